This design comes from an exercise in tuning for small area, a short achievable clock period and few clock cycles per item on the open sky130 flow, not from production work. Where RTL was checked, it was by simulation tests only, not by an equivalence proof against the original. Order is by start time. A run may have started before the one above it ended, and the first run may already hold edits. Not every run is shown, and edits may drop behaviour that the tests do not exercise. No functional check of the RTL was part of runs 5 to 12, 15 to 17, 19, 24 to 26, 28, 29, 33, 34, 38, 39, 43 and 44.

==> design.v <==
`timescale 1ns / 1ps
module verilog_multiplier(clk, rst, ready, op1, op2, res, done);
    input wire clk, rst;
    input wire ready;
    input wire[31:0] op1, op2;
    output reg[31:0] res;
    output reg done;
    parameter ST_START=0, ST_INIT=1, ST_SNAN1=2, ST_SNAN2=3, ST_QNAN=4, ST_ZERO=5, ST_INF=6, ST_ADJ3=7, ST_ADJ2=8, ST_ADJ1=9, ST_ELAB=10, ST_SHIFTR=11, ST_SHIFTL=12, ST_NORM=13, ST_CHECK=14, ST_SUBNORM=15, ST_ROUND=16, ST_WRITE=17, ST_FINISH=18;
    reg[4:0] STATE, NEXT_STATE;
    reg sign1, sign2;
    reg[7:0] exp1, exp2;
    reg[23:0] mant1, mant2;
    reg[9:0] exp_tmp;
    reg[47:0] mant_tmp;
always @(STATE, ready, exp1, mant1, exp2, mant2, exp_tmp, mant_tmp)
begin
    case (STATE)        
        ST_START: begin
            if (ready == 1'b1)
                NEXT_STATE <= ST_INIT;
            else
                NEXT_STATE <= STATE;
        end
        ST_INIT: begin        
            if (((exp1 == 8'd0 && mant1[22:0] == 23'd0) && (exp2 == 8'd255 && mant2[22:0] == 23'd0)) || 
               ((exp1 == 8'd255 && mant1[22:0] == 23'd0) && (exp2 == 8'd0 && mant2[22:0] == 23'd0)))
                NEXT_STATE <= ST_QNAN;
            else if (exp2 == 8'd255 && mant2[22:0] != 23'd0)
                NEXT_STATE <= ST_SNAN2;
            else if (exp1 == 8'd255 && mant1[22:0] != 23'd0)
                NEXT_STATE <= ST_SNAN1;
            else if ((exp1 == 8'd0 && mant1[22:0] == 23'd0) || (exp2 == 8'd0 && mant2[22:0] == 23'd0))
                NEXT_STATE <= ST_ZERO;
            else if ((exp1 == 8'd255 && mant1[22:0] == 23'd0) || (exp2 == 8'd255 && mant2[22:0] == 23'd0))
                NEXT_STATE <= ST_INF;
            else if ((exp1 == 8'd0 && mant1[22:0] != 23'd0) && (exp2 == 8'd0 && mant2[22:0] != 23'd0))
                NEXT_STATE <= ST_ADJ3;
            else if (exp2 == 8'd0 && mant2[22:0] != 23'd0)
                NEXT_STATE <= ST_ADJ2;
            else if (exp1 == 8'd0 && mant1[22:0] != 23'd0)
                NEXT_STATE <= ST_ADJ1;
            else
                NEXT_STATE <= ST_ELAB;            
        end
        ST_QNAN: begin
            NEXT_STATE <= ST_FINISH;
        end
        ST_SNAN2: begin
            NEXT_STATE <= ST_FINISH;
        end
        ST_SNAN1: begin
            NEXT_STATE <= ST_FINISH;
        end
        ST_ZERO: begin
            NEXT_STATE <= ST_FINISH;
        end
        ST_INF: begin
            NEXT_STATE <= ST_FINISH;
        end
        ST_ADJ3: begin
            NEXT_STATE <= ST_ELAB;
        end
        ST_ADJ2: begin
            NEXT_STATE <= ST_ELAB;
        end
        ST_ADJ1: begin
            NEXT_STATE <= ST_ELAB;
        end
        ST_ELAB: begin
            if (mant_tmp[47] == 1'b1)                                
                NEXT_STATE <= ST_SHIFTR;
            else if (mant_tmp[46] == 1'b1)                           
                NEXT_STATE <= ST_CHECK;
            else                                                     
                NEXT_STATE <= ST_SHIFTL;                             
        end
        ST_SHIFTR: begin
            NEXT_STATE <= ST_CHECK;
        end
        ST_SHIFTL: begin
            NEXT_STATE <= ST_NORM;
        end
        ST_NORM: begin                
            if ((exp_tmp[9] == 10'd1) || (exp_tmp == 10'd0))         
                NEXT_STATE <= ST_CHECK;                              
            else if (mant_tmp[46] == 10'd1)
                NEXT_STATE <= ST_CHECK;                              
            else
                NEXT_STATE <= ST_SHIFTL;                             
        end
        ST_CHECK: begin           
            if (exp_tmp[9:8] == 2'b01)                                               
                NEXT_STATE <= ST_INF;                                                
            else if (exp_tmp == 10'd0)                                               
                NEXT_STATE <= ST_SUBNORM;                                            
            else if ((exp_tmp[9:8] == 2'b00) && (mant_tmp[22] == 1'b0))              
                NEXT_STATE <= ST_WRITE;                                              
            else if ((exp_tmp[9:8] == 2'b00) && (mant_tmp[22] == 1'b1))              
                NEXT_STATE <= ST_ROUND;                                              
            else if (((exp_tmp + 10'd21) < 10'b1000000000))                          
                NEXT_STATE <= ST_SHIFTR;                                             
            else                                                                     
                NEXT_STATE <= ST_ZERO;                                               
        end
        ST_SUBNORM: begin
            NEXT_STATE <= ST_WRITE;
        end
        ST_ROUND: begin
            if (mant_tmp[47] == 1)
                NEXT_STATE <= ST_SHIFTR;      
            else
                NEXT_STATE <= ST_WRITE;
        end
        ST_WRITE: begin
            NEXT_STATE <= ST_FINISH;
        end
        ST_FINISH: begin
            NEXT_STATE <= ST_START;
        end
        default : begin
            NEXT_STATE <= STATE;
        end
    endcase
end
always @(posedge clk, posedge rst)
begin
    if (rst == 1'b1) begin                   
        STATE <= ST_START;
        done <= 1'b0;
        res <= 32'd0;
        exp_tmp <= 24'd0;            
        mant_tmp <= 48'd0;  
        sign1 <= 1'b0;             
        exp1 <= 10'd0;
        mant1 <= 24'd0; 
        sign2 <= 1'b0;             
        exp2 <= 10'd0;
        mant2 <= 24'd0;
end 
else begin
        STATE <= NEXT_STATE;                 
        case (NEXT_STATE)
            ST_START: begin 
                done <= 1'b0;                
                exp_tmp <= 24'd0;
                mant_tmp <= 48'd0;
                sign1 <= 1'b0;             
                exp1 <= 10'd0;
                mant1 <= 24'd0;
                sign2 <= 1'b0;             
                exp2 <= 10'd0;
                mant2 <= 24'd0;
            end       
            ST_INIT: begin
                sign1 <= op1[31];             
                exp1 <= op1[30:23];
                mant1[23] <= 1'b1;
                mant1[22:0] <= op1[22:0];
                sign2 <= op2[31];             
                exp2 <= op2[30:23];
                mant2[23] <= 1'b1;
                mant2[22:0] <= op2[22:0];
            end
            ST_QNAN: begin
                res[31] <= 1'b1;
                res[30:23] <= 8'd255;
                res[22] <= 1'b1;
                res[21:0] <= 8'd0;
            end
            ST_SNAN2: begin
                res[31] <= sign2;
                res[30:23] <= 8'd255;
                res[22] <= 1'b1;
                res[21:0] <= mant2[21:0];
            end
            ST_SNAN1: begin
                res[31] <= sign1;
                res[30:23] <= 8'd255;
                res[22] <= 1'b1;
                res[21:0] <= mant1[21:0];
            end
            ST_ZERO: begin
                res[31] = sign1 ^ sign2;
                res[30:23] = 8'd0;
                res[22:0] = 31'd0;
            end
            ST_INF: begin
                res[31] = sign1 ^ sign2;
                res[30:23] = 8'd255;
                res[22:0] = 31'd0;
            end
            ST_ADJ3: begin
                mant1[23] = 1'b0;
                exp1 = 10'd1;    
                mant2[23] = 1'b0;
                exp2 = 10'd1;    
            end
            ST_ADJ2: begin
                mant2[23] = 1'b0;
                exp2 = 10'd1;    
            end
            ST_ADJ1: begin
                mant1[23] = 1'b0;
                exp1 = 10'd1;    
            end
            ST_ELAB: begin
                exp_tmp <= exp1 + exp2 - 10'd127;
                mant_tmp <= mant1 * mant2;
            end
            ST_SHIFTR: begin
                mant_tmp <= mant_tmp >> 1'b1;
                exp_tmp <= exp_tmp + 10'd1;
            end
            ST_SHIFTL: begin
                mant_tmp <= mant_tmp << 1'b1;
                exp_tmp <= exp_tmp - 10'd1;
            end
            ST_NORM: begin
            end
            ST_CHECK: begin
            end
            ST_SUBNORM: begin
                mant_tmp <= mant_tmp >> 1'd1;  
            end
            ST_ROUND: begin
                mant_tmp[47:23] <= mant_tmp[47:23] + 24'd1;          
            end
            ST_WRITE: begin
                res[31] = sign1 ^ sign2;
                res[30:23] = exp_tmp[7:0];
                res[22:0] = mant_tmp[45:23];
            end
            ST_FINISH: begin
                done = 1'b1;
            end                
            default : begin
            end
        endcase
    end    
end
endmodule
==> run.sh <==
#!/bin/bash
# synth_recipe.tcl (not shown) runs the flow's synth.tcl, then flattens the netlist and writes it again
# the make line also repeats each setting of config.mk as NAME=value (left out here)
make -C /OpenROAD-flow-scripts/flow DESIGN_CONFIG=/design/flow/config.mk WORK_HOME=/design/flow/orfs CLKGATE_MAP_FILE= SYNTH_SCRIPT=/design/flow/synth_recipe.tcl finish
==> config.mk <==
export PLATFORM = sky130hd
export DESIGN_NAME = verilog_multiplier
export DESIGN_NICKNAME = verilog_multiplier
export VERILOG_FILES = /design/flow/design.v
export SDC_FILE = /design/flow/constraint.sdc
export NUM_CORES = 4
export LEC_CHECK = 0
export CAP_MARGIN = 20
export CORE_MARGIN = 2
export CORE_UTILIZATION = 40
export SLEW_MARGIN = 20
==> constraint.sdc <==
create_clock -name core_clock -period 8.0 [get_ports {clk}]
set_input_delay 1.6000 -clock core_clock [delete_from_list [all_inputs] [get_ports {clk}]]
set_output_delay 1.6000 -clock core_clock [all_outputs]
set_load 0.01 [all_outputs]
==> reports/results.ini, run 1 <==
[synthesis]
ys_seq_area_frac = 0.146
synth-main-ff-cell = dfrtp_1
synth_top_family_by_area = adder cells
synth_cell_types = 79
synth_xor_xnor_area_share = 0.0189
syn_inst = 3097
synthSimpleGateAreaFrac = 0.170
synth_seq_cells = 162
syn_area_um2 = 27800
ys_warn_count = 1
yosys.area_share.adder = 0.438
avgSynthCellArea_um2 = 8.98
synth-edff-count = 0
synth_compound_area_frac = 0.114
synthMuxAreaShare = 0.00144
ys_async_sr_fraction = 1.00

[clocking]
ctsHtreeMaxLevel = 4
hold_buffers = 0
cts_tree = built
clkTransAtPathRegs_ns = 0.08
cts_buffers = 17
root_buffer = clkbuf_16
clock-sinks = 162
clockBufferDepth = 2
clk_latency_ns = 0.47

[placed_design]
placed_cell_area_um2 = 30000
portBuffers = 99
place_ws_ns = 0.223
hpwl_um = 61400
gp_congestion = 0.909

[timing]
layout_setup_ws_ns = 0.318
setup_viol = 0
fmax_mhz = 130
rsz0062_at_grt = false
finalMaxSlewViolations = 0
tns_ns = 0
worst_pin_slew_ns = 1.18
relSlewSlack = 0.212
fin_skew_ns = 0.0213
finalWorstPathRequiredPeriod_ns = 7.68
hold_violations = 0
fin_crit_sh = 0.960

[worst_setup_path]
rr_startpoint = mant1[17]
startpoint = mant1[17]
r2r-end = mant_tmp[46]
worstPathArrival_ns = 8.05
reg2regPathDepth = 25
crit_end = mant_tmp[46]
rrSetupSlack_ns = 0.32
path_class = register to register
cp_max_fo = 9
cp.required_ns = 8.37
end_kind = register
cp-start-kind = register

[grt]
grt_pass1_vias = 22700
grt_pass1_wl_um = 128000
grt_max_degree = 80
overflow = 0
antenna_found_initial = 0
grtUsageTotal = 0.229

[run_status]
status = timing/DRC/antenna clean

[die]
std_cell_rows = 96
start_util = 0.405
coreArea_um2 = 68700
dieWidth_um = 268
die_h_um = 268
dieArea_um2 = 71700
num_io_pins = 100

[finish]
num-fill-cells = 6806
drive_gt1_frac = 0.0558
n_antenna_cell = 0
num-nets-final = 3857
syn_to_final_growth_pct = 9.75
final_area_um2 = 30500
post-route-util = 0.444

[routing]
drc_errors = 0
wire_per_inst_um = 19.2
drtIter0Drc = 1832
antenna_left = 0
first_pass_iters = 7
finalWirelength_um = 77900
vias_per_cell = 5.32
dr_total_vias = 21500

[flow_run]
max_cap_violations = 0

[min_path]
hp-class = register to register

## Yosys cell counts (4+ instances only)
cell      count  area, µm²
buf_2        31        155
or3_1         8       50.1
fa_1        484       9690
mux2i_1       4       40.0
o21bai_1     10       75.1
dfrtp_1     162       4050
a21oi_1      72        360
o211ai_1     12       90.1
ha_1        199       2490
nor3b_1       5       37.5
and4_1        5       43.8
clkbuf_1    170        638
or2_2         4       25.0
nand3_1      29        145
a22o_1       68        596
o22ai_1       7       43.8
xor2_1       23        201
a222oi_1     45        450
inv_1       600       2250
nor2b_1      17        106
a211oi_1      7       52.6
nor2_1       65        244
a22oi_1      16        120
nand2b_1      8       50.1
a21o_1       25        188
and3_1       12       75.1
nand4_1      13       81.3
nor3_1       19       95.1
a21boi_0      4       30.0
xnor2_1      37        324
a211o_1       4       35.0
and2_1      287       1800
a221oi_1      8       70.1
a221o_1      22        220
nand2_1     449       1690
o21a_1        4       30.0
o21ai_0      51        255
o21ai_1      14       70.1
nor4_1       22        138
o31ai_1       7       52.6
## layout by cell type (no fill, tap or decap), types with 37 or more instances in the layout
cell type / count
a222oi_1: 45
inv_1: 599
dfrtp_1: 153
fa_1: 484
buf_4: 97
a22o_1: 68
xnor2_1: 37
a21oi_1: 72
clkdlybuf4s50_1: 99
nor2_1: 65
and2_1: 287
ha_1: 199
nand2_1: 448
o21ai_0: 51
## routing by layer
layer	vias to the layer above	global-route usage	routed length (µm)
li1	9745	-	-
met1	11000	0.328	34900
met2	729	0.368	36300
met3	104	0.0282	4960
met4	0	0.0572	1720
met5	-	0	0
## through the flow
step                      instances  hold WS [ns]
after floorplan                3097         0.447
after global routing           4051         0.502
final                          4051         0.475
after detailed placement       4019         0.463
after global placement         4019         0.460
after CTS                      4051         0.482
## worst max-delay path, cell delays in order (launching register included)
cell and delay (ns):
dfrtp_1 0.71, nand2_1 0.17, fa_1 0.56, inv_1 0.05
fa_1 0.48, inv_1 0.06, fa_1 0.49, fa_1 0.51
inv_1 0.05, fa_1 0.49, fa_1 0.51, inv_1 0.05
fa_1 0.50, inv_1 0.06, ha_1 0.33, and2_1 0.23
and4_1 0.25, o211ai_1 0.15, a21oi_1 0.27, o31ai_1 0.14
a21oi_1 0.34, o221ai_2 0.21, o311ai_0 0.47, a21oi_1 0.15
xor2_1 0.17, o211ai_1 0.15
## state kept, by name (all words and copies together), names as in the netlist
name	cells
STATE	5
done	1
exp1	8
exp2	8
exp_tmp	10
mant1	24
mant2	24
mant_tmp	48
res	32
sign1	1
sign2	1
## worst min-delay path by stage
stage                     start     endpoint  slack (ns)  cells past startpoint
finish                   res[4]       res[4]        0.47                      2
global route             res[4]       res[4]        0.50                      2
CTS                      res[4]       res[4]        0.48                      2
detailed placement      res[17]      res[17]        0.46                      2
global placement         res[5]       res[5]        0.46                      2
floorplan           mant_tmp[0]  mant_tmp[0]        0.45                      2
## area by class of cell
| cell class | count | area [µm²] | share of cell area |
|---|---|---|---|
| timing repair buffer | 199 | 1780 | 0.0583 |
| sequential | 162 | 4070 | 0.133 |
| tap | 931 | 1160 | 0.0381 |
| multi-input combinational | 2124 | 20700 | 0.678 |
| clock buffer | 19 | 433 | 0.0142 |
| clock inverter | 13 | 133 | 0.00434 |
| inverter | 603 | 2270 | 0.0743 |
## cells by family after synthesis
group                    after synthesis
AND/OR/NAND/NOR                      960
buffers and inverters                811
adder cells (fa/ha/maj)              683
AO/OA/AOI/OAI                        417
flip-flops                           162
XOR/XNOR                              60
multiplexers                           4
## timing repair
action,CTS,global route
buffers inserted,0,0
resized for setup,0,11
setup endpoints to repair,0,6
Testbench counts, summed over its fixed seeds: cycles 22,733, items 3,200.
Power of run 1 is not shown: the default activity estimate is doubtful for this run.
## Run 2: large edit since run 1, in outline
design.v: 241 -> 461 lines; modules unchanged: 0
  verilog_multiplier: edited, 240 -> 460 lines, shown in part
==> module verilog_multiplier as of run 2, first 25 of 460 lines <==
module verilog_multiplier(clk, rst, ready, op1, op2, res, done);
    input wire clk, rst;
    input wire ready;
    input wire [31:0] op1, op2;
    output wire [31:0] res;
    output reg done;
    localparam IDLE = 3'd0, M1 = 3'd1, M2 = 3'd2, M3 = 3'd3,
               CHK = 3'd4, LSH = 3'd5, RSH = 3'd6;
    reg [2:0] st;
    reg [23:0] m1;       
    reg [23:0] acc;      
    reg [23:0] mq;       
    reg [9:0]  E;        
    reg        sgn;
    reg        rare;     
    reg        nornd;    
    reg        spec, fz, fnan, fs1, fs2;
    wire e1z = (op1[30:23] == 8'd0);
    wire e2z = (op2[30:23] == 8'd0);
    wire e1f = (op1[30:23] == 8'hff);
    wire e2f = (op2[30:23] == 8'hff);
    wire f1z = (op1[22:0] == 23'd0);
    wire f2z = (op2[22:0] == 23'd0);
    wire zero1 = e1z & f1z, zero2 = e2z & f2z;
    wire inf1 = e1f & f1z, inf2 = e2f & f2z;
==> reports/results.ini, run 2 <==
[run_status]
status = timing/DRC/antenna clean

[clocking]
clock-sinks = 94
hold_buffers = 0
post-cts-setup-buffer-count = 0
clk_latency_ns = 0.38
clockBufferDepth = 2
cts_buffers = 9
clkTransAtPathRegs_ns = 0.08
ctsResizeCount = 0
ctsHtreeMaxLevel = 3
cts_tree = built
root_buffer = clkbuf_16

[grt]
overflow = 0
antenna_found_initial = 3
grt_pass1_vias = 11900
grtUsageTotal = 0.246
grt_pass1_wl_um = 67800
grt_max_degree = 47

[die]
dieWidth_um = 189
start_util = 0.407
die_h_um = 189
coreArea_um2 = 33500
std_cell_rows = 67
num_io_pins = 100
dieArea_um2 = 35600

[placed_design]
hpwl_um = 33400
gp_congestion = 0.916
placed_cell_area_um2 = 15000
portBuffers = 99

[timing]
finalWorstPathRequiredPeriod_ns = 6.79
fmax_mhz = 147
worst_pin_slew_ns = 1.16
hold_violations = 0
finalMaxSlewViolations = 0
rsz0062_at_grt = false
relSlewSlack = 0.229
fin_skew_ns = 0.0160
tns_ns = 0
setup_viol = 0
fin_crit_sh = 0.849

[worst_setup_path]
cpMaxStageDelayCell = clkdlybuf4s50_1
cp-start-kind = register
crit_chain = buf_4 -> mux2i_1 -> nor2_1 -> ha_1 -> ha_1 -> nand2_1 -> a2111oi_4 -> and2_1 -> nand4b_4 -> nor3_4 -> o211a_1 -> fa_1 -> ha_1 -> nand4_1 -> a21oi_2 -> buf_4 -> nand3_1 -> nand3_1 -> clkdlybuf4s50_1
end_kind = primary output
crit_path_frequent_cell = ha_1
cp_max_fo = 31
worstPathArrival_ns = 5.19
path_class = register to primary output
cp.required_ns = 6.40
slowest_delay_ns = 0.59

[synthesis]
synth-edff-count = 90
syn_inst = 1606
yosysMostFrequentCell = inv_1
synth_seq_cells = 94
synthTopCellsByArea = fa_1 (23%), edfxtp_1 (20%), inv_1 (6.8%)
synth_cell_types = 75
yosysTopAreaCell = fa_1
syn_area_um2 = 13600
synth-main-ff-cell = edfxtp_1
ys_async_sr_fraction = 0.0426
synthTopCellsByCount = inv_1 (247), nand2_1 (188), fa_1 (156)
ys_warn_count = 1
ys_seq_area_frac = 0.205
avgSynthCellArea_um2 = 8.50
synth_top_area_frac = 0.229

[finish]
layout_common_cells = inv_1 (247), nand2_1 (188), fa_1 (156), clkdlybuf4s50_1 (99), a21oi_1 (93)
largestRegisters = acc x24, m1 x24, mq x24
n_antenna_cell = 0
final_area_um2 = 15300
drive_gt1_frac = 0.0348
syn_to_final_growth_pct = 11.8
mostFrequentLayoutCell = inv_1
num-fill-cells = 3339
num-nets-final = 1918

[min_path]
hp-class = register to register

[routing]
first_pass_iters = 7
antenna_left = 0
drc_errors = 0
dr_total_vias = 12000
drtIter0Drc = 1147
vias_per_cell = 5.73
wire_per_inst_um = 20.6
finalWirelength_um = 42900

[flow_run]
max_cap_violations = 0

## run 2: changes by cell type after synthesis, sizes merged, moves of 19 or more
| cell | previous run | this run |
|---|---|---|
| dfrtp | 162 | 4 |
| fa | 484 | 156 |
| edfxtp | 0 | 90 |
| a21oi | 73 | 95 |
| nand2 | 450 | 188 |
| ha | 199 | 61 |
| clkbuf | 170 | 80 |
| inv | 603 | 247 |
| a222oi | 45 | 4 |
| a221o | 22 | 3 |
| a22oi | 16 | 40 |
| a22o | 68 | 43 |
| and2 | 287 | 93 |
## run 2: final cells by class
class | instances | area (µm²) | share of cell area
clock buffers | 9 | 225 | 0.0148
clock inverters | 7 | 75.1 | 0.00492
inverters | 249 | 935 | 0.0613
multi-input cells | 1162 | 9530 | 0.624
flip-flops and latches | 94 | 2800 | 0.184
well taps | 448 | 561 | 0.0367
repair buffers | 118 | 1130 | 0.0743
## run 2: kinds of logic (layout without fill, tap and decap cells)
| kind of cell | count (synthesis) | in the layout | synth area share |
|---|---|---|---|
| and+or+nand+nor | 493 | 493 | 0.176 |
| buffers and inverters | 350 | 383 | 0.0984 |
| adders and majority gates | 217 | 217 | 0.285 |
| DFF | 94 | 94 | 0.205 |
| xor gates and xnor gates | 64 | 64 | 0.0411 |
| AOI/OAI and AO/OA | 373 | 373 | 0.183 |
| muxes | 15 | 15 | 0.0114 |
## run 2: through the flow
step / util / setup WS (ns) / hold slack [ns] / cells
finish: 0.455 / 1.21 / 0.639 / 2087
global route: 0.455 / 0.939 / 0.684 / 2087
CTS: 0.455 / 1.31 / 0.642 / 2087
detailed placement: 0.446 / 1.73 / 0.623 / 2071
global placement: 0.446 / 1.82 / 0.619 / 2071
floorplan: - / 1.62 / 0.565 / 1606
## run 2: final timing paths
kind | cells after the start | slack [ns] | startpoint | end
worst min register to register | 3 | 0.64 | rare | st[2]
max in group asynchronous | 2 | 6.41 | rst | st[1]
worst max-delay path | 19 | 1.21 | acc[23] | res[12]
worst min-delay path | 3 | 0.64 | rare | st[2]
worst max register to register | 16 | 2.06 | mq[0] | acc[22]
min in group asynchronous | 2 | 1.43 | rst | done
## run 2: layer usage
metal	vias up	track usage	part of all wire
met5	-	0	0
met4	0	0.0757	0.026
met3	63	0.0374	0.075
met2	480	0.395	0.46
met1	5963	0.343	0.44
li1	5461	-	-
## run 2: worst max-delay path: cells and delay by family, from the launching register on
kind | cells | cell delay [ns]
simple gates | 8 | 1.45
buf+inv | 3 | 1.20
fa+ha+maj | 4 | 0.88
compound gates | 3 | 0.74
flops | 1 | 0.39
mux | 1 | 0.14
Testbench counts for the RTL of run 2, summed over its fixed seeds: cycles 16,000, items 3,200.
Power of run 2 is not shown: default switching activity piles up to over one toggle a cycle in this logic, so the estimate is an artifact.
==> run 3: changes to the inputs <==
--- a/config.mk
+++ b/config.mk
@@ -5,7 +5,9 @@
 export SDC_FILE = /design/flow/constraint.sdc
 export NUM_CORES = 4
 export LEC_CHECK = 0
+export ABC_CLOCK_PERIOD_IN_PS = 3500
 export CAP_MARGIN = 20
 export CORE_MARGIN = 2
 export CORE_UTILIZATION = 40
+export SETUP_SLACK_MARGIN = 4.5
 export SLEW_MARGIN = 20
==> reports/results.ini, run 3 <==
[run_status]
status = timing/DRC/antenna clean

[worst_setup_path]
worstPathArrival_ns = 4.04
cpMaxStageDelayCell = edfxtp_1
cp.required_ns = 6.40
startpoint = acc[23]
crit_chain = buf_12 -> mux2i_1 -> nor2_2 -> ha_4 -> ha_4 -> nand2_4 -> a2111oi_4 -> and2_4 -> nand4b_4 -> nor3_4 -> o211a_1 -> fa_2 -> ha_4 -> nand4_1 -> a21oi_4 -> buf_12 -> buf_12 -> buf_16 -> a22o_1 -> buf_2
cp_max_fo = 7
rr_startpoint = mq[0]
reg2regPathDepth = 21
cp-start-kind = register
end_kind = primary output
slowest_delay_ns = 0.44
rrSetupSlack_ns = 3.17
path_class = register to primary output
r2r-end = acc[16]

[clocking]
clock-sinks = 94
cts_buffers = 9
clkTransAtPathRegs_ns = 0.08
ctsHtreeMaxLevel = 3
clockBufferDepth = 2
root_buffer = clkbuf_16
cts_tree = built
clk_latency_ns = 0.37
hold_buffers = 0

[finish]
ff_latch_area_um2 = 2800
num-nets-final = 2062
mostFrequentLayoutCell = inv_1
n_antenna_cell = 0
syn_to_final_growth_pct = 31.9
layout_common_cells = inv_1 (230), nand2_1 (170), fa_1 (131), buf_4 (107), edfxtp_1 (90)
multiInputGateArea_um2 = 10900
post-route-util = 0.537
largestRegisters = acc x24, m1 x24, mq x24
drive_gt1_frac = 0.252
num-fill-cells = 3099

[synthesis]
ys_warn_count = 1
synthTopCellsByArea = fa_1 (23%), edfxtp_1 (20%), inv_1 (6.8%)
synth-edff-count = 90
synth_cell_types = 75
synth-main-ff-cell = edfxtp_1
yosysTopAreaCell = fa_1
syn_inst = 1606
yosysMostFrequentCell = inv_1
synth_seq_cells = 94
syn_area_um2 = 13600
synth_top_area_frac = 0.229
avgSynthCellArea_um2 = 8.50
ys_seq_area_frac = 0.205
synthTopCellsByCount = inv_1 (247), nand2_1 (188), fa_1 (156)
ys_async_sr_fraction = 0.0426

[grt]
antenna_found_initial = 1
grtUsageTotal = 0.270
grt_pass1_vias = 12700
grtUsageMet1 = 0.358
grtUsageMet3 = 0.0466
grt_pass1_wl_um = 73200
overflow = 0
grtUsageMet2 = 0.440
grt.busiest_layer = met2
grt_max_degree = 49

[timing]
finalWorstPathRequiredPeriod_ns = 5.64
fmax_mhz = 177
finalMaxSlewViolations = 0
hold_violations = 0
relSlewSlack = 0.320
fin_crit_sh = 0.705
worst_pin_slew_ns = 1.02
fin_skew_ns = 0.0163
rsz0062_at_grt = true
tns_ns = 0
setup_viol = 0
layout_setup_ws_ns = 2.36

[routing]
dr_total_vias = 12700
vias_per_cell = 5.71
antenna_left = 0
drtIter0Drc = 1240
first_pass_iters = 6
wire_per_inst_um = 21.5
drc_errors = 0
finalWirelength_um = 47900

[min_path]
holdPathStages = 3
hp-class = register to register
worstHoldStart = rare
min_to = st[2]

[placed_design]
place_ws_ns = 1.61
gp_congestion = 0.914
portBuffers = 99
hpwl_um = 33500

[die]
die_h_um = 189
dieWidth_um = 189
start_util = 0.407
num_io_pins = 100
dieArea_um2 = 35600
coreArea_um2 = 33500
std_cell_rows = 67

[flow_run]
max_cap_violations = 0

run 3: cell counts after synthesis:
Identical to the previous run, type by type.
run 3: per-stage QoR:
stage | hold slack [ns] | cells | instance area [µm²]
global placement | 0.604 | 2070 | 15400
CTS | 0.654 | 2210 | 17600
finish | 0.646 | 2231 | 18000
floorplan | 0.565 | 1606 | 14400
detailed placement | 0.632 | 2070 | 15400
global route | 0.715 | 2231 | 18000
run 3: layer usage:
layer / up-vias / routed length [µm]
met5: - / 0
met2: 565 / 22500
met4: 0 / 1760
met1: 6338 / 20000
met3: 89 / 3590
li1: 5738 / -
run 3: worst max-delay path: cells and delay by family (launching register included):
kind                     cells  cell delay [ns]
AO/OA/AOI/OAI                4             0.82
adder cells (fa/ha/maj)      4             0.69
buffers and inverters        5             0.67
flip-flops                   1             0.44
multiplexers                 1             0.11
AND/OR/NAND/NOR              6             0.92
run 3: cells by family (layout without fill, tap and decap cells):
| group | count (synthesis) | after routing | share of synthesized area |
|---|---|---|---|
| simple gates | 493 | 493 | 0.176 |
| compound gates | 373 | 373 | 0.183 |
| buf+inv | 350 | 527 | 0.0984 |
| fa+ha+maj | 217 | 217 | 0.285 |
| flops | 94 | 94 | 0.205 |
| xor+xnor | 64 | 64 | 0.0411 |
| mux | 15 | 15 | 0.0114 |
run 3: layout make-up:
class                      instances  area share
clock buffer                       9      0.0125
clock inverter                     7     0.00445
inverter                         249      0.0519
multi-input combinational       1162       0.603
sequential                        94       0.156
tap                              448      0.0311
timing repair buffer             262       0.141
run 3: worst max path at each step:
stage | slack [ns] | endpoint
CTS | 2.35 | res[9]
finish | 2.36 | res[9]
global route | 2.17 | res[9]
global placement | 1.75 | res[12]
floorplan | 2.21 | res[14]
detailed placement | 1.61 | res[12]
run 3: what timing repair did:
item / in CTS / in global routing
gates resized for setup: 370 / 63
setup buffers: 118 / 21
cloned: 6 / 0
pin swaps: 103 / 57
hold endpoints to repair: 0 / 0
setup endpoints to repair: 68 / 104
Power of run 3 is left out for the same reason.
==> run 4: changes to the inputs <==
--- a/config.mk
+++ b/config.mk
@@ -5,9 +5,8 @@
 export SDC_FILE = /design/flow/constraint.sdc
 export NUM_CORES = 4
 export LEC_CHECK = 0
-export ABC_CLOCK_PERIOD_IN_PS = 3500
+export ABC_CLOCK_PERIOD_IN_PS = 3000
 export CAP_MARGIN = 20
 export CORE_MARGIN = 2
 export CORE_UTILIZATION = 40
-export SETUP_SLACK_MARGIN = 4.5
 export SLEW_MARGIN = 20
==> reports/results.ini, run 4 <==
[timing]
setup_viol = 0
relSlewSlack = 0.229
tns_ns = 0
fin_skew_ns = 0.0160
rsz0062_at_grt = false
finalMaxSlewViolations = 0
fin_crit_sh = 0.849
hold_violations = 0
fmax_mhz = 147
layout_setup_ws_ns = 1.21
finalWorstPathRequiredPeriod_ns = 6.79
worst_pin_slew_ns = 1.16

[run_status]
status = timing/DRC/antenna clean

[synthesis]
syn_area_um2 = 13600
synthTopCellsByArea = fa_1 (23%), edfxtp_1 (20%), inv_1 (6.8%)
synth_seq_cells = 94
ys_warn_count = 1
synth_cell_types = 75
ys_async_sr_fraction = 0.0426
avgSynthCellArea_um2 = 8.50
synth-main-ff-cell = edfxtp_1
syn_inst = 1606
synth_top_area_frac = 0.229
yosysMostFrequentCell = inv_1
ys_seq_area_frac = 0.205
synth-edff-count = 90
synthTopCellsByCount = inv_1 (247), nand2_1 (188), fa_1 (156)
yosysTopAreaCell = fa_1

[min_path]
min_to = st[2]
holdPathStages = 3
hp-class = register to register
worstHoldStart = rare

[routing]
first_pass_iters = 7
vias_per_cell = 5.73
drc_errors = 0
finalWirelength_um = 42900
antenna_left = 0
wire_per_inst_um = 20.6
drtIter0Drc = 1147
dr_total_vias = 12000

[placed_design]
gp_congestion = 0.916
hpwl_um = 33400
place_ws_ns = 1.73
placed_cell_area_um2 = 15000
portBuffers = 99

[grt]
antenna_found_initial = 3
grtUsageTotal = 0.246
grt_max_degree = 47
grt_pass1_wl_um = 67800
overflow = 0
grt_pass1_vias = 11900

[worst_setup_path]
cp_max_fo = 31
reg2regPathDepth = 16
cp.required_ns = 6.40
cp-start-kind = register
end_kind = primary output
r2r-end = acc[22]
path_class = register to primary output
rrSetupSlack_ns = 2.06
worstPathArrival_ns = 5.19
rr_startpoint = mq[0]

[clocking]
clkTransAtPathRegs_ns = 0.08
clock-sinks = 94
hold_buffers = 0
ctsHtreeMaxLevel = 3
post-cts-setup-buffer-count = 0
ctsResizeCount = 0
cts_buffers = 9
clk_latency_ns = 0.38
root_buffer = clkbuf_16
clockBufferDepth = 2
cts_tree = built

[finish]
layout_common_cells = inv_1 (247), nand2_1 (188), fa_1 (156), clkdlybuf4s50_1 (99), a21oi_1 (93)
syn_to_final_growth_pct = 11.8
largestRegisters = acc x24, m1 x24, mq x24
final_area_um2 = 15300
drive_gt1_frac = 0.0348
n_antenna_cell = 0
mostFrequentLayoutCell = inv_1
num-nets-final = 1918

[die]
dieArea_um2 = 35600
std_cell_rows = 67
die_h_um = 189
num_io_pins = 100
start_util = 0.407
dieWidth_um = 189
coreArea_um2 = 33500

[flow_run]
max_cap_violations = 0

run 4: cell counts after synthesis:
No cell type changed its count.
run 4: cell type report:
cell class                      count  area [µm²]
Clock buffer                        9         225
Clock inverter                      7        75.1
Fill cell                        3339       18300
Inverter                          249         935
Multi-Input combinational cell   1162        9530
Sequential cell                    94        2800
Tap cell                          448         561
Timing Repair Buffer              118        1130
run 4: worst max-delay path by stage:
stage	startpoint	endpoint	slack, ns
final	acc[23]	res[12]	1.21
after CTS	acc[23]	res[12]	1.31
after global routing	acc[23]	res[12]	0.94
after floorplan	acc[23]	res[14]	1.62
after detailed placement	acc[23]	res[12]	1.73
after global placement	acc[23]	res[12]	1.82
run 4: critical path, stage by stage, from the launching register on:
cell             delay [ns]
edfxtp_1               0.39
buf_4                  0.23
mux2i_1                0.14
nor2_1                 0.14
ha_1                   0.18
ha_1                   0.22
nand2_1                0.12
a2111oi_4              0.34
and2_1                 0.41
nand4b_4               0.17
nor3_4                 0.21
o211a_1                0.20
fa_1                   0.22
ha_1                   0.26
nand4_1                0.15
a21oi_2                0.20
buf_4                  0.38
nand3_1                0.14
nand3_1                0.11
clkdlybuf4s50_1        0.59
run 4: kinds of logic (layout without fill, tap and decap cells):
family	after synthesis	after routing	synth area share
buffers and inverters	350	383	0.0984
AO/OA/AOI/OAI	373	373	0.183
XOR/XNOR	64	64	0.0411
flip-flops	94	94	0.205
AND/OR/NAND/NOR	493	493	0.176
adder cells (fa/ha/maj)	217	217	0.285
multiplexers	15	15	0.0114
run 4: metal layers:
metal  vias up  global-route usage  share of wire
li1       5461                   -              -
met5         -                   0              0
met2       480               0.395           0.46
met3        63              0.0374          0.075
met1      5963               0.343           0.44
met4         0              0.0757          0.026
run 4: per-stage QoR:
| stage | util | hold WS, ns | cells |
|---|---|---|---|
| global placement | 0.446 | 0.619 | 2071 |
| finish | 0.455 | 0.639 | 2087 |
| floorplan | - | 0.565 | 1606 |
| CTS | 0.455 | 0.642 | 2087 |
| global route | 0.455 | 0.684 | 2087 |
| detailed placement | 0.446 | 0.623 | 2071 |
Power of run 4 is left out for the same reason.
--- run 5: outline of the changes from run 4 ---
design.v: 461 -> 1122 lines; modules unchanged: 0
  verilog_multiplier: edited, 460 -> 1121 lines, shown in part
==> module verilog_multiplier, changes in run 5, first 17 of 1507 lines <==
@@ -4,17 +4,11 @@
     input wire [31:0] op1, op2;
     output wire [31:0] res;
     output reg done;
-    localparam IDLE = 3'd0, M1 = 3'd1, M2 = 3'd2, M3 = 3'd3,
-               CHK = 3'd4, LSH = 3'd5, RSH = 3'd6;
-    reg [2:0] st;
-    reg [23:0] m1;       
-    reg [23:0] acc;      
-    reg [23:0] mq;       
+    localparam IDLE = 2'd0, R0 = 2'd1, LSH = 2'd2, RSH = 2'd3;
+    reg [1:0] st;
+    reg [47:0] S, C;     
     reg [9:0]  E;        
-    reg        sgn;
-    reg        rare;     
-    reg        nornd;    
--- a/config.mk
+++ b/config.mk
@@ -5,8 +5,8 @@
 export SDC_FILE = /design/flow/constraint.sdc
 export NUM_CORES = 4
 export LEC_CHECK = 0
-export ABC_CLOCK_PERIOD_IN_PS = 3000
 export CAP_MARGIN = 20
 export CORE_MARGIN = 2
 export CORE_UTILIZATION = 40
+export SETUP_SLACK_MARGIN = 3.0
 export SLEW_MARGIN = 20
==> reports/results.ini, run 5 <==
[run_status]
status = timing/DRC/antenna clean

[die]
dieWidth_um = 259
dieArea_um2 = 67300
die_h_um = 259
coreArea_um2 = 64500
start_util = 0.405
std_cell_rows = 93
num_io_pins = 100

[timing]
rsz0062_at_grt = true
holdWs_ns = 0.675
fin_crit_sh = 0.854
finalWorstPathRequiredPeriod_ns = 6.83
fmax_mhz = 146
setup_viol = 0
fin_skew_ns = 0.0167
tns_ns = 0
hold_violations = 0
relSlewSlack = 0.350
finalMaxSlewViolations = 0
worst_pin_slew_ns = 0.972

[clocking]
clock-sinks = 111
clockBufferDepth = 2
cts_tree = built
hold_buffers = 0
cts_buffers = 9
ctsHtreeMaxLevel = 3
clk_latency_ns = 0.38
root_buffer = clkbuf_16
clkTransAtPathRegs_ns = 0.08

[routing]
wire_per_inst_um = 20.6
first_pass_iters = 5
vias_per_cell = 5.34
dr_total_vias = 21700
finalWirelength_um = 83600
antenna_left = 0
drc_errors = 0
drtIter0Drc = 1660

[placed_design]
hpwl_um = 64600
portBuffers = 99
gp_congestion = 0.951

[worst_setup_path]
cp_max_fo = 8
path_class = register to primary output
r2r-end = E[6]
crit_path_frequent_cell = ha_4
crit_chain = ha_4 -> and4_4 -> a311oi_1 -> a2111o_1 -> a2111oi_4 -> buf_4 -> nor2_4 -> xor2_2 -> nor4b_2 -> nand4_2 -> nor4_4 -> xnor2_4 -> inv_2 -> ha_4 -> ha_4 -> nand3_4 -> nor2_4 -> xnor2_4 -> nand2b_4 -> buf_12 -> a311oi_1 -> buf_2
slowest_delay_ns = 0.50
rr_startpoint = C[9]
cp.required_ns = 6.40
worstPathArrival_ns = 5.23
cpMaxStageDelayCell = a2111o_1
reg2regPathDepth = 14
rrSetupSlack_ns = 3.09
cp-start-kind = register
end_kind = primary output

[finish]
n_antenna_cell = 0
drive_gt1_frac = 0.237
largest_register_ffs = 48
num-nets-final = 3847
syn_to_final_growth_pct = 18.8
largestRegisters = S x48, C x46, E x10
top_register = S
layout_common_cells = inv_1 (423), and2_1 (381), fa_1 (343), nand2_1 (336), fa_2 (142)
mostFrequentLayoutCell = inv_1

[synthesis]
synth_cell_types = 99
yosysMostFrequentCell = inv_1
synth-main-ff-cell = dfxtp_1
syn_area_um2 = 26100
syn_inst = 3104
synthTopCellsByArea = fa_1 (37%), and2_1 (9.8%), inv_1 (7.5%)
synthTopCellsByCount = inv_1 (524), fa_1 (485), and2_1 (409)
ys_seq_area_frac = 0.0915
synth_top_area_frac = 0.372
ys_warn_count = 1
ys_async_sr_fraction = 0.0270
synth_seq_cells = 111
synth-edff-count = 15
yosysTopAreaCell = fa_1
avgSynthCellArea_um2 = 8.41

[grt]
overflow = 0
grt_pass1_vias = 23000
grtUsageTotal = 0.253
grt_max_degree = 64
antenna_found_initial = 0
grt_pass1_wl_um = 132000

[flow_run]
max_cap_violations = 0

[min_path]
holdPathStages = 2
worstHoldStart = st[1]
min_to = st[1]
hp-class = register to register

-- run 5: layout make-up --
cell class              instances  area, µm²
clock buffers                  10        229
repair buffers                279       2660
inverters                     525       1970
well taps                     855       1070
flip-flops and latches        111       2390
multi-input cells            2281      22600
clock inverters                 6       60.1
fillers                      6219      33500
-- run 5: worst max-delay path by stage --
stage                     startpoint  endpoint  slack [ns]  depth (start not counted)
after floorplan                 S[1]   res[12]        1.66                         23
after global placement         C[32]    res[8]        0.57                         21
after detailed placement        C[9]   res[10]        0.54                         21
after CTS                       C[1]   res[21]        1.14                         23
after global routing            C[1]   res[21]        0.98                         23
final                           C[9]   res[21]        1.17                         22
-- run 5: metal layers --
layer	wire length [µm]	GRT usage
met1	36700	0.339
met2	40200	0.430
met3	4460	0.0298
met4	2260	0.0715
met5	0	0
-- run 5: worst max-delay path, delay by kind of cell, from the launching register on --
family | cells | cell delay [ns]
AO/OA/AOI/OAI | 4 | 1.25
XOR/XNOR | 3 | 0.55
adder cells (fa/ha/maj) | 3 | 0.65
buffers and inverters | 4 | 0.63
flip-flops | 1 | 0.34
AND/OR/NAND/NOR | 8 | 1.42
-- run 5: timing repair --
| item | 4_1_cts | 5_1_grt |
|---|---|---|
| setup buffers | 52 | 30 |
| gates resized for setup | 713 | 144 |
| endpoints found under the hold margin | 0 | 0 |
| cloned | 2 | 0 |
| pin swaps | 135 | 97 |
| setup endpoints to repair | 123 | 109 |
-- run 5: logic make-up (layout without fill, tap and decap cells) --
logic type      after synthesis  after routing  share of synthesized area
buf+inv                     712            820                      0.106
compound gates              436            436                      0.110
simple gates               1131           1131                      0.228
flops                       111            111                     0.0915
xor+xnor                    111            111                     0.0384
mux                          30             30                     0.0116
fa+ha+maj                   573            573                      0.414
-- run 5: through the flow --
step / worst slack [ns] / cells / util / instance area [µm²]
5_1_grt: 0.978 / 4067 / 0.481 / 31000
3_5_place_dp: 0.542 / 3967 / 0.447 / 28800
4_1_cts: 1.14 / 4037 / 0.471 / 30300
6_report: 1.17 / 4067 / 0.481 / 31000
3_3_place_gp: 0.570 / 3967 / 0.447 / 28800
2_1_floorplan: 1.66 / 3104 / - / 27100
Power of run 5 is not shown: the default activity estimate is doubtful for this run.
==> run 6: changes to the inputs <==
--- a/config.mk
+++ b/config.mk
@@ -8,5 +8,4 @@
 export CAP_MARGIN = 20
 export CORE_MARGIN = 2
 export CORE_UTILIZATION = 40
-export SETUP_SLACK_MARGIN = 3.0
 export SLEW_MARGIN = 20
==> reports/results.ini, run 6 <==
[run_status]
status = timing/DRC/antenna clean

[timing]
finalMaxSlewViolations = 0
fin_crit_sh = 0.957
setup_viol = 0
fmax_mhz = 131
hold_violations = 0
worst_pin_slew_ns = 1.13
holdWs_ns = 0.692
finalWorstPathRequiredPeriod_ns = 7.66
layout_setup_ws_ns = 0.343
relSlewSlack = 0.246
fin_skew_ns = 0.0188

[min_path]
worstHoldStart = st[1]
hp-class = register to register

[synthesis]
yosysMostFrequentCell = inv_1
synthTopCellsByCount = inv_1 (524), fa_1 (485), and2_1 (409)
synth-main-ff-cell = dfxtp_1
ys_async_sr_fraction = 0.0270
avgSynthCellArea_um2 = 8.41
ys_warn_count = 1
ys_seq_area_frac = 0.0915
synth_top_area_frac = 0.372
synth-edff-count = 15
synth_seq_cells = 111
synth_cell_types = 99
yosysTopAreaCell = fa_1
syn_inst = 3104
synthTopCellsByArea = fa_1 (37%), and2_1 (9.8%), inv_1 (7.5%)
syn_area_um2 = 26100

[clocking]
clockBufferDepth = 2
cts_buffers = 9
root_buffer = clkbuf_16
hold_buffers = 0
cts_tree = built
clk_latency_ns = 0.38
clkTransAtPathRegs_ns = 0.09
ctsHtreeMaxLevel = 3
clock-sinks = 111

[finish]
mostFrequentLayoutCell = inv_1
n_antenna_cell = 0
largestRegisters = S x48, C x46, E x10
drive_gt1_frac = 0.0597
top_register = S
layout_common_cells = inv_1 (524), fa_1 (485), and2_1 (409), nand2_1 (360), a21oi_1 (131)
syn_to_final_growth_pct = 9.47
final_area_um2 = 28600
largest_register_ffs = 48
num-nets-final = 3766

[grt]
antenna_found_initial = 0
grtUsageTotal = 0.248
grt_pass1_wl_um = 130000
overflow = 0
grt_max_degree = 81
grt_pass1_vias = 22400

[die]
dieWidth_um = 259
std_cell_rows = 93
coreArea_um2 = 64500
num_io_pins = 100
die_h_um = 259
dieArea_um2 = 67300
start_util = 0.405

[routing]
drtIter0Drc = 1486
antenna_left = 0
vias_per_cell = 5.34
dr_total_vias = 21300
first_pass_iters = 5
drc_errors = 0
wire_per_inst_um = 20.5
finalWirelength_um = 81800

[worst_setup_path]
rr_startpoint = S[8]
cp-start-kind = register
cp_max_fo = 23
startpoint = C[24]
rrSetupSlack_ns = 3.10
cp.required_ns = 6.40
end_kind = primary output
path_class = register to primary output
worstPathArrival_ns = 6.06

[flow_run]
max_cap_violations = 0

[placed_design]
place_ws_ns = 0.495
portBuffers = 99
hpwl_um = 64400
gp_congestion = 0.942
placed_cell_area_um2 = 28100

==> run 6: critical path, cell delays in order, from the launching register on <==
cell and delay (ns):
dfxtp_1 0.31, ha_1 0.41, a21oi_1 0.29, o21ai_0 0.15, a2111oi_0 0.66, o21bai_1 0.26
o21ba_2 0.29, or4_1 0.54, nand3b_4 0.18, nand4b_4 0.12, nor4_4 0.19, xnor2_2 0.16
inv_2 0.06, ha_1 0.20, ha_1 0.21, nand3_1 0.14, nor2_1 0.07, xnor2_1 0.13
buf_4 0.17, nand2b_1 0.07, buf_4 0.23, o31ai_1 0.26, clkdlybuf4s50_1 0.57
==> run 6: cell families after synthesis <==
group / share of synthesized area
compound gates: 0.110
xor+xnor: 0.0384
fa+ha+maj: 0.414
buf+inv: 0.106
flops: 0.0915
mux: 0.0116
simple gates: 0.228
==> run 6: what timing repair did <==
item | 4_1_cts | 5_1_grt
setup buffers | 0 | 4
gates resized for setup | 0 | 23
setup endpoints to repair | 0 | 23
==> run 6: cell type report <==
| class | instances | area [µm²] |
|---|---|---|
| clock inverters | 5 | 32.5 |
| well taps | 855 | 1070 |
| inverters | 525 | 1970 |
| flip-flops and latches | 111 | 2390 |
| fillers | 6508 | 35900 |
| repair buffers | 198 | 1730 |
| clock buffers | 11 | 233 |
| multi-input cells | 2281 | 21100 |
==> run 6: metal layers <==
layer	wire length (µm)	GRT usage	up-vias
met5	0	0	-
met4	1840	0.0608	0
met3	4380	0.0279	134
met2	39200	0.424	686
met1	36400	0.336	10700
li1	-	-	9749
==> run 6: worst paths after layout <==
check                      endpoint  depth (start not counted)
setup / recovery            res[22]                         22
hold / removal                st[1]                          2
setup reg to reg               E[6]                         15
hold reg to reg               st[1]                          2
max in group asynchronous     st[0]                          2
min in group asynchronous     st[1]                          2
==> run 6: through the flow <==
stage	TNS (ns)	utilization	cells
after CTS	0	0.440	3982
after floorplan	0	-	3104
final	0	0.443	3986
after global placement	0	0.436	3965
after global routing	-0.0283	0.443	3986
after detailed placement	0	0.436	3966
Power of run 6 is not shown: the default activity estimate is doubtful for this run.
--- run 7: outline of the changes from run 6 ---
design.v: 1122 -> 1124 lines; modules unchanged: 0
  verilog_multiplier: edited, 1121 -> 1123 lines, shown in part
==> module verilog_multiplier as of run 7, first 18 of 1123 lines <==
module verilog_multiplier(clk, rst, ready, op1, op2, res, done);
    input wire clk, rst;
    input wire ready;
    input wire [31:0] op1, op2;
    output wire [31:0] res;
    output reg done;
    localparam IDLE = 2'd0, R0 = 2'd1, LSH = 2'd2, RSH = 2'd3;
    reg [1:0] st;
    reg [47:0] S, C;     
    reg [9:0]  E;        
    reg        sgn, fnan, fz, nornd;
    wire e1z = (op1[30:23] == 8'd0);
    wire e2z = (op2[30:23] == 8'd0);
    wire e1f = (op1[30:23] == 8'hff);
    wire e2f = (op2[30:23] == 8'hff);
    wire f1z = (op1[22:0] == 23'd0);
    wire f2z = (op2[22:0] == 23'd0);
    wire zero1 = e1z & f1z, zero2 = e2z & f2z;
--- a/config.mk
+++ b/config.mk
@@ -8,4 +8,5 @@
 export CAP_MARGIN = 20
 export CORE_MARGIN = 2
 export CORE_UTILIZATION = 40
+export SETUP_SLACK_MARGIN = 3.0
 export SLEW_MARGIN = 20
==> reports/results.ini, run 7 <==
[grt]
grtUsageTotal = 0.273
overflow = 0
grt_pass1_wl_um = 141000
grt_max_degree = 67
grt_pass1_vias = 24100
antenna_found_initial = 1

[placed_design]
placed_cell_area_um2 = 28700
hpwl_um = 66900
place_ws_ns = 0.998
portBuffers = 99
gp_congestion = 0.970

[synthesis]
synthSimpleGateAreaFrac = 0.220
yosys.area_share.adder = 0.411
synth_top_area_frac = 0.371
synthMuxAreaShare = 0.0269
syn_inst = 3087
synth_xor_xnor_area_share = 0.0331
synth-edff-count = 15
yosysTopAreaCell = fa_1
ys_seq_area_frac = 0.0911
ys_async_sr_fraction = 0.0270
yosysMostFrequentCell = fa_1
synth_compound_area_frac = 0.117
synth_top_family_by_area = adder cells
synth_seq_cells = 111
avgSynthCellArea_um2 = 8.49
synthTopCellsByCount = fa_1 (485), inv_1 (477), nand2_1 (383)
syn_area_um2 = 26200
synth-main-ff-cell = dfxtp_1
synthTopCellsByArea = fa_1 (37%), and2_1 (8.8%), dfxtp_1 (7.1%)
ys_warn_count = 1
synth_cell_types = 103

[worst_setup_path]
worstPathArrival_ns = 4.65
crit_chain = ha_1 -> nand2_1 -> o21ai_0 -> a21oi_1 -> o21bai_1 -> a21oi_2 -> xnor2_1 -> nand4_1 -> buf_4 -> nor2_2 -> a31oi_4 -> o21ai_1 -> or3b_4 -> buf_16 -> a2111oi_4 -> buf_2
slowest_delay_ns = 0.51
path_class = register to primary output
cpMaxStageDelayCell = xnor2_1
cp_max_fo = 7
end_kind = primary output
cp-start-kind = register
cp.required_ns = 6.40

[finish]
drive_gt1_frac = 0.224
layout_common_cells = inv_1 (435), fa_1 (379), nand2_1 (370), and2_1 (308), buf_4 (157)
syn_to_final_growth_pct = 20.0
num-nets-final = 3852
top_register = S
largest_register_ffs = 48
mostFrequentLayoutCell = inv_1
largestRegisters = S x48, C x46, E x10
final_area_um2 = 31400

[clocking]
cts_buffers = 9
clkTransAtPathRegs_ns = 0.08
clock-sinks = 111
ctsHtreeMaxLevel = 3
clk_latency_ns = 0.38
cts_tree = built
clockBufferDepth = 2
root_buffer = clkbuf_16

[routing]
drtIter0Drc = 1996
antenna_left = 0
vias_per_cell = 5.61
finalWirelength_um = 90900
first_pass_iters = 8
drc_errors = 0
wire_per_inst_um = 22.3
dr_total_vias = 22900

[die]
dieArea_um2 = 67600
std_cell_rows = 93
dieWidth_um = 260
num_io_pins = 100
start_util = 0.406
die_h_um = 260
coreArea_um2 = 64600

[timing]
hold_violations = 0
relSlewSlack = 0.481
layout_setup_ws_ns = 1.75
fmax_mhz = 160
finalMaxSlewViolations = 0
fin_skew_ns = 0.0129
fin_crit_sh = 0.781
finalWorstPathRequiredPeriod_ns = 6.25
rsz0062_at_grt = true
worst_pin_slew_ns = 0.779
setup_viol = 0
tns_ns = 0

[min_path]
hp-class = register to register

[run_status]
status = timing/DRC/antenna clean

[flow_run]
max_cap_violations = 0

run 7: cell count changes after synthesis, moves of 10 or more:
| cell | previous run | this run |
|---|---|---|
| xnor2_1 | 73 | 60 |
| nor2_1 | 117 | 106 |
| mux2i_1 | 29 | 67 |
| a221oi_1 | 2 | 13 |
| and2_1 | 409 | 369 |
| inv_1 | 524 | 477 |
| a21oi_1 | 132 | 95 |
| o21ai_0 | 101 | 133 |
| nand2_1 | 360 | 383 |
| a22o_1 | 11 | 1 |
| clkbuf_1 | 148 | 163 |
run 7: repair_timing:
action / 4_1_cts / 5_1_grt
buffers inserted: 105 / 21
hold buffers: 0 / 0
resized for setup: 827 / 95
gates cloned: 6 / 0
setup endpoints to repair: 148 / 78
pin swaps: 141 / 72
run 7: through the flow:
step / hold WS, ns / util / std cells
6_report: 0.570 / 0.487 / 4076
5_1_grt: 0.616 / 0.487 / 4075
4_1_cts: 0.576 / 0.480 / 4054
3_5_place_dp: 0.555 / 0.444 / 3927
3_3_place_gp: 0.546 / 0.444 / 3927
2_1_floorplan: 0.506 / - / 3087
run 7: final timing paths:
kind                       start      to  slack [ns]  depth (start not counted)
max reg2reg                C[12]    E[4]        3.54                         13
max                        C[19]  res[7]        1.75                         16
max in group asynchronous    rst   st[1]        6.43                          2
min                         S[0]    S[1]        0.57                          2
min reg2reg                 S[0]    S[1]        0.57                          2
min in group asynchronous    rst   st[0]        1.42                          2
run 7: cell type report:
| type | count | area [µm²] |
|---|---|---|
| clock buffers | 11 | 253 |
| repair buffers | 323 | 3280 |
| multi-input cells | 2291 | 22600 |
| flip-flops and latches | 111 | 2390 |
| diodes | 1 | 2.50 |
| clock inverters | 5 | 31.3 |
| well taps | 855 | 1070 |
| fillers | 6104 | 33100 |
| inverters | 479 | 1800 |
run 7: cell families (layout without fill, tap and decap cells):
family                     Yosys count  in the layout
xor gates and xnor gates            95             95
adders and majority gates          570            570
buffers and inverters              685            818
AOI/OAI and AO/OA                  446            446
and+or+nand+nor                   1110           1110
other                                0              1
DFF                                111            111
muxes                               70             70
run 7: per-layer routing:
layer  vias up  track usage  part of all wire
met5         -            0                 0
met4         0       0.0782             0.032
met3       177       0.0361             0.075
met2      1009        0.457              0.47
met1     11700        0.370              0.42
li1       9990            -                 -
run 7: worst max-delay path: cells and delay by family (launching register included):
family | cells | cell delay (ns)
xor gates and xnor gates | 1 | 0.51
DFF | 1 | 0.31
and+or+nand+nor | 4 | 0.90
AOI/OAI and AO/OA | 7 | 1.57
adders and majority gates | 1 | 0.44
buffers and inverters | 3 | 0.56
Power of run 7 is not shown: the default activity estimate is doubtful for this run.
==> run 8: changes to the inputs <==
--- a/config.mk
+++ b/config.mk
@@ -8,5 +8,5 @@
 export CAP_MARGIN = 20
 export CORE_MARGIN = 2
 export CORE_UTILIZATION = 40
-export SETUP_SLACK_MARGIN = 3.0
+export SETUP_SLACK_MARGIN = 1.5
 export SLEW_MARGIN = 20
==> reports/results.ini, run 8 <==
[timing]
rsz0062_at_grt = false
fin_crit_sh = 0.789
setup_viol = 0
fmax_mhz = 158
hold_violations = 0
finalWorstPathRequiredPeriod_ns = 6.31
fin_skew_ns = 0.0150
relSlewSlack = 0.305
finalMaxSlewViolations = 0
tns_ns = 0
worst_pin_slew_ns = 1.04

[worst_setup_path]
cp-start-kind = register
path_class = register to primary output
cp.required_ns = 6.40
cp_max_fo = 11
end_kind = primary output
worstPathArrival_ns = 4.71

[synthesis]
syn_area_um2 = 26200
synth_xor_xnor_area_share = 0.0331
synthTopCellsByCount = fa_1 (485), inv_1 (477), nand2_1 (383)
synthTopCellsByArea = fa_1 (37%), and2_1 (8.8%), dfxtp_1 (7.1%)
synth_seq_cells = 111
synth_top_family_by_area = adder cells
avgSynthCellArea_um2 = 8.49
syn_inst = 3087
synthSimpleGateAreaFrac = 0.220
ys_seq_area_frac = 0.0911
synth_cell_types = 103
yosys.area_share.adder = 0.411
synth_top_area_frac = 0.371
yosysMostFrequentCell = fa_1
synth-edff-count = 15
yosysTopAreaCell = fa_1
synthMuxAreaShare = 0.0269
ys_warn_count = 1
synth_compound_area_frac = 0.117
synth-main-ff-cell = dfxtp_1
ys_async_sr_fraction = 0.0270

[placed_design]
hpwl_um = 64800
gp_congestion = 0.965
portBuffers = 99

[clocking]
ctsHtreeMaxLevel = 3
clkTransAtPathRegs_ns = 0.08
clock-sinks = 111
root_buffer = clkbuf_16
clockBufferDepth = 2
cts_tree = built
cts_buffers = 9
clk_latency_ns = 0.37

[finish]
num-nets-final = 3751
num-fill-cells = 6395
post-route-util = 0.452
largest_register_ffs = 48
largestRegisters = S x48, C x46, E x10
syn_to_final_growth_pct = 11.4
top_register = S
layout_common_cells = fa_1 (484), inv_1 (477), nand2_1 (381), and2_1 (369), o21ai_0 (129)
mostFrequentLayoutCell = fa_1
drive_gt1_frac = 0.0846

[flow_run]
max_cap_violations = 0

[routing]
drc_errors = 0
drtIter0Drc = 1800
antenna_left = 0
top_layer = met4
first_pass_iters = 6
vias_per_cell = 5.48
dr_total_vias = 21800
wire_per_inst_um = 21.2
finalWirelength_um = 84200
m1WireLength_um = 37100
dr_wl_met2_um = 38200
wl_met3_um = 6960

[grt]
antenna_found_initial = 2
overflow = 0
grt_pass1_wl_um = 132000
grt_pass1_vias = 22200
grt_max_degree = 93
grtUsageTotal = 0.254

[die]
dieArea_um2 = 67600
die_h_um = 260
dieWidth_um = 260
num_io_pins = 100
std_cell_rows = 93
coreArea_um2 = 64600
start_util = 0.406

[run_status]
status = timing/DRC/antenna clean

[min_path]
hp-class = register to register

## run 8: final cells by class
class                   count  area (µm²)  area share
repair buffers            222        2010      0.0687
well taps                 855        1070      0.0367
multi-input cells        2291       21600       0.740
diodes                      2        5.00    0.000172
clock inverters             5        78.8     0.00270
clock buffers              11         253     0.00866
flip-flops and latches    111        2390      0.0818
inverters                 479        1800      0.0616
## run 8: logic make-up after synthesis
family	count (synthesis)
muxes	70
AOI/OAI and AO/OA	446
xor gates and xnor gates	95
DFF	111
adders and majority gates	570
and+or+nand+nor	1110
buffers and inverters	685
## run 8: final timing paths
path,startpoint,end,slack [ns],cells after the start
worst max register to register,C[12],S[19],3.23,16
max in group asynchronous,rst,done,6.47,2
worst max-delay path,S[32],res[5],1.69,17
min in group asynchronous,rst,st[1],1.39,2
worst min-delay path,S[0],S[1],0.58,2
worst min register to register,S[0],S[1],0.58,2
## run 8: routing by layer
metal / vias to the layer above / global-route usage
li1: 9804 / -
met2: 901 / 0.407
met1: 11000 / 0.361
met5: - / 0
met3: 106 / 0.0388
met4: 0 / 0.0568
## run 8: worst max-delay path, stage by stage, from the launching register on
cell           delay (ns)
dfxtp_1              0.33
ha_4                 0.31
nand2_4              0.06
or4_4                0.56
or2_0                0.23
a311o_1              0.40
a211oi_2             0.38
buf_4                0.18
or4_1                0.12
nand3_2              0.10
nor3_4               0.23
a31oi_2              0.13
buf_6                0.16
o21ai_1              0.10
or3b_4               0.44
clkbuf_16            0.20
a211oi_2             0.14
dlygate4sd2_1        0.29
## run 8: what timing repair did
| action | CTS | global route |
|---|---|---|
| pin swaps | 7 | 21 |
| hold endpoints to repair | 0 | 0 |
| endpoints found under the setup margin | 33 | 47 |
| gates cloned | 0 | 1 |
| hold buffers | 0 | 0 |
| resized for setup | 42 | 91 |
| buffers inserted | 12 | 20 |
## run 8: through the flow
stage / hold slack [ns] / std cells / worst slack [ns] / cell area [µm²]
finish: 0.581 / 3976 / 1.69 / 29200
global route: 0.589 / 3974 / 1.49 / 29200
CTS: 0.577 / 3952 / 1.30 / 28600
detailed placement: 0.553 / 3924 / 1.06 / 28100
global placement: 0.563 / 3924 / 1.10 / 28100
floorplan: 0.507 / 3087 / 2.14 / 26200
Power of run 8 is not shown: the default activity estimate is doubtful for this run.
==> run 9: changes to the inputs <==
--- a/design.v
+++ b/design.v
@@ -1045,14 +1045,14 @@
 assign t_1011 = ((a[23] & b[22]) & (a[22] & b[23])) | ((a[23] & b[22]) & t_923) | ((a[22] & b[23]) & t_923);
 assign tree_s = {1'b0, t_1011, t_1009, t_1007, t_1005, t_1003, t_1001, t_999, t_997, t_995, t_993, t_991, t_989, t_987, t_985, t_983, t_981, t_979, t_977, t_975, t_973, t_971, t_969, t_967, t_965, t_963, t_961, t_959, t_957, t_955, t_953, t_951, t_949, t_947, t_945, t_943, t_941, t_939, t_937, t_935, t_933, t_931, t_929, t_927, t_925, t_924, (a[1] & b[0]), (a[0] & b[0])};
 assign tree_c = {1'b0, (a[23] & b[23]), t_1010, t_1008, t_1006, t_1004, t_1002, t_1000, t_998, t_996, t_994, t_992, t_990, t_988, t_986, t_984, t_982, t_980, t_978, t_976, t_974, t_972, t_970, t_968, t_966, t_964, t_962, t_960, t_958, t_956, t_954, t_952, t_950, t_948, t_946, t_944, t_942, t_940, t_938, t_936, t_934, t_932, t_930, t_928, t_926, (a[0] & b[2]), (a[0] & b[1]), 1'b0};
-    wire [47:0] p = S + C;
+    wire rnd = (st == IDLE) & ~nornd;
+    wire [47:0] q0 = S + C + {25'd0, rnd, 22'd0};
+    wire [47:0] q1 = S + C + {24'd0, 1'b1, 23'd0};
+    wire [47:0] p = q0;
     wire top = p[47];
     wire p46 = p[46];
-    wire [24:0] w0 = p[47:23];
-    wire [24:0] w1 = w0 + 25'd1;
-    wire r = p[22] & ~nornd;
-    wire hi = top | (r & w1[24]);
-    wire [22:0] field = top ? w1[23:1] : r ? w1[22:0] : w0[22:0];
+    wire hi = q0[47];
+    wire [22:0] field = hi ? q1[46:24] : q0[45:23];
     wire [9:0] e1 = E + 10'd1;
     wire [7:0] ex = hi ? e1[7:0] : E[7:0];
     wire ovf = hi ? e1[8] : E[8];
==> reports/results.ini, run 9 <==
[finish]
largestRegisters = S x48, C x46, E x10
top_register = S
num-fill-cells = 6441
post-route-util = 0.457
drive_gt1_frac = 0.109
layout_common_cells = inv_1 (485), fa_1 (484), nand2_1 (387), and2_1 (365), nor2_1 (134)
largest_register_ffs = 48
num-nets-final = 3794
mostFrequentLayoutCell = inv_1
syn_to_final_growth_pct = 12.8

[synthesis]
yosysTopAreaCell = fa_1
synth_cell_types = 97
ys_seq_area_frac = 0.0913
synth-main-ff-cell = dfxtp_1
syn_area_um2 = 26200
syn_inst = 3105
synthTopCellsByCount = fa_1 (485), inv_1 (485), nand2_1 (391)
synth_seq_cells = 111
synthTopCellsByArea = fa_1 (37%), and2_1 (8.8%), dfxtp_1 (7.1%)
synth_top_area_frac = 0.371
avgSynthCellArea_um2 = 8.42
ys_async_sr_fraction = 0.0270
synth-edff-count = 15
ys_warn_count = 1

[die]
dieArea_um2 = 67400
dieWidth_um = 260
std_cell_rows = 93
die_h_um = 260
coreArea_um2 = 64600
num_io_pins = 100
start_util = 0.405

[routing]
wire_per_inst_um = 21.6
dr_total_vias = 22300
finalWirelength_um = 86800
drc_errors = 0
vias_per_cell = 5.56
first_pass_iters = 6
drtIter0Drc = 1591
antenna_left = 0

[clocking]
clkTransAtPathRegs_ns = 0.07
root_buffer = clkbuf_16
cts_buffers = 9
clk_latency_ns = 0.37
cts_tree = built
ctsHtreeMaxLevel = 3
clockBufferDepth = 2
clock-sinks = 111

[placed_design]
portBuffers = 99
gp_congestion = 0.965
hpwl_um = 66700
place_ws_ns = 0.289

[timing]
hold_violations = 0
finalWorstPathRequiredPeriod_ns = 6.56
worst_pin_slew_ns = 1.01
fin_crit_sh = 0.821
tns_ns = 0
layout_setup_ws_ns = 1.44
fmax_mhz = 152
fin_skew_ns = 0.0160
relSlewSlack = 0.327
finalMaxSlewViolations = 0
setup_viol = 0
rsz0062_at_grt = true

[min_path]
hp-class = register to register

[worst_setup_path]
worstPathArrival_ns = 4.96
cp-start-kind = register
crit_buf_inv = 3
slowest_delay_ns = 0.48
cp.required_ns = 6.40
cp_max_fo = 7
path_delay_family = simple AND/OR/NAND/NOR gates
path_class = register to primary output
crit_chain = ha_2 -> fa_2 -> a211oi_4 -> buf_4 -> o211a_1 -> nor3_4 -> o21a_4 -> nor3_1 -> nand4bb_4 -> or3_4 -> or4_4 -> or4_4 -> nand2_4 -> nor3_2 -> or3_4 -> buf_6 -> a211oi_4 -> buf_2
end_kind = primary output
cpMaxStageDelayCell = or4_4

[run_status]
status = timing/DRC/antenna clean

[grt]
grt_pass1_vias = 22900
grt_max_degree = 89
grtUsageTotal = 0.257
antenna_found_initial = 2
overflow = 0
grt_pass1_wl_um = 134000

[flow_run]
max_cap_violations = 0

run 9: cell count changes after synthesis, sizes merged, moves of 11 or more:
cell,before,now
nor2,106,146
o21ai,139,75
o221ai,5,18
mux2i,67,46
o211ai,33,20
a221oi,15,4
a221o,2,22
a21oi,98,131
run 9: logic make-up after synthesis:
logic type | synth area share
and+or+nand+nor | 0.228
DFF | 0.0913
xor gates and xnor gates | 0.0321
buffers and inverters | 0.0999
adders and majority gates | 0.413
AOI/OAI and AO/OA | 0.115
muxes | 0.0202
run 9: worst paths after layout:
check	to	slack, ns	depth (start not counted)	start
setup reg to reg	S[6]	2.36	17	C[1]
min in group asynchronous	done	1.40	2	rst
hold reg to reg	S[1]	0.48	2	S[0]
max in group asynchronous	st[0]	6.47	2	rst
setup / recovery	res[19]	1.44	18	C[1]
hold / removal	S[1]	0.48	2	S[0]
run 9: routing by layer:
layer | track usage | up-vias | part of all wire
met5 | 0 | - | 0
met4 | 0.0789 | 0 | 0.033
met3 | 0.0445 | 172 | 0.077
met2 | 0.414 | 889 | 0.46
met1 | 0.354 | 11300 | 0.43
li1 | - | 9951 | -
run 9: area by class of cell:
class / count / area, µm² / share of cell area
multi-input cells: 2316 / 21900 / 0.743
flip-flops and latches: 111 / 2390 / 0.0810
repair buffers: 231 / 2020 / 0.0686
inverters: 486 / 1820 / 0.0618
well taps: 855 / 1070 / 0.0363
clock buffers: 11 / 243 / 0.00823
clock inverters: 5 / 40.0 / 0.00136
diodes: 1 / 2.50 / 0.0000848
run 9: stage by stage:
| step | std cells | hold slack (ns) | area (µm²) |
|---|---|---|---|
| floorplan | 3105 | 0.429 | 26200 |
| global placement | 3948 | 0.459 | 28100 |
| detailed placement | 3948 | 0.464 | 28100 |
| CTS | 3990 | 0.476 | 28700 |
| global route | 4016 | 0.508 | 29500 |
| finish | 4016 | 0.478 | 29500 |
run 9: worst min-delay path, stage by stage, from the launching register on:
cell      delay, ns
edfxtp_1       0.32
a32oi_1        0.05
o21ai_0        0.07
run 9: timing repair:
item,CTS,global route
endpoints found under the hold margin,0,0
hold buffers,0,0
cloned,2,3
setup buffers,24,22
pin swaps,23,32
gates resized for setup,186,125
endpoints found under the setup margin,36,41
Power of run 9 is not shown: the default activity estimate is doubtful for this run.
==> run 10: changes to the inputs <==
--- a/config.mk
+++ b/config.mk
@@ -8,5 +8,5 @@
 export CAP_MARGIN = 20
 export CORE_MARGIN = 2
 export CORE_UTILIZATION = 40
-export SETUP_SLACK_MARGIN = 1.5
+export SETUP_SLACK_MARGIN = 2.5
 export SLEW_MARGIN = 20
==> reports/results.ini, run 10 <==
[routing]
first_pass_iters = 6
wire_per_inst_um = 22.7
antenna_left = 0
drtIter0Drc = 1925
drc_errors = 0
vias_per_cell = 5.59
finalWirelength_um = 92300
dr_total_vias = 22700

[timing]
hold_violations = 0
fin_skew_ns = 0.0174
holdWs_ns = 0.506
finalMaxSlewViolations = 0
tns_ns = 0
relSlewSlack = 0.306
fin_crit_sh = 0.837
setup_viol = 0
finalWorstPathRequiredPeriod_ns = 6.69
fmax_mhz = 149
layout_setup_ws_ns = 1.31
worst_pin_slew_ns = 1.03
rsz0062_at_grt = true

[die]
start_util = 0.405
dieArea_um2 = 67400
coreArea_um2 = 64600
die_h_um = 260
num_io_pins = 100
dieWidth_um = 260
std_cell_rows = 93

[synthesis]
synth_compound_area_frac = 0.115
avgSynthCellArea_um2 = 8.42
synth-main-ff-cell = dfxtp_1
ys_warn_count = 1
synth_top_family_by_area = adder cells
synthTopCellsByArea = fa_1 (37%), and2_1 (8.8%), dfxtp_1 (7.1%)
syn_inst = 3105
ys_seq_area_frac = 0.0913
synth_seq_cells = 111
synthSimpleGateAreaFrac = 0.228
syn_area_um2 = 26200
synth-edff-count = 15
yosysTopAreaCell = fa_1
ys_async_sr_fraction = 0.0270
synthTopCellsByCount = fa_1 (485), inv_1 (485), nand2_1 (391)
synth_top_area_frac = 0.371
yosys.area_share.adder = 0.413
synth_xor_xnor_area_share = 0.0322
synth_cell_types = 97
synthMuxAreaShare = 0.0202

[clocking]
cts_tree = built
clockBufferDepth = 2
root_buffer = clkbuf_16
cts_buffers = 9
clk_latency_ns = 0.38
ctsHtreeMaxLevel = 3
clkTransAtPathRegs_ns = 0.07
clock-sinks = 111
hold_buffers = 0

[worst_setup_path]
cp-start-kind = register
worstPathArrival_ns = 5.09
crit_chain = ha_4 -> fa_2 -> a211oi_4 -> o21ai_2 -> a41oi_2 -> a21o_1 -> xnor2_2 -> ha_2 -> nand2_2 -> or3_4 -> or4_4 -> or4_4 -> nand2_8 -> nor3_2 -> or3_4 -> buf_6 -> buf_12 -> a211oi_4 -> buf_2
end_kind = primary output
slowest_delay_ns = 0.49
cp_max_fo = 5
startpoint = S[1]
path_class = register to primary output
cpMaxStageDelayCell = or4_4
rr_startpoint = C[16]
cp.required_ns = 6.40

[finish]
num-fill-cells = 6272
drive_gt1_frac = 0.157
largestRegisters = S x48, C x46, E x10
layout_common_cells = inv_1 (463), fa_1 (449), nand2_1 (378), and2_1 (347), nor2_1 (139)
multiInputGateArea_um2 = 22100
num-nets-final = 3841
mostFrequentLayoutCell = inv_1
largest_register_ffs = 48
final_area_um2 = 30700
ff_latch_area_um2 = 2390
syn_to_final_growth_pct = 17.3
top_register = S

[placed_design]
portBuffers = 99
hpwl_um = 67900
gp_congestion = 0.994
placed_cell_area_um2 = 28400
place_ws_ns = 0.336

[grt]
overflow = 0
grtUsageTotal = 0.273
grt_pass1_wl_um = 141000
grt_max_degree = 82
grt_pass1_vias = 23600
antenna_found_initial = 1

[flow_run]
max_cap_violations = 0

[min_path]
hp-class = register to register
worstHoldStart = S[0]

[run_status]
status = timing/DRC/antenna clean

==> run 10: cell count changes in the layout (fill, tap and decap cells not counted), sizes merged, moves of 3 or more <==
cell / before / now
clkdlybuf4s50: 41 / 6
clkbuf: 13 / 28
clkdlybuf4s15: 2 / 11
buf: 157 / 233
clkinv: 4 / 1
dlymetal6s2s: 19 / 0
bufbuf: 0 / 3
==> run 10: layout make-up <==
cell class / count / area share
Antenna cell: 1 / 0.0000816
Clock buffer: 13 / 0.00816
Clock inverter: 3 / 0.00143
Inverter: 486 / 0.0595
Multi-Input combinational cell: 2318 / 0.722
Sequential cell: 111 / 0.0779
Tap cell: 855 / 0.0349
Timing Repair Buffer: 276 / 0.0961
==> run 10: stage by stage <==
step,std cells,utilization
final,4063,0.475
after global routing,4062,0.475
after CTS,4018,0.460
after detailed placement,3944,0.440
after global placement,3944,0.440
after floorplan,3105,-
==> run 10: kinds of logic after synthesis <==
group	Yosys count
adders and majority gates	572
buffers and inverters	678
DFF	111
muxes	52
AOI/OAI and AO/OA	432
xor gates and xnor gates	96
and+or+nand+nor	1164
==> run 10: final timing paths <==
path,cells past startpoint,slack (ns),end
max,19,1.31,res[2]
min,2,0.51,S[1]
max reg2reg,17,2.56,S[3]
min reg2reg,2,0.51,S[1]
max in group asynchronous,2,6.49,st[0]
min in group asynchronous,2,1.38,done
==> run 10: timing repair <==
item	in CTS	in global routing
gates cloned	9	7
endpoints found under the setup margin	118	98
endpoints found under the hold margin	0	0
setup buffers	49	37
pin swaps	59	76
gates resized for setup	501	172
==> run 10: routing by layer <==
layer	global-route usage	wire (µm)
met1	0.377	39400
met2	0.442	42700
met3	0.0321	6830
met4	0.0982	3390
met5	0	0
==> run 10: worst max-delay path, delay by kind of cell (launching register included) <==
family | cells | cell delay, ns
simple gates | 7 | 1.97
compound gates | 5 | 1.07
fa+ha+maj | 3 | 0.75
buf+inv | 3 | 0.46
flops | 1 | 0.33
xor+xnor | 1 | 0.15
Power of run 10 is not shown: the default activity estimate is doubtful for this run.
## Run 11: large edit since run 10, in outline
design.v: 1124 -> 1287 lines; modules unchanged: 0
  verilog_multiplier: edited, 1123 -> 1286 lines, shown in part
==> module verilog_multiplier, changes in run 11, first 5 of 183 lines <==
@@ -29,6 +29,7 @@
     wire [23:0] a = {~e1z, op1[22:0]};
     wire [23:0] b = {~e2z, op2[22:0]};
     wire [47:0] tree_s, tree_c;
+    wire rnd;
--- a/config.mk
+++ b/config.mk
@@ -8,5 +8,5 @@
 export CAP_MARGIN = 20
 export CORE_MARGIN = 2
 export CORE_UTILIZATION = 40
-export SETUP_SLACK_MARGIN = 2.5
+export SETUP_SLACK_MARGIN = 1.5
 export SLEW_MARGIN = 20
==> reports/results.ini, run 11 <==
[grt]
grtUsageMet1 = 0.367
antenna_found_initial = 3
grtUsageMet2 = 0.419
grtUsageTotal = 0.261
overflow = 0
grt.busiest_layer = met2
grtUsageMet3 = 0.0364
grt_max_degree = 57
grt_pass1_vias = 21400
grt_pass1_wl_um = 127000

[synthesis]
syn_inst = 2848
syn_area_um2 = 24800
yosysTopAreaCell = fa_1
synth_top_area_frac = 0.395
synth-main-ff-cell = dfxtp_1
ys_warn_count = 1
ys_seq_area_frac = 0.0963
synthTopCellsByArea = fa_1 (39%), and2_1 (9.2%), dfxtp_1 (7.5%)
synth_seq_cells = 111
ys_async_sr_fraction = 0.0270
yosysMostFrequentCell = fa_1
avgSynthCellArea_um2 = 8.70
synthTopCellsByCount = fa_1 (489), inv_1 (484), and2_1 (365)
synth_cell_types = 79
synth-edff-count = 15

[worst_setup_path]
cp-start-kind = register
reg2regPathDepth = 19
cp_max_fo = 6
rr_startpoint = S[5]
rrSetupSlack_ns = 2.71
cp.required_ns = 6.40
worstPathArrival_ns = 4.88
path_class = register to primary output
r2r-end = S[44]
end_kind = primary output

[timing]
tns_ns = 0
worst_pin_slew_ns = 1.12
fin_skew_ns = 0.0120
setup_viol = 0
relSlewSlack = 0.253
rsz0062_at_grt = true
fin_crit_sh = 0.810
finalWorstPathRequiredPeriod_ns = 6.48
finalMaxSlewViolations = 0
fmax_mhz = 154
hold_violations = 0

[run_status]
status = timing/DRC/antenna clean

[finish]
n_antenna_cell = 0
top_register = S
largestRegisters = S x48, C x46, E x10
largest_register_ffs = 48
layout_common_cells = fa_1 (487), inv_1 (483), and2_1 (365), nand2_1 (321), buf_4 (100)
drive_gt1_frac = 0.0737
final_area_um2 = 27700
mostFrequentLayoutCell = fa_1
num-nets-final = 3547
syn_to_final_growth_pct = 11.7
finalNonFillerCells = 3679

[placed_design]
portBuffers = 99
gp_congestion = 0.921
hpwl_um = 63400
placedCellCount = 3641
placed_cell_area_um2 = 26700

[min_path]
hp-class = register to register
holdPathStages = 1
min_to = st[0]
worstHoldStart = st[0]

[clocking]
ctsHtreeMaxLevel = 3
root_buffer = clkbuf_16
clock-sinks = 111
clkTransAtPathRegs_ns = 0.08
clk_latency_ns = 0.37
hold_buffers = 0
cts_tree = built
cts_buffers = 9
clockBufferDepth = 2

[routing]
antenna_left = 0
wire_per_inst_um = 22.4
finalWirelength_um = 82600
drc_errors = 0
dr_total_vias = 20700
drtIter0Drc = 1591
vias_per_cell = 5.63
first_pass_iters = 5

[die]
dieWidth_um = 253
coreArea_um2 = 61500
die_h_um = 253
num_io_pins = 100
start_util = 0.403
std_cell_rows = 91
dieArea_um2 = 64000

[flow_run]
max_cap_violations = 0

run 11: cell count changes in the layout (fill, tap and decap cells not counted), sizes merged, moves of 18 or more:
| cell | delta |
|---|---|
| a221o | -18 |
| xnor2 | -21 |
| ha | +20 |
| a221oi | +21 |
| buf | -126 |
| mux2i | -35 |
| a21oi | -43 |
| o221ai | +19 |
| clkdlybuf4s50 | +54 |
| a211oi | -20 |
| nor2 | -46 |
| nand2 | -70 |
| nand4 | -20 |
run 11: per-layer routing:
layer  part of all wire  up-vias
met3              0.080      156
met2               0.46      931
li1                   -     9066
met5            0.00027        -
met1               0.43    10600
met4              0.030        4
run 11: cells by family after synthesis:
group                      after synthesis  share of synthesized area
adders and majority gates              596                      0.449
AOI/OAI and AO/OA                      399                      0.114
and+or+nand+nor                        992                      0.206
DFF                                    111                     0.0963
muxes                                   13                    0.00535
buffers and inverters                  665                      0.104
xor gates and xnor gates                72                     0.0254
run 11: stage by stage:
step | util | hold WS (ns) | worst slack [ns]
after floorplan | - | 0.535 | 1.79
after global placement | 0.434 | 0.554 | 0.638
after detailed placement | 0.434 | 0.563 | 0.548
after CTS | 0.445 | 0.581 | 1.48
after global routing | 0.450 | 0.603 | 1.35
final | 0.450 | 0.578 | 1.52
run 11: timing repair:
item	4_1_cts	5_1_grt
endpoints found under the setup margin	32	38
gates cloned	1	2
pin swaps	15	19
resized for setup	99	53
hold endpoints to repair	0	0
buffers inserted	9	10
run 11: critical path, stage by stage (launching register included):
cell and delay [ns]:
dfxtp_2 0.33, ha_4 0.23, a21o_1 0.19, a31o_4 0.23, o31ai_4 0.24, a2111oi_4 0.13
nor2_2 0.17, fa_2 0.21, inv_1 0.05, fa_2 0.41, a21oi_4 0.18, nor2_4 0.07
o311ai_4 0.28, buf_4 0.18, nand2_2 0.12, a311oi_4 0.41, o21bai_1 0.12, xor2_1 0.32
a21oi_1 0.17, o31ai_4 0.27, clkbuf_2 0.19
run 11: cell type report:
type                            count  area, µm²
Timing Repair Buffer              205       1850
Multi-Input combinational cell   2072      20300
Sequential cell                   111       2390
Clock buffer                       10        229
Fill cell                        5947      33800
Tap cell                          790        988
Clock inverter                      6       75.1
Inverter                          485       1820
run 11: worst max-delay path by stage:
stage | start | to | slack (ns) | cells after the start
4_1_cts | C[5] | res[22] | 1.48 | 19
3_5_place_dp | C[5] | res[22] | 0.55 | 19
3_3_place_gp | C[5] | res[13] | 0.64 | 18
5_1_grt | C[2] | res[3] | 1.35 | 19
2_1_floorplan | C[5] | res[13] | 1.79 | 18
6_report | S[5] | res[22] | 1.52 | 20
Power of run 11 is not shown: the default activity estimate is doubtful for this run.
==> run 12: changes to the inputs <==
==> flow/run.sh (new file) <==
#!/bin/bash
# Own flow: the standard layout, except that synthesis runs Yosys's fine
# stage without its early "abc -fast", so that extract_fa finds the design's
# full adders as written (no inverter between adders). The standard synthesis
# runs first; its register names are given to the own netlist's registers,
# and the standard netlist is used as it is if the registers do not match.
set -uo pipefail
W=$(pwd)
R=$W/orfs/results/$FLOW_PLATFORM/verilog_multiplier/base
bash standard.sh synth > log_standard_synth.txt 2>&1 || exit 1
cp "$R/1_2_yosys.v" "$W/ref_1_2_yosys.v"
sed '1s/.*/proc synth {args} { if {[lsearch -glob $args "fine:*"] >= 0} { yosys synth -nofsm -noshare -noabc {*}$args } else { yosys synth -nofsm -noshare {*}$args } }/' synth_recipe.tcl > own_synth.tcl
sed "s|SYNTH_SCRIPT=[^ ]*|SYNTH_SCRIPT=$W/own_synth.tcl|" standard.sh > own_standard.sh
if bash own_standard.sh do-yosys > log_own_synth.txt 2>&1 \
   && python3 flow/rename.py "$W/ref_1_2_yosys.v" "$R/1_2_yosys.v" "$W/own_1_2_yosys.v" > log_rename.txt 2>&1; then
  cp "$W/own_1_2_yosys.v" "$R/1_2_yosys.v"
  echo "own synthesis used" >> log_rename.txt
else
  cp "$W/ref_1_2_yosys.v" "$R/1_2_yosys.v"
  echo "standard synthesis used" >> log_rename.txt
fi
rm -f "$R/1_synth.odb" "$R/1_synth.sdc"
bash standard.sh > log_standard_finish.txt 2>&1
==> flow/rename.py (new file) <==
#!/usr/bin/env python3
# rename.py REF OWN OUT: give OWN's flip-flops the instance names that the
# standard synthesis (REF) gave the same registers. Registers are matched by
# their name without Yosys's "$_<cell>_" suffix. Exits 1 if the registers
# (count, names or cell types, drive strength aside) do not correspond.
import re, sys

pat = re.compile(r'^(\s*)(sky130_fd_sc_hd__(\w+?)_(\d+))\s+(\\\S+|\w+)\s*\(', re.M)

def flops(text):
    out = {}
    for m in pat.finditer(text):
        typ = m.group(3)
        if not (typ.startswith("df") or typ.startswith("edf") or typ.startswith("sdf") or typ.startswith("dl")):
            continue
        name = m.group(5)
        key = re.sub(r'\$_[A-Z0-9_]+_$', '', name.rstrip())
        if key in out:
            sys.exit("duplicate key %s" % key)
        out[key] = (typ, name)
    return out

ref = open(sys.argv[1]).read()
own = open(sys.argv[2]).read()
fr, fo = flops(ref), flops(own)
if set(fr) != set(fo):
    sys.exit("register sets differ: %s" % sorted(set(fr) ^ set(fo))[:10])
for k in fr:
    if fr[k][0] != fo[k][0]:
        sys.exit("cell type differs for %s: %s %s" % (k, fr[k][0], fo[k][0]))
ren = {fo[k][1]: fr[k][1] for k in fr if fo[k][1] != fr[k][1]}
def sub(m):
    name = m.group(5)
    if name in ren:
        return "%s%s %s (" % (m.group(1), m.group(2), ren[name] if ren[name].startswith("\\") is False else ren[name] + " ")
    return m.group(0)
new = pat.sub(sub, own)
# no instance name may clash after renaming
names = [m.group(5).rstrip() for m in pat.finditer(new)]
if len(names) != len(set(names)):
    sys.exit("name clash after renaming")
open(sys.argv[3], "w").write(new)
print("renamed %d of %d registers" % (len(ren), len(fr)))
==> standard.sh (new file) <==
#!/bin/bash
# synth_recipe.tcl (not shown) runs the flow's synth.tcl, then flattens the netlist and writes it again
# the make line also repeats each setting of config.mk as NAME=value (left out here)
make -C /OpenROAD-flow-scripts/flow DESIGN_CONFIG=/design/flow/config.mk WORK_HOME=/design/flow/orfs CLKGATE_MAP_FILE= SYNTH_SCRIPT=/design/flow/synth_recipe.tcl "${@:-finish}"
removed: run.sh
==> reports/results.ini, run 12 <==
[routing]
finalWirelength_um = 77100
dr_total_vias = 18400
first_pass_iters = 6
vias_per_cell = 5.74
drtIter0Drc = 1396
wire_per_inst_um = 24.1
drc_errors = 0
antenna_left = 0

[finish]
largest_register_ffs = 48
largestRegisters = S x48, C x46, E x10
mostFrequentLayoutCell = and2_1
syn_to_final_growth_pct = 11.2
final_area_um2 = 26300
drive_gt1_frac = 0.0826
top_register = S
finalNonFillerCells = 3199
num-fill-cells = 5621
num-nets-final = 3082
layout_common_cells = and2_1 (620), fa_1 (487), nand2_1 (132), nor2_1 (107), ha_1 (101)

[synthesis]
yosysTopAreaCell = fa_1
synthTopCellsByCount = and2_1 (620), fa_1 (489), clkbuf_1 (136)
synth-edff-count = 15
synth_top_area_frac = 0.414
syn_area_um2 = 23700
synth_seq_cells = 111
avgSynthCellArea_um2 = 9.92
synthTopCellsByArea = fa_1 (41%), and2_1 (16%), dfxtp_1 (7.9%)
ys_warn_count = 1
syn_inst = 2384
yosysMostFrequentCell = and2_1
synth-main-ff-cell = dfxtp_1
ys_async_sr_fraction = 0.0270
synth_cell_types = 90
ys_seq_area_frac = 0.101

[timing]
holdWs_ns = 0.585
worst_pin_slew_ns = 1.15
fin_crit_sh = 0.793
fmax_mhz = 158
hold_violations = 0
setup_viol = 0
finalMaxSlewViolations = 0
tns_ns = 0
rsz0062_at_grt = true
relSlewSlack = 0.233
fin_skew_ns = 0.0149
finalWorstPathRequiredPeriod_ns = 6.34

[clocking]
root_buffer = clkbuf_16
clkTransAtPathRegs_ns = 0.08
cts_tree = built
clk_latency_ns = 0.38
clockBufferDepth = 2
ctsHtreeMaxLevel = 3
cts_buffers = 9
clock-sinks = 111

[worst_setup_path]
cp_max_fo = 12
cp-start-kind = input pin
cp.required_ns = 8.27
worstPathArrival_ns = 6.61
path_class = input pin to register
end_kind = register

[grt]
overflow = 0
grtUsageTotal = 0.259
antenna_found_initial = 4
grt_pass1_vias = 20000
grt_pass1_wl_um = 120000
grt_max_degree = 66

[die]
std_cell_rows = 89
num_io_pins = 100
die_h_um = 247
coreArea_um2 = 58800
dieArea_um2 = 61100
dieWidth_um = 247
start_util = 0.402

[placed_design]
portBuffers = 99
placed_cell_area_um2 = 25500
placedCellCount = 3157
gp_congestion = 0.917
hpwl_um = 57800

[run_status]
status = timing/DRC/antenna clean

[min_path]
hp-class = register to register

[flow_run]
max_cap_violations = 0

[run 12: final timing paths]
path                          to  slack [ns]    from  cells past startpoint
min                        st[0]        0.58   st[0]                      1
min in group asynchronous   done        1.39     rst                      2
max in group asynchronous  st[0]        6.48     rst                      2
min reg2reg                st[0]        0.58   st[0]                      1
max                        S[32]        1.66  op2[5]                     12
max reg2reg                S[39]        2.65    S[2]                     18
[run 12: final cells by class]
cell class                 count  area, µm²  share of cell area
inverter                      23       86.3             0.00328
tap                          773        967              0.0368
timing repair buffer         190       1760              0.0668
multi-input combinational   2082      20800               0.789
clock inverter                 4       55.1             0.00209
clock buffer                  12        289              0.0110
antenna                        4       10.0            0.000380
sequential                   111       2390              0.0910
[run 12: logic make-up after synthesis]
logic type | synth area share
AND/OR/NAND/NOR | 0.237
adder cells (fa/ha/maj) | 0.471
AO/OA/AOI/OAI | 0.105
buffers and inverters | 0.0336
flip-flops | 0.101
XOR/XNOR | 0.0336
multiplexers | 0.0187
[run 12: metrics by stage]
stage,utilization,setup slack (ns)
4_1_cts,0.443,1.44
5_1_grt,0.447,1.47
3_3_place_gp,0.433,0.862
3_5_place_dp,0.433,0.819
2_1_floorplan,-,1.76
6_report,0.448,1.66
[run 12: layer usage]
metal	track usage	vias up	part of all wire
met5	0	-	0.00012
met4	0.0815	2	0.032
met3	0.0414	167	0.073
met2	0.417	752	0.46
met1	0.357	9497	0.44
li1	-	7953	-
[run 12: timing repair]
| action | 4_1_cts | 5_1_grt |
|---|---|---|
| endpoints found under the setup margin | 36 | 41 |
| buffers inserted | 12 | 6 |
| endpoints found under the hold margin | 0 | 0 |
| gates resized for setup | 77 | 66 |
| pin swaps | 11 | 19 |
| hold buffers | 0 | 0 |
| gates cloned | 2 | 2 |
[run 12: critical path: stages]
cell	delay, ns
clkdlybuf4s50_1	0.77
and2_1	0.33
fa_1	0.46
fa_1	0.49
fa_1	0.49
fa_1	0.47
fa_1	0.58
fa_1	0.43
fa_1	0.39
mux2i_1	0.14
a21oi_1	0.16
a22o_1	0.27
Power of run 12 is not shown: the default activity estimate is doubtful for this run.
==> run 13: changes to the inputs <==
--- a/design.v
+++ b/design.v
@@ -1046,8 +1046,98 @@
 assign t_1011 = ((a[23] & b[22]) & (a[22] & b[23])) | ((a[23] & b[22]) & t_923) | ((a[22] & b[23]) & t_923);
 assign tree_s = {1'b0, t_1011, t_1009, t_1007, t_1005, t_1003, t_1001, t_999, t_997, t_995, t_993, t_991, t_989, t_987, t_985, t_983, t_981, t_979, t_977, t_975, t_973, t_971, t_969, t_967, t_965, t_963, t_961, t_959, t_957, t_955, t_953, t_951, t_949, t_947, t_945, t_943, t_941, t_939, t_937, t_935, t_933, t_931, t_929, t_927, t_925, t_924, (a[1] & b[0]), (a[0] & b[0])};
 assign tree_c = {1'b0, (a[23] & b[23]), t_1010, t_1008, t_1006, t_1004, t_1002, t_1000, t_998, t_996, t_994, t_992, t_990, t_988, t_986, t_984, t_982, t_980, t_978, t_976, t_974, t_972, t_970, t_968, t_966, t_964, t_962, t_960, t_958, t_956, t_954, t_952, t_950, t_948, t_946, t_944, t_942, t_940, t_938, t_936, t_934, t_932, t_930, t_928, t_926, (a[0] & b[2]), (a[0] & b[1]), 1'b0};
-wire [22:0] lo = S[21:0] + C[21:0];
-wire c22 = lo[22];
+wire lk_g0_1 = (S[1] & C[1]) | ((S[1] ^ C[1]) & (S[0] & C[0]));
+wire lk_p0_1 = (S[1] ^ C[1]) & (S[0] ^ C[0]);
+wire lk_g0_3 = (S[3] & C[3]) | ((S[3] ^ C[3]) & (S[2] & C[2]));
+wire lk_p0_3 = (S[3] ^ C[3]) & (S[2] ^ C[2]);
+wire lk_g0_5 = (S[5] & C[5]) | ((S[5] ^ C[5]) & (S[4] & C[4]));
+wire lk_p0_5 = (S[5] ^ C[5]) & (S[4] ^ C[4]);
+wire lk_g0_7 = (S[7] & C[7]) | ((S[7] ^ C[7]) & (S[6] & C[6]));
+wire lk_p0_7 = (S[7] ^ C[7]) & (S[6] ^ C[6]);
+wire lk_g0_9 = (S[9] & C[9]) | ((S[9] ^ C[9]) & (S[8] & C[8]));
+wire lk_p0_9 = (S[9] ^ C[9]) & (S[8] ^ C[8]);
+wire lk_g0_11 = (S[11] & C[11]) | ((S[11] ^ C[11]) & (S[10] & C[10]));
+wire lk_p0_11 = (S[11] ^ C[11]) & (S[10] ^ C[10]);
+wire lk_g0_13 = (S[13] & C[13]) | ((S[13] ^ C[13]) & (S[12] & C[12]));
+wire lk_p0_13 = (S[13] ^ C[13]) & (S[12] ^ C[12]);
+wire lk_g0_15 = (S[15] & C[15]) | ((S[15] ^ C[15]) & (S[14] & C[14]));
+wire lk_p0_15 = (S[15] ^ C[15]) & (S[14] ^ C[14]);
+wire lk_g0_17 = (S[17] & C[17]) | ((S[17] ^ C[17]) & (S[16] & C[16]));
+wire lk_p0_17 = (S[17] ^ C[17]) & (S[16] ^ C[16]);
+wire lk_g0_19 = (S[19] & C[19]) | ((S[19] ^ C[19]) & (S[18] & C[18]));
+wire lk_p0_19 = (S[19] ^ C[19]) & (S[18] ^ C[18]);
+wire lk_g0_21 = (S[21] & C[21]) | ((S[21] ^ C[21]) & (S[20] & C[20]));
+wire lk_p0_21 = (S[21] ^ C[21]) & (S[20] ^ C[20]);
+wire lk_g1_2 = (S[2] & C[2]) | ((S[2] ^ C[2]) & lk_g0_1);
+wire lk_p1_2 = (S[2] ^ C[2]) & lk_p0_1;
+wire lk_g1_3 = lk_g0_3 | (lk_p0_3 & lk_g0_1);
+wire lk_p1_3 = lk_p0_3 & lk_p0_1;
+wire lk_g1_6 = (S[6] & C[6]) | ((S[6] ^ C[6]) & lk_g0_5);
+wire lk_p1_6 = (S[6] ^ C[6]) & lk_p0_5;
+wire lk_g1_7 = lk_g0_7 | (lk_p0_7 & lk_g0_5);
+wire lk_p1_7 = lk_p0_7 & lk_p0_5;
+wire lk_g1_10 = (S[10] & C[10]) | ((S[10] ^ C[10]) & lk_g0_9);
+wire lk_p1_10 = (S[10] ^ C[10]) & lk_p0_9;
+wire lk_g1_11 = lk_g0_11 | (lk_p0_11 & lk_g0_9);
+wire lk_p1_11 = lk_p0_11 & lk_p0_9;
+wire lk_g1_14 = (S[14] & C[14]) | ((S[14] ^ C[14]) & lk_g0_13);
+wire lk_p1_14 = (S[14] ^ C[14]) & lk_p0_13;
+wire lk_g1_15 = lk_g0_15 | (lk_p0_15 & lk_g0_13);
+wire lk_p1_15 = lk_p0_15 & lk_p0_13;
+wire lk_g1_18 = (S[18] & C[18]) | ((S[18] ^ C[18]) & lk_g0_17);
+wire lk_p1_18 = (S[18] ^ C[18]) & lk_p0_17;
+wire lk_g1_19 = lk_g0_19 | (lk_p0_19 & lk_g0_17);
+wire lk_p1_19 = lk_p0_19 & lk_p0_17;
+wire lk_g2_4 = (S[4] & C[4]) | ((S[4] ^ C[4]) & lk_g1_3);
+wire lk_p2_4 = (S[4] ^ C[4]) & lk_p1_3;
+wire lk_g2_5 = lk_g0_5 | (lk_p0_5 & lk_g1_3);
+wire lk_p2_5 = lk_p0_5 & lk_p1_3;
+wire lk_g2_6 = lk_g1_6 | (lk_p1_6 & lk_g1_3);
+wire lk_p2_6 = lk_p1_6 & lk_p1_3;
+wire lk_g2_7 = lk_g1_7 | (lk_p1_7 & lk_g1_3);
+wire lk_p2_7 = lk_p1_7 & lk_p1_3;
+wire lk_g2_12 = (S[12] & C[12]) | ((S[12] ^ C[12]) & lk_g1_11);
+wire lk_p2_12 = (S[12] ^ C[12]) & lk_p1_11;
+wire lk_g2_13 = lk_g0_13 | (lk_p0_13 & lk_g1_11);
+wire lk_p2_13 = lk_p0_13 & lk_p1_11;
+wire lk_g2_14 = lk_g1_14 | (lk_p1_14 & lk_g1_11);
+wire lk_p2_14 = lk_p1_14 & lk_p1_11;
+wire lk_g2_15 = lk_g1_15 | (lk_p1_15 & lk_g1_11);
+wire lk_p2_15 = lk_p1_15 & lk_p1_11;
+wire lk_g2_20 = (S[20] & C[20]) | ((S[20] ^ C[20]) & lk_g1_19);
+wire lk_p2_20 = (S[20] ^ C[20]) & lk_p1_19;
+wire lk_g2_21 = lk_g0_21 | (lk_p0_21 & lk_g1_19);
+wire lk_p2_21 = lk_p0_21 & lk_p1_19;
+wire lk_g3_8 = (S[8] & C[8]) | ((S[8] ^ C[8]) & lk_g2_7);
+wire lk_p3_8 = (S[8] ^ C[8]) & lk_p2_7;
+wire lk_g3_9 = lk_g0_9 | (lk_p0_9 & lk_g2_7);
+wire lk_p3_9 = lk_p0_9 & lk_p2_7;
+wire lk_g3_10 = lk_g1_10 | (lk_p1_10 & lk_g2_7);
+wire lk_p3_10 = lk_p1_10 & lk_p2_7;
+wire lk_g3_11 = lk_g1_11 | (lk_p1_11 & lk_g2_7);
+wire lk_p3_11 = lk_p1_11 & lk_p2_7;
+wire lk_g3_12 = lk_g2_12 | (lk_p2_12 & lk_g2_7);
+wire lk_p3_12 = lk_p2_12 & lk_p2_7;
+wire lk_g3_13 = lk_g2_13 | (lk_p2_13 & lk_g2_7);
+wire lk_p3_13 = lk_p2_13 & lk_p2_7;
+wire lk_g3_14 = lk_g2_14 | (lk_p2_14 & lk_g2_7);
+wire lk_p3_14 = lk_p2_14 & lk_p2_7;
+wire lk_g3_15 = lk_g2_15 | (lk_p2_15 & lk_g2_7);
+wire lk_p3_15 = lk_p2_15 & lk_p2_7;
+wire lk_g4_16 = (S[16] & C[16]) | ((S[16] ^ C[16]) & lk_g3_15);
+wire lk_p4_16 = (S[16] ^ C[16]) & lk_p3_15;
+wire lk_g4_17 = lk_g0_17 | (lk_p0_17 & lk_g3_15);
+wire lk_p4_17 = lk_p0_17 & lk_p3_15;
+wire lk_g4_18 = lk_g1_18 | (lk_p1_18 & lk_g3_15);
+wire lk_p4_18 = lk_p1_18 & lk_p3_15;
+wire lk_g4_19 = lk_g1_19 | (lk_p1_19 & lk_g3_15);
+wire lk_p4_19 = lk_p1_19 & lk_p3_15;
+wire lk_g4_20 = lk_g2_20 | (lk_p2_20 & lk_g3_15);
+wire lk_p4_20 = lk_p2_20 & lk_p3_15;
+wire lk_g4_21 = lk_g2_21 | (lk_p2_21 & lk_g3_15);
+wire lk_p4_21 = lk_p2_21 & lk_p3_15;
+wire c22 = lk_g4_21;
+wire [21:0] lo = {((S[21] ^ C[21]) ^ lk_g4_20), ((S[20] ^ C[20]) ^ lk_g4_19), ((S[19] ^ C[19]) ^ lk_g4_18), ((S[18] ^ C[18]) ^ lk_g4_17), ((S[17] ^ C[17]) ^ lk_g4_16), ((S[16] ^ C[16]) ^ lk_g3_15), ((S[15] ^ C[15]) ^ lk_g3_14), ((S[14] ^ C[14]) ^ lk_g3_13), ((S[13] ^ C[13]) ^ lk_g3_12), ((S[12] ^ C[12]) ^ lk_g3_11), ((S[11] ^ C[11]) ^ lk_g3_10), ((S[10] ^ C[10]) ^ lk_g3_9), ((S[9] ^ C[9]) ^ lk_g3_8), ((S[8] ^ C[8]) ^ lk_g2_7), ((S[7] ^ C[7]) ^ lk_g2_6), ((S[6] ^ C[6]) ^ lk_g2_5), ((S[5] ^ C[5]) ^ lk_g2_4), ((S[4] ^ C[4]) ^ lk_g1_3), ((S[3] ^ C[3]) ^ lk_g1_2), ((S[2] ^ C[2]) ^ lk_g0_1), ((S[1] ^ C[1]) ^ (S[0] & C[0])), (S[0] ^ C[0])};
 wire [47:22] ha = S[47:22] ^ C[47:22];
 wire [47:22] hb = S[47:22] & C[47:22];
 wire ut24 = ha[24] ^ hb[23];
@@ -1215,14 +1305,17 @@
     wire top = p[47];
     wire p46 = p[46];
     wire hi = q0[47];
-    wire [22:0] field = hi ? q1[46:24] : q0[45:23];
     wire [9:0] e1 = E + 10'd1;
-    wire [7:0] ex = hi ? e1[7:0] : E[7:0];
-    wire ovf = hi ? e1[8] : E[8];
+    wire kz1 = fz | e1[8];
+    wire kz0 = fz | E[8];
+    wire [7:0] x1 = fz ? 8'd0 : e1[8] ? 8'hff : e1[7:0];
+    wire [7:0] x0 = fz ? 8'd0 : E[8] ? 8'hff : E[7:0];
+    wire [22:0] d1 = q1[46:24] & {23{~kz1}};
+    wire [22:0] d0 = q0[45:23] & {23{~kz0}};
     assign res[31] = sgn;
-    assign res[30:23] = fz ? 8'd0 : ovf ? 8'hff : ex;
-    assign res[22] = fnan | (~fz & ~ovf & field[22]);
-    assign res[21:0] = (fz | ovf) ? 22'd0 : field[21:0];
+    assign res[30:23] = hi ? x1 : x0;
+    assign res[22] = fnan | (hi ? d1[22] : d0[22]);
+    assign res[21:0] = hi ? d1[21:0] : d0[21:0];
     wire e_pos = ~E[9] & (E != 10'd0);      
     wire e_zero = (E == 10'd0);
     wire e_under = E[9] & (E < 10'h3eb);     
--- a/flow/run.sh
+++ b/flow/run.sh
@@ -20,4 +20,4 @@
   echo "standard synthesis used" >> log_rename.txt
 fi
 rm -f "$R/1_synth.odb" "$R/1_synth.sdc"
-bash standard.sh > log_standard_finish.txt 2>&1
+bash standard.sh "BUFFER_PORTS_ARGS=-buffer_cell sky130_fd_sc_hd__buf_4" finish > log_standard_finish.txt 2>&1
--- a/config.mk
+++ b/config.mk
@@ -8,5 +8,5 @@
 export CAP_MARGIN = 20
 export CORE_MARGIN = 2
 export CORE_UTILIZATION = 40
-export SETUP_SLACK_MARGIN = 1.5
+export SETUP_SLACK_MARGIN = 2.5
 export SLEW_MARGIN = 20
==> reports/results.ini, run 13 <==
[synthesis]
synth-main-ff-cell = dfxtp_1
yosysTopAreaCell = fa_1
ys_async_sr_fraction = 0.0270
synth_cell_types = 93
synthTopCellsByArea = fa_1 (42%), and2_1 (15%), dfxtp_1 (7.9%)
ys_seq_area_frac = 0.101
yosysMostFrequentCell = and2_1
synthTopCellsByCount = and2_1 (578), fa_1 (492), clkbuf_1 (134)
avgSynthCellArea_um2 = 10.1
ys_warn_count = 1
syn_area_um2 = 23600
synth_seq_cells = 111
syn_inst = 2330
synth-edff-count = 15
synth_top_area_frac = 0.417

[clocking]
ctsHtreeMaxLevel = 3
clkTransAtPathRegs_ns = 0.08
cts_tree = built
cts_buffers = 9
hold_buffers = 0
clock-sinks = 111
clk_latency_ns = 0.38
root_buffer = clkbuf_16
clockBufferDepth = 2

[die]
dieWidth_um = 247
die_h_um = 247
dieArea_um2 = 61000
start_util = 0.402
coreArea_um2 = 58700
std_cell_rows = 89
num_io_pins = 100

[timing]
rsz0062_at_grt = true
worst_pin_slew_ns = 1.11
setup_viol = 0
fin_crit_sh = 0.766
layout_setup_ws_ns = 1.87
fmax_mhz = 163
hold_violations = 0
fin_skew_ns = 0.0138
finalWorstPathRequiredPeriod_ns = 6.13
relSlewSlack = 0.258
finalMaxSlewViolations = 0
tns_ns = 0

[routing]
wire_per_inst_um = 24.5
first_pass_iters = 6
dr_total_vias = 18300
drtIter0Drc = 1507
finalWirelength_um = 76000
antenna_left = 0
vias_per_cell = 5.87
drc_errors = 0

[grt]
antenna_found_initial = 1
grt_pass1_vias = 19900
overflow = 0
grt_pass1_wl_um = 118000
grt_max_degree = 70
grtUsageTotal = 0.254

[worst_setup_path]
r2r-end = S[0]
rrSetupSlack_ns = 2.66
startpoint = C[4]
crit_end = res[28]
cp-start-kind = register
cp_max_fo = 6
rr_startpoint = C[4]
reg2regPathDepth = 17
worstPathArrival_ns = 4.53
path_class = register to primary output
cp.required_ns = 6.40
end_kind = primary output

[placed_design]
place_ws_ns = 1.36
portBuffers = 99
hpwl_um = 53100
gp_congestion = 0.884

[finish]
top_register = S
n_antenna_cell = 0
syn_to_final_growth_pct = 10.5
mostFrequentLayoutCell = and2_1
layout_common_cells = and2_1 (570), fa_1 (442), buf_4 (113), ha_1 (106)
num-fill-cells = 5499
drive_gt1_frac = 0.143
largest_register_ffs = 48
multiInputGateArea_um2 = 20800
num-nets-final = 2999
ff_latch_area_um2 = 2390
largestRegisters = S x48, C x46, E x10

[run_status]
status = timing/DRC/antenna clean

[min_path]
hp-class = register to register
holdPathStages = 2

[flow_run]
max_cap_violations = 0

-- run 13: cell count changes after synthesis, sizes merged, moves of 13 or more --
| cell | before | now |
|---|---|---|
| and3 | 11 | 61 |
| nand2 | 133 | 89 |
| and2 | 621 | 578 |
| a21oi | 102 | 86 |
| nor3 | 17 | 33 |
| nor2 | 108 | 95 |
| o22ai | 5 | 18 |
-- run 13: layout make-up --
type                    count  area share
clock buffers               9     0.00863
well taps                 773      0.0371
clock inverters             7     0.00288
flip-flops and latches    111      0.0917
inverters                  29     0.00417
repair buffers            158      0.0575
multi-input cells        2022       0.798
-- run 13: cell families after synthesis --
logic type / synth area share
buffers and inverters: 0.0396
XOR/XNOR: 0.0300
flip-flops: 0.101
multiplexers: 0.0215
adder cells (fa/ha/maj): 0.475
AO/OA/AOI/OAI: 0.101
AND/OR/NAND/NOR: 0.232
-- run 13: worst min path at each step --
stage / start / end
after detailed placement: S[0] / S[1]
after CTS: S[0] / S[1]
after global routing: S[0] / S[1]
final: S[0] / S[1]
after global placement: S[0] / S[1]
after floorplan: S[0] / S[1]
-- run 13: worst max-delay path, cell delays in order (launching register included) --
cell and delay [ns]:
dfxtp_2 0.34, ha_4 0.23, and2_4 0.15, a221o_1 0.32, o2111a_2 0.31, o21ai_2 0.14
a21o_1 0.14, nand2_2 0.06, fa_2 0.34, fa_2 0.38, nand3_2 0.10, o211ai_4 0.10
a31oi_4 0.21, buf_6 0.14, mux2i_4 0.40, nor3_4 0.11, nand2_1 0.15, a21oi_2 0.07
a311oi_2 0.28, buf_4 0.17
-- run 13: layer usage --
metal  share of wire  vias up  track usage
met5               0        -            0
met4           0.026        0       0.0744
met3           0.070      127       0.0358
met2            0.47      766        0.417
met1            0.44     9589        0.350
li1                -     7773            -
-- run 13: stage by stage --
step	cells	instance area [µm²]	utilization	hold WS (ns)
finish	3109	26100	0.445	0.508
global route	3109	26100	0.445	0.532
CTS	3100	25700	0.438	0.503
detailed placement	3048	24800	0.423	0.479
global placement	3047	24800	0.423	0.473
floorplan	2330	23900	-	0.429
-- run 13: repair_timing --
action / 4_1_cts / 5_1_grt
setup endpoints to repair: 43 / 45
gates resized for setup: 67 / 88
pin swaps: 24 / 25
setup buffers: 35 / 7
gates cloned: 1 / 2
Testbench counts for the RTL of run 13, summed over its fixed seeds: cycles 6,400, items 3,200.
Power of run 13 is not shown: the default activity estimate is doubtful for this run.
==> run 14: changes to the inputs <==
--- a/config.mk
+++ b/config.mk
@@ -8,5 +8,5 @@
 export CAP_MARGIN = 20
 export CORE_MARGIN = 2
 export CORE_UTILIZATION = 40
-export SETUP_SLACK_MARGIN = 2.5
+export SETUP_SLACK_MARGIN = 1.5
 export SLEW_MARGIN = 20
==> reports/results.ini, run 14 <==
[placed_design]
place_ws_ns = 1.44
portBuffers = 99
placedCellCount = 3050
hpwl_um = 52300
gp_congestion = 0.885

[timing]
tns_ns = 0
hold_violations = 0
finalMaxSlewViolations = 0
layout_setup_ws_ns = 1.66
relSlewSlack = 0.405
fmax_mhz = 158
setup_viol = 0
finalWorstPathRequiredPeriod_ns = 6.34
fin_crit_sh = 0.792
fin_skew_ns = 0.0139
rsz0062_at_grt = false
worst_pin_slew_ns = 0.885

[synthesis]
synth-edff-count = 15
syn_inst = 2330
synthSimpleGateAreaFrac = 0.232
synthMuxAreaShare = 0.0215
synth_compound_area_frac = 0.101
synth-main-ff-cell = dfxtp_1
synth_cell_types = 93
synthTopCellsByCount = and2_1 (578), fa_1 (492), clkbuf_1 (134)
ys_async_sr_fraction = 0.0270
ys_seq_area_frac = 0.101
ys_warn_count = 1
synth_seq_cells = 111
synth_top_family_by_area = adder cells
syn_area_um2 = 23600
synth_top_area_frac = 0.417
yosys.area_share.adder = 0.475
synthTopCellsByArea = fa_1 (42%), and2_1 (15%), dfxtp_1 (7.9%)
yosysTopAreaCell = fa_1
yosysMostFrequentCell = and2_1
avgSynthCellArea_um2 = 10.1
synth_xor_xnor_area_share = 0.0300

[die]
coreArea_um2 = 58700
dieWidth_um = 247
start_util = 0.402
die_h_um = 247
num_io_pins = 100
std_cell_rows = 89
dieArea_um2 = 61000

[routing]
vias_per_cell = 5.86
wl_met3_um = 4920
m1WireLength_um = 33000
dr_wl_met2_um = 35300
finalWirelength_um = 74800
antenna_left = 0
drc_errors = 0
first_pass_iters = 5
dr_total_vias = 18000
wire_per_inst_um = 24.3
top_layer = met4
drtIter0Drc = 1432

[worst_setup_path]
rrSetupSlack_ns = 2.68
cp.required_ns = 6.40
reg2regPathDepth = 17
cp-start-kind = register
r2r-end = S[0]
path_class = register to primary output
cp_max_fo = 8
rr_startpoint = C[4]
worstPathArrival_ns = 4.74
end_kind = primary output

[clocking]
cts_tree = built
clk_latency_ns = 0.37
root_buffer = clkbuf_16
hold_buffers = 0
ctsHtreeMaxLevel = 3
cts_buffers = 9
clkTransAtPathRegs_ns = 0.08
clockBufferDepth = 2
clock-sinks = 111

[finish]
largestRegisters = S x48, C x46, E x10
syn_to_final_growth_pct = 6.68
num-nets-final = 2968
layout_common_cells = and2_1 (578), fa_1 (490), buf_4 (124), ha_1 (107), dfxtp_1 (92)
mostFrequentLayoutCell = and2_1
top_register = S
drive_gt1_frac = 0.0885
largest_register_ffs = 48
finalNonFillerCells = 3079

[grt]
grt_max_degree = 59
grt_pass1_vias = 19500
grt_pass1_wl_um = 118000
grtUsageTotal = 0.252
overflow = 0
antenna_found_initial = 1

[run_status]
status = timing/DRC/antenna clean

[flow_run]
max_cap_violations = 0

[min_path]
hp-class = register to register
holdPathStages = 2
min_to = S[1]
worstHoldStart = S[0]

run 14: per-layer routing:
metal | vias to the layer above | GRT usage
met1 | 9507 | 0.354
met5 | - | 0
met3 | 118 | 0.0316
li1 | 7703 | -
met2 | 701 | 0.411
met4 | 0 | 0.0666
run 14: layout make-up:
type                    count  area (µm²)
fillers                  5605       33500
repair buffers            128         985
inverters                  29         109
well taps                 773         967
clock buffers              11         253
clock inverters             5        51.3
diodes                      1        2.50
flip-flops and latches    111        2390
multi-input cells        2021       20400
run 14: kinds of logic after synthesis:
group	Yosys count
compound gates	341
xor+xnor	81
fa+ha+maj	601
buf+inv	198
flops	111
mux	50
simple gates	948
run 14: repair_timing:
item                                    in CTS  in global routing
gates cloned                                 1                  0
pin swaps                                    2                  7
resized for setup                           16                 17
setup buffers                                3                  7
endpoints found under the setup margin      31                 28
endpoints found under the hold margin        0                  0
run 14: worst max-delay path by stage:
stage	startpoint	to	slack, ns	cells after the start
floorplan	C[5]	res[8]	2.08	18
detailed placement	C[7]	res[14]	1.44	18
CTS	C[5]	res[26]	1.53	19
finish	C[4]	res[22]	1.66	19
global placement	C[7]	res[14]	1.57	18
global route	S[4]	res[27]	1.48	19
run 14: worst max-delay path: stages, from the launching register on:
cell and delay (ns):
dfxtp_2 0.34, ha_1 0.27, and2_1 0.17, a221o_1 0.33
o2111a_2 0.29, o21ai_2 0.14, a21o_1 0.13, nand2_1 0.07
fa_2 0.37, fa_2 0.41, nand3_2 0.11, o211ai_4 0.13
a31oi_4 0.26, mux2_4 0.35, a21o_4 0.25, nor2_4 0.17
buf_6 0.17, a21oi_1 0.08, o21ai_1 0.17, buf_4 0.17
run 14: through the flow:
| stage | hold slack [ns] | area [µm²] | utilization |
|---|---|---|---|
| after floorplan | 0.429 | 23600 | - |
| after global placement | 0.454 | 24600 | 0.420 |
| after detailed placement | 0.458 | 24700 | 0.420 |
| after CTS | 0.483 | 25100 | 0.427 |
| after global routing | 0.510 | 25200 | 0.429 |
| final | 0.477 | 25200 | 0.429 |
Power of run 14 is not shown: the default activity estimate is doubtful for this run.
--- run 15: outline of the changes from run 14 ---
design.v: 1380 -> 1382 lines; modules unchanged: 0
  verilog_multiplier: edited, 1379 -> 1381 lines, shown in part
==> module verilog_multiplier as of run 15, first 23 of 1381 lines <==
module verilog_multiplier(clk, rst, ready, op1, op2, res, done);
    input wire clk, rst;
    input wire ready;
    input wire [31:0] op1, op2;
    output wire [31:0] res;
    output reg done;
    localparam IDLE = 2'd0, R0 = 2'd1, LSH = 2'd2, RSH = 2'd3;
    reg [1:0] st;
    reg [47:0] S, C;     
    reg [9:0]  E;        
    reg        sgn, fnan, fz, nornd, fpay;
    reg [21:0] pay;      
    wire e1z = (op1[30:23] == 8'd0);
    wire e2z = (op2[30:23] == 8'd0);
    wire e1f = (op1[30:23] == 8'hff);
    wire e2f = (op2[30:23] == 8'hff);
    wire f1z = (op1[22:0] == 23'd0);
    wire f2z = (op2[22:0] == 23'd0);
    wire zero1 = e1z & f1z, zero2 = e2z & f2z;
    wire inf1 = e1f & f1z, inf2 = e2f & f2z;
    wire nan1 = e1f & ~f1z, nan2 = e2f & ~f2z;
    wire qnan = (zero1 & inf2) | (inf1 & zero2);
    wire nanx = ~qnan & (nan1 | nan2);           
==> reports/results.ini, run 15 <==
[routing]
antenna_left = 0
wire_per_inst_um = 26.6
first_pass_iters = 6
drc_errors = 0
dr_total_vias = 19300
drtIter0Drc = 1912
finalWirelength_um = 81400
vias_per_cell = 6.30

[die]
coreArea_um2 = 59000
dieArea_um2 = 61600
die_h_um = 248
dieWidth_um = 248
std_cell_rows = 89
start_util = 0.404
num_io_pins = 100

[worst_setup_path]
end_kind = primary output
cp-start-kind = register
cp.required_ns = 6.40
path_class = register to primary output
worstPathArrival_ns = 4.78
cp_max_fo = 20

[placed_design]
gp_congestion = 0.891
hpwl_um = 54400
portBuffers = 99

[clocking]
hold_buffers = 0
clk_latency_ns = 0.45
clockBufferDepth = 2
cts_buffers = 17
clkTransAtPathRegs_ns = 0.07
root_buffer = clkbuf_16
clock-sinks = 134
cts_tree = built
ctsHtreeMaxLevel = 4

[timing]
rsz0062_at_grt = true
fmax_mhz = 157
relSlewSlack = 0.222
worst_pin_slew_ns = 1.17
finalMaxSlewViolations = 0
hold_violations = 0
finalWorstPathRequiredPeriod_ns = 6.38
tns_ns = 0
setup_viol = 0
fin_skew_ns = 0.0135
fin_crit_sh = 0.797

[grt]
overflow = 0
grt_max_degree = 339
grtUsageTotal = 0.268
grt_pass1_wl_um = 124000
antenna_found_initial = 5
grt_pass1_vias = 20400

[synthesis]
avgSynthCellArea_um2 = 10.1
yosysMostFrequentCell = and3_1
synth-main-ff-cell = dfxtp_1
ys_async_sr_fraction = 0.0224
ys_seq_area_frac = 0.119
synth_seq_cells = 134
syn_area_um2 = 23800
ys_warn_count = 1
synthTopCellsByArea = fa_1 (41%), and3_1 (15%), dfxtp_1 (9.7%)
yosysTopAreaCell = fa_1
synth_top_area_frac = 0.412
synthTopCellsByCount = and3_1 (561), fa_1 (491), clkbuf_1 (183)
synth_cell_types = 94
synth-edff-count = 15
syn_inst = 2353

[finish]
mostFrequentLayoutCell = and3_1
layout_common_cells = and3_1 (560), fa_1 (491), dfxtp_1 (116), buf_4 (112), ha_1 (111)
largestRegisters = S x48, C x46, pay x22
n_antenna_cell = 0
drive_gt1_frac = 0.0945
num-nets-final = 2942
syn_to_final_growth_pct = 6.97
top_register = S
largest_register_ffs = 48

[min_path]
hp-class = register to register

[run_status]
status = timing/DRC/antenna clean

[flow_run]
max_cap_violations = 0

-- run 15: path summary, 6_finish.rpt --
path                            start     end  slack (ns)  cells after the start
worst min register to register   S[0]    S[1]        0.49                      2
worst max-delay path            C[33]  res[7]        1.62                     12
min in group asynchronous         rst    done        1.01                      2
worst max register to register  st[1]   S[19]        1.85                     13
max in group asynchronous         rst   st[1]        6.86                      2
worst min-delay path             S[0]    S[1]        0.49                      2
-- run 15: final cells by class --
cell class                 instances  area (µm²)
multi-input combinational       1956       20000
fill                            5652       33500
clock inverter                    10         106
inverter                          49         184
clock buffer                      22         517
tap                              773         967
timing repair buffer             114         881
sequential                       134        2850
-- run 15: logic make-up (layout without fill, tap and decap cells) --
family,Yosys count,count (layout),synth area share
simple gates,860,860,0.210
buf+inv,263,195,0.0441
mux,63,63,0.0276
fa+ha+maj,603,603,0.471
flops,134,134,0.119
compound gates,347,347,0.0979
xor+xnor,83,83,0.0305
-- run 15: critical path, cell delays in order (launching register included) --
cell and delay, ns:
dfxtp_1 0.31, ha_1 0.31, ha_1 0.55, a211oi_2 0.13
o21bai_2 0.39, o31ai_4 0.13, o221ai_2 0.41, a21oi_4 0.12
o21ai_2 0.30, nand4_2 0.24, or3_2 0.71, o21ai_0 0.48
buf_4 0.21
-- run 15: through the flow --
stage / std cells / hold slack [ns] / worst slack, ns / cell area [µm²] / utilization
final: 3058 / 0.489 / 1.62 / 25500 / 0.432
after global routing: 3058 / 0.532 / 1.47 / 25500 / 0.432
after CTS: 3056 / 0.489 / 1.51 / 25500 / 0.432
after detailed placement: 3023 / 0.474 / 1.78 / 24800 / 0.421
after global placement: 3022 / 0.464 / 1.64 / 24800 / 0.421
after floorplan: 2353 / 0.437 / 2.25 / 23800 / -
-- run 15: timing repair --
| action | 4_1_cts | 5_1_grt |
|---|---|---|
| pin swaps | 1 | 1 |
| setup buffers | 1 | 2 |
| gates resized for setup | 3 | 5 |
| gates cloned | 0 | 0 |
| setup endpoints to repair | 13 | 18 |
-- run 15: layer usage --
metal	track usage	wire [µm]
met5	0	9
met1	0.376	34800
met4	0.0814	2070
met2	0.416	36200
met3	0.0584	8290
Power of run 15 is not shown: the default activity estimate is doubtful for this run.
--- run 16: outline of the changes from run 15 ---
design.v: 1382 -> 1393 lines; modules unchanged: 0
  verilog_multiplier: edited, 1381 -> 1392 lines, shown in part
==> module verilog_multiplier, changes in run 16, first 21 of 175 lines <==
@@ -6,7 +6,9 @@
     output reg done;
     localparam IDLE = 2'd0, R0 = 2'd1, LSH = 2'd2, RSH = 2'd3;
     reg [1:0] st;
-    reg [47:0] S, C;     
+    reg [47:0] S;
+    reg [47:22] C;
+    reg        cc22;
     reg [9:0]  E;        
     reg        sgn, fnan, fz, nornd, fpay;
     reg [21:0] pay;      
@@ -30,6 +32,10 @@
     wire [23:0] a = {~e1z, op1[22:0]};
     wire [23:0] b = {~e2z, op2[22:0]};
     wire [47:0] tree_s, tree_c;
+    wire [21:0] t_lo;
+    wire t_c22;
+    wire [47:23] t_ha;
+    wire [46:23] t_hb;
     wire idle = (st == IDLE);    
     wire rnd;
==> reports/results.ini, run 16 <==
[grt]
grtUsageTotal = 0.253
grt_pass1_wl_um = 116000
overflow = 0
grt_pass1_vias = 19900
antenna_found_initial = 1
grt_max_degree = 236

[die]
start_util = 0.406
std_cell_rows = 87
num_io_pins = 100
die_h_um = 243
dieWidth_um = 243
coreArea_um2 = 56500
dieArea_um2 = 59300

[worst_setup_path]
end_kind = primary output
cpMaxStageDelayCell = ha_4
reg2regPathDepth = 16
path_class = register to primary output
cp-start-kind = register
cp.required_ns = 6.40
cp_max_fo = 33
path_delay_family = buffers and inverters
worstSetupPathDepth = 15
crit_chain = inv_1 -> ha_4 -> buf_4 -> buf_4 -> nand4b_1 -> nand3_1 -> nand2_1 -> a21boi_2 -> o21a_2 -> xor2_2 -> nor4_4 -> buf_4 -> a222oi_1 -> inv_1 -> buf_4
crit_buf_inv = 6
crit_path_frequent_cell = buf_4
worstPathArrival_ns = 4.64
slowest_delay_ns = 0.48

[timing]
relSlewSlack = 0.292
fin_crit_sh = 0.780
fmax_mhz = 160
holdWs_ns = 0.477
finalWorstPathRequiredPeriod_ns = 6.24
hold_violations = 0
finalMaxSlewViolations = 0
rsz0062_at_grt = false
setup_viol = 0
worst_pin_slew_ns = 1.06
fin_skew_ns = 0.0214
tns_ns = 0

[min_path]
hp-class = register to register
holdPathStages = 2

[synthesis]
yosysTopAreaCell = fa_1
synthTopCellsByCount = and3_1 (561), fa_1 (491), clkbuf_1 (186)
syn_inst = 2259
synthMuxAreaShare = 0.0313
syn_area_um2 = 22900
synth_top_area_frac = 0.429
avgSynthCellArea_um2 = 10.2
ys_async_sr_fraction = 0.0263
synth-edff-count = 15
yosysMostFrequentCell = and3_1
ys_seq_area_frac = 0.107
synth_cell_types = 76
synth_seq_cells = 114
synth_compound_area_frac = 0.0884
yosys.area_share.adder = 0.490
synth_xor_xnor_area_share = 0.0309
synth_top_family_by_area = adder cells
synth-main-ff-cell = dfxtp_1
ys_warn_count = 1
synthTopCellsByArea = fa_1 (43%), and3_1 (15%), dfxtp_1 (8.4%)
synthSimpleGateAreaFrac = 0.210

[routing]
drc_errors = 0
antenna_left = 0
finalWirelength_um = 74300
wire_per_inst_um = 25.1
dr_total_vias = 18500
drtIter0Drc = 1678
first_pass_iters = 7
vias_per_cell = 6.24

[clocking]
cts_buffers = 17
clkTransAtPathRegs_ns = 0.06
hold_buffers = 0
clk_latency_ns = 0.44
root_buffer = clkbuf_16
ctsHtreeMaxLevel = 4
clock-sinks = 114
clockBufferDepth = 2
cts_tree = built

[placed_design]
hpwl_um = 50100
gp_congestion = 0.855
portBuffers = 99

[finish]
layout_common_cells = and3_1 (561), fa_1 (491), buf_4 (113), ha_1 (111), dfxtp_1 (96)
mostFrequentLayoutCell = and3_1
largestRegisters = S x48, C x25, pay x22
drive_gt1_frac = 0.0926
largest_register_ffs = 48
syn_to_final_growth_pct = 7.35
top_register = S
num-nets-final = 2859

[run_status]
status = timing/DRC/antenna clean

[flow_run]
max_cap_violations = 0

[run 16: cell count changes in the layout (fill, tap and decap cells not counted), moves of 5 or more]
cell,previous run,this run
a22oi_1,21,14
a221o_1,9,18
o21ai_1,37,9
nand2_1,71,78
inv_1,49,42
a21o_1,13,18
o21a_1,10,4
o21ai_0,57,68
dfxtp_1,116,96
a221oi_1,1,6
xnor2_1,48,43
nor2_1,93,75
[run 16: kinds of logic after synthesis]
group / Yosys count
and+or+nand+nor: 834
adders and majority gates: 603
buffers and inverters: 250
muxes: 68
DFF: 114
AOI/OAI and AO/OA: 310
xor gates and xnor gates: 80
[run 16: repair_timing]
item,in CTS,in global routing
buffers inserted,1,2
endpoints found under the hold margin,0,0
endpoints found under the setup margin,1,7
pin swaps,1,1
resized for setup,0,6
[run 16: worst paths after layout]
path | slack (ns) | end | start
min in group asynchronous | 1.03 | st[1] | rst
max | 1.76 | res[6] | st[1]
max reg2reg | 1.87 | cc22 | st[1]
min reg2reg | 0.48 | S[1] | S[0]
max in group asynchronous | 6.83 | done | rst
min | 0.48 | S[1] | S[0]
[run 16: per-layer routing]
| metal | GRT usage | vias up | wire length, µm |
|---|---|---|---|
| li1 | - | 7788 | - |
| met1 | 0.344 | 9595 | 31200 |
| met2 | 0.407 | 953 | 34500 |
| met3 | 0.0525 | 133 | 6970 |
| met4 | 0.0754 | 0 | 1740 |
| met5 | 0 | - | 0 |
[run 16: metrics by stage]
step | instances | worst slack, ns | instance area [µm²] | util
floorplan | 2259 | 1.72 | 22900 | -
global placement | 2923 | 1.25 | 24000 | 0.424
detailed placement | 2923 | 1.14 | 24000 | 0.424
CTS | 2956 | 1.59 | 24600 | 0.435
global route | 2958 | 1.52 | 24600 | 0.436
finish | 2959 | 1.76 | 24600 | 0.436
[run 16: worst register-to-register path, cell delays in order, from the launching register on]
cell       delay (ns)
dfrtp_1          0.42
inv_1            0.13
ha_4             0.48
buf_4            0.72
and3_1           0.33
fa_1             0.47
fa_1             0.47
fa_1             0.55
fa_1             0.46
fa_1             0.49
ha_1             0.34
nand2_1          0.09
a2bb2oi_1        0.23
a31oi_1          0.16
o21a_1           0.23
o21a_1           0.18
or2_2            0.26
[run 16: layout make-up]
class | count | area [µm²]
fill | 5346 | 31900
timing repair buffer | 119 | 933
tap | 756 | 946
antenna | 1 | 2.50
multi-input combinational | 1895 | 19600
clock buffer | 17 | 425
sequential | 114 | 2450
inverter | 42 | 158
clock inverter | 15 | 148
Power of run 16 is not shown: default switching activity piles up to over one toggle a cycle in this logic, so the estimate is an artifact.
==> run 17: changes to the inputs <==
--- a/config.mk
+++ b/config.mk
@@ -8,5 +8,5 @@
 export CAP_MARGIN = 20
 export CORE_MARGIN = 2
 export CORE_UTILIZATION = 40
-export SETUP_SLACK_MARGIN = 1.5
+export SETUP_SLACK_MARGIN = 2.5
 export SLEW_MARGIN = 20
==> reports/results.ini, run 17 <==
[die]
die_h_um = 243
dieArea_um2 = 59300
start_util = 0.406
num_io_pins = 100
std_cell_rows = 87
coreArea_um2 = 56500
dieWidth_um = 243

[clocking]
clock-sinks = 114
clkTransAtPathRegs_ns = 0.06
root_buffer = clkbuf_16
ctsHtreeMaxLevel = 4
clockBufferDepth = 2
clk_latency_ns = 0.43
cts_buffers = 17
cts_tree = built

[grt]
grt_max_degree = 82
grt_pass1_wl_um = 118000
grtUsageTotal = 0.257
antenna_found_initial = 1
grt_pass1_vias = 20000
overflow = 0

[routing]
dr_wl_met2_um = 36300
wl_met3_um = 7240
wire_per_inst_um = 25.8
finalWirelength_um = 78400
drtIter0Drc = 1595
drc_errors = 0
m1WireLength_um = 32800
antenna_left = 0
dr_total_vias = 18800
top_layer = met4
first_pass_iters = 7
vias_per_cell = 6.19

[worst_setup_path]
cp.required_ns = 8.32
cp_max_fo = 6
path_delay_family = adder cells
crit_path_frequent_cell = fa_1
crit_buf_inv = 4
worstPathArrival_ns = 6.25
reg2regPathDepth = 20
worstSetupPathDepth = 19
path_class = input pin to register
cp-start-kind = input pin
end_kind = register
cpMaxStageDelayCell = fa_1
crit_chain = bufbuf_16 -> buf_4 -> and3_1 -> fa_1 -> fa_1 -> fa_1 -> fa_1 -> ha_4 -> a21oi_1 -> o21ai_2 -> nand2_1 -> o211ai_1 -> buf_4 -> buf_6 -> o211ai_1 -> a31oi_2 -> o21a_1 -> o21a_1 -> or2_4
slowest_delay_ns = 0.56

[synthesis]
synth_cell_types = 76
synth_compound_area_frac = 0.0884
avgSynthCellArea_um2 = 10.2
synth_seq_cells = 114
synth-edff-count = 15
synth_top_area_frac = 0.429
yosys.area_share.adder = 0.490
synthMuxAreaShare = 0.0313
synth_top_family_by_area = adder cells
ys_async_sr_fraction = 0.0263
synth_xor_xnor_area_share = 0.0309
synth-main-ff-cell = dfxtp_1
syn_inst = 2259
synthTopCellsByArea = fa_1 (43%), and3_1 (15%), dfxtp_1 (8.4%)
synthTopCellsByCount = and3_1 (561), fa_1 (491), clkbuf_1 (186)
yosysMostFrequentCell = and3_1
synthSimpleGateAreaFrac = 0.210
syn_area_um2 = 22900
ys_seq_area_frac = 0.107
ys_warn_count = 1
yosysTopAreaCell = fa_1

[placed_design]
hpwl_um = 50300
gp_congestion = 0.888
portBuffers = 99

[min_path]
hp-class = register to register
holdPathStages = 2

[finish]
num-nets-final = 2933
largestRegisters = S x48, C x25, pay x22
drive_gt1_frac = 0.192
layout_common_cells = and3_1 (527), fa_1 (400), buf_4 (106), ha_1 (98), dfxtp_1 (96)
syn_to_final_growth_pct = 17.0
largest_register_ffs = 48
top_register = S
mostFrequentLayoutCell = and3_1
n_antenna_cell = 0

[timing]
fin_crit_sh = 0.741
worst_pin_slew_ns = 0.831
relSlewSlack = 0.438
setup_viol = 0
finalWorstPathRequiredPeriod_ns = 5.93
fmax_mhz = 169
fin_skew_ns = 0.0113
tns_ns = 0
rsz0062_at_grt = true
finalMaxSlewViolations = 0
hold_violations = 0

[run_status]
status = timing/DRC/antenna clean

[flow_run]
max_cap_violations = 0

[run 17: layout make-up]
cell class                      instances  area [µm²]
Clock buffer                           18         450
Inverter                               42         158
Fill cell                            5058       29700
Sequential cell                       114        2450
Tap cell                              756         946
Clock inverter                         14         125
Timing Repair Buffer                  193        2490
Multi-Input combinational cell       1895       20200
[run 17: metrics by stage]
step,setup slack [ns],cell area [µm²],util,hold WS (ns),instances
finish,2.07,26800,0.475,0.490,3032
global route,1.91,26800,0.475,0.534,3032
CTS,2.18,25800,0.458,0.489,2996
detailed placement,1.33,24300,0.431,0.486,2927
global placement,1.42,24300,0.431,0.448,2927
floorplan,1.88,23400,-,0.433,2259
[run 17: kinds of logic (layout without fill, tap and decap cells)]
kind of cell             Yosys count  count (layout)
AND/OR/NAND/NOR                  834             834
buffers and inverters            250             267
multiplexers                      68              68
adder cells (fa/ha/maj)          603             603
XOR/XNOR                          80              80
AO/OA/AOI/OAI                    310             310
flip-flops                       114             114
[run 17: path summary, 6_finish.rpt]
kind / start / to / slack (ns)
max: op2[0] / cc22 / 2.07
min: S[0] / S[1] / 0.49
max reg2reg: st[0] / S[16] / 2.40
min reg2reg: S[0] / S[1] / 0.49
max in group asynchronous: rst / done / 6.76
min in group asynchronous: rst / st[1] / 1.06
[run 17: worst reg2reg max path, delay by kind of cell, from the launching register on]
kind	cells	cell delay, ns
adder cells (fa/ha/maj)	8	3.42
buffers and inverters	5	0.74
AO/OA/AOI/OAI	5	0.59
flip-flops	1	0.42
AND/OR/NAND/NOR	2	0.30
[run 17: per-layer routing]
layer,global-route usage,vias up
li1,-,7948
met1,0.354,9770
met2,0.412,941
met3,0.0495,119
met4,0.0769,0
met5,0,-
[run 17: repair_timing]
action	in CTS	in global routing
gates resized for setup	109	116
gates cloned	6	12
pin swaps	49	83
endpoints found under the setup margin	69	48
endpoints found under the hold margin	0	0
hold buffers	0	0
buffers inserted	31	24
Power of run 17 is left out for the same reason.
==> run 18: changes to the inputs <==
--- a/design.v
+++ b/design.v
@@ -8,10 +8,11 @@
     localparam IDLE = 2'd0, R0 = 2'd1, LSH = 2'd2, RSH = 2'd3;
     reg [1:0] st;
     reg [47:0] S;
-    reg [47:22] C;
-    reg        cc22;
+    reg [47:16] C;
+    reg        ccl;
     reg [9:0]  E;        
-    reg        sgn, fnan, fz, nornd, fpay;
+    reg        sgn, fnan, fz, fpay;
+    reg        rndr;     
     reg [21:0] pay;      
     wire e1z = (op1[30:23] == 8'd0);
     wire e2z = (op2[30:23] == 8'd0);
@@ -33,8 +34,8 @@
     wire [23:0] a = {~e1z, op1[22:0]};
     wire [23:0] b = {~e2z, op2[22:0]};
     wire [47:0] tree_s, tree_c;
-    wire [21:0] t_lo;
-    wire t_c22;
+    wire [15:0] t_lo;
+    wire t_cl;
     wire [47:23] t_ha;
     wire [46:23] t_hb;
     wire idle = (st == IDLE);    
@@ -1070,12 +1071,6 @@
 wire lk_p0_13 = (tree_s[13] ^ tree_c[13]) & (tree_s[12] ^ tree_c[12]);
 wire lk_g0_15 = (tree_s[15] & tree_c[15]) | ((tree_s[15] ^ tree_c[15]) & (tree_s[14] & tree_c[14]));
 wire lk_p0_15 = (tree_s[15] ^ tree_c[15]) & (tree_s[14] ^ tree_c[14]);
-wire lk_g0_17 = (tree_s[17] & tree_c[17]) | ((tree_s[17] ^ tree_c[17]) & (tree_s[16] & tree_c[16]));
-wire lk_p0_17 = (tree_s[17] ^ tree_c[17]) & (tree_s[16] ^ tree_c[16]);
-wire lk_g0_19 = (tree_s[19] & tree_c[19]) | ((tree_s[19] ^ tree_c[19]) & (tree_s[18] & tree_c[18]));
-wire lk_p0_19 = (tree_s[19] ^ tree_c[19]) & (tree_s[18] ^ tree_c[18]);
-wire lk_g0_21 = (tree_s[21] & tree_c[21]) | ((tree_s[21] ^ tree_c[21]) & (tree_s[20] & tree_c[20]));
-wire lk_p0_21 = (tree_s[21] ^ tree_c[21]) & (tree_s[20] ^ tree_c[20]);
 wire lk_g1_2 = (tree_s[2] & tree_c[2]) | ((tree_s[2] ^ tree_c[2]) & lk_g0_1);
 wire lk_p1_2 = (tree_s[2] ^ tree_c[2]) & lk_p0_1;
 wire lk_g1_3 = lk_g0_3 | (lk_p0_3 & lk_g0_1);
@@ -1092,10 +1087,6 @@
 wire lk_p1_14 = (tree_s[14] ^ tree_c[14]) & lk_p0_13;
 wire lk_g1_15 = lk_g0_15 | (lk_p0_15 & lk_g0_13);
 wire lk_p1_15 = lk_p0_15 & lk_p0_13;
-wire lk_g1_18 = (tree_s[18] & tree_c[18]) | ((tree_s[18] ^ tree_c[18]) & lk_g0_17);
-wire lk_p1_18 = (tree_s[18] ^ tree_c[18]) & lk_p0_17;
-wire lk_g1_19 = lk_g0_19 | (lk_p0_19 & lk_g0_17);
-wire lk_p1_19 = lk_p0_19 & lk_p0_17;
 wire lk_g2_4 = (tree_s[4] & tree_c[4]) | ((tree_s[4] ^ tree_c[4]) & lk_g1_3);
 wire lk_p2_4 = (tree_s[4] ^ tree_c[4]) & lk_p1_3;
 wire lk_g2_5 = lk_g0_5 | (lk_p0_5 & lk_g1_3);
@@ -1112,10 +1103,6 @@
 wire lk_p2_14 = lk_p1_14 & lk_p1_11;
 wire lk_g2_15 = lk_g1_15 | (lk_p1_15 & lk_g1_11);
 wire lk_p2_15 = lk_p1_15 & lk_p1_11;
-wire lk_g2_20 = (tree_s[20] & tree_c[20]) | ((tree_s[20] ^ tree_c[20]) & lk_g1_19);
-wire lk_p2_20 = (tree_s[20] ^ tree_c[20]) & lk_p1_19;
-wire lk_g2_21 = lk_g0_21 | (lk_p0_21 & lk_g1_19);
-wire lk_p2_21 = lk_p0_21 & lk_p1_19;
 wire lk_g3_8 = (tree_s[8] & tree_c[8]) | ((tree_s[8] ^ tree_c[8]) & lk_g2_7);
 wire lk_p3_8 = (tree_s[8] ^ tree_c[8]) & lk_p2_7;
 wire lk_g3_9 = lk_g0_9 | (lk_p0_9 & lk_g2_7);
@@ -1132,24 +1119,30 @@
 wire lk_p3_14 = lk_p2_14 & lk_p2_7;
 wire lk_g3_15 = lk_g2_15 | (lk_p2_15 & lk_g2_7);
 wire lk_p3_15 = lk_p2_15 & lk_p2_7;
-wire lk_g4_16 = (tree_s[16] & tree_c[16]) | ((tree_s[16] ^ tree_c[16]) & lk_g3_15);
-wire lk_p4_16 = (tree_s[16] ^ tree_c[16]) & lk_p3_15;
-wire lk_g4_17 = lk_g0_17 | (lk_p0_17 & lk_g3_15);
-wire lk_p4_17 = lk_p0_17 & lk_p3_15;
-wire lk_g4_18 = lk_g1_18 | (lk_p1_18 & lk_g3_15);
-wire lk_p4_18 = lk_p1_18 & lk_p3_15;
-wire lk_g4_19 = lk_g1_19 | (lk_p1_19 & lk_g3_15);
-wire lk_p4_19 = lk_p1_19 & lk_p3_15;
-wire lk_g4_20 = lk_g2_20 | (lk_p2_20 & lk_g3_15);
-wire lk_p4_20 = lk_p2_20 & lk_p3_15;
-wire lk_g4_21 = lk_g2_21 | (lk_p2_21 & lk_g3_15);
-wire lk_p4_21 = lk_p2_21 & lk_p3_15;
-assign t_c22 = lk_g4_21;
-assign t_lo = {((tree_s[21] ^ tree_c[21]) ^ lk_g4_20), ((tree_s[20] ^ tree_c[20]) ^ lk_g4_19), ((tree_s[19] ^ tree_c[19]) ^ lk_g4_18), ((tree_s[18] ^ tree_c[18]) ^ lk_g4_17), ((tree_s[17] ^ tree_c[17]) ^ lk_g4_16), ((tree_s[16] ^ tree_c[16]) ^ lk_g3_15), ((tree_s[15] ^ tree_c[15]) ^ lk_g3_14), ((tree_s[14] ^ tree_c[14]) ^ lk_g3_13), ((tree_s[13] ^ tree_c[13]) ^ lk_g3_12), ((tree_s[12] ^ tree_c[12]) ^ lk_g3_11), ((tree_s[11] ^ tree_c[11]) ^ lk_g3_10), ((tree_s[10] ^ tree_c[10]) ^ lk_g3_9), ((tree_s[9] ^ tree_c[9]) ^ lk_g3_8), ((tree_s[8] ^ tree_c[8]) ^ lk_g2_7), ((tree_s[7] ^ tree_c[7]) ^ lk_g2_6), ((tree_s[6] ^ tree_c[6]) ^ lk_g2_5), ((tree_s[5] ^ tree_c[5]) ^ lk_g2_4), ((tree_s[4] ^ tree_c[4]) ^ lk_g1_3), ((tree_s[3] ^ tree_c[3]) ^ lk_g1_2), ((tree_s[2] ^ tree_c[2]) ^ lk_g0_1), ((tree_s[1] ^ tree_c[1]) ^ (tree_s[0] & tree_c[0])), (tree_s[0] ^ tree_c[0])};
+assign t_cl = lk_g3_15;
+assign t_lo = {((tree_s[15] ^ tree_c[15]) ^ lk_g3_14), ((tree_s[14] ^ tree_c[14]) ^ lk_g3_13), ((tree_s[13] ^ tree_c[13]) ^ lk_g3_12), ((tree_s[12] ^ tree_c[12]) ^ lk_g3_11), ((tree_s[11] ^ tree_c[11]) ^ lk_g3_10), ((tree_s[10] ^ tree_c[10]) ^ lk_g3_9), ((tree_s[9] ^ tree_c[9]) ^ lk_g3_8), ((tree_s[8] ^ tree_c[8]) ^ lk_g2_7), ((tree_s[7] ^ tree_c[7]) ^ lk_g2_6), ((tree_s[6] ^ tree_c[6]) ^ lk_g2_5), ((tree_s[5] ^ tree_c[5]) ^ lk_g2_4), ((tree_s[4] ^ tree_c[4]) ^ lk_g1_3), ((tree_s[3] ^ tree_c[3]) ^ lk_g1_2), ((tree_s[2] ^ tree_c[2]) ^ lk_g0_1), ((tree_s[1] ^ tree_c[1]) ^ (tree_s[0] & tree_c[0])), (tree_s[0] ^ tree_c[0])};
 assign t_ha = tree_s[47:23] ^ tree_c[47:23];
 assign t_hb = tree_s[46:23] & tree_c[46:23];
-wire c22 = cc22;
-wire [21:0] lo = S[21:0];
+wire mk_g0_1 = (S[16] & C[16]) | ((S[16] ^ C[16]) & ccl);
+wire mk_p0_1 = (S[16] ^ C[16]) & 1'b0;
+wire mk_g0_3 = (S[18] & C[18]) | ((S[18] ^ C[18]) & (S[17] & C[17]));
+wire mk_p0_3 = (S[18] ^ C[18]) & (S[17] ^ C[17]);
+wire mk_g0_5 = (S[20] & C[20]) | ((S[20] ^ C[20]) & (S[19] & C[19]));
+wire mk_p0_5 = (S[20] ^ C[20]) & (S[19] ^ C[19]);
+wire mk_g1_2 = (S[17] & C[17]) | ((S[17] ^ C[17]) & mk_g0_1);
+wire mk_p1_2 = (S[17] ^ C[17]) & mk_p0_1;
+wire mk_g1_3 = mk_g0_3 | (mk_p0_3 & mk_g0_1);
+wire mk_p1_3 = mk_p0_3 & mk_p0_1;
+wire mk_g1_6 = (S[21] & C[21]) | ((S[21] ^ C[21]) & mk_g0_5);
+wire mk_p1_6 = (S[21] ^ C[21]) & mk_p0_5;
+wire mk_g2_4 = (S[19] & C[19]) | ((S[19] ^ C[19]) & mk_g1_3);
+wire mk_p2_4 = (S[19] ^ C[19]) & mk_p1_3;
+wire mk_g2_5 = mk_g0_5 | (mk_p0_5 & mk_g1_3);
+wire mk_p2_5 = mk_p0_5 & mk_p1_3;
+wire mk_g2_6 = mk_g1_6 | (mk_p1_6 & mk_g1_3);
+wire mk_p2_6 = mk_p1_6 & mk_p1_3;
+wire c22 = mk_g2_6;
+wire [21:0] lo = {((S[21] ^ C[21]) ^ mk_g2_5), ((S[20] ^ C[20]) ^ mk_g2_4), ((S[19] ^ C[19]) ^ mk_g1_3), ((S[18] ^ C[18]) ^ mk_g1_2), ((S[17] ^ C[17]) ^ mk_g0_1), ((S[16] ^ C[16]) ^ ccl), S[15:0]};
 wire [47:22] ha = {S[47:23], S[22] ^ C[22]};
 wire [46:22] hb = {C[47:24], S[22] & C[22]};
 wire ut24 = ha[24] ^ hb[23];
@@ -1312,7 +1305,7 @@
 wire k1 = ha[23] | hb[22] | (c22 & ha[22]);
 wire [47:0] q0 = {(ut47 ^ (sk_g4_22 | (sk_p4_22 & k0))), (ut46 ^ (sk_g4_21 | (sk_p4_21 & k0))), (ut45 ^ (sk_g4_20 | (sk_p4_20 & k0))), (ut44 ^ (sk_g4_19 | (sk_p4_19 & k0))), (ut43 ^ (sk_g4_18 | (sk_p4_18 & k0))), (ut42 ^ (sk_g4_17 | (sk_p4_17 & k0))), (ut41 ^ (sk_g4_16 | (sk_p4_16 & k0))), (ut40 ^ (sk_g3_15 | (sk_p3_15 & k0))), (ut39 ^ (sk_g3_14 | (sk_p3_14 & k0))), (ut38 ^ (sk_g3_13 | (sk_p3_13 & k0))), (ut37 ^ (sk_g3_12 | (sk_p3_12 & k0))), (ut36 ^ (sk_g3_11 | (sk_p3_11 & k0))), (ut35 ^ (sk_g3_10 | (sk_p3_10 & k0))), (ut34 ^ (sk_g3_9 | (sk_p3_9 & k0))), (ut33 ^ (sk_g3_8 | (sk_p3_8 & k0))), (ut32 ^ (sk_g2_7 | (sk_p2_7 & k0))), (ut31 ^ (sk_g2_6 | (sk_p2_6 & k0))), (ut30 ^ (sk_g2_5 | (sk_p2_5 & k0))), (ut29 ^ (sk_g2_4 | (sk_p2_4 & k0))), (ut28 ^ (sk_g1_3 | (sk_p1_3 & k0))), (ut27 ^ (sk_g1_2 | (sk_p1_2 & k0))), (ut26 ^ (sk_g0_1 | (sk_p0_1 & k0))), (ut25 ^ (ug24 | (ut24 & k0))), (ut24 ^ k0), q0b23, q0b22, lo[21:0]};
 wire [47:24] q1 = {(ut47 ^ (sk_g4_22 | (sk_p4_22 & k1))), (ut46 ^ (sk_g4_21 | (sk_p4_21 & k1))), (ut45 ^ (sk_g4_20 | (sk_p4_20 & k1))), (ut44 ^ (sk_g4_19 | (sk_p4_19 & k1))), (ut43 ^ (sk_g4_18 | (sk_p4_18 & k1))), (ut42 ^ (sk_g4_17 | (sk_p4_17 & k1))), (ut41 ^ (sk_g4_16 | (sk_p4_16 & k1))), (ut40 ^ (sk_g3_15 | (sk_p3_15 & k1))), (ut39 ^ (sk_g3_14 | (sk_p3_14 & k1))), (ut38 ^ (sk_g3_13 | (sk_p3_13 & k1))), (ut37 ^ (sk_g3_12 | (sk_p3_12 & k1))), (ut36 ^ (sk_g3_11 | (sk_p3_11 & k1))), (ut35 ^ (sk_g3_10 | (sk_p3_10 & k1))), (ut34 ^ (sk_g3_9 | (sk_p3_9 & k1))), (ut33 ^ (sk_g3_8 | (sk_p3_8 & k1))), (ut32 ^ (sk_g2_7 | (sk_p2_7 & k1))), (ut31 ^ (sk_g2_6 | (sk_p2_6 & k1))), (ut30 ^ (sk_g2_5 | (sk_p2_5 & k1))), (ut29 ^ (sk_g2_4 | (sk_p2_4 & k1))), (ut28 ^ (sk_g1_3 | (sk_p1_3 & k1))), (ut27 ^ (sk_g1_2 | (sk_p1_2 & k1))), (ut26 ^ (sk_g0_1 | (sk_p0_1 & k1))), (ut25 ^ (ug24 | (ut24 & k1))), (ut24 ^ k1)};
-    assign rnd = (st == IDLE) & ~nornd;
+    assign rnd = rndr;
     wire [47:0] p = q0;
     wire top = p[47];
     wire p46 = p[46];
@@ -1335,26 +1328,29 @@
         if (rst) begin
             st <= IDLE;
             done <= 1'b0;
+            rndr <= 1'b1;
         end else begin
             done <= 1'b0;
+            rndr <= 1'b0;
             case (st)
-                IDLE: if (ready) begin
-                    if (fast) done <= 1'b1;
-                    else st <= R0;
-                end
+                IDLE: if (ready & ~fast) st <= R0;
+                      else begin
+                          if (ready) done <= 1'b1;
+                          rndr <= 1'b1;
+                      end
                 R0: begin
                     if (top) begin
-                        if (~E[9]) begin done <= 1'b1; st <= IDLE; end
+                        if (~E[9]) begin done <= 1'b1; st <= IDLE; rndr <= 1'b1; end
                         else st <= RSH;
                     end else if (p46) begin
-                        if (e_pos) begin done <= 1'b1; st <= IDLE; end
+                        if (e_pos) begin done <= 1'b1; st <= IDLE; rndr <= 1'b1; end
                         else st <= RSH;
                     end else
                         st <= LSH;
                 end
                 LSH: begin
                     if (~e_pos) st <= RSH;
-                    else if (p46) begin done <= 1'b1; st <= IDLE; end
+                    else if (p46) begin done <= 1'b1; st <= IDLE; rndr <= 1'b1; end
                 end
                 RSH: begin
                     if (e_under | e_zero) begin done <= 1'b1; st <= IDLE; end
@@ -1366,9 +1362,9 @@
     wire shr = (st == R0) ? (top & E[9]) : (st == RSH) ? ~e_under : 1'b0;
     wire [47:0] p_next = shl ? {p[46:0], 1'b0} : shr ? {1'b0, p[47:1]} : p;
     always @(posedge clk) begin
-        S <= {t_ha, tree_s[22], t_lo} | (p_next & {48{~idle}});
-        C <= {t_hb, 1'b0, tree_c[22]};
-        cc22 <= t_c22;
+        S <= {t_ha, tree_s[22:16], t_lo} | (p_next & {48{~idle}});
+        C <= {t_hb, 1'b0, tree_c[22:16]};
+        ccl <= t_cl;
         pay <= nan2 ? op2[21:0] : op1[21:0];
         case (st)
             IDLE: begin
@@ -1377,7 +1373,6 @@
                 fnan <= qnan | nanx;
                 fpay <= nanx;
                 fz <= zerox;
-                nornd <= 1'b0;
             end
             R0, LSH: begin
                 if (shl) E <= E - 10'd1;
@@ -1385,8 +1380,7 @@
             end
             RSH: begin
                 if (e_under) fz <= 1'b1;
-                else if (e_zero) nornd <= 1'b1;
-                else E <= E + 10'd1;
+                else if (~e_zero) E <= E + 10'd1;
             end
         endcase
     end
--- a/config.mk
+++ b/config.mk
@@ -8,5 +8,5 @@
 export CAP_MARGIN = 20
 export CORE_MARGIN = 2
 export CORE_UTILIZATION = 40
-export SETUP_SLACK_MARGIN = 2.5
+export SETUP_SLACK_MARGIN = 1.5
 export SLEW_MARGIN = 20
==> reports/results.ini, run 18 <==
[run_status]
status = timing/DRC/antenna clean

[worst_setup_path]
slowest_delay_ns = 0.61
startpoint = st[0]
rr_startpoint = st[0]
end_kind = register
path_class = register to register
crit_chain = inv_1 -> ha_4 -> buf_4 -> and3_1 -> fa_1 -> fa_1 -> fa_1 -> fa_1 -> fa_1 -> fa_1 -> fa_1 -> ha_1 -> a221o_1
cp.required_ns = 8.31
cpMaxStageDelayCell = buf_4
crit_path_frequent_cell = fa_1
cp_max_fo = 84
worstPathArrival_ns = 6.51
cp-start-kind = register

[routing]
dr_total_vias = 18500
vias_per_cell = 6.23
drtIter0Drc = 1856
drc_errors = 0
antenna_left = 0
finalWirelength_um = 75600
wire_per_inst_um = 25.5
first_pass_iters = 6

[finish]
multiInputGateArea_um2 = 19400
num-fill-cells = 5405
syn_to_final_growth_pct = 7.09
ff_latch_area_um2 = 2560
layout_common_cells = and3_1 (560), fa_1 (493), nand2_1 (148), buf_4 (113), ha_1 (110)
top_register = S
drive_gt1_frac = 0.0879
largest_register_ffs = 48
mostFrequentLayoutCell = and3_1
largestRegisters = S x48, C x31, pay x22
num-nets-final = 2867

[synthesis]
ys_warn_count = 1
ys_seq_area_frac = 0.112
yosysTopAreaCell = fa_1
synth_top_area_frac = 0.430
synth_cell_types = 78
synth_seq_cells = 120
avgSynthCellArea_um2 = 10.1
yosysMostFrequentCell = and3_1
synth-edff-count = 14
syn_area_um2 = 23000
synthTopCellsByCount = and3_1 (560), fa_1 (493), clkbuf_1 (188)
syn_inst = 2269
synthTopCellsByArea = fa_1 (43%), and3_1 (15%), dfxtp_1 (8.9%)
ys_async_sr_fraction = 0.0333
synth-main-ff-cell = dfxtp_1

[grt]
antenna_found_initial = 1
grtUsageTotal = 0.258
grt_pass1_vias = 19800
grt_pass1_wl_um = 118000
overflow = 0
grt_max_degree = 173

[timing]
worst_pin_slew_ns = 0.856
finalMaxSlewViolations = 0
rsz0062_at_grt = false
fmax_mhz = 161
relSlewSlack = 0.429
finalWorstPathRequiredPeriod_ns = 6.20
setup_viol = 0
hold_violations = 0
fin_skew_ns = 0.0146
tns_ns = 0
fin_crit_sh = 0.775

[die]
coreArea_um2 = 56600
num_io_pins = 100
die_h_um = 244
dieWidth_um = 244
start_util = 0.406
dieArea_um2 = 59400
std_cell_rows = 87

[clocking]
cts_buffers = 17
root_buffer = clkbuf_16
clockBufferDepth = 2
cts_tree = built
clock-sinks = 120
ctsHtreeMaxLevel = 4
clk_latency_ns = 0.44
clkTransAtPathRegs_ns = 0.06
post-cts-setup-buffer-count = 0

[placed_design]
portBuffers = 99
gp_congestion = 0.936
hpwl_um = 51000

[min_path]
hp-class = register to register
worstHoldStart = S[11]

[flow_run]
max_cap_violations = 0

## run 18: repair_timing
action,CTS,global route
resized for setup,0,1
endpoints found under the setup margin,0,3
hold buffers,0,0
## run 18: cell families (layout without fill, tap and decap cells)
family	after synthesis	after routing	share of synthesized area
flip-flops	120	120	0.112
AO/OA/AOI/OAI	272	272	0.0854
other	0	1	0
XOR/XNOR	84	84	0.0320
multiplexers	30	30	0.0145
adder cells (fa/ha/maj)	605	605	0.490
AND/OR/NAND/NOR	903	903	0.222
buffers and inverters	255	194	0.0443
## run 18: cell type report
cell class,count,share of cell area
multi-input cells,1894,0.789
flip-flops and latches,120,0.104
well taps,756,0.0384
repair buffers,114,0.0353
clock buffers,21,0.0193
inverters,49,0.00748
clock inverters,10,0.00575
diodes,1,0.000102
## run 18: final timing paths
path                            cells after the start  slack [ns]    end
worst max register to register                     13        1.80  S[23]
worst min-delay path                                2        0.47  S[11]
min in group asynchronous                           2        1.07   done
max in group asynchronous                           2        6.69   rndr
worst max-delay path                               13        1.80  S[23]
worst min register to register                      2        0.47  S[11]
## run 18: metrics by stage
| step | std cells | util | cell area (µm²) | hold slack (ns) | setup WS, ns |
|---|---|---|---|---|---|
| floorplan | 2269 | - | 23000 | 0.431 | 1.79 |
| global placement | 2933 | 0.424 | 24000 | 0.451 | 1.50 |
| detailed placement | 2933 | 0.424 | 24000 | 0.457 | 1.42 |
| CTS | 2964 | 0.435 | 24600 | 0.465 | 1.64 |
| global route | 2964 | 0.435 | 24600 | 0.488 | 1.51 |
| finish | 2965 | 0.435 | 24600 | 0.469 | 1.80 |
## run 18: layer usage
layer,vias up,share of wire,global-route usage
met3,123,0.092,0.0585
li1,7778,-,-
met2,950,0.44,0.394
met5,-,0,0
met4,0,0.024,0.0775
met1,9633,0.44,0.364
## run 18: critical path: cells and delay by family (launching register included)
family | cells | cell delay [ns]
adders and majority gates | 9 | 4.34
DFF | 1 | 0.41
and+or+nand+nor | 1 | 0.27
buffers and inverters | 2 | 0.74
AOI/OAI and AO/OA | 1 | 0.25
Testbench counts for the RTL of run 18, summed over its fixed seeds: cycles 6,400, items 3,200.
Power of run 18 is not shown: the default activity estimate is doubtful for this run.
==> run 19: changes to the inputs <==
--- a/design.v
+++ b/design.v
@@ -8,7 +8,7 @@
     localparam IDLE = 2'd0, R0 = 2'd1, LSH = 2'd2, RSH = 2'd3;
     reg [1:0] st;
     reg [47:0] S;
-    reg [47:16] C;
+    reg [47:12] C;
     reg        ccl;
     reg [9:0]  E;        
     reg        sgn, fnan, fz, fpay;
@@ -34,7 +34,7 @@
     wire [23:0] a = {~e1z, op1[22:0]};
     wire [23:0] b = {~e2z, op2[22:0]};
     wire [47:0] tree_s, tree_c;
-    wire [15:0] t_lo;
+    wire [11:0] t_lo;
     wire t_cl;
     wire [47:23] t_ha;
     wire [46:23] t_hb;
@@ -1067,10 +1067,6 @@
 wire lk_p0_9 = (tree_s[9] ^ tree_c[9]) & (tree_s[8] ^ tree_c[8]);
 wire lk_g0_11 = (tree_s[11] & tree_c[11]) | ((tree_s[11] ^ tree_c[11]) & (tree_s[10] & tree_c[10]));
 wire lk_p0_11 = (tree_s[11] ^ tree_c[11]) & (tree_s[10] ^ tree_c[10]);
-wire lk_g0_13 = (tree_s[13] & tree_c[13]) | ((tree_s[13] ^ tree_c[13]) & (tree_s[12] & tree_c[12]));
-wire lk_p0_13 = (tree_s[13] ^ tree_c[13]) & (tree_s[12] ^ tree_c[12]);
-wire lk_g0_15 = (tree_s[15] & tree_c[15]) | ((tree_s[15] ^ tree_c[15]) & (tree_s[14] & tree_c[14]));
-wire lk_p0_15 = (tree_s[15] ^ tree_c[15]) & (tree_s[14] ^ tree_c[14]);
 wire lk_g1_2 = (tree_s[2] & tree_c[2]) | ((tree_s[2] ^ tree_c[2]) & lk_g0_1);
 wire lk_p1_2 = (tree_s[2] ^ tree_c[2]) & lk_p0_1;
 wire lk_g1_3 = lk_g0_3 | (lk_p0_3 & lk_g0_1);
@@ -1083,10 +1079,6 @@
 wire lk_p1_10 = (tree_s[10] ^ tree_c[10]) & lk_p0_9;
 wire lk_g1_11 = lk_g0_11 | (lk_p0_11 & lk_g0_9);
 wire lk_p1_11 = lk_p0_11 & lk_p0_9;
-wire lk_g1_14 = (tree_s[14] & tree_c[14]) | ((tree_s[14] ^ tree_c[14]) & lk_g0_13);
-wire lk_p1_14 = (tree_s[14] ^ tree_c[14]) & lk_p0_13;
-wire lk_g1_15 = lk_g0_15 | (lk_p0_15 & lk_g0_13);
-wire lk_p1_15 = lk_p0_15 & lk_p0_13;
 wire lk_g2_4 = (tree_s[4] & tree_c[4]) | ((tree_s[4] ^ tree_c[4]) & lk_g1_3);
 wire lk_p2_4 = (tree_s[4] ^ tree_c[4]) & lk_p1_3;
 wire lk_g2_5 = lk_g0_5 | (lk_p0_5 & lk_g1_3);
@@ -1095,14 +1087,6 @@
 wire lk_p2_6 = lk_p1_6 & lk_p1_3;
 wire lk_g2_7 = lk_g1_7 | (lk_p1_7 & lk_g1_3);
 wire lk_p2_7 = lk_p1_7 & lk_p1_3;
-wire lk_g2_12 = (tree_s[12] & tree_c[12]) | ((tree_s[12] ^ tree_c[12]) & lk_g1_11);
-wire lk_p2_12 = (tree_s[12] ^ tree_c[12]) & lk_p1_11;
-wire lk_g2_13 = lk_g0_13 | (lk_p0_13 & lk_g1_11);
-wire lk_p2_13 = lk_p0_13 & lk_p1_11;
-wire lk_g2_14 = lk_g1_14 | (lk_p1_14 & lk_g1_11);
-wire lk_p2_14 = lk_p1_14 & lk_p1_11;
-wire lk_g2_15 = lk_g1_15 | (lk_p1_15 & lk_g1_11);
-wire lk_p2_15 = lk_p1_15 & lk_p1_11;
 wire lk_g3_8 = (tree_s[8] & tree_c[8]) | ((tree_s[8] ^ tree_c[8]) & lk_g2_7);
 wire lk_p3_8 = (tree_s[8] ^ tree_c[8]) & lk_p2_7;
 wire lk_g3_9 = lk_g0_9 | (lk_p0_9 & lk_g2_7);
@@ -1111,38 +1095,46 @@
 wire lk_p3_10 = lk_p1_10 & lk_p2_7;
 wire lk_g3_11 = lk_g1_11 | (lk_p1_11 & lk_g2_7);
 wire lk_p3_11 = lk_p1_11 & lk_p2_7;
-wire lk_g3_12 = lk_g2_12 | (lk_p2_12 & lk_g2_7);
-wire lk_p3_12 = lk_p2_12 & lk_p2_7;
-wire lk_g3_13 = lk_g2_13 | (lk_p2_13 & lk_g2_7);
-wire lk_p3_13 = lk_p2_13 & lk_p2_7;
-wire lk_g3_14 = lk_g2_14 | (lk_p2_14 & lk_g2_7);
-wire lk_p3_14 = lk_p2_14 & lk_p2_7;
-wire lk_g3_15 = lk_g2_15 | (lk_p2_15 & lk_g2_7);
-wire lk_p3_15 = lk_p2_15 & lk_p2_7;
-assign t_cl = lk_g3_15;
-assign t_lo = {((tree_s[15] ^ tree_c[15]) ^ lk_g3_14), ((tree_s[14] ^ tree_c[14]) ^ lk_g3_13), ((tree_s[13] ^ tree_c[13]) ^ lk_g3_12), ((tree_s[12] ^ tree_c[12]) ^ lk_g3_11), ((tree_s[11] ^ tree_c[11]) ^ lk_g3_10), ((tree_s[10] ^ tree_c[10]) ^ lk_g3_9), ((tree_s[9] ^ tree_c[9]) ^ lk_g3_8), ((tree_s[8] ^ tree_c[8]) ^ lk_g2_7), ((tree_s[7] ^ tree_c[7]) ^ lk_g2_6), ((tree_s[6] ^ tree_c[6]) ^ lk_g2_5), ((tree_s[5] ^ tree_c[5]) ^ lk_g2_4), ((tree_s[4] ^ tree_c[4]) ^ lk_g1_3), ((tree_s[3] ^ tree_c[3]) ^ lk_g1_2), ((tree_s[2] ^ tree_c[2]) ^ lk_g0_1), ((tree_s[1] ^ tree_c[1]) ^ (tree_s[0] & tree_c[0])), (tree_s[0] ^ tree_c[0])};
+assign t_cl = lk_g3_11;
+assign t_lo = {((tree_s[11] ^ tree_c[11]) ^ lk_g3_10), ((tree_s[10] ^ tree_c[10]) ^ lk_g3_9), ((tree_s[9] ^ tree_c[9]) ^ lk_g3_8), ((tree_s[8] ^ tree_c[8]) ^ lk_g2_7), ((tree_s[7] ^ tree_c[7]) ^ lk_g2_6), ((tree_s[6] ^ tree_c[6]) ^ lk_g2_5), ((tree_s[5] ^ tree_c[5]) ^ lk_g2_4), ((tree_s[4] ^ tree_c[4]) ^ lk_g1_3), ((tree_s[3] ^ tree_c[3]) ^ lk_g1_2), ((tree_s[2] ^ tree_c[2]) ^ lk_g0_1), ((tree_s[1] ^ tree_c[1]) ^ (tree_s[0] & tree_c[0])), (tree_s[0] ^ tree_c[0])};
 assign t_ha = tree_s[47:23] ^ tree_c[47:23];
 assign t_hb = tree_s[46:23] & tree_c[46:23];
-wire mk_g0_1 = (S[16] & C[16]) | ((S[16] ^ C[16]) & ccl);
-wire mk_p0_1 = (S[16] ^ C[16]) & 1'b0;
-wire mk_g0_3 = (S[18] & C[18]) | ((S[18] ^ C[18]) & (S[17] & C[17]));
-wire mk_p0_3 = (S[18] ^ C[18]) & (S[17] ^ C[17]);
-wire mk_g0_5 = (S[20] & C[20]) | ((S[20] ^ C[20]) & (S[19] & C[19]));
-wire mk_p0_5 = (S[20] ^ C[20]) & (S[19] ^ C[19]);
-wire mk_g1_2 = (S[17] & C[17]) | ((S[17] ^ C[17]) & mk_g0_1);
-wire mk_p1_2 = (S[17] ^ C[17]) & mk_p0_1;
+wire mk_g0_1 = (S[12] & C[12]) | ((S[12] ^ C[12]) & ccl);
+wire mk_p0_1 = (S[12] ^ C[12]) & 1'b0;
+wire mk_g0_3 = (S[14] & C[14]) | ((S[14] ^ C[14]) & (S[13] & C[13]));
+wire mk_p0_3 = (S[14] ^ C[14]) & (S[13] ^ C[13]);
+wire mk_g0_5 = (S[16] & C[16]) | ((S[16] ^ C[16]) & (S[15] & C[15]));
+wire mk_p0_5 = (S[16] ^ C[16]) & (S[15] ^ C[15]);
+wire mk_g0_7 = (S[18] & C[18]) | ((S[18] ^ C[18]) & (S[17] & C[17]));
+wire mk_p0_7 = (S[18] ^ C[18]) & (S[17] ^ C[17]);
+wire mk_g0_9 = (S[20] & C[20]) | ((S[20] ^ C[20]) & (S[19] & C[19]));
+wire mk_p0_9 = (S[20] ^ C[20]) & (S[19] ^ C[19]);
+wire mk_g1_2 = (S[13] & C[13]) | ((S[13] ^ C[13]) & mk_g0_1);
+wire mk_p1_2 = (S[13] ^ C[13]) & mk_p0_1;
 wire mk_g1_3 = mk_g0_3 | (mk_p0_3 & mk_g0_1);
 wire mk_p1_3 = mk_p0_3 & mk_p0_1;
-wire mk_g1_6 = (S[21] & C[21]) | ((S[21] ^ C[21]) & mk_g0_5);
-wire mk_p1_6 = (S[21] ^ C[21]) & mk_p0_5;
-wire mk_g2_4 = (S[19] & C[19]) | ((S[19] ^ C[19]) & mk_g1_3);
-wire mk_p2_4 = (S[19] ^ C[19]) & mk_p1_3;
+wire mk_g1_6 = (S[17] & C[17]) | ((S[17] ^ C[17]) & mk_g0_5);
+wire mk_p1_6 = (S[17] ^ C[17]) & mk_p0_5;
+wire mk_g1_7 = mk_g0_7 | (mk_p0_7 & mk_g0_5);
+wire mk_p1_7 = mk_p0_7 & mk_p0_5;
+wire mk_g1_10 = (S[21] & C[21]) | ((S[21] ^ C[21]) & mk_g0_9);
+wire mk_p1_10 = (S[21] ^ C[21]) & mk_p0_9;
+wire mk_g2_4 = (S[15] & C[15]) | ((S[15] ^ C[15]) & mk_g1_3);
+wire mk_p2_4 = (S[15] ^ C[15]) & mk_p1_3;
 wire mk_g2_5 = mk_g0_5 | (mk_p0_5 & mk_g1_3);
 wire mk_p2_5 = mk_p0_5 & mk_p1_3;
 wire mk_g2_6 = mk_g1_6 | (mk_p1_6 & mk_g1_3);
 wire mk_p2_6 = mk_p1_6 & mk_p1_3;
-wire c22 = mk_g2_6;
-wire [21:0] lo = {((S[21] ^ C[21]) ^ mk_g2_5), ((S[20] ^ C[20]) ^ mk_g2_4), ((S[19] ^ C[19]) ^ mk_g1_3), ((S[18] ^ C[18]) ^ mk_g1_2), ((S[17] ^ C[17]) ^ mk_g0_1), ((S[16] ^ C[16]) ^ ccl), S[15:0]};
+wire mk_g2_7 = mk_g1_7 | (mk_p1_7 & mk_g1_3);
+wire mk_p2_7 = mk_p1_7 & mk_p1_3;
+wire mk_g3_8 = (S[19] & C[19]) | ((S[19] ^ C[19]) & mk_g2_7);
+wire mk_p3_8 = (S[19] ^ C[19]) & mk_p2_7;
+wire mk_g3_9 = mk_g0_9 | (mk_p0_9 & mk_g2_7);
+wire mk_p3_9 = mk_p0_9 & mk_p2_7;
+wire mk_g3_10 = mk_g1_10 | (mk_p1_10 & mk_g2_7);
+wire mk_p3_10 = mk_p1_10 & mk_p2_7;
+wire c22 = mk_g3_10;
+wire [21:0] lo = {((S[21] ^ C[21]) ^ mk_g3_9), ((S[20] ^ C[20]) ^ mk_g3_8), ((S[19] ^ C[19]) ^ mk_g2_7), ((S[18] ^ C[18]) ^ mk_g2_6), ((S[17] ^ C[17]) ^ mk_g2_5), ((S[16] ^ C[16]) ^ mk_g2_4), ((S[15] ^ C[15]) ^ mk_g1_3), ((S[14] ^ C[14]) ^ mk_g1_2), ((S[13] ^ C[13]) ^ mk_g0_1), ((S[12] ^ C[12]) ^ ccl), S[11:0]};
 wire [47:22] ha = {S[47:23], S[22] ^ C[22]};
 wire [46:22] hb = {C[47:24], S[22] & C[22]};
 wire ut24 = ha[24] ^ hb[23];
@@ -1362,8 +1354,8 @@
     wire shr = (st == R0) ? (top & E[9]) : (st == RSH) ? ~e_under : 1'b0;
     wire [47:0] p_next = shl ? {p[46:0], 1'b0} : shr ? {1'b0, p[47:1]} : p;
     always @(posedge clk) begin
-        S <= {t_ha, tree_s[22:16], t_lo} | (p_next & {48{~idle}});
-        C <= {t_hb, 1'b0, tree_c[22:16]};
+        S <= {t_ha, tree_s[22:12], t_lo} | (p_next & {48{~idle}});
+        C <= {t_hb, 1'b0, tree_c[22:12]};
         ccl <= t_cl;
         pay <= nan2 ? op2[21:0] : op1[21:0];
         case (st)
==> reports/results.ini, run 19 <==
[routing]
drtIter0Drc = 1697
drc_errors = 0
vias_per_cell = 6.24
top_layer = met4
first_pass_iters = 5
dr_total_vias = 18600
dr_wl_met2_um = 35100
finalWirelength_um = 77400
wl_met3_um = 7150
m1WireLength_um = 33000
antenna_left = 0
wire_per_inst_um = 25.9

[synthesis]
synth_seq_cells = 124
synthTopCellsByArea = fa_1 (42%), and3_1 (15%), dfxtp_1 (9.1%)
synth-edff-count = 14
synth-main-ff-cell = dfxtp_1
ys_seq_area_frac = 0.113
synthSimpleGateAreaFrac = 0.215
synth_xor_xnor_area_share = 0.0285
syn_area_um2 = 23400
ys_async_sr_fraction = 0.0323
avgSynthCellArea_um2 = 10.2
synth_cell_types = 77
yosysTopAreaCell = fa_1
synth_top_family_by_area = adder cells
syn_inst = 2285
synthMuxAreaShare = 0.0301
synth_compound_area_frac = 0.0878
yosys.area_share.adder = 0.482
ys_warn_count = 1
synth_top_area_frac = 0.423
synthTopCellsByCount = and3_1 (543), fa_1 (494), clkbuf_1 (183)
yosysMostFrequentCell = and3_1

[timing]
hold_violations = 0
finalMaxSlewViolations = 0
rsz0062_at_grt = false
relSlewSlack = 0.278
fin_crit_sh = 0.783
setup_viol = 0
fin_skew_ns = 0.0151
fmax_mhz = 160
worst_pin_slew_ns = 1.08
tns_ns = 0
finalWorstPathRequiredPeriod_ns = 6.26

[placed_design]
gp_congestion = 0.907
portBuffers = 99
hpwl_um = 52700

[worst_setup_path]
crit_chain = fa_1 -> a21o_1 -> and3_1 -> o21a_1 -> nor2_1 -> o21bai_1 -> ha_1 -> nand2b_1 -> and3_1 -> a211oi_1 -> inv_1 -> a41o_1 -> xnor2_1 -> nor2_1 -> a221o_1 -> buf_4
cpMaxStageDelayCell = a211oi_1
worstPathArrival_ns = 4.66
path_delay_family = compound AO/OA/AOI/OAI gates
slowest_delay_ns = 0.54
r2r-end = S[23]
crit_buf_inv = 2
cp.required_ns = 6.40
startpoint = C[12]
cp-start-kind = register
cp_max_fo = 5
crit_end = res[11]
rrSetupSlack_ns = 1.78
rr_startpoint = st[0]
worstSetupPathDepth = 16
end_kind = primary output
path_class = register to primary output
reg2regPathDepth = 13

[clocking]
ctsHtreeMaxLevel = 4
root_buffer = clkbuf_16
clk_latency_ns = 0.44
cts_tree = built
clkTransAtPathRegs_ns = 0.05
clock-sinks = 124
cts_buffers = 17
clockBufferDepth = 2

[run_status]
status = timing/DRC/antenna clean

[grt]
grtUsageTotal = 0.261
grt_pass1_wl_um = 120000
overflow = 0
antenna_found_initial = 0
grt_max_degree = 119
grt_pass1_vias = 20200

[die]
std_cell_rows = 88
dieArea_um2 = 60400
num_io_pins = 100
start_util = 0.405
dieWidth_um = 246
coreArea_um2 = 57800
die_h_um = 246

[finish]
num-fill-cells = 5476
top_register = S
ff_latch_area_um2 = 2640
syn_to_final_growth_pct = 7.09
multiInputGateArea_um2 = 19800
layout_common_cells = and3_1 (543), fa_1 (494), buf_4 (113), ha_1 (110), dfxtp_1 (106)
largest_register_ffs = 48
mostFrequentLayoutCell = and3_1
n_antenna_cell = 0
num-nets-final = 2879
drive_gt1_frac = 0.0977
largestRegisters = S x48, C x35, pay x22

[min_path]
hp-class = register to register

[flow_run]
max_cap_violations = 0

## run 19: cell types whose count changed after synthesis, moves of 10 or more
cell / previous run / this run
a221o_1: 4 / 45
a221oi_1: 37 / 1
and2_1: 7 / 24
and3_1: 560 / 543
inv_1: 49 / 39
mux2_2: 24 / 49
nand2_1: 148 / 89
nand2b_1: 5 / 15
nor2_1: 71 / 87
## run 19: final cells by class
type | count | area share
multi-input combinational | 1908 | 0.789
clock inverter | 11 | 0.00714
tap | 765 | 0.0382
clock buffer | 21 | 0.0188
timing repair buffer | 114 | 0.0347
inverter | 42 | 0.00629
sequential | 124 | 0.106
## run 19: cells by family after synthesis
kind of cell    after synthesis
fa+ha+maj                   605
buf+inv                     253
mux                          64
xor+xnor                     76
compound gates              283
flops                       124
simple gates                880
## run 19: stage by stage
step           hold slack (ns)  std cells  utilization  cell area [µm²]  setup WS (ns)
4_1_cts                  0.489       2985        0.433            25000           1.63
5_1_grt                  0.512       2985        0.433            25100           1.51
6_report                 0.488       2985        0.433            25100           1.74
3_3_place_gp             0.464       2953        0.422            24400           1.54
3_5_place_dp             0.476       2953        0.422            24400           1.49
2_1_floorplan            0.455       2285            -            23400           1.80
## run 19: layer usage
metal / vias up / global-route usage
li1: 7882 / -
met1: 9640 / 0.359
met2: 956 / 0.410
met3: 141 / 0.0527
met4: 0 / 0.0879
met5: - / 0
## run 19: how the worst min path moves through the flow
stage,startpoint,to,slack [ns],depth (start not counted)
floorplan,S[0],S[1],0.46,1
global placement,S[0],S[1],0.46,1
detailed placement,S[0],S[1],0.48,1
CTS,S[0],S[1],0.49,1
global route,S[0],S[1],0.51,1
finish,S[0],S[1],0.49,1
## run 19: timing repair
action | CTS | global route
hold buffers | 0 | 0
buffers inserted | 0 | 0
setup endpoints to repair | 0 | 1
resized for setup | 0 | 1
Power of run 19 is not shown: the default activity estimate is doubtful for this run.
==> run 20: changes to the inputs <==
==> design.v: back to that of run 18 <==
--- a/config.mk
+++ b/config.mk
@@ -8,5 +8,5 @@
 export CAP_MARGIN = 20
 export CORE_MARGIN = 2
 export CORE_UTILIZATION = 40
-export SETUP_SLACK_MARGIN = 1.5
+export SETUP_SLACK_MARGIN = 2.0
 export SLEW_MARGIN = 20
==> reports/results.ini, run 20 <==
[run_status]
status = timing/DRC/antenna clean

[worst_setup_path]
cp.required_ns = 8.32
cp-start-kind = input pin
rr_startpoint = st[0]
path_delay_family = adder cells
r2r-end = S[30]
rrSetupSlack_ns = 2.33
cpMaxStageDelayCell = fa_1
crit_buf_inv = 1
worstPathArrival_ns = 6.19
reg2regPathDepth = 14
path_class = input pin to register
slowest_delay_ns = 0.62
crit_path_frequent_cell = fa_1
end_kind = register
crit_chain = buf_4 -> and3_1 -> fa_1 -> fa_1 -> fa_1 -> fa_1 -> fa_1 -> fa_1 -> fa_1 -> ha_1 -> a221oi_1 -> nand2_1
cp_max_fo = 26
worstSetupPathDepth = 12

[finish]
post-route-util = 0.436
layout_common_cells = and3_1 (559), fa_1 (493), nand2_1 (147), buf_4 (111), ha_1 (110)
largestRegisters = S x48, C x31, pay x22
num-nets-final = 2875
drive_gt1_frac = 0.0939
largest_register_ffs = 48
mostFrequentLayoutCell = and3_1
n_antenna_cell = 0
top_register = S
syn_to_final_growth_pct = 7.47

[clocking]
clockBufferDepth = 2
root_buffer = clkbuf_16
cts_tree = built
cts_buffers = 17
clkTransAtPathRegs_ns = 0.06
clock-sinks = 120
hold_buffers = 0
clk_latency_ns = 0.44
ctsHtreeMaxLevel = 4

[routing]
vias_per_cell = 6.25
drc_errors = 0
drtIter0Drc = 1700
first_pass_iters = 5
antenna_left = 0
dr_total_vias = 18600
wire_per_inst_um = 25.7
finalWirelength_um = 76500

[timing]
rsz0062_at_grt = false
fin_crit_sh = 0.734
fin_skew_ns = 0.0129
setup_viol = 0
hold_violations = 0
worst_pin_slew_ns = 1.09
holdWs_ns = 0.460
finalMaxSlewViolations = 0
relSlewSlack = 0.259
finalWorstPathRequiredPeriod_ns = 5.87
tns_ns = 0
fmax_mhz = 170

[min_path]
worstHoldStart = S[11]
holdPathStages = 2
hp-class = register to register
min_to = S[11]

[synthesis]
synthTopCellsByArea = fa_1 (43%), and3_1 (15%), dfxtp_1 (8.9%)
synth-edff-count = 14
ys_async_sr_fraction = 0.0333
yosysMostFrequentCell = and3_1
synth_seq_cells = 120
synth-main-ff-cell = dfxtp_1
avgSynthCellArea_um2 = 10.1
syn_area_um2 = 23000
ys_warn_count = 1
synth_cell_types = 78
synth_top_area_frac = 0.430
syn_inst = 2269
yosysTopAreaCell = fa_1
ys_seq_area_frac = 0.112
synthTopCellsByCount = and3_1 (560), fa_1 (493), clkbuf_1 (188)

[die]
start_util = 0.406
dieArea_um2 = 59400
coreArea_um2 = 56600
dieWidth_um = 244
std_cell_rows = 87
die_h_um = 244
num_io_pins = 100

[grt]
grt_max_degree = 208
grtUsageTotal = 0.259
antenna_found_initial = 0
overflow = 0
grt_pass1_wl_um = 118000
grt_pass1_vias = 19700

[placed_design]
portBuffers = 99
hpwl_um = 51000
gp_congestion = 0.920

[flow_run]
max_cap_violations = 0

## run 20: cell types whose count changed after synthesis, moves of 9 or more
cell	delta
mux2i_1	-9
inv_1	+10
a221o_1	-41
buf_2	-9
nand2_1	+59
mux2_2	-25
nor2_1	-16
nand2b_1	-10
a221oi_1	+36
and2_1	-17
and3_1	+17
## run 20: through the flow
step,cell area (µm²),setup WS [ns],cells
floorplan,23000,2.01,2269
global placement,24000,1.49,2932
detailed placement,24000,1.51,2932
CTS,24600,2.02,2965
global route,24700,2.00,2972
finish,24700,2.13,2972
## run 20: worst max-delay path by stage
stage                       start       to  slack (ns)
after floorplan           op1[25]    S[26]        2.01
after global placement    op2[26]    S[26]        1.49
after detailed placement  op2[26]    S[24]        1.51
after CTS                   C[22]  res[12]        2.02
after global routing       op1[7]    S[15]        2.00
final                      op2[2]    S[24]        2.13
## run 20: final cells by class
| class | count | area [µm²] |
|---|---|---|
| clock buffer | 21 | 472 |
| clock inverter | 10 | 68.8 |
| fill | 5468 | 31900 |
| inverter | 49 | 184 |
| multi-input combinational | 1894 | 19400 |
| sequential | 120 | 2560 |
| tap | 756 | 946 |
| timing repair buffer | 122 | 1010 |
## run 20: worst min-delay path: stages, from the launching register on
cell	delay (ns)
dfxtp_1	0.32
nand2_1	0.06
nand2_1	0.04
## run 20: routing by layer
layer	GRT usage	wire length (µm)
met1	0.376	33000
met2	0.392	33700
met3	0.0492	7760
met4	0.0811	2090
met5	0	0
## run 20: cell families after synthesis
family,share of synthesized area
compound gates,0.0854
xor+xnor,0.0320
fa+ha+maj,0.490
buf+inv,0.0443
flops,0.112
mux,0.0145
simple gates,0.222
## run 20: what timing repair did
action | 4_1_cts | 5_1_grt
setup endpoints to repair | 16 | 24
pin swaps | 1 | 3
gates cloned | 0 | 1
buffers inserted | 2 | 6
resized for setup | 3 | 13
Testbench counts for the RTL of run 20, summed over its fixed seeds: cycles 6,400, items 3,200.
Power of run 20 is not shown: the default activity estimate is doubtful for this run.
==> run 21: changes to the inputs <==
--- a/config.mk
+++ b/config.mk
@@ -7,6 +7,6 @@
 export LEC_CHECK = 0
 export CAP_MARGIN = 20
 export CORE_MARGIN = 2
-export CORE_UTILIZATION = 40
-export SETUP_SLACK_MARGIN = 2.0
+export CORE_UTILIZATION = 60
+export SETUP_SLACK_MARGIN = 1.5
 export SLEW_MARGIN = 20
==> reports/results.ini, run 21 <==
[grt]
grt_pass1_wl_um = 115000
overflow = 0
grt_pass1_vias = 19200
antenna_found_initial = 3
grtUsageTotal = 0.393
grt_max_degree = 129

[finish]
layout_common_cells = and3_1 (560), fa_1 (493), nand2_1 (148), buf_4 (116), ha_1 (110)
largestRegisters = S x48, C x31, pay x22
drive_gt1_frac = 0.0904
top_register = S
syn_to_final_growth_pct = 5.75
largest_register_ffs = 48
finalNonFillerCells = 2726
mostFrequentLayoutCell = and3_1
num-nets-final = 2871

[synthesis]
synthTopCellsByCount = and3_1 (560), fa_1 (493), clkbuf_1 (188)
syn_area_um2 = 23000
ys_seq_area_frac = 0.112
synth_cell_types = 78
syn_inst = 2269
yosysTopAreaCell = fa_1
synth-main-ff-cell = dfxtp_1
ys_warn_count = 1
synth-edff-count = 14
yosysMostFrequentCell = and3_1
synth_top_area_frac = 0.430
synth_seq_cells = 120
ys_async_sr_fraction = 0.0333
synthTopCellsByArea = fa_1 (43%), and3_1 (15%), dfxtp_1 (8.9%)
avgSynthCellArea_um2 = 10.1

[routing]
wire_per_inst_um = 27.7
antenna_left = 0
first_pass_iters = 7
dr_total_vias = 18800
finalWirelength_um = 75500
drc_errors = 0
vias_per_cell = 6.91
drtIter0Drc = 2138

[min_path]
hp-class = register to register

[clocking]
cts_tree = built
cts_buffers = 17
clk_latency_ns = 0.44
post-cts-setup-buffer-count = 0
clkTransAtPathRegs_ns = 0.06
hold_buffers = 0
root_buffer = clkbuf_16
clock-sinks = 120
clockBufferDepth = 2
ctsHtreeMaxLevel = 4
ctsResizeCount = 0

[flow_run]
max_cap_violations = 0

[timing]
fin_crit_sh = 0.766
tns_ns = 0
relSlewSlack = 0.354
finalWorstPathRequiredPeriod_ns = 6.13
worst_pin_slew_ns = 0.965
rsz0062_at_grt = false
holdWs_ns = 0.468
fmax_mhz = 163
finalMaxSlewViolations = 0
setup_viol = 0
hold_violations = 0
fin_skew_ns = 0.00881

[worst_setup_path]
worstPathArrival_ns = 6.46
cpMaxStageDelayCell = fa_1
cp.required_ns = 8.33
path_class = register to register
slowest_delay_ns = 0.56
cp-start-kind = register
crit_buf_inv = 3
cp_max_fo = 96
crit_path_frequent_cell = fa_1
crit_chain = inv_1 -> ha_4 -> buf_16 -> buf_4 -> and3_1 -> fa_1 -> fa_1 -> fa_1 -> fa_1 -> fa_1 -> fa_1 -> fa_1 -> ha_1 -> a221oi_1 -> nand2_1
path_delay_family = adder cells
end_kind = register

[placed_design]
placedCellCount = 2691
gp_congestion = 0.926
portBuffers = 99
hpwl_um = 50100

[die]
std_cell_rows = 71
die_h_um = 200
start_util = 0.610
dieWidth_um = 200
coreArea_um2 = 37700
dieArea_um2 = 39900
num_io_pins = 100

[run_status]
status = timing/DRC/antenna clean

run 21: cell counts after synthesis:
Identical to the previous run, type by type.
run 21: cell type report:
type	instances	area, µm²
multi-input combinational	1894	19400
fill	3155	13400
sequential	120	2560
timing repair buffer	118	910
tap	511	639
clock buffer	17	425
inverter	49	184
clock inverter	15	140
antenna	2	5.00
run 21: per-stage QoR:
stage          area, µm²  utilization  worst slack, ns
2_1_floorplan      23000            -             1.79
3_3_place_gp       23700        0.629             1.49
3_5_place_dp       23700        0.629             1.40
4_1_cts            24300        0.644             1.61
5_1_grt            24300        0.645             1.59
6_report           24300        0.645             1.87
run 21: worst register-to-register path, stage by stage (launching register included):
cell	delay, ns
dfrtp_1	0.42
inv_1	0.13
ha_4	0.47
buf_16	0.36
buf_4	0.48
and3_1	0.25
fa_1	0.46
fa_1	0.51
fa_1	0.56
fa_1	0.46
fa_1	0.41
fa_1	0.53
fa_1	0.42
ha_1	0.28
a221oi_1	0.21
nand2_1	0.07
run 21: cell families after synthesis:
kind of cell | share of synthesized area
simple gates | 0.222
xor+xnor | 0.0320
fa+ha+maj | 0.490
compound gates | 0.0854
flops | 0.112
buf+inv | 0.0443
mux | 0.0145
run 21: final timing paths:
path | startpoint | to | slack [ns] | depth (start not counted)
worst max-delay path | st[0] | S[27] | 1.87 | 15
worst min-delay path | S[11] | S[11] | 0.47 | 2
worst max register to register | st[0] | S[27] | 1.87 | 15
worst min register to register | S[11] | S[11] | 0.47 | 2
max in group asynchronous | rst | rndr | 6.74 | 2
min in group asynchronous | rst | st[0] | 1.04 | 2
run 21: routing by layer:
layer,part of all wire,routed length (µm),global-route usage
met2,0.44,33100,0.586
met1,0.40,30500,0.559
met3,0.13,9730,0.111
met4,0.027,2070,0.120
met5,0.00072,54,0.0102
Power of run 21 is not shown: the default activity estimate is doubtful for this run.
==> run 22: changes to the inputs <==
--- a/config.mk
+++ b/config.mk
@@ -8,5 +8,5 @@
 export CAP_MARGIN = 20
 export CORE_MARGIN = 2
 export CORE_UTILIZATION = 60
-export SETUP_SLACK_MARGIN = 1.5
+export SETUP_SLACK_MARGIN = 2.5
 export SLEW_MARGIN = 20
==> reports/results.ini, run 22 <==
[finish]
largest_register_ffs = 48
drive_gt1_frac = 0.167
layout_common_cells = and3_1 (532), fa_1 (429), nand2_1 (147), ha_1 (102), dfxtp_1 (99)
syn_to_final_growth_pct = 13.3
top_register = S
num-nets-final = 2914
n_antenna_cell = 0
mostFrequentLayoutCell = and3_1
largestRegisters = S x48, C x31, pay x22

[timing]
setup_viol = 0
layout_setup_ws_ns = 2.48
worst_pin_slew_ns = 0.662
fin_crit_sh = 0.689
fin_skew_ns = 0.00815
fmax_mhz = 181
finalWorstPathRequiredPeriod_ns = 5.52
tns_ns = 0
finalMaxSlewViolations = 0
rsz0062_at_grt = true
relSlewSlack = 0.556
hold_violations = 0

[worst_setup_path]
worstPathArrival_ns = 5.84
end_kind = register
path_class = input pin to register
cp_max_fo = 13
cp-start-kind = input pin
cp.required_ns = 8.32

[die]
num_io_pins = 100
die_h_um = 200
dieWidth_um = 200
dieArea_um2 = 39900
std_cell_rows = 71
coreArea_um2 = 37700
start_util = 0.610

[grt]
grt_pass1_wl_um = 115000
overflow = 0
antenna_found_initial = 1
grtUsageTotal = 0.389
grt_pass1_vias = 19700
grt_max_degree = 99

[clocking]
cts_buffers = 17
clockBufferDepth = 2
root_buffer = clkbuf_16
clk_latency_ns = 0.44
clock-sinks = 120
hold_buffers = 0
cts_tree = built
ctsHtreeMaxLevel = 4
clkTransAtPathRegs_ns = 0.06

[routing]
vias_per_cell = 6.86
drtIter0Drc = 1843
wire_per_inst_um = 28.1
first_pass_iters = 6
dr_total_vias = 19000
finalWirelength_um = 77800
drc_errors = 0
antenna_left = 0

[synthesis]
syn_area_um2 = 23000
ys_warn_count = 1
yosysMostFrequentCell = and3_1
ys_async_sr_fraction = 0.0333
yosysTopAreaCell = fa_1
avgSynthCellArea_um2 = 10.1
synthTopCellsByArea = fa_1 (43%), and3_1 (15%), dfxtp_1 (8.9%)
synth_top_area_frac = 0.430
synthTopCellsByCount = and3_1 (560), fa_1 (493), clkbuf_1 (188)
synth-edff-count = 14
ys_seq_area_frac = 0.112
synth_cell_types = 78
synth-main-ff-cell = dfxtp_1
syn_inst = 2269
synth_seq_cells = 120

[placed_design]
place_ws_ns = 1.66
hpwl_um = 49500
portBuffers = 99
gp_congestion = 0.917

[run_status]
status = timing/DRC/antenna clean

[flow_run]
max_cap_violations = 0

[min_path]
hp-class = register to register

==> run 22: cell types whose count changed in the layout (fill, tap and decap cells not counted), moves of 8 or more <==
cell | before | now
and3_1 | 560 | 532
and3_4 | 1 | 29
buf_12 | 0 | 19
buf_16 | 1 | 11
buf_4 | 116 | 97
buf_6 | 1 | 13
buf_8 | 0 | 8
clkbuf_16 | 17 | 30
fa_1 | 493 | 429
fa_2 | 0 | 64
ha_1 | 110 | 102
o21ai_0 | 39 | 31
==> run 22: per-stage QoR <==
| step | util | hold slack [ns] | area [µm²] | cells |
|---|---|---|---|---|
| detailed placement | 0.634 | 0.458 | 23900 | 2686 |
| global placement | 0.634 | 0.453 | 23900 | 2686 |
| global route | 0.691 | 0.485 | 26000 | 2767 |
| finish | 0.691 | 0.467 | 26000 | 2767 |
| CTS | 0.666 | 0.467 | 25100 | 2741 |
| floorplan | - | 0.431 | 23300 | 2269 |
==> run 22: what timing repair did <==
item	in CTS	in global routing
resized for setup	89	120
buffers inserted	21	15
endpoints found under the setup margin	59	48
pin swaps	24	58
cloned	2	11
==> run 22: cell families (layout without fill, tap and decap cells) <==
kind of cell               count (synthesis)  count (layout)  share of synthesized area
adders and majority gates                605             605                      0.490
and+or+nand+nor                          903             904                      0.222
AOI/OAI and AO/OA                        272             272                     0.0854
buffers and inverters                    255             241                     0.0443
muxes                                     30              30                     0.0145
DFF                                      120             120                      0.112
xor gates and xnor gates                  84              84                     0.0320
==> run 22: routing by layer <==
layer / global-route usage / share of wire / up-vias
li1: - / - / 7891
met1: 0.546 / 0.40 / 9718
met2: 0.579 / 0.44 / 1244
met3: 0.129 / 0.13 / 139
met4: 0.114 / 0.024 / 0
met5: 0 / 0 / -
==> run 22: critical path, cell delays in order <==
cell	delay, ns
buf_16	0.13
and3_1	0.20
fa_1	0.57
fa_2	0.47
fa_2	0.56
fa_2	0.45
fa_2	0.37
fa_2	0.53
fa_1	0.41
ha_1	0.29
a221oi_2	0.17
nand2_1	0.07
==> run 22: cell type report <==
type | instances | area, µm²
Inverter | 49 | 184
Clock inverter | 11 | 109
Tap cell | 511 | 639
Clock buffer | 21 | 493
Timing Repair Buffer | 160 | 1990
Multi-Input combinational cell | 1895 | 20100
Fill cell | 2929 | 11600
Sequential cell | 120 | 2570
==> run 22: worst paths after layout <==
path,start,to,slack [ns],depth (start not counted)
max,op2[3],S[24],2.48,12
min,S[6],S[6],0.47,2
max reg2reg,st[0],S[28],2.62,15
min reg2reg,S[6],S[6],0.47,2
max in group asynchronous,rst,rndr,6.73,2
min in group asynchronous,rst,done,1.04,2
Power of run 22 is not shown: the default activity estimate is doubtful for this run.
==> run 23: changes to the inputs <==
--- a/config.mk
+++ b/config.mk
@@ -8,5 +8,5 @@
 export CAP_MARGIN = 20
 export CORE_MARGIN = 2
 export CORE_UTILIZATION = 60
-export SETUP_SLACK_MARGIN = 2.5
+export SETUP_SLACK_MARGIN = 2.0
 export SLEW_MARGIN = 20
==> reports/results.ini, run 23 <==
[timing]
fmax_mhz = 171
finalMaxSlewViolations = 0
hold_violations = 0
fin_skew_ns = 0.0162
fin_crit_sh = 0.731
tns_ns = 0
finalWorstPathRequiredPeriod_ns = 5.85
rsz0062_at_grt = false
setup_viol = 0
worst_pin_slew_ns = 0.814
relSlewSlack = 0.455

[synthesis]
syn_inst = 2269
yosysMostFrequentCell = and3_1
synth_cell_types = 78
synth-edff-count = 14
ys_warn_count = 1
yosysTopAreaCell = fa_1
synth_seq_cells = 120
synth_top_area_frac = 0.430
ys_seq_area_frac = 0.112
synthTopCellsByCount = and3_1 (560), fa_1 (493), clkbuf_1 (188)
synthTopCellsByArea = fa_1 (43%), and3_1 (15%), dfxtp_1 (8.9%)
ys_async_sr_fraction = 0.0333
avgSynthCellArea_um2 = 10.1
syn_area_um2 = 23000
synth-main-ff-cell = dfxtp_1

[grt]
grtUsageTotal = 0.391
overflow = 0
grt_max_degree = 164
grt_pass1_vias = 19700
grt_pass1_wl_um = 115000
antenna_found_initial = 1

[die]
dieWidth_um = 200
num_io_pins = 100
die_h_um = 200
coreArea_um2 = 37700
start_util = 0.610
dieArea_um2 = 39900
std_cell_rows = 71

[worst_setup_path]
cp_max_fo = 26
cp-start-kind = input pin
rr_startpoint = st[0]
worstPathArrival_ns = 6.16
r2r-end = S[23]
path_class = input pin to register
reg2regPathDepth = 13
rrSetupSlack_ns = 2.27
cp.required_ns = 8.31
end_kind = register

[clocking]
clock-sinks = 120
clk_latency_ns = 0.43
clockBufferDepth = 2
clkTransAtPathRegs_ns = 0.07
root_buffer = clkbuf_16
ctsHtreeMaxLevel = 4
cts_tree = built
cts_buffers = 17

[finish]
top_register = S
largest_register_ffs = 48
mostFrequentLayoutCell = and3_1
syn_to_final_growth_pct = 6.49
layout_common_cells = and3_1 (559), fa_1 (492), nand2_1 (147), buf_4 (111), ha_1 (110)
largestRegisters = S x48, C x31, pay x22
finalNonFillerCells = 2728
num-nets-final = 2876
drive_gt1_frac = 0.0947
n_antenna_cell = 0

[routing]
antenna_left = 0
finalWirelength_um = 75200
drtIter0Drc = 1824
dr_total_vias = 18800
wire_per_inst_um = 27.6
vias_per_cell = 6.90
first_pass_iters = 8
drc_errors = 0

[run_status]
status = timing/DRC/antenna clean

[placed_design]
hpwl_um = 49600
gp_congestion = 0.913
placedCellCount = 2686
portBuffers = 99

[min_path]
worstHoldStart = S[8]
min_to = S[7]
hp-class = register to register
holdPathStages = 2

[flow_run]
max_cap_violations = 0

## run 23: cell counts after synthesis
Identical to the previous run, type by type.
## run 23: worst max-delay path by stage
stage                 start      end  slack, ns  cells past startpoint
global placement    op1[25]    S[26]       1.65                     13
floorplan           op1[25]    S[26]       2.01                     13
finish              op1[19]    S[24]       2.15                     12
detailed placement  op1[25]    S[27]       1.54                     13
global route        op1[10]    S[15]       2.00                     15
CTS                   C[22]  res[12]       1.99                     13
## run 23: worst max-delay path, cell delays in order
cell and delay, ns:
buf_4 0.35, and3_1 0.25, fa_1 0.44, fa_1 0.43
fa_1 0.45, fa_1 0.61, fa_1 0.47, fa_1 0.54
fa_1 0.42, ha_1 0.29, a221oi_1 0.22, nand2_1 0.08
## run 23: per-stage QoR
step | cell area [µm²] | setup slack, ns | utilization | hold slack (ns)
global route | 24500 | 2.00 | 0.650 | 0.487
global placement | 23700 | 1.65 | 0.629 | 0.447
floorplan | 23000 | 2.01 | - | 0.431
CTS | 24400 | 1.99 | 0.647 | 0.462
detailed placement | 23700 | 1.54 | 0.629 | 0.456
finish | 24500 | 2.15 | 0.650 | 0.458
## run 23: cells by family (layout without fill, tap and decap cells)
| logic type | count (synthesis) | after routing | share of synthesized area |
|---|---|---|---|
| flops | 120 | 120 | 0.112 |
| simple gates | 903 | 904 | 0.222 |
| xor+xnor | 84 | 84 | 0.0320 |
| mux | 30 | 30 | 0.0145 |
| compound gates | 272 | 272 | 0.0854 |
| fa+ha+maj | 605 | 605 | 0.490 |
| buf+inv | 255 | 202 | 0.0443 |
## run 23: cell type report
type	count	area (µm²)
inverters	49	184
well taps	511	639
repair buffers	122	1010
fillers	3149	13200
clock buffers	22	507
flip-flops and latches	120	2560
clock inverters	9	86.3
multi-input cells	1895	19500
## run 23: layer usage
layer / track usage / vias to the layer above / share of wire / routed length [µm]
met4: 0.115 / 0 / 0.025 / 1900
met1: 0.553 / 9608 / 0.41 / 30600
met5: 0 / - / 0 / 0
met2: 0.590 / 1276 / 0.44 / 33000
li1: - / 7791 / - / -
met3: 0.109 / 140 / 0.13 / 9770
## run 23: repair_timing
action,4_1_cts,5_1_grt
hold buffers,0,0
buffers inserted,4,6
resized for setup,3,14
endpoints found under the setup margin,23,36
endpoints found under the hold margin,0,0
gates cloned,1,0
pin swaps,2,3
Power of run 23 is not shown: the default activity estimate is doubtful for this run.
==> run 24: changes to the inputs <==
--- a/design.v
+++ b/design.v
@@ -5,8 +5,8 @@
     input wire [31:0] op1, op2;
     output wire [31:0] res;
     output reg done;
-    localparam IDLE = 2'd0, R0 = 2'd1, LSH = 2'd2, RSH = 2'd3;
-    reg [1:0] st;
+    localparam IDLE = 3'd0, R0 = 3'd1, CHK = 3'd2, LSH = 3'd3, RSH = 3'd4;
+    reg [2:0] st;
     reg [47:0] S;
     reg [47:16] C;
     reg        ccl;
@@ -1306,9 +1306,8 @@
 wire [47:0] q0 = {(ut47 ^ (sk_g4_22 | (sk_p4_22 & k0))), (ut46 ^ (sk_g4_21 | (sk_p4_21 & k0))), (ut45 ^ (sk_g4_20 | (sk_p4_20 & k0))), (ut44 ^ (sk_g4_19 | (sk_p4_19 & k0))), (ut43 ^ (sk_g4_18 | (sk_p4_18 & k0))), (ut42 ^ (sk_g4_17 | (sk_p4_17 & k0))), (ut41 ^ (sk_g4_16 | (sk_p4_16 & k0))), (ut40 ^ (sk_g3_15 | (sk_p3_15 & k0))), (ut39 ^ (sk_g3_14 | (sk_p3_14 & k0))), (ut38 ^ (sk_g3_13 | (sk_p3_13 & k0))), (ut37 ^ (sk_g3_12 | (sk_p3_12 & k0))), (ut36 ^ (sk_g3_11 | (sk_p3_11 & k0))), (ut35 ^ (sk_g3_10 | (sk_p3_10 & k0))), (ut34 ^ (sk_g3_9 | (sk_p3_9 & k0))), (ut33 ^ (sk_g3_8 | (sk_p3_8 & k0))), (ut32 ^ (sk_g2_7 | (sk_p2_7 & k0))), (ut31 ^ (sk_g2_6 | (sk_p2_6 & k0))), (ut30 ^ (sk_g2_5 | (sk_p2_5 & k0))), (ut29 ^ (sk_g2_4 | (sk_p2_4 & k0))), (ut28 ^ (sk_g1_3 | (sk_p1_3 & k0))), (ut27 ^ (sk_g1_2 | (sk_p1_2 & k0))), (ut26 ^ (sk_g0_1 | (sk_p0_1 & k0))), (ut25 ^ (ug24 | (ut24 & k0))), (ut24 ^ k0), q0b23, q0b22, lo[21:0]};
 wire [47:24] q1 = {(ut47 ^ (sk_g4_22 | (sk_p4_22 & k1))), (ut46 ^ (sk_g4_21 | (sk_p4_21 & k1))), (ut45 ^ (sk_g4_20 | (sk_p4_20 & k1))), (ut44 ^ (sk_g4_19 | (sk_p4_19 & k1))), (ut43 ^ (sk_g4_18 | (sk_p4_18 & k1))), (ut42 ^ (sk_g4_17 | (sk_p4_17 & k1))), (ut41 ^ (sk_g4_16 | (sk_p4_16 & k1))), (ut40 ^ (sk_g3_15 | (sk_p3_15 & k1))), (ut39 ^ (sk_g3_14 | (sk_p3_14 & k1))), (ut38 ^ (sk_g3_13 | (sk_p3_13 & k1))), (ut37 ^ (sk_g3_12 | (sk_p3_12 & k1))), (ut36 ^ (sk_g3_11 | (sk_p3_11 & k1))), (ut35 ^ (sk_g3_10 | (sk_p3_10 & k1))), (ut34 ^ (sk_g3_9 | (sk_p3_9 & k1))), (ut33 ^ (sk_g3_8 | (sk_p3_8 & k1))), (ut32 ^ (sk_g2_7 | (sk_p2_7 & k1))), (ut31 ^ (sk_g2_6 | (sk_p2_6 & k1))), (ut30 ^ (sk_g2_5 | (sk_p2_5 & k1))), (ut29 ^ (sk_g2_4 | (sk_p2_4 & k1))), (ut28 ^ (sk_g1_3 | (sk_p1_3 & k1))), (ut27 ^ (sk_g1_2 | (sk_p1_2 & k1))), (ut26 ^ (sk_g0_1 | (sk_p0_1 & k1))), (ut25 ^ (ug24 | (ut24 & k1))), (ut24 ^ k1)};
     assign rnd = rndr;
-    wire [47:0] p = q0;
-    wire top = p[47];
-    wire p46 = p[46];
+    wire top = S[47];
+    wire p46 = S[46];
     wire hi = q0[47];
     wire [9:0] e1 = E + 10'd1;
     wire kz1 = fz | e1[8] | fpay;
@@ -1338,7 +1337,8 @@
                           if (ready) done <= 1'b1;
                           rndr <= 1'b1;
                       end
-                R0: begin
+                R0: st <= CHK;
+                CHK: begin
                     if (top) begin
                         if (~E[9]) begin done <= 1'b1; st <= IDLE; rndr <= 1'b1; end
                         else st <= RSH;
@@ -1358,9 +1358,9 @@
             endcase
         end
     end
-    wire shl = (st == R0) ? (~top & ~p46) : (st == LSH) ? (e_pos & ~p46) : 1'b0;
-    wire shr = (st == R0) ? (top & E[9]) : (st == RSH) ? ~e_under : 1'b0;
-    wire [47:0] p_next = shl ? {p[46:0], 1'b0} : shr ? {1'b0, p[47:1]} : p;
+    wire shl = (st == CHK) ? (~top & ~p46) : (st == LSH) ? (e_pos & ~p46) : 1'b0;
+    wire shr = (st == CHK) ? (top & E[9]) : (st == RSH) ? ~e_under : 1'b0;
+    wire [47:0] p_next = (st == R0) ? q0 : shl ? {S[46:0], 1'b0} : shr ? {1'b0, S[47:1]} : S;
     always @(posedge clk) begin
         S <= {t_ha, tree_s[22:16], t_lo} | (p_next & {48{~idle}});
         C <= {t_hb, 1'b0, tree_c[22:16]};
@@ -1374,7 +1374,7 @@
                 fpay <= nanx;
                 fz <= zerox;
             end
-            R0, LSH: begin
+            CHK, LSH: begin
                 if (shl) E <= E - 10'd1;
                 else if (shr) E <= E + 10'd1;
             end
==> reports/results.ini, run 24 <==
[min_path]
hp-class = register to register

[die]
coreArea_um2 = 40900
dieWidth_um = 208
num_io_pins = 100
start_util = 0.608
dieArea_um2 = 43100
std_cell_rows = 74
die_h_um = 208

[routing]
drc_errors = 0
antenna_left = 0
finalWirelength_um = 86100
vias_per_cell = 6.33
dr_total_vias = 21000
wire_per_inst_um = 26.0
drtIter0Drc = 2304
first_pass_iters = 6

[finish]
mostFrequentLayoutCell = inv_1
largestRegisters = S x47, C x31, pay x22
drive_gt1_frac = 0.0953
syn_to_final_growth_pct = 6.36
num-nets-final = 3434
post-route-util = 0.647
layout_common_cells = inv_1 (496), fa_1 (490), nand2_1 (336), and3_1 (302), buf_4 (116)
num-fill-cells = 3501
largest_register_ffs = 47
top_register = S

[worst_setup_path]
crit_chain = buf_6 -> and2_4 -> nand2_1 -> fa_1 -> fa_1 -> inv_1 -> fa_1 -> inv_1 -> fa_1 -> inv_1 -> fa_1 -> fa_1 -> fa_1 -> ha_1 -> a221o_1
crit_path_frequent_cell = fa_1
path_delay_family = adder cells
worstPathArrival_ns = 6.23
cpMaxStageDelayCell = fa_1
slowest_delay_ns = 0.53
cp.required_ns = 8.33
crit_buf_inv = 4
cp-start-kind = input pin
path_class = input pin to register
end_kind = register
cp_max_fo = 20

[grt]
grt_pass1_wl_um = 131000
grt_pass1_vias = 22000
antenna_found_initial = 3
grt_max_degree = 179
grtUsageTotal = 0.405
overflow = 0

[run_status]
status = timing/DRC/antenna clean

[timing]
hold_violations = 0
fin_skew_ns = 0.0126
relSlewSlack = 0.275
finalMaxSlewViolations = 0
tns_ns = 0
rsz0062_at_grt = false
fin_crit_sh = 0.738
finalWorstPathRequiredPeriod_ns = 5.90
worst_pin_slew_ns = 1.09
fmax_mhz = 169
setup_viol = 0

[synthesis]
ys_warn_count = 1
avgSynthCellArea_um2 = 8.83
syn_inst = 2816
syn_area_um2 = 24900

[clocking]
cts_tree = built
ctsHtreeMaxLevel = 4
clock-sinks = 121
cts_buffers = 17
clkTransAtPathRegs_ns = 0.06
root_buffer = clkbuf_16
clockBufferDepth = 2
clk_latency_ns = 0.44

[placed_design]
portBuffers = 99
gp_congestion = 0.936
hpwl_um = 60400

[flow_run]
max_cap_violations = 0

[run 24: routing by layer]
metal | up-vias | share of wire | global-route usage
met5 | - | 0 | 0
met4 | 0 | 0.047 | 0.171
met3 | 267 | 0.12 | 0.116
met2 | 1378 | 0.44 | 0.622
met1 | 10500 | 0.39 | 0.540
li1 | 8887 | - | -
[run 24: final timing paths]
check / start / endpoint / slack, ns / cells after the start
min in group asynchronous: rst / done / 1.06 / 2
max reg2reg: st[1] / S[27] / 2.22 / 18
min: S[8] / S[8] / 0.53 / 2
max in group asynchronous: rst / rndr / 6.69 / 2
min reg2reg: S[8] / S[8] / 0.53 / 2
max: op1[16] / S[27] / 2.10 / 15
[run 24: through the flow]
stage / setup WS (ns) / cell area [µm²] / cells / hold WS [ns]
2_1_floorplan: 1.98 / 24900 / 2816 / 0.483
3_3_place_gp: 1.25 / 25600 / 3261 / 0.511
3_5_place_dp: 1.18 / 25600 / 3261 / 0.513
4_1_cts: 2.00 / 26200 / 3295 / 0.528
5_1_grt: 2.00 / 26500 / 3315 / 0.578
6_report: 2.10 / 26500 / 3317 / 0.525
[run 24: layout make-up]
class,instances,area [µm²],area share
Sequential cell,121,2600,0.0983
Antenna cell,3,7.51,0.000284
Inverter,497,1870,0.0705
Clock inverter,10,93.8,0.00355
Clock buffer,22,474,0.0179
Tap cell,532,666,0.0252
Timing Repair Buffer,133,1110,0.0418
Multi-Input combinational cell,1999,19600,0.743
[run 24: tightest hold or removal path, delay by kind of cell, from the launching register on]
kind / cells / cell delay, ns
flops: 1 / 0.33
compound gates: 1 / 0.08
simple gates: 1 / 0.06
[run 24: timing repair]
action | in CTS | in global routing
hold buffers | 0 | 0
pin swaps | 1 | 4
endpoints found under the setup margin | 22 | 20
resized for setup | 21 | 36
cloned | 1 | 2
setup buffers | 1 | 17
Power of run 24 is not shown: the default activity estimate is doubtful for this run.
==> run 25: changes to the inputs <==
--- a/config.mk
+++ b/config.mk
@@ -8,5 +8,5 @@
 export CAP_MARGIN = 20
 export CORE_MARGIN = 2
 export CORE_UTILIZATION = 60
-export SETUP_SLACK_MARGIN = 2.0
+export SETUP_SLACK_MARGIN = 2.5
 export SLEW_MARGIN = 20
==> reports/results.ini, run 25 <==
[run_status]
status = timing/DRC/antenna clean

[placed_design]
hpwl_um = 61200
portBuffers = 99
gp_congestion = 0.989

[synthesis]
ys_warn_count = 1
syn_area_um2 = 24900
syn_inst = 2816
avgSynthCellArea_um2 = 8.83

[clocking]
cts_buffers = 17
cts_tree = built
ctsHtreeMaxLevel = 4
clockBufferDepth = 2
clkTransAtPathRegs_ns = 0.06
clk_latency_ns = 0.45
clock-sinks = 121
root_buffer = clkbuf_16

[finish]
num-nets-final = 3498
largestRegisters = S x47, C x31, pay x22
syn_to_final_growth_pct = 12.3
largest_register_ffs = 47
top_register = S
num-fill-cells = 3332
drive_gt1_frac = 0.157
layout_common_cells = inv_1 (478), fa_1 (448), nand2_1 (324), and3_1 (293), buf_4 (130)
mostFrequentLayoutCell = inv_1

[routing]
finalWirelength_um = 88500
vias_per_cell = 6.32
drtIter0Drc = 2588
wire_per_inst_um = 26.2
dr_total_vias = 21400
first_pass_iters = 7
antenna_left = 0
drc_errors = 0

[timing]
relSlewSlack = 0.287
rsz0062_at_grt = true
tns_ns = 0
fin_crit_sh = 0.714
hold_violations = 0
worst_pin_slew_ns = 1.07
fin_skew_ns = 0.0122
setup_viol = 0
finalWorstPathRequiredPeriod_ns = 5.71
finalMaxSlewViolations = 0
fmax_mhz = 175

[grt]
grt.busiest_layer = met2
grtUsageMet1 = 0.541
grtUsageTotal = 0.408
grt_pass1_wl_um = 132000
grtUsageMet2 = 0.633
grtUsageMet3 = 0.0964
overflow = 0
grt_max_degree = 102
grt_pass1_vias = 22200
antenna_found_initial = 4

[die]
num_io_pins = 100
std_cell_rows = 74
dieWidth_um = 208
dieArea_um2 = 43100
start_util = 0.608
die_h_um = 208
coreArea_um2 = 40900

[worst_setup_path]
cp.required_ns = 8.34
end_kind = register
cp_max_fo = 4
cp-start-kind = input pin
path_class = input pin to register
worstPathArrival_ns = 6.04

[min_path]
hp-class = register to register

[flow_run]
max_cap_violations = 0

## run 25: stage by stage
step / util / area (µm²) / worst slack [ns] / instances / hold slack, ns
2_1_floorplan: - / 25000 / 1.99 / 2816 / 0.483
3_3_place_gp: 0.627 / 25600 / 1.51 / 3262 / 0.507
3_5_place_dp: 0.627 / 25600 / 1.44 / 3262 / 0.520
4_1_cts: 0.659 / 27000 / 2.31 / 3324 / 0.532
5_1_grt: 0.683 / 27900 / 2.22 / 3378 / 0.563
6_report: 0.683 / 27900 / 2.29 / 3382 / 0.536
## run 25: final cells by class
cell class | instances | area (µm²) | area share
Clock buffer | 17 | 425 | 0.0152
Clock inverter | 15 | 176 | 0.00631
Antenna cell | 4 | 10.0 | 0.000358
Timing Repair Buffer | 194 | 2100 | 0.0751
Multi-Input combinational cell | 2002 | 20100 | 0.719
Sequential cell | 121 | 2610 | 0.0932
Inverter | 497 | 1870 | 0.0668
Tap cell | 532 | 666 | 0.0238
## run 25: routing by layer
metal	wire, µm	vias up
met5	0	-
met2	39600	1393
met3	10600	318
met4	4860	0
met1	33500	10600
li1	-	9035
## run 25: worst max-delay path: stages
cell	delay [ns]
buf_16	0.10
and2_4	0.17
nand2_2	0.07
fa_1	0.55
inv_1	0.06
fa_2	0.51
inv_1	0.05
fa_1	0.47
inv_1	0.05
fa_1	0.48
inv_1	0.06
fa_2	0.35
inv_2	0.06
fa_2	0.44
fa_1	0.48
ha_1	0.29
a221o_1	0.26
## run 25: repair_timing
| action | 4_1_cts | 5_1_grt |
|---|---|---|
| buffers inserted | 28 | 47 |
| cloned | 2 | 7 |
| hold buffers | 0 | 0 |
| gates resized for setup | 139 | 122 |
| pin swaps | 21 | 55 |
| endpoints found under the setup margin | 58 | 32 |
## run 25: final timing paths
check / end / cells after the start / start / slack, ns
max: S[27] / 17 / op1[21] / 2.29
min: S[5] / 2 / S[5] / 0.54
max reg2reg: S[26] / 15 / st[1] / 2.53
min reg2reg: S[5] / 2 / S[5] / 0.54
max in group asynchronous: rndr / 2 / rst / 6.72
min in group asynchronous: st[1] / 2 / rst / 1.05
Power of run 25 is not shown: the default activity estimate is doubtful for this run.
==> run 26: changes to the inputs <==
==> flow/rename.py (replaced) <==
#!/usr/bin/env python3
# rename.py REF OWN OUT: make OWN's flip-flops match those of the standard
# synthesis REF: the same instance names and cell types (drive strength may
# differ). Registers are paired by the net their Q drives. Where the two
# syntheses inferred an enable differently, the register is rebuilt in REF's
# cell type with the same function: an enable flip-flop with its enable tied
# high, or a plain flip-flop behind a 2:1 multiplexer. Exits 1 if registers
# cannot be paired.
import re, sys

inst_re = re.compile(r'^(\s*)(sky130_fd_sc_hd__(\w+?)_(\d+))\s+(\\\S+\s|\w+)\s*\((.*?)\);', re.M | re.S)
pin_re = re.compile(r'\.(\w+)\(([^()]*)\)')

def is_ff(base):
    return base.startswith(("df", "edf", "sdf", "dl"))

def flops(text):
    out = {}
    for m in inst_re.finditer(text):
        base = m.group(3)
        if not is_ff(base):
            continue
        pins = {p: n.strip() for p, n in pin_re.findall(m.group(6))}
        q = pins.get("Q") or pins.get("Q_N")
        if q is None or q in out:
            sys.exit("cannot key register %s" % m.group(5))
        out[q] = (base, m.group(5).strip(), pins, m)
    return out

ref = open(sys.argv[1]).read()
own = open(sys.argv[2]).read()
fr, fo = flops(ref), flops(own)
if set(fr) != set(fo):
    sys.exit("register sets differ: %s" % sorted(set(fr) ^ set(fo))[:10])

def esc(name):
    return name + " " if name.startswith("\\") else name

edits = {}   # start offset -> (end offset, replacement)
extra = []
decl = []
need_one = False
renamed = converted = 0
for q, (rbase, rname, rpins, _) in fr.items():
    obase, oname, opins, m = fo[q]
    ind = m.group(1)
    if rbase == obase:
        if oname != rname:
            text = m.group(0)
            new = text.replace(m.group(5), esc(rname), 1)
            edits[m.start()] = (m.end(), new)
            renamed += 1
        continue
    pins = ", ".join(".%s(%s)" % (p, n) for p, n in opins.items())
    if rbase == "edfxtp" and obase == "dfxtp":
        new = "%ssky130_fd_sc_hd__edfxtp_1 %s (.CLK(%s), .D(%s), .DE(my_one), .Q(%s));" % (
            ind, esc(rname), esc(opins["CLK"]), esc(opins["D"]), esc(opins["Q"]))
        need_one = True
    elif rbase == "dfxtp" and obase == "edfxtp":
        mo = "my_mux_%d" % converted
        decl.append("  wire %s;" % mo)
        extra.append("  sky130_fd_sc_hd__mux2_1 %s_c (.A0(%s), .A1(%s), .S(%s), .X(%s));" % (
            mo, esc(opins["Q"]), esc(opins["D"]), esc(opins["DE"]), mo))
        new = "%ssky130_fd_sc_hd__dfxtp_1 %s (.CLK(%s), .D(%s), .Q(%s));" % (
            ind, esc(rname), esc(opins["CLK"]), mo, esc(opins["Q"]))
    else:
        sys.exit("cell type differs for %s: %s %s" % (q, rbase, obase))
    edits[m.start()] = (m.end(), new)
    converted += 1

out, pos = [], 0
for start in sorted(edits):
    end, new = edits[start]
    out.append(own[pos:start]); out.append(new); pos = end
out.append(own[pos:])
text = "".join(out)
if need_one:
    decl.append("  wire my_one, my_zero;")
    extra.append("  sky130_fd_sc_hd__conb_1 my_tie (.HI(my_one), .LO(my_zero));")
if extra:
    i = text.rindex("endmodule")
    text = text[:i] + "\n".join(extra) + "\n" + text[i:]
if decl:
    i = text.index("\n  wire ")
    text = text[:i + 1] + "\n".join(decl) + "\n" + text[i + 1:]
# the result must pair with REF exactly
f2 = flops(text)
for q, (rbase, rname, _, _) in fr.items():
    if q not in f2 or f2[q][0] != rbase or f2[q][1] != rname:
        sys.exit("pairing failed for %s" % q)
names = [m.group(5).strip() for m in inst_re.finditer(text)]
if len(names) != len(set(names)):
    sys.exit("name clash after renaming")
open(sys.argv[3], "w").write(text)
print("renamed %d, rebuilt %d of %d registers" % (renamed, converted, len(fr)))
--- a/config.mk
+++ b/config.mk
@@ -8,5 +8,5 @@
 export CAP_MARGIN = 20
 export CORE_MARGIN = 2
 export CORE_UTILIZATION = 60
-export SETUP_SLACK_MARGIN = 2.5
+export SETUP_SLACK_MARGIN = 2.0
 export SLEW_MARGIN = 20
==> reports/results.ini, run 26 <==
[finish]
drive_gt1_frac = 0.0974
syn_to_final_growth_pct = 6.30
num-fill-cells = 3177
mostFrequentLayoutCell = and3_1
largest_register_ffs = 47
num-nets-final = 2933
multiInputGateArea_um2 = 19800
top_register = S
layout_common_cells = and3_1 (542), fa_1 (493), nand2_1 (166), nor2_1 (116), buf_4 (115)
largestRegisters = S x47, C x31, pay x22
ff_latch_area_um2 = 2600

[clocking]
ctsHtreeMaxLevel = 4
hold_buffers = 0
clk_latency_ns = 0.42
cts_buffers = 17
clkTransAtPathRegs_ns = 0.06
clock-sinks = 121
clockBufferDepth = 2
root_buffer = clkbuf_16
cts_tree = built

[die]
std_cell_rows = 72
die_h_um = 201
dieArea_um2 = 40300
start_util = 0.604
coreArea_um2 = 38500
num_io_pins = 100
dieWidth_um = 201

[timing]
finalWorstPathRequiredPeriod_ns = 5.92
finalMaxSlewViolations = 0
fin_crit_sh = 0.740
hold_violations = 0
holdWs_ns = 0.532
relSlewSlack = 0.322
layout_setup_ws_ns = 2.08
setup_viol = 0
worst_pin_slew_ns = 1.02
fmax_mhz = 169
tns_ns = 0
fin_skew_ns = 0.0103
rsz0062_at_grt = false

[flow_run]
max_cap_violations = 0

[min_path]
holdPathStages = 2
hp-class = register to register
min_to = S[4]
worstHoldStart = S[4]

[routing]
antenna_left = 0
dr_total_vias = 18900
vias_per_cell = 6.76
finalWirelength_um = 74400
first_pass_iters = 5
wire_per_inst_um = 26.6
drc_errors = 0
drtIter0Drc = 1970

[worst_setup_path]
crit_chain = ha_1 -> inv_1 -> ha_1 -> o21a_1 -> a31oi_2 -> a2111oi_2 -> nor3_2 -> a211oi_4 -> mux2_2 -> and2_1 -> a221o_1 -> buf_4
reg2regPathDepth = 15
r2r-end = S[25]
rr_startpoint = st[2]
path_class = register to primary output
cp.required_ns = 6.40
crit_path_frequent_cell = ha_1
cp_max_fo = 23
worstPathArrival_ns = 4.32
rrSetupSlack_ns = 2.25
slowest_delay_ns = 0.73
cpMaxStageDelayCell = a2111oi_2
end_kind = primary output
cp-start-kind = register

[run_status]
status = timing/DRC/antenna clean

[synthesis]
avgSynthCellArea_um2 = 9.91
syn_area_um2 = 23200
syn_inst = 2345
ys_warn_count = 1

[placed_design]
portBuffers = 99
place_ws_ns = 1.63
hpwl_um = 48400
gp_congestion = 0.911

[grt]
grt_pass1_wl_um = 116000
grtUsageTotal = 0.377
overflow = 0
antenna_found_initial = 1
grt_max_degree = 136
grt_pass1_vias = 19800

==> run 26: worst max-delay path: cells and delay by family, from the launching register on <==
family	cells	cell delay, ns
simple gates	2	0.37
mux	1	0.60
buf+inv	2	0.22
flops	1	0.37
compound gates	5	1.79
fa+ha+maj	2	0.53
==> run 26: per-layer routing <==
metal	GRT usage	vias up	routed length, µm
met1	0.538	9636	30700
met5	0	-	0
met2	0.582	1118	33700
met4	0.122	0	2250
li1	-	8002	-
met3	0.0776	161	7730
==> run 26: metrics by stage <==
| stage | util | std cells | cell area [µm²] |
|---|---|---|---|
| final | 0.642 | 2799 | 24700 |
| after global routing | 0.642 | 2798 | 24700 |
| after CTS | 0.640 | 2795 | 24600 |
| after detailed placement | 0.622 | 2761 | 23900 |
| after global placement | 0.622 | 2761 | 23900 |
| after floorplan | - | 2345 | 23200 |
==> run 26: area by class of cell <==
class,instances,area share
Multi-Input combinational cell,1981,0.800
Sequential cell,121,0.105
Clock buffer,23,0.0210
Timing Repair inverter,2,0.000709
Timing Repair Buffer,118,0.0367
Inverter,26,0.00502
Antenna cell,1,0.000101
Tap cell,518,0.0262
Clock inverter,9,0.00446
==> run 26: what timing repair did <==
action,4_1_cts,5_1_grt
pin swaps,0,1
gates cloned,2,0
setup buffers,0,3
gates resized for setup,5,12
endpoints found under the setup margin,23,22
==> run 26: worst max-delay path by stage <==
stage / startpoint / to / cells past startpoint
after CTS: S[16] / res[11] / 16
after detailed placement: op1[30] / S[25] / 13
final: S[22] / res[10] / 12
after floorplan: op1[30] / S[26] / 12
after global routing: S[22] / res[10] / 12
after global placement: op1[30] / S[35] / 12
Power of run 26 is not shown: the default activity estimate is doubtful for this run.
==> run 27: changes to the inputs <==
==> design.v: back to that of run 18 <==
==> reports/results.ini, run 27 <==
[synthesis]
synth_top_area_frac = 0.430
ys_async_sr_fraction = 0.0333
synth_top_family_by_area = adder cells
synth-edff-count = 14
synth_compound_area_frac = 0.0854
synth_xor_xnor_area_share = 0.0320
syn_area_um2 = 23000
yosysMostFrequentCell = and3_1
syn_inst = 2269
synthTopCellsByCount = and3_1 (560), fa_1 (493), clkbuf_1 (188)
avgSynthCellArea_um2 = 10.1
synth_seq_cells = 120
ys_seq_area_frac = 0.112
yosys.area_share.adder = 0.490
synth_cell_types = 78
synthTopCellsByArea = fa_1 (43%), and3_1 (15%), dfxtp_1 (8.9%)
synthMuxAreaShare = 0.0145
ys_warn_count = 1
synth-main-ff-cell = dfxtp_1
yosysTopAreaCell = fa_1
synthSimpleGateAreaFrac = 0.222

[finish]
drive_gt1_frac = 0.0947
syn_to_final_growth_pct = 6.49
multiInputGateArea_um2 = 19500
num-fill-cells = 3149
largestRegisters = S x48, C x31, pay x22
mostFrequentLayoutCell = and3_1
layout_common_cells = and3_1 (559), fa_1 (492), nand2_1 (147), buf_4 (111), ha_1 (110)
n_antenna_cell = 0
top_register = S
largest_register_ffs = 48
num-nets-final = 2876
finalNonFillerCells = 2728
ff_latch_area_um2 = 2560

[die]
start_util = 0.610
dieWidth_um = 200
dieArea_um2 = 39900
coreArea_um2 = 37700
die_h_um = 200
std_cell_rows = 71
num_io_pins = 100

[grt]
grt_pass1_vias = 19700
grtUsageTotal = 0.391
antenna_found_initial = 1
grt_pass1_wl_um = 115000
grt_max_degree = 164
overflow = 0

[timing]
layout_setup_ws_ns = 2.15
finalMaxSlewViolations = 0
fin_crit_sh = 0.731
worst_pin_slew_ns = 0.814
fmax_mhz = 171
hold_violations = 0
finalWorstPathRequiredPeriod_ns = 5.85
rsz0062_at_grt = false
relSlewSlack = 0.455
tns_ns = 0
setup_viol = 0
holdWs_ns = 0.458
fin_skew_ns = 0.0162

[worst_setup_path]
path_delay_family = adder cells
crit_chain = buf_4 -> and3_1 -> fa_1 -> fa_1 -> fa_1 -> fa_1 -> fa_1 -> fa_1 -> fa_1 -> ha_1 -> a221oi_1 -> nand2_1
slowest_delay_ns = 0.61
worstPathArrival_ns = 6.16
cpMaxStageDelayCell = fa_1
end_kind = register
crit_path_frequent_cell = fa_1
cp.required_ns = 8.31
cp-start-kind = input pin
path_class = input pin to register
cp_max_fo = 26
crit_buf_inv = 1

[min_path]
hp-class = register to register

[flow_run]
max_cap_violations = 0

[run_status]
status = timing/DRC/antenna clean

[clocking]
cts_buffers = 17
clock-sinks = 120
clkTransAtPathRegs_ns = 0.07
ctsHtreeMaxLevel = 4
hold_buffers = 0
cts_tree = built
root_buffer = clkbuf_16
clk_latency_ns = 0.43
clockBufferDepth = 2

[placed_design]
portBuffers = 99
place_ws_ns = 1.54
gp_congestion = 0.913
placedCellCount = 2686
hpwl_um = 49600

[routing]
finalWirelength_um = 75200
drc_errors = 0
first_pass_iters = 8
antenna_left = 0
wire_per_inst_um = 27.6
vias_per_cell = 6.90
dr_total_vias = 18800
drtIter0Drc = 1824

[run 27: kinds of logic after synthesis]
group	after synthesis
simple gates	903
fa+ha+maj	605
compound gates	272
buf+inv	255
flops	120
xor+xnor	84
mux	30
[run 27: final cells by class]
type / instances / area share
Multi-Input combinational cell: 1895 / 0.796
Clock buffer: 22 / 0.0207
Timing Repair Buffer: 122 / 0.0414
Clock inverter: 9 / 0.00353
Inverter: 49 / 0.00752
Sequential cell: 120 / 0.105
Tap cell: 511 / 0.0261
[run 27: tightest hold or removal path, stage by stage, from the launching register on]
cell and delay [ns]:
dfxtp_1 0.33, nand2_1 0.06, nand2_1 0.04
[run 27: timing repair]
item | in CTS | in global routing
setup buffers | 4 | 6
pin swaps | 2 | 3
gates resized for setup | 3 | 14
endpoints found under the setup margin | 23 | 36
gates cloned | 1 | 0
[run 27: metrics by stage]
stage	utilization	instance area [µm²]
3_5_place_dp	0.629	23700
5_1_grt	0.650	24500
4_1_cts	0.647	24400
3_3_place_gp	0.629	23700
6_report	0.650	24500
2_1_floorplan	-	23000
[run 27: path summary, 6_finish.rpt]
path | slack [ns] | start | depth (start not counted) | to
worst max-delay path | 2.15 | op1[19] | 12 | S[24]
worst min-delay path | 0.46 | S[8] | 2 | S[7]
worst max register to register | 2.27 | st[0] | 13 | S[23]
worst min register to register | 0.46 | S[8] | 2 | S[7]
max in group asynchronous | 6.72 | rst | 2 | rndr
min in group asynchronous | 1.06 | rst | 2 | st[1]
[run 27: per-layer routing]
layer | routed length, µm | global-route usage | part of all wire
met2 | 33000 | 0.590 | 0.44
met3 | 9770 | 0.109 | 0.13
met4 | 1900 | 0.115 | 0.025
met1 | 30600 | 0.553 | 0.41
met5 | 0 | 0 | 0
Testbench counts for the RTL of run 27, summed over its fixed seeds: cycles 6,400, items 3,200.
Power of run 27 is not shown: the default activity estimate is doubtful for this run.
==> run 28: too many edits to list; what changed since run 27 <==
design.v: 1387 -> 1387 lines; modules unchanged: 0
  verilog_multiplier: edited, 1386 -> 1386 lines, shown in part
==> module verilog_multiplier, changes in run 28, first 21 of 93 lines <==
@@ -4,8 +4,8 @@
     input wire [31:0] op1, op2;
     output wire [31:0] res;
     output reg done;
-    localparam IDLE = 2'd0, R0 = 2'd1, LSH = 2'd2, RSH = 2'd3;
-    reg [1:0] st;
+    localparam IDLE = 3'd0, R0 = 3'd1, CHK = 3'd2, LSH = 3'd3, RSH = 3'd4;
+    reg [2:0] st;
     reg [47:0] S;
     reg [47:16] C;
     reg        ccl;
@@ -35,8 +35,8 @@
     wire [47:0] tree_s, tree_c;
     wire [15:0] t_lo;
     wire t_cl;
-    wire [47:23] t_ha;
-    wire [46:23] t_hb;
+    wire [47:22] t_ha;
+    wire [46:22] t_hb;
     wire idle = (st == IDLE);    
     wire rnd;
==> reports/results.ini, run 28 <==
[die]
coreArea_um2 = 38600
die_h_um = 202
dieArea_um2 = 40800
std_cell_rows = 72
dieWidth_um = 202
start_util = 0.608
num_io_pins = 100

[clocking]
cts_buffers = 17
hold_buffers = 0
ctsHtreeMaxLevel = 4
clock-sinks = 121
clk_latency_ns = 0.44
clkTransAtPathRegs_ns = 0.06
clockBufferDepth = 2
cts_tree = built
root_buffer = clkbuf_16

[routing]
m1WireLength_um = 29700
drtIter0Drc = 2316
vias_per_cell = 7.01
dr_wl_met2_um = 37100
top_layer = met4
first_pass_iters = 6
wl_met3_um = 7140
dr_total_vias = 20000
finalWirelength_um = 78600
drc_errors = 0
wire_per_inst_um = 27.5
antenna_left = 0

[worst_setup_path]
cp_max_fo = 6
worstPathArrival_ns = 4.26
cp-start-kind = register
end_kind = primary output
path_class = register to primary output
cp.required_ns = 6.40

[placed_design]
placedCellCount = 2811
portBuffers = 99
placed_cell_area_um2 = 24200
hpwl_um = 50800
place_ws_ns = 1.57
gp_congestion = 0.903

[timing]
tns_ns = 0
finalWorstPathRequiredPeriod_ns = 5.86
fin_skew_ns = 0.0170
fin_crit_sh = 0.733
worst_pin_slew_ns = 1.11
finalMaxSlewViolations = 0
setup_viol = 0
relSlewSlack = 0.238
fmax_mhz = 171
hold_violations = 0
layout_setup_ws_ns = 2.14
rsz0062_at_grt = false

[finish]
num-nets-final = 2981
finalNonFillerCells = 2853
drive_gt1_frac = 0.0885
largestRegisters = S x47, C x31, pay x22
syn_to_final_growth_pct = 5.88
top_register = S
layout_common_cells = and3_1 (544), fa_1 (493), nand2_1 (155), nor2_1 (146), buf_4 (113)
largest_register_ffs = 47
mostFrequentLayoutCell = and3_1
final_area_um2 = 24900

[synthesis]
ys_warn_count = 1
avgSynthCellArea_um2 = 9.78
syn_area_um2 = 23500
syn_inst = 2404

[flow_run]
max_cap_violations = 0

[grt]
grt_max_degree = 114
overflow = 0
grt_pass1_vias = 21200
antenna_found_initial = 5
grt_pass1_wl_um = 122000
grtUsageTotal = 0.395

[run_status]
status = timing/DRC/antenna clean

[min_path]
hp-class = register to register

## run 28: cell types whose count changed in the layout (fill, tap and decap cells not counted), moves of 18 or more
cell and change:
a31oi_1 +23, o221ai_1 +18, a221oi_1 -34, nor2_1 +76
o21ai_0 +27, inv_1 -24, a221o_1 +24, xnor2_1 -18
## run 28: per-stage QoR
step                      hold slack [ns]  utilization
after global placement              0.512        0.626
after CTS                           0.534        0.642
after detailed placement            0.526        0.626
after floorplan                     0.492            -
after global routing                0.567        0.644
final                               0.528        0.644
## run 28: worst max-delay path, stage by stage, from the launching register on
cell	delay [ns]
dfxtp_1	0.35
fa_1	0.49
a211oi_2	0.24
o21ai_2	0.13
a21o_1	0.23
ha_1	0.19
nand2b_2	0.25
a2111o_1	0.45
a31oi_4	0.24
o21ai_1	0.18
a21oi_2	0.27
o21ai_0	0.13
xor2_1	0.16
a221o_1	0.36
buf_4	0.16
## run 28: path summary, 6_finish.rpt
check,slack (ns),cells after the start,to,start
setup / recovery,2.14,14,res[15],S[16]
hold / removal,0.53,2,S[1],S[1]
setup reg to reg,2.18,14,S[28],st[2]
hold reg to reg,0.53,2,S[1],S[1]
max in group asynchronous,6.64,2,rndr,rst
min in group asynchronous,1.09,2,done,rst
## run 28: cell type report
class	count	area [µm²]
clock buffers	19	464
repair inverters	2	17.5
inverters	27	128
well taps	518	648
fillers	3222	13700
repair buffers	116	890
clock inverters	13	106
flip-flops and latches	121	2600
multi-input cells	2030	20000
diodes	7	17.5
## run 28: timing repair
action | in CTS | in global routing
resized for setup | 10 | 12
setup endpoints to repair | 31 | 31
cloned | 2 | 0
pin swaps | 1 | 3
setup buffers | 0 | 1
## run 28: layer usage
metal,up-vias,global-route usage
met3,315,0.0747
met5,-,0
met1,10200,0.504
li1,8257,-
met2,1218,0.635
met4,0,0.223
Power of run 28 is left out: the tool's default activity adds up to more than one toggle a clock period on the data nets, which glitch-free logic cannot reach.
==> run 29: changes to the inputs <==
--- a/design.v
+++ b/design.v
@@ -8,7 +8,7 @@
     localparam IDLE = 3'd0, R0 = 3'd1, CHK = 3'd2, LSH = 3'd3, RSH = 3'd4;
     reg [2:0] st;
     reg [47:0] S;
-    reg [47:16] C;
+    reg [47:14] C;
     reg        ccl;
     reg [9:0]  E;        
     reg        sgn, fnan, fz, fpay;
@@ -34,7 +34,7 @@
     wire [23:0] a = {~e1z, op1[22:0]};
     wire [23:0] b = {~e2z, op2[22:0]};
     wire [47:0] tree_s, tree_c;
-    wire [15:0] t_lo;
+    wire [13:0] t_lo;
     wire t_cl;
     wire [47:22] t_ha;
     wire [46:22] t_hb;
@@ -1069,8 +1069,6 @@
 wire lk_p0_11 = (tree_s[11] ^ tree_c[11]) & (tree_s[10] ^ tree_c[10]);
 wire lk_g0_13 = (tree_s[13] & tree_c[13]) | ((tree_s[13] ^ tree_c[13]) & (tree_s[12] & tree_c[12]));
 wire lk_p0_13 = (tree_s[13] ^ tree_c[13]) & (tree_s[12] ^ tree_c[12]);
-wire lk_g0_15 = (tree_s[15] & tree_c[15]) | ((tree_s[15] ^ tree_c[15]) & (tree_s[14] & tree_c[14]));
-wire lk_p0_15 = (tree_s[15] ^ tree_c[15]) & (tree_s[14] ^ tree_c[14]);
 wire lk_g1_2 = (tree_s[2] & tree_c[2]) | ((tree_s[2] ^ tree_c[2]) & lk_g0_1);
 wire lk_p1_2 = (tree_s[2] ^ tree_c[2]) & lk_p0_1;
 wire lk_g1_3 = lk_g0_3 | (lk_p0_3 & lk_g0_1);
@@ -1083,10 +1081,6 @@
 wire lk_p1_10 = (tree_s[10] ^ tree_c[10]) & lk_p0_9;
 wire lk_g1_11 = lk_g0_11 | (lk_p0_11 & lk_g0_9);
 wire lk_p1_11 = lk_p0_11 & lk_p0_9;
-wire lk_g1_14 = (tree_s[14] & tree_c[14]) | ((tree_s[14] ^ tree_c[14]) & lk_g0_13);
-wire lk_p1_14 = (tree_s[14] ^ tree_c[14]) & lk_p0_13;
-wire lk_g1_15 = lk_g0_15 | (lk_p0_15 & lk_g0_13);
-wire lk_p1_15 = lk_p0_15 & lk_p0_13;
 wire lk_g2_4 = (tree_s[4] & tree_c[4]) | ((tree_s[4] ^ tree_c[4]) & lk_g1_3);
 wire lk_p2_4 = (tree_s[4] ^ tree_c[4]) & lk_p1_3;
 wire lk_g2_5 = lk_g0_5 | (lk_p0_5 & lk_g1_3);
@@ -1099,10 +1093,6 @@
 wire lk_p2_12 = (tree_s[12] ^ tree_c[12]) & lk_p1_11;
 wire lk_g2_13 = lk_g0_13 | (lk_p0_13 & lk_g1_11);
 wire lk_p2_13 = lk_p0_13 & lk_p1_11;
-wire lk_g2_14 = lk_g1_14 | (lk_p1_14 & lk_g1_11);
-wire lk_p2_14 = lk_p1_14 & lk_p1_11;
-wire lk_g2_15 = lk_g1_15 | (lk_p1_15 & lk_g1_11);
-wire lk_p2_15 = lk_p1_15 & lk_p1_11;
 wire lk_g3_8 = (tree_s[8] & tree_c[8]) | ((tree_s[8] ^ tree_c[8]) & lk_g2_7);
 wire lk_p3_8 = (tree_s[8] ^ tree_c[8]) & lk_p2_7;
 wire lk_g3_9 = lk_g0_9 | (lk_p0_9 & lk_g2_7);
@@ -1115,34 +1105,38 @@
 wire lk_p3_12 = lk_p2_12 & lk_p2_7;
 wire lk_g3_13 = lk_g2_13 | (lk_p2_13 & lk_g2_7);
 wire lk_p3_13 = lk_p2_13 & lk_p2_7;
-wire lk_g3_14 = lk_g2_14 | (lk_p2_14 & lk_g2_7);
-wire lk_p3_14 = lk_p2_14 & lk_p2_7;
-wire lk_g3_15 = lk_g2_15 | (lk_p2_15 & lk_g2_7);
-wire lk_p3_15 = lk_p2_15 & lk_p2_7;
-assign t_cl = lk_g3_15;
-assign t_lo = {((tree_s[15] ^ tree_c[15]) ^ lk_g3_14), ((tree_s[14] ^ tree_c[14]) ^ lk_g3_13), ((tree_s[13] ^ tree_c[13]) ^ lk_g3_12), ((tree_s[12] ^ tree_c[12]) ^ lk_g3_11), ((tree_s[11] ^ tree_c[11]) ^ lk_g3_10), ((tree_s[10] ^ tree_c[10]) ^ lk_g3_9), ((tree_s[9] ^ tree_c[9]) ^ lk_g3_8), ((tree_s[8] ^ tree_c[8]) ^ lk_g2_7), ((tree_s[7] ^ tree_c[7]) ^ lk_g2_6), ((tree_s[6] ^ tree_c[6]) ^ lk_g2_5), ((tree_s[5] ^ tree_c[5]) ^ lk_g2_4), ((tree_s[4] ^ tree_c[4]) ^ lk_g1_3), ((tree_s[3] ^ tree_c[3]) ^ lk_g1_2), ((tree_s[2] ^ tree_c[2]) ^ lk_g0_1), ((tree_s[1] ^ tree_c[1]) ^ (tree_s[0] & tree_c[0])), (tree_s[0] ^ tree_c[0])};
+assign t_cl = lk_g3_13;
+assign t_lo = {((tree_s[13] ^ tree_c[13]) ^ lk_g3_12), ((tree_s[12] ^ tree_c[12]) ^ lk_g3_11), ((tree_s[11] ^ tree_c[11]) ^ lk_g3_10), ((tree_s[10] ^ tree_c[10]) ^ lk_g3_9), ((tree_s[9] ^ tree_c[9]) ^ lk_g3_8), ((tree_s[8] ^ tree_c[8]) ^ lk_g2_7), ((tree_s[7] ^ tree_c[7]) ^ lk_g2_6), ((tree_s[6] ^ tree_c[6]) ^ lk_g2_5), ((tree_s[5] ^ tree_c[5]) ^ lk_g2_4), ((tree_s[4] ^ tree_c[4]) ^ lk_g1_3), ((tree_s[3] ^ tree_c[3]) ^ lk_g1_2), ((tree_s[2] ^ tree_c[2]) ^ lk_g0_1), ((tree_s[1] ^ tree_c[1]) ^ (tree_s[0] & tree_c[0])), (tree_s[0] ^ tree_c[0])};
 assign t_ha = tree_s[47:22] ^ tree_c[47:22];
 assign t_hb = tree_s[46:22] & tree_c[46:22];
-wire mk_g0_1 = (S[16] & C[16]) | ((S[16] ^ C[16]) & ccl);
-wire mk_p0_1 = (S[16] ^ C[16]) & 1'b0;
-wire mk_g0_3 = (S[18] & C[18]) | ((S[18] ^ C[18]) & (S[17] & C[17]));
-wire mk_p0_3 = (S[18] ^ C[18]) & (S[17] ^ C[17]);
-wire mk_g0_5 = (S[20] & C[20]) | ((S[20] ^ C[20]) & (S[19] & C[19]));
-wire mk_p0_5 = (S[20] ^ C[20]) & (S[19] ^ C[19]);
-wire mk_g1_2 = (S[17] & C[17]) | ((S[17] ^ C[17]) & mk_g0_1);
-wire mk_p1_2 = (S[17] ^ C[17]) & mk_p0_1;
+wire mk_g0_1 = (S[14] & C[14]) | ((S[14] ^ C[14]) & ccl);
+wire mk_p0_1 = (S[14] ^ C[14]) & 1'b0;
+wire mk_g0_3 = (S[16] & C[16]) | ((S[16] ^ C[16]) & (S[15] & C[15]));
+wire mk_p0_3 = (S[16] ^ C[16]) & (S[15] ^ C[15]);
+wire mk_g0_5 = (S[18] & C[18]) | ((S[18] ^ C[18]) & (S[17] & C[17]));
+wire mk_p0_5 = (S[18] ^ C[18]) & (S[17] ^ C[17]);
+wire mk_g0_7 = (S[20] & C[20]) | ((S[20] ^ C[20]) & (S[19] & C[19]));
+wire mk_p0_7 = (S[20] ^ C[20]) & (S[19] ^ C[19]);
+wire mk_g1_2 = (S[15] & C[15]) | ((S[15] ^ C[15]) & mk_g0_1);
+wire mk_p1_2 = (S[15] ^ C[15]) & mk_p0_1;
 wire mk_g1_3 = mk_g0_3 | (mk_p0_3 & mk_g0_1);
 wire mk_p1_3 = mk_p0_3 & mk_p0_1;
-wire mk_g1_6 = (S[21] & C[21]) | ((S[21] ^ C[21]) & mk_g0_5);
-wire mk_p1_6 = (S[21] ^ C[21]) & mk_p0_5;
-wire mk_g2_4 = (S[19] & C[19]) | ((S[19] ^ C[19]) & mk_g1_3);
-wire mk_p2_4 = (S[19] ^ C[19]) & mk_p1_3;
+wire mk_g1_6 = (S[19] & C[19]) | ((S[19] ^ C[19]) & mk_g0_5);
+wire mk_p1_6 = (S[19] ^ C[19]) & mk_p0_5;
+wire mk_g1_7 = mk_g0_7 | (mk_p0_7 & mk_g0_5);
+wire mk_p1_7 = mk_p0_7 & mk_p0_5;
+wire mk_g2_4 = (S[17] & C[17]) | ((S[17] ^ C[17]) & mk_g1_3);
+wire mk_p2_4 = (S[17] ^ C[17]) & mk_p1_3;
 wire mk_g2_5 = mk_g0_5 | (mk_p0_5 & mk_g1_3);
 wire mk_p2_5 = mk_p0_5 & mk_p1_3;
 wire mk_g2_6 = mk_g1_6 | (mk_p1_6 & mk_g1_3);
 wire mk_p2_6 = mk_p1_6 & mk_p1_3;
-wire c22 = mk_g2_6;
-wire [21:0] lo = {((S[21] ^ C[21]) ^ mk_g2_5), ((S[20] ^ C[20]) ^ mk_g2_4), ((S[19] ^ C[19]) ^ mk_g1_3), ((S[18] ^ C[18]) ^ mk_g1_2), ((S[17] ^ C[17]) ^ mk_g0_1), ((S[16] ^ C[16]) ^ ccl), S[15:0]};
+wire mk_g2_7 = mk_g1_7 | (mk_p1_7 & mk_g1_3);
+wire mk_p2_7 = mk_p1_7 & mk_p1_3;
+wire mk_g3_8 = (S[21] & C[21]) | ((S[21] ^ C[21]) & mk_g2_7);
+wire mk_p3_8 = (S[21] ^ C[21]) & mk_p2_7;
+wire c22 = mk_g3_8;
+wire [21:0] lo = {((S[21] ^ C[21]) ^ mk_g2_7), ((S[20] ^ C[20]) ^ mk_g2_6), ((S[19] ^ C[19]) ^ mk_g2_5), ((S[18] ^ C[18]) ^ mk_g2_4), ((S[17] ^ C[17]) ^ mk_g1_3), ((S[16] ^ C[16]) ^ mk_g1_2), ((S[15] ^ C[15]) ^ mk_g0_1), ((S[14] ^ C[14]) ^ ccl), S[13:0]};
 wire [47:22] ha = S[47:22];
 wire [46:22] hb = C[47:23];
 wire ut24 = ha[24] ^ hb[23];
@@ -1362,8 +1356,8 @@
     wire shr = (st == CHK) ? (top & E[9]) : (st == RSH) ? ~e_under : 1'b0;
     wire [47:0] p_next = (st == R0) ? q0 : shl ? {S[46:0], 1'b0} : shr ? {1'b0, S[47:1]} : S;
     always @(posedge clk) begin
-        S <= {t_ha, tree_s[21:16], t_lo} | (p_next & {48{~idle}});
-        C <= {t_hb, 1'b0, tree_c[21:16]};
+        S <= {t_ha, tree_s[21:14], t_lo} | (p_next & {48{~idle}});
+        C <= {t_hb, 1'b0, tree_c[21:14]};
         ccl <= t_cl;
         pay <= nan2 ? op2[21:0] : op1[21:0];
         case (st)
==> reports/results.ini, run 29 <==
[worst_setup_path]
r2r-end = S[23]
slowest_delay_ns = 0.58
startpoint = S[14]
end_kind = primary output
cp-start-kind = register
crit_chain = fa_2 -> a21o_1 -> a21o_1 -> a21o_1 -> a21oi_2 -> o21bai_1 -> a21o_1 -> fa_2 -> maj3_2 -> o211a_4 -> o2111a_2 -> or4_4 -> a211oi_4 -> buf_6 -> o21a_4 -> a221o_1 -> buf_6
path_class = register to primary output
rrSetupSlack_ns = 2.17
cp_max_fo = 7
rr_startpoint = st[2]
cp.required_ns = 6.40
path_delay_family = compound AO/OA/AOI/OAI gates
cpMaxStageDelayCell = or4_4
worstPathArrival_ns = 4.89
crit_buf_inv = 2
reg2regPathDepth = 13
crit_path_frequent_cell = a21o_1

[finish]
largestRegisters = S x47, C x33, pay x22
drive_gt1_frac = 0.116
num-nets-final = 2946
syn_to_final_growth_pct = 7.60
top_register = S
num-fill-cells = 3160
layout_common_cells = and3_1 (536), fa_1 (490), nor2_1 (119), buf_4 (116), ha_1 (105)
largest_register_ffs = 47
mostFrequentLayoutCell = and3_1

[synthesis]
avgSynthCellArea_um2 = 10.1
ys_warn_count = 1
syn_inst = 2346
syn_area_um2 = 23700

[routing]
finalWirelength_um = 77300
drtIter0Drc = 1997
dr_total_vias = 19300
wire_per_inst_um = 27.5
drc_errors = 0
first_pass_iters = 6
antenna_left = 0
vias_per_cell = 6.87

[flow_run]
max_cap_violations = 0

[timing]
worst_pin_slew_ns = 0.987
relSlewSlack = 0.334
tns_ns = 0
fmax_mhz = 154
finalWorstPathRequiredPeriod_ns = 6.49
hold_violations = 0
setup_viol = 0
rsz0062_at_grt = true
fin_skew_ns = 0.0101
finalMaxSlewViolations = 0
fin_crit_sh = 0.812

[clocking]
hold_buffers = 0
clk_latency_ns = 0.43
cts_buffers = 17
clock-sinks = 123
cts_tree = built
clockBufferDepth = 2
clkTransAtPathRegs_ns = 0.06
root_buffer = clkbuf_16
ctsHtreeMaxLevel = 4

[grt]
grtUsageTotal = 0.387
grt_max_degree = 152
antenna_found_initial = 1
grt_pass1_vias = 20400
grt_pass1_wl_um = 120000
overflow = 0

[die]
std_cell_rows = 72
dieArea_um2 = 41100
num_io_pins = 100
coreArea_um2 = 38800
dieWidth_um = 203
start_util = 0.611
die_h_um = 203

[placed_design]
portBuffers = 99
gp_congestion = 0.944
hpwl_um = 50800

[min_path]
hp-class = register to register
holdPathStages = 2
min_to = S[13]
worstHoldStart = S[13]

[run_status]
status = timing/DRC/antenna clean

run 29: cell count changes in the layout (fill, tap and decap cells not counted), sizes merged, moves of 7 or more:
cell / change
nand2b: -11
nand2: -53
a211o: +7
a31oi: -23
a311o: +13
xnor2: +8
a211oi: +7
nor2: -23
o221ai: -12
buf: +15
and3: -8
mux2i: +44
a21oi: -12
run 29: layer usage:
| layer | track usage | routed length (µm) |
|---|---|---|
| met2 | 0.603 | 34800 |
| met5 | 0 | 0 |
| met4 | 0.124 | 2550 |
| met3 | 0.0838 | 8570 |
| met1 | 0.546 | 31400 |
run 29: layout make-up:
| cell class | instances | area, µm² | share of cell area |
|---|---|---|---|
| antenna | 1 | 2.50 | 0.0000981 |
| clock buffer | 18 | 439 | 0.0172 |
| clock inverter | 14 | 161 | 0.00633 |
| inverter | 30 | 139 | 0.00544 |
| multi-input combinational | 1974 | 20400 | 0.799 |
| sequential | 123 | 2640 | 0.104 |
| tap | 518 | 648 | 0.0254 |
| timing repair buffer | 132 | 1080 | 0.0422 |
| timing repair inverter | 2 | 17.5 | 0.000687 |
run 29: worst max-delay path by stage:
stage               cells after the start      to  slack [ns]
global placement                       17  res[7]        1.36
detailed placement                     17  res[3]        1.21
finish                                 17  res[4]        1.51
floorplan                              12   S[27]        2.00
global route                           17  res[4]        1.39
CTS                                    17  res[3]        1.45
run 29: through the flow:
| stage | cells | instance area (µm²) | worst slack [ns] | util | hold slack [ns] |
|---|---|---|---|---|---|
| final | 2812 | 25500 | 1.51 | 0.657 | 0.544 |
| after global routing | 2811 | 25500 | 1.39 | 0.657 | 0.583 |
| after CTS | 2802 | 25300 | 1.45 | 0.651 | 0.548 |
| after detailed placement | 2759 | 24400 | 1.21 | 0.629 | 0.539 |
| after global placement | 2759 | 24400 | 1.36 | 0.629 | 0.533 |
| after floorplan | 2346 | 23700 | 2.00 | - | 0.507 |
run 29: timing repair:
action	4_1_cts	5_1_grt
endpoints found under the setup margin	55	43
pin swaps	31	23
resized for setup	38	34
cloned	2	0
setup buffers	9	8
run 29: worst reg2reg max path, cell delays in order, from the launching register on:
cell       delay [ns]
dfrtp_1          0.52
nor2_4           0.18
nand2_2          0.32
bufinv_16        0.46
and3_1           0.27
fa_1             0.46
fa_1             0.44
fa_1             0.55
fa_1             0.46
fa_1             0.41
fa_1             0.65
fa_1             0.48
ha_1             0.29
a211o_1          0.23
Power of run 29 is not shown: the default activity estimate is doubtful for this run.
==> run 30: changes to the inputs <==
==> design.v: back to that of run 18 <==
--- a/config.mk
+++ b/config.mk
@@ -8,5 +8,5 @@
 export CAP_MARGIN = 20
 export CORE_MARGIN = 2
 export CORE_UTILIZATION = 60
-export SETUP_SLACK_MARGIN = 2.0
+export SETUP_SLACK_MARGIN = 2.25
 export SLEW_MARGIN = 20
==> reports/results.ini, run 30 <==
[timing]
rsz0062_at_grt = false
worst_pin_slew_ns = 0.857
holdWs_ns = 0.465
fin_crit_sh = 0.713
hold_violations = 0
relSlewSlack = 0.427
finalWorstPathRequiredPeriod_ns = 5.70
fmax_mhz = 175
setup_viol = 0
finalMaxSlewViolations = 0
tns_ns = 0
fin_skew_ns = 0.0153

[routing]
vias_per_cell = 6.92
drtIter0Drc = 1829
drc_errors = 0
dr_total_vias = 19000
finalWirelength_um = 75900
first_pass_iters = 5
wire_per_inst_um = 27.7
antenna_left = 0

[clocking]
cts_tree = built
clockBufferDepth = 2
clkTransAtPathRegs_ns = 0.06
root_buffer = clkbuf_16
ctsHtreeMaxLevel = 4
clk_latency_ns = 0.43
cts_buffers = 17
hold_buffers = 0
clock-sinks = 120

[grt]
overflow = 0
grt_pass1_wl_um = 115000
grtUsageTotal = 0.389
grt_pass1_vias = 19400
antenna_found_initial = 4
grt_max_degree = 153

[synthesis]
ys_seq_area_frac = 0.112
synthTopCellsByArea = fa_1 (43%), and3_1 (15%), dfxtp_1 (8.9%)
ys_async_sr_fraction = 0.0333
synth_top_area_frac = 0.430
synth_seq_cells = 120
yosysTopAreaCell = fa_1
synthTopCellsByCount = and3_1 (560), fa_1 (493), clkbuf_1 (188)
yosysMostFrequentCell = and3_1
avgSynthCellArea_um2 = 10.1
ys_warn_count = 1
synth-edff-count = 14
synth-main-ff-cell = dfxtp_1
syn_area_um2 = 23000
synth_cell_types = 78
syn_inst = 2269

[finish]
largestRegisters = S x48, C x31, pay x22
largest_register_ffs = 48
layout_common_cells = and3_1 (549), fa_1 (465), nand2_1 (148), ha_1 (107), dfxtp_1 (102)
mostFrequentLayoutCell = and3_1
num-fill-cells = 3072
drive_gt1_frac = 0.125
syn_to_final_growth_pct = 8.70
num-nets-final = 2890
top_register = S

[die]
coreArea_um2 = 37700
die_h_um = 200
dieWidth_um = 200
num_io_pins = 100
start_util = 0.610
dieArea_um2 = 39900
std_cell_rows = 71

[placed_design]
gp_congestion = 0.929
portBuffers = 99
hpwl_um = 49100

[worst_setup_path]
cp_max_fo = 26
slowest_delay_ns = 0.57
rrSetupSlack_ns = 2.49
crit_buf_inv = 1
crit_path_frequent_cell = fa_1
cp.required_ns = 8.30
worstPathArrival_ns = 6.00
path_class = input pin to register
end_kind = register
cpMaxStageDelayCell = fa_1
path_delay_family = adder cells
cp-start-kind = input pin
crit_chain = buf_4 -> and3_1 -> fa_1 -> fa_2 -> fa_1 -> fa_1 -> fa_2 -> fa_1 -> fa_1 -> ha_1 -> a221oi_1 -> nand2_1

[run_status]
status = timing/DRC/antenna clean

[flow_run]
max_cap_violations = 0

[min_path]
hp-class = register to register

run 30: cell families (layout without fill, tap and decap cells):
family                   Yosys count  count (layout)  share of synthesized area
flip-flops                       120             120                      0.112
other                              0               2                          0
AO/OA/AOI/OAI                    272             272                     0.0854
multiplexers                      30              30                     0.0145
adder cells (fa/ha/maj)          605             605                      0.490
AND/OR/NAND/NOR                  903             904                      0.222
buffers and inverters            255             217                     0.0443
XOR/XNOR                          84              84                     0.0320
run 30: per-layer routing:
metal,routed length (µm),part of all wire,vias up,GRT usage
met5,0,0,-,0
met4,2060,0.027,0,0.104
met3,10000,0.13,175,0.111
met2,33100,0.44,1314,0.577
met1,30700,0.40,9683,0.562
li1,-,-,7832,-
run 30: through the flow:
| stage | std cells | instance area, µm² | setup WS, ns | util |
|---|---|---|---|---|
| 2_1_floorplan | 2269 | 23200 | 2.20 | - |
| 3_3_place_gp | 2686 | 23800 | 1.66 | 0.633 |
| 3_5_place_dp | 2686 | 23800 | 1.63 | 0.633 |
| 4_1_cts | 2732 | 24600 | 2.20 | 0.653 |
| 5_1_grt | 2744 | 25000 | 2.25 | 0.663 |
| 6_report | 2745 | 25000 | 2.30 | 0.663 |
run 30: worst paths after layout:
kind,depth (start not counted),end,from
min reg2reg,2,S[5],S[5]
min,2,S[5],S[5]
max reg2reg,14,S[23],st[1]
min in group asynchronous,2,done,rst
max in group asynchronous,2,rndr,rst
max,12,S[28],op1[14]
run 30: what timing repair did:
item	CTS	global route
pin swaps	7	10
cloned	1	1
setup endpoints to repair	36	30
gates resized for setup	9	64
buffers inserted	13	10
run 30: worst min-delay path, cell delays in order (launching register included):
cell and delay, ns:
dfxtp_1 0.32, nand2_1 0.06, nand2_1 0.04
run 30: area by class of cell:
cell class,instances,area (µm²),area share
antenna,2,5.00,0.000200
clock buffer,17,425,0.0170
clock inverter,15,165,0.00661
inverter,49,184,0.00736
multi-input combinational,1895,19700,0.789
sequential,120,2560,0.103
tap,511,639,0.0256
timing repair buffer,136,1280,0.0514
Testbench counts for the RTL of run 30, summed over its fixed seeds: cycles 6,400, items 3,200.
Power of run 30 is not shown: the default activity estimate is doubtful for this run.
==> run 31: changes to the inputs <==
--- a/config.mk
+++ b/config.mk
@@ -7,6 +7,6 @@
 export LEC_CHECK = 0
 export CAP_MARGIN = 20
 export CORE_MARGIN = 2
-export CORE_UTILIZATION = 60
-export SETUP_SLACK_MARGIN = 2.25
+export CORE_UTILIZATION = 70
+export SETUP_SLACK_MARGIN = 2.0
 export SLEW_MARGIN = 20
==> reports/results.ini, run 31 <==
[run_status]
status = timing/DRC/antenna clean

[timing]
fmax_mhz = 172
tns_ns = 0
setup_viol = 0
finalWorstPathRequiredPeriod_ns = 5.83
hold_violations = 0
worst_pin_slew_ns = 0.842
relSlewSlack = 0.436
finalMaxSlewViolations = 0
fin_skew_ns = 0.0140
rsz0062_at_grt = false
fin_crit_sh = 0.729

[synthesis]
synth_seq_cells = 120
synth_cell_types = 78
synth_compound_area_frac = 0.0854
ys_async_sr_fraction = 0.0333
synthTopCellsByCount = and3_1 (560), fa_1 (493), clkbuf_1 (188)
syn_area_um2 = 23000
syn_inst = 2269
ys_warn_count = 1
yosys.area_share.adder = 0.490
synth-main-ff-cell = dfxtp_1
synth-edff-count = 14
synthSimpleGateAreaFrac = 0.222
synth_top_area_frac = 0.430
synthTopCellsByArea = fa_1 (43%), and3_1 (15%), dfxtp_1 (8.9%)
yosysMostFrequentCell = and3_1
synth_xor_xnor_area_share = 0.0320
synth_top_family_by_area = adder cells
avgSynthCellArea_um2 = 10.1
ys_seq_area_frac = 0.112
synthMuxAreaShare = 0.0145
yosysTopAreaCell = fa_1

[die]
dieWidth_um = 185
die_h_um = 185
coreArea_um2 = 32500
dieArea_um2 = 34300
num_io_pins = 100
start_util = 0.708
std_cell_rows = 66

[min_path]
holdPathStages = 2
hp-class = register to register

[clocking]
clkTransAtPathRegs_ns = 0.06
clockBufferDepth = 2
cts_buffers = 17
clock-sinks = 120
ctsHtreeMaxLevel = 4
clk_latency_ns = 0.44
root_buffer = clkbuf_16
cts_tree = built

[grt]
grt_pass1_vias = 20100
overflow = 0
grt_pass1_wl_um = 112000
antenna_found_initial = 2
grt_max_degree = 216
grtUsageTotal = 0.441

[finish]
num-nets-final = 2878
drive_gt1_frac = 0.0964
largestRegisters = S x48, C x31, pay x22
mostFrequentLayoutCell = and3_1
layout_common_cells = and3_1 (559), fa_1 (491), nand2_1 (148), buf_4 (116), ha_1 (110)
largest_register_ffs = 48
syn_to_final_growth_pct = 6.43
num-fill-cells = 2311
top_register = S

[worst_setup_path]
cp.required_ns = 8.32
reg2regPathDepth = 14
cp_max_fo = 26
worstPathArrival_ns = 6.15
path_class = input pin to register
rrSetupSlack_ns = 2.23
end_kind = register
cp-start-kind = input pin

[placed_design]
gp_congestion = 0.934
portBuffers = 99
hpwl_um = 47600

[routing]
finalWirelength_um = 73800
first_pass_iters = 7
dr_total_vias = 19300
antenna_left = 0
drtIter0Drc = 2354
vias_per_cell = 7.25
drc_errors = 0
wire_per_inst_um = 27.7

[flow_run]
max_cap_violations = 0

-- run 31: per-layer routing --
layer  wire, µm  vias up  GRT usage
met3      11100      255      0.151
met5          0        -    0.00593
li1           -     7798          -
met4       2790        0      0.171
met1      27400     9725      0.596
met2      32500     1529      0.661
-- run 31: cell type report --
type	count	area, µm²	share of cell area
tap	442	553	0.0226
clock buffer	22	495	0.0203
timing repair buffer	124	1040	0.0424
multi-input combinational	1895	19500	0.797
antenna	1	2.50	0.000102
sequential	120	2560	0.105
clock inverter	10	138	0.00563
inverter	49	184	0.00752
-- run 31: cells by family after synthesis --
family	after synthesis
multiplexers	30
flip-flops	120
buffers and inverters	255
AND/OR/NAND/NOR	903
XOR/XNOR	84
adder cells (fa/ha/maj)	605
AO/OA/AOI/OAI	272
-- run 31: timing repair --
action                     in CTS  in global routing
resized for setup               3                 11
setup endpoints to repair      23                 33
gates cloned                    1                  1
hold buffers                    0                  0
pin swaps                       1                  7
setup buffers                   3                  9
-- run 31: through the flow --
stage	cells	utilization	worst slack [ns]	hold WS [ns]	cell area [µm²]
2_1_floorplan	2269	-	2.01	0.431	23000
3_3_place_gp	2616	0.727	1.67	0.446	23600
3_5_place_dp	2616	0.727	1.55	0.455	23600
4_1_cts	2652	0.748	2.01	0.463	24300
5_1_grt	2662	0.753	2.02	0.495	24400
6_report	2663	0.753	2.17	0.464	24500
-- run 31: worst paths after layout --
kind / startpoint / endpoint
min in group asynchronous: rst / st[0]
setup / recovery: op1[20] / S[26]
hold / removal: S[11] / S[11]
max in group asynchronous: rst / rndr
hold reg to reg: S[11] / S[11]
setup reg to reg: st[1] / S[26]
-- run 31: worst max-delay path: stages --
cell	delay, ns
buf_4	0.35
and3_1	0.24
fa_1	0.45
fa_1	0.52
fa_1	0.44
fa_1	0.42
fa_1	0.65
fa_1	0.47
fa_1	0.40
ha_1	0.31
a221oi_1	0.21
nand2_1	0.08
Power of run 31 is not shown: the default activity estimate is doubtful for this run.
==> run 32: changes to the inputs <==
--- a/config.mk
+++ b/config.mk
@@ -7,6 +7,8 @@
 export LEC_CHECK = 0
 export CAP_MARGIN = 20
 export CORE_MARGIN = 2
-export CORE_UTILIZATION = 70
+export CORE_UTILIZATION = 60
+export CTS_CLUSTER_DIAMETER = 100
+export CTS_CLUSTER_SIZE = 40
 export SETUP_SLACK_MARGIN = 2.0
 export SLEW_MARGIN = 20
==> reports/results.ini, run 32 <==
[worst_setup_path]
cp-start-kind = input pin
rrSetupSlack_ns = 2.27
rr_startpoint = st[0]
cp.required_ns = 8.31
worstPathArrival_ns = 6.16
r2r-end = S[23]
end_kind = register
path_class = input pin to register
cp_max_fo = 26
reg2regPathDepth = 13

[synthesis]
synthTopCellsByArea = fa_1 (43%), and3_1 (15%), dfxtp_1 (8.9%)
synth_cell_types = 78
yosys.area_share.adder = 0.490
ys_seq_area_frac = 0.112
synth_xor_xnor_area_share = 0.0320
synth_top_area_frac = 0.430
synthTopCellsByCount = and3_1 (560), fa_1 (493), clkbuf_1 (188)
synthSimpleGateAreaFrac = 0.222
syn_area_um2 = 23000
synth_top_family_by_area = adder cells
ys_warn_count = 1
synth_seq_cells = 120
avgSynthCellArea_um2 = 10.1
syn_inst = 2269
synth-main-ff-cell = dfxtp_1
synthMuxAreaShare = 0.0145
ys_async_sr_fraction = 0.0333
yosysTopAreaCell = fa_1
synth_compound_area_frac = 0.0854
synth-edff-count = 14
yosysMostFrequentCell = and3_1

[grt]
antenna_found_initial = 1
grt_max_degree = 164
grt_pass1_wl_um = 115000
grt_pass1_vias = 19700
overflow = 0
grtUsageTotal = 0.391

[clocking]
clock-sinks = 120
ctsHtreeMaxLevel = 4
clockBufferDepth = 2
hold_buffers = 0
clkTransAtPathRegs_ns = 0.07
cts_tree = built
clk_latency_ns = 0.43
cts_buffers = 17
root_buffer = clkbuf_16

[die]
num_io_pins = 100
start_util = 0.610
die_h_um = 200
dieArea_um2 = 39900
std_cell_rows = 71
dieWidth_um = 200
coreArea_um2 = 37700

[finish]
top_register = S
syn_to_final_growth_pct = 6.49
num-fill-cells = 3149
n_antenna_cell = 0
mostFrequentLayoutCell = and3_1
largest_register_ffs = 48
largestRegisters = S x48, C x31, pay x22
layout_common_cells = and3_1 (559), fa_1 (492), nand2_1 (147), buf_4 (111), ha_1 (110)
drive_gt1_frac = 0.0947
num-nets-final = 2876

[run_status]
status = timing/DRC/antenna clean

[timing]
fin_crit_sh = 0.731
hold_violations = 0
rsz0062_at_grt = false
finalWorstPathRequiredPeriod_ns = 5.85
setup_viol = 0
finalMaxSlewViolations = 0
worst_pin_slew_ns = 0.814
fin_skew_ns = 0.0162
tns_ns = 0
relSlewSlack = 0.455
fmax_mhz = 171

[min_path]
holdPathStages = 2
hp-class = register to register
min_to = S[7]
worstHoldStart = S[8]

[routing]
dr_total_vias = 18800
first_pass_iters = 8
wire_per_inst_um = 27.6
finalWirelength_um = 75200
antenna_left = 0
vias_per_cell = 6.90
drc_errors = 0
drtIter0Drc = 1824

[flow_run]
max_cap_violations = 0

[placed_design]
portBuffers = 99
hpwl_um = 49600
gp_congestion = 0.913

[run 32: cell count changes in the layout (fill, tap and decap cells not counted), moves of 2 or more]
cell and change:
buf_12 +3, buf_16 -2, buf_4 -5, buf_6 +3, bufinv_16 -2, o21ai_0 -3, o21ai_1 +3
[run 32: cells by family (layout without fill, tap and decap cells)]
| group | Yosys count | count (layout) |
|---|---|---|
| compound gates | 272 | 272 |
| fa+ha+maj | 605 | 605 |
| simple gates | 903 | 904 |
| mux | 30 | 30 |
| flops | 120 | 120 |
| buf+inv | 255 | 202 |
| xor+xnor | 84 | 84 |
[run 32: area by class of cell]
type	count	area [µm²]	area share
multi-input combinational	1895	19500	0.796
sequential	120	2560	0.105
timing repair buffer	122	1010	0.0414
tap	511	639	0.0261
clock buffer	22	507	0.0207
inverter	49	184	0.00752
clock inverter	9	86.3	0.00353
[run 32: per-layer routing]
metal | global-route usage | up-vias | wire length (µm)
met4 | 0.115 | 0 | 1900
met2 | 0.590 | 1276 | 33000
met3 | 0.109 | 140 | 9770
li1 | - | 7791 | -
met1 | 0.553 | 9608 | 30600
met5 | 0 | - | 0
[run 32: worst max-delay path by stage]
stage,slack [ns],end,start
after global routing,2.00,S[15],op1[10]
after detailed placement,1.54,S[27],op1[25]
after CTS,1.99,res[12],C[22]
after floorplan,2.01,S[26],op1[25]
final,2.15,S[24],op1[19]
after global placement,1.65,S[26],op1[25]
[run 32: timing repair]
item                       4_1_cts  5_1_grt
resized for setup                3       14
pin swaps                        2        3
cloned                           1        0
buffers inserted                 4        6
setup endpoints to repair       23       36
[run 32: critical path, stage by stage]
cell      delay [ns]
buf_4           0.35
and3_1          0.25
fa_1            0.44
fa_1            0.43
fa_1            0.45
fa_1            0.61
fa_1            0.47
fa_1            0.54
fa_1            0.42
ha_1            0.29
a221oi_1        0.22
nand2_1         0.08
[run 32: metrics by stage]
step | instances | hold WS [ns] | utilization | worst slack (ns) | area [µm²]
CTS | 2722 | 0.462 | 0.647 | 1.99 | 24400
detailed placement | 2686 | 0.456 | 0.629 | 1.54 | 23700
floorplan | 2269 | 0.431 | - | 2.01 | 23000
global placement | 2686 | 0.447 | 0.629 | 1.65 | 23700
finish | 2728 | 0.458 | 0.650 | 2.15 | 24500
global route | 2728 | 0.487 | 0.650 | 2.00 | 24500
Power of run 32 is not shown: the default activity estimate is doubtful for this run.
## Run 33: large edit since run 32, in outline
design.v: 1387 -> 1390 lines; modules unchanged: 0
  verilog_multiplier: edited, 1386 -> 1389 lines, shown in part
==> module verilog_multiplier, changes in run 33, first 15 of 1177 lines <==
@@ -32,340 +32,343 @@
     wire fast = special | (~e1z & ~e2z & (esum >= 9'd128));
     wire [23:0] a = {~e1z, op1[22:0]};
     wire [23:0] b = {~e2z, op2[22:0]};
-    wire [47:0] tree_s, tree_c;
+    wire [47:0] tree_sn, tree_cn;    
+    wire [47:0] tree_s = ~tree_sn, tree_c = ~tree_cn;
     wire [15:0] t_lo;
     wire t_cl;
     wire [47:23] t_ha;
     wire [46:23] t_hb;
     wire idle = (st == IDLE);    
+    wire nidle = ~idle;
+    wire [23:0] na = ~a, nb = ~b;
     wire rnd;
--- a/config.mk
+++ b/config.mk
@@ -8,7 +8,5 @@
 export CAP_MARGIN = 20
 export CORE_MARGIN = 2
 export CORE_UTILIZATION = 60
-export CTS_CLUSTER_DIAMETER = 100
-export CTS_CLUSTER_SIZE = 40
 export SETUP_SLACK_MARGIN = 2.0
 export SLEW_MARGIN = 20
==> reports/results.ini, run 33 <==
[run_status]
status = timing/DRC/antenna clean

[finish]
syn_to_final_growth_pct = 7.83
final_area_um2 = 24500
largest_register_ffs = 48
num-fill-cells = 3141
largestRegisters = S x48, C x31, pay x22
n_antenna_cell = 0
top_register = S
layout_common_cells = nand2_1 (588), fa_1 (482), inv_1 (205), buf_4 (133), ha_1 (108)
multiInputGateArea_um2 = 18800
mostFrequentLayoutCell = nand2_1
num-nets-final = 3056
ff_latch_area_um2 = 2560
drive_gt1_frac = 0.117

[worst_setup_path]
crit_chain = buf_4 -> and2_1 -> buf_4 -> nand2_1 -> fa_1 -> fa_1 -> fa_1 -> fa_1 -> fa_1 -> fa_1 -> inv_1 -> ha_1 -> a221o_1
r2r-end = S[23]
worstPathArrival_ns = 6.28
path_class = input pin to register
cp_max_fo = 13
cp-start-kind = input pin
cp.required_ns = 8.31
cpMaxStageDelayCell = fa_1
end_kind = register
slowest_delay_ns = 0.53
rrSetupSlack_ns = 2.10
crit_path_frequent_cell = fa_1
rr_startpoint = st[0]
reg2regPathDepth = 15

[die]
coreArea_um2 = 37500
die_h_um = 198
std_cell_rows = 71
num_io_pins = 100
dieArea_um2 = 39400
dieWidth_um = 198
start_util = 0.605

[timing]
layout_setup_ws_ns = 2.03
relSlewSlack = 0.303
fin_crit_sh = 0.747
fmax_mhz = 167
fin_skew_ns = 0.0115
finalMaxSlewViolations = 0
finalWorstPathRequiredPeriod_ns = 5.97
worst_pin_slew_ns = 1.04
setup_viol = 0
holdWs_ns = 0.498
tns_ns = 0
hold_violations = 0
rsz0062_at_grt = true

[synthesis]
ys_seq_area_frac = 0.113
synth-main-ff-cell = dfxtp_1
synth-edff-count = 14
synthTopCellsByArea = fa_1 (43%), nand2_1 (9.7%), dfxtp_1 (9.0%)
avgSynthCellArea_um2 = 9.44
ys_warn_count = 1
syn_inst = 2404
synthTopCellsByCount = nand2_1 (588), fa_1 (493), inv_1 (205)
synth_cell_types = 76
ys_async_sr_fraction = 0.0333
yosysMostFrequentCell = nand2_1
syn_area_um2 = 22700
synth_seq_cells = 120
yosysTopAreaCell = fa_1
synth_top_area_frac = 0.435

[grt]
grt_pass1_wl_um = 120000
antenna_found_initial = 0
grtUsageTotal = 0.420
grt_max_degree = 41
overflow = 0
grt_pass1_vias = 19600

[placed_design]
place_ws_ns = 1.10
placed_cell_area_um2 = 23700
hpwl_um = 58200
portBuffers = 99
gp_congestion = 0.993

[clocking]
root_buffer = clkbuf_16
hold_buffers = 0
cts_buffers = 17
clk_latency_ns = 0.44
ctsHtreeMaxLevel = 4
clockBufferDepth = 2
clkTransAtPathRegs_ns = 0.06
clock-sinks = 120
cts_tree = built

[routing]
wire_per_inst_um = 27.2
first_pass_iters = 6
finalWirelength_um = 79000
antenna_left = 0
drtIter0Drc = 2072
dr_total_vias = 18800
drc_errors = 0
vias_per_cell = 6.47

[min_path]
min_to = S[5]
hp-class = register to register
holdPathStages = 1
worstHoldStart = S[4]

[flow_run]
max_cap_violations = 0

-- run 33: layout make-up --
cell class | count | share of cell area
Clock buffer | 22 | 0.0194
Inverter | 205 | 0.0314
Multi-Input combinational cell | 1895 | 0.767
Sequential cell | 120 | 0.105
Timing Repair Buffer | 146 | 0.0476
Tap cell | 511 | 0.0261
Clock inverter | 8 | 0.00389
-- run 33: what timing repair did --
item | in CTS | in global routing
setup buffers | 0 | 9
pin swaps | 0 | 5
endpoints found under the setup margin | 47 | 25
gates resized for setup | 30 | 39
-- run 33: how the worst max path moves through the flow --
stage,end,start,slack (ns),cells after the start
floorplan,S[29],op1[22],1.99,13
global placement,S[29],op1[22],1.19,13
detailed placement,S[25],op1[22],1.10,13
CTS,S[25],op1[16],1.98,13
global route,res[21],C[16],1.86,15
finish,S[33],op2[19],2.03,13
-- run 33: cells by family after synthesis --
| logic type | after synthesis | synth area share |
|---|---|---|
| adders and majority gates | 605 | 0.496 |
| buffers and inverters | 389 | 0.0671 |
| and+or+nand+nor | 841 | 0.161 |
| AOI/OAI and AO/OA | 297 | 0.0965 |
| DFF | 120 | 0.113 |
| xor gates and xnor gates | 79 | 0.0305 |
| muxes | 73 | 0.0355 |
-- run 33: through the flow --
| stage | util | std cells |
|---|---|---|
| after floorplan | - | 2404 |
| final | 0.653 | 2907 |
| after global placement | 0.631 | 2868 |
| after CTS | 0.648 | 2898 |
| after global routing | 0.653 | 2907 |
| after detailed placement | 0.631 | 2868 |
-- run 33: metal layers --
layer / vias up / wire length [µm] / track usage
li1: 7743 / - / -
met1: 9453 / 30200 / 0.566
met2: 1347 / 34700 / 0.631
met3: 252 / 10600 / 0.135
met4: 0 / 3550 / 0.170
met5: - / 0 / 0
-- run 33: critical path, delay by kind of cell --
kind            cells  cell delay, ns
compound gates      1            0.30
fa+ha+maj           7            3.29
buf+inv             3            0.60
simple gates        2            0.47
Power of run 33 is not shown: default switching activity piles up to over one toggle a cycle in this logic, so the estimate is an artifact.
==> run 34: changes to the inputs <==
--- a/config.mk
+++ b/config.mk
@@ -8,5 +8,5 @@
 export CAP_MARGIN = 20
 export CORE_MARGIN = 2
 export CORE_UTILIZATION = 60
-export SETUP_SLACK_MARGIN = 2.0
+export SETUP_SLACK_MARGIN = 2.25
 export SLEW_MARGIN = 20
==> reports/results.ini, run 34 <==
[run_status]
status = timing/DRC/antenna clean

[clocking]
cts_tree = built
clkTransAtPathRegs_ns = 0.06
clock-sinks = 120
clockBufferDepth = 2
cts_buffers = 17
ctsHtreeMaxLevel = 4
clk_latency_ns = 0.44
root_buffer = clkbuf_16

[finish]
num-fill-cells = 3116
multiInputGateArea_um2 = 19100
largestRegisters = S x48, C x31, pay x22
mostFrequentLayoutCell = nand2_1
drive_gt1_frac = 0.173
largest_register_ffs = 48
top_register = S
layout_common_cells = nand2_1 (581), fa_1 (423), inv_1 (203), buf_4 (151), ha_1 (107)
syn_to_final_growth_pct = 11.2
ff_latch_area_um2 = 2560
num-nets-final = 3103

[worst_setup_path]
crit_end = S[25]
rr_startpoint = st[1]
crit_path_frequent_cell = fa_2
end_kind = register
path_delay_family = adder cells
worstSetupPathDepth = 12
cp.required_ns = 8.32
r2r-end = S[26]
startpoint = op2[10]
cpMaxStageDelayCell = fa_1
reg2regPathDepth = 16
crit_buf_inv = 2
slowest_delay_ns = 0.56
rrSetupSlack_ns = 2.39
path_class = input pin to register
worstPathArrival_ns = 6.05
crit_chain = buf_4 -> nand2_1 -> fa_2 -> fa_2 -> fa_1 -> fa_2 -> fa_2 -> fa_2 -> fa_1 -> inv_1 -> ha_1 -> a221o_1
cp_max_fo = 26
cp-start-kind = input pin

[routing]
antenna_left = 0
wire_per_inst_um = 27.1
first_pass_iters = 8
finalWirelength_um = 80100
drtIter0Drc = 1953
drc_errors = 0
vias_per_cell = 6.43
dr_total_vias = 19000

[placed_design]
portBuffers = 99
hpwl_um = 57400
gp_congestion = 0.970
place_ws_ns = 1.09

[synthesis]
ys_async_sr_fraction = 0.0333
synth-edff-count = 14
ys_seq_area_frac = 0.113
synth-main-ff-cell = dfxtp_1
synthTopCellsByCount = nand2_1 (588), fa_1 (493), inv_1 (205)
synth_cell_types = 76
yosysMostFrequentCell = nand2_1
ys_warn_count = 1
avgSynthCellArea_um2 = 9.44
syn_area_um2 = 22700
yosysTopAreaCell = fa_1
synth_seq_cells = 120
syn_inst = 2404
synth_top_area_frac = 0.435
synthTopCellsByArea = fa_1 (43%), nand2_1 (9.7%), dfxtp_1 (9.0%)

[timing]
relSlewSlack = 0.380
hold_violations = 0
finalWorstPathRequiredPeriod_ns = 5.74
rsz0062_at_grt = false
layout_setup_ws_ns = 2.26
tns_ns = 0
fin_skew_ns = 0.0124
worst_pin_slew_ns = 0.924
setup_viol = 0
finalMaxSlewViolations = 0
fin_crit_sh = 0.717
fmax_mhz = 174

[die]
start_util = 0.605
coreArea_um2 = 37500
num_io_pins = 100
std_cell_rows = 71
die_h_um = 198
dieArea_um2 = 39400
dieWidth_um = 198

[flow_run]
max_cap_violations = 0

[grt]
grt_pass1_wl_um = 119000
overflow = 0
grt_pass1_vias = 19400
antenna_found_initial = 2
grtUsageTotal = 0.417
grt_max_degree = 50

[min_path]
hp-class = register to register

-- run 34: cells by family (layout without fill, tap and decap cells) --
family	count (synthesis)	in the layout	synth area share
AO/OA/AOI/OAI	297	297	0.0965
XOR/XNOR	79	79	0.0305
adder cells (fa/ha/maj)	605	605	0.496
buffers and inverters	389	423	0.0671
flip-flops	120	120	0.113
multiplexers	73	73	0.0355
other	0	1	0
AND/OR/NAND/NOR	841	848	0.161
-- run 34: layer usage --
metal,vias to the layer above,GRT usage,share of wire
li1,7836,-,-
met1,9608,0.558,0.38
met2,1321,0.634,0.44
met3,235,0.133,0.13
met4,2,0.168,0.045
met5,-,0,0.00016
-- run 34: final cells by class --
cell class                      instances  area share
Inverter                              205      0.0305
Antenna cell                            1   0.0000992
Multi-Input combinational cell       1902       0.757
Clock inverter                         13     0.00466
Sequential cell                       120       0.102
Timing Repair Buffer                  186      0.0630
Tap cell                              511      0.0253
Clock buffer                           19      0.0180
-- run 34: worst min-delay path by stage --
stage	startpoint	end	depth (start not counted)
4_1_cts	S[0]	S[1]	1
3_5_place_dp	S[0]	S[1]	1
5_1_grt	S[0]	S[1]	1
2_1_floorplan	S[0]	S[1]	1
6_report	S[0]	S[1]	1
3_3_place_gp	S[0]	S[1]	1
-- run 34: repair_timing --
action,4_1_cts,5_1_grt
setup endpoints to repair,56,35
buffers inserted,24,27
resized for setup,69,64
hold buffers,0,0
cloned,2,6
pin swaps,7,18
-- run 34: metrics by stage --
stage | hold WS, ns | util | std cells | cell area, µm²
after CTS | 0.497 | 0.660 | 2923 | 24700
after global routing | 0.525 | 0.673 | 2956 | 25200
final | 0.493 | 0.673 | 2957 | 25200
after detailed placement | 0.478 | 0.636 | 2865 | 23800
after global placement | 0.462 | 0.636 | 2865 | 23800
after floorplan | 0.456 | - | 2404 | 23200
Power of run 34 is left out for the same reason.
==> run 35: changes to the inputs <==
==> design.v: back to that of run 18 <==
--- a/flow/run.sh
+++ b/flow/run.sh
@@ -20,4 +20,4 @@
   echo "standard synthesis used" >> log_rename.txt
 fi
 rm -f "$R/1_synth.odb" "$R/1_synth.sdc"
-bash standard.sh "BUFFER_PORTS_ARGS=-buffer_cell sky130_fd_sc_hd__buf_4" finish > log_standard_finish.txt 2>&1
+bash standard.sh "BUFFER_PORTS_ARGS=-buffer_cell sky130_fd_sc_hd__buf_2" finish > log_standard_finish.txt 2>&1
--- a/config.mk
+++ b/config.mk
@@ -8,5 +8,6 @@
 export CAP_MARGIN = 20
 export CORE_MARGIN = 2
 export CORE_UTILIZATION = 60
-export SETUP_SLACK_MARGIN = 2.25
+export GPL_ROUTABILITY_DRIVEN = 0
+export SETUP_SLACK_MARGIN = 2.0
 export SLEW_MARGIN = 20
==> reports/results.ini, run 35 <==
[grt]
antenna_found_initial = 0
overflow = 0
grt_max_degree = 94
grtUsageTotal = 0.382
grt_pass1_vias = 19200
grt_pass1_wl_um = 113000

[clocking]
clkTransAtPathRegs_ns = 0.06
clock-sinks = 120
ctsHtreeMaxLevel = 4
cts_tree = built
cts_buffers = 17
root_buffer = clkbuf_16
clk_latency_ns = 0.43
clockBufferDepth = 2
hold_buffers = 0

[routing]
vias_per_cell = 6.83
drc_errors = 0
antenna_left = 0
dr_total_vias = 18700
wire_per_inst_um = 27.0
first_pass_iters = 6
finalWirelength_um = 73700
drtIter0Drc = 1714

[synthesis]
ys_seq_area_frac = 0.112
yosysMostFrequentCell = and3_1
synthTopCellsByArea = fa_1 (43%), and3_1 (15%), dfxtp_1 (8.9%)
synthTopCellsByCount = and3_1 (560), fa_1 (493), clkbuf_1 (188)
avgSynthCellArea_um2 = 10.1
synth_cell_types = 78
synth_seq_cells = 120
synth-edff-count = 14
syn_inst = 2269
ys_warn_count = 1
synth-main-ff-cell = dfxtp_1
synth_top_area_frac = 0.430
syn_area_um2 = 23000
ys_async_sr_fraction = 0.0333
yosysTopAreaCell = fa_1

[worst_setup_path]
path_class = input pin to register
slowest_delay_ns = 0.56
cp-start-kind = input pin
cp_max_fo = 26
path_delay_family = adder cells
cpMaxStageDelayCell = fa_1
worstPathArrival_ns = 6.21
worstSetupPathDepth = 12
crit_buf_inv = 1
end_kind = register
cp.required_ns = 8.31
rrSetupSlack_ns = 2.27
crit_chain = clkbuf_4 -> and3_1 -> fa_1 -> fa_1 -> fa_1 -> fa_1 -> fa_1 -> fa_1 -> fa_1 -> ha_1 -> a221oi_1 -> nand2_1
reg2regPathDepth = 14
crit_path_frequent_cell = fa_1

[die]
num_io_pins = 100
std_cell_rows = 71
start_util = 0.610
die_h_um = 200
dieArea_um2 = 39900
coreArea_um2 = 37700
dieWidth_um = 200

[finish]
syn_to_final_growth_pct = 5.74
num-nets-final = 2879
n_antenna_cell = 0
top_register = S
largestRegisters = S x48, C x31, pay x22
largest_register_ffs = 48
layout_common_cells = and3_1 (559), fa_1 (493), nand2_1 (148), ha_1 (110), dfxtp_1 (102)
num-fill-cells = 3147
mostFrequentLayoutCell = and3_1
drive_gt1_frac = 0.0959

[timing]
finalWorstPathRequiredPeriod_ns = 5.91
fmax_mhz = 169
relSlewSlack = 0.207
fin_skew_ns = 0.0116
rsz0062_at_grt = false
fin_crit_sh = 0.738
worst_pin_slew_ns = 1.19
setup_viol = 0
tns_ns = 0
hold_violations = 0
finalMaxSlewViolations = 0

[placed_design]
portBuffers = 99
hpwl_um = 49300

[min_path]
holdPathStages = 2
hp-class = register to register

[run_status]
status = timing/DRC/antenna clean

[flow_run]
max_cap_violations = 0

[run 35: worst paths after layout]
| check | end | from |
|---|---|---|
| max | S[24] | op1[14] |
| min | S[7] | S[8] |
| max reg2reg | S[31] | st[0] |
| min reg2reg | S[7] | S[8] |
| max in group asynchronous | rndr | rst |
| min in group asynchronous | st[1] | rst |
[run 35: area by class of cell]
class	count	area, µm²	share of cell area
clock buffer	18	439	0.0181
clock inverter	14	161	0.00664
inverter	49	184	0.00757
multi-input combinational	1895	19500	0.801
sequential	120	2560	0.106
tap	511	639	0.0263
timing repair buffer	125	837	0.0345
[run 35: logic make-up (layout without fill, tap and decap cells)]
kind of cell               after synthesis  count (layout)  synth area share
and+or+nand+nor                        903             904             0.222
adders and majority gates              605             605             0.490
AOI/OAI and AO/OA                      272             272            0.0854
buffers and inverters                  255             206            0.0443
DFF                                    120             120             0.112
xor gates and xnor gates                84              84            0.0320
muxes                                   30              30            0.0145
[run 35: timing repair]
item                                    CTS  global route
cloned                                    1             0
resized for setup                         1            49
setup buffers                             1             8
pin swaps                                 2             6
endpoints found under the setup margin   17            38
[run 35: layer usage]
| layer | share of wire | vias to the layer above | global-route usage |
|---|---|---|---|
| li1 | - | 7811 | - |
| met1 | 0.42 | 9558 | 0.558 |
| met2 | 0.43 | 1172 | 0.563 |
| met3 | 0.13 | 128 | 0.103 |
| met4 | 0.023 | 0 | 0.108 |
| met5 | 0 | - | 0 |
[run 35: worst register-to-register path: stages, from the launching register on]
cell      delay, ns
dfrtp_1        0.42
inv_1          0.14
ha_4           0.45
buf_12         0.33
buf_6          0.42
and3_1         0.26
fa_1           0.45
fa_1           0.57
fa_1           0.51
fa_1           0.46
fa_1           0.54
fa_1           0.44
ha_1           0.31
a221oi_1       0.22
o21ai_1        0.09
[run 35: per-stage QoR]
step	setup WS (ns)	utilization	hold WS (ns)	area [µm²]	std cells
finish	2.09	0.645	0.459	24300	2732
global route	2.00	0.645	0.485	24300	2732
CTS	1.93	0.639	0.462	24100	2724
detailed placement	1.54	0.623	0.453	23500	2690
global placement	1.60	0.623	0.452	23500	2690
floorplan	2.01	-	0.431	23000	2269
Testbench counts for the RTL of run 35, summed over its fixed seeds: cycles 6,400, items 3,200.
Power of run 35 is not shown: the default activity estimate is doubtful for this run.
==> run 36: changes to the inputs <==
--- a/config.mk
+++ b/config.mk
@@ -8,6 +8,6 @@
 export CAP_MARGIN = 20
 export CORE_MARGIN = 2
 export CORE_UTILIZATION = 60
-export GPL_ROUTABILITY_DRIVEN = 0
+export PLACE_DENSITY = 0.8
 export SETUP_SLACK_MARGIN = 2.0
 export SLEW_MARGIN = 20
==> reports/results.ini, run 36 <==
[min_path]
hp-class = register to register

[finish]
mostFrequentLayoutCell = and3_1
largest_register_ffs = 48
syn_to_final_growth_pct = 5.65
num-nets-final = 2875
drive_gt1_frac = 0.0934
layout_common_cells = and3_1 (560), fa_1 (492), nand2_1 (147), ha_1 (110), dfxtp_1 (102)
largestRegisters = S x48, C x31, pay x22
top_register = S

[routing]
drc_errors = 0
finalWirelength_um = 72400
dr_total_vias = 19200
first_pass_iters = 6
vias_per_cell = 7.04
drtIter0Drc = 2670
antenna_left = 0
wire_per_inst_um = 26.5

[synthesis]
yosysTopAreaCell = fa_1
syn_inst = 2269
ys_async_sr_fraction = 0.0333
ys_seq_area_frac = 0.112
ys_warn_count = 1
synth-main-ff-cell = dfxtp_1
synth_top_area_frac = 0.430
avgSynthCellArea_um2 = 10.1
syn_area_um2 = 23000
synth_seq_cells = 120
synthTopCellsByCount = and3_1 (560), fa_1 (493), clkbuf_1 (188)
yosysMostFrequentCell = and3_1
synthTopCellsByArea = fa_1 (43%), and3_1 (15%), dfxtp_1 (8.9%)
synth-edff-count = 14
synth_cell_types = 78

[run_status]
status = timing/DRC/antenna clean

[die]
start_util = 0.610
die_h_um = 200
coreArea_um2 = 37700
dieWidth_um = 200
num_io_pins = 100
dieArea_um2 = 39900
std_cell_rows = 71

[grt]
grtUsageTotal = 0.375
grtUsageMet3 = 0.120
grtUsageMet2 = 0.571
grtUsageMet1 = 0.503
grt.busiest_layer = met2
grt_max_degree = 102
antenna_found_initial = 0
overflow = 0
grt_pass1_vias = 19800
grt_pass1_wl_um = 113000

[timing]
relSlewSlack = 0.494
finalWorstPathRequiredPeriod_ns = 5.88
hold_violations = 0
rsz0062_at_grt = true
fin_crit_sh = 0.736
finalMaxSlewViolations = 0
tns_ns = 0
worst_pin_slew_ns = 0.759
fin_skew_ns = 0.0110
setup_viol = 0
fmax_mhz = 170

[clocking]
clockBufferDepth = 2
clk_latency_ns = 0.42
cts_buffers = 17
root_buffer = clkbuf_16
cts_tree = built
clock-sinks = 120
ctsHtreeMaxLevel = 4
clkTransAtPathRegs_ns = 0.06

[placed_design]
gp_congestion = 0.983
portBuffers = 99
hpwl_um = 49300

[worst_setup_path]
cp.required_ns = 8.30
end_kind = register
cp_max_fo = 26
worstPathArrival_ns = 6.19
cp-start-kind = input pin
path_class = input pin to register

[flow_run]
max_cap_violations = 0

-- run 36: changes by cell type in the layout (fill, tap and decap cells not counted), sizes merged --
cell / change
nor3: -1
clkinv: -4
buf: +7
inv: -2
bufinv: -1
clkbuf: -6
clkinvlp: +3
diode: +2
-- run 36: kinds of logic (layout without fill, tap and decap cells) --
kind of cell,after synthesis,count (layout),share of synthesized area
buf+inv,255,203,0.0443
simple gates,903,903,0.222
flops,120,120,0.112
fa+ha+maj,605,605,0.490
mux,30,30,0.0145
xor+xnor,84,84,0.0320
other cells,0,2,0
compound gates,272,272,0.0854
-- run 36: worst max-delay path, cell delays in order --
cell and delay [ns]:
clkbuf_4 0.29, and3_1 0.27, fa_1 0.39, fa_1 0.54
fa_1 0.60, fa_1 0.44, fa_1 0.41, fa_1 0.56
fa_1 0.48, ha_1 0.30, a221oi_1 0.21, nand2_1 0.08
-- run 36: cell type report --
cell class / instances / area (µm²)
Fill cell: 3036 / 13400
Antenna cell: 2 / 5.00
Clock buffer: 22 / 475
Clock inverter: 10 / 90.1
Timing Repair Buffer: 122 / 843
Inverter: 49 / 184
Multi-Input combinational cell: 1894 / 19500
Sequential cell: 120 / 2560
Tap cell: 511 / 639
-- run 36: through the flow --
stage / utilization / setup WS (ns) / hold slack [ns] / instances / area (µm²)
after floorplan: - / 2.01 / 0.431 / 2269 / 23000
after global placement: 0.622 / 1.63 / 0.447 / 2688 / 23400
after detailed placement: 0.623 / 1.51 / 0.452 / 2689 / 23500
after CTS: 0.640 / 2.00 / 0.461 / 2724 / 24100
after global routing: 0.644 / 1.95 / 0.474 / 2728 / 24300
final: 0.644 / 2.12 / 0.464 / 2730 / 24300
-- run 36: worst paths after layout --
kind                       startpoint    end  slack [ns]  depth (start not counted)
min reg2reg                     S[10]  S[10]        0.46                          2
min in group asynchronous         rst   done        1.06                          2
max                           op1[17]  S[24]        2.12                         12
min                             S[10]  S[10]        0.46                          2
max in group asynchronous         rst   rndr        6.72                          2
max reg2reg                     st[1]  S[24]        2.35                         14
-- run 36: timing repair --
item	4_1_cts	5_1_grt
gates resized for setup	11	56
cloned	0	0
pin swaps	2	3
hold buffers	0	0
hold endpoints to repair	0	0
endpoints found under the setup margin	16	34
setup buffers	3	4
-- run 36: metal layers --
layer | vias up | part of all wire | routed length (µm)
met3 | 226 | 0.14 | 10100
met1 | 9710 | 0.37 | 26900
met2 | 1468 | 0.45 | 32600
met5 | - | 0 | 0
met4 | 0 | 0.039 | 2810
li1 | 7802 | - | -
Power of run 36 is not shown: the default activity estimate is doubtful for this run.
==> run 37: changes to the inputs <==
--- a/config.mk
+++ b/config.mk
@@ -8,6 +8,5 @@
 export CAP_MARGIN = 20
 export CORE_MARGIN = 2
 export CORE_UTILIZATION = 60
-export PLACE_DENSITY = 0.8
 export SETUP_SLACK_MARGIN = 2.0
 export SLEW_MARGIN = 20
==> reports/results.ini, run 37 <==
[worst_setup_path]
crit_buf_inv = 1
r2r-end = S[31]
path_class = input pin to register
crit_chain = buf_2 -> and3_1 -> ha_1 -> fa_1 -> fa_1 -> fa_1 -> fa_1 -> ha_1 -> and3_1 -> o211ai_1 -> a41oi_1 -> o21a_1 -> or3_1 -> nand2_1 -> nand3_1
rrSetupSlack_ns = 2.32
path_delay_family = adder cells
rr_startpoint = st[0]
cpMaxStageDelayCell = buf_2
cp.required_ns = 8.33
reg2regPathDepth = 14
slowest_delay_ns = 0.56
worstPathArrival_ns = 6.17
cp_max_fo = 27
end_kind = register
crit_path_frequent_cell = fa_1
cp-start-kind = input pin

[routing]
dr_total_vias = 18600
wl_met3_um = 9440
antenna_left = 0
vias_per_cell = 6.82
wire_per_inst_um = 27.3
dr_wl_met2_um = 32400
top_layer = met4
m1WireLength_um = 30700
finalWirelength_um = 74600
drtIter0Drc = 1961
drc_errors = 0
first_pass_iters = 7

[min_path]
min_to = S[3]
holdPathStages = 2
worstHoldStart = S[3]
hp-class = register to register

[synthesis]
synth-edff-count = 14
synthTopCellsByCount = and3_1 (560), fa_1 (493), clkbuf_1 (188)
synth_top_area_frac = 0.430
synth_top_family_by_area = adder cells
ys_warn_count = 1
ys_async_sr_fraction = 0.0333
synth_compound_area_frac = 0.0854
synth-main-ff-cell = dfxtp_1
synthMuxAreaShare = 0.0145
yosysMostFrequentCell = and3_1
synthTopCellsByArea = fa_1 (43%), and3_1 (15%), dfxtp_1 (8.9%)
syn_area_um2 = 23000
yosys.area_share.adder = 0.490
synth_seq_cells = 120
syn_inst = 2269
ys_seq_area_frac = 0.112
yosysTopAreaCell = fa_1
synth_xor_xnor_area_share = 0.0320
synth_cell_types = 78
synthSimpleGateAreaFrac = 0.222
avgSynthCellArea_um2 = 10.1

[timing]
fin_crit_sh = 0.731
relSlewSlack = 0.501
fin_skew_ns = 0.0104
tns_ns = 0
setup_viol = 0
worst_pin_slew_ns = 0.749
hold_violations = 0
fmax_mhz = 171
finalMaxSlewViolations = 0
rsz0062_at_grt = false
finalWorstPathRequiredPeriod_ns = 5.85

[finish]
final_area_um2 = 24200
post-route-util = 0.643
mostFrequentLayoutCell = and3_1
largest_register_ffs = 48
layout_common_cells = and3_1 (560), fa_1 (490), nand2_1 (148), ha_1 (110), dfxtp_1 (102)
top_register = S
largestRegisters = S x48, C x31, pay x22
num-nets-final = 2876
finalNonFillerCells = 2729
syn_to_final_growth_pct = 5.47
num-fill-cells = 3187
drive_gt1_frac = 0.0938

[die]
num_io_pins = 100
coreArea_um2 = 37700
dieArea_um2 = 39900
die_h_um = 200
start_util = 0.610
dieWidth_um = 200
std_cell_rows = 71

[grt]
grt_pass1_wl_um = 114000
grtUsageTotal = 0.388
grt_max_degree = 121
overflow = 0
grt_pass1_vias = 19400
antenna_found_initial = 2

[clocking]
cts_tree = built
clock-sinks = 120
clockBufferDepth = 2
cts_buffers = 17
root_buffer = clkbuf_16
clk_latency_ns = 0.44
hold_buffers = 0
ctsHtreeMaxLevel = 4
clkTransAtPathRegs_ns = 0.06

[run_status]
status = timing/DRC/antenna clean

[placed_design]
placed_cell_area_um2 = 23500
gp_congestion = 0.947
hpwl_um = 49700
portBuffers = 99
placedCellCount = 2692

[flow_run]
max_cap_violations = 0

-- run 37: cell counts after synthesis --
No cell type changed its count.
-- run 37: tightest hold or removal path, cell delays in order (launching register included) --
cell and delay [ns]:
dfxtp_1 0.32, nand2_1 0.06, nand2_1 0.04
-- run 37: what timing repair did --
item | in CTS | in global routing
pin swaps | 2 | 3
setup buffers | 3 | 2
endpoints found under the setup margin | 13 | 23
gates cloned | 0 | 0
hold endpoints to repair | 0 | 0
resized for setup | 8 | 56
-- run 37: cells by family (layout without fill, tap and decap cells) --
logic type | Yosys count | in the layout
AND/OR/NAND/NOR | 903 | 903
adder cells (fa/ha/maj) | 605 | 605
AO/OA/AOI/OAI | 272 | 272
buffers and inverters | 255 | 203
flip-flops | 120 | 120
XOR/XNOR | 84 | 84
multiplexers | 30 | 30
other | 0 | 1
-- run 37: routing by layer --
metal | GRT usage | vias up
met3 | 0.127 | 149
li1 | - | 7802
met2 | 0.568 | 1163
met5 | 0 | -
met4 | 0.117 | 0
met1 | 0.551 | 9500
-- run 37: worst max path at each step --
stage | from | endpoint | depth (start not counted)
after floorplan | op1[25] | S[26] | 13
after global placement | op1[18] | S[24] | 12
after detailed placement | op1[25] | S[31] | 13
after CTS | op1[20] | S[24] | 12
after global routing | op1[18] | S[24] | 12
final | op1[5] | S[15] | 15
-- run 37: metrics by stage --
step / hold WS (ns) / setup WS [ns]
2_1_floorplan: 0.431 / 2.01
3_3_place_gp: 0.451 / 1.54
3_5_place_dp: 0.456 / 1.55
4_1_cts: 0.465 / 2.01
5_1_grt: 0.486 / 2.00
6_report: 0.464 / 2.15
-- run 37: cell type report --
type | count | area, µm² | area share
Timing Repair Buffer | 123 | 823 | 0.0340
Tap cell | 511 | 639 | 0.0264
Inverter | 49 | 184 | 0.00759
Antenna cell | 1 | 2.50 | 0.000103
Sequential cell | 120 | 2560 | 0.106
Clock buffer | 24 | 503 | 0.0208
Clock inverter | 7 | 65.1 | 0.00269
Multi-Input combinational cell | 1894 | 19400 | 0.803
Power of run 37 is not shown: the default activity estimate is doubtful for this run.
## Run 38: large edit since run 37, in outline
design.v: 1387 -> 1389 lines; modules unchanged: 0
  verilog_multiplier: edited, 1386 -> 1388 lines, shown in part
==> module verilog_multiplier as of run 38, first 25 of 1388 lines <==
module verilog_multiplier(clk, rst, ready, op1, op2, res, done);
    input wire clk, rst;
    input wire ready;
    input wire [31:0] op1, op2;
    output wire [31:0] res;
    output reg done;
    localparam IDLE = 2'd0, R0 = 2'd1, LSH = 2'd2, RSH = 2'd3;
    reg [1:0] st;
    reg [47:0] S;
    reg [47:16] C;
    reg        ccl;
    reg [9:0]  E;        
    reg        sgn, fnan, fz, fpay;
    reg        rndr;     
    reg [21:0] pay;      
    wire e1z = (op1[30:23] == 8'd0);
    wire e2z = (op2[30:23] == 8'd0);
    wire e1f = (op1[30:23] == 8'hff);
    wire e2f = (op2[30:23] == 8'hff);
    wire f1z = (op1[22:0] == 23'd0);
    wire f2z = (op2[22:0] == 23'd0);
    wire zero1 = e1z & f1z, zero2 = e2z & f2z;
    wire inf1 = e1f & f1z, inf2 = e2f & f2z;
    wire nan1 = e1f & ~f1z, nan2 = e2f & ~f2z;
    wire qnan = (zero1 & inf2) | (inf1 & zero2);
==> reports/results.ini, run 38 <==
[synthesis]
ys_warn_count = 1
syn_inst = 2481
avgSynthCellArea_um2 = 9.30
syn_area_um2 = 23100

[clocking]
clkTransAtPathRegs_ns = 0.07
post-cts-setup-buffer-count = 0
clk_latency_ns = 0.43
cts_tree = built
clockBufferDepth = 2
root_buffer = clkbuf_16
cts_buffers = 17
ctsHtreeMaxLevel = 4
clock-sinks = 120
hold_buffers = 0

[die]
start_util = 0.611
dieWidth_um = 200
coreArea_um2 = 37800
die_h_um = 200
dieArea_um2 = 40000
num_io_pins = 100
std_cell_rows = 71

[routing]
wire_per_inst_um = 25.0
dr_total_vias = 18800
drtIter0Drc = 1737
finalWirelength_um = 73600
antenna_left = 0
vias_per_cell = 6.38
drc_errors = 0
first_pass_iters = 9

[finish]
syn_to_final_growth_pct = 5.17
drive_gt1_frac = 0.0880
finalNonFillerCells = 2944
num-nets-final = 3091
layout_common_cells = nand2_1 (580), fa_1 (493), inv_1 (196), ha_1 (110), dfxtp_1 (87)
n_antenna_cell = 0
mostFrequentLayoutCell = nand2_1

[timing]
finalWorstPathRequiredPeriod_ns = 5.89
tns_ns = 0
setup_viol = 0
finalMaxSlewViolations = 0
fin_crit_sh = 0.737
rsz0062_at_grt = false
worst_pin_slew_ns = 1.00
fmax_mhz = 170
hold_violations = 0
layout_setup_ws_ns = 2.11
relSlewSlack = 0.331
fin_skew_ns = 0.0133

[grt]
grtUsageTotal = 0.386
grt_max_degree = 64
grt.busiest_layer = met2
grtUsageMet2 = 0.605
grtUsageMet3 = 0.0904
overflow = 0
grtUsageMet1 = 0.514
antenna_found_initial = 0
grt_pass1_vias = 19800
grt_pass1_wl_um = 114000

[worst_setup_path]
path_delay_family = adder cells
cp_max_fo = 26
worstPathArrival_ns = 6.23
cp.required_ns = 8.34
crit_chain = buf_4 -> nand2_1 -> fa_1 -> fa_1 -> fa_1 -> fa_1 -> fa_1 -> fa_1 -> fa_1 -> inv_1 -> ha_1 -> inv_1 -> a221oi_1
worstSetupPathDepth = 13
crit_path_frequent_cell = fa_1
cp-start-kind = input pin
path_class = input pin to register
reg2regPathDepth = 10
crit_buf_inv = 3
slowest_delay_ns = 0.58
cpMaxStageDelayCell = fa_1
end_kind = register

[min_path]
hp-class = register to register
holdPathStages = 1

[placed_design]
hpwl_um = 51300
place_ws_ns = 1.46
gp_congestion = 0.914
portBuffers = 99
placedCellCount = 2912

[run_status]
status = timing/DRC/antenna clean

[flow_run]
max_cap_violations = 0

-- run 38: stage by stage --
step / util / area [µm²] / hold WS, ns
floorplan: - / 23400 / 0.516
global placement: 0.623 / 23500 / 0.550
detailed placement: 0.624 / 23600 / 0.575
CTS: 0.641 / 24200 / 0.588
global route: 0.643 / 24300 / 0.627
finish: 0.643 / 24300 / 0.594
-- run 38: routing by layer --
metal  up-vias  share of wire
met2      1146           0.46
met1      9536           0.39
met5         -              0
met3       232           0.11
li1       7866              -
met4         0          0.046
-- run 38: final timing paths --
kind                       startpoint       end  slack, ns
hold reg to reg                 st[1]     st[1]       0.59
setup reg to reg                C[36]  register       3.72
max in group asynchronous         rst      rndr       6.71
setup / recovery               op2[5]     S[30]       2.11
hold / removal                  st[1]     st[1]       0.59
min in group asynchronous         rst      done       1.06
-- run 38: timing repair --
| action | 4_1_cts | 5_1_grt |
|---|---|---|
| setup endpoints to repair | 8 | 34 |
| pin swaps | 0 | 1 |
| resized for setup | 15 | 24 |
-- run 38: layout make-up --
class / count / area [µm²]
clock buffers: 19 / 464
well taps: 511 / 639
flip-flops and latches: 120 / 2710
clock inverters: 13 / 143
inverters: 198 / 743
repair buffers: 119 / 742
multi-input cells: 1964 / 18800
fillers: 3255 / 13500
Power of run 38 is not shown: the default activity estimate is doubtful for this run.
--- run 39: outline of the changes from run 38 ---
design.v: 1389 -> 1387 lines; modules unchanged: 0
  verilog_multiplier: edited, 1388 -> 1386 lines, shown in part
==> module verilog_multiplier as of run 39, first 25 of 1386 lines <==
module verilog_multiplier(clk, rst, ready, op1, op2, res, done);
    input wire clk, rst;
    input wire ready;
    input wire [31:0] op1, op2;
    output wire [31:0] res;
    output reg done;
    localparam IDLE = 2'd0, R0 = 2'd1, LSH = 2'd2, RSH = 2'd3;
    reg [1:0] st;
    reg [47:0] S;
    reg [47:16] C;
    reg        ccl;
    reg [9:0]  E;        
    reg        sgn, fnan, fz, fpay;
    reg        rndr;     
    reg [21:0] pay;      
    wire e1z = (op1[30:23] == 8'd0);
    wire e2z = (op2[30:23] == 8'd0);
    wire e1f = (op1[30:23] == 8'hff);
    wire e2f = (op2[30:23] == 8'hff);
    wire f1z = (op1[22:0] == 23'd0);
    wire f2z = (op2[22:0] == 23'd0);
    wire zero1 = e1z & f1z, zero2 = e2z & f2z;
    wire inf1 = e1f & f1z, inf2 = e2f & f2z;
    wire nan1 = e1f & ~f1z, nan2 = e2f & ~f2z;
    wire qnan = (zero1 & inf2) | (inf1 & zero2);
==> reports/results.ini, run 39 <==
[die]
dieArea_um2 = 40000
std_cell_rows = 71
die_h_um = 200
dieWidth_um = 200
start_util = 0.610
coreArea_um2 = 37800
num_io_pins = 100

[routing]
vias_per_cell = 6.88
antenna_left = 0
finalWirelength_um = 73300
drc_errors = 0
dr_total_vias = 18500
drtIter0Drc = 1786
first_pass_iters = 7
wire_per_inst_um = 27.2

[grt]
grt_pass1_vias = 19200
antenna_found_initial = 0
grtUsageMet3 = 0.0990
grt.busiest_layer = met2
grt_pass1_wl_um = 112000
grtUsageMet1 = 0.530
grtUsageTotal = 0.378
grt_max_degree = 155
overflow = 0
grtUsageMet2 = 0.573

[worst_setup_path]
path_delay_family = adder cells
rr_startpoint = st[0]
path_class = input pin to register
crit_path_frequent_cell = fa_1
end_kind = register
crit_buf_inv = 1
cpMaxStageDelayCell = fa_1
cp-start-kind = input pin
cp.required_ns = 8.31
reg2regPathDepth = 13
rrSetupSlack_ns = 2.31
slowest_delay_ns = 0.59
crit_chain = buf_2 -> and3_1 -> fa_1 -> fa_1 -> fa_1 -> fa_1 -> fa_1 -> fa_1 -> fa_1 -> ha_1 -> a21oi_1 -> o21ai_1
r2r-end = S[28]
cp_max_fo = 26
worstPathArrival_ns = 6.24
worstSetupPathDepth = 12

[synthesis]
synthTopCellsByArea = fa_1 (43%), and3_1 (15%), dfxtp_1 (8.9%)
syn_inst = 2237
ys_seq_area_frac = 0.111
yosysTopAreaCell = fa_1
syn_area_um2 = 23000
ys_async_sr_fraction = 0.0333
synth-edff-count = 14
synth_seq_cells = 120
yosysMostFrequentCell = and3_1
synth-main-ff-cell = dfxtp_1
synth_cell_types = 77
synth_top_area_frac = 0.429
ys_warn_count = 1
avgSynthCellArea_um2 = 10.3
synthTopCellsByCount = and3_1 (564), fa_1 (493), clkbuf_1 (188)

[timing]
tns_ns = 0
finalMaxSlewViolations = 0
fin_crit_sh = 0.742
rsz0062_at_grt = true
setup_viol = 0
worst_pin_slew_ns = 1.10
fmax_mhz = 169
hold_violations = 0
fin_skew_ns = 0.00620
relSlewSlack = 0.269
finalWorstPathRequiredPeriod_ns = 5.93

[min_path]
min_to = S[1]
holdPathStages = 2
hp-class = register to register
worstHoldStart = S[0]

[placed_design]
hpwl_um = 48500
portBuffers = 99
gp_congestion = 0.933

[clocking]
root_buffer = clkbuf_16
ctsHtreeMaxLevel = 4
clock-sinks = 120
cts_buffers = 17
hold_buffers = 0
clkTransAtPathRegs_ns = 0.06
clk_latency_ns = 0.44
cts_tree = built
clockBufferDepth = 2

[finish]
top_register = S
mostFrequentLayoutCell = and3_1
largestRegisters = S x48, C x31, pay x22
num-nets-final = 2836
syn_to_final_growth_pct = 5.05
drive_gt1_frac = 0.0909
layout_common_cells = and3_1 (564), fa_1 (493), ha_1 (110), dfxtp_1 (102), a21oi_1 (86)
largest_register_ffs = 48

[run_status]
status = timing/DRC/antenna clean

[flow_run]
max_cap_violations = 0

-- run 39: per-stage QoR --
| step | setup WS [ns] | hold slack (ns) | instances | cell area [µm²] | utilization |
|---|---|---|---|---|---|
| floorplan | 1.99 | 0.439 | 2237 | 23000 | - |
| global placement | 1.60 | 0.459 | 2655 | 23500 | 0.622 |
| detailed placement | 1.55 | 0.479 | 2655 | 23500 | 0.622 |
| CTS | 2.00 | 0.493 | 2688 | 24100 | 0.638 |
| global route | 2.00 | 0.536 | 2689 | 24200 | 0.641 |
| finish | 2.07 | 0.498 | 2690 | 24200 | 0.641 |
-- run 39: kinds of logic after synthesis --
group / count (synthesis) / share of synthesized area
simple gates: 798 / 0.203
fa+ha+maj: 605 / 0.489
compound gates: 308 / 0.0867
buf+inv: 244 / 0.0419
flops: 120 / 0.111
xor+xnor: 90 / 0.0349
mux: 72 / 0.0327
-- run 39: routing by layer --
| layer | vias to the layer above | part of all wire |
|---|---|---|
| met2 | 1119 | 0.45 |
| met5 | - | 0.00050 |
| met3 | 174 | 0.11 |
| met1 | 9515 | 0.41 |
| met4 | 2 | 0.031 |
| li1 | 7694 | - |
-- run 39: cell type report --
type	count	area, µm²
Antenna cell	1	2.50
Clock buffer	18	429
Clock inverter	14	146
Fill cell	3120	13600
Inverter	35	131
Multi-Input combinational cell	1873	19500
Sequential cell	120	2560
Tap cell	511	639
Timing Repair Buffer	118	731
-- run 39: worst max path at each step --
stage	to	slack (ns)	start
after floorplan	S[25]	1.99	op1[25]
after global placement	S[31]	1.60	op1[25]
after detailed placement	S[28]	1.55	op1[25]
after CTS	S[28]	2.00	op1[25]
after global routing	S[15]	2.00	op1[8]
final	S[27]	2.07	op1[13]
-- run 39: worst min-delay path: cells and delay by family (launching register included) --
| family | cells | cell delay (ns) |
|---|---|---|
| AOI/OAI and AO/OA | 2 | 0.13 |
| DFF | 1 | 0.33 |
-- run 39: what timing repair did --
item                       4_1_cts  5_1_grt
buffers inserted                 1        1
resized for setup                1       25
pin swaps                        1        2
setup endpoints to repair        9       25
Power of run 39 is not shown: the default activity estimate is doubtful for this run.
==> run 40: changes to the inputs <==
==> design.v: back to that of run 18 <==
--- a/config.mk
+++ b/config.mk
@@ -8,5 +8,5 @@
 export CAP_MARGIN = 20
 export CORE_MARGIN = 2
 export CORE_UTILIZATION = 60
-export SETUP_SLACK_MARGIN = 2.0
+export SETUP_SLACK_MARGIN = 2.25
 export SLEW_MARGIN = 20
==> reports/results.ini, run 40 <==
[die]
dieWidth_um = 200
num_io_pins = 100
coreArea_um2 = 37700
start_util = 0.610
std_cell_rows = 71
die_h_um = 200
dieArea_um2 = 39900

[worst_setup_path]
cp-start-kind = input pin
crit_path_frequent_cell = fa_1
r2r-end = S[15]
worstPathArrival_ns = 5.98
crit_chain = buf_2 -> and3_1 -> fa_1 -> fa_1 -> fa_1 -> fa_1 -> fa_1 -> fa_1 -> ha_1 -> a221oi_2 -> nand2_1
cp_max_fo = 26
rr_startpoint = st[1]
end_kind = register
rrSetupSlack_ns = 2.42
path_class = input pin to register
cpMaxStageDelayCell = fa_1
cp.required_ns = 8.31
reg2regPathDepth = 17
slowest_delay_ns = 0.65

[routing]
drc_errors = 0
dr_total_vias = 18800
vias_per_cell = 6.86
antenna_left = 0
first_pass_iters = 8
finalWirelength_um = 75700
drtIter0Drc = 1955
wire_per_inst_um = 27.6

[timing]
holdWs_ns = 0.462
hold_violations = 0
rsz0062_at_grt = true
finalWorstPathRequiredPeriod_ns = 5.67
setup_viol = 0
fmax_mhz = 176
relSlewSlack = 0.402
fin_skew_ns = 0.00982
fin_crit_sh = 0.709
finalMaxSlewViolations = 0
worst_pin_slew_ns = 0.894
tns_ns = 0

[grt]
grt_max_degree = 103
antenna_found_initial = 0
overflow = 0
grt_pass1_vias = 19700
grtUsageTotal = 0.392
grt_pass1_wl_um = 116000

[finish]
top_register = S
ff_latch_area_um2 = 2560
drive_gt1_frac = 0.124
layout_common_cells = and3_1 (548), fa_1 (462), nand2_1 (147), ha_1 (108), dfxtp_1 (102)
num-fill-cells = 3115
num-nets-final = 2888
syn_to_final_growth_pct = 7.95
largest_register_ffs = 48
largestRegisters = S x48, C x31, pay x22
final_area_um2 = 24800
multiInputGateArea_um2 = 19700
mostFrequentLayoutCell = and3_1

[synthesis]
syn_inst = 2269
synth_cell_types = 78
synth_seq_cells = 120
synth-main-ff-cell = dfxtp_1
yosysTopAreaCell = fa_1
synthTopCellsByCount = and3_1 (560), fa_1 (493), clkbuf_1 (188)
synth_top_area_frac = 0.430
ys_warn_count = 1
synth-edff-count = 14
syn_area_um2 = 23000
yosysMostFrequentCell = and3_1
ys_seq_area_frac = 0.112
synthTopCellsByArea = fa_1 (43%), and3_1 (15%), dfxtp_1 (8.9%)
ys_async_sr_fraction = 0.0333
avgSynthCellArea_um2 = 10.1

[min_path]
holdPathStages = 2
min_to = S[2]
worstHoldStart = S[2]
hp-class = register to register

[clocking]
hold_buffers = 0
clk_latency_ns = 0.43
clock-sinks = 120
root_buffer = clkbuf_16
cts_tree = built
ctsHtreeMaxLevel = 4
cts_buffers = 17
clockBufferDepth = 2
clkTransAtPathRegs_ns = 0.05

[placed_design]
placed_cell_area_um2 = 23600
gp_congestion = 0.966
hpwl_um = 49800
portBuffers = 99

[flow_run]
max_cap_violations = 0

[run_status]
status = timing/DRC/antenna clean

## run 40: changes by cell type after synthesis, sizes merged, moves of 16 or more
cell / delta
nand2: +87
mux2i: -44
a221oi: +37
o21ai: -34
a21oi: -32
nor3: +16
## run 40: repair_timing
| action | CTS | global route |
|---|---|---|
| cloned | 3 | 0 |
| gates resized for setup | 43 | 60 |
| setup endpoints to repair | 38 | 29 |
| setup buffers | 14 | 7 |
| pin swaps | 6 | 11 |
## run 40: area by class of cell
class                           count  share of cell area
Timing Repair Buffer              134              0.0452
Antenna cell                        1            0.000101
Clock inverter                      8             0.00378
Multi-Input combinational cell   1895               0.794
Clock buffer                       22              0.0200
Tap cell                          511              0.0258
Inverter                           49             0.00742
Sequential cell                   120               0.103
## run 40: routing by layer
metal | share of wire | GRT usage | vias to the layer above | routed length (µm)
met5 | 0.0016 | 0.0102 | - | 123
met4 | 0.029 | 0.135 | 4 | 2180
met3 | 0.12 | 0.127 | 178 | 9120
met2 | 0.44 | 0.581 | 1178 | 33300
met1 | 0.41 | 0.544 | 9578 | 31000
li1 | - | - | 7848 | -
## run 40: worst max-delay path by stage
stage / slack, ns / start / end
6_report: 2.33 / op2[17] / S[24]
5_1_grt: 2.23 / op1[10] / S[15]
4_1_cts: 2.24 / op1[5] / S[15]
3_5_place_dp: 1.59 / op1[9] / S[15]
2_1_floorplan: 2.20 / op1[17] / S[26]
3_3_place_gp: 1.70 / op1[11] / S[15]
## run 40: cells by family after synthesis
group	after synthesis	synth area share
simple gates	903	0.222
buf+inv	255	0.0443
flops	120	0.112
fa+ha+maj	605	0.490
mux	30	0.0145
compound gates	272	0.0854
xor+xnor	84	0.0320
## run 40: per-stage QoR
stage,util,instances,setup slack [ns]
6_report,0.658,2740,2.33
2_1_floorplan,-,2269,2.20
3_3_place_gp,0.626,2685,1.70
3_5_place_dp,0.626,2685,1.59
5_1_grt,0.658,2739,2.23
4_1_cts,0.650,2732,2.24
## run 40: worst max-delay path: cells and delay by family
kind | cells | cell delay [ns]
buffers and inverters | 1 | 0.56
AND/OR/NAND/NOR | 2 | 0.37
AO/OA/AOI/OAI | 1 | 0.17
adder cells (fa/ha/maj) | 7 | 3.27
Testbench counts for the RTL of run 40, summed over its fixed seeds: cycles 6,400, items 3,200.
Power of run 40 is not shown: the default activity estimate is doubtful for this run.
==> run 41: changes to the inputs <==
--- a/config.mk
+++ b/config.mk
@@ -10,3 +10,4 @@
 export CORE_UTILIZATION = 60
 export SETUP_SLACK_MARGIN = 2.25
 export SLEW_MARGIN = 20
+export TNS_END_PERCENT = 20
==> reports/results.ini, run 41 <==
[clocking]
clock-sinks = 120
ctsHtreeMaxLevel = 4
root_buffer = clkbuf_16
hold_buffers = 0
cts_tree = built
clk_latency_ns = 0.44
clkTransAtPathRegs_ns = 0.06
clockBufferDepth = 2
cts_buffers = 17

[worst_setup_path]
crit_buf_inv = 1
cp_max_fo = 26
worstPathArrival_ns = 5.99
cpMaxStageDelayCell = fa_1
rrSetupSlack_ns = 2.49
cp-start-kind = input pin
rr_startpoint = st[0]
end_kind = register
slowest_delay_ns = 0.53
r2r-end = S[24]
crit_chain = buf_4 -> and3_1 -> fa_1 -> fa_1 -> fa_1 -> fa_1 -> fa_1 -> fa_1 -> fa_1 -> ha_1 -> a221oi_1 -> nand2_1
path_class = input pin to register
cp.required_ns = 8.32
path_delay_family = adder cells
crit_path_frequent_cell = fa_1
startpoint = op2[0]
reg2regPathDepth = 16

[routing]
wire_per_inst_um = 27.7
drtIter0Drc = 2068
first_pass_iters = 6
drc_errors = 0
vias_per_cell = 6.92
antenna_left = 0
dr_total_vias = 19000
finalWirelength_um = 76100

[synthesis]
avgSynthCellArea_um2 = 10.1
synthTopCellsByCount = and3_1 (560), fa_1 (493), clkbuf_1 (188)
synth_cell_types = 78
ys_warn_count = 1
synth_seq_cells = 120
synthTopCellsByArea = fa_1 (43%), and3_1 (15%), dfxtp_1 (8.9%)
ys_async_sr_fraction = 0.0333
syn_inst = 2269
ys_seq_area_frac = 0.112
synth_top_area_frac = 0.430
syn_area_um2 = 23000
yosysTopAreaCell = fa_1
synth-main-ff-cell = dfxtp_1
yosysMostFrequentCell = and3_1
synth-edff-count = 14

[placed_design]
placed_cell_area_um2 = 23600
portBuffers = 99
hpwl_um = 50500
gp_congestion = 0.948

[grt]
grt_pass1_wl_um = 115000
overflow = 0
grt_max_degree = 154
grtUsageTotal = 0.390
grt_pass1_vias = 19300
antenna_found_initial = 0

[flow_run]
max_cap_violations = 0

[finish]
num-fill-cells = 3158
final_area_um2 = 24700
top_register = S
multiInputGateArea_um2 = 19700
syn_to_final_growth_pct = 7.67
ff_latch_area_um2 = 2560
largest_register_ffs = 48
num-nets-final = 2890
drive_gt1_frac = 0.121
mostFrequentLayoutCell = and3_1
layout_common_cells = and3_1 (553), fa_1 (466), nand2_1 (147), ha_1 (108), dfxtp_1 (102)
largestRegisters = S x48, C x31, pay x22

[timing]
fin_skew_ns = 0.0117
setup_viol = 0
relSlewSlack = 0.414
hold_violations = 0
rsz0062_at_grt = true
finalWorstPathRequiredPeriod_ns = 5.68
fin_crit_sh = 0.709
finalMaxSlewViolations = 0
fmax_mhz = 176
tns_ns = 0
worst_pin_slew_ns = 0.875

[die]
start_util = 0.610
die_h_um = 200
dieWidth_um = 200
num_io_pins = 100
dieArea_um2 = 39900
coreArea_um2 = 37700
std_cell_rows = 71

[min_path]
holdPathStages = 2
hp-class = register to register
worstHoldStart = S[3]
min_to = S[3]

[run_status]
status = timing/DRC/antenna clean

## run 41: cell counts after synthesis
No cell type changed its count.
## run 41: logic make-up after synthesis
group,after synthesis,synth area share
adder cells (fa/ha/maj),605,0.490
AND/OR/NAND/NOR,903,0.222
multiplexers,30,0.0145
flip-flops,120,0.112
XOR/XNOR,84,0.0320
buffers and inverters,255,0.0443
AO/OA/AOI/OAI,272,0.0854
## run 41: worst max path at each step
stage / endpoint / slack (ns) / cells past startpoint
floorplan: S[26] / 2.20 / 12
global placement: S[24] / 1.68 / 12
detailed placement: S[15] / 1.60 / 15
CTS: S[15] / 2.15 / 15
global route: S[24] / 2.21 / 12
finish: S[24] / 2.32 / 12
## run 41: per-stage QoR
stage / hold WS [ns] / instances / utilization / setup WS [ns]
after detailed placement: 0.456 / 2687 / 0.625 / 1.60
after global placement: 0.450 / 2687 / 0.625 / 1.68
after global routing: 0.485 / 2743 / 0.657 / 2.21
final: 0.465 / 2744 / 0.657 / 2.32
after floorplan: 0.431 / 2269 / - / 2.20
after CTS: 0.465 / 2729 / 0.645 / 2.15
## run 41: repair_timing
action / CTS / global route
endpoints found under the setup margin: 42 / 52
buffers inserted: 9 / 12
gates cloned: 1 / 1
gates resized for setup: 23 / 87
pin swaps: 5 / 13
## run 41: layout make-up
class | count | share of cell area
repair buffers | 136 | 0.0444
flip-flops and latches | 120 | 0.104
clock buffers | 20 | 0.0193
multi-input cells | 1895 | 0.795
inverters | 49 | 0.00744
well taps | 511 | 0.0258
diodes | 1 | 0.000101
clock inverters | 12 | 0.00445
## run 41: worst min-delay path, stage by stage, from the launching register on
cell	delay [ns]
dfxtp_1	0.32
nand2_1	0.06
nand2_1	0.04
## run 41: per-layer routing
| metal | vias up | part of all wire | global-route usage |
|---|---|---|---|
| met2 | 1224 | 0.44 | 0.574 |
| met3 | 151 | 0.12 | 0.0952 |
| met4 | 0 | 0.025 | 0.113 |
| li1 | 7839 | - | - |
| met5 | - | 0 | 0 |
| met1 | 9770 | 0.41 | 0.575 |
Power of run 41 is not shown: the default activity estimate is doubtful for this run.
==> run 42: changes to the inputs <==
--- a/config.mk
+++ b/config.mk
@@ -8,6 +8,6 @@
 export CAP_MARGIN = 20
 export CORE_MARGIN = 2
 export CORE_UTILIZATION = 60
-export SETUP_SLACK_MARGIN = 2.25
+export SETUP_SLACK_MARGIN = 2.4
 export SLEW_MARGIN = 20
 export TNS_END_PERCENT = 20
==> reports/results.ini, run 42 <==
[die]
coreArea_um2 = 37700
start_util = 0.610
dieWidth_um = 200
num_io_pins = 100
std_cell_rows = 71
die_h_um = 200
dieArea_um2 = 39900

[timing]
fin_crit_sh = 0.700
fin_skew_ns = 0.0121
tns_ns = 0
finalMaxSlewViolations = 0
hold_violations = 0
fmax_mhz = 179
setup_viol = 0
worst_pin_slew_ns = 0.929
relSlewSlack = 0.378
finalWorstPathRequiredPeriod_ns = 5.60
rsz0062_at_grt = true

[routing]
vias_per_cell = 6.89
dr_total_vias = 19000
first_pass_iters = 8
wire_per_inst_um = 27.9
drc_errors = 0
antenna_left = 0
finalWirelength_um = 76900
drtIter0Drc = 1800

[synthesis]
syn_area_um2 = 23000
yosysMostFrequentCell = and3_1
avgSynthCellArea_um2 = 10.1
synth-edff-count = 14
synthTopCellsByArea = fa_1 (43%), and3_1 (15%), dfxtp_1 (8.9%)
ys_seq_area_frac = 0.112
synth_seq_cells = 120
ys_async_sr_fraction = 0.0333
synth-main-ff-cell = dfxtp_1
ys_warn_count = 1
syn_inst = 2269
yosysTopAreaCell = fa_1
synth_cell_types = 78
synthTopCellsByCount = and3_1 (560), fa_1 (493), clkbuf_1 (188)
synth_top_area_frac = 0.430

[worst_setup_path]
worstPathArrival_ns = 5.91
cp-start-kind = input pin
cpMaxStageDelayCell = fa_1
end_kind = register
path_class = input pin to register
crit_path_frequent_cell = fa_1
cp.required_ns = 8.32
slowest_delay_ns = 0.57
crit_chain = buf_6 -> and3_1 -> fa_1 -> fa_1 -> fa_1 -> fa_1 -> fa_1 -> fa_1 -> fa_1 -> ha_1 -> a221oi_2 -> nand2_1
cp_max_fo = 26

[finish]
drive_gt1_frac = 0.137
largestRegisters = S x48, C x31, pay x22
largest_register_ffs = 48
layout_common_cells = and3_1 (553), fa_1 (456), nand2_1 (147), ha_1 (106), dfxtp_1 (102)
mostFrequentLayoutCell = and3_1
finalNonFillerCells = 2753
num-nets-final = 2899
num-fill-cells = 3042
top_register = S
syn_to_final_growth_pct = 9.32

[clocking]
clock-sinks = 120
root_buffer = clkbuf_16
clk_latency_ns = 0.44
clockBufferDepth = 2
cts_tree = built
ctsHtreeMaxLevel = 4
cts_buffers = 17
hold_buffers = 0
clkTransAtPathRegs_ns = 0.06

[grt]
grtUsageTotal = 0.397
grt_max_degree = 153
grt_pass1_vias = 19700
grt_pass1_wl_um = 117000
antenna_found_initial = 0
overflow = 0

[flow_run]
max_cap_violations = 0

[placed_design]
hpwl_um = 49600
portBuffers = 99
gp_congestion = 0.916
placedCellCount = 2685

[run_status]
status = timing/DRC/antenna clean

[min_path]
hp-class = register to register

==> run 42: cell count changes in the layout (fill, tap and decap cells not counted), sizes merged <==
cell | previous run | this run
clkinv | 3 | 4
clkbuf | 25 | 26
nor2 | 72 | 73
buf | 131 | 136
bufbuf | 0 | 1
inv | 54 | 52
bufinv | 1 | 3
==> run 42: critical path: cells and delay by family <==
kind,cells,cell delay [ns]
buf+inv,1,0.25
simple gates,2,0.31
fa+ha+maj,8,3.57
compound gates,1,0.17
==> run 42: routing by layer <==
layer	global-route usage	vias up	wire length, µm	share of wire
met5	0	-	0	0
met4	0.158	0	2830	0.037
met3	0.108	184	8810	0.11
met2	0.583	1220	33700	0.44
met1	0.562	9711	31600	0.41
li1	-	7857	-	-
==> run 42: metrics by stage <==
stage | hold slack [ns] | instance area [µm²] | util | setup WS, ns
floorplan | 0.431 | 23100 | - | 2.20
global placement | 0.450 | 23500 | 0.625 | 1.62
detailed placement | 0.454 | 23500 | 0.625 | 1.53
CTS | 0.465 | 24700 | 0.655 | 2.36
global route | 0.479 | 25100 | 0.667 | 2.33
finish | 0.466 | 25100 | 0.667 | 2.40
==> run 42: area by class of cell <==
| cell class | count | area, µm² | area share |
|---|---|---|---|
| clock buffers | 19 | 464 | 0.0185 |
| clock inverters | 13 | 164 | 0.00653 |
| diodes | 1 | 2.50 | 0.0000996 |
| multi-input cells | 1896 | 19800 | 0.789 |
| well taps | 511 | 639 | 0.0255 |
| repair buffers | 144 | 1280 | 0.0511 |
| inverters | 49 | 184 | 0.00732 |
| flip-flops and latches | 120 | 2560 | 0.102 |
==> run 42: what timing repair did <==
item / in CTS / in global routing
pin swaps: 11 / 19
resized for setup: 79 / 74
endpoints found under the setup margin: 52 / 47
buffers inserted: 17 / 15
gates cloned: 3 / 0
==> run 42: logic make-up (layout without fill, tap and decap cells) <==
group                    count (synthesis)  after routing  synth area share
AND/OR/NAND/NOR                        903            905             0.222
adder cells (fa/ha/maj)                605            605             0.490
AO/OA/AOI/OAI                          272            272            0.0854
buffers and inverters                  255            225            0.0443
flip-flops                             120            120             0.112
XOR/XNOR                                84             84            0.0320
multiplexers                            30             30            0.0145
other                                    0              1                 0
==> run 42: worst paths after layout <==
path                       startpoint  endpoint  slack (ns)  depth (start not counted)
setup / recovery               op2[3]     S[27]        2.40                         12
hold / removal                   S[2]      S[2]        0.47                          2
setup reg to reg                st[0]     S[27]        2.54                         14
hold reg to reg                  S[2]      S[2]        0.47                          2
max in group asynchronous         rst      rndr        6.74                          2
min in group asynchronous         rst     st[1]        1.03                          2
Power of run 42 is not shown: the default activity estimate is doubtful for this run.
==> run 43: changes to the inputs <==
--- a/design.v
+++ b/design.v
@@ -1144,7 +1144,7 @@
 wire c22 = mk_g2_6;
 wire [21:0] lo = {((S[21] ^ C[21]) ^ mk_g2_5), ((S[20] ^ C[20]) ^ mk_g2_4), ((S[19] ^ C[19]) ^ mk_g1_3), ((S[18] ^ C[18]) ^ mk_g1_2), ((S[17] ^ C[17]) ^ mk_g0_1), ((S[16] ^ C[16]) ^ ccl), S[15:0]};
 wire [47:22] ha = {S[47:23], S[22] ^ C[22]};
-wire [46:22] hb = {C[47:24], S[22] & C[22]};
+wire [46:22] hb = {C[47:24], (S[22] & C[22]) | C[23]};
 wire ut24 = ha[24] ^ hb[23];
 wire ug24 = ha[24] & hb[23];
 wire ut25 = ha[25] ^ hb[24];
@@ -1362,8 +1362,8 @@
     wire shr = (st == R0) ? (top & E[9]) : (st == RSH) ? ~e_under : 1'b0;
     wire [47:0] p_next = shl ? {p[46:0], 1'b0} : shr ? {1'b0, p[47:1]} : p;
     always @(posedge clk) begin
-        S <= {t_ha, tree_s[22:16], t_lo} | (p_next & {48{~idle}});
-        C <= {t_hb, 1'b0, tree_c[22:16]};
+        S <= {t_ha, tree_s[22:16], t_lo | (p_next[15:0] & {16{~idle}})};
+        C <= {t_hb, 1'b0, tree_c[22:16]} | (p_next[47:16] & {(48-16){~idle}});
         ccl <= t_cl;
         pay <= nan2 ? op2[21:0] : op1[21:0];
         case (st)
--- a/config.mk
+++ b/config.mk
@@ -8,6 +8,6 @@
 export CAP_MARGIN = 20
 export CORE_MARGIN = 2
 export CORE_UTILIZATION = 60
-export SETUP_SLACK_MARGIN = 2.4
+export SETUP_SLACK_MARGIN = 2.25
 export SLEW_MARGIN = 20
 export TNS_END_PERCENT = 20
==> reports/results.ini, run 43 <==
[flow_run]
max_cap_violations = 0

[clocking]
ctsHtreeMaxLevel = 4
cts_buffers = 17
clock-sinks = 120
clkTransAtPathRegs_ns = 0.06
clockBufferDepth = 2
cts_tree = built
clk_latency_ns = 0.44
root_buffer = clkbuf_16

[die]
dieArea_um2 = 40300
die_h_um = 201
dieWidth_um = 201
std_cell_rows = 72
num_io_pins = 100
coreArea_um2 = 38500
start_util = 0.605

[routing]
top_layer = met4
drtIter0Drc = 2055
wire_per_inst_um = 27.3
dr_total_vias = 19000
first_pass_iters = 6
drc_errors = 0
dr_wl_met2_um = 32700
wl_met3_um = 9690
finalWirelength_um = 76200
antenna_left = 0
vias_per_cell = 6.82
m1WireLength_um = 31600

[synthesis]
synth_seq_cells = 120
ys_seq_area_frac = 0.110
synthTopCellsByCount = and3_1 (538), fa_1 (493), clkbuf_1 (190)
yosysTopAreaCell = fa_1
syn_area_um2 = 23300
syn_inst = 2308
synth-edff-count = 14
synthTopCellsByArea = fa_1 (42%), and3_1 (14%), dfxtp_1 (8.8%)
synth_cell_types = 79
ys_warn_count = 1
ys_async_sr_fraction = 0.0333
yosysMostFrequentCell = and3_1
synth_top_area_frac = 0.424
avgSynthCellArea_um2 = 10.1
synth-main-ff-cell = dfxtp_1

[timing]
fin_skew_ns = 0.00986
finalMaxSlewViolations = 0
finalWorstPathRequiredPeriod_ns = 5.68
layout_setup_ws_ns = 2.32
rsz0062_at_grt = true
fin_crit_sh = 0.710
tns_ns = 0
relSlewSlack = 0.241
worst_pin_slew_ns = 1.13
fmax_mhz = 176
hold_violations = 0
setup_viol = 0

[grt]
overflow = 0
grtUsageTotal = 0.388
grt_pass1_vias = 20000
grt_max_degree = 120
antenna_found_initial = 0
grt_pass1_wl_um = 119000

[worst_setup_path]
cp_max_fo = 26
cp.required_ns = 8.31
crit_chain = buf_4 -> and3_1 -> ha_1 -> fa_1 -> fa_1 -> fa_1 -> fa_1 -> ha_1 -> o21ai_0 -> o31ai_2 -> o41ai_2 -> o21ai_2 -> or3_1 -> nand2_1 -> o211ai_1
path_class = input pin to register
slowest_delay_ns = 0.54
crit_path_frequent_cell = fa_1
worstPathArrival_ns = 5.99
end_kind = register
rr_startpoint = st[0]
cp-start-kind = input pin
cpMaxStageDelayCell = fa_1
startpoint = op2[0]

[finish]
num-fill-cells = 3196
final_area_um2 = 24800
top_register = S
layout_common_cells = and3_1 (538), fa_1 (491), nor2_1 (110), ha_1 (110), dfxtp_1 (102)
n_antenna_cell = 0
largest_register_ffs = 47
num-nets-final = 2931
largestRegisters = S x47, C x32, pay x22
multiInputGateArea_um2 = 19900
mostFrequentLayoutCell = and3_1
drive_gt1_frac = 0.104
syn_to_final_growth_pct = 6.51
ff_latch_area_um2 = 2560

[placed_design]
placed_cell_area_um2 = 23800
hpwl_um = 51500
portBuffers = 99
gp_congestion = 0.950
place_ws_ns = 1.53

[min_path]
hp-class = register to register
worstHoldStart = S[0]

[run_status]
status = timing/DRC/antenna clean

[run 43: cell count changes in the layout (fill, tap and decap cells not counted), sizes merged, moves of 23 or more]
cell / before / now
nor2: 73 / 113
a221oi: 40 / 2
mux2i: 6 / 37
and3: 561 / 538
a21oi: 57 / 87
o21ai: 48 / 93
nand2: 148 / 77
[run 43: layout make-up]
| type | count | share of cell area |
|---|---|---|
| tap | 518 | 0.0262 |
| multi-input combinational | 1945 | 0.802 |
| timing repair buffer | 135 | 0.0399 |
| clock inverter | 10 | 0.00283 |
| sequential | 120 | 0.104 |
| clock buffer | 21 | 0.0190 |
| inverter | 41 | 0.00621 |
[run 43: logic make-up after synthesis]
group | after synthesis | synth area share
xor gates and xnor gates | 73 | 0.0275
AOI/OAI and AO/OA | 340 | 0.0963
and+or+nand+nor | 866 | 0.212
muxes | 62 | 0.0280
DFF | 120 | 0.110
buffers and inverters | 243 | 0.0415
adders and majority gates | 604 | 0.484
[run 43: worst paths after layout]
path	end	slack, ns	depth (start not counted)
setup reg to reg	S[15]	2.46	14
max in group asynchronous	rndr	6.71	2
hold / removal	S[1]	0.48	2
min in group asynchronous	done	1.04	2
hold reg to reg	S[1]	0.48	2
setup / recovery	S[15]	2.32	15
[run 43: timing repair]
item | CTS | global route
pin swaps | 1 | 5
setup endpoints to repair | 34 | 50
resized for setup | 20 | 81
cloned | 0 | 1
hold endpoints to repair | 0 | 0
hold buffers | 0 | 0
buffers inserted | 1 | 15
[run 43: layer usage]
metal  vias up  global-route usage
li1       7987                   -
met1      9627               0.556
met2      1265               0.566
met3       153               0.114
met4         0               0.130
met5         -                   0
[run 43: critical path, delay by kind of cell]
family                     cells  cell delay, ns
buffers and inverters          1            0.31
and+or+nand+nor                3            0.59
AOI/OAI and AO/OA              5            0.94
adders and majority gates      6            2.51
[run 43: metrics by stage]
| step | utilization | cells | hold WS [ns] |
|---|---|---|---|
| detailed placement | 0.619 | 2741 | 0.462 |
| global route | 0.644 | 2790 | 0.528 |
| CTS | 0.636 | 2773 | 0.479 |
| finish | 0.644 | 2790 | 0.476 |
| global placement | 0.619 | 2740 | 0.451 |
| floorplan | - | 2308 | 0.439 |
Power of run 43 is not shown: the default activity estimate is doubtful for this run.
==> run 44: changes to the inputs <==
--- a/design.v
+++ b/design.v
@@ -8,7 +8,7 @@
     localparam IDLE = 2'd0, R0 = 2'd1, LSH = 2'd2, RSH = 2'd3;
     reg [1:0] st;
     reg [47:0] S;
-    reg [47:16] C;
+    reg [47:14] C;
     reg        ccl;
     reg [9:0]  E;        
     reg        sgn, fnan, fz, fpay;
@@ -34,7 +34,7 @@
     wire [23:0] a = {~e1z, op1[22:0]};
     wire [23:0] b = {~e2z, op2[22:0]};
     wire [47:0] tree_s, tree_c;
-    wire [15:0] t_lo;
+    wire [13:0] t_lo;
     wire t_cl;
     wire [47:23] t_ha;
     wire [46:23] t_hb;
@@ -1069,8 +1069,6 @@
 wire lk_p0_11 = (tree_s[11] ^ tree_c[11]) & (tree_s[10] ^ tree_c[10]);
 wire lk_g0_13 = (tree_s[13] & tree_c[13]) | ((tree_s[13] ^ tree_c[13]) & (tree_s[12] & tree_c[12]));
 wire lk_p0_13 = (tree_s[13] ^ tree_c[13]) & (tree_s[12] ^ tree_c[12]);
-wire lk_g0_15 = (tree_s[15] & tree_c[15]) | ((tree_s[15] ^ tree_c[15]) & (tree_s[14] & tree_c[14]));
-wire lk_p0_15 = (tree_s[15] ^ tree_c[15]) & (tree_s[14] ^ tree_c[14]);
 wire lk_g1_2 = (tree_s[2] & tree_c[2]) | ((tree_s[2] ^ tree_c[2]) & lk_g0_1);
 wire lk_p1_2 = (tree_s[2] ^ tree_c[2]) & lk_p0_1;
 wire lk_g1_3 = lk_g0_3 | (lk_p0_3 & lk_g0_1);
@@ -1083,10 +1081,6 @@
 wire lk_p1_10 = (tree_s[10] ^ tree_c[10]) & lk_p0_9;
 wire lk_g1_11 = lk_g0_11 | (lk_p0_11 & lk_g0_9);
 wire lk_p1_11 = lk_p0_11 & lk_p0_9;
-wire lk_g1_14 = (tree_s[14] & tree_c[14]) | ((tree_s[14] ^ tree_c[14]) & lk_g0_13);
-wire lk_p1_14 = (tree_s[14] ^ tree_c[14]) & lk_p0_13;
-wire lk_g1_15 = lk_g0_15 | (lk_p0_15 & lk_g0_13);
-wire lk_p1_15 = lk_p0_15 & lk_p0_13;
 wire lk_g2_4 = (tree_s[4] & tree_c[4]) | ((tree_s[4] ^ tree_c[4]) & lk_g1_3);
 wire lk_p2_4 = (tree_s[4] ^ tree_c[4]) & lk_p1_3;
 wire lk_g2_5 = lk_g0_5 | (lk_p0_5 & lk_g1_3);
@@ -1099,10 +1093,6 @@
 wire lk_p2_12 = (tree_s[12] ^ tree_c[12]) & lk_p1_11;
 wire lk_g2_13 = lk_g0_13 | (lk_p0_13 & lk_g1_11);
 wire lk_p2_13 = lk_p0_13 & lk_p1_11;
-wire lk_g2_14 = lk_g1_14 | (lk_p1_14 & lk_g1_11);
-wire lk_p2_14 = lk_p1_14 & lk_p1_11;
-wire lk_g2_15 = lk_g1_15 | (lk_p1_15 & lk_g1_11);
-wire lk_p2_15 = lk_p1_15 & lk_p1_11;
 wire lk_g3_8 = (tree_s[8] & tree_c[8]) | ((tree_s[8] ^ tree_c[8]) & lk_g2_7);
 wire lk_p3_8 = (tree_s[8] ^ tree_c[8]) & lk_p2_7;
 wire lk_g3_9 = lk_g0_9 | (lk_p0_9 & lk_g2_7);
@@ -1115,34 +1105,38 @@
 wire lk_p3_12 = lk_p2_12 & lk_p2_7;
 wire lk_g3_13 = lk_g2_13 | (lk_p2_13 & lk_g2_7);
 wire lk_p3_13 = lk_p2_13 & lk_p2_7;
-wire lk_g3_14 = lk_g2_14 | (lk_p2_14 & lk_g2_7);
-wire lk_p3_14 = lk_p2_14 & lk_p2_7;
-wire lk_g3_15 = lk_g2_15 | (lk_p2_15 & lk_g2_7);
-wire lk_p3_15 = lk_p2_15 & lk_p2_7;
-assign t_cl = lk_g3_15;
-assign t_lo = {((tree_s[15] ^ tree_c[15]) ^ lk_g3_14), ((tree_s[14] ^ tree_c[14]) ^ lk_g3_13), ((tree_s[13] ^ tree_c[13]) ^ lk_g3_12), ((tree_s[12] ^ tree_c[12]) ^ lk_g3_11), ((tree_s[11] ^ tree_c[11]) ^ lk_g3_10), ((tree_s[10] ^ tree_c[10]) ^ lk_g3_9), ((tree_s[9] ^ tree_c[9]) ^ lk_g3_8), ((tree_s[8] ^ tree_c[8]) ^ lk_g2_7), ((tree_s[7] ^ tree_c[7]) ^ lk_g2_6), ((tree_s[6] ^ tree_c[6]) ^ lk_g2_5), ((tree_s[5] ^ tree_c[5]) ^ lk_g2_4), ((tree_s[4] ^ tree_c[4]) ^ lk_g1_3), ((tree_s[3] ^ tree_c[3]) ^ lk_g1_2), ((tree_s[2] ^ tree_c[2]) ^ lk_g0_1), ((tree_s[1] ^ tree_c[1]) ^ (tree_s[0] & tree_c[0])), (tree_s[0] ^ tree_c[0])};
+assign t_cl = lk_g3_13;
+assign t_lo = {((tree_s[13] ^ tree_c[13]) ^ lk_g3_12), ((tree_s[12] ^ tree_c[12]) ^ lk_g3_11), ((tree_s[11] ^ tree_c[11]) ^ lk_g3_10), ((tree_s[10] ^ tree_c[10]) ^ lk_g3_9), ((tree_s[9] ^ tree_c[9]) ^ lk_g3_8), ((tree_s[8] ^ tree_c[8]) ^ lk_g2_7), ((tree_s[7] ^ tree_c[7]) ^ lk_g2_6), ((tree_s[6] ^ tree_c[6]) ^ lk_g2_5), ((tree_s[5] ^ tree_c[5]) ^ lk_g2_4), ((tree_s[4] ^ tree_c[4]) ^ lk_g1_3), ((tree_s[3] ^ tree_c[3]) ^ lk_g1_2), ((tree_s[2] ^ tree_c[2]) ^ lk_g0_1), ((tree_s[1] ^ tree_c[1]) ^ (tree_s[0] & tree_c[0])), (tree_s[0] ^ tree_c[0])};
 assign t_ha = tree_s[47:23] ^ tree_c[47:23];
 assign t_hb = tree_s[46:23] & tree_c[46:23];
-wire mk_g0_1 = (S[16] & C[16]) | ((S[16] ^ C[16]) & ccl);
-wire mk_p0_1 = (S[16] ^ C[16]) & 1'b0;
-wire mk_g0_3 = (S[18] & C[18]) | ((S[18] ^ C[18]) & (S[17] & C[17]));
-wire mk_p0_3 = (S[18] ^ C[18]) & (S[17] ^ C[17]);
-wire mk_g0_5 = (S[20] & C[20]) | ((S[20] ^ C[20]) & (S[19] & C[19]));
-wire mk_p0_5 = (S[20] ^ C[20]) & (S[19] ^ C[19]);
-wire mk_g1_2 = (S[17] & C[17]) | ((S[17] ^ C[17]) & mk_g0_1);
-wire mk_p1_2 = (S[17] ^ C[17]) & mk_p0_1;
+wire mk_g0_1 = (S[14] & C[14]) | ((S[14] ^ C[14]) & ccl);
+wire mk_p0_1 = (S[14] ^ C[14]) & 1'b0;
+wire mk_g0_3 = (S[16] & C[16]) | ((S[16] ^ C[16]) & (S[15] & C[15]));
+wire mk_p0_3 = (S[16] ^ C[16]) & (S[15] ^ C[15]);
+wire mk_g0_5 = (S[18] & C[18]) | ((S[18] ^ C[18]) & (S[17] & C[17]));
+wire mk_p0_5 = (S[18] ^ C[18]) & (S[17] ^ C[17]);
+wire mk_g0_7 = (S[20] & C[20]) | ((S[20] ^ C[20]) & (S[19] & C[19]));
+wire mk_p0_7 = (S[20] ^ C[20]) & (S[19] ^ C[19]);
+wire mk_g1_2 = (S[15] & C[15]) | ((S[15] ^ C[15]) & mk_g0_1);
+wire mk_p1_2 = (S[15] ^ C[15]) & mk_p0_1;
 wire mk_g1_3 = mk_g0_3 | (mk_p0_3 & mk_g0_1);
 wire mk_p1_3 = mk_p0_3 & mk_p0_1;
-wire mk_g1_6 = (S[21] & C[21]) | ((S[21] ^ C[21]) & mk_g0_5);
-wire mk_p1_6 = (S[21] ^ C[21]) & mk_p0_5;
-wire mk_g2_4 = (S[19] & C[19]) | ((S[19] ^ C[19]) & mk_g1_3);
-wire mk_p2_4 = (S[19] ^ C[19]) & mk_p1_3;
+wire mk_g1_6 = (S[19] & C[19]) | ((S[19] ^ C[19]) & mk_g0_5);
+wire mk_p1_6 = (S[19] ^ C[19]) & mk_p0_5;
+wire mk_g1_7 = mk_g0_7 | (mk_p0_7 & mk_g0_5);
+wire mk_p1_7 = mk_p0_7 & mk_p0_5;
+wire mk_g2_4 = (S[17] & C[17]) | ((S[17] ^ C[17]) & mk_g1_3);
+wire mk_p2_4 = (S[17] ^ C[17]) & mk_p1_3;
 wire mk_g2_5 = mk_g0_5 | (mk_p0_5 & mk_g1_3);
 wire mk_p2_5 = mk_p0_5 & mk_p1_3;
 wire mk_g2_6 = mk_g1_6 | (mk_p1_6 & mk_g1_3);
 wire mk_p2_6 = mk_p1_6 & mk_p1_3;
-wire c22 = mk_g2_6;
-wire [21:0] lo = {((S[21] ^ C[21]) ^ mk_g2_5), ((S[20] ^ C[20]) ^ mk_g2_4), ((S[19] ^ C[19]) ^ mk_g1_3), ((S[18] ^ C[18]) ^ mk_g1_2), ((S[17] ^ C[17]) ^ mk_g0_1), ((S[16] ^ C[16]) ^ ccl), S[15:0]};
+wire mk_g2_7 = mk_g1_7 | (mk_p1_7 & mk_g1_3);
+wire mk_p2_7 = mk_p1_7 & mk_p1_3;
+wire mk_g3_8 = (S[21] & C[21]) | ((S[21] ^ C[21]) & mk_g2_7);
+wire mk_p3_8 = (S[21] ^ C[21]) & mk_p2_7;
+wire c22 = mk_g3_8;
+wire [21:0] lo = {((S[21] ^ C[21]) ^ mk_g2_7), ((S[20] ^ C[20]) ^ mk_g2_6), ((S[19] ^ C[19]) ^ mk_g2_5), ((S[18] ^ C[18]) ^ mk_g2_4), ((S[17] ^ C[17]) ^ mk_g1_3), ((S[16] ^ C[16]) ^ mk_g1_2), ((S[15] ^ C[15]) ^ mk_g0_1), ((S[14] ^ C[14]) ^ ccl), S[13:0]};
 wire [47:22] ha = {S[47:23], S[22] ^ C[22]};
 wire [46:22] hb = {C[47:24], (S[22] & C[22]) | C[23]};
 wire ut24 = ha[24] ^ hb[23];
@@ -1362,8 +1356,8 @@
     wire shr = (st == R0) ? (top & E[9]) : (st == RSH) ? ~e_under : 1'b0;
     wire [47:0] p_next = shl ? {p[46:0], 1'b0} : shr ? {1'b0, p[47:1]} : p;
     always @(posedge clk) begin
-        S <= {t_ha, tree_s[22:16], t_lo | (p_next[15:0] & {16{~idle}})};
-        C <= {t_hb, 1'b0, tree_c[22:16]} | (p_next[47:16] & {(48-16){~idle}});
+        S <= {t_ha, tree_s[22:14], t_lo | (p_next[13:0] & {14{~idle}})};
+        C <= {t_hb, 1'b0, tree_c[22:14]} | (p_next[47:14] & {(48-14){~idle}});
         ccl <= t_cl;
         pay <= nan2 ? op2[21:0] : op1[21:0];
         case (st)
==> reports/results.ini, run 44 <==
[run_status]
status = timing/DRC/antenna clean

[clocking]
clockBufferDepth = 2
root_buffer = clkbuf_16
clkTransAtPathRegs_ns = 0.05
cts_tree = built
cts_buffers = 17
ctsHtreeMaxLevel = 4
hold_buffers = 0
clock-sinks = 122
clk_latency_ns = 0.44

[timing]
tns_ns = 0
layout_setup_ws_ns = 1.46
relSlewSlack = 0.220
fmax_mhz = 153
fin_crit_sh = 0.817
finalWorstPathRequiredPeriod_ns = 6.54
worst_pin_slew_ns = 1.17
fin_skew_ns = 0.0155
rsz0062_at_grt = true
hold_violations = 0
setup_viol = 0
finalMaxSlewViolations = 0

[flow_run]
max_cap_violations = 0

[synthesis]
syn_inst = 2280
synth_cell_types = 86
ys_warn_count = 1
syn_area_um2 = 23200
avgSynthCellArea_um2 = 10.2
ys_seq_area_frac = 0.112
synthTopCellsByCount = and3_1 (534), fa_1 (494), clkbuf_1 (184)
yosysMostFrequentCell = and3_1
synthTopCellsByArea = fa_1 (43%), and3_1 (14%), dfxtp_1 (9.0%)
synth-main-ff-cell = dfxtp_1
ys_async_sr_fraction = 0.0328
synth_seq_cells = 122
synth-edff-count = 14
synth_top_area_frac = 0.426
yosysTopAreaCell = fa_1

[placed_design]
gp_congestion = 0.911
place_ws_ns = 1.53
hpwl_um = 51300
portBuffers = 99

[worst_setup_path]
crit_path_frequent_cell = a21o_1
cp-start-kind = register
cp.required_ns = 6.40
path_class = register to primary output
crit_chain = fa_2 -> a21o_1 -> a21o_1 -> a21o_1 -> a21oi_2 -> o21bai_2 -> buf_4 -> a21o_1 -> fa_2 -> maj3_2 -> a21o_4 -> nand3_4 -> a21boi_4 -> nor3_4 -> nor3_2 -> buf_6 -> or4_4 -> buf_6 -> buf_16 -> o221ai_2 -> buf_2
cpMaxStageDelayCell = or4_4
slowest_delay_ns = 0.55
end_kind = primary output
cp_max_fo = 6
worstPathArrival_ns = 4.94

[routing]
first_pass_iters = 6
drc_errors = 0
finalWirelength_um = 77900
drtIter0Drc = 1899
vias_per_cell = 6.90
antenna_left = 0
wire_per_inst_um = 27.8
dr_total_vias = 19300

[die]
start_util = 0.604
dieArea_um2 = 40300
num_io_pins = 100
std_cell_rows = 72
coreArea_um2 = 38500
die_h_um = 201
dieWidth_um = 201

[grt]
antenna_found_initial = 3
grt_max_degree = 95
grt_pass1_wl_um = 120000
grtUsageTotal = 0.390
overflow = 0
grt_pass1_vias = 20400

[finish]
layout_common_cells = and3_1 (534), fa_1 (488), ha_1 (109), dfxtp_1 (102), buf_2 (95)
top_register = S
largest_register_ffs = 47
num-fill-cells = 3123
largestRegisters = S x47, C x34, pay x22
drive_gt1_frac = 0.131
mostFrequentLayoutCell = and3_1
syn_to_final_growth_pct = 8.92
num-nets-final = 2941
post-route-util = 0.657

[min_path]
hp-class = register to register

run 44: metrics by stage:
stage          instance area [µm²]  cells  hold slack [ns]
6_report                     25300   2800            0.515
5_1_grt                      25300   2799            0.546
4_1_cts                      25000   2790            0.512
3_5_place_dp                 23800   2709            0.501
3_3_place_gp                 23800   2708            0.485
2_1_floorplan                23300   2280            0.456
run 44: final timing paths:
path | from | end | slack [ns] | cells after the start
worst min register to register | S[7] | S[6] | 0.51 | 1
min in group asynchronous | rst | done | 1.06 | 2
max in group asynchronous | rst | rndr | 6.69 | 2
worst min-delay path | S[7] | S[6] | 0.51 | 1
worst max-delay path | C[14] | res[20] | 1.46 | 21
worst max register to register | C[14] | C[21] | 1.62 | 48
run 44: layout make-up:
type                    instances  area (µm²)  share of cell area
clock buffers                  24         492              0.0194
clock inverters                 6        87.6             0.00346
well taps                     518         648              0.0256
diodes                          1        2.50           0.0000989
multi-input cells            1903       19900               0.787
repair buffers                178        1370              0.0540
flip-flops and latches        122        2610               0.103
inverters                      48         180             0.00712
run 44: worst max-delay path, delay by kind of cell, from the launching register on:
| family | cells | cell delay (ns) |
|---|---|---|
| flip-flops | 1 | 0.32 |
| adder cells (fa/ha/maj) | 3 | 1.07 |
| buffers and inverters | 5 | 0.74 |
| AO/OA/AOI/OAI | 9 | 1.48 |
| AND/OR/NAND/NOR | 4 | 0.90 |
run 44: kinds of logic (layout without fill, tap and decap cells):
kind of cell | after synthesis | in the layout | share of synthesized area
adders and majority gates | 605 | 605 | 0.486
AOI/OAI and AO/OA | 308 | 308 | 0.0956
buffers and inverters | 255 | 256 | 0.0434
other | 0 | 1 | 0
muxes | 38 | 38 | 0.0177
and+or+nand+nor | 875 | 875 | 0.216
DFF | 122 | 122 | 0.112
xor gates and xnor gates | 77 | 77 | 0.0290
run 44: timing repair:
| action | 4_1_cts | 5_1_grt |
|---|---|---|
| cloned | 3 | 0 |
| endpoints found under the hold margin | 0 | 0 |
| resized for setup | 43 | 41 |
| pin swaps | 17 | 19 |
| buffers inserted | 48 | 9 |
| setup endpoints to repair | 52 | 83 |
run 44: metal layers:
| metal | track usage | wire, µm | share of wire | vias up |
|---|---|---|---|---|
| met3 | 0.105 | 9220 | 0.12 | 193 |
| met2 | 0.590 | 34400 | 0.44 | 1294 |
| li1 | - | - | - | 7995 |
| met4 | 0.127 | 2290 | 0.029 | 4 |
| met1 | 0.550 | 32000 | 0.41 | 9830 |
| met5 | 0 | 27 | 0.00035 | - |
Power of run 44 is left out: the tool's default activity adds up to more than one toggle a clock period on the data nets, which glitch-free logic cannot reach.
==> run 45: changes to the inputs <==
==> design.v: back to that of run 18 <==
--- a/config.mk
+++ b/config.mk
@@ -8,6 +8,6 @@
 export CAP_MARGIN = 20
 export CORE_MARGIN = 2
 export CORE_UTILIZATION = 60
-export SETUP_SLACK_MARGIN = 2.25
+export SETUP_SLACK_MARGIN = 2.3
 export SLEW_MARGIN = 20
-export TNS_END_PERCENT = 20
+export TNS_END_PERCENT = 5
==> reports/results.ini, run 45 <==
[run_status]
status = timing/DRC/antenna clean

[grt]
grt_pass1_vias = 19200
antenna_found_initial = 1
overflow = 0
grtUsageTotal = 0.388
grt_max_degree = 189
grt_pass1_wl_um = 114000

[synthesis]
ys_seq_area_frac = 0.112
syn_area_um2 = 23000
synth_cell_types = 78
yosysTopAreaCell = fa_1
ys_async_sr_fraction = 0.0333
synthTopCellsByArea = fa_1 (43%), and3_1 (15%), dfxtp_1 (8.9%)
synthTopCellsByCount = and3_1 (560), fa_1 (493), clkbuf_1 (188)
synth_seq_cells = 120
yosysMostFrequentCell = and3_1
syn_inst = 2269
synth-main-ff-cell = dfxtp_1
avgSynthCellArea_um2 = 10.1
ys_warn_count = 1
synth_top_area_frac = 0.430
synth-edff-count = 14

[timing]
relSlewSlack = 0.411
fin_crit_sh = 0.713
tns_ns = 0
setup_viol = 0
holdWs_ns = 0.466
hold_violations = 0
fmax_mhz = 175
finalWorstPathRequiredPeriod_ns = 5.70
layout_setup_ws_ns = 2.30
rsz0062_at_grt = true
worst_pin_slew_ns = 0.881
fin_skew_ns = 0.0113
finalMaxSlewViolations = 0

[worst_setup_path]
cp.required_ns = 8.30
path_class = input pin to register
worstPathArrival_ns = 6.00
cp_max_fo = 26
end_kind = register
cp-start-kind = input pin

[clocking]
ctsHtreeMaxLevel = 4
clk_latency_ns = 0.44
clockBufferDepth = 2
cts_tree = built
clock-sinks = 120
root_buffer = clkbuf_16
cts_buffers = 17
clkTransAtPathRegs_ns = 0.06
hold_buffers = 0

[finish]
drive_gt1_frac = 0.120
mostFrequentLayoutCell = and3_1
num-nets-final = 2886
num-fill-cells = 3066
largest_register_ffs = 48
multiInputGateArea_um2 = 19700
ff_latch_area_um2 = 2560
layout_common_cells = and3_1 (554), fa_1 (463), nand2_1 (148), ha_1 (108), dfxtp_1 (102)
syn_to_final_growth_pct = 7.93
largestRegisters = S x48, C x31, pay x22
top_register = S

[routing]
first_pass_iters = 8
vias_per_cell = 6.85
drc_errors = 0
dr_total_vias = 18800
wire_per_inst_um = 27.3
antenna_left = 0
finalWirelength_um = 74900
drtIter0Drc = 2082

[flow_run]
max_cap_violations = 0

[die]
start_util = 0.610
num_io_pins = 100
std_cell_rows = 71
coreArea_um2 = 37700
die_h_um = 200
dieArea_um2 = 39900
dieWidth_um = 200

[placed_design]
portBuffers = 99
place_ws_ns = 1.59
gp_congestion = 0.954
hpwl_um = 50200

[min_path]
hp-class = register to register

run 45: cell types whose count changed after synthesis, moves of 9 or more:
cell      change
o221ai_1     -11
a21o_1       -11
a221o_1      -10
nor2_1       -10
and2_1       -17
nand3_1       -9
and3_1       +26
o21ai_1      -16
a221oi_1     +32
nand2_1      +59
run 45: worst max-delay path, cell delays in order:
cell and delay, ns:
buf_6 0.17, and3_4 0.22, fa_1 0.48, fa_1 0.47, fa_1 0.42, fa_1 0.46
fa_1 0.48, fa_1 0.46, fa_1 0.49, ha_1 0.32, a221oi_1 0.26, o21ai_0 0.14
run 45: cells by family after synthesis:
kind of cell / after synthesis / share of synthesized area
compound gates: 272 / 0.0854
mux: 30 / 0.0145
xor+xnor: 84 / 0.0320
buf+inv: 255 / 0.0443
flops: 120 / 0.112
fa+ha+maj: 605 / 0.490
simple gates: 903 / 0.222
run 45: worst paths after layout:
| path | start | to | slack, ns | depth (start not counted) |
|---|---|---|---|---|
| worst max-delay path | op2[6] | S[32] | 2.30 | 12 |
| worst max register to register | st[1] | S[28] | 2.50 | 14 |
| worst min register to register | S[2] | S[2] | 0.47 | 2 |
| min in group asynchronous | rst | st[0] | 1.04 | 2 |
| max in group asynchronous | rst | rndr | 6.73 | 2 |
| worst min-delay path | S[2] | S[2] | 0.47 | 2 |
run 45: repair_timing:
action	4_1_cts	5_1_grt
gates cloned	1	1
pin swaps	5	13
endpoints found under the setup margin	53	46
endpoints found under the hold margin	0	0
buffers inserted	8	10
gates resized for setup	22	93
run 45: layer usage:
layer	vias to the layer above	GRT usage	wire, µm
met5	-	0	0
met4	0	0.131	2110
met3	170	0.104	9440
met2	1220	0.561	32100
met1	9531	0.566	31300
li1	7839	-	-
run 45: layout make-up:
class | instances | share of cell area
antenna | 1 | 0.000101
clock buffer | 24 | 0.0219
clock inverter | 8 | 0.00611
inverter | 49 | 0.00742
multi-input combinational | 1895 | 0.793
sequential | 120 | 0.103
tap | 511 | 0.0258
timing repair buffer | 132 | 0.0423
run 45: metrics by stage:
stage / instances / cell area (µm²) / util
6_report: 2740 / 24800 / 0.658
4_1_cts: 2728 / 24400 / 0.648
3_5_place_dp: 2687 / 23500 / 0.625
2_1_floorplan: 2269 / 23100 / -
3_3_place_gp: 2687 / 23500 / 0.625
5_1_grt: 2740 / 24800 / 0.658
Testbench counts for the RTL of run 45, summed over its fixed seeds: cycles 6,400, items 3,200.
Power of run 45 is not shown: the default activity estimate is doubtful for this run.
==> run 46: changes to the inputs <==
--- a/config.mk
+++ b/config.mk
@@ -8,6 +8,7 @@
 export CAP_MARGIN = 20
 export CORE_MARGIN = 2
 export CORE_UTILIZATION = 60
-export SETUP_SLACK_MARGIN = 2.3
+export CTS_BUF_LIST = sky130_fd_sc_hd__clkbuf_4 sky130_fd_sc_hd__clkbuf_8
+export SETUP_SLACK_MARGIN = 2.25
 export SLEW_MARGIN = 20
-export TNS_END_PERCENT = 5
+export TNS_END_PERCENT = 20
==> reports/results.ini, run 46 <==
[grt]
overflow = 0
grt_pass1_wl_um = 115000
grtUsageTotal = 0.390
grtUsageMet2 = 0.574
grt.busiest_layer = met2
grtUsageMet3 = 0.0959
grtUsageMet1 = 0.574
grt_pass1_vias = 19300
antenna_found_initial = 0
grt_max_degree = 154

[timing]
fmax_mhz = 176
tns_ns = 0
hold_violations = 0
layout_setup_ws_ns = 2.31
fin_crit_sh = 0.711
setup_viol = 0
worst_pin_slew_ns = 0.877
finalMaxSlewViolations = 0
relSlewSlack = 0.413
fin_skew_ns = 0.0196
finalWorstPathRequiredPeriod_ns = 5.69
rsz0062_at_grt = true

[routing]
antenna_left = 0
drc_errors = 0
finalWirelength_um = 75800
wire_per_inst_um = 27.6
dr_total_vias = 19000
vias_per_cell = 6.91
first_pass_iters = 6
drtIter0Drc = 1978

[finish]
syn_to_final_growth_pct = 6.79
num-nets-final = 2892
drive_gt1_frac = 0.121
layout_common_cells = and3_1 (554), fa_1 (467), nand2_1 (147), ha_1 (109), dfxtp_1 (102)
ff_latch_area_um2 = 2560
largest_register_ffs = 48
num-fill-cells = 3186
top_register = S
mostFrequentLayoutCell = and3_1
largestRegisters = S x48, C x31, pay x22
final_area_um2 = 24500
multiInputGateArea_um2 = 19700

[clocking]
clockBufferDepth = 2
root_buffer = clkbuf_8
hold_buffers = 0
ctsHtreeMaxLevel = 4
cts_tree = built
clk_latency_ns = 0.47
clkTransAtPathRegs_ns = 0.08
cts_buffers = 17
clock-sinks = 120

[synthesis]
ys_async_sr_fraction = 0.0333
synth-edff-count = 14
synth_top_family_by_area = adder cells
yosys.area_share.adder = 0.490
synthSimpleGateAreaFrac = 0.222
yosysTopAreaCell = fa_1
synth_xor_xnor_area_share = 0.0320
synthTopCellsByCount = and3_1 (560), fa_1 (493), clkbuf_1 (188)
synthMuxAreaShare = 0.0145
synthTopCellsByArea = fa_1 (43%), and3_1 (15%), dfxtp_1 (8.9%)
ys_seq_area_frac = 0.112
synth_cell_types = 78
synth_top_area_frac = 0.430
synth_compound_area_frac = 0.0854
synth_seq_cells = 120
ys_warn_count = 1
yosysMostFrequentCell = and3_1
avgSynthCellArea_um2 = 10.1
syn_inst = 2269
synth-main-ff-cell = dfxtp_1
syn_area_um2 = 23000

[die]
dieWidth_um = 200
num_io_pins = 100
dieArea_um2 = 39900
die_h_um = 200
coreArea_um2 = 37700
start_util = 0.610
std_cell_rows = 71

[worst_setup_path]
cp.required_ns = 8.35
path_class = input pin to register
rrSetupSlack_ns = 2.48
end_kind = register
worstPathArrival_ns = 6.04
cp_max_fo = 26
cp-start-kind = input pin

[min_path]
hp-class = register to register

[placed_design]
gp_congestion = 0.948
place_ws_ns = 1.60
placed_cell_area_um2 = 23600
hpwl_um = 50500
portBuffers = 99

[run_status]
status = timing/DRC/antenna clean

[flow_run]
max_cap_violations = 0

run 46: cell count changes in the layout (fill, tap and decap cells not counted), sizes merged, moves of 2 or more:
cell / change
clkinvlp: +2
buf: +8
clkbuf: -7
inv: +4
bufinv: -2
run 46: critical path, cell delays in order:
cell	delay [ns]
buf_4	0.33
and3_1	0.24
fa_1	0.44
fa_1	0.50
fa_1	0.54
fa_1	0.44
fa_2	0.36
fa_1	0.54
fa_1	0.42
ha_1	0.32
a221oi_1	0.22
nand2_1	0.08
run 46: routing by layer:
layer	part of all wire	vias to the layer above
li1	-	7838
met1	0.41	9757
met2	0.43	1246
met3	0.13	140
met4	0.025	0
met5	0	-
run 46: logic make-up after synthesis:
group,count (synthesis)
fa+ha+maj,605
buf+inv,255
simple gates,903
flops,120
xor+xnor,84
mux,30
compound gates,272
run 46: worst paths after layout:
check                      depth (start not counted)  endpoint   start
hold reg to reg                                    2      S[3]    S[3]
hold / removal                                     2      S[3]    S[3]
setup reg to reg                                  16     S[24]   st[0]
min in group asynchronous                          2      done     rst
setup / recovery                                  12     S[24]  op2[5]
max in group asynchronous                          2      rndr     rst
run 46: timing repair:
action,in CTS,in global routing
gates cloned,1,1
endpoints found under the setup margin,40,45
buffers inserted,11,12
pin swaps,5,14
gates resized for setup,15,97
run 46: cell type report:
| type | instances | area share |
|---|---|---|
| multi-input cells | 1895 | 0.801 |
| flip-flops and latches | 120 | 0.104 |
| repair buffers | 138 | 0.0444 |
| well taps | 511 | 0.0261 |
| clock buffers | 19 | 0.0107 |
| inverters | 49 | 0.00750 |
| clock inverters | 13 | 0.00571 |
| diodes | 2 | 0.000204 |
run 46: through the flow:
step                       util  instances  hold WS [ns]
after floorplan               -       2269         0.431
after global placement    0.625       2687         0.450
after detailed placement  0.625       2687         0.456
after CTS                 0.640       2731         0.468
after global routing      0.651       2745         0.488
final                     0.651       2747         0.470
Power of run 46 is not shown: the default activity estimate is doubtful for this run.

[port drivers added, routing unchanged]
The flow's constraints put no driver on any port. The routed layouts listed below were extracted and timed again, unchanged, in two steps.
Step 1 (the two cells are an assumption about what drives the block):
set clk [get_ports {clk}]
set_driving_cell -lib_cell sky130_fd_sc_hd__clkbuf_16 $clk
set_driving_cell -lib_cell sky130_fd_sc_hd__buf_2 [delete_from_list [all_inputs] $clk]
Step 2 also shifts input and output timing later by t, the mid clock arrival at the registers, as if the neighbouring blocks saw the same clock.
Three values: no drivers, after step 1, after step 2; two values: the first two.
run	t (ns)	setup WS [ns]	worst hold slack (ns)	clock arrival spread, ns
run 1	0.508	0.318 / 0.318 / 0.318	0.475 / 0.475 / 0.475	0.021 / 0.021
run 2	0.414	1.205 / 1.157 / 1.572	0.639 / 0.639 / 0.639	0.017 / 0.017
run 3	0.413	2.362 / 2.312 / 2.726	0.646 / 0.646 / 0.646	0.017 / 0.017
run 4	0.414	1.205 / 1.157 / 1.572	0.639 / 0.639 / 0.639	0.017 / 0.017
run 5	0.425	1.172 / 1.116 / 1.541	0.675 / 0.675 / 0.675	0.018 / 0.017
run 6	0.420	0.343 / 0.295 / 0.489	0.692 / 0.692 / 0.692	0.019 / 0.019
run 7	0.425	1.750 / 1.695 / 2.065	0.570 / 0.570 / 0.570	0.013 / 0.013
run 8	0.416	1.690 / 1.639 / 1.326	0.581 / 0.581 / 0.581	0.015 / 0.015
run 9	0.406	1.436 / 1.392 / 1.286	0.478 / 0.478 / 0.478	0.016 / 0.016
run 10	0.417	1.305 / 1.257 / 1.675	0.506 / 0.506 / 0.506	0.017 / 0.017
run 11	0.418	1.523 / 1.474 / 1.211	0.578 / 0.578 / 0.578	0.012 / 0.012
run 12	0.425	1.658 / 1.634 / 1.263	0.585 / 0.585 / 0.585	0.015 / 0.015
run 13	0.427	1.873 / 1.820 / 2.118	0.508 / 0.508 / 0.508	0.014 / 0.014
run 14	0.413	1.661 / 1.608 / 1.655	0.477 / 0.477 / 0.477	0.013 / 0.014
run 15	0.498	1.625 / 1.572 / 1.784	0.489 / 0.489 / 0.489	0.014 / 0.014
run 16	0.479	1.760 / 1.715 / 1.311	0.477 / 0.477 / 0.477	0.022 / 0.021
run 17	0.477	2.072 / 1.981 / 1.504	0.490 / 0.490 / 0.490	0.012 / 0.012
run 18	0.483	1.800 / 1.770 / 1.387	0.469 / 0.469 / 0.469	0.016 / 0.016
run 19	0.480	1.737 / 1.691 / 1.484	0.488 / 0.488 / 0.488	0.015 / 0.015
run 20	0.479	2.127 / 2.121 / 1.672	0.460 / 0.460 / 0.460	0.013 / 0.013
run 21	0.488	1.869 / 1.845 / 1.418	0.468 / 0.468 / 0.468	0.009 / 0.009
run 22	0.482	2.485 / 2.378 / 1.896	0.467 / 0.467 / 0.467	0.008 / 0.009
run 23	0.473	2.148 / 2.161 / 1.701	0.458 / 0.458 / 0.458	0.016 / 0.016
run 24	0.484	2.098 / 2.106 / 1.621	0.525 / 0.525 / 0.525	0.014 / 0.013
run 25	0.491	2.291 / 2.129 / 1.637	0.536 / 0.536 / 0.536	0.013 / 0.013
run 26	0.465	2.079 / 2.033 / 1.727	0.532 / 0.532 / 0.532	0.011 / 0.011
run 27	0.473	2.148 / 2.161 / 1.701	0.458 / 0.458 / 0.458	0.016 / 0.016
run 28	0.476	2.135 / 2.089 / 1.725	0.528 / 0.528 / 0.528	0.017 / 0.017
run 29	0.481	1.505 / 1.449 / 1.711	0.544 / 0.544 / 0.544	0.011 / 0.011
run 30	0.472	2.299 / 2.322 / 1.850	0.465 / 0.465 / 0.465	0.015 / 0.016
run 31	0.484	2.171 / 2.130 / 1.714	0.464 / 0.464 / 0.464	0.014 / 0.014
run 32	0.473	2.148 / 2.161 / 1.701	0.458 / 0.458 / 0.458	0.016 / 0.016
run 33	0.482	2.027 / 2.047 / 1.564	0.498 / 0.498 / 0.498	0.012 / 0.011
run 34	0.490	2.264 / 2.231 / 1.741	0.493 / 0.493 / 0.493	0.012 / 0.012
run 35	0.471	2.094 / 2.123 / 1.652	0.459 / 0.459 / 0.459	0.012 / 0.011
run 36	0.466	2.116 / 2.140 / 1.675	0.464 / 0.464 / 0.464	0.011 / 0.011
run 37	0.480	2.153 / 2.136 / 1.696	0.464 / 0.464 / 0.464	0.011 / 0.011
run 38	0.476	2.106 / 2.130 / 1.654	0.594 / 0.594 / 0.594	0.014 / 0.014
run 39	0.490	2.067 / 2.091 / 1.600	0.498 / 0.498 / 0.498	0.007 / 0.007
run 40	0.473	2.328 / 2.352 / 1.879	0.462 / 0.462 / 0.462	0.009 / 0.010
run 41	0.478	2.324 / 2.333 / 1.873	0.465 / 0.465 / 0.465	0.011 / 0.012
run 42	0.482	2.401 / 2.400 / 1.918	0.466 / 0.466 / 0.466	0.012 / 0.012
run 43	0.493	2.320 / 2.353 / 1.860	0.476 / 0.476 / 0.476	0.010 / 0.010
run 44	0.489	1.461 / 1.406 / 1.554	0.515 / 0.515 / 0.515	0.015 / 0.016
run 45	0.480	2.295 / 2.313 / 1.833	0.466 / 0.466 / 0.466	0.011 / 0.011
run 46	0.509	2.309 / 2.320 / 1.828	0.470 / 0.470 / 0.470	0.020 / 0.020
After both steps every run listed still meets setup and hold. For run 25, which loses most, drivers alone change the setup slack by -0.162 ns; drivers and shift together by -0.654 ns.
